This is an optimization exercise on Yosys and OpenROAD, whose aim is small area, not a production implementation.
At most, simulation tests tie the RTL to the original design; equivalence was not proved.
Order is by start time. A run may have started before the one above it ended, and the first run may already hold edits.
Not every run is shown, and edits may drop behaviour that the tests do not exercise.
The RTL of runs 1, 4, 5, 9 and 10 was laid out without a check of its function.

**design/flow/design.v**
```verilog
module CORDIC_Stage (
	input clk,
	input rst,
	input sign_in,
	input USE_SIN_in,
	input [7:0] ite,
	input [32:0] arctan_in_1,
	input [32:0] arctan_in_2,
	input [32:0] target_in,
	input [32:0] curr_angle_in,
	input [32:0] x_in,
	input [32:0] y_in,
	output sign_out,
	output USE_SIN_out,
	output [32:0] curr_angle_out,
	output [32:0] x_out,
	output [32:0] y_out,
	output [32:0] target_out
	);
	reg sign;
	reg [32:0] x[0:1];
	reg [32:0] y[0:1];
	reg [32:0] y_tmp[0:3];
	reg [32:0] x_tmp[0:3];
	reg [3:0] count[0:1];
	reg [32:0] current_angle[0:1];
	reg [32:0] atan[0:1];
	reg [32:0] target_q;
	reg USE_SIN_q;
	reg sign_q;
	reg [32:0] x_q;
	reg [32:0] y_q;
	reg [32:0] current_angle_q;
	always @(posedge clk) begin
			sign = sign_in;
			target_q <= target_in;
			USE_SIN_q <= USE_SIN_in;
			count[0] = ite[7:4];
			y_tmp[0] = sign ? y_in : ~y_in+1;
			y_tmp[1] = {y_tmp[0][32], y_tmp[0][31:0]>>count[0]};
			x_tmp[0] = sign ? x_in : ~x_in+1;
			x_tmp[1] = {x_tmp[0][32], x_tmp[0][31:0]>>count[0]};
			x[0] = x_in + y_tmp[1];
			y[0] = x_tmp[1] + y_in;
			atan[0] = sign ? arctan_in_1 : ~arctan_in_1+1;
			current_angle[0] = curr_angle_in + atan[0];
			if (current_angle[0] > target_in) begin
				sign = 1'b0;
			end
			else begin
				sign = 1'b1;
			end
			count[1] = ite[3:0];
			y_tmp[2] = sign ? y[0] : ~y[0]+1;
			y_tmp[3] = {y_tmp[2][32], y_tmp[2][31:0]>>count[1]};
			x_tmp[2] = sign ? x[0] : ~x[0]+1;
			x_tmp[3] = {x_tmp[2][32], x_tmp[2][31:0]>>count[1]};
			x[1] = x[0] + y_tmp[3];
			y[1] = x_tmp[3] + y[0];
			atan[1] = sign ? arctan_in_2 : ~arctan_in_2+1;
			current_angle[1] = current_angle[0] + atan[1];
			if (current_angle[1] > target_in) begin
				sign = 1'b0;
			end
			else begin
				sign = 1'b1;
			end
			sign_q <= sign;
			x_q <= x[1];
			y_q <= y[1];
			current_angle_q <= current_angle[1];
	end
	assign sign_out = sign_q;
	assign curr_angle_out = current_angle_q;
	assign x_out = x_q;
	assign y_out = y_q;
	assign USE_SIN_out = USE_SIN_q;
	assign target_out = target_q;
endmodule
module CORDIC_Top (
    input clk,
    input [31:0] target,
	 output [31:0] cos_x
);
	wire sign_intermediate[0:6];
	wire USE_SIN_intermediate[0:6];
	wire [32:0] angle_intermediate[0:6];
	wire [32:0] x_intermediate[0:6];
	wire [32:0] y_intermediate[0:6];
	wire [32:0] target_intermediate[0:6];
	wire [32:0] arctan[0:13];
	wire [7:0] ite[0:6];
	wire [32:0] x_init = 33'b01;
	wire [32:0] y_init = 33'b001;
	assign arctan[0]  = 33'b000011111010110110111011000000000;
	assign arctan[1]  = 33'b000001111111010101101110101010000;
	assign arctan[2]  = 33'b000000111111111010101011011110000;
	assign arctan[3]  = 33'b000000011111111111010101010111000;
	assign arctan[4]  = 33'b000000001111111111111010101010110;
	assign arctan[5]  = 33'b000000000111111111111111010101011;
	assign arctan[6]  = 33'b000000000011111111111111111010110;
	assign arctan[7]  = 33'b000000000001111111111111111111011;
	assign arctan[8]  = 33'b000000000000111111111111111111111;
	assign arctan[9]  = 33'b000000000000100000000000000000000;
	assign arctan[10] = 33'b000000000000010000000000000000000;
	assign arctan[11] = 33'b000000000000001000000000000000000;
	assign arctan[12] = 33'b000000000000000100000000000000000;
	assign arctan[13] = 33'b000000000000000010000000000000000;
	assign ite[0]  = 8'b00100011;
	assign ite[1]  = 8'b01000101;
	assign ite[2]  = 8'b01100111;
	assign ite[3]  = 8'b10001001;
	assign ite[4]  = 8'b10101011;
	assign ite[5]  = 8'b11001101;
	assign ite[6]  = 8'b11101111;
	reg init_sign;
	reg USE_SIN;
	wire [32:0] init_angle = 33'b000111011010110001100111000000000;
	reg [32:0] ext_target;
	reg [32:0] fin_target;
	always @* begin
		ext_target = { 1'b0 , target};
		USE_SIN = 0;
		if (ext_target > init_angle) begin
			if (ext_target > 33'b00111) begin
				fin_target = 33'b011001001000011111101101010100010 + (~ext_target + 1);
				init_sign = 1;
				USE_SIN = 1;
			end else begin
				init_sign = 1;
				fin_target = ext_target;
			end
		end
		else begin
			init_sign = 0;
			fin_target = ext_target;
		end
	end
	CORDIC_Stage stage1(
		 .clk(clk),
		 .sign_in(init_sign),
		 .USE_SIN_in(USE_SIN),
		 .ite(ite[0]),
		 .target_in(fin_target),
		 .arctan_in_1(arctan[0]),
		 .arctan_in_2(arctan[1]),
		 .curr_angle_in(init_angle),
		 .x_in(x_init),
		 .y_in(y_init),
		 .sign_out(sign_intermediate[0]),
		 .curr_angle_out(angle_intermediate[0]),
		 .x_out(x_intermediate[0]),
		 .y_out(y_intermediate[0]),
		 .target_out(target_intermediate[0]),
		 .USE_SIN_out(USE_SIN_intermediate[0])
	);
	CORDIC_Stage stage2(
		 .clk(clk),
		 .sign_in(sign_intermediate[0]),
		 .USE_SIN_in(USE_SIN_intermediate[0]),
		 .ite(ite[1]),
		 .target_in(target_intermediate[0]),
		 .arctan_in_1(arctan[2]),
		 .arctan_in_2(arctan[3]),
		 .curr_angle_in(angle_intermediate[0]),
		 .x_in(x_intermediate[0]),
		 .y_in(y_intermediate[0]),
		 .sign_out(sign_intermediate[1]),
		 .curr_angle_out(angle_intermediate[1]),
		 .x_out(x_intermediate[1]),
		 .y_out(y_intermediate[1]),
		 .target_out(target_intermediate[1]),
		 .USE_SIN_out(USE_SIN_intermediate[1])
	);
	CORDIC_Stage stage3(
		 .clk(clk),
		 .sign_in(sign_intermediate[1]),
		 .USE_SIN_in(USE_SIN_intermediate[1]),
		 .ite(ite[2]),
		 .target_in(target_intermediate[1]),
		 .arctan_in_1(arctan[4]),
		 .arctan_in_2(arctan[5]),
		 .curr_angle_in(angle_intermediate[1]),
		 .x_in(x_intermediate[1]),
		 .y_in(y_intermediate[1]),
		 .sign_out(sign_intermediate[2]),
		 .curr_angle_out(angle_intermediate[2]),
		 .x_out(x_intermediate[2]),
		 .y_out(y_intermediate[2]),
		 .target_out(target_intermediate[2]),
		 .USE_SIN_out(USE_SIN_intermediate[2])
	);
	CORDIC_Stage stage4(
		 .clk(clk),
		 .sign_in(sign_intermediate[2]),
		 .USE_SIN_in(USE_SIN_intermediate[2]),
		 .ite(ite[3]),
		 .target_in(target_intermediate[2]),
		 .arctan_in_1(arctan[6]),
		 .arctan_in_2(arctan[7]),
		 .curr_angle_in(angle_intermediate[2]),
		 .x_in(x_intermediate[2]),
		 .y_in(y_intermediate[2]),
		 .sign_out(sign_intermediate[3]),
		 .curr_angle_out(angle_intermediate[3]),
		 .x_out(x_intermediate[3]),
		 .y_out(y_intermediate[3]),
		 .target_out(target_intermediate[3]),
		 .USE_SIN_out(USE_SIN_intermediate[3])
	);
	CORDIC_Stage stage5(
		 .clk(clk),
		 .sign_in(sign_intermediate[3]),
		 .USE_SIN_in(USE_SIN_intermediate[3]),
		 .ite(ite[4]),
		 .target_in(target_intermediate[3]),
		 .arctan_in_1(arctan[8]),
		 .arctan_in_2(arctan[9]),
		 .curr_angle_in(angle_intermediate[3]),
		 .x_in(x_intermediate[3]),
		 .y_in(y_intermediate[3]),
		 .sign_out(sign_intermediate[4]),
		 .curr_angle_out(angle_intermediate[4]),
		 .x_out(x_intermediate[4]),
		 .y_out(y_intermediate[4]),
		 .target_out(target_intermediate[4]),
		 .USE_SIN_out(USE_SIN_intermediate[4])
	);
	CORDIC_Stage stage6(
		 .clk(clk),
		 .sign_in(sign_intermediate[4]),
		 .USE_SIN_in(USE_SIN_intermediate[4]),
		 .ite(ite[5]),
		 .target_in(target_intermediate[4]),
		 .arctan_in_1(arctan[10]),
		 .arctan_in_2(arctan[11]),
		 .curr_angle_in(angle_intermediate[4]),
		 .x_in(x_intermediate[4]),
		 .y_in(y_intermediate[4]),
		 .sign_out(sign_intermediate[5]),
		 .curr_angle_out(angle_intermediate[5]),
		 .x_out(x_intermediate[5]),
		 .y_out(y_intermediate[5]),
		 .target_out(target_intermediate[5]),
		 .USE_SIN_out(USE_SIN_intermediate[5])
	);
	CORDIC_Stage stage7(
		 .clk(clk),
		 .sign_in(sign_intermediate[5]),
		 .USE_SIN_in(USE_SIN_intermediate[5]),
		 .ite(ite[6]),
		 .target_in(target_intermediate[5]),
		 .arctan_in_1(arctan[12]),
		 .arctan_in_2(arctan[13]),
		 .curr_angle_in(angle_intermediate[5]),
		 .x_in(x_intermediate[5]),
		 .y_in(y_intermediate[5]),
		 .sign_out(sign_intermediate[6]),
		 .curr_angle_out(angle_intermediate[6]),
		 .x_out(x_intermediate[6]),
		 .y_out(y_intermediate[6]),
		 .target_out(target_intermediate[6]),
		 .USE_SIN_out(USE_SIN_intermediate[6])
	);
	wire [31:0] K = 32'b01101101111011001010110110001011;
	wire [31:0] done;
	assign done = USE_SIN_intermediate[6] ? y_intermediate[6][31:0] : x_intermediate[6][31:0];
	assign cos_x = done*K;
endmodule
```
**design/flow/run.sh**
```bash
#!/bin/bash
# synth_recipe.tcl (not shown) runs the flow's synth.tcl, then flattens the netlist and writes it again
# the make line also repeats each setting of config.mk as NAME=value (left out here)
make -C /OpenROAD-flow-scripts/flow DESIGN_CONFIG=/design/flow/config.mk WORK_HOME=/design/flow/orfs CLKGATE_MAP_FILE= SYNTH_SCRIPT=/design/flow/synth_recipe.tcl finish
```
**design/flow/config.mk**
```make
export PLATFORM = sky130hd
export DESIGN_NAME = CORDIC_Top
export DESIGN_NICKNAME = CORDIC_Top
export VERILOG_FILES = /design/flow/design.v
export SDC_FILE = /design/flow/constraint.sdc
export NUM_CORES = 4
export LEC_CHECK = 0
export CAP_MARGIN = 20
export CORE_MARGIN = 2
export CORE_UTILIZATION = 40
export SLEW_MARGIN = 20
```
**design/flow/constraint.sdc**
```tcl
create_clock -name core_clock -period 10.0 [get_ports {clk}]
set_input_delay 2.0000 -clock core_clock [delete_from_list [all_inputs] [get_ports {clk}]]
set_output_delay 2.0000 -clock core_clock [all_outputs]
set_load 0.01 [all_outputs]
```
==> impl_metrics.ini, run 1 <==
[synth]
synth_xor_area_frac = 0.1243
muxShareOfSynthArea = 0.0006792
synth-simple-area-share = 0.1602
synth_nets = 8525
yosys.area.top_type = ha_1
ys.flop_type = dfxtp_1
synth_seq_cells = 572
synth_fa_ha_area_frac = 0.2858
synth_top_family_by_area = adder cells
synthTopCellsByArea = ha_1 22%, dfxtp_1 19%, xnor2_1 8.5%
synth-compound-area-share = 0.1843
async_reset_ff_frac = 0
synth_top_area_frac = 0.2153
avgSynthCellArea_um2 = 8.405
synth_seq_area_share = 0.1884
synth_area_mm2 = 0.06079
syn-instance-count = 7232
synth_edf_count = 0
yosys_warnings = 9
synthDistinctLibCells = 101

[critical_path]
crit_required_ns = 8.00
ff2ff_setup_slack_ns = 0.77
r2r_cells = 42
cp_cell_sequence = ha_1 > inv_1 > fa_1 > fa_1 > fa_1 > fa_1 > inv_1 > fa_1 > fa_1 > fa_1 > ha_1 > and3_1 > and3_1 > o211ai_1 > nand3_1 > o41ai_1 > buf_4 > o2111ai_1 > a21oi_1 > xnor2_1 > clkdlybuf4s50_1
worstSetupPathType = reg2out
crit_fanout = 5
r2r-end = stage2.sign_q$_DFF_P_
cp-end-kind = primary output
start_kind = flip-flop
cp.arrival_ns = 7.73
slowest_stage = fa_1
worst_path_most_repeated_cell = fa_1
rr_startpoint = stage1.sign_q$_DFF_P_
slowest_delay_ns = 0.59

[placed_design]
portBuffers = 64
place_area_mm2 = 0.06457
place.gp.congestion = 0.9197
hpwl_um = 137600

[final_layout]
regArea_mm2 = 0.01146
n_antenna_cell = 0
area_growth_syn_to_layout_pct = 10.60
multiInputGateArea_mm2 = 0.04600
fin_nets = 8695
final_area_mm2 = 0.06723
drive_gt1_frac = 0.04786
fill_cells = 14950

[clocking]
cts.clk_slew.worst_paths_ns = 0.06
clk_latency_ns = 0.69
clkSinkCount = 572
cts_root_buffer = clkbuf_16
numCtsBuffers = 70
clockBufferDepth = 3
cts_tree = yes
post_cts_buffers = 0
cts.htree.levels = 3

[grt]
grt_pass1_vias = 49800
grt_usage = 0.2038
grt_overflow = 0
antenna_found_initial = 1
grt_pass1_wl_um = 260700
grt_max_degree = 40

[sta]
min_period_over_period = 0.9729
setup_viol = 0
fin_skew_ns = 0.03949
rsz0062_at_grt = yes
finalCriticalPeriod_ns = 9.729
relSlewSlack = 0.3481
fmax_mhz = 102.8
worst_pin_slew_ns = 0.9626
hold_violations = 0
fin_setup_tns_ns = 0
slew_viol_final = 0

[worst_hold_path]
hp-class = reg2reg
min_from = stage4.target_q[0]$_DFF_P_
min_path_cells = 0
min_to = stage5.target_q[0]$_DFF_P_

[routing]
wl_per_cell_um = 16.90
drc = 0
vias = 50360
wl_um = 160400
drt_first_pass_iters = 6
drt_iter0_drc = 2729
postRouteAntennaNets = 0
vias_per_cell = 5.307

[die]
coreArea_mm2 = 0.1514
dieArea_mm2 = 0.1551
rows = 143
dieHeight_um = 393.8
initial_core_util = 0.4016
die_w_um = 393.8
ios = 65

[run]
max_cap_violations = 0

[outcome]
status = timing/DRC/antenna clean
## final cells by class
class | instances | share of cell area
inverters | 811 | 0.04528
clock inverters | 40 | 0.01035
multi-input cells | 5757 | 0.6842
repair buffers | 190 | 0.02380
clock buffers | 89 | 0.02816
well taps | 2030 | 0.03778
flip-flops and latches | 572 | 0.1705
## synth_stat cells, drive strengths merged (182+ instances only)
library cell	number
nand2	333
xor2	271
a21o	224
dfxtp	572
nor2	515
inv	809
fa	214
nor3	182
a21oi	520
xnor2	589
o21ai	335
ha	1046
## registers in the layout, summed over array words and instances (netlist names), 33 cells and up
register         cells
stage1.target_q     33
stage2.target_q     33
stage3.target_q     33
stage4.target_q     33
stage5.target_q     33
stage6.target_q     33
## timing repair
action,CTS,global route
endpoints found under the setup margin,1,18
gates resized for setup,5,22
hold buffers,0,0
## logic make-up after synthesis
group,Yosys count
buffers and inverters,903
flip-flops,572
XOR/XNOR,861
AO/OA/AOI/OAI,1734
AND/OR/NAND/NOR,1898
multiplexers,4
adder cells (fa/ha/maj),1260
## per-stage QoR
step,instances,setup WS [ns],util,hold WS (ns)
finish,9489,0.2714,0.4442,0.3467
global route,9489,-0.05039,0.4442,0.3533
CTS,9489,0.08758,0.4437,0.3459
detailed placement,9360,0.4766,0.4266,0.3316
global placement,9360,0.5468,0.4266,0.3385
floorplan,7232,0.1835,-,0.3230
## layer usage
metal / GRT usage / vias up / part of all wire
met2: 0.3548 / 813 / 0.47
met4: 0.05768 / 0 / 0.025
li1: - / 25740 / -
met1: 0.2657 / 23600 / 0.47
met3: 0.02116 / 206 / 0.034
met5: 0 / - / 0
## worst max-delay path: cells and delay by family, from the launching register on
family          cells  cell delay, ns
compound gates      4            0.70
flops               1            0.36
fa+ha+maj           9            4.27
xor+xnor            1            0.15
simple gates        3            0.61
buf+inv             4            0.99
## layout by cell type, fill, tap and decap left out, drive strengths merged, types with 121 or more instances in the layout
master  netlist  layout
a21o        224     224
a21oi       520     520
buf          24     126
dfxtp       572     572
fa          214     214
ha         1046    1046
inv         809     812
nand2       333     333
nand2b      129     129
nand3       132     132
nor2        515     515
nor2b       121     121
nor3        182     182
o21a        139     139
o21ai       335     335
xnor2       589     589
xor2        271     271
## worst max path at each step
stage,startpoint,endpoint,slack (ns),cells past startpoint
finish,stage7.y_q[16]$_DFF_P_,cos_x[30],0.27,21
global route,stage7.y_q[2]$_DFF_P_,cos_x[31],-0.05,29
CTS,stage7.y_q[16]$_DFF_P_,cos_x[30],0.09,21
detailed placement,stage7.y_q[2]$_DFF_P_,cos_x[31],0.48,26
global placement,stage7.y_q[2]$_DFF_P_,cos_x[31],0.55,26
floorplan,stage2.sign_q$_DFF_P_,stage3.sign_q$_DFF_P_,0.18,43
Power of run 1 is not shown: default switching activity piles up to over one toggle a cycle in this logic, so the estimate is an artifact.
==> run 2: changes to the inputs <==
==> design/flow/design.v (replaced) <==
module CORDIC_Stage #(parameter SH = 2) (
	input s,
	input [32:0] x_in,
	output [32:0] x_out
);
	wire [31:0] lo = s ? x_in[31:0] : ~x_in[31:0];
	wire [32:0] t = {s ? x_in[32] : ~x_in[32], lo >> SH};
	wire cin = ~s & ~(|x_in[SH-1:0]);
	assign x_out = x_in + t + cin;
endmodule
module CORDIC_Top (
    input clk,
    input [31:0] target,
    output [31:0] cos_x
);
	wire s0 = target > 32'h3b58ce00;
	wire big = target > 32'hc90fdaa2;
	wire [31:0] r1w = s0 ? (32'h6e5b96a2 - target) : (target - 32'h1bfd5800);
	wire r1pos = big | (~r1w[31] & (r1w[30] | r1w[29]));
	wire r1neg = ~big & r1w[31] & ~(r1w[30] & r1w[29]);
	wire [29:0] r1c = r1pos ? 30'h1fffffff : r1neg ? 30'h20000000 : r1w[29:0];
	reg [29:0] q1_r; reg q1_s0;
	always @(posedge clk) begin q1_r <= r1c; q1_s0 <= s0; end
	wire c1_s1 = ~q1_r[29];
	wire [29:0] c1_r2 = q1_r + (c1_s1 ? 30'h301522b0 : 30'hfeadd50);
	wire c1_s2 = ~c1_r2[29];
	wire [29:0] c1_r3 = c1_r2 + (c1_s2 ? 30'h3802a910 : 30'h7fd56f0);
	wire c1_s3 = ~c1_r3[29];
	wire [29:0] c1_r4 = c1_r3 + (c1_s3 ? 30'h3c005548 : 30'h3ffaab8);
	wire c1_pos = ~c1_r4[29] & (|c1_r4[28:26]);
	wire c1_neg = c1_r4[29] & ~(&c1_r4[28:26]);
	wire [26:0] c1_r4c = c1_pos ? 27'h3ffffff : c1_neg ? 27'h4000000 : c1_r4[26:0];
	reg [26:0] q2_r; reg [3:0] q2_s;
	always @(posedge clk) begin q2_r <= c1_r4c; q2_s <= {c1_s3, c1_s2, c1_s1, q1_s0}; end
	wire c2_s4 = ~q2_r[26];
	wire [26:0] c2_r5a = q2_r + (c2_s4 ? 27'h6000aaa : 27'h1fff556);
	wire c2_wrap = ~(c2_s4 | (|q2_s));
	wire [26:0] c2_r5 = c2_wrap ? 27'h4000000 : c2_r5a;
	wire c2_s5 = ~c2_r5[26];
	wire [26:0] c2_r6 = c2_r5 + (c2_s5 ? 27'h7000155 : 27'hfffeab);
	wire c2_s6 = ~c2_r6[26];
	wire [26:0] c2_r7 = c2_r6 + (c2_s6 ? 27'h780002a : 27'h7fffd6);
	wire c2_pos = ~c2_r7[26] & (|c2_r7[25:23]);
	wire c2_neg = c2_r7[26] & ~(&c2_r7[25:23]);
	wire [23:0] c2_r7c = c2_pos ? 24'h7fffff : c2_neg ? 24'h800000 : c2_r7[23:0];
	reg [23:0] q3_r; reg [6:0] q3_s;
	always @(posedge clk) begin q3_r <= c2_r7c; q3_s <= {c2_s6, c2_s5, c2_s4, q2_s}; end
	wire c3_s7 = ~q3_r[23];
	wire [23:0] c3_r8 = q3_r + (c3_s7 ? 24'hc00005 : 24'h3ffffb);
	wire c3_s8 = ~c3_r8[23];
	wire [23:0] c3_r9 = c3_r8 + (c3_s8 ? 24'he00001 : 24'h1fffff);
	wire [7:0] c3_q9 = c3_r9[23:16];
	wire c3_s9 = ~c3_q9[7];
	wire [7:0] c3_q10 = c3_q9 + (c3_s9 ? 8'hf0 : 8'h10);
	wire c3_s10 = ~c3_q10[7];
	wire [7:0] c3_q11 = c3_q10 + (c3_s10 ? 8'hf8 : 8'h08);
	wire c3_s11 = ~c3_q11[7];
	wire [7:0] c3_q12 = c3_q11 + (c3_s11 ? 8'hfc : 8'h04);
	wire c3_s12 = ~c3_q12[7];
	wire [7:0] c3_q13 = c3_q12 + (c3_s12 ? 8'hfe : 8'h02);
	wire c3_s13 = ~c3_q13[7];
	reg [32:0] c3_x5;
	always @* begin
		case (q3_s[4:0])
			5'd0: c3_x5 = 33'h169ce5000;
			5'd1: c3_x5 = 33'h137bdc000;
			5'd2: c3_x5 = 33'h15b807000;
			5'd3: c3_x5 = 33'h11b220000;
			5'd4: c3_x5 = 33'h16509b000;
			5'd5: c3_x5 = 33'h12c4c4000;
			5'd6: c3_x5 = 33'h154d39000;
			5'd7: c3_x5 = 33'h10be00000;
			5'd8: c3_x5 = 33'h167fdb000;
			5'd9: c3_x5 = 33'h132b24000;
			5'd10: c3_x5 = 33'h158c39000;
			5'd11: c3_x5 = 33'h1143e0000;
			5'd12: c3_x5 = 33'h162ea5000;
			5'd13: c3_x5 = 33'h12683c000;
			5'd14: c3_x5 = 33'h151a87000;
			5'd15: c3_x5 = 33'h104000000;
			5'd16: c3_x5 = 33'h06909b000;
			5'd17: c3_x5 = 33'h035624000;
			5'd18: c3_x5 = 33'h05a479000;
			5'd19: c3_x5 = 33'h017de0000;
			5'd20: c3_x5 = 33'h0641e5000;
			5'd21: c3_x5 = 33'h02993c000;
			5'd22: c3_x5 = 33'h053647000;
			5'd23: c3_x5 = 33'h008200000;
			5'd24: c3_x5 = 33'h0672a5000;
			5'd25: c3_x5 = 33'h0302dc000;
			5'd26: c3_x5 = 33'h057747000;
			5'd27: c3_x5 = 33'h010c20000;
			5'd28: c3_x5 = 33'h061edb000;
			5'd29: c3_x5 = 33'h0239c4000;
			5'd30: c3_x5 = 33'h0501f9000;
			5'd31: c3_x5 = 33'h000000001;
			default: c3_x5 = 33'h0;
		endcase
	end
	wire [32:0] c3_x6, c3_x7, c3_x8;
	CORDIC_Stage #(.SH(7)) it5 (.s(q3_s[5]), .x_in(c3_x5), .x_out(c3_x6));
	CORDIC_Stage #(.SH(8)) it6 (.s(q3_s[6]), .x_in(c3_x6), .x_out(c3_x7));
	CORDIC_Stage #(.SH(9)) it7 (.s(c3_s7), .x_in(c3_x7), .x_out(c3_x8));
	reg [32:0] q4_x; reg [13:8] q4_s;
	always @(posedge clk) begin q4_x <= c3_x8; q4_s <= {c3_s13, c3_s12, c3_s11, c3_s10, c3_s9, c3_s8}; end
	wire [32:0] c4_x9, c4_x10;
	CORDIC_Stage #(.SH(10)) it8 (.s(q4_s[8]), .x_in(q4_x), .x_out(c4_x9));
	CORDIC_Stage #(.SH(11)) it9 (.s(q4_s[9]), .x_in(c4_x9), .x_out(c4_x10));
	reg [32:0] q5_x; reg [13:10] q5_s;
	always @(posedge clk) begin q5_x <= c4_x10; q5_s <= q4_s[13:10]; end
	wire [32:0] c5_x11, c5_x12;
	CORDIC_Stage #(.SH(12)) it10 (.s(q5_s[10]), .x_in(q5_x), .x_out(c5_x11));
	CORDIC_Stage #(.SH(13)) it11 (.s(q5_s[11]), .x_in(c5_x11), .x_out(c5_x12));
	reg [32:0] q6_x; reg [13:12] q6_s;
	always @(posedge clk) begin q6_x <= c5_x12; q6_s <= q5_s[13:12]; end
	wire [32:0] c6_x13, c6_x14;
	CORDIC_Stage #(.SH(14)) it12 (.s(q6_s[12]), .x_in(q6_x), .x_out(c6_x13));
	CORDIC_Stage #(.SH(15)) it13 (.s(q6_s[13]), .x_in(c6_x13), .x_out(c6_x14));
	reg [31:0] q7_x;
	always @(posedge clk) q7_x <= c6_x14[31:0];
	assign cos_x = q7_x * 32'h6DECAD8B;
endmodule
==> impl_metrics.ini, run 2 <==
[synth]
muxShareOfSynthArea = 0.004953
synth_seq_cells = 246
synthMostInstantiatedCell = ha_1
synth_nets = 5393
synth-simple-area-share = 0.1425
yosys-top-cells-count = 566 x ha_1, 494 x inv_1, 469 x xnor2_1
synth_fa_ha_area_frac = 0.3031
ys.flop_type = dfxtp_1
synth_area_mm2 = 0.03764
syn-instance-count = 4578
synth_seq_area_share = 0.1309
synthDistinctLibCells = 91
yosys_warnings = 1
avgSynthCellArea_um2 = 8.221
synth_xor_area_frac = 0.1518
synth-compound-area-share = 0.2066
synthTopCellsByArea = ha_1 19%, dfxtp_1 13%, fa_1 11%
synth_edf_count = 0
synth_top_area_frac = 0.1882
yosys.area.top_type = ha_1
async_reset_ff_frac = 0
synth_top_family_by_area = adder cells

[sta]
worst_pin_slew_ns = 0.9141
fmax_mhz = 104.1
hold_violations = 0
min_period_over_period = 0.9603
hold_slack_ns = 0.3240
slew_viol_final = 0
relSlewSlack = 0.3854
setup_viol = 0
fin_skew_ns = 0.05053
finalCriticalPeriod_ns = 9.603

[final_layout]
regArea_mm2 = 0.004935
drive_gt1_frac = 0.03858
fin_nets = 5431
fill_cells = 9363
multiInputGateArea_mm2 = 0.03051
final_cell_mix = 566 x ha_1, 494 x inv_1, 468 x xnor2_1, 337 x a21oi_1, 305 x nor2_1
fin_cells = 5894
area_growth_syn_to_layout_pct = 8.946
final_common_cell = ha_1
n_antenna_cell = 0

[clocking]
clk_latency_ns = 0.62
clkSinkCount = 246
cts.clk_slew.worst_paths_ns = 0.06
cts_tree = yes
numCtsBuffers = 30
cts_root_buffer = clkbuf_16
clockBufferDepth = 3
cts.htree.levels = 1

[worst_hold_path]
min_path_cells = 0
hp-class = reg2reg

[critical_path]
crit_fanout = 6
worstSetupPathType = reg2out
cp-end-kind = primary output
cp-endpoint = cos_x[30]
crit_start = q7_x[14]$_DFF_P_
r2r_cells = 40
ff2ff_setup_slack_ns = 0.84
crit_required_ns = 8.00
start_kind = flip-flop
cp.arrival_ns = 7.60
r2r-end = q3_r[2]$_SDFF_PP1_
rr_startpoint = q2_r[26]$_SDFF_PP0_

[grt]
antenna_found_initial = 0
grt_pass1_wl_um = 157700
grt_overflow = 0
grt_max_degree = 39
grt_pass1_vias = 30890
grt_usage = 0.1940

[die]
coreArea_mm2 = 0.09333
rows = 112
dieArea_mm2 = 0.09656
die_w_um = 310.7
initial_core_util = 0.4033
ios = 65
dieHeight_um = 310.7

[routing]
wl_per_cell_um = 16.09
drt_iter0_drc = 1837
drt_first_pass_iters = 8
drc = 0
wl_um = 94840
postRouteAntennaNets = 0
vias_per_cell = 5.324
vias = 31380

[placed_design]
hpwl_um = 80390
place.gp.congestion = 0.8919
place_inst = 5838
portBuffers = 64

[run]
max_cap_violations = 0

[outcome]
status = timing/DRC/antenna clean
[run 2: cell families (layout without fill, tap and decap cells)]
logic type / after synthesis / in the layout
flops: 246 / 246
xor+xnor: 650 / 650
fa+ha+maj: 782 / 782
simple gates: 1076 / 1076
compound gates: 1207 / 1207
mux: 16 / 16
buf+inv: 601 / 663
[run 2: per-layer routing]
metal / track usage / routed length [um] / vias to the layer above
met3: 0.01993 / 3254 / 106
met1: 0.2605 / 45090 / 14710
met2: 0.3350 / 44530 / 509
met4: 0.04260 / 1957 / 0
li1: - / - / 16060
met5: 0 / 0 / -
[run 2: worst min-delay path by stage]
| stage | slack [ns] | startpoint | end |
|---|---|---|---|
| floorplan | 0.31 | q1_s0$_DFF_P_ | q2_s[0]$_DFF_P_ |
| global placement | 0.31 | q4_s[12]$_DFF_P_ | q5_s[12]$_DFF_P_ |
| detailed placement | 0.31 | q1_s0$_DFF_P_ | q2_s[0]$_DFF_P_ |
| CTS | 0.33 | q1_s0$_DFF_P_ | q2_s[0]$_DFF_P_ |
| global route | 0.34 | q4_s[13]$_DFF_P_ | q5_s[13]$_DFF_P_ |
| finish | 0.32 | q1_s0$_DFF_P_ | q2_s[0]$_DFF_P_ |
[run 2: per-stage QoR]
step / cell area [um2] / setup TNS [ns] / utilization / setup WS (ns)
after floorplan: 37650 / 0 / - / 0.09066
after global placement: 39840 / 0 / 0.4268 / 0.8256
after detailed placement: 39840 / 0 / 0.4268 / 0.6046
after CTS: 40960 / 0 / 0.4389 / 0.2430
after global routing: 41000 / -0.01006 / 0.4393 / -0.01006
final: 41000 / 0 / 0.4393 / 0.3972
[run 2: area by class of cell]
| cell class | instances | area share |
|---|---|---|
| inverter | 496 | 0.04541 |
| clock inverter | 20 | 0.007507 |
| tap | 1254 | 0.03827 |
| timing repair buffer | 111 | 0.02453 |
| multi-input combinational | 3731 | 0.7441 |
| clock buffer | 36 | 0.01987 |
| sequential | 246 | 0.1204 |
[run 2: what timing repair did]
item,4_1_cts,5_1_grt
hold buffers,0,0
endpoints found under the setup margin,0,27
gates resized for setup,0,18
setup buffers,0,0
[run 2: worst max-delay path, cell delays in order, from the launching register on]
cell	delay, ns
dfxtp_1	0.39
ha_1	0.36
inv_1	0.08
fa_1	0.52
fa_1	0.55
inv_1	0.05
fa_1	0.41
fa_1	0.48
fa_1	0.53
fa_1	0.49
inv_1	0.05
fa_1	0.47
inv_1	0.08
ha_1	0.37
a21o_1	0.21
a21oi_1	0.15
nor2b_1	0.07
o21ai_0	0.13
and3b_2	0.26
a21oi_1	0.11
or3_1	0.36
a21oi_1	0.18
xnor2_1	0.15
clkdlybuf4s50_1	0.56
Power of run 2 is left out for the same reason.
--- run 3: outline of the changes from run 2 ---
design/flow/design.v: 122 -> 1667 lines; modules unchanged: 0
  CORDIC_Stage_8: new, 109 lines, not shown
  CORDIC_Stage_9: new, 107 lines, not shown
  CORDIC_Stage_10: new, 105 lines, not shown
  CORDIC_Stage_11: new, 103 lines
  CORDIC_Stage_12: new, 101 lines
  CORDIC_Stage_13: new, 99 lines
  CORDIC_Stage_14: new, 97 lines
  CORDIC_Stage_15: new, 95 lines
  CORDIC_Mul: new, 459 lines, shown in part
  CORDIC_Top: edited, 112 -> 392 lines, not shown
  removed: CORDIC_Stage
==> module CORDIC_Stage_11 as of run 3 <==
module CORDIC_Stage_11 (input s, input [32:0] x, output [32:0] y);
	wire cin = ~s & ~(|x[10:0]);
	wire ns = ~s;
	wire as_1 = x[0] ^ (x[11] ^ ns) ^ cin;
	wire ac_2 = (x[0] & (x[11] ^ ns)) | (x[0] & cin) | ((x[11] ^ ns) & cin);
	wire as_3 = x[1] ^ (x[12] ^ ns) ^ ac_2;
	wire ac_4 = (x[1] & (x[12] ^ ns)) | (x[1] & ac_2) | ((x[12] ^ ns) & ac_2);
	wire as_5 = x[2] ^ (x[13] ^ ns) ^ ac_4;
	wire ac_6 = (x[2] & (x[13] ^ ns)) | (x[2] & ac_4) | ((x[13] ^ ns) & ac_4);
	wire as_7 = x[3] ^ (x[14] ^ ns) ^ ac_6;
	wire ac_8 = (x[3] & (x[14] ^ ns)) | (x[3] & ac_6) | ((x[14] ^ ns) & ac_6);
	wire as_9 = x[4] ^ (x[15] ^ ns) ^ ac_8;
	wire ac_10 = (x[4] & (x[15] ^ ns)) | (x[4] & ac_8) | ((x[15] ^ ns) & ac_8);
	wire az_11 = x[5] ^ (x[16] ^ ns);
	wire ak_12 = x[5] & (x[16] ^ ns);
	wire az_13 = x[6] ^ (x[17] ^ ns) ^ ak_12;
	wire ak_14 = (x[6] & (x[17] ^ ns)) | (x[6] & ak_12) | ((x[17] ^ ns) & ak_12);
	wire az_15 = x[7] ^ (x[18] ^ ns) ^ ak_14;
	wire ak_16 = (x[7] & (x[18] ^ ns)) | (x[7] & ak_14) | ((x[18] ^ ns) & ak_14);
	wire az_17 = x[8] ^ (x[19] ^ ns) ^ ak_16;
	wire ak_18 = (x[8] & (x[19] ^ ns)) | (x[8] & ak_16) | ((x[19] ^ ns) & ak_16);
	wire az_19 = x[9] ^ (x[20] ^ ns) ^ ak_18;
	wire ak_20 = (x[9] & (x[20] ^ ns)) | (x[9] & ak_18) | ((x[20] ^ ns) & ak_18);
	wire ao_21 = az_11 ^ ac_10;
	wire ao_22 = az_13 ^ (ac_10 & az_11);
	wire ap_23 = az_11 & az_13;
	wire ao_24 = az_15 ^ (ac_10 & ap_23);
	wire ap_25 = ap_23 & az_15;
	wire ao_26 = az_17 ^ (ac_10 & ap_25);
	wire ap_27 = ap_25 & az_17;
	wire ao_28 = az_19 ^ (ac_10 & ap_27);
	wire ap_29 = ap_27 & az_19;
	wire aco_30 = ak_20 | (ac_10 & ap_29);
	wire az_31 = x[10] ^ (x[21] ^ ns);
	wire ak_32 = x[10] & (x[21] ^ ns);
	wire az_33 = x[11] ^ (x[22] ^ ns) ^ ak_32;
	wire ak_34 = (x[11] & (x[22] ^ ns)) | (x[11] & ak_32) | ((x[22] ^ ns) & ak_32);
	wire az_35 = x[12] ^ (x[23] ^ ns) ^ ak_34;
	wire ak_36 = (x[12] & (x[23] ^ ns)) | (x[12] & ak_34) | ((x[23] ^ ns) & ak_34);
	wire az_37 = x[13] ^ (x[24] ^ ns) ^ ak_36;
	wire ak_38 = (x[13] & (x[24] ^ ns)) | (x[13] & ak_36) | ((x[24] ^ ns) & ak_36);
	wire az_39 = x[14] ^ (x[25] ^ ns) ^ ak_38;
	wire ak_40 = (x[14] & (x[25] ^ ns)) | (x[14] & ak_38) | ((x[25] ^ ns) & ak_38);
	wire ao_41 = az_31 ^ aco_30;
	wire ao_42 = az_33 ^ (aco_30 & az_31);
	wire ap_43 = az_31 & az_33;
	wire ao_44 = az_35 ^ (aco_30 & ap_43);
	wire ap_45 = ap_43 & az_35;
	wire ao_46 = az_37 ^ (aco_30 & ap_45);
	wire ap_47 = ap_45 & az_37;
	wire ao_48 = az_39 ^ (aco_30 & ap_47);
	wire ap_49 = ap_47 & az_39;
	wire aco_50 = ak_40 | (aco_30 & ap_49);
	wire az_51 = x[15] ^ (x[26] ^ ns);
	wire ak_52 = x[15] & (x[26] ^ ns);
	wire az_53 = x[16] ^ (x[27] ^ ns) ^ ak_52;
	wire ak_54 = (x[16] & (x[27] ^ ns)) | (x[16] & ak_52) | ((x[27] ^ ns) & ak_52);
	wire az_55 = x[17] ^ (x[28] ^ ns) ^ ak_54;
	wire ak_56 = (x[17] & (x[28] ^ ns)) | (x[17] & ak_54) | ((x[28] ^ ns) & ak_54);
	wire az_57 = x[18] ^ (x[29] ^ ns) ^ ak_56;
	wire ak_58 = (x[18] & (x[29] ^ ns)) | (x[18] & ak_56) | ((x[29] ^ ns) & ak_56);
	wire az_59 = x[19] ^ (x[30] ^ ns) ^ ak_58;
	wire ak_60 = (x[19] & (x[30] ^ ns)) | (x[19] & ak_58) | ((x[30] ^ ns) & ak_58);
	wire ao_61 = az_51 ^ aco_50;
	wire ao_62 = az_53 ^ (aco_50 & az_51);
	wire ap_63 = az_51 & az_53;
	wire ao_64 = az_55 ^ (aco_50 & ap_63);
	wire ap_65 = ap_63 & az_55;
	wire ao_66 = az_57 ^ (aco_50 & ap_65);
	wire ap_67 = ap_65 & az_57;
	wire ao_68 = az_59 ^ (aco_50 & ap_67);
	wire ap_69 = ap_67 & az_59;
	wire aco_70 = ak_60 | (aco_50 & ap_69);
	wire az_71 = x[20] ^ (x[31] ^ ns);
	wire ak_72 = x[20] & (x[31] ^ ns);
	wire ao_73 = az_71 ^ aco_70;
	wire aco_74 = ak_72 | (aco_70 & az_71);
	wire hi_75 = x[21] ^ aco_74;
	wire hq_76 = x[21];
	wire hi_77 = x[22] ^ (aco_74 & hq_76);
	wire hq_78 = hq_76 & x[22];
	wire hi_79 = x[23] ^ (aco_74 & hq_78);
	wire hq_80 = hq_78 & x[23];
	wire hi_81 = x[24] ^ (aco_74 & hq_80);
	wire hq_82 = hq_80 & x[24];
	wire hi_83 = x[25] ^ (aco_74 & hq_82);
	wire hq_84 = hq_82 & x[25];
	wire hi_85 = x[26] ^ (aco_74 & hq_84);
	wire hq_86 = hq_84 & x[26];
	wire hi_87 = x[27] ^ (aco_74 & hq_86);
	wire hq_88 = hq_86 & x[27];
	wire hi_89 = x[28] ^ (aco_74 & hq_88);
	wire hq_90 = hq_88 & x[28];
	wire hi_91 = x[29] ^ (aco_74 & hq_90);
	wire hq_92 = hq_90 & x[29];
	wire hi_93 = x[30] ^ (aco_74 & hq_92);
	wire hq_94 = hq_92 & x[30];
	wire hi_95 = x[31] ^ (aco_74 & hq_94);
	wire hq_96 = hq_94 & x[31];
	wire hco_97 = aco_74 & hq_96;
	assign y[31:0] = {hi_95, hi_93, hi_91, hi_89, hi_87, hi_85, hi_83, hi_81, hi_79, hi_77, hi_75, ao_73, ao_68, ao_66, ao_64, ao_62, ao_61, ao_48, ao_46, ao_44, ao_42, ao_41, ao_28, ao_26, ao_24, ao_22, ao_21, as_9, as_7, as_5, as_3, as_1};
	assign y[32] = s ? hco_97 : ~hco_97;
endmodule
==> module CORDIC_Stage_12 as of run 3 <==
module CORDIC_Stage_12 (input s, input [32:0] x, output [32:0] y);
	wire cin = ~s & ~(|x[11:0]);
	wire ns = ~s;
	wire as_1 = x[0] ^ (x[12] ^ ns) ^ cin;
	wire ac_2 = (x[0] & (x[12] ^ ns)) | (x[0] & cin) | ((x[12] ^ ns) & cin);
	wire as_3 = x[1] ^ (x[13] ^ ns) ^ ac_2;
	wire ac_4 = (x[1] & (x[13] ^ ns)) | (x[1] & ac_2) | ((x[13] ^ ns) & ac_2);
	wire as_5 = x[2] ^ (x[14] ^ ns) ^ ac_4;
	wire ac_6 = (x[2] & (x[14] ^ ns)) | (x[2] & ac_4) | ((x[14] ^ ns) & ac_4);
	wire as_7 = x[3] ^ (x[15] ^ ns) ^ ac_6;
	wire ac_8 = (x[3] & (x[15] ^ ns)) | (x[3] & ac_6) | ((x[15] ^ ns) & ac_6);
	wire as_9 = x[4] ^ (x[16] ^ ns) ^ ac_8;
	wire ac_10 = (x[4] & (x[16] ^ ns)) | (x[4] & ac_8) | ((x[16] ^ ns) & ac_8);
	wire az_11 = x[5] ^ (x[17] ^ ns);
	wire ak_12 = x[5] & (x[17] ^ ns);
	wire az_13 = x[6] ^ (x[18] ^ ns) ^ ak_12;
	wire ak_14 = (x[6] & (x[18] ^ ns)) | (x[6] & ak_12) | ((x[18] ^ ns) & ak_12);
	wire az_15 = x[7] ^ (x[19] ^ ns) ^ ak_14;
	wire ak_16 = (x[7] & (x[19] ^ ns)) | (x[7] & ak_14) | ((x[19] ^ ns) & ak_14);
	wire az_17 = x[8] ^ (x[20] ^ ns) ^ ak_16;
	wire ak_18 = (x[8] & (x[20] ^ ns)) | (x[8] & ak_16) | ((x[20] ^ ns) & ak_16);
	wire az_19 = x[9] ^ (x[21] ^ ns) ^ ak_18;
	wire ak_20 = (x[9] & (x[21] ^ ns)) | (x[9] & ak_18) | ((x[21] ^ ns) & ak_18);
	wire ao_21 = az_11 ^ ac_10;
	wire ao_22 = az_13 ^ (ac_10 & az_11);
	wire ap_23 = az_11 & az_13;
	wire ao_24 = az_15 ^ (ac_10 & ap_23);
	wire ap_25 = ap_23 & az_15;
	wire ao_26 = az_17 ^ (ac_10 & ap_25);
	wire ap_27 = ap_25 & az_17;
	wire ao_28 = az_19 ^ (ac_10 & ap_27);
	wire ap_29 = ap_27 & az_19;
	wire aco_30 = ak_20 | (ac_10 & ap_29);
	wire az_31 = x[10] ^ (x[22] ^ ns);
	wire ak_32 = x[10] & (x[22] ^ ns);
	wire az_33 = x[11] ^ (x[23] ^ ns) ^ ak_32;
	wire ak_34 = (x[11] & (x[23] ^ ns)) | (x[11] & ak_32) | ((x[23] ^ ns) & ak_32);
	wire az_35 = x[12] ^ (x[24] ^ ns) ^ ak_34;
	wire ak_36 = (x[12] & (x[24] ^ ns)) | (x[12] & ak_34) | ((x[24] ^ ns) & ak_34);
	wire az_37 = x[13] ^ (x[25] ^ ns) ^ ak_36;
	wire ak_38 = (x[13] & (x[25] ^ ns)) | (x[13] & ak_36) | ((x[25] ^ ns) & ak_36);
	wire az_39 = x[14] ^ (x[26] ^ ns) ^ ak_38;
	wire ak_40 = (x[14] & (x[26] ^ ns)) | (x[14] & ak_38) | ((x[26] ^ ns) & ak_38);
	wire ao_41 = az_31 ^ aco_30;
	wire ao_42 = az_33 ^ (aco_30 & az_31);
	wire ap_43 = az_31 & az_33;
	wire ao_44 = az_35 ^ (aco_30 & ap_43);
	wire ap_45 = ap_43 & az_35;
	wire ao_46 = az_37 ^ (aco_30 & ap_45);
	wire ap_47 = ap_45 & az_37;
	wire ao_48 = az_39 ^ (aco_30 & ap_47);
	wire ap_49 = ap_47 & az_39;
	wire aco_50 = ak_40 | (aco_30 & ap_49);
	wire az_51 = x[15] ^ (x[27] ^ ns);
	wire ak_52 = x[15] & (x[27] ^ ns);
	wire az_53 = x[16] ^ (x[28] ^ ns) ^ ak_52;
	wire ak_54 = (x[16] & (x[28] ^ ns)) | (x[16] & ak_52) | ((x[28] ^ ns) & ak_52);
	wire az_55 = x[17] ^ (x[29] ^ ns) ^ ak_54;
	wire ak_56 = (x[17] & (x[29] ^ ns)) | (x[17] & ak_54) | ((x[29] ^ ns) & ak_54);
	wire az_57 = x[18] ^ (x[30] ^ ns) ^ ak_56;
	wire ak_58 = (x[18] & (x[30] ^ ns)) | (x[18] & ak_56) | ((x[30] ^ ns) & ak_56);
	wire az_59 = x[19] ^ (x[31] ^ ns) ^ ak_58;
	wire ak_60 = (x[19] & (x[31] ^ ns)) | (x[19] & ak_58) | ((x[31] ^ ns) & ak_58);
	wire ao_61 = az_51 ^ aco_50;
	wire ao_62 = az_53 ^ (aco_50 & az_51);
	wire ap_63 = az_51 & az_53;
	wire ao_64 = az_55 ^ (aco_50 & ap_63);
	wire ap_65 = ap_63 & az_55;
	wire ao_66 = az_57 ^ (aco_50 & ap_65);
	wire ap_67 = ap_65 & az_57;
	wire ao_68 = az_59 ^ (aco_50 & ap_67);
	wire ap_69 = ap_67 & az_59;
	wire aco_70 = ak_60 | (aco_50 & ap_69);
	wire hi_71 = x[20] ^ aco_70;
	wire hq_72 = x[20];
	wire hi_73 = x[21] ^ (aco_70 & hq_72);
	wire hq_74 = hq_72 & x[21];
	wire hi_75 = x[22] ^ (aco_70 & hq_74);
	wire hq_76 = hq_74 & x[22];
	wire hi_77 = x[23] ^ (aco_70 & hq_76);
	wire hq_78 = hq_76 & x[23];
	wire hi_79 = x[24] ^ (aco_70 & hq_78);
	wire hq_80 = hq_78 & x[24];
	wire hi_81 = x[25] ^ (aco_70 & hq_80);
	wire hq_82 = hq_80 & x[25];
	wire hi_83 = x[26] ^ (aco_70 & hq_82);
	wire hq_84 = hq_82 & x[26];
	wire hi_85 = x[27] ^ (aco_70 & hq_84);
	wire hq_86 = hq_84 & x[27];
	wire hi_87 = x[28] ^ (aco_70 & hq_86);
	wire hq_88 = hq_86 & x[28];
	wire hi_89 = x[29] ^ (aco_70 & hq_88);
	wire hq_90 = hq_88 & x[29];
	wire hi_91 = x[30] ^ (aco_70 & hq_90);
	wire hq_92 = hq_90 & x[30];
	wire hi_93 = x[31] ^ (aco_70 & hq_92);
	wire hq_94 = hq_92 & x[31];
	wire hco_95 = aco_70 & hq_94;
	assign y[31:0] = {hi_93, hi_91, hi_89, hi_87, hi_85, hi_83, hi_81, hi_79, hi_77, hi_75, hi_73, hi_71, ao_68, ao_66, ao_64, ao_62, ao_61, ao_48, ao_46, ao_44, ao_42, ao_41, ao_28, ao_26, ao_24, ao_22, ao_21, as_9, as_7, as_5, as_3, as_1};
	assign y[32] = s ? hco_95 : ~hco_95;
endmodule
==> module CORDIC_Stage_13 as of run 3 <==
module CORDIC_Stage_13 (input s, input [32:0] x, output [32:0] y);
	wire cin = ~s & ~(|x[12:0]);
	wire ns = ~s;
	wire as_1 = x[0] ^ (x[13] ^ ns) ^ cin;
	wire ac_2 = (x[0] & (x[13] ^ ns)) | (x[0] & cin) | ((x[13] ^ ns) & cin);
	wire as_3 = x[1] ^ (x[14] ^ ns) ^ ac_2;
	wire ac_4 = (x[1] & (x[14] ^ ns)) | (x[1] & ac_2) | ((x[14] ^ ns) & ac_2);
	wire as_5 = x[2] ^ (x[15] ^ ns) ^ ac_4;
	wire ac_6 = (x[2] & (x[15] ^ ns)) | (x[2] & ac_4) | ((x[15] ^ ns) & ac_4);
	wire as_7 = x[3] ^ (x[16] ^ ns) ^ ac_6;
	wire ac_8 = (x[3] & (x[16] ^ ns)) | (x[3] & ac_6) | ((x[16] ^ ns) & ac_6);
	wire as_9 = x[4] ^ (x[17] ^ ns) ^ ac_8;
	wire ac_10 = (x[4] & (x[17] ^ ns)) | (x[4] & ac_8) | ((x[17] ^ ns) & ac_8);
	wire az_11 = x[5] ^ (x[18] ^ ns);
	wire ak_12 = x[5] & (x[18] ^ ns);
	wire az_13 = x[6] ^ (x[19] ^ ns) ^ ak_12;
	wire ak_14 = (x[6] & (x[19] ^ ns)) | (x[6] & ak_12) | ((x[19] ^ ns) & ak_12);
	wire az_15 = x[7] ^ (x[20] ^ ns) ^ ak_14;
	wire ak_16 = (x[7] & (x[20] ^ ns)) | (x[7] & ak_14) | ((x[20] ^ ns) & ak_14);
	wire az_17 = x[8] ^ (x[21] ^ ns) ^ ak_16;
	wire ak_18 = (x[8] & (x[21] ^ ns)) | (x[8] & ak_16) | ((x[21] ^ ns) & ak_16);
	wire az_19 = x[9] ^ (x[22] ^ ns) ^ ak_18;
	wire ak_20 = (x[9] & (x[22] ^ ns)) | (x[9] & ak_18) | ((x[22] ^ ns) & ak_18);
	wire ao_21 = az_11 ^ ac_10;
	wire ao_22 = az_13 ^ (ac_10 & az_11);
	wire ap_23 = az_11 & az_13;
	wire ao_24 = az_15 ^ (ac_10 & ap_23);
	wire ap_25 = ap_23 & az_15;
	wire ao_26 = az_17 ^ (ac_10 & ap_25);
	wire ap_27 = ap_25 & az_17;
	wire ao_28 = az_19 ^ (ac_10 & ap_27);
	wire ap_29 = ap_27 & az_19;
	wire aco_30 = ak_20 | (ac_10 & ap_29);
	wire az_31 = x[10] ^ (x[23] ^ ns);
	wire ak_32 = x[10] & (x[23] ^ ns);
	wire az_33 = x[11] ^ (x[24] ^ ns) ^ ak_32;
	wire ak_34 = (x[11] & (x[24] ^ ns)) | (x[11] & ak_32) | ((x[24] ^ ns) & ak_32);
	wire az_35 = x[12] ^ (x[25] ^ ns) ^ ak_34;
	wire ak_36 = (x[12] & (x[25] ^ ns)) | (x[12] & ak_34) | ((x[25] ^ ns) & ak_34);
	wire az_37 = x[13] ^ (x[26] ^ ns) ^ ak_36;
	wire ak_38 = (x[13] & (x[26] ^ ns)) | (x[13] & ak_36) | ((x[26] ^ ns) & ak_36);
	wire az_39 = x[14] ^ (x[27] ^ ns) ^ ak_38;
	wire ak_40 = (x[14] & (x[27] ^ ns)) | (x[14] & ak_38) | ((x[27] ^ ns) & ak_38);
	wire ao_41 = az_31 ^ aco_30;
	wire ao_42 = az_33 ^ (aco_30 & az_31);
	wire ap_43 = az_31 & az_33;
	wire ao_44 = az_35 ^ (aco_30 & ap_43);
	wire ap_45 = ap_43 & az_35;
	wire ao_46 = az_37 ^ (aco_30 & ap_45);
	wire ap_47 = ap_45 & az_37;
	wire ao_48 = az_39 ^ (aco_30 & ap_47);
	wire ap_49 = ap_47 & az_39;
	wire aco_50 = ak_40 | (aco_30 & ap_49);
	wire az_51 = x[15] ^ (x[28] ^ ns);
	wire ak_52 = x[15] & (x[28] ^ ns);
	wire az_53 = x[16] ^ (x[29] ^ ns) ^ ak_52;
	wire ak_54 = (x[16] & (x[29] ^ ns)) | (x[16] & ak_52) | ((x[29] ^ ns) & ak_52);
	wire az_55 = x[17] ^ (x[30] ^ ns) ^ ak_54;
	wire ak_56 = (x[17] & (x[30] ^ ns)) | (x[17] & ak_54) | ((x[30] ^ ns) & ak_54);
	wire az_57 = x[18] ^ (x[31] ^ ns) ^ ak_56;
	wire ak_58 = (x[18] & (x[31] ^ ns)) | (x[18] & ak_56) | ((x[31] ^ ns) & ak_56);
	wire ao_59 = az_51 ^ aco_50;
	wire ao_60 = az_53 ^ (aco_50 & az_51);
	wire ap_61 = az_51 & az_53;
	wire ao_62 = az_55 ^ (aco_50 & ap_61);
	wire ap_63 = ap_61 & az_55;
	wire ao_64 = az_57 ^ (aco_50 & ap_63);
	wire ap_65 = ap_63 & az_57;
	wire aco_66 = ak_58 | (aco_50 & ap_65);
	wire hi_67 = x[19] ^ aco_66;
	wire hq_68 = x[19];
	wire hi_69 = x[20] ^ (aco_66 & hq_68);
	wire hq_70 = hq_68 & x[20];
	wire hi_71 = x[21] ^ (aco_66 & hq_70);
	wire hq_72 = hq_70 & x[21];
	wire hi_73 = x[22] ^ (aco_66 & hq_72);
	wire hq_74 = hq_72 & x[22];
	wire hi_75 = x[23] ^ (aco_66 & hq_74);
	wire hq_76 = hq_74 & x[23];
	wire hi_77 = x[24] ^ (aco_66 & hq_76);
	wire hq_78 = hq_76 & x[24];
	wire hi_79 = x[25] ^ (aco_66 & hq_78);
	wire hq_80 = hq_78 & x[25];
	wire hi_81 = x[26] ^ (aco_66 & hq_80);
	wire hq_82 = hq_80 & x[26];
	wire hi_83 = x[27] ^ (aco_66 & hq_82);
	wire hq_84 = hq_82 & x[27];
	wire hi_85 = x[28] ^ (aco_66 & hq_84);
	wire hq_86 = hq_84 & x[28];
	wire hi_87 = x[29] ^ (aco_66 & hq_86);
	wire hq_88 = hq_86 & x[29];
	wire hi_89 = x[30] ^ (aco_66 & hq_88);
	wire hq_90 = hq_88 & x[30];
	wire hi_91 = x[31] ^ (aco_66 & hq_90);
	wire hq_92 = hq_90 & x[31];
	wire hco_93 = aco_66 & hq_92;
	assign y[31:0] = {hi_91, hi_89, hi_87, hi_85, hi_83, hi_81, hi_79, hi_77, hi_75, hi_73, hi_71, hi_69, hi_67, ao_64, ao_62, ao_60, ao_59, ao_48, ao_46, ao_44, ao_42, ao_41, ao_28, ao_26, ao_24, ao_22, ao_21, as_9, as_7, as_5, as_3, as_1};
	assign y[32] = s ? hco_93 : ~hco_93;
endmodule
==> module CORDIC_Stage_14 as of run 3 <==
module CORDIC_Stage_14 (input s, input [32:0] x, output [32:0] y);
	wire cin = ~s & ~(|x[13:0]);
	wire ns = ~s;
	wire as_1 = x[0] ^ (x[14] ^ ns) ^ cin;
	wire ac_2 = (x[0] & (x[14] ^ ns)) | (x[0] & cin) | ((x[14] ^ ns) & cin);
	wire as_3 = x[1] ^ (x[15] ^ ns) ^ ac_2;
	wire ac_4 = (x[1] & (x[15] ^ ns)) | (x[1] & ac_2) | ((x[15] ^ ns) & ac_2);
	wire as_5 = x[2] ^ (x[16] ^ ns) ^ ac_4;
	wire ac_6 = (x[2] & (x[16] ^ ns)) | (x[2] & ac_4) | ((x[16] ^ ns) & ac_4);
	wire as_7 = x[3] ^ (x[17] ^ ns) ^ ac_6;
	wire ac_8 = (x[3] & (x[17] ^ ns)) | (x[3] & ac_6) | ((x[17] ^ ns) & ac_6);
	wire as_9 = x[4] ^ (x[18] ^ ns) ^ ac_8;
	wire ac_10 = (x[4] & (x[18] ^ ns)) | (x[4] & ac_8) | ((x[18] ^ ns) & ac_8);
	wire az_11 = x[5] ^ (x[19] ^ ns);
	wire ak_12 = x[5] & (x[19] ^ ns);
	wire az_13 = x[6] ^ (x[20] ^ ns) ^ ak_12;
	wire ak_14 = (x[6] & (x[20] ^ ns)) | (x[6] & ak_12) | ((x[20] ^ ns) & ak_12);
	wire az_15 = x[7] ^ (x[21] ^ ns) ^ ak_14;
	wire ak_16 = (x[7] & (x[21] ^ ns)) | (x[7] & ak_14) | ((x[21] ^ ns) & ak_14);
	wire az_17 = x[8] ^ (x[22] ^ ns) ^ ak_16;
	wire ak_18 = (x[8] & (x[22] ^ ns)) | (x[8] & ak_16) | ((x[22] ^ ns) & ak_16);
	wire az_19 = x[9] ^ (x[23] ^ ns) ^ ak_18;
	wire ak_20 = (x[9] & (x[23] ^ ns)) | (x[9] & ak_18) | ((x[23] ^ ns) & ak_18);
	wire ao_21 = az_11 ^ ac_10;
	wire ao_22 = az_13 ^ (ac_10 & az_11);
	wire ap_23 = az_11 & az_13;
	wire ao_24 = az_15 ^ (ac_10 & ap_23);
	wire ap_25 = ap_23 & az_15;
	wire ao_26 = az_17 ^ (ac_10 & ap_25);
	wire ap_27 = ap_25 & az_17;
	wire ao_28 = az_19 ^ (ac_10 & ap_27);
	wire ap_29 = ap_27 & az_19;
	wire aco_30 = ak_20 | (ac_10 & ap_29);
	wire az_31 = x[10] ^ (x[24] ^ ns);
	wire ak_32 = x[10] & (x[24] ^ ns);
	wire az_33 = x[11] ^ (x[25] ^ ns) ^ ak_32;
	wire ak_34 = (x[11] & (x[25] ^ ns)) | (x[11] & ak_32) | ((x[25] ^ ns) & ak_32);
	wire az_35 = x[12] ^ (x[26] ^ ns) ^ ak_34;
	wire ak_36 = (x[12] & (x[26] ^ ns)) | (x[12] & ak_34) | ((x[26] ^ ns) & ak_34);
	wire az_37 = x[13] ^ (x[27] ^ ns) ^ ak_36;
	wire ak_38 = (x[13] & (x[27] ^ ns)) | (x[13] & ak_36) | ((x[27] ^ ns) & ak_36);
	wire az_39 = x[14] ^ (x[28] ^ ns) ^ ak_38;
	wire ak_40 = (x[14] & (x[28] ^ ns)) | (x[14] & ak_38) | ((x[28] ^ ns) & ak_38);
	wire ao_41 = az_31 ^ aco_30;
	wire ao_42 = az_33 ^ (aco_30 & az_31);
	wire ap_43 = az_31 & az_33;
	wire ao_44 = az_35 ^ (aco_30 & ap_43);
	wire ap_45 = ap_43 & az_35;
	wire ao_46 = az_37 ^ (aco_30 & ap_45);
	wire ap_47 = ap_45 & az_37;
	wire ao_48 = az_39 ^ (aco_30 & ap_47);
	wire ap_49 = ap_47 & az_39;
	wire aco_50 = ak_40 | (aco_30 & ap_49);
	wire az_51 = x[15] ^ (x[29] ^ ns);
	wire ak_52 = x[15] & (x[29] ^ ns);
	wire az_53 = x[16] ^ (x[30] ^ ns) ^ ak_52;
	wire ak_54 = (x[16] & (x[30] ^ ns)) | (x[16] & ak_52) | ((x[30] ^ ns) & ak_52);
	wire az_55 = x[17] ^ (x[31] ^ ns) ^ ak_54;
	wire ak_56 = (x[17] & (x[31] ^ ns)) | (x[17] & ak_54) | ((x[31] ^ ns) & ak_54);
	wire ao_57 = az_51 ^ aco_50;
	wire ao_58 = az_53 ^ (aco_50 & az_51);
	wire ap_59 = az_51 & az_53;
	wire ao_60 = az_55 ^ (aco_50 & ap_59);
	wire ap_61 = ap_59 & az_55;
	wire aco_62 = ak_56 | (aco_50 & ap_61);
	wire hi_63 = x[18] ^ aco_62;
	wire hq_64 = x[18];
	wire hi_65 = x[19] ^ (aco_62 & hq_64);
	wire hq_66 = hq_64 & x[19];
	wire hi_67 = x[20] ^ (aco_62 & hq_66);
	wire hq_68 = hq_66 & x[20];
	wire hi_69 = x[21] ^ (aco_62 & hq_68);
	wire hq_70 = hq_68 & x[21];
	wire hi_71 = x[22] ^ (aco_62 & hq_70);
	wire hq_72 = hq_70 & x[22];
	wire hi_73 = x[23] ^ (aco_62 & hq_72);
	wire hq_74 = hq_72 & x[23];
	wire hi_75 = x[24] ^ (aco_62 & hq_74);
	wire hq_76 = hq_74 & x[24];
	wire hi_77 = x[25] ^ (aco_62 & hq_76);
	wire hq_78 = hq_76 & x[25];
	wire hi_79 = x[26] ^ (aco_62 & hq_78);
	wire hq_80 = hq_78 & x[26];
	wire hi_81 = x[27] ^ (aco_62 & hq_80);
	wire hq_82 = hq_80 & x[27];
	wire hi_83 = x[28] ^ (aco_62 & hq_82);
	wire hq_84 = hq_82 & x[28];
	wire hi_85 = x[29] ^ (aco_62 & hq_84);
	wire hq_86 = hq_84 & x[29];
	wire hi_87 = x[30] ^ (aco_62 & hq_86);
	wire hq_88 = hq_86 & x[30];
	wire hi_89 = x[31] ^ (aco_62 & hq_88);
	wire hq_90 = hq_88 & x[31];
	wire hco_91 = aco_62 & hq_90;
	assign y[31:0] = {hi_89, hi_87, hi_85, hi_83, hi_81, hi_79, hi_77, hi_75, hi_73, hi_71, hi_69, hi_67, hi_65, hi_63, ao_60, ao_58, ao_57, ao_48, ao_46, ao_44, ao_42, ao_41, ao_28, ao_26, ao_24, ao_22, ao_21, as_9, as_7, as_5, as_3, as_1};
	assign y[32] = s ? hco_91 : ~hco_91;
endmodule
==> module CORDIC_Stage_15 as of run 3 <==
module CORDIC_Stage_15 (input s, input [32:0] x, output [32:0] y);
	wire cin = ~s & ~(|x[14:0]);
	wire ns = ~s;
	wire as_1 = x[0] ^ (x[15] ^ ns) ^ cin;
	wire ac_2 = (x[0] & (x[15] ^ ns)) | (x[0] & cin) | ((x[15] ^ ns) & cin);
	wire as_3 = x[1] ^ (x[16] ^ ns) ^ ac_2;
	wire ac_4 = (x[1] & (x[16] ^ ns)) | (x[1] & ac_2) | ((x[16] ^ ns) & ac_2);
	wire as_5 = x[2] ^ (x[17] ^ ns) ^ ac_4;
	wire ac_6 = (x[2] & (x[17] ^ ns)) | (x[2] & ac_4) | ((x[17] ^ ns) & ac_4);
	wire as_7 = x[3] ^ (x[18] ^ ns) ^ ac_6;
	wire ac_8 = (x[3] & (x[18] ^ ns)) | (x[3] & ac_6) | ((x[18] ^ ns) & ac_6);
	wire as_9 = x[4] ^ (x[19] ^ ns) ^ ac_8;
	wire ac_10 = (x[4] & (x[19] ^ ns)) | (x[4] & ac_8) | ((x[19] ^ ns) & ac_8);
	wire az_11 = x[5] ^ (x[20] ^ ns);
	wire ak_12 = x[5] & (x[20] ^ ns);
	wire az_13 = x[6] ^ (x[21] ^ ns) ^ ak_12;
	wire ak_14 = (x[6] & (x[21] ^ ns)) | (x[6] & ak_12) | ((x[21] ^ ns) & ak_12);
	wire az_15 = x[7] ^ (x[22] ^ ns) ^ ak_14;
	wire ak_16 = (x[7] & (x[22] ^ ns)) | (x[7] & ak_14) | ((x[22] ^ ns) & ak_14);
	wire az_17 = x[8] ^ (x[23] ^ ns) ^ ak_16;
	wire ak_18 = (x[8] & (x[23] ^ ns)) | (x[8] & ak_16) | ((x[23] ^ ns) & ak_16);
	wire az_19 = x[9] ^ (x[24] ^ ns) ^ ak_18;
	wire ak_20 = (x[9] & (x[24] ^ ns)) | (x[9] & ak_18) | ((x[24] ^ ns) & ak_18);
	wire ao_21 = az_11 ^ ac_10;
	wire ao_22 = az_13 ^ (ac_10 & az_11);
	wire ap_23 = az_11 & az_13;
	wire ao_24 = az_15 ^ (ac_10 & ap_23);
	wire ap_25 = ap_23 & az_15;
	wire ao_26 = az_17 ^ (ac_10 & ap_25);
	wire ap_27 = ap_25 & az_17;
	wire ao_28 = az_19 ^ (ac_10 & ap_27);
	wire ap_29 = ap_27 & az_19;
	wire aco_30 = ak_20 | (ac_10 & ap_29);
	wire az_31 = x[10] ^ (x[25] ^ ns);
	wire ak_32 = x[10] & (x[25] ^ ns);
	wire az_33 = x[11] ^ (x[26] ^ ns) ^ ak_32;
	wire ak_34 = (x[11] & (x[26] ^ ns)) | (x[11] & ak_32) | ((x[26] ^ ns) & ak_32);
	wire az_35 = x[12] ^ (x[27] ^ ns) ^ ak_34;
	wire ak_36 = (x[12] & (x[27] ^ ns)) | (x[12] & ak_34) | ((x[27] ^ ns) & ak_34);
	wire az_37 = x[13] ^ (x[28] ^ ns) ^ ak_36;
	wire ak_38 = (x[13] & (x[28] ^ ns)) | (x[13] & ak_36) | ((x[28] ^ ns) & ak_36);
	wire az_39 = x[14] ^ (x[29] ^ ns) ^ ak_38;
	wire ak_40 = (x[14] & (x[29] ^ ns)) | (x[14] & ak_38) | ((x[29] ^ ns) & ak_38);
	wire ao_41 = az_31 ^ aco_30;
	wire ao_42 = az_33 ^ (aco_30 & az_31);
	wire ap_43 = az_31 & az_33;
	wire ao_44 = az_35 ^ (aco_30 & ap_43);
	wire ap_45 = ap_43 & az_35;
	wire ao_46 = az_37 ^ (aco_30 & ap_45);
	wire ap_47 = ap_45 & az_37;
	wire ao_48 = az_39 ^ (aco_30 & ap_47);
	wire ap_49 = ap_47 & az_39;
	wire aco_50 = ak_40 | (aco_30 & ap_49);
	wire az_51 = x[15] ^ (x[30] ^ ns);
	wire ak_52 = x[15] & (x[30] ^ ns);
	wire az_53 = x[16] ^ (x[31] ^ ns) ^ ak_52;
	wire ak_54 = (x[16] & (x[31] ^ ns)) | (x[16] & ak_52) | ((x[31] ^ ns) & ak_52);
	wire ao_55 = az_51 ^ aco_50;
	wire ao_56 = az_53 ^ (aco_50 & az_51);
	wire ap_57 = az_51 & az_53;
	wire aco_58 = ak_54 | (aco_50 & ap_57);
	wire hi_59 = x[17] ^ aco_58;
	wire hq_60 = x[17];
	wire hi_61 = x[18] ^ (aco_58 & hq_60);
	wire hq_62 = hq_60 & x[18];
	wire hi_63 = x[19] ^ (aco_58 & hq_62);
	wire hq_64 = hq_62 & x[19];
	wire hi_65 = x[20] ^ (aco_58 & hq_64);
	wire hq_66 = hq_64 & x[20];
	wire hi_67 = x[21] ^ (aco_58 & hq_66);
	wire hq_68 = hq_66 & x[21];
	wire hi_69 = x[22] ^ (aco_58 & hq_68);
	wire hq_70 = hq_68 & x[22];
	wire hi_71 = x[23] ^ (aco_58 & hq_70);
	wire hq_72 = hq_70 & x[23];
	wire hi_73 = x[24] ^ (aco_58 & hq_72);
	wire hq_74 = hq_72 & x[24];
	wire hi_75 = x[25] ^ (aco_58 & hq_74);
	wire hq_76 = hq_74 & x[25];
	wire hi_77 = x[26] ^ (aco_58 & hq_76);
	wire hq_78 = hq_76 & x[26];
	wire hi_79 = x[27] ^ (aco_58 & hq_78);
	wire hq_80 = hq_78 & x[27];
	wire hi_81 = x[28] ^ (aco_58 & hq_80);
	wire hq_82 = hq_80 & x[28];
	wire hi_83 = x[29] ^ (aco_58 & hq_82);
	wire hq_84 = hq_82 & x[29];
	wire hi_85 = x[30] ^ (aco_58 & hq_84);
	wire hq_86 = hq_84 & x[30];
	wire hi_87 = x[31] ^ (aco_58 & hq_86);
	wire hq_88 = hq_86 & x[31];
	wire hco_89 = aco_58 & hq_88;
	assign y[31:0] = {hi_87, hi_85, hi_83, hi_81, hi_79, hi_77, hi_75, hi_73, hi_71, hi_69, hi_67, hi_65, hi_63, hi_61, hi_59, ao_56, ao_55, ao_48, ao_46, ao_44, ao_42, ao_41, ao_28, ao_26, ao_24, ao_22, ao_21, as_9, as_7, as_5, as_3, as_1};
	assign y[32] = s ? hco_89 : ~hco_89;
endmodule
==> module CORDIC_Mul as of run 3, first 34 of 459 lines <==
module CORDIC_Mul (input [31:0] a, output [31:0] y);
	wire ms_1 = ~a[2] ^ ~a[0] ^ 1'b1;
	wire mc_2 = (~a[2] & ~a[0]) | (~a[2] & 1'b1) | (~a[0] & 1'b1);
	wire ms_3 = ~a[4] ^ ~a[2] ^ a[0];
	wire mc_4 = (~a[4] & ~a[2]) | (~a[4] & a[0]) | (~a[2] & a[0]);
	wire ms_5 = ~a[5] ^ ~a[3] ^ a[1];
	wire mc_6 = (~a[5] & ~a[3]) | (~a[5] & a[1]) | (~a[3] & a[1]);
	wire ms_7 = ~a[6] ^ ~a[4] ^ a[2];
	wire mc_8 = (~a[6] & ~a[4]) | (~a[6] & a[2]) | (~a[4] & a[2]);
	wire ms_9 = ~a[7] ^ ~a[5] ^ a[3];
	wire mc_10 = (~a[7] & ~a[5]) | (~a[7] & a[3]) | (~a[5] & a[3]);
	wire ms_11 = ~a[8] ^ ~a[6] ^ a[4];
	wire mc_12 = (~a[8] & ~a[6]) | (~a[8] & a[4]) | (~a[6] & a[4]);
	wire ms_13 = ~a[9] ^ ~a[7] ^ a[5];
	wire mc_14 = (~a[9] & ~a[7]) | (~a[9] & a[5]) | (~a[7] & a[5]);
	wire ms_15 = ~a[2] ^ ~a[0] ^ 1'b1;
	wire mc_16 = (~a[2] & ~a[0]) | (~a[2] & 1'b1) | (~a[0] & 1'b1);
	wire ms_17 = ~a[10] ^ ~a[8] ^ a[6];
	wire mc_18 = (~a[10] & ~a[8]) | (~a[10] & a[6]) | (~a[8] & a[6]);
	wire ms_19 = ~a[11] ^ ~a[9] ^ a[7];
	wire mc_20 = (~a[11] & ~a[9]) | (~a[11] & a[7]) | (~a[9] & a[7]);
	wire ms_21 = ~a[12] ^ ~a[10] ^ a[8];
	wire mc_22 = (~a[12] & ~a[10]) | (~a[12] & a[8]) | (~a[10] & a[8]);
	wire ms_23 = ~a[5] ^ ~a[3] ^ ~a[0];
	wire mc_24 = (~a[5] & ~a[3]) | (~a[5] & ~a[0]) | (~a[3] & ~a[0]);
	wire ms_25 = ~a[13] ^ ~a[11] ^ a[9];
	wire mc_26 = (~a[13] & ~a[11]) | (~a[13] & a[9]) | (~a[11] & a[9]);
	wire ms_27 = ~a[6] ^ ~a[4] ^ ~a[1];
	wire mc_28 = (~a[6] & ~a[4]) | (~a[6] & ~a[1]) | (~a[4] & ~a[1]);
	wire ms_29 = ~a[14] ^ ~a[12] ^ a[10];
	wire mc_30 = (~a[14] & ~a[12]) | (~a[14] & a[10]) | (~a[12] & a[10]);
	wire ms_31 = ~a[7] ^ ~a[5] ^ ~a[2];
	wire mc_32 = (~a[7] & ~a[5]) | (~a[7] & ~a[2]) | (~a[5] & ~a[2]);
	wire ms_33 = ~a[15] ^ ~a[13] ^ a[11];
==> impl_metrics.ini, run 3 <==
[outcome]
status = timing/DRC/antenna clean

[die]
ios = 65
coreArea_mm2 = 0.06308
dieHeight_um = 256.7
dieArea_mm2 = 0.06590
rows = 92
die_w_um = 256.7
initial_core_util = 0.4050

[grt]
grt_overflow = 0
grt_usage = 0.1945
grt_max_degree = 59
grt_pass1_vias = 19930
antenna_found_initial = 0
grt_pass1_wl_um = 105100

[sta]
relSlewSlack = 0.3455
finalCriticalPeriod_ns = 9.607
worst_pin_slew_ns = 0.9804
setup_viol = 0
slew_viol_final = 0
fmax_mhz = 104.1
min_period_over_period = 0.9607
fin_skew_ns = 0.02368
hold_violations = 0
worst_slack_ns = 0.3931
fin_setup_tns_ns = 0

[final_layout]
fin_cells = 3646
area_growth_syn_to_layout_pct = 10.35
final_common_cell = inv_1
fill_cells = 6171
final_area_mm2 = 0.02819
drive_gt1_frac = 0.07071
fin_nets = 3327
final_cell_mix = 378 x inv_1, 353 x fa_1, 288 x xnor2_1, 209 x dfxtp_1, 158 x ha_1
n_antenna_cell = 0

[clocking]
clkSinkCount = 216
cts_hold_buffers = 0
cts_tree = yes
clk_latency_ns = 0.54
cts.htree.levels = 1
cts.clk_slew.worst_paths_ns = 0.06
clockBufferDepth = 3
cts_root_buffer = clkbuf_16
numCtsBuffers = 25

[synth]
synthTopCellsByArea = fa_1 28%, dfxtp_1 17%, xnor2_1 9.9%
syn-instance-count = 2750
synth_nets = 3294
synthDistinctLibCells = 95
synth_top_area_frac = 0.2766
synth_seq_area_share = 0.1693
yosys-top-cells-count = 378 x inv_1, 353 x fa_1, 289 x xnor2_1
async_reset_ff_frac = 0
yosys_warnings = 1
synthMostInstantiatedCell = inv_1
ys.flop_type = dfxtp_1
synth_area_mm2 = 0.02554
synth_edf_count = 0
avgSynthCellArea_um2 = 9.289
yosys.area.top_type = fa_1
synth_seq_cells = 216

[critical_path]
cp.arrival_ns = 7.61
r2r_cells = 31
start_kind = flip-flop
cp-end-kind = primary output
rr_startpoint = q4_s[8]$_DFF_P_
r2r-end = q5_x[29]$_DFF_P_
crit_required_ns = 8.00
crit_start = q7_x[18]$_DFF_P_
worstSetupPathType = reg2out
ff2ff_setup_slack_ns = 0.90
crit_fanout = 5

[routing]
vias_per_cell = 5.160
drt_first_pass_iters = 8
drt_iter0_drc = 1212
drc = 0
postRouteAntennaNets = 0
wl_um = 63650
vias = 18810
wl_per_cell_um = 17.46

[worst_hold_path]
min_path_cells = 0
hp-class = reg2reg
min_to = q6_s[13]$_DFF_P_
min_from = q5_s[13]$_DFF_P_

[run]
max_cap_violations = 0

[placed_design]
place_area_mm2 = 0.02712
preCtsSetupSlack_ns = -0.2452
place_inst = 3587
place.gp.congestion = 0.9162
hpwl_um = 52630
portBuffers = 64
run 3: changes by cell type in the layout (fill, tap and decap cells not counted), moves of 67 or more:
cell	before	now
o21ai_0	264	97
xnor2_1	468	288
ha_1	566	158
o21a_1	81	14
a21oi_1	337	95
a21o_1	163	22
fa_1	216	353
inv_1	494	378
nor2_1	305	117
run 3: what timing repair did:
action,4_1_cts,5_1_grt
pin swaps,0,5
setup endpoints to repair,4,39
setup buffers,0,12
endpoints found under the hold margin,0,0
cloned,0,3
gates resized for setup,5,18
run 3: logic make-up (layout without fill, tap and decap cells):
logic type	after synthesis	after routing	synth area share
AO/OA/AOI/OAI	403	406	0.1048
XOR/XNOR	434	434	0.1488
adder cells (fa/ha/maj)	513	513	0.3548
buffers and inverters	537	584	0.08518
flip-flops	216	216	0.1693
multiplexers	11	11	0.005878
other	1	1	0.0001468
AND/OR/NAND/NOR	635	635	0.1311
run 3: cell type report:
cell class	count	area, um2	area share
Clock inverter	13	165.2	0.005859
Tap cell	846	1059	0.03755
Multi-Input combinational cell	2000	19160	0.6798
Clock buffer	31	688.2	0.02441
Inverter	382	1434	0.05087
Sequential cell	216	4335	0.1538
Timing Repair Buffer	158	1346	0.04776
run 3: worst max path at each step:
stage	cells after the start	end
after CTS	22	cos_x[30]
final	21	cos_x[30]
after global placement	30	q1_r[17]$_SDFF_PP1_
after global routing	31	q1_r[14]$_SDFF_PP1_
after detailed placement	30	q1_r[6]$_SDFF_PP1_
after floorplan	31	q1_r[12]$_SDFF_PP1_
run 3: metrics by stage:
| stage | util | hold slack (ns) |
|---|---|---|
| floorplan | - | 0.3096 |
| global placement | 0.4298 | 0.3112 |
| detailed placement | 0.4299 | 0.3121 |
| CTS | 0.4436 | 0.3259 |
| global route | 0.4469 | 0.3357 |
| finish | 0.4469 | 0.3252 |
run 3: worst max-delay path: stages (launching register included):
cell,delay (ns)
dfxtp_1,0.55
inv_1,0.16
fa_1,0.47
fa_1,0.49
inv_1,0.05
fa_1,0.48
fa_1,0.47
inv_1,0.07
ha_1,0.16
fa_1,0.16
inv_1,0.04
fa_1,0.37
fa_1,0.40
fa_1,0.39
fa_1,0.39
fa_1,0.49
or4_1,0.47
o41ai_4,0.28
nand3_2,0.19
o41a_1,0.35
nor2_1,0.11
clkdlybuf4s50_1,0.54
run 3: metal layers:
layer	part of all wire	track usage
met1	0.46	0.2625
met2	0.49	0.3342
met3	0.039	0.02620
met4	0.019	0.03779
met5	0	0
Power of run 3 is left out for the same reason.
==> run 4: changes to the inputs <==
--- a/design/flow/design.v
+++ b/design/flow/design.v
@@ -815,370 +815,370 @@
 	assign y[32] = s ? hco_89 : ~hco_89;
 endmodule
 module CORDIC_Mul (input [31:0] a, output [31:0] y);
-	wire ms_1 = ~a[2] ^ ~a[0] ^ 1'b1;
-	wire mc_2 = (~a[2] & ~a[0]) | (~a[2] & 1'b1) | (~a[0] & 1'b1);
-	wire ms_3 = ~a[4] ^ ~a[2] ^ a[0];
-	wire mc_4 = (~a[4] & ~a[2]) | (~a[4] & a[0]) | (~a[2] & a[0]);
-	wire ms_5 = ~a[5] ^ ~a[3] ^ a[1];
-	wire mc_6 = (~a[5] & ~a[3]) | (~a[5] & a[1]) | (~a[3] & a[1]);
-	wire ms_7 = ~a[6] ^ ~a[4] ^ a[2];
-	wire mc_8 = (~a[6] & ~a[4]) | (~a[6] & a[2]) | (~a[4] & a[2]);
-	wire ms_9 = ~a[7] ^ ~a[5] ^ a[3];
-	wire mc_10 = (~a[7] & ~a[5]) | (~a[7] & a[3]) | (~a[5] & a[3]);
-	wire ms_11 = ~a[8] ^ ~a[6] ^ a[4];
-	wire mc_12 = (~a[8] & ~a[6]) | (~a[8] & a[4]) | (~a[6] & a[4]);
-	wire ms_13 = ~a[9] ^ ~a[7] ^ a[5];
-	wire mc_14 = (~a[9] & ~a[7]) | (~a[9] & a[5]) | (~a[7] & a[5]);
-	wire ms_15 = ~a[2] ^ ~a[0] ^ 1'b1;
-	wire mc_16 = (~a[2] & ~a[0]) | (~a[2] & 1'b1) | (~a[0] & 1'b1);
-	wire ms_17 = ~a[10] ^ ~a[8] ^ a[6];
-	wire mc_18 = (~a[10] & ~a[8]) | (~a[10] & a[6]) | (~a[8] & a[6]);
-	wire ms_19 = ~a[11] ^ ~a[9] ^ a[7];
-	wire mc_20 = (~a[11] & ~a[9]) | (~a[11] & a[7]) | (~a[9] & a[7]);
-	wire ms_21 = ~a[12] ^ ~a[10] ^ a[8];
-	wire mc_22 = (~a[12] & ~a[10]) | (~a[12] & a[8]) | (~a[10] & a[8]);
-	wire ms_23 = ~a[5] ^ ~a[3] ^ ~a[0];
-	wire mc_24 = (~a[5] & ~a[3]) | (~a[5] & ~a[0]) | (~a[3] & ~a[0]);
-	wire ms_25 = ~a[13] ^ ~a[11] ^ a[9];
-	wire mc_26 = (~a[13] & ~a[11]) | (~a[13] & a[9]) | (~a[11] & a[9]);
-	wire ms_27 = ~a[6] ^ ~a[4] ^ ~a[1];
-	wire mc_28 = (~a[6] & ~a[4]) | (~a[6] & ~a[1]) | (~a[4] & ~a[1]);
-	wire ms_29 = ~a[14] ^ ~a[12] ^ a[10];
-	wire mc_30 = (~a[14] & ~a[12]) | (~a[14] & a[10]) | (~a[12] & a[10]);
-	wire ms_31 = ~a[7] ^ ~a[5] ^ ~a[2];
-	wire mc_32 = (~a[7] & ~a[5]) | (~a[7] & ~a[2]) | (~a[5] & ~a[2]);
-	wire ms_33 = ~a[15] ^ ~a[13] ^ a[11];
-	wire mc_34 = (~a[15] & ~a[13]) | (~a[15] & a[11]) | (~a[13] & a[11]);
-	wire ms_35 = ~a[8] ^ ~a[6] ^ ~a[3];
-	wire mc_36 = (~a[8] & ~a[6]) | (~a[8] & ~a[3]) | (~a[6] & ~a[3]);
-	wire ms_37 = ~a[16] ^ ~a[14] ^ a[12];
-	wire mc_38 = (~a[16] & ~a[14]) | (~a[16] & a[12]) | (~a[14] & a[12]);
-	wire ms_39 = ~a[9] ^ ~a[7] ^ ~a[4];
-	wire mc_40 = (~a[9] & ~a[7]) | (~a[9] & ~a[4]) | (~a[7] & ~a[4]);
-	wire ms_41 = ~a[17] ^ ~a[15] ^ a[13];
-	wire mc_42 = (~a[17] & ~a[15]) | (~a[17] & a[13]) | (~a[15] & a[13]);
-	wire ms_43 = ~a[10] ^ ~a[8] ^ ~a[5];
-	wire mc_44 = (~a[10] & ~a[8]) | (~a[10] & ~a[5]) | (~a[8] & ~a[5]);
-	wire ms_45 = ~a[18] ^ ~a[16] ^ a[14];
-	wire mc_46 = (~a[18] & ~a[16]) | (~a[18] & a[14]) | (~a[16] & a[14]);
-	wire ms_47 = ~a[11] ^ ~a[9] ^ ~a[6];
-	wire mc_48 = (~a[11] & ~a[9]) | (~a[11] & ~a[6]) | (~a[9] & ~a[6]);
-	wire ms_49 = ~a[4] ^ a[2] ^ ~a[0];
-	wire mc_50 = (~a[4] & a[2]) | (~a[4] & ~a[0]) | (a[2] & ~a[0]);
-	wire ms_51 = ~a[19] ^ ~a[17] ^ a[15];
-	wire mc_52 = (~a[19] & ~a[17]) | (~a[19] & a[15]) | (~a[17] & a[15]);
-	wire ms_53 = ~a[12] ^ ~a[10] ^ ~a[7];
-	wire mc_54 = (~a[12] & ~a[10]) | (~a[12] & ~a[7]) | (~a[10] & ~a[7]);
-	wire ms_55 = ~a[5] ^ a[3] ^ ~a[1];
-	wire mc_56 = (~a[5] & a[3]) | (~a[5] & ~a[1]) | (a[3] & ~a[1]);
-	wire ms_57 = ~a[20] ^ ~a[18] ^ a[16];
-	wire mc_58 = (~a[20] & ~a[18]) | (~a[20] & a[16]) | (~a[18] & a[16]);
-	wire ms_59 = ~a[13] ^ ~a[11] ^ ~a[8];
-	wire mc_60 = (~a[13] & ~a[11]) | (~a[13] & ~a[8]) | (~a[11] & ~a[8]);
-	wire ms_61 = ~a[6] ^ a[4] ^ ~a[2];
-	wire mc_62 = (~a[6] & a[4]) | (~a[6] & ~a[2]) | (a[4] & ~a[2]);
-	wire ms_63 = ~a[21] ^ ~a[19] ^ a[17];
-	wire mc_64 = (~a[21] & ~a[19]) | (~a[21] & a[17]) | (~a[19] & a[17]);
-	wire ms_65 = ~a[14] ^ ~a[12] ^ ~a[9];
-	wire mc_66 = (~a[14] & ~a[12]) | (~a[14] & ~a[9]) | (~a[12] & ~a[9]);
-	wire ms_67 = ~a[7] ^ a[5] ^ ~a[3];
-	wire mc_68 = (~a[7] & a[5]) | (~a[7] & ~a[3]) | (a[5] & ~a[3]);
-	wire ms_69 = ~a[22] ^ ~a[20] ^ a[18];
-	wire mc_70 = (~a[22] & ~a[20]) | (~a[22] & a[18]) | (~a[20] & a[18]);
-	wire ms_71 = ~a[15] ^ ~a[13] ^ ~a[10];
-	wire mc_72 = (~a[15] & ~a[13]) | (~a[15] & ~a[10]) | (~a[13] & ~a[10]);
-	wire ms_73 = ~a[8] ^ a[6] ^ ~a[4];
-	wire mc_74 = (~a[8] & a[6]) | (~a[8] & ~a[4]) | (a[6] & ~a[4]);
-	wire ms_75 = ~a[23] ^ ~a[21] ^ a[19];
-	wire mc_76 = (~a[23] & ~a[21]) | (~a[23] & a[19]) | (~a[21] & a[19]);
-	wire ms_77 = ~a[16] ^ ~a[14] ^ ~a[11];
-	wire mc_78 = (~a[16] & ~a[14]) | (~a[16] & ~a[11]) | (~a[14] & ~a[11]);
-	wire ms_79 = ~a[9] ^ a[7] ^ ~a[5];
-	wire mc_80 = (~a[9] & a[7]) | (~a[9] & ~a[5]) | (a[7] & ~a[5]);
-	wire ms_81 = ~a[24] ^ ~a[22] ^ a[20];
-	wire mc_82 = (~a[24] & ~a[22]) | (~a[24] & a[20]) | (~a[22] & a[20]);
-	wire ms_83 = ~a[17] ^ ~a[15] ^ ~a[12];
-	wire mc_84 = (~a[17] & ~a[15]) | (~a[17] & ~a[12]) | (~a[15] & ~a[12]);
-	wire ms_85 = ~a[10] ^ a[8] ^ ~a[6];
-	wire mc_86 = (~a[10] & a[8]) | (~a[10] & ~a[6]) | (a[8] & ~a[6]);
-	wire ms_87 = ~a[25] ^ ~a[23] ^ a[21];
-	wire mc_88 = (~a[25] & ~a[23]) | (~a[25] & a[21]) | (~a[23] & a[21]);
-	wire ms_89 = ~a[18] ^ ~a[16] ^ ~a[13];
-	wire mc_90 = (~a[18] & ~a[16]) | (~a[18] & ~a[13]) | (~a[16] & ~a[13]);
-	wire ms_91 = ~a[11] ^ a[9] ^ ~a[7];
-	wire mc_92 = (~a[11] & a[9]) | (~a[11] & ~a[7]) | (a[9] & ~a[7]);
-	wire ms_93 = ~a[5] ^ ~a[0] ^ 1'b1;
-	wire mc_94 = (~a[5] & ~a[0]) | (~a[5] & 1'b1) | (~a[0] & 1'b1);
-	wire ms_95 = ~a[26] ^ ~a[24] ^ a[22];
-	wire mc_96 = (~a[26] & ~a[24]) | (~a[26] & a[22]) | (~a[24] & a[22]);
-	wire ms_97 = ~a[19] ^ ~a[17] ^ ~a[14];
-	wire mc_98 = (~a[19] & ~a[17]) | (~a[19] & ~a[14]) | (~a[17] & ~a[14]);
-	wire ms_99 = ~a[12] ^ a[10] ^ ~a[8];
-	wire mc_100 = (~a[12] & a[10]) | (~a[12] & ~a[8]) | (a[10] & ~a[8]);
-	wire ms_101 = ~a[27] ^ ~a[25] ^ a[23];
-	wire mc_102 = (~a[27] & ~a[25]) | (~a[27] & a[23]) | (~a[25] & a[23]);
-	wire ms_103 = ~a[20] ^ ~a[18] ^ ~a[15];
-	wire mc_104 = (~a[20] & ~a[18]) | (~a[20] & ~a[15]) | (~a[18] & ~a[15]);
-	wire ms_105 = ~a[13] ^ a[11] ^ ~a[9];
-	wire mc_106 = (~a[13] & a[11]) | (~a[13] & ~a[9]) | (a[11] & ~a[9]);
-	wire ms_107 = ~a[28] ^ ~a[26] ^ a[24];
-	wire mc_108 = (~a[28] & ~a[26]) | (~a[28] & a[24]) | (~a[26] & a[24]);
-	wire ms_109 = ~a[21] ^ ~a[19] ^ ~a[16];
-	wire mc_110 = (~a[21] & ~a[19]) | (~a[21] & ~a[16]) | (~a[19] & ~a[16]);
-	wire ms_111 = ~a[14] ^ a[12] ^ ~a[10];
-	wire mc_112 = (~a[14] & a[12]) | (~a[14] & ~a[10]) | (a[12] & ~a[10]);
-	wire ms_113 = ~a[8] ^ ~a[3] ^ ~a[0];
-	wire mc_114 = (~a[8] & ~a[3]) | (~a[8] & ~a[0]) | (~a[3] & ~a[0]);
-	wire ms_115 = ~a[29] ^ ~a[27] ^ a[25];
-	wire mc_116 = (~a[29] & ~a[27]) | (~a[29] & a[25]) | (~a[27] & a[25]);
-	wire ms_117 = ~a[22] ^ ~a[20] ^ ~a[17];
-	wire mc_118 = (~a[22] & ~a[20]) | (~a[22] & ~a[17]) | (~a[20] & ~a[17]);
-	wire ms_119 = ~a[15] ^ a[13] ^ ~a[11];
-	wire mc_120 = (~a[15] & a[13]) | (~a[15] & ~a[11]) | (a[13] & ~a[11]);
-	wire ms_121 = ~a[9] ^ ~a[4] ^ ~a[1];
-	wire mc_122 = (~a[9] & ~a[4]) | (~a[9] & ~a[1]) | (~a[4] & ~a[1]);
-	wire ms_123 = ~a[30] ^ ~a[28] ^ a[26];
-	wire mc_124 = (~a[30] & ~a[28]) | (~a[30] & a[26]) | (~a[28] & a[26]);
-	wire ms_125 = ~a[23] ^ ~a[21] ^ ~a[18];
-	wire mc_126 = (~a[23] & ~a[21]) | (~a[23] & ~a[18]) | (~a[21] & ~a[18]);
-	wire ms_127 = ~a[16] ^ a[14] ^ ~a[12];
-	wire mc_128 = (~a[16] & a[14]) | (~a[16] & ~a[12]) | (a[14] & ~a[12]);
-	wire ms_129 = ~a[10] ^ ~a[5] ^ ~a[2];
-	wire mc_130 = (~a[10] & ~a[5]) | (~a[10] & ~a[2]) | (~a[5] & ~a[2]);
-	wire ms_131 = ~a[31] ^ ~a[29] ^ a[27];
-	wire mc_132 = (~a[31] & ~a[29]) | (~a[31] & a[27]) | (~a[29] & a[27]);
-	wire ms_133 = ~a[24] ^ ~a[22] ^ ~a[19];
-	wire mc_134 = (~a[24] & ~a[22]) | (~a[24] & ~a[19]) | (~a[22] & ~a[19]);
-	wire ms_135 = ~a[17] ^ a[15] ^ ~a[13];
-	wire mc_136 = (~a[17] & a[15]) | (~a[17] & ~a[13]) | (a[15] & ~a[13]);
-	wire ms_137 = ~a[11] ^ ~a[6] ^ ~a[3];
-	wire mc_138 = (~a[11] & ~a[6]) | (~a[11] & ~a[3]) | (~a[6] & ~a[3]);
-	wire ms_139 = mc_2 ^ ~a[3] ^ ~a[1];
-	wire mc_140 = (mc_2 & ~a[3]) | (mc_2 & ~a[1]) | (~a[3] & ~a[1]);
-	wire ms_141 = mc_8 ^ ms_9 ^ ~a[0];
-	wire mc_142 = (mc_8 & ms_9) | (mc_8 & ~a[0]) | (ms_9 & ~a[0]);
-	wire ms_143 = mc_10 ^ ms_11 ^ ~a[1];
-	wire mc_144 = (mc_10 & ms_11) | (mc_10 & ~a[1]) | (ms_11 & ~a[1]);
-	wire ms_145 = mc_12 ^ ms_13 ^ ms_15;
-	wire mc_146 = (mc_12 & ms_13) | (mc_12 & ms_15) | (ms_13 & ms_15);
-	wire ms_147 = mc_14 ^ mc_16 ^ ms_17;
-	wire mc_148 = (mc_14 & mc_16) | (mc_14 & ms_17) | (mc_16 & ms_17);
-	wire ms_149 = mc_18 ^ ms_19 ^ ~a[4];
-	wire mc_150 = (mc_18 & ms_19) | (mc_18 & ~a[4]) | (ms_19 & ~a[4]);
-	wire ms_151 = mc_20 ^ ms_21 ^ ms_23;
-	wire mc_152 = (mc_20 & ms_21) | (mc_20 & ms_23) | (ms_21 & ms_23);
-	wire ms_153 = mc_22 ^ mc_24 ^ ms_25;
-	wire mc_154 = (mc_22 & mc_24) | (mc_22 & ms_25) | (mc_24 & ms_25);
-	wire ms_155 = mc_26 ^ mc_28 ^ ms_29;
-	wire mc_156 = (mc_26 & mc_28) | (mc_26 & ms_29) | (mc_28 & ms_29);
-	wire ms_157 = ms_31 ^ ~a[0] ^ 1'b1;
-	wire mc_158 = (ms_31 & ~a[0]) | (ms_31 & 1'b1) | (~a[0] & 1'b1);
-	wire ms_159 = mc_30 ^ mc_32 ^ ms_33;
-	wire mc_160 = (mc_30 & mc_32) | (mc_30 & ms_33) | (mc_32 & ms_33);
-	wire ms_161 = mc_34 ^ mc_36 ^ ms_37;
-	wire mc_162 = (mc_34 & mc_36) | (mc_34 & ms_37) | (mc_36 & ms_37);
-	wire ms_163 = ms_39 ^ ~a[2] ^ a[0];
-	wire mc_164 = (ms_39 & ~a[2]) | (ms_39 & a[0]) | (~a[2] & a[0]);
-	wire ms_165 = mc_38 ^ mc_40 ^ ms_41;
-	wire mc_166 = (mc_38 & mc_40) | (mc_38 & ms_41) | (mc_40 & ms_41);
-	wire ms_167 = ms_43 ^ ~a[3] ^ a[1];
-	wire mc_168 = (ms_43 & ~a[3]) | (ms_43 & a[1]) | (~a[3] & a[1]);
-	wire ms_169 = mc_42 ^ mc_44 ^ ms_45;
-	wire mc_170 = (mc_42 & mc_44) | (mc_42 & ms_45) | (mc_44 & ms_45);
-	wire ms_171 = ms_47 ^ ms_49 ^ 1'b1;
-	wire mc_172 = (ms_47 & ms_49) | (ms_47 & 1'b1) | (ms_49 & 1'b1);
-	wire ms_173 = mc_46 ^ mc_48 ^ mc_50;
-	wire mc_174 = (mc_46 & mc_48) | (mc_46 & mc_50) | (mc_48 & mc_50);
-	wire ms_175 = ms_51 ^ ms_53 ^ ms_55;
-	wire mc_176 = (ms_51 & ms_53) | (ms_51 & ms_55) | (ms_53 & ms_55);
-	wire ms_177 = mc_52 ^ mc_54 ^ mc_56;
-	wire mc_178 = (mc_52 & mc_54) | (mc_52 & mc_56) | (mc_54 & mc_56);
-	wire ms_179 = ms_57 ^ ms_59 ^ ms_61;
-	wire mc_180 = (ms_57 & ms_59) | (ms_57 & ms_61) | (ms_59 & ms_61);
-	wire ms_181 = mc_58 ^ mc_60 ^ mc_62;
-	wire mc_182 = (mc_58 & mc_60) | (mc_58 & mc_62) | (mc_60 & mc_62);
-	wire ms_183 = ms_63 ^ ms_65 ^ ms_67;
-	wire mc_184 = (ms_63 & ms_65) | (ms_63 & ms_67) | (ms_65 & ms_67);
-	wire ms_185 = mc_64 ^ mc_66 ^ mc_68;
-	wire mc_186 = (mc_64 & mc_66) | (mc_64 & mc_68) | (mc_66 & mc_68);
-	wire ms_187 = ms_69 ^ ms_71 ^ ms_73;
-	wire mc_188 = (ms_69 & ms_71) | (ms_69 & ms_73) | (ms_71 & ms_73);
-	wire ms_189 = mc_70 ^ mc_72 ^ mc_74;
-	wire mc_190 = (mc_70 & mc_72) | (mc_70 & mc_74) | (mc_72 & mc_74);
-	wire ms_191 = ms_75 ^ ms_77 ^ ms_79;
-	wire mc_192 = (ms_75 & ms_77) | (ms_75 & ms_79) | (ms_77 & ms_79);
-	wire ms_193 = mc_76 ^ mc_78 ^ mc_80;
-	wire mc_194 = (mc_76 & mc_78) | (mc_76 & mc_80) | (mc_78 & mc_80);
-	wire ms_195 = ms_81 ^ ms_83 ^ ms_85;
-	wire mc_196 = (ms_81 & ms_83) | (ms_81 & ms_85) | (ms_83 & ms_85);
-	wire ms_197 = mc_82 ^ mc_84 ^ mc_86;
-	wire mc_198 = (mc_82 & mc_84) | (mc_82 & mc_86) | (mc_84 & mc_86);
-	wire ms_199 = ms_87 ^ ms_89 ^ ms_91;
-	wire mc_200 = (ms_87 & ms_89) | (ms_87 & ms_91) | (ms_89 & ms_91);
-	wire ms_201 = mc_88 ^ mc_90 ^ mc_92;
-	wire mc_202 = (mc_88 & mc_90) | (mc_88 & mc_92) | (mc_90 & mc_92);
-	wire ms_203 = mc_94 ^ ms_95 ^ ms_97;
-	wire mc_204 = (mc_94 & ms_95) | (mc_94 & ms_97) | (ms_95 & ms_97);
-	wire ms_205 = ms_99 ^ ~a[6] ^ ~a[1];
-	wire mc_206 = (ms_99 & ~a[6]) | (ms_99 & ~a[1]) | (~a[6] & ~a[1]);
-	wire ms_207 = mc_96 ^ mc_98 ^ mc_100;
-	wire mc_208 = (mc_96 & mc_98) | (mc_96 & mc_100) | (mc_98 & mc_100);
-	wire ms_209 = ms_101 ^ ms_103 ^ ms_105;
-	wire mc_210 = (ms_101 & ms_103) | (ms_101 & ms_105) | (ms_103 & ms_105);
-	wire ms_211 = mc_102 ^ mc_104 ^ mc_106;
-	wire mc_212 = (mc_102 & mc_104) | (mc_102 & mc_106) | (mc_104 & mc_106);
-	wire ms_213 = ms_107 ^ ms_109 ^ ms_111;
-	wire mc_214 = (ms_107 & ms_109) | (ms_107 & ms_111) | (ms_109 & ms_111);
-	wire ms_215 = mc_108 ^ mc_110 ^ mc_112;
-	wire mc_216 = (mc_108 & mc_110) | (mc_108 & mc_112) | (mc_110 & mc_112);
-	wire ms_217 = mc_114 ^ ms_115 ^ ms_117;
-	wire mc_218 = (mc_114 & ms_115) | (mc_114 & ms_117) | (ms_115 & ms_117);
-	wire ms_219 = mc_116 ^ mc_118 ^ mc_120;
-	wire mc_220 = (mc_116 & mc_118) | (mc_116 & mc_120) | (mc_118 & mc_120);
-	wire ms_221 = mc_122 ^ ms_123 ^ ms_125;
-	wire mc_222 = (mc_122 & ms_123) | (mc_122 & ms_125) | (ms_123 & ms_125);
-	wire ms_223 = mc_124 ^ mc_126 ^ mc_128;
-	wire mc_224 = (mc_124 & mc_126) | (mc_124 & mc_128) | (mc_126 & mc_128);
-	wire ms_225 = mc_130 ^ ms_131 ^ ms_133;
-	wire mc_226 = (mc_130 & ms_131) | (mc_130 & ms_133) | (ms_131 & ms_133);
-	wire ms_227 = ms_135 ^ ms_137 ^ a[0];
-	wire mc_228 = (ms_135 & ms_137) | (ms_135 & a[0]) | (ms_137 & a[0]);
-	wire ms_229 = mc_146 ^ ms_147 ^ ~a[3];
-	wire mc_230 = (mc_146 & ms_147) | (mc_146 & ~a[3]) | (ms_147 & ~a[3]);
-	wire ms_231 = mc_148 ^ ms_149 ^ ~a[2];
-	wire mc_232 = (mc_148 & ms_149) | (mc_148 & ~a[2]) | (ms_149 & ~a[2]);
-	wire ms_233 = mc_150 ^ ms_151 ^ 1'b1;
-	wire mc_234 = (mc_150 & ms_151) | (mc_150 & 1'b1) | (ms_151 & 1'b1);
-	wire ms_235 = mc_152 ^ ms_153 ^ ms_27;
-	wire mc_236 = (mc_152 & ms_153) | (mc_152 & ms_27) | (ms_153 & ms_27);
-	wire ms_237 = mc_154 ^ ms_155 ^ ms_157;
-	wire mc_238 = (mc_154 & ms_155) | (mc_154 & ms_157) | (ms_155 & ms_157);
-	wire ms_239 = mc_156 ^ mc_158 ^ ms_159;
-	wire mc_240 = (mc_156 & mc_158) | (mc_156 & ms_159) | (mc_158 & ms_159);
-	wire ms_241 = mc_160 ^ ms_161 ^ ms_163;
-	wire mc_242 = (mc_160 & ms_161) | (mc_160 & ms_163) | (ms_161 & ms_163);
-	wire ms_243 = mc_162 ^ mc_164 ^ ms_165;
-	wire mc_244 = (mc_162 & mc_164) | (mc_162 & ms_165) | (mc_164 & ms_165);
-	wire ms_245 = mc_166 ^ mc_168 ^ ms_169;
-	wire mc_246 = (mc_166 & mc_168) | (mc_166 & ms_169) | (mc_168 & ms_169);
-	wire ms_247 = mc_170 ^ mc_172 ^ ms_173;
-	wire mc_248 = (mc_170 & mc_172) | (mc_170 & ms_173) | (mc_172 & ms_173);
-	wire ms_249 = mc_174 ^ mc_176 ^ ms_177;
-	wire mc_250 = (mc_174 & mc_176) | (mc_174 & ms_177) | (mc_176 & ms_177);
-	wire ms_251 = ms_179 ^ ~a[0] ^ 1'b1;
-	wire mc_252 = (ms_179 & ~a[0]) | (ms_179 & 1'b1) | (~a[0] & 1'b1);
-	wire ms_253 = mc_178 ^ mc_180 ^ ms_181;
-	wire mc_254 = (mc_178 & mc_180) | (mc_178 & ms_181) | (mc_180 & ms_181);
-	wire ms_255 = mc_182 ^ mc_184 ^ ms_185;
-	wire mc_256 = (mc_182 & mc_184) | (mc_182 & ms_185) | (mc_184 & ms_185);
-	wire ms_257 = mc_186 ^ mc_188 ^ ms_189;
-	wire mc_258 = (mc_186 & mc_188) | (mc_186 & ms_189) | (mc_188 & ms_189);
-	wire ms_259 = mc_190 ^ mc_192 ^ ms_193;
-	wire mc_260 = (mc_190 & mc_192) | (mc_190 & ms_193) | (mc_192 & ms_193);
-	wire ms_261 = mc_194 ^ mc_196 ^ ms_197;
-	wire mc_262 = (mc_194 & mc_196) | (mc_194 & ms_197) | (mc_196 & ms_197);
-	wire ms_263 = mc_198 ^ mc_200 ^ ms_201;
-	wire mc_264 = (mc_198 & mc_200) | (mc_198 & ms_201) | (mc_200 & ms_201);
-	wire ms_265 = mc_202 ^ mc_204 ^ mc_206;
-	wire mc_266 = (mc_202 & mc_204) | (mc_202 & mc_206) | (mc_204 & mc_206);
-	wire ms_267 = ms_207 ^ ms_209 ^ ~a[7];
-	wire mc_268 = (ms_207 & ms_209) | (ms_207 & ~a[7]) | (ms_209 & ~a[7]);
-	wire ms_269 = mc_208 ^ mc_210 ^ ms_211;
-	wire mc_270 = (mc_208 & mc_210) | (mc_208 & ms_211) | (mc_210 & ms_211);
-	wire ms_271 = ms_213 ^ ms_113 ^ 1'b1;
-	wire mc_272 = (ms_213 & ms_113) | (ms_213 & 1'b1) | (ms_113 & 1'b1);
-	wire ms_273 = mc_212 ^ mc_214 ^ ms_215;
-	wire mc_274 = (mc_212 & mc_214) | (mc_212 & ms_215) | (mc_214 & ms_215);
-	wire ms_275 = ms_217 ^ ms_119 ^ ms_121;
-	wire mc_276 = (ms_217 & ms_119) | (ms_217 & ms_121) | (ms_119 & ms_121);
-	wire ms_277 = mc_216 ^ mc_218 ^ ms_219;
-	wire mc_278 = (mc_216 & mc_218) | (mc_216 & ms_219) | (mc_218 & ms_219);
-	wire ms_279 = ms_221 ^ ms_127 ^ ms_129;
-	wire mc_280 = (ms_221 & ms_127) | (ms_221 & ms_129) | (ms_127 & ms_129);
-	wire ms_281 = mc_220 ^ mc_222 ^ ms_223;
-	wire mc_282 = (mc_220 & mc_222) | (mc_220 & ms_223) | (mc_222 & ms_223);
-	wire ms_283 = mc_238 ^ ms_239 ^ ms_35;
-	wire mc_284 = (mc_238 & ms_239) | (mc_238 & ms_35) | (ms_239 & ms_35);
-	wire ms_285 = mc_242 ^ ms_243 ^ ms_167;
-	wire mc_286 = (mc_242 & ms_243) | (mc_242 & ms_167) | (ms_243 & ms_167);
-	wire ms_287 = mc_244 ^ ms_245 ^ ms_171;
-	wire mc_288 = (mc_244 & ms_245) | (mc_244 & ms_171) | (ms_245 & ms_171);
-	wire ms_289 = mc_246 ^ ms_247 ^ ms_175;
-	wire mc_290 = (mc_246 & ms_247) | (mc_246 & ms_175) | (ms_247 & ms_175);
-	wire ms_291 = mc_248 ^ ms_249 ^ ms_251;
-	wire mc_292 = (mc_248 & ms_249) | (mc_248 & ms_251) | (ms_249 & ms_251);
-	wire ms_293 = mc_250 ^ mc_252 ^ ms_253;
-	wire mc_294 = (mc_250 & mc_252) | (mc_250 & ms_253) | (mc_252 & ms_253);
-	wire ms_295 = mc_254 ^ ms_255 ^ ms_187;
-	wire mc_296 = (mc_254 & ms_255) | (mc_254 & ms_187) | (ms_255 & ms_187);
-	wire ms_297 = mc_256 ^ ms_257 ^ ms_191;
-	wire mc_298 = (mc_256 & ms_257) | (mc_256 & ms_191) | (ms_257 & ms_191);
-	wire ms_299 = mc_258 ^ ms_259 ^ ms_195;
-	wire mc_300 = (mc_258 & ms_259) | (mc_258 & ms_195) | (ms_259 & ms_195);
-	wire ms_301 = mc_260 ^ ms_261 ^ ms_199;
-	wire mc_302 = (mc_260 & ms_261) | (mc_260 & ms_199) | (ms_261 & ms_199);
-	wire ms_303 = mc_262 ^ ms_263 ^ ms_203;
-	wire mc_304 = (mc_262 & ms_263) | (mc_262 & ms_203) | (ms_263 & ms_203);
-	wire ms_305 = mc_264 ^ ms_265 ^ ms_267;
-	wire mc_306 = (mc_264 & ms_265) | (mc_264 & ms_267) | (ms_265 & ms_267);
-	wire ms_307 = mc_266 ^ mc_268 ^ ms_269;
-	wire mc_308 = (mc_266 & mc_268) | (mc_266 & ms_269) | (mc_268 & ms_269);
-	wire ms_309 = mc_270 ^ mc_272 ^ ms_273;
-	wire mc_310 = (mc_270 & mc_272) | (mc_270 & ms_273) | (mc_272 & ms_273);
-	wire ms_311 = mc_274 ^ mc_276 ^ ms_277;
-	wire mc_312 = (mc_274 & mc_276) | (mc_274 & ms_277) | (mc_276 & ms_277);
-	wire ms_313 = mc_278 ^ mc_280 ^ ms_281;
-	wire mc_314 = (mc_278 & mc_280) | (mc_278 & ms_281) | (mc_280 & ms_281);
-	wire ms_315 = mc_284 ^ mc_240 ^ ms_241;
-	wire mc_316 = (mc_284 & mc_240) | (mc_284 & ms_241) | (mc_240 & ms_241);
-	wire ms_317 = mc_292 ^ ms_293 ^ ms_183;
-	wire mc_318 = (mc_292 & ms_293) | (mc_292 & ms_183) | (ms_293 & ms_183);
-	wire ms_319 = mc_294 ^ ms_295 ^ ~a[2];
-	wire mc_320 = (mc_294 & ms_295) | (mc_294 & ~a[2]) | (ms_295 & ~a[2]);
-	wire ms_321 = mc_296 ^ ms_297 ^ ~a[3];
-	wire mc_322 = (mc_296 & ms_297) | (mc_296 & ~a[3]) | (ms_297 & ~a[3]);
-	wire ms_323 = mc_298 ^ ms_299 ^ ~a[4];
-	wire mc_324 = (mc_298 & ms_299) | (mc_298 & ~a[4]) | (ms_299 & ~a[4]);
-	wire ms_325 = mc_300 ^ ms_301 ^ ms_93;
-	wire mc_326 = (mc_300 & ms_301) | (mc_300 & ms_93) | (ms_301 & ms_93);
-	wire ms_327 = mc_302 ^ ms_303 ^ ms_205;
-	wire mc_328 = (mc_302 & ms_303) | (mc_302 & ms_205) | (ms_303 & ms_205);
-	wire ms_329 = mc_304 ^ ms_305 ^ ~a[2];
-	wire mc_330 = (mc_304 & ms_305) | (mc_304 & ~a[2]) | (ms_305 & ~a[2]);
-	wire ms_331 = mc_306 ^ ms_307 ^ ms_271;
-	wire mc_332 = (mc_306 & ms_307) | (mc_306 & ms_271) | (ms_307 & ms_271);
-	wire ms_333 = mc_308 ^ ms_309 ^ ms_275;
-	wire mc_334 = (mc_308 & ms_309) | (mc_308 & ms_275) | (ms_309 & ms_275);
-	wire ms_335 = mc_310 ^ ms_311 ^ ms_279;
-	wire mc_336 = (mc_310 & ms_311) | (mc_310 & ms_279) | (ms_311 & ms_279);
-	wire ms_337 = mc_312 ^ ms_313 ^ ms_225;
-	wire mc_338 = (mc_312 & ms_313) | (mc_312 & ms_225) | (ms_313 & ms_225);
-	wire ms_339 = mc_336 ^ ms_337 ^ ms_227;
-	wire mc_340 = (mc_336 & ms_337) | (mc_336 & ms_227) | (ms_337 & ms_227);
-	wire fs_341 = ~a[0] ^ 1'b1 ^ 1'b0;
-	wire fc_342 = (~a[0] & 1'b1) | (~a[0] & 1'b0) | (1'b1 & 1'b0);
-	wire fs_343 = ~a[1] ^ 1'b0 ^ fc_342;
-	wire fc_344 = (~a[1] & 1'b0) | (~a[1] & fc_342) | (1'b0 & fc_342);
+	wire ms_1 = a[2] ^ a[0] ^ 1'b1;
+	wire mc_2 = (a[2] & a[0]) | (a[2] & 1'b1) | (a[0] & 1'b1);
+	wire ms_3 = a[3] ^ a[1] ^ 1'b1;
+	wire mc_4 = (a[3] & a[1]) | (a[3] & 1'b1) | (a[1] & 1'b1);
+	wire ms_5 = a[4] ^ a[2] ^ ~a[0];
+	wire mc_6 = (a[4] & a[2]) | (a[4] & ~a[0]) | (a[2] & ~a[0]);
+	wire ms_7 = a[5] ^ a[3] ^ ~a[1];
+	wire mc_8 = (a[5] & a[3]) | (a[5] & ~a[1]) | (a[3] & ~a[1]);
+	wire ms_9 = a[6] ^ a[4] ^ ~a[2];
+	wire mc_10 = (a[6] & a[4]) | (a[6] & ~a[2]) | (a[4] & ~a[2]);
+	wire ms_11 = a[7] ^ a[5] ^ a[0];
+	wire mc_12 = (a[7] & a[5]) | (a[7] & a[0]) | (a[5] & a[0]);
+	wire ms_13 = a[8] ^ a[6] ^ a[1];
+	wire mc_14 = (a[8] & a[6]) | (a[8] & a[1]) | (a[6] & a[1]);
+	wire ms_15 = a[9] ^ a[7] ^ a[2];
+	wire mc_16 = (a[9] & a[7]) | (a[9] & a[2]) | (a[7] & a[2]);
+	wire ms_17 = a[10] ^ a[8] ^ a[3];
+	wire mc_18 = (a[10] & a[8]) | (a[10] & a[3]) | (a[8] & a[3]);
+	wire ms_19 = a[11] ^ a[9] ^ a[4];
+	wire mc_20 = (a[11] & a[9]) | (a[11] & a[4]) | (a[9] & a[4]);
+	wire ms_21 = a[12] ^ a[10] ^ a[5];
+	wire mc_22 = (a[12] & a[10]) | (a[12] & a[5]) | (a[10] & a[5]);
+	wire ms_23 = a[3] ^ a[0] ^ ~a[8];
+	wire mc_24 = (a[3] & a[0]) | (a[3] & ~a[8]) | (a[0] & ~a[8]);
+	wire ms_25 = a[13] ^ a[11] ^ a[6];
+	wire mc_26 = (a[13] & a[11]) | (a[13] & a[6]) | (a[11] & a[6]);
+	wire ms_27 = a[4] ^ a[1] ^ ~a[9];
+	wire mc_28 = (a[4] & a[1]) | (a[4] & ~a[9]) | (a[1] & ~a[9]);
+	wire ms_29 = a[14] ^ a[12] ^ a[7];
+	wire mc_30 = (a[14] & a[12]) | (a[14] & a[7]) | (a[12] & a[7]);
+	wire ms_31 = a[5] ^ a[2] ^ a[0];
+	wire mc_32 = (a[5] & a[2]) | (a[5] & a[0]) | (a[2] & a[0]);
+	wire ms_33 = a[15] ^ a[13] ^ a[8];
+	wire mc_34 = (a[15] & a[13]) | (a[15] & a[8]) | (a[13] & a[8]);
+	wire ms_35 = a[6] ^ a[3] ^ a[1];
+	wire mc_36 = (a[6] & a[3]) | (a[6] & a[1]) | (a[3] & a[1]);
+	wire ms_37 = a[16] ^ a[14] ^ a[9];
+	wire mc_38 = (a[16] & a[14]) | (a[16] & a[9]) | (a[14] & a[9]);
+	wire ms_39 = a[7] ^ a[4] ^ a[2];
+	wire mc_40 = (a[7] & a[4]) | (a[7] & a[2]) | (a[4] & a[2]);
+	wire ms_41 = ~1'b1 ^ a[12] ^ a[0];
+	wire mc_42 = (~1'b1 & a[12]) | (~1'b1 & a[0]) | (a[12] & a[0]);
+	wire ms_43 = a[17] ^ a[15] ^ a[10];
+	wire mc_44 = (a[17] & a[15]) | (a[17] & a[10]) | (a[15] & a[10]);
+	wire ms_45 = a[8] ^ a[5] ^ a[3];
+	wire mc_46 = (a[8] & a[5]) | (a[8] & a[3]) | (a[5] & a[3]);
+	wire ms_47 = a[18] ^ a[16] ^ a[11];
+	wire mc_48 = (a[18] & a[16]) | (a[18] & a[11]) | (a[16] & a[11]);
+	wire ms_49 = a[9] ^ a[6] ^ a[4];
+	wire mc_50 = (a[9] & a[6]) | (a[9] & a[4]) | (a[6] & a[4]);
+	wire ms_51 = ~a[0] ^ a[14] ^ a[2];
+	wire mc_52 = (~a[0] & a[14]) | (~a[0] & a[2]) | (a[14] & a[2]);
+	wire ms_53 = a[19] ^ a[17] ^ a[12];
+	wire mc_54 = (a[19] & a[17]) | (a[19] & a[12]) | (a[17] & a[12]);
+	wire ms_55 = a[10] ^ a[7] ^ a[5];
+	wire mc_56 = (a[10] & a[7]) | (a[10] & a[5]) | (a[7] & a[5]);
+	wire ms_57 = ~a[1] ^ a[15] ^ a[3];
+	wire mc_58 = (~a[1] & a[15]) | (~a[1] & a[3]) | (a[15] & a[3]);
+	wire ms_59 = a[20] ^ a[18] ^ a[13];
+	wire mc_60 = (a[20] & a[18]) | (a[20] & a[13]) | (a[18] & a[13]);
+	wire ms_61 = a[11] ^ a[8] ^ a[6];
+	wire mc_62 = (a[11] & a[8]) | (a[11] & a[6]) | (a[8] & a[6]);
+	wire ms_63 = a[2] ^ a[0] ^ ~a[16];
+	wire mc_64 = (a[2] & a[0]) | (a[2] & ~a[16]) | (a[0] & ~a[16]);
+	wire ms_65 = a[21] ^ a[19] ^ a[14];
+	wire mc_66 = (a[21] & a[19]) | (a[21] & a[14]) | (a[19] & a[14]);
+	wire ms_67 = a[12] ^ a[9] ^ a[7];
+	wire mc_68 = (a[12] & a[9]) | (a[12] & a[7]) | (a[9] & a[7]);
+	wire ms_69 = a[3] ^ a[1] ^ ~a[17];
+	wire mc_70 = (a[3] & a[1]) | (a[3] & ~a[17]) | (a[1] & ~a[17]);
+	wire ms_71 = a[22] ^ a[20] ^ a[15];
+	wire mc_72 = (a[22] & a[20]) | (a[22] & a[15]) | (a[20] & a[15]);
+	wire ms_73 = a[13] ^ a[10] ^ a[8];
+	wire mc_74 = (a[13] & a[10]) | (a[13] & a[8]) | (a[10] & a[8]);
+	wire ms_75 = a[4] ^ a[2] ^ ~a[18];
+	wire mc_76 = (a[4] & a[2]) | (a[4] & ~a[18]) | (a[2] & ~a[18]);
+	wire ms_77 = a[23] ^ a[21] ^ a[16];
+	wire mc_78 = (a[23] & a[21]) | (a[23] & a[16]) | (a[21] & a[16]);
+	wire ms_79 = a[14] ^ a[11] ^ a[9];
+	wire mc_80 = (a[14] & a[11]) | (a[14] & a[9]) | (a[11] & a[9]);
+	wire ms_81 = a[5] ^ a[3] ^ ~a[19];
+	wire mc_82 = (a[5] & a[3]) | (a[5] & ~a[19]) | (a[3] & ~a[19]);
+	wire ms_83 = a[24] ^ a[22] ^ a[17];
+	wire mc_84 = (a[24] & a[22]) | (a[24] & a[17]) | (a[22] & a[17]);
+	wire ms_85 = a[15] ^ a[12] ^ a[10];
+	wire mc_86 = (a[15] & a[12]) | (a[15] & a[10]) | (a[12] & a[10]);
+	wire ms_87 = a[6] ^ a[4] ^ ~a[20];
+	wire mc_88 = (a[6] & a[4]) | (a[6] & ~a[20]) | (a[4] & ~a[20]);
+	wire ms_89 = a[25] ^ a[23] ^ a[18];
+	wire mc_90 = (a[25] & a[23]) | (a[25] & a[18]) | (a[23] & a[18]);
+	wire ms_91 = a[16] ^ a[13] ^ a[11];
+	wire mc_92 = (a[16] & a[13]) | (a[16] & a[11]) | (a[13] & a[11]);
+	wire ms_93 = a[7] ^ a[5] ^ a[0];
+	wire mc_94 = (a[7] & a[5]) | (a[7] & a[0]) | (a[5] & a[0]);
+	wire ms_95 = a[26] ^ a[24] ^ a[19];
+	wire mc_96 = (a[26] & a[24]) | (a[26] & a[19]) | (a[24] & a[19]);
+	wire ms_97 = a[17] ^ a[14] ^ a[12];
+	wire mc_98 = (a[17] & a[14]) | (a[17] & a[12]) | (a[14] & a[12]);
+	wire ms_99 = a[8] ^ a[6] ^ a[1];
+	wire mc_100 = (a[8] & a[6]) | (a[8] & a[1]) | (a[6] & a[1]);
+	wire ms_101 = a[27] ^ a[25] ^ a[20];
+	wire mc_102 = (a[27] & a[25]) | (a[27] & a[20]) | (a[25] & a[20]);
+	wire ms_103 = a[18] ^ a[15] ^ a[13];
+	wire mc_104 = (a[18] & a[15]) | (a[18] & a[13]) | (a[15] & a[13]);
+	wire ms_105 = a[9] ^ a[7] ^ a[2];
+	wire mc_106 = (a[9] & a[7]) | (a[9] & a[2]) | (a[7] & a[2]);
+	wire ms_107 = a[28] ^ a[26] ^ a[21];
+	wire mc_108 = (a[28] & a[26]) | (a[28] & a[21]) | (a[26] & a[21]);
+	wire ms_109 = a[19] ^ a[16] ^ a[14];
+	wire mc_110 = (a[19] & a[16]) | (a[19] & a[14]) | (a[16] & a[14]);
+	wire ms_111 = a[10] ^ a[8] ^ a[3];
+	wire mc_112 = (a[10] & a[8]) | (a[10] & a[3]) | (a[8] & a[3]);
+	wire ms_113 = ~a[0] ^ a[24] ^ a[12];
+	wire mc_114 = (~a[0] & a[24]) | (~a[0] & a[12]) | (a[24] & a[12]);
+	wire ms_115 = a[29] ^ a[27] ^ a[22];
+	wire mc_116 = (a[29] & a[27]) | (a[29] & a[22]) | (a[27] & a[22]);
+	wire ms_117 = a[20] ^ a[17] ^ a[15];
+	wire mc_118 = (a[20] & a[17]) | (a[20] & a[15]) | (a[17] & a[15]);
+	wire ms_119 = a[11] ^ a[9] ^ a[4];
+	wire mc_120 = (a[11] & a[9]) | (a[11] & a[4]) | (a[9] & a[4]);
+	wire ms_121 = ~a[1] ^ a[25] ^ a[13];
+	wire mc_122 = (~a[1] & a[25]) | (~a[1] & a[13]) | (a[25] & a[13]);
+	wire ms_123 = a[30] ^ a[28] ^ a[23];
+	wire mc_124 = (a[30] & a[28]) | (a[30] & a[23]) | (a[28] & a[23]);
+	wire ms_125 = a[21] ^ a[18] ^ a[16];
+	wire mc_126 = (a[21] & a[18]) | (a[21] & a[16]) | (a[18] & a[16]);
+	wire ms_127 = a[12] ^ a[10] ^ a[5];
+	wire mc_128 = (a[12] & a[10]) | (a[12] & a[5]) | (a[10] & a[5]);
+	wire ms_129 = ~a[2] ^ a[26] ^ a[14];
+	wire mc_130 = (~a[2] & a[26]) | (~a[2] & a[14]) | (a[26] & a[14]);
+	wire ms_131 = a[31] ^ a[29] ^ a[24];
+	wire mc_132 = (a[31] & a[29]) | (a[31] & a[24]) | (a[29] & a[24]);
+	wire ms_133 = a[22] ^ a[19] ^ a[17];
+	wire mc_134 = (a[22] & a[19]) | (a[22] & a[17]) | (a[19] & a[17]);
+	wire ms_135 = a[13] ^ a[11] ^ a[6];
+	wire mc_136 = (a[13] & a[11]) | (a[13] & a[6]) | (a[11] & a[6]);
+	wire ms_137 = a[27] ^ a[15] ^ a[0];
+	wire mc_138 = (a[27] & a[15]) | (a[27] & a[0]) | (a[15] & a[0]);
+	wire ms_139 = mc_10 ^ ms_11 ^ ~a[3];
+	wire mc_140 = (mc_10 & ms_11) | (mc_10 & ~a[3]) | (ms_11 & ~a[3]);
+	wire ms_141 = mc_12 ^ ms_13 ^ ~a[4];
+	wire mc_142 = (mc_12 & ms_13) | (mc_12 & ~a[4]) | (ms_13 & ~a[4]);
+	wire ms_143 = mc_14 ^ ms_15 ^ a[0];
+	wire mc_144 = (mc_14 & ms_15) | (mc_14 & a[0]) | (ms_15 & a[0]);
+	wire ms_145 = mc_16 ^ ms_17 ^ a[1];
+	wire mc_146 = (mc_16 & ms_17) | (mc_16 & a[1]) | (ms_17 & a[1]);
+	wire ms_147 = mc_18 ^ ms_19 ^ a[2];
+	wire mc_148 = (mc_18 & ms_19) | (mc_18 & a[2]) | (ms_19 & a[2]);
+	wire ms_149 = mc_20 ^ ms_21 ^ ms_23;
+	wire mc_150 = (mc_20 & ms_21) | (mc_20 & ms_23) | (ms_21 & ms_23);
+	wire ms_151 = mc_22 ^ mc_24 ^ ms_25;
+	wire mc_152 = (mc_22 & mc_24) | (mc_22 & ms_25) | (mc_24 & ms_25);
+	wire ms_153 = mc_26 ^ mc_28 ^ ms_29;
+	wire mc_154 = (mc_26 & mc_28) | (mc_26 & ms_29) | (mc_28 & ms_29);
+	wire ms_155 = mc_30 ^ mc_32 ^ ms_33;
+	wire mc_156 = (mc_30 & mc_32) | (mc_30 & ms_33) | (mc_32 & ms_33);
+	wire ms_157 = mc_34 ^ mc_36 ^ ms_37;
+	wire mc_158 = (mc_34 & mc_36) | (mc_34 & ms_37) | (mc_36 & ms_37);
+	wire ms_159 = mc_38 ^ mc_40 ^ ms_43;
+	wire mc_160 = (mc_38 & mc_40) | (mc_38 & ms_43) | (mc_40 & ms_43);
+	wire ms_161 = mc_42 ^ a[13] ^ a[1];
+	wire mc_162 = (mc_42 & a[13]) | (mc_42 & a[1]) | (a[13] & a[1]);
+	wire ms_163 = mc_44 ^ mc_46 ^ ms_47;
+	wire mc_164 = (mc_44 & mc_46) | (mc_44 & ms_47) | (mc_46 & ms_47);
+	wire ms_165 = mc_48 ^ mc_50 ^ ms_53;
+	wire mc_166 = (mc_48 & mc_50) | (mc_48 & ms_53) | (mc_50 & ms_53);
+	wire ms_167 = ~ms_55 ^ mc_52 ^ ms_57;
+	wire mc_168 = (~ms_55 & mc_52) | (~ms_55 & ms_57) | (mc_52 & ms_57);
+	wire ms_169 = mc_54 ^ mc_56 ^ ms_59;
+	wire mc_170 = (mc_54 & mc_56) | (mc_54 & ms_59) | (mc_56 & ms_59);
+	wire ms_171 = ms_61 ^ ms_63 ^ ~mc_58;
+	wire mc_172 = (ms_61 & ms_63) | (ms_61 & ~mc_58) | (ms_63 & ~mc_58);
+	wire ms_173 = mc_60 ^ mc_62 ^ mc_64;
+	wire mc_174 = (mc_60 & mc_62) | (mc_60 & mc_64) | (mc_62 & mc_64);
+	wire ms_175 = ms_65 ^ ms_67 ^ ms_69;
+	wire mc_176 = (ms_65 & ms_67) | (ms_65 & ms_69) | (ms_67 & ms_69);
+	wire ms_177 = mc_66 ^ mc_68 ^ mc_70;
+	wire mc_178 = (mc_66 & mc_68) | (mc_66 & mc_70) | (mc_68 & mc_70);
+	wire ms_179 = ms_71 ^ ms_73 ^ ms_75;
+	wire mc_180 = (ms_71 & ms_73) | (ms_71 & ms_75) | (ms_73 & ms_75);
+	wire ms_181 = mc_72 ^ mc_74 ^ mc_76;
+	wire mc_182 = (mc_72 & mc_74) | (mc_72 & mc_76) | (mc_74 & mc_76);
+	wire ms_183 = ms_77 ^ ms_79 ^ ms_81;
+	wire mc_184 = (ms_77 & ms_79) | (ms_77 & ms_81) | (ms_79 & ms_81);
+	wire ms_185 = mc_78 ^ mc_80 ^ mc_82;
+	wire mc_186 = (mc_78 & mc_80) | (mc_78 & mc_82) | (mc_80 & mc_82);
+	wire ms_187 = ms_83 ^ ms_85 ^ ms_87;
+	wire mc_188 = (ms_83 & ms_85) | (ms_83 & ms_87) | (ms_85 & ms_87);
+	wire ms_189 = mc_84 ^ mc_86 ^ mc_88;
+	wire mc_190 = (mc_84 & mc_86) | (mc_84 & mc_88) | (mc_86 & mc_88);
+	wire ms_191 = ms_89 ^ ms_91 ^ ms_93;
+	wire mc_192 = (ms_89 & ms_91) | (ms_89 & ms_93) | (ms_91 & ms_93);
+	wire ms_193 = mc_90 ^ mc_92 ^ mc_94;
+	wire mc_194 = (mc_90 & mc_92) | (mc_90 & mc_94) | (mc_92 & mc_94);
+	wire ms_195 = ms_95 ^ ms_97 ^ ms_99;
+	wire mc_196 = (ms_95 & ms_97) | (ms_95 & ms_99) | (ms_97 & ms_99);
+	wire ms_197 = mc_96 ^ mc_98 ^ mc_100;
+	wire mc_198 = (mc_96 & mc_98) | (mc_96 & mc_100) | (mc_98 & mc_100);
+	wire ms_199 = ms_101 ^ ms_103 ^ ms_105;
+	wire mc_200 = (ms_101 & ms_103) | (ms_101 & ms_105) | (ms_103 & ms_105);
+	wire ms_201 = mc_102 ^ mc_104 ^ mc_106;
+	wire mc_202 = (mc_102 & mc_104) | (mc_102 & mc_106) | (mc_104 & mc_106);
+	wire ms_203 = ms_107 ^ ms_109 ^ ms_111;
+	wire mc_204 = (ms_107 & ms_109) | (ms_107 & ms_111) | (ms_109 & ms_111);
+	wire ms_205 = mc_108 ^ mc_110 ^ mc_112;
+	wire mc_206 = (mc_108 & mc_110) | (mc_108 & mc_112) | (mc_110 & mc_112);
+	wire ms_207 = ms_115 ^ ms_117 ^ ms_119;
+	wire mc_208 = (ms_115 & ms_117) | (ms_115 & ms_119) | (ms_117 & ms_119);
+	wire ms_209 = mc_116 ^ mc_118 ^ mc_120;
+	wire mc_210 = (mc_116 & mc_118) | (mc_116 & mc_120) | (mc_118 & mc_120);
+	wire ms_211 = ms_123 ^ ms_125 ^ ms_127;
+	wire mc_212 = (ms_123 & ms_125) | (ms_123 & ms_127) | (ms_125 & ms_127);
+	wire ms_213 = mc_124 ^ mc_126 ^ mc_128;
+	wire mc_214 = (mc_124 & mc_126) | (mc_124 & mc_128) | (mc_126 & mc_128);
+	wire ms_215 = ms_131 ^ ms_133 ^ ms_135;
+	wire mc_216 = (ms_131 & ms_133) | (ms_131 & ms_135) | (ms_133 & ms_135);
+	wire ms_217 = a[3] ^ 1'b1 ^ ~mc_130;
+	wire mc_218 = (a[3] & 1'b1) | (a[3] & ~mc_130) | (1'b1 & ~mc_130);
+	wire ms_219 = mc_142 ^ ms_143 ^ ~a[5];
+	wire mc_220 = (mc_142 & ms_143) | (mc_142 & ~a[5]) | (ms_143 & ~a[5]);
+	wire ms_221 = mc_144 ^ ms_145 ^ ~a[6];
+	wire mc_222 = (mc_144 & ms_145) | (mc_144 & ~a[6]) | (ms_145 & ~a[6]);
+	wire ms_223 = mc_146 ^ ms_147 ^ ~a[7];
+	wire mc_224 = (mc_146 & ms_147) | (mc_146 & ~a[7]) | (ms_147 & ~a[7]);
+	wire ms_225 = mc_150 ^ ms_151 ^ ms_27;
+	wire mc_226 = (mc_150 & ms_151) | (mc_150 & ms_27) | (ms_151 & ms_27);
+	wire ms_227 = mc_152 ^ ms_153 ^ ms_31;
+	wire mc_228 = (mc_152 & ms_153) | (mc_152 & ms_31) | (ms_153 & ms_31);
+	wire ms_229 = mc_154 ^ ms_155 ^ ms_35;
+	wire mc_230 = (mc_154 & ms_155) | (mc_154 & ms_35) | (ms_155 & ms_35);
+	wire ms_231 = mc_156 ^ ms_157 ^ ms_39;
+	wire mc_232 = (mc_156 & ms_157) | (mc_156 & ms_39) | (ms_157 & ms_39);
+	wire ms_233 = mc_158 ^ ms_159 ^ ms_45;
+	wire mc_234 = (mc_158 & ms_159) | (mc_158 & ms_45) | (ms_159 & ms_45);
+	wire ms_235 = mc_160 ^ ms_163 ^ ms_49;
+	wire mc_236 = (mc_160 & ms_163) | (mc_160 & ms_49) | (ms_163 & ms_49);
+	wire ms_237 = mc_164 ^ ms_165 ^ ~ms_167;
+	wire mc_238 = (mc_164 & ms_165) | (mc_164 & ~ms_167) | (ms_165 & ~ms_167);
+	wire ms_239 = mc_166 ^ ms_169 ^ ms_171;
+	wire mc_240 = (mc_166 & ms_169) | (mc_166 & ms_171) | (ms_169 & ms_171);
+	wire ms_241 = mc_170 ^ mc_172 ^ ms_173;
+	wire mc_242 = (mc_170 & mc_172) | (mc_170 & ms_173) | (mc_172 & ms_173);
+	wire ms_243 = mc_174 ^ mc_176 ^ ms_177;
+	wire mc_244 = (mc_174 & mc_176) | (mc_174 & ms_177) | (mc_176 & ms_177);
+	wire ms_245 = mc_178 ^ mc_180 ^ ms_181;
+	wire mc_246 = (mc_178 & mc_180) | (mc_178 & ms_181) | (mc_180 & ms_181);
+	wire ms_247 = mc_182 ^ mc_184 ^ ms_185;
+	wire mc_248 = (mc_182 & mc_184) | (mc_182 & ms_185) | (mc_184 & ms_185);
+	wire ms_249 = mc_186 ^ mc_188 ^ ms_189;
+	wire mc_250 = (mc_186 & mc_188) | (mc_186 & ms_189) | (mc_188 & ms_189);
+	wire ms_251 = ~ms_191 ^ a[21] ^ a[9];
+	wire mc_252 = (~ms_191 & a[21]) | (~ms_191 & a[9]) | (a[21] & a[9]);
+	wire ms_253 = mc_190 ^ mc_192 ^ ms_193;
+	wire mc_254 = (mc_190 & mc_192) | (mc_190 & ms_193) | (mc_192 & ms_193);
+	wire ms_255 = ~ms_195 ^ a[22] ^ a[10];
+	wire mc_256 = (~ms_195 & a[22]) | (~ms_195 & a[10]) | (a[22] & a[10]);
+	wire ms_257 = mc_194 ^ mc_196 ^ ms_197;
+	wire mc_258 = (mc_194 & mc_196) | (mc_194 & ms_197) | (mc_196 & ms_197);
+	wire ms_259 = ~ms_199 ^ a[23] ^ a[11];
+	wire mc_260 = (~ms_199 & a[23]) | (~ms_199 & a[11]) | (a[23] & a[11]);
+	wire ms_261 = mc_198 ^ mc_200 ^ ms_201;
+	wire mc_262 = (mc_198 & mc_200) | (mc_198 & ms_201) | (mc_200 & ms_201);
+	wire ms_263 = mc_202 ^ mc_204 ^ ms_205;
+	wire mc_264 = (mc_202 & mc_204) | (mc_202 & ms_205) | (mc_204 & ms_205);
+	wire ms_265 = ~ms_207 ^ mc_114 ^ ms_121;
+	wire mc_266 = (~ms_207 & mc_114) | (~ms_207 & ms_121) | (mc_114 & ms_121);
+	wire ms_267 = mc_206 ^ mc_208 ^ ms_209;
+	wire mc_268 = (mc_206 & mc_208) | (mc_206 & ms_209) | (mc_208 & ms_209);
+	wire ms_269 = ~ms_211 ^ mc_122 ^ ms_129;
+	wire mc_270 = (~ms_211 & mc_122) | (~ms_211 & ms_129) | (mc_122 & ms_129);
+	wire ms_271 = mc_210 ^ mc_212 ^ ms_213;
+	wire mc_272 = (mc_210 & mc_212) | (mc_210 & ms_213) | (mc_212 & ms_213);
+	wire ms_273 = ms_215 ^ ms_217 ^ ~ms_137;
+	wire mc_274 = (ms_215 & ms_217) | (ms_215 & ~ms_137) | (ms_217 & ~ms_137);
+	wire ms_275 = mc_224 ^ mc_148 ^ ms_149;
+	wire mc_276 = (mc_224 & mc_148) | (mc_224 & ms_149) | (mc_148 & ms_149);
+	wire ms_277 = mc_226 ^ ms_227 ^ ~a[10];
+	wire mc_278 = (mc_226 & ms_227) | (mc_226 & ~a[10]) | (ms_227 & ~a[10]);
+	wire ms_279 = mc_228 ^ ms_229 ^ ~a[11];
+	wire mc_280 = (mc_228 & ms_229) | (mc_228 & ~a[11]) | (ms_229 & ~a[11]);
+	wire ms_281 = mc_230 ^ ms_231 ^ ~ms_41;
+	wire mc_282 = (mc_230 & ms_231) | (mc_230 & ~ms_41) | (ms_231 & ~ms_41);
+	wire ms_283 = mc_232 ^ ms_233 ^ ~ms_161;
+	wire mc_284 = (mc_232 & ms_233) | (mc_232 & ~ms_161) | (ms_233 & ~ms_161);
+	wire ms_285 = mc_234 ^ ms_235 ^ ~mc_162;
+	wire mc_286 = (mc_234 & ms_235) | (mc_234 & ~mc_162) | (ms_235 & ~mc_162);
+	wire ms_287 = mc_238 ^ ms_239 ^ ~mc_168;
+	wire mc_288 = (mc_238 & ms_239) | (mc_238 & ~mc_168) | (ms_239 & ~mc_168);
+	wire ms_289 = mc_240 ^ ms_241 ^ ms_175;
+	wire mc_290 = (mc_240 & ms_241) | (mc_240 & ms_175) | (ms_241 & ms_175);
+	wire ms_291 = mc_242 ^ ms_243 ^ ms_179;
+	wire mc_292 = (mc_242 & ms_243) | (mc_242 & ms_179) | (ms_243 & ms_179);
+	wire ms_293 = mc_244 ^ ms_245 ^ ms_183;
+	wire mc_294 = (mc_244 & ms_245) | (mc_244 & ms_183) | (ms_245 & ms_183);
+	wire ms_295 = mc_246 ^ ms_247 ^ ms_187;
+	wire mc_296 = (mc_246 & ms_247) | (mc_246 & ms_187) | (ms_247 & ms_187);
+	wire ms_297 = mc_248 ^ ms_249 ^ ~ms_251;
+	wire mc_298 = (mc_248 & ms_249) | (mc_248 & ~ms_251) | (ms_249 & ~ms_251);
+	wire ms_299 = mc_250 ^ ms_253 ^ ~mc_252;
+	wire mc_300 = (mc_250 & ms_253) | (mc_250 & ~mc_252) | (ms_253 & ~mc_252);
+	wire ms_301 = mc_254 ^ ms_257 ^ ~mc_256;
+	wire mc_302 = (mc_254 & ms_257) | (mc_254 & ~mc_256) | (ms_257 & ~mc_256);
+	wire ms_303 = mc_258 ^ ms_261 ^ ms_203;
+	wire mc_304 = (mc_258 & ms_261) | (mc_258 & ms_203) | (ms_261 & ms_203);
+	wire ms_305 = mc_262 ^ ms_263 ^ ~ms_265;
+	wire mc_306 = (mc_262 & ms_263) | (mc_262 & ~ms_265) | (ms_263 & ~ms_265);
+	wire ms_307 = mc_264 ^ ms_267 ^ ~mc_266;
+	wire mc_308 = (mc_264 & ms_267) | (mc_264 & ~mc_266) | (ms_267 & ~mc_266);
+	wire ms_309 = mc_268 ^ ms_271 ^ ms_273;
+	wire mc_310 = (mc_268 & ms_271) | (mc_268 & ms_273) | (ms_271 & ms_273);
+	wire ms_311 = mc_284 ^ ms_285 ^ ~ms_51;
+	wire mc_312 = (mc_284 & ms_285) | (mc_284 & ~ms_51) | (ms_285 & ~ms_51);
+	wire ms_313 = mc_286 ^ mc_236 ^ ms_237;
+	wire mc_314 = (mc_286 & mc_236) | (mc_286 & ms_237) | (mc_236 & ms_237);
+	wire ms_315 = mc_288 ^ ms_289 ^ ~a[5];
+	wire mc_316 = (mc_288 & ms_289) | (mc_288 & ~a[5]) | (ms_289 & ~a[5]);
+	wire ms_317 = mc_290 ^ ms_291 ^ ~a[6];
+	wire mc_318 = (mc_290 & ms_291) | (mc_290 & ~a[6]) | (ms_291 & ~a[6]);
+	wire ms_319 = mc_292 ^ ms_293 ^ ~a[7];
+	wire mc_320 = (mc_292 & ms_293) | (mc_292 & ~a[7]) | (ms_293 & ~a[7]);
+	wire ms_321 = mc_294 ^ ms_295 ^ ~a[8];
+	wire mc_322 = (mc_294 & ms_295) | (mc_294 & ~a[8]) | (ms_295 & ~a[8]);
+	wire ms_323 = mc_298 ^ ms_299 ^ ~ms_255;
+	wire mc_324 = (mc_298 & ms_299) | (mc_298 & ~ms_255) | (ms_299 & ~ms_255);
+	wire ms_325 = mc_300 ^ ms_301 ^ ~ms_259;
+	wire mc_326 = (mc_300 & ms_301) | (mc_300 & ~ms_259) | (ms_301 & ~ms_259);
+	wire ms_327 = mc_302 ^ ms_303 ^ ~mc_260;
+	wire mc_328 = (mc_302 & ms_303) | (mc_302 & ~mc_260) | (ms_303 & ~mc_260);
+	wire ms_329 = mc_306 ^ ms_307 ^ ~ms_269;
+	wire mc_330 = (mc_306 & ms_307) | (mc_306 & ~ms_269) | (ms_307 & ~ms_269);
+	wire ms_331 = mc_308 ^ ms_309 ^ ~mc_270;
+	wire mc_332 = (mc_308 & ms_309) | (mc_308 & ~mc_270) | (ms_309 & ~mc_270);
+	wire ms_333 = mc_314 ^ ms_287 ^ ~a[4];
+	wire mc_334 = (mc_314 & ms_287) | (mc_314 & ~a[4]) | (ms_287 & ~a[4]);
+	wire ms_335 = mc_322 ^ mc_296 ^ ms_297;
+	wire mc_336 = (mc_322 & mc_296) | (mc_322 & ms_297) | (mc_296 & ms_297);
+	wire ms_337 = mc_326 ^ ms_327 ^ ~ms_113;
+	wire mc_338 = (mc_326 & ms_327) | (mc_326 & ~ms_113) | (ms_327 & ~ms_113);
+	wire ms_339 = mc_328 ^ mc_304 ^ ms_305;
+	wire mc_340 = (mc_328 & mc_304) | (mc_328 & ms_305) | (mc_304 & ms_305);
+	wire fs_341 = a[0] ^ 1'b1 ^ 1'b0;
+	wire fc_342 = (a[0] & 1'b1) | (a[0] & 1'b0) | (1'b1 & 1'b0);
+	wire fs_343 = a[1] ^ 1'b1 ^ fc_342;
+	wire fc_344 = (a[1] & 1'b1) | (a[1] & fc_342) | (1'b1 & fc_342);
 	wire fs_345 = ms_1 ^ 1'b0 ^ fc_344;
 	wire fc_346 = (ms_1 & 1'b0) | (ms_1 & fc_344) | (1'b0 & fc_344);
-	wire fs_347 = ms_139 ^ 1'b0 ^ fc_346;
-	wire fc_348 = (ms_139 & 1'b0) | (ms_139 & fc_346) | (1'b0 & fc_346);
-	wire fs_349 = mc_140 ^ ms_3 ^ fc_348;
-	wire fc_350 = (mc_140 & ms_3) | (mc_140 & fc_348) | (ms_3 & fc_348);
-	wire fs_351 = mc_4 ^ ms_5 ^ fc_350;
-	wire fc_352 = (mc_4 & ms_5) | (mc_4 & fc_350) | (ms_5 & fc_350);
-	wire fz_353 = mc_6 ^ ms_7;
-	wire fk_354 = mc_6 & ms_7;
-	wire fz_355 = ms_141 ^ 1'b1 ^ fk_354;
-	wire fk_356 = (ms_141 & 1'b1) | (ms_141 & fk_354) | (1'b1 & fk_354);
-	wire fz_357 = mc_142 ^ ms_143 ^ fk_356;
-	wire fk_358 = (mc_142 & ms_143) | (mc_142 & fk_356) | (ms_143 & fk_356);
-	wire fz_359 = mc_144 ^ ms_145 ^ fk_358;
-	wire fk_360 = (mc_144 & ms_145) | (mc_144 & fk_358) | (ms_145 & fk_358);
-	wire fz_361 = ms_229 ^ ~a[1] ^ fk_360;
-	wire fk_362 = (ms_229 & ~a[1]) | (ms_229 & fk_360) | (~a[1] & fk_360);
-	wire fz_363 = mc_230 ^ ms_231 ^ fk_362;
-	wire fk_364 = (mc_230 & ms_231) | (mc_230 & fk_362) | (ms_231 & fk_362);
+	wire fs_347 = mc_2 ^ ms_3 ^ fc_346;
+	wire fc_348 = (mc_2 & ms_3) | (mc_2 & fc_346) | (ms_3 & fc_346);
+	wire fs_349 = mc_4 ^ ms_5 ^ fc_348;
+	wire fc_350 = (mc_4 & ms_5) | (mc_4 & fc_348) | (ms_5 & fc_348);
+	wire fs_351 = mc_6 ^ ms_7 ^ fc_350;
+	wire fc_352 = (mc_6 & ms_7) | (mc_6 & fc_350) | (ms_7 & fc_350);
+	wire fz_353 = mc_8 ^ ms_9;
+	wire fk_354 = mc_8 & ms_9;
+	wire fz_355 = ms_139 ^ 1'b0 ^ fk_354;
+	wire fk_356 = (ms_139 & 1'b0) | (ms_139 & fk_354) | (1'b0 & fk_354);
+	wire fz_357 = mc_140 ^ ms_141 ^ fk_356;
+	wire fk_358 = (mc_140 & ms_141) | (mc_140 & fk_356) | (ms_141 & fk_356);
+	wire fz_359 = ms_219 ^ 1'b0 ^ fk_358;
+	wire fk_360 = (ms_219 & 1'b0) | (ms_219 & fk_358) | (1'b0 & fk_358);
+	wire fz_361 = mc_220 ^ ms_221 ^ fk_360;
+	wire fk_362 = (mc_220 & ms_221) | (mc_220 & fk_360) | (ms_221 & fk_360);
+	wire fz_363 = mc_222 ^ ms_223 ^ fk_362;
+	wire fk_364 = (mc_222 & ms_223) | (mc_222 & fk_362) | (ms_223 & fk_362);
 	wire fo_365 = fz_353 ^ fc_352;
 	wire fo_366 = fz_355 ^ (fc_352 & fz_353);
 	wire fp_367 = fz_353 & fz_355;
@@ -1191,18 +1191,18 @@
 	wire fo_374 = fz_363 ^ (fc_352 & fp_373);
 	wire fp_375 = fp_373 & fz_363;
 	wire fco_376 = fk_364 | (fc_352 & fp_375);
-	wire fz_377 = mc_232 ^ ms_233;
-	wire fk_378 = mc_232 & ms_233;
-	wire fz_379 = mc_234 ^ ms_235 ^ fk_378;
-	wire fk_380 = (mc_234 & ms_235) | (mc_234 & fk_378) | (ms_235 & fk_378);
-	wire fz_381 = mc_236 ^ ms_237 ^ fk_380;
-	wire fk_382 = (mc_236 & ms_237) | (mc_236 & fk_380) | (ms_237 & fk_380);
-	wire fz_383 = ms_283 ^ ~a[1] ^ fk_382;
-	wire fk_384 = (ms_283 & ~a[1]) | (ms_283 & fk_382) | (~a[1] & fk_382);
-	wire fz_385 = ms_315 ^ 1'b0 ^ fk_384;
-	wire fk_386 = (ms_315 & 1'b0) | (ms_315 & fk_384) | (1'b0 & fk_384);
-	wire fz_387 = mc_316 ^ ms_285 ^ fk_386;
-	wire fk_388 = (mc_316 & ms_285) | (mc_316 & fk_386) | (ms_285 & fk_386);
+	wire fz_377 = ms_275 ^ 1'b0;
+	wire fk_378 = ms_275 & 1'b0;
+	wire fz_379 = mc_276 ^ ms_225 ^ fk_378;
+	wire fk_380 = (mc_276 & ms_225) | (mc_276 & fk_378) | (ms_225 & fk_378);
+	wire fz_381 = ms_277 ^ 1'b0 ^ fk_380;
+	wire fk_382 = (ms_277 & 1'b0) | (ms_277 & fk_380) | (1'b0 & fk_380);
+	wire fz_383 = mc_278 ^ ms_279 ^ fk_382;
+	wire fk_384 = (mc_278 & ms_279) | (mc_278 & fk_382) | (ms_279 & fk_382);
+	wire fz_385 = mc_280 ^ ms_281 ^ fk_384;
+	wire fk_386 = (mc_280 & ms_281) | (mc_280 & fk_384) | (ms_281 & fk_384);
+	wire fz_387 = mc_282 ^ ms_283 ^ fk_386;
+	wire fk_388 = (mc_282 & ms_283) | (mc_282 & fk_386) | (ms_283 & fk_386);
 	wire fo_389 = fz_377 ^ fco_376;
 	wire fo_390 = fz_379 ^ (fco_376 & fz_377);
 	wire fp_391 = fz_377 & fz_379;
@@ -1215,20 +1215,20 @@
 	wire fo_398 = fz_387 ^ (fco_376 & fp_397);
 	wire fp_399 = fp_397 & fz_387;
 	wire fco_400 = fk_388 | (fco_376 & fp_399);
-	wire fz_401 = mc_286 ^ ms_287;
-	wire fk_402 = mc_286 & ms_287;
-	wire fz_403 = mc_288 ^ ms_289 ^ fk_402;
-	wire fk_404 = (mc_288 & ms_289) | (mc_288 & fk_402) | (ms_289 & fk_402);
-	wire fz_405 = mc_290 ^ ms_291 ^ fk_404;
-	wire fk_406 = (mc_290 & ms_291) | (mc_290 & fk_404) | (ms_291 & fk_404);
-	wire fz_407 = ms_317 ^ ~a[1] ^ fk_406;
-	wire fk_408 = (ms_317 & ~a[1]) | (ms_317 & fk_406) | (~a[1] & fk_406);
-	wire fz_409 = mc_318 ^ ms_319 ^ fk_408;
-	wire fk_410 = (mc_318 & ms_319) | (mc_318 & fk_408) | (ms_319 & fk_408);
-	wire fz_411 = mc_320 ^ ms_321 ^ fk_410;
-	wire fk_412 = (mc_320 & ms_321) | (mc_320 & fk_410) | (ms_321 & fk_410);
-	wire fz_413 = mc_322 ^ ms_323 ^ fk_412;
-	wire fk_414 = (mc_322 & ms_323) | (mc_322 & fk_412) | (ms_323 & fk_412);
+	wire fz_401 = ms_311 ^ 1'b0;
+	wire fk_402 = ms_311 & 1'b0;
+	wire fz_403 = mc_312 ^ ms_313 ^ fk_402;
+	wire fk_404 = (mc_312 & ms_313) | (mc_312 & fk_402) | (ms_313 & fk_402);
+	wire fz_405 = ms_333 ^ 1'b0 ^ fk_404;
+	wire fk_406 = (ms_333 & 1'b0) | (ms_333 & fk_404) | (1'b0 & fk_404);
+	wire fz_407 = mc_334 ^ ms_315 ^ fk_406;
+	wire fk_408 = (mc_334 & ms_315) | (mc_334 & fk_406) | (ms_315 & fk_406);
+	wire fz_409 = mc_316 ^ ms_317 ^ fk_408;
+	wire fk_410 = (mc_316 & ms_317) | (mc_316 & fk_408) | (ms_317 & fk_408);
+	wire fz_411 = mc_318 ^ ms_319 ^ fk_410;
+	wire fk_412 = (mc_318 & ms_319) | (mc_318 & fk_410) | (ms_319 & fk_410);
+	wire fz_413 = mc_320 ^ ms_321 ^ fk_412;
+	wire fk_414 = (mc_320 & ms_321) | (mc_320 & fk_412) | (ms_321 & fk_412);
 	wire fo_415 = fz_401 ^ fco_400;
 	wire fo_416 = fz_403 ^ (fco_400 & fz_401);
 	wire fp_417 = fz_401 & fz_403;
@@ -1243,20 +1243,20 @@
 	wire fo_426 = fz_413 ^ (fco_400 & fp_425);
 	wire fp_427 = fp_425 & fz_413;
 	wire fco_428 = fk_414 | (fco_400 & fp_427);
-	wire fz_429 = mc_324 ^ ms_325;
-	wire fk_430 = mc_324 & ms_325;
-	wire fz_431 = mc_326 ^ ms_327 ^ fk_430;
-	wire fk_432 = (mc_326 & ms_327) | (mc_326 & fk_430) | (ms_327 & fk_430);
-	wire fz_433 = mc_328 ^ ms_329 ^ fk_432;
-	wire fk_434 = (mc_328 & ms_329) | (mc_328 & fk_432) | (ms_329 & fk_432);
-	wire fz_435 = mc_330 ^ ms_331 ^ fk_434;
-	wire fk_436 = (mc_330 & ms_331) | (mc_330 & fk_434) | (ms_331 & fk_434);
-	wire fz_437 = mc_332 ^ ms_333 ^ fk_436;
-	wire fk_438 = (mc_332 & ms_333) | (mc_332 & fk_436) | (ms_333 & fk_436);
-	wire fz_439 = mc_334 ^ ms_335 ^ fk_438;
-	wire fk_440 = (mc_334 & ms_335) | (mc_334 & fk_438) | (ms_335 & fk_438);
-	wire fz_441 = ms_339 ^ 1'b0 ^ fk_440;
-	wire fk_442 = (ms_339 & 1'b0) | (ms_339 & fk_440) | (1'b0 & fk_440);
+	wire fz_429 = ms_335 ^ 1'b0;
+	wire fk_430 = ms_335 & 1'b0;
+	wire fz_431 = mc_336 ^ ms_323 ^ fk_430;
+	wire fk_432 = (mc_336 & ms_323) | (mc_336 & fk_430) | (ms_323 & fk_430);
+	wire fz_433 = mc_324 ^ ms_325 ^ fk_432;
+	wire fk_434 = (mc_324 & ms_325) | (mc_324 & fk_432) | (ms_325 & fk_432);
+	wire fz_435 = ms_337 ^ 1'b0 ^ fk_434;
+	wire fk_436 = (ms_337 & 1'b0) | (ms_337 & fk_434) | (1'b0 & fk_434);
+	wire fz_437 = mc_338 ^ ms_339 ^ fk_436;
+	wire fk_438 = (mc_338 & ms_339) | (mc_338 & fk_436) | (ms_339 & fk_436);
+	wire fz_439 = mc_340 ^ ms_329 ^ fk_438;
+	wire fk_440 = (mc_340 & ms_329) | (mc_340 & fk_438) | (ms_329 & fk_438);
+	wire fz_441 = mc_330 ^ ms_331 ^ fk_440;
+	wire fk_442 = (mc_330 & ms_331) | (mc_330 & fk_440) | (ms_331 & fk_440);
 	wire fo_443 = fz_429 ^ fco_428;
 	wire fo_444 = fz_431 ^ (fco_428 & fz_429);
 	wire fp_445 = fz_429 & fz_431;
@@ -1271,7 +1271,7 @@
 	wire fo_454 = fz_441 ^ (fco_428 & fp_453);
 	wire fp_455 = fp_453 & fz_441;
 	wire fco_456 = fk_442 | (fco_428 & fp_455);
-	assign y = {fo_454, fo_452, fo_450, fo_448, fo_446, fo_444, fo_443, fo_426, fo_424, fo_422, fo_420, fo_418, fo_416, fo_415, fo_398, fo_396, fo_394, fo_392, fo_390, fo_389, fo_374, fo_372, fo_370, fo_368, fo_366, fo_365, fs_351, fs_349, fs_347, fs_345, fs_343, fs_341};
+	assign y = ~{fo_454, fo_452, fo_450, fo_448, fo_446, fo_444, fo_443, fo_426, fo_424, fo_422, fo_420, fo_418, fo_416, fo_415, fo_398, fo_396, fo_394, fo_392, fo_390, fo_389, fo_374, fo_372, fo_370, fo_368, fo_366, fo_365, fs_351, fs_349, fs_347, fs_345, fs_343, fs_341};
 endmodule
 module CORDIC_Top (
     input clk,
--- a/design/flow/config.mk
+++ b/design/flow/config.mk
@@ -5,7 +5,8 @@
 export SDC_FILE = /design/flow/constraint.sdc
 export NUM_CORES = 4
 export LEC_CHECK = 0
-export CAP_MARGIN = 20
+export CAP_MARGIN = 10
 export CORE_MARGIN = 2
 export CORE_UTILIZATION = 40
-export SLEW_MARGIN = 20
+export CTS_BUF_LIST = sky130_fd_sc_hd__clkbuf_4
+export SLEW_MARGIN = 10
==> impl_metrics.ini, run 4 <==
[outcome]
status = timing/DRC/antenna clean

[synth]
synth_seq_area_share = 0.1724
yosys-top-cells-count = 382 x inv_1, 347 x fa_1, 269 x xnor2_1
synthDistinctLibCells = 87
synth_edf_count = 0
synth_nets = 3242
syn-instance-count = 2708
muxShareOfSynthArea = 0.002594
synth_top_family_by_area = adder cells
synth_area_mm2 = 0.02508
async_reset_ff_frac = 0
synth_top_area_frac = 0.2770
synth_xor_area_frac = 0.1514
synthTopCellsByArea = fa_1 28%, dfxtp_1 17%, xnor2_1 9.4%
synthMostInstantiatedCell = inv_1
yosys_warnings = 1
avgSynthCellArea_um2 = 9.261
synth-simple-area-share = 0.1359
synth-compound-area-share = 0.1060
ys.flop_type = dfxtp_1
yosys.area.top_type = fa_1
synth_seq_cells = 216
synth_fa_ha_area_frac = 0.3550

[final_layout]
final_common_cell = inv_1
fin_nets = 3357
area_growth_syn_to_layout_pct = 11.49
fin_cells = 3704
fill_cells = 6041
final_area_mm2 = 0.02796
final_cell_mix = 382 x inv_1, 347 x fa_1, 269 x xnor2_1, 203 x dfxtp_1, 162 x xor2_1
drive_gt1_frac = 0.09075

[sta]
setup_viol = 0
finalCriticalPeriod_ns = 9.534
relSlewSlack = 0.3062
fin_setup_tns_ns = 0
hold_violations = 0
fmax_mhz = 104.9
rsz0062_at_grt = no
min_period_over_period = 0.9534
hold_slack_ns = 0.2959
fin_skew_ns = 0.06736
worst_pin_slew_ns = 1.027
slew_viol_final = 0

[die]
coreArea_mm2 = 0.06183
rows = 91
die_w_um = 254.4
ios = 65
dieHeight_um = 254.4
dieArea_mm2 = 0.06472
initial_core_util = 0.4056

[critical_path]
crit_fanout = 7
start_kind = flip-flop
worstSetupPathType = reg2out
rr_startpoint = q3_s[5]$_DFF_P_
crit_required_ns = 8.00
r2r-end = q4_x[29]$_DFF_P_
crit_start = q7_x[12]$_DFF_P_
cp-end-kind = primary output
r2r_cells = 37
ff2ff_setup_slack_ns = 0.82
cp.arrival_ns = 7.53

[clocking]
cts_hold_buffers = 0
cts.clk_slew.worst_paths_ns = 0.07
cts_root_buffer = clkbuf_4
numCtsBuffers = 57
clk_latency_ns = 0.79
cts_tree = yes
clkSinkCount = 216
cts.htree.levels = 2
clockBufferDepth = 3

[routing]
drt_iter0_drc = 1006
postRouteAntennaNets = 0
wl_um = 63070
wl_per_cell_um = 17.03
drt_first_pass_iters = 5
vias = 19010
drc = 0
vias_per_cell = 5.133

[worst_hold_path]
min_path_cells = 0
min_from = q3_s[9]$_SDFF_PP1_
min_to = q4_s[9]$_DFF_P_
hp-class = reg2reg

[placed_design]
hpwl_um = 52260
place_area_mm2 = 0.02717
place.gp.congestion = 0.9182
portBuffers = 64
place_inst = 3601

[grt]
antenna_found_initial = 2
grt_overflow = 0
grt_usage = 0.2014
grt_pass1_wl_um = 104600
grt_max_degree = 55
grt_pass1_vias = 19890

[run]
max_cap_violations = 0
[run 4: cell types whose count changed after synthesis, moves of 7 or more]
cell | before | now
nor3b_1 | 16 | 2
xor2_1 | 145 | 162
nand2b_1 | 20 | 33
and4b_1 | 1 | 8
nor2_1 | 117 | 126
nand2_1 | 157 | 134
and2_1 | 23 | 13
a211oi_1 | 9 | 20
xnor2_1 | 289 | 269
nand3b_1 | 9 | 16
buf_2 | 12 | 2
buf_4 | 34 | 2
nor2b_1 | 13 | 23
[run 4: worst max-delay path: stages (launching register included)]
cell and delay (ns):
dfxtp_1 0.69, inv_1 0.26, fa_1 0.50, fa_1 0.57, fa_1 0.44, fa_1 0.49
fa_1 0.51, inv_1 0.04, ha_1 0.19, inv_1 0.06, fa_1 0.16, inv_1 0.05
fa_1 0.39, fa_1 0.37, inv_1 0.08, fa_1 0.42, nand4b_1 0.26, a21oi_2 0.22
and2_1 0.20, nand3b_1 0.10, xnor2_1 0.17, clkdlybuf4s50_1 0.56
[run 4: worst max path at each step]
stage | end | cells past startpoint
floorplan | q1_r[18]$_SDFF_PP1_ | 32
global placement | q1_r[1]$_SDFF_PP1_ | 35
detailed placement | q1_r[1]$_SDFF_PP1_ | 35
CTS | cos_x[31] | 26
global route | cos_x[31] | 26
finish | cos_x[31] | 21
[run 4: metrics by stage]
stage                     setup WS, ns  utilization
after detailed placement       -0.1936       0.4395
after global placement        -0.03729       0.4395
after CTS                      0.01934       0.4515
after global routing           0.02113       0.4522
final                           0.4660       0.4522
after floorplan                 0.2864            -
[run 4: repair_timing]
action / CTS / global route
gates resized for setup: 0 / 19
hold endpoints to repair: 0 / 0
endpoints found under the setup margin: 0 / 12
buffers inserted: 0 / 0
[run 4: cell type report]
cell class | count | area, um2 | share of cell area
antenna | 2 | 5.005 | 0.0001790
clock buffer | 77 | 578.1 | 0.02067
clock inverter | 24 | 161.4 | 0.005773
inverter | 384 | 1441 | 0.05155
multi-input combinational | 1988 | 18860 | 0.6745
sequential | 216 | 4348 | 0.1555
tap | 837 | 1047 | 0.03745
timing repair buffer | 176 | 1519 | 0.05433
[run 4: logic make-up (layout without fill, tap and decap cells)]
family          count (synthesis)  count (layout)
fa+ha+maj                     504             504
flops                         216             216
other cells                     1               3
compound gates                409             409
xor+xnor                      432             432
mux                             5               5
simple gates                  637             637
buf+inv                       504             661
[run 4: metal layers]
| metal | vias to the layer above | track usage | wire [um] |
|---|---|---|---|
| li1 | 9161 | - | - |
| met1 | 9321 | 0.2730 | 28900 |
| met2 | 448 | 0.3388 | 30080 |
| met3 | 81 | 0.03072 | 2927 |
| met4 | 0 | 0.04588 | 1148 |
| met5 | - | 0 | 0 |
Power of run 4 is left out for the same reason.
==> run 5: changes to the inputs <==
==> design/flow/config.mk (replaced) <==
export PLATFORM = sky130hd
export DESIGN_NAME = CORDIC_Top
export DESIGN_NICKNAME = CORDIC_Top
export VERILOG_FILES = /design/flow/design.v
export SDC_FILE = /design/flow/constraint.sdc
export NUM_CORES = 4
export LEC_CHECK = 0
export CAP_MARGIN = 20
export CORE_MARGIN = 2
export CORE_UTILIZATION = 40
export SLEW_MARGIN = 20
==> impl_metrics.ini, run 5 <==
[final_layout]
area_growth_syn_to_layout_pct = 12.17
fill_cells = 5993
n_antenna_cell = 0
final_area_mm2 = 0.02813
fin_cells = 3645
final_cell_mix = 382 x inv_1, 347 x fa_1, 269 x xnor2_1, 212 x dfxtp_1, 162 x xor2_1
final_common_cell = inv_1
fin_nets = 3324
drive_gt1_frac = 0.07372

[placed_design]
place_area_mm2 = 0.02717
portBuffers = 64
place.gp.congestion = 0.9182
hpwl_um = 52260
place_inst = 3601

[synth]
async_reset_ff_frac = 0
syn-instance-count = 2708
synthTopCellsByArea = fa_1 28%, dfxtp_1 17%, xnor2_1 9.4%
ys.flop_type = dfxtp_1
synthDistinctLibCells = 87
yosys.area.top_type = fa_1
synthMostInstantiatedCell = inv_1
synth_seq_area_share = 0.1724
synth_edf_count = 0
synth_seq_cells = 216
synth_area_mm2 = 0.02508
yosys-top-cells-count = 382 x inv_1, 347 x fa_1, 269 x xnor2_1
synth_top_area_frac = 0.2770
avgSynthCellArea_um2 = 9.261
synth_nets = 3242
yosys_warnings = 1

[routing]
wl_um = 62690
vias_per_cell = 5.130
drt_iter0_drc = 1028
drc = 0
drt_first_pass_iters = 5
vias = 18700
wl_per_cell_um = 17.20
postRouteAntennaNets = 0

[clocking]
clockBufferDepth = 3
cts_root_buffer = clkbuf_16
cts.clk_slew.worst_paths_ns = 0.07
cts_hold_buffers = 0
numCtsBuffers = 24
post_cts_buffers = 0
cts.htree.levels = 1
cts_tree = yes
clkSinkCount = 216
clk_latency_ns = 0.55
post_cts_resized = 0

[sta]
worst_pin_slew_ns = 1.050
slew_viol_final = 0
fin_skew_ns = 0.01979
min_period_over_period = 0.9517
relSlewSlack = 0.2908
rsz0062_at_grt = no
finalCriticalPeriod_ns = 9.517
fin_setup_tns_ns = 0
hold_slack_ns = 0.3066
fmax_mhz = 105.1
hold_violations = 0
setup_viol = 0

[grt]
grt_overflow = 0
grt_max_degree = 55
antenna_found_initial = 0
grt_pass1_vias = 19550
grt_pass1_wl_um = 103500
grt_usage = 0.1991

[die]
rows = 91
dieArea_mm2 = 0.06472
die_w_um = 254.4
coreArea_mm2 = 0.06183
dieHeight_um = 254.4
initial_core_util = 0.4056
ios = 65

[run]
max_cap_violations = 0

[critical_path]
crit_buf_inv = 7
worst_path_most_repeated_cell = fa_1
cp-end-kind = flip-flop
slowest_delay_ns = 0.55
worstSetupPathType = in2reg
crit_fanout = 27
start_kind = input pin
slowest_stage = or4_4
cp_top_family = simple AND/OR/NAND/NOR gates
cp.arrival_ns = 9.92
crit_required_ns = 10.41

[outcome]
status = timing/DRC/antenna clean

[worst_hold_path]
hp-class = reg2reg
[run 5: changes by cell type in the layout (fill, tap and decap cells not counted), moves of 2 or more]
cell / change
o21ai_1: +2
clkinvlp_4: -2
clkbuf_4: -77
clkinv_1: -13
dfxtp_4: -3
bufinv_16: +5
diode_2: -2
clkbuf_16: +25
inv_6: +3
dfxtp_1: +9
o21ai_0: -2
dfxtp_2: -6
[run 5: area by class of cell]
class,count,area [um2],area share
Inverter,384,1441,0.05124
Timing Repair Buffer,176,1519,0.05400
Tap cell,837,1047,0.03723
Clock buffer,26,629.4,0.02237
Multi-Input combinational cell,1988,18870,0.6708
Clock inverter,18,294.0,0.01045
Sequential cell,216,4329,0.1539
[run 5: worst paths after layout]
| check | depth (start not counted) | to | slack (ns) | from |
|---|---|---|---|---|
| worst max-delay path | 35 | q1_r[1]$_SDFF_PP1_ | 0.48 | target[19] |
| worst min-delay path | 0 | q4_s[9]$_DFF_P_ | 0.31 | q3_s[9]$_SDFF_PP1_ |
| worst max register to register | 37 | q4_x[29]$_DFF_P_ | 0.81 | q3_s[5]$_DFF_P_ |
| worst min register to register | 0 | q4_s[9]$_DFF_P_ | 0.31 | q3_s[9]$_SDFF_PP1_ |
[run 5: metrics by stage]
step,worst slack [ns],util
detailed placement,-0.1936,0.4395
floorplan,0.2864,-
CTS,0.3243,0.4545
global placement,-0.03729,0.4395
global route,0.001554,0.4550
finish,0.4834,0.4550
[run 5: kinds of logic (layout without fill, tap and decap cells)]
kind of cell	count (synthesis)	count (layout)	share of synthesized area
simple gates	637	637	0.1359
fa+ha+maj	504	504	0.3550
buf+inv	504	604	0.07653
xor+xnor	432	432	0.1514
compound gates	409	409	0.1060
flops	216	216	0.1724
mux	5	5	0.002594
other cells	1	1	0.0001495
[run 5: routing by layer]
layer / GRT usage / routed length (um) / share of wire / vias to the layer above
met2: 0.3355 / 29860 / 0.48 / 396
met5: 0 / 0 / 0 / -
met1: 0.2702 / 28580 / 0.46 / 9184
met4: 0.04571 / 1389 / 0.022 / 0
met3: 0.02888 / 2853 / 0.046 / 73
li1: - / - / - / 9047
Power of run 5 is left out for the same reason.
==> run 6: changes to the inputs <==
--- a/design/flow/design.v
+++ b/design/flow/design.v
@@ -1,4 +1,4 @@
-module CORDIC_Stage_8 (input s, input [32:0] x, output [32:0] y);
+module CORDIC_Stage_8 (input s, input [31:0] x, output [31:0] y);
 	wire cin = ~s & ~(|x[7:0]);
 	wire ns = ~s;
 	wire as_1 = x[0] ^ (x[8] ^ ns) ^ cin;
@@ -104,10 +104,9 @@
 	wire hi_101 = x[31] ^ (aco_86 & hq_100);
 	wire hq_102 = hq_100 & x[31];
 	wire hco_103 = aco_86 & hq_102;
-	assign y[31:0] = {hi_101, hi_99, hi_97, hi_95, hi_93, hi_91, hi_89, hi_87, ao_84, ao_82, ao_80, ao_79, ao_68, ao_66, ao_64, ao_62, ao_61, ao_48, ao_46, ao_44, ao_42, ao_41, ao_28, ao_26, ao_24, ao_22, ao_21, as_9, as_7, as_5, as_3, as_1};
-	assign y[32] = s ? hco_103 : ~hco_103;
+	assign y = {hi_101, hi_99, hi_97, hi_95, hi_93, hi_91, hi_89, hi_87, ao_84, ao_82, ao_80, ao_79, ao_68, ao_66, ao_64, ao_62, ao_61, ao_48, ao_46, ao_44, ao_42, ao_41, ao_28, ao_26, ao_24, ao_22, ao_21, as_9, as_7, as_5, as_3, as_1};
 endmodule
-module CORDIC_Stage_9 (input s, input [32:0] x, output [32:0] y);
+module CORDIC_Stage_9 (input s, input [31:0] x, output [31:0] y);
 	wire cin = ~s & ~(|x[8:0]);
 	wire ns = ~s;
 	wire as_1 = x[0] ^ (x[9] ^ ns) ^ cin;
@@ -211,10 +210,9 @@
 	wire hi_99 = x[31] ^ (aco_82 & hq_98);
 	wire hq_100 = hq_98 & x[31];
 	wire hco_101 = aco_82 & hq_100;
-	assign y[31:0] = {hi_99, hi_97, hi_95, hi_93, hi_91, hi_89, hi_87, hi_85, hi_83, ao_80, ao_78, ao_77, ao_68, ao_66, ao_64, ao_62, ao_61, ao_48, ao_46, ao_44, ao_42, ao_41, ao_28, ao_26, ao_24, ao_22, ao_21, as_9, as_7, as_5, as_3, as_1};
-	assign y[32] = s ? hco_101 : ~hco_101;
+	assign y = {hi_99, hi_97, hi_95, hi_93, hi_91, hi_89, hi_87, hi_85, hi_83, ao_80, ao_78, ao_77, ao_68, ao_66, ao_64, ao_62, ao_61, ao_48, ao_46, ao_44, ao_42, ao_41, ao_28, ao_26, ao_24, ao_22, ao_21, as_9, as_7, as_5, as_3, as_1};
 endmodule
-module CORDIC_Stage_10 (input s, input [32:0] x, output [32:0] y);
+module CORDIC_Stage_10 (input s, input [31:0] x, output [31:0] y);
 	wire cin = ~s & ~(|x[9:0]);
 	wire ns = ~s;
 	wire as_1 = x[0] ^ (x[10] ^ ns) ^ cin;
@@ -316,10 +314,9 @@
 	wire hi_97 = x[31] ^ (aco_78 & hq_96);
 	wire hq_98 = hq_96 & x[31];
 	wire hco_99 = aco_78 & hq_98;
-	assign y[31:0] = {hi_97, hi_95, hi_93, hi_91, hi_89, hi_87, hi_85, hi_83, hi_81, hi_79, ao_76, ao_75, ao_68, ao_66, ao_64, ao_62, ao_61, ao_48, ao_46, ao_44, ao_42, ao_41, ao_28, ao_26, ao_24, ao_22, ao_21, as_9, as_7, as_5, as_3, as_1};
-	assign y[32] = s ? hco_99 : ~hco_99;
+	assign y = {hi_97, hi_95, hi_93, hi_91, hi_89, hi_87, hi_85, hi_83, hi_81, hi_79, ao_76, ao_75, ao_68, ao_66, ao_64, ao_62, ao_61, ao_48, ao_46, ao_44, ao_42, ao_41, ao_28, ao_26, ao_24, ao_22, ao_21, as_9, as_7, as_5, as_3, as_1};
 endmodule
-module CORDIC_Stage_11 (input s, input [32:0] x, output [32:0] y);
+module CORDIC_Stage_11 (input s, input [31:0] x, output [31:0] y);
 	wire cin = ~s & ~(|x[10:0]);
 	wire ns = ~s;
 	wire as_1 = x[0] ^ (x[11] ^ ns) ^ cin;
@@ -419,10 +416,9 @@
 	wire hi_95 = x[31] ^ (aco_74 & hq_94);
 	wire hq_96 = hq_94 & x[31];
 	wire hco_97 = aco_74 & hq_96;
-	assign y[31:0] = {hi_95, hi_93, hi_91, hi_89, hi_87, hi_85, hi_83, hi_81, hi_79, hi_77, hi_75, ao_73, ao_68, ao_66, ao_64, ao_62, ao_61, ao_48, ao_46, ao_44, ao_42, ao_41, ao_28, ao_26, ao_24, ao_22, ao_21, as_9, as_7, as_5, as_3, as_1};
-	assign y[32] = s ? hco_97 : ~hco_97;
+	assign y = {hi_95, hi_93, hi_91, hi_89, hi_87, hi_85, hi_83, hi_81, hi_79, hi_77, hi_75, ao_73, ao_68, ao_66, ao_64, ao_62, ao_61, ao_48, ao_46, ao_44, ao_42, ao_41, ao_28, ao_26, ao_24, ao_22, ao_21, as_9, as_7, as_5, as_3, as_1};
 endmodule
-module CORDIC_Stage_12 (input s, input [32:0] x, output [32:0] y);
+module CORDIC_Stage_12 (input s, input [31:0] x, output [31:0] y);
 	wire cin = ~s & ~(|x[11:0]);
 	wire ns = ~s;
 	wire as_1 = x[0] ^ (x[12] ^ ns) ^ cin;
@@ -520,10 +516,9 @@
 	wire hi_93 = x[31] ^ (aco_70 & hq_92);
 	wire hq_94 = hq_92 & x[31];
 	wire hco_95 = aco_70 & hq_94;
-	assign y[31:0] = {hi_93, hi_91, hi_89, hi_87, hi_85, hi_83, hi_81, hi_79, hi_77, hi_75, hi_73, hi_71, ao_68, ao_66, ao_64, ao_62, ao_61, ao_48, ao_46, ao_44, ao_42, ao_41, ao_28, ao_26, ao_24, ao_22, ao_21, as_9, as_7, as_5, as_3, as_1};
-	assign y[32] = s ? hco_95 : ~hco_95;
+	assign y = {hi_93, hi_91, hi_89, hi_87, hi_85, hi_83, hi_81, hi_79, hi_77, hi_75, hi_73, hi_71, ao_68, ao_66, ao_64, ao_62, ao_61, ao_48, ao_46, ao_44, ao_42, ao_41, ao_28, ao_26, ao_24, ao_22, ao_21, as_9, as_7, as_5, as_3, as_1};
 endmodule
-module CORDIC_Stage_13 (input s, input [32:0] x, output [32:0] y);
+module CORDIC_Stage_13 (input s, input [31:0] x, output [31:0] y);
 	wire cin = ~s & ~(|x[12:0]);
 	wire ns = ~s;
 	wire as_1 = x[0] ^ (x[13] ^ ns) ^ cin;
@@ -619,10 +614,9 @@
 	wire hi_91 = x[31] ^ (aco_66 & hq_90);
 	wire hq_92 = hq_90 & x[31];
 	wire hco_93 = aco_66 & hq_92;
-	assign y[31:0] = {hi_91, hi_89, hi_87, hi_85, hi_83, hi_81, hi_79, hi_77, hi_75, hi_73, hi_71, hi_69, hi_67, ao_64, ao_62, ao_60, ao_59, ao_48, ao_46, ao_44, ao_42, ao_41, ao_28, ao_26, ao_24, ao_22, ao_21, as_9, as_7, as_5, as_3, as_1};
-	assign y[32] = s ? hco_93 : ~hco_93;
+	assign y = {hi_91, hi_89, hi_87, hi_85, hi_83, hi_81, hi_79, hi_77, hi_75, hi_73, hi_71, hi_69, hi_67, ao_64, ao_62, ao_60, ao_59, ao_48, ao_46, ao_44, ao_42, ao_41, ao_28, ao_26, ao_24, ao_22, ao_21, as_9, as_7, as_5, as_3, as_1};
 endmodule
-module CORDIC_Stage_14 (input s, input [32:0] x, output [32:0] y);
+module CORDIC_Stage_14 (input s, input [31:0] x, output [31:0] y);
 	wire cin = ~s & ~(|x[13:0]);
 	wire ns = ~s;
 	wire as_1 = x[0] ^ (x[14] ^ ns) ^ cin;
@@ -716,10 +710,9 @@
 	wire hi_89 = x[31] ^ (aco_62 & hq_88);
 	wire hq_90 = hq_88 & x[31];
 	wire hco_91 = aco_62 & hq_90;
-	assign y[31:0] = {hi_89, hi_87, hi_85, hi_83, hi_81, hi_79, hi_77, hi_75, hi_73, hi_71, hi_69, hi_67, hi_65, hi_63, ao_60, ao_58, ao_57, ao_48, ao_46, ao_44, ao_42, ao_41, ao_28, ao_26, ao_24, ao_22, ao_21, as_9, as_7, as_5, as_3, as_1};
-	assign y[32] = s ? hco_91 : ~hco_91;
+	assign y = {hi_89, hi_87, hi_85, hi_83, hi_81, hi_79, hi_77, hi_75, hi_73, hi_71, hi_69, hi_67, hi_65, hi_63, ao_60, ao_58, ao_57, ao_48, ao_46, ao_44, ao_42, ao_41, ao_28, ao_26, ao_24, ao_22, ao_21, as_9, as_7, as_5, as_3, as_1};
 endmodule
-module CORDIC_Stage_15 (input s, input [32:0] x, output [32:0] y);
+module CORDIC_Stage_15 (input s, input [31:0] x, output [31:0] y);
 	wire cin = ~s & ~(|x[14:0]);
 	wire ns = ~s;
 	wire as_1 = x[0] ^ (x[15] ^ ns) ^ cin;
@@ -811,8 +804,7 @@
 	wire hi_87 = x[31] ^ (aco_58 & hq_86);
 	wire hq_88 = hq_86 & x[31];
 	wire hco_89 = aco_58 & hq_88;
-	assign y[31:0] = {hi_87, hi_85, hi_83, hi_81, hi_79, hi_77, hi_75, hi_73, hi_71, hi_69, hi_67, hi_65, hi_63, hi_61, hi_59, ao_56, ao_55, ao_48, ao_46, ao_44, ao_42, ao_41, ao_28, ao_26, ao_24, ao_22, ao_21, as_9, as_7, as_5, as_3, as_1};
-	assign y[32] = s ? hco_89 : ~hco_89;
+	assign y = {hi_87, hi_85, hi_83, hi_81, hi_79, hi_77, hi_75, hi_73, hi_71, hi_69, hi_67, hi_65, hi_63, hi_61, hi_59, ao_56, ao_55, ao_48, ao_46, ao_44, ao_42, ao_41, ao_28, ao_26, ao_24, ao_22, ao_21, as_9, as_7, as_5, as_3, as_1};
 endmodule
 module CORDIC_Mul (input [31:0] a, output [31:0] y);
 	wire ms_1 = a[2] ^ a[0] ^ 1'b1;
@@ -1543,125 +1535,40 @@
 	wire e8_11 = ((q2_r) ^ 25'h1000000) >= 25'h1bfffd1;
 	wire s7 = s6 ? e7_1 : e7_0;
 	wire s8 = s6 ? (s7 ? e8_11 : e8_10) : (s7 ? e8_01 : e8_00);
-	wire [24:0] ec_a = q2_r;
 	wire [24:0] ec_k = (s6 ? (s7 ? (s8 ? 25'h1200030 : 25'h160002e) : (s8 ? 25'h1a00026 : 25'h1e00024)) : (s7 ? (s8 ? 25'h1fffdc : 25'h5fffda) : (s8 ? 25'h9fffd2 : 25'hdfffd0)));
-	wire ecs_1 = ec_a[0] ^ ec_k[0] ^ 1'b0;
-	wire ecc_2 = (ec_a[0] & ec_k[0]) | (ec_a[0] & 1'b0) | (ec_k[0] & 1'b0);
-	wire ecs_3 = ec_a[1] ^ ec_k[1] ^ ecc_2;
-	wire ecc_4 = (ec_a[1] & ec_k[1]) | (ec_a[1] & ecc_2) | (ec_k[1] & ecc_2);
-	wire ecs_5 = ec_a[2] ^ ec_k[2] ^ ecc_4;
-	wire ecc_6 = (ec_a[2] & ec_k[2]) | (ec_a[2] & ecc_4) | (ec_k[2] & ecc_4);
-	wire ecs_7 = ec_a[3] ^ ec_k[3] ^ ecc_6;
-	wire ecc_8 = (ec_a[3] & ec_k[3]) | (ec_a[3] & ecc_6) | (ec_k[3] & ecc_6);
-	wire ecs_9 = ec_a[4] ^ ec_k[4] ^ ecc_8;
-	wire ecc_10 = (ec_a[4] & ec_k[4]) | (ec_a[4] & ecc_8) | (ec_k[4] & ecc_8);
-	wire ecz_11 = ec_a[5] ^ ec_k[5];
-	wire eck_12 = ec_a[5] & ec_k[5];
-	wire ecz_13 = ec_a[6] ^ ec_k[6] ^ eck_12;
-	wire eck_14 = (ec_a[6] & ec_k[6]) | (ec_a[6] & eck_12) | (ec_k[6] & eck_12);
-	wire ecz_15 = ec_a[7] ^ ec_k[7] ^ eck_14;
-	wire eck_16 = (ec_a[7] & ec_k[7]) | (ec_a[7] & eck_14) | (ec_k[7] & eck_14);
-	wire ecz_17 = ec_a[8] ^ ec_k[8] ^ eck_16;
-	wire eck_18 = (ec_a[8] & ec_k[8]) | (ec_a[8] & eck_16) | (ec_k[8] & eck_16);
-	wire ecz_19 = ec_a[9] ^ ec_k[9] ^ eck_18;
-	wire eck_20 = (ec_a[9] & ec_k[9]) | (ec_a[9] & eck_18) | (ec_k[9] & eck_18);
-	wire eco_21 = ecz_11 ^ ecc_10;
-	wire eco_22 = ecz_13 ^ (ecc_10 & ecz_11);
-	wire ecp_23 = ecz_11 & ecz_13;
-	wire eco_24 = ecz_15 ^ (ecc_10 & ecp_23);
-	wire ecp_25 = ecp_23 & ecz_15;
-	wire eco_26 = ecz_17 ^ (ecc_10 & ecp_25);
-	wire ecp_27 = ecp_25 & ecz_17;
-	wire eco_28 = ecz_19 ^ (ecc_10 & ecp_27);
-	wire ecp_29 = ecp_27 & ecz_19;
-	wire ecco_30 = eck_20 | (ecc_10 & ecp_29);
-	wire ecz_31 = ec_a[10] ^ ec_k[10];
-	wire eck_32 = ec_a[10] & ec_k[10];
-	wire ecz_33 = ec_a[11] ^ ec_k[11] ^ eck_32;
-	wire eck_34 = (ec_a[11] & ec_k[11]) | (ec_a[11] & eck_32) | (ec_k[11] & eck_32);
-	wire ecz_35 = ec_a[12] ^ ec_k[12] ^ eck_34;
-	wire eck_36 = (ec_a[12] & ec_k[12]) | (ec_a[12] & eck_34) | (ec_k[12] & eck_34);
-	wire ecz_37 = ec_a[13] ^ ec_k[13] ^ eck_36;
-	wire eck_38 = (ec_a[13] & ec_k[13]) | (ec_a[13] & eck_36) | (ec_k[13] & eck_36);
-	wire ecz_39 = ec_a[14] ^ ec_k[14] ^ eck_38;
-	wire eck_40 = (ec_a[14] & ec_k[14]) | (ec_a[14] & eck_38) | (ec_k[14] & eck_38);
-	wire eco_41 = ecz_31 ^ ecco_30;
-	wire eco_42 = ecz_33 ^ (ecco_30 & ecz_31);
-	wire ecp_43 = ecz_31 & ecz_33;
-	wire eco_44 = ecz_35 ^ (ecco_30 & ecp_43);
-	wire ecp_45 = ecp_43 & ecz_35;
-	wire eco_46 = ecz_37 ^ (ecco_30 & ecp_45);
-	wire ecp_47 = ecp_45 & ecz_37;
-	wire eco_48 = ecz_39 ^ (ecco_30 & ecp_47);
-	wire ecp_49 = ecp_47 & ecz_39;
-	wire ecco_50 = eck_40 | (ecco_30 & ecp_49);
-	wire ecz_51 = ec_a[15] ^ ec_k[15];
-	wire eck_52 = ec_a[15] & ec_k[15];
-	wire ecz_53 = ec_a[16] ^ ec_k[16] ^ eck_52;
-	wire eck_54 = (ec_a[16] & ec_k[16]) | (ec_a[16] & eck_52) | (ec_k[16] & eck_52);
-	wire ecz_55 = ec_a[17] ^ ec_k[17] ^ eck_54;
-	wire eck_56 = (ec_a[17] & ec_k[17]) | (ec_a[17] & eck_54) | (ec_k[17] & eck_54);
-	wire ecz_57 = ec_a[18] ^ ec_k[18] ^ eck_56;
-	wire eck_58 = (ec_a[18] & ec_k[18]) | (ec_a[18] & eck_56) | (ec_k[18] & eck_56);
-	wire ecz_59 = ec_a[19] ^ ec_k[19] ^ eck_58;
-	wire eck_60 = (ec_a[19] & ec_k[19]) | (ec_a[19] & eck_58) | (ec_k[19] & eck_58);
-	wire eco_61 = ecz_51 ^ ecco_50;
-	wire eco_62 = ecz_53 ^ (ecco_50 & ecz_51);
-	wire ecp_63 = ecz_51 & ecz_53;
-	wire eco_64 = ecz_55 ^ (ecco_50 & ecp_63);
-	wire ecp_65 = ecp_63 & ecz_55;
-	wire eco_66 = ecz_57 ^ (ecco_50 & ecp_65);
-	wire ecp_67 = ecp_65 & ecz_57;
-	wire eco_68 = ecz_59 ^ (ecco_50 & ecp_67);
-	wire ecp_69 = ecp_67 & ecz_59;
-	wire ecco_70 = eck_60 | (ecco_50 & ecp_69);
-	wire ecz_71 = ec_a[20] ^ ec_k[20];
-	wire eck_72 = ec_a[20] & ec_k[20];
-	wire ecz_73 = ec_a[21] ^ ec_k[21] ^ eck_72;
-	wire eck_74 = (ec_a[21] & ec_k[21]) | (ec_a[21] & eck_72) | (ec_k[21] & eck_72);
-	wire ecz_75 = ec_a[22] ^ ec_k[22] ^ eck_74;
-	wire eck_76 = (ec_a[22] & ec_k[22]) | (ec_a[22] & eck_74) | (ec_k[22] & eck_74);
-	wire ecz_77 = ec_a[23] ^ ec_k[23] ^ eck_76;
-	wire eck_78 = (ec_a[23] & ec_k[23]) | (ec_a[23] & eck_76) | (ec_k[23] & eck_76);
-	wire ecz_79 = ec_a[24] ^ ec_k[24] ^ eck_78;
-	wire eck_80 = (ec_a[24] & ec_k[24]) | (ec_a[24] & eck_78) | (ec_k[24] & eck_78);
-	wire eco_81 = ecz_71 ^ ecco_70;
-	wire eco_82 = ecz_73 ^ (ecco_70 & ecz_71);
-	wire ecp_83 = ecz_71 & ecz_73;
-	wire eco_84 = ecz_75 ^ (ecco_70 & ecp_83);
-	wire ecp_85 = ecp_83 & ecz_75;
-	wire eco_86 = ecz_77 ^ (ecco_70 & ecp_85);
-	wire ecp_87 = ecp_85 & ecz_77;
-	wire eco_88 = ecz_79 ^ (ecco_70 & ecp_87);
-	wire ecp_89 = ecp_87 & ecz_79;
-	wire ecco_90 = eck_80 | (ecco_70 & ecp_89);
-	wire [24:0] r9 = {eco_88, eco_86, eco_84, eco_82, eco_81, eco_68, eco_66, eco_64, eco_62, eco_61, eco_48, eco_46, eco_44, eco_42, eco_41, eco_28, eco_26, eco_24, eco_22, eco_21, ecs_9, ecs_7, ecs_5, ecs_3, ecs_1};
-	wire [8:0] q9 = r9[24:16];
+	wire [16:0] ec_c;
+	assign ec_c[0] = 1'b0;
+	genvar gi;
+	generate for (gi = 0; gi < 16; gi = gi + 1) begin : ecc
+		assign ec_c[gi+1] = (q2_r[gi] & ec_k[gi]) | (ec_c[gi] & (q2_r[gi] | ec_k[gi]));
+	end endgenerate
+	wire [8:0] r9h = q2_r[24:16] + ec_k[24:16] + {8'b0, ec_c[16]};
+	wire [8:0] q9 = r9h;
 	wire q9pos = ~q9[8] & (|q9[7:5]);
 	wire q9neg = q9[8] & ~(&q9[7:5]);
 	wire [5:0] u = q9pos ? 6'h3f : q9neg ? 6'h00 : {~q9[5], q9[4:0]};
 	reg [13:0] q3_s;
 	always @(posedge clk) q3_s <= {u[1], u[2], u[3], u[4], u[5], s8, s7, s6, q2_s};
-	wire [32:0] x6 = (q3_s[0] ? (q3_s[1] ? (q3_s[2] ? (q3_s[3] ? (q3_s[4] ? (q3_s[5] ? 33'h1 : 33'h102000000) : (q3_s[5] ? 33'h4080000 : 33'h105f80000)) : (q3_s[4] ? (q3_s[5] ? 33'h8304000 : 33'h10a0fc000) : (q3_s[5] ? 33'hbf7c000 : 33'h10dc84000))) : (q3_s[3] ? (q3_s[4] ? (q3_s[5] ? 33'h10e38400 : 33'h112a07c00) : (q3_s[5] ? 33'h14667c00 : 33'h116158400)) : (q3_s[4] ? (q3_s[5] ? 33'h180dbc00 : 33'h119ae4400) : (q3_s[5] ? 33'h1b584400 : 33'h11cebbc00)))) : (q3_s[2] ? (q3_s[3] ? (q3_s[4] ? (q3_s[5] ? 33'h23e37880 : 33'h125550780) : (q3_s[5] ? 33'h26d0c780 : 33'h12836b880)) : (q3_s[4] ? (q3_s[5] ? 33'h29e6e780 : 33'h12b409880) : (q3_s[5] ? 33'h2ca4d880 : 33'h12df3a780))) : (q3_s[3] ? (q3_s[4] ? (q3_s[5] ? 33'h308e1b80 : 33'h131cd6480) : (q3_s[5] ? 33'h3317a480 : 33'h1344cdb80)) : (q3_s[4] ? (q3_s[5] ? 33'h35cd0480 : 33'h136f77b80) : (q3_s[5] ? 33'h382d3b80 : 33'h1394e4480))))) : (q3_s[1] ? (q3_s[2] ? (q3_s[3] ? (q3_s[4] ? (q3_s[5] ? 33'h50bfcf20 : 33'h1517f50e0) : (q3_s[5] ? 33'h524bc0e0 : 33'h153051f20)) : (q3_s[4] ? (q3_s[5] ? 33'h540b38e0 : 33'h154bda720) : (q3_s[5] ? 33'h557d3720 : 33'h15629e8e0))) : (q3_s[3] ? (q3_s[4] ? (q3_s[5] ? 33'h582358e0 : 33'h158c58720) : (q3_s[5] ? 33'h59751720 : 33'h15a1208e0)) : (q3_s[4] ? (q3_s[5] ? 33'h5afc1f20 : 33'h15b9300e0) : (q3_s[5] ? 33'h5c3770e0 : 33'h15cc96f20)))) : (q3_s[2] ? (q3_s[3] ? (q3_s[4] ? (q3_s[5] ? 33'h62b18b60 : 33'h16329d4a0) : (q3_s[5] ? 33'h63b024a0 : 33'h164247b60)) : (q3_s[4] ? (q3_s[5] ? 33'h64e68ca0 : 33'h165561360) : (q3_s[5] ? 33'h65d3c360 : 33'h1663f9ca0))) : (q3_s[3] ? (q3_s[4] ? (q3_s[5] ? 33'h67f8a4a0 : 33'h1685bfb60) : (q3_s[5] ? 33'h68cdab60 : 33'h1692db4a0)) : (q3_s[4] ? (q3_s[5] ? 33'h69dbc360 : 33'h16a379ca0) : (q3_s[5] ? 33'h6aa1eca0 : 33'h16afab360))))));
-	wire [32:0] x7, x8;
+	wire [31:0] x6 = (q3_s[0] ? (q3_s[1] ? (q3_s[2] ? (q3_s[3] ? (q3_s[4] ? (q3_s[5] ? 32'h1 : 32'h2000000) : (q3_s[5] ? 32'h4080000 : 32'h5f80000)) : (q3_s[4] ? (q3_s[5] ? 32'h8304000 : 32'ha0fc000) : (q3_s[5] ? 32'hbf7c000 : 32'hdc84000))) : (q3_s[3] ? (q3_s[4] ? (q3_s[5] ? 32'h10e38400 : 32'h12a07c00) : (q3_s[5] ? 32'h14667c00 : 32'h16158400)) : (q3_s[4] ? (q3_s[5] ? 32'h180dbc00 : 32'h19ae4400) : (q3_s[5] ? 32'h1b584400 : 32'h1cebbc00)))) : (q3_s[2] ? (q3_s[3] ? (q3_s[4] ? (q3_s[5] ? 32'h23e37880 : 32'h25550780) : (q3_s[5] ? 32'h26d0c780 : 32'h2836b880)) : (q3_s[4] ? (q3_s[5] ? 32'h29e6e780 : 32'h2b409880) : (q3_s[5] ? 32'h2ca4d880 : 32'h2df3a780))) : (q3_s[3] ? (q3_s[4] ? (q3_s[5] ? 32'h308e1b80 : 32'h31cd6480) : (q3_s[5] ? 32'h3317a480 : 32'h344cdb80)) : (q3_s[4] ? (q3_s[5] ? 32'h35cd0480 : 32'h36f77b80) : (q3_s[5] ? 32'h382d3b80 : 32'h394e4480))))) : (q3_s[1] ? (q3_s[2] ? (q3_s[3] ? (q3_s[4] ? (q3_s[5] ? 32'h50bfcf20 : 32'h517f50e0) : (q3_s[5] ? 32'h524bc0e0 : 32'h53051f20)) : (q3_s[4] ? (q3_s[5] ? 32'h540b38e0 : 32'h54bda720) : (q3_s[5] ? 32'h557d3720 : 32'h5629e8e0))) : (q3_s[3] ? (q3_s[4] ? (q3_s[5] ? 32'h582358e0 : 32'h58c58720) : (q3_s[5] ? 32'h59751720 : 32'h5a1208e0)) : (q3_s[4] ? (q3_s[5] ? 32'h5afc1f20 : 32'h5b9300e0) : (q3_s[5] ? 32'h5c3770e0 : 32'h5cc96f20)))) : (q3_s[2] ? (q3_s[3] ? (q3_s[4] ? (q3_s[5] ? 32'h62b18b60 : 32'h6329d4a0) : (q3_s[5] ? 32'h63b024a0 : 32'h64247b60)) : (q3_s[4] ? (q3_s[5] ? 32'h64e68ca0 : 32'h65561360) : (q3_s[5] ? 32'h65d3c360 : 32'h663f9ca0))) : (q3_s[3] ? (q3_s[4] ? (q3_s[5] ? 32'h67f8a4a0 : 32'h685bfb60) : (q3_s[5] ? 32'h68cdab60 : 32'h692db4a0)) : (q3_s[4] ? (q3_s[5] ? 32'h69dbc360 : 32'h6a379ca0) : (q3_s[5] ? 32'h6aa1eca0 : 32'h6afab360))))));
+	wire [31:0] x7, x8;
 	CORDIC_Stage_8 it6 (.s(q3_s[6]), .x(x6), .y(x7));
 	CORDIC_Stage_9 it7 (.s(q3_s[7]), .x(x7), .y(x8));
-	reg [32:0] q4_x; reg [13:8] q4_s;
+	reg [31:0] q4_x; reg [13:8] q4_s;
 	always @(posedge clk) begin q4_x <= x8; q4_s <= q3_s[13:8]; end
-	wire [32:0] x9, x10;
+	wire [31:0] x9, x10;
 	CORDIC_Stage_10 it8 (.s(q4_s[8]), .x(q4_x), .y(x9));
 	CORDIC_Stage_11 it9 (.s(q4_s[9]), .x(x9), .y(x10));
-	reg [32:0] q5_x; reg [13:10] q5_s;
+	reg [31:0] q5_x; reg [13:10] q5_s;
 	always @(posedge clk) begin q5_x <= x10; q5_s <= q4_s[13:10]; end
-	wire [32:0] x11, x12;
+	wire [31:0] x11, x12;
 	CORDIC_Stage_12 it10 (.s(q5_s[10]), .x(q5_x), .y(x11));
 	CORDIC_Stage_13 it11 (.s(q5_s[11]), .x(x11), .y(x12));
-	reg [32:0] q6_x; reg [13:12] q6_s;
+	reg [31:0] q6_x; reg [13:12] q6_s;
 	always @(posedge clk) begin q6_x <= x12; q6_s <= q5_s[13:12]; end
-	wire [32:0] x13, x14;
+	wire [31:0] x13, x14;
 	CORDIC_Stage_14 it12 (.s(q6_s[12]), .x(q6_x), .y(x13));
 	CORDIC_Stage_15 it13 (.s(q6_s[13]), .x(x13), .y(x14));
 	reg [31:0] q7_x;
-	always @(posedge clk) q7_x <= x14[31:0];
+	always @(posedge clk) q7_x <= x14;
 	CORDIC_Mul mul (.a(q7_x), .y(cos_x));
 endmodule
==> design/flow/config.mk (replaced) <==
export PLATFORM = sky130hd
export DESIGN_NAME = CORDIC_Top
export DESIGN_NICKNAME = CORDIC_Top
export VERILOG_FILES = /design/flow/design.v
export SDC_FILE = /design/flow/constraint.sdc
export NUM_CORES = 4
export LEC_CHECK = 0
export CAP_MARGIN = 10
export CORE_MARGIN = 2
export CORE_UTILIZATION = 60
export CTS_BUF_LIST = sky130_fd_sc_hd__clkbuf_4
export GPL_TIMING_DRIVEN = 0
export SLEW_MARGIN = 10
==> impl_metrics.ini, run 6 <==
[synth]
synth_edf_count = 0
yosys_warnings = 1
avgSynthCellArea_um2 = 9.336
async_reset_ff_frac = 0
synth_seq_area_share = 0.1758
synth_top_area_frac = 0.2742
yosys-top-cells-count = 366 x inv_1, 337 x fa_1, 309 x xnor2_1
synth_nets = 3157
synth_seq_cells = 216
yosys.area.top_type = fa_1
synthTopCellsByArea = fa_1 27%, dfxtp_1 18%, xnor2_1 11%
synthDistinctLibCells = 87
synth_area_mm2 = 0.02460
synthMostInstantiatedCell = inv_1
syn-instance-count = 2635
ys.flop_type = dfxtp_1

[critical_path]
rr_startpoint = q3_s[2]$_DFF_P_
crit_buf_inv = 5
start_kind = input pin
cp.arrival_ns = 10.15
slowest_delay_ns = 0.51
ff2ff_setup_slack_ns = 0.53
worst_path_most_repeated_cell = fa_1
crit_required_ns = 10.56
r2r-end = q4_x[29]$_DFF_P_
cp_top_family = adder cells
crit_fanout = 10
worstSetupPathType = in2reg
r2r_cells = 36
cp-end-kind = flip-flop
slowest_stage = clkdlybuf4s50_1

[outcome]
status = timing/DRC/antenna clean

[routing]
drt_first_pass_iters = 5
wl_um = 61260
drc = 0
wl_per_cell_um = 18.50
drt_iter0_drc = 1310
vias_per_cell = 5.700
vias = 18880
postRouteAntennaNets = 0

[sta]
slew_viol_final = 0
fmax_mhz = 104.3
relSlewSlack = 0.3881
fin_skew_ns = 0.03949
finalCriticalPeriod_ns = 9.590
hold_slack_ns = 0.3276
worst_pin_slew_ns = 0.9095
min_period_over_period = 0.9590
fin_setup_tns_ns = 0
setup_viol = 0
hold_violations = 0

[final_layout]
drive_gt1_frac = 0.05796
final_util = 0.6578
fin_nets = 3262
fill_cells = 3339
fin_cells = 3312
multiInputGateArea_mm2 = 0.01854
final_common_cell = inv_1
area_growth_syn_to_layout_pct = 8.682
regArea_mm2 = 0.004343
final_cell_mix = 366 x inv_1, 337 x fa_1, 309 x xnor2_1, 203 x dfxtp_1, 152 x ha_1

[die]
rows = 74
ios = 65
die_w_um = 206.5
initial_core_util = 0.6052
dieArea_mm2 = 0.04264
coreArea_mm2 = 0.04065
dieHeight_um = 206.5

[clocking]
cts.clk_slew.worst_paths_ns = 0.07
clk_latency_ns = 0.73
cts_hold_buffers = 0
clkSinkCount = 216
numCtsBuffers = 54
clockBufferDepth = 3
cts.htree.levels = 2
cts_tree = yes
cts_root_buffer = clkbuf_4

[grt]
grt_pass1_vias = 19330
antenna_found_initial = 2
grt_overflow = 0
grt_pass1_wl_um = 100000
grt_usage = 0.2975
grt_max_degree = 16

[worst_hold_path]
min_to = q5_s[12]$_DFF_P_
hp-class = reg2reg
min_from = q4_s[12]$_DFF_P_
min_path_cells = 0

[placed_design]
place_inst = 3217
hpwl_um = 50290
place.gp.congestion = 0.9711
portBuffers = 50

[run]
max_cap_violations = 0
-- run 6: what timing repair did --
action	4_1_cts	5_1_grt
setup buffers	0	2
resized for setup	8	49
endpoints found under the setup margin	37	50
pin swaps	0	3
-- run 6: cell families after synthesis --
| family | synth area share |
|---|---|
| and+or+nand+nor | 0.1295 |
| adders and majority gates | 0.3524 |
| buffers and inverters | 0.07507 |
| xor gates and xnor gates | 0.1563 |
| AOI/OAI and AO/OA | 0.1056 |
| DFF | 0.1758 |
| muxes | 0.005238 |
| other | 0.0001524 |
-- run 6: metal layers --
layer  GRT usage  vias up  wire length (um)
met5           0        -                 0
li1            -     8930                 -
met3     0.04163      102              3676
met2      0.4780      610             28230
met4     0.07449        0              1075
met1      0.4245     9236             28270
-- run 6: worst max path at each step --
stage	cells after the start	slack, ns	startpoint	endpoint
floorplan	31	1.21	target[11]	q1_r[17]$_SDFF_PP1_
global placement	32	-1.06	target[11]	q1_r[25]$_SDFF_PP1_
detailed placement	32	-1.17	target[11]	q1_r[25]$_SDFF_PP1_
CTS	32	0.001	q3_s[3]$_DFF_P_	q4_x[29]$_DFF_P_
global route	32	-0.02	target[27]	q1_r[11]$_SDFF_PP1_
finish	32	0.41	target[26]	q1_r[11]$_SDFF_PP1_
-- run 6: worst register-to-register path, delay by kind of cell, from the launching register on --
kind / cells / cell delay (ns)
simple gates: 7 / 1.35
xor+xnor: 3 / 0.68
buf+inv: 8 / 1.32
flops: 1 / 0.48
compound gates: 9 / 2.66
fa+ha+maj: 9 / 2.88
-- run 6: stage by stage --
step                cell area [um2]  setup slack, ns
global route                  26730         -0.01641
finish                        26740           0.4099
detailed placement            25770           -1.170
CTS                           26620         0.001289
floorplan                     24600            1.210
global placement              25770           -1.059
-- run 6: cell type report --
cell class | count | area share
diodes | 2 | 0.0001872
plain buffers | 108 | 0.01731
clock buffers | 64 | 0.01797
clock inverters | 30 | 0.01254
inverters | 371 | 0.05208
multi-input cells | 1937 | 0.6933
flip-flops and latches | 216 | 0.1624
well taps | 532 | 0.02490
repair buffers | 52 | 0.01928
Power of run 6 is left out for the same reason.
==> run 7: changes to the inputs <==
--- a/design/flow/config.mk
+++ b/design/flow/config.mk
@@ -7,7 +7,7 @@
 export LEC_CHECK = 0
 export CAP_MARGIN = 10
 export CORE_MARGIN = 2
-export CORE_UTILIZATION = 60
+export CORE_UTILIZATION = 40
 export CTS_BUF_LIST = sky130_fd_sc_hd__clkbuf_4
 export GPL_TIMING_DRIVEN = 0
 export SLEW_MARGIN = 10
==> impl_metrics.ini, run 7 <==
[outcome]
status = timing/DRC/antenna clean

[synth]
synth_top_area_frac = 0.2742
yosys_warnings = 1
synthDistinctLibCells = 87
syn-instance-count = 2635
yosys.area.top_type = fa_1
synth_nets = 3157
yosys-top-cells-count = 366 x inv_1, 337 x fa_1, 309 x xnor2_1
avgSynthCellArea_um2 = 9.336
synthTopCellsByArea = fa_1 27%, dfxtp_1 18%, xnor2_1 11%
synth_seq_cells = 216
ys.flop_type = dfxtp_1
async_reset_ff_frac = 0
synth_seq_area_share = 0.1758
synthMostInstantiatedCell = inv_1
synth_edf_count = 0
synth_area_mm2 = 0.02460

[final_layout]
drive_gt1_frac = 0.06403
final_common_cell = inv_1
area_growth_syn_to_layout_pct = 9.745
fin_nets = 3264
final_cell_mix = 366 x inv_1, 337 x fa_1, 308 x xnor2_1, 200 x dfxtp_1, 151 x ha_1
fill_cells = 5911

[sta]
hold_violations = 0
setup_viol = 0
hold_slack_ns = 0.3111
finalCriticalPeriod_ns = 9.553
fin_skew_ns = 0.03447
worst_pin_slew_ns = 1.000
fmax_mhz = 104.7
relSlewSlack = 0.3293
slew_viol_final = 0
min_period_over_period = 0.9553

[die]
rows = 90
dieArea_mm2 = 0.06350
dieHeight_um = 252.0
coreArea_mm2 = 0.06058
ios = 65
initial_core_util = 0.4061
die_w_um = 252.0

[grt]
grt_pass1_vias = 19820
antenna_found_initial = 1
grt_usage = 0.2049
grt_overflow = 0
grt_max_degree = 16
grt_pass1_wl_um = 104700

[critical_path]
slowest_stage = dfxtp_1
worstSetupPathType = reg2out
crit_fanout = 5
cp-end-kind = primary output
cp_top_family = adder cells
slowest_delay_ns = 0.57
crit_buf_inv = 10
crit_required_ns = 8.00
start_kind = flip-flop
cp.arrival_ns = 7.55
worst_path_most_repeated_cell = fa_1

[routing]
vias_per_cell = 5.240
drt_iter0_drc = 1137
drt_first_pass_iters = 5
drc = 0
wl_per_cell_um = 17.73
vias = 18670
postRouteAntennaNets = 0
wl_um = 63170

[worst_hold_path]
hp-class = reg2reg

[clocking]
clockBufferDepth = 3
clk_latency_ns = 0.74
clkSinkCount = 216
cts_tree = yes
cts.htree.levels = 2
cts_root_buffer = clkbuf_4
cts_hold_buffers = 0
cts.clk_slew.worst_paths_ns = 0.08
numCtsBuffers = 55

[placed_design]
portBuffers = 50
place.gp.congestion = 0.9311
hpwl_um = 52590

[run]
max_cap_violations = 0
-- run 7: cell counts after synthesis --
Identical to the previous run, type by type.
-- run 7: worst reg2reg max path: cells and delay by family, from the launching register on --
| family | cells | cell delay, ns |
|---|---|---|
| adder cells (fa/ha/maj) | 11 | 3.63 |
| AND/OR/NAND/NOR | 7 | 1.59 |
| buffers and inverters | 7 | 1.49 |
| AO/OA/AOI/OAI | 5 | 1.28 |
| multiplexers | 1 | 0.54 |
| XOR/XNOR | 2 | 0.46 |
| flip-flops | 1 | 0.39 |
-- run 7: logic make-up (layout without fill, tap and decap cells) --
logic type	count (synthesis)	after routing	share of synthesized area
XOR/XNOR	439	439	0.1563
AND/OR/NAND/NOR	607	607	0.1295
other	1	2	0.0001524
multiplexers	9	9	0.005238
flip-flops	216	216	0.1758
buffers and inverters	482	627	0.07507
AO/OA/AOI/OAI	390	390	0.1056
adder cells (fa/ha/maj)	491	491	0.3524
-- run 7: metal layers --
layer / vias up / track usage / wire, um
li1: 8930 / - / -
met1: 9150 / 0.2640 / 27500
met2: 459 / 0.3550 / 31170
met3: 131 / 0.02538 / 2495
met4: 0 / 0.06982 / 2006
met5: - / 0 / 0
-- run 7: path summary, 6_finish.rpt --
kind | startpoint | end | slack [ns] | depth (start not counted)
worst max-delay path | q7_x[17]$_DFF_P_ | cos_x[31] | 0.45 | 25
worst min-delay path | q4_s[13]$_DFF_P_ | q5_s[13]$_DFF_P_ | 0.31 | 0
worst max register to register | q3_s[2]$_DFF_P_ | q4_x[29]$_DFF_P_ | 0.54 | 33
worst min register to register | q4_s[13]$_DFF_P_ | q5_s[13]$_DFF_P_ | 0.31 | 0
-- run 7: through the flow --
step / utilization / cell area, um2 / TNS [ns] / setup slack (ns) / cells
after floorplan: - / 24600 / 0 / 1.210 / 2635
final: 0.4456 / 27000 / 0 / 0.4468 / 3563
after CTS: 0.4432 / 26850 / 0 / 0.001203 / 3562
after global routing: 0.4456 / 27000 / -0.06588 / -0.02252 / 3563
after detailed placement: 0.4305 / 26080 / -32.68 / -1.221 / 3467
after global placement: 0.4305 / 26080 / -28.73 / -1.078 / 3467
-- run 7: final cells by class --
cell class / count / area [um2] / share of cell area
inverter: 371 / 1393 / 0.05158
multi-input combinational: 1937 / 18570 / 0.6879
antenna: 1 / 2.502 / 0.00009269
timing repair buffer: 52 / 515.5 / 0.01909
clock inverter: 23 / 180.2 / 0.006673
buffer: 109 / 473.0 / 0.01752
clock buffer: 72 / 540.5 / 0.02002
sequential: 216 / 4344 / 0.1609
tap: 782 / 978.4 / 0.03624
-- run 7: what timing repair did --
action,CTS,global route
gates resized for setup,15,57
setup buffers,0,2
endpoints found under the setup margin,38,47
pin swaps,0,1
Power of run 7 is left out for the same reason.
==> run 8: changes to the inputs <==
--- a/design/flow/config.mk
+++ b/design/flow/config.mk
@@ -8,6 +8,8 @@
 export CAP_MARGIN = 10
 export CORE_MARGIN = 2
 export CORE_UTILIZATION = 40
-export CTS_BUF_LIST = sky130_fd_sc_hd__clkbuf_4
+export CTS_BUF_LIST = sky130_fd_sc_hd__clkbuf_8
+export CTS_CLUSTER_DIAMETER = 60
+export CTS_CLUSTER_SIZE = 16
 export GPL_TIMING_DRIVEN = 0
 export SLEW_MARGIN = 10
==> impl_metrics.ini, run 8 <==
[sta]
hold_violations = 0
fmax_mhz = 105.1
slew_viol_final = 0
fin_skew_ns = 0.03015
relSlewSlack = 0.3209
finalCriticalPeriod_ns = 9.515
setup_viol = 0
min_period_over_period = 0.9515
worst_pin_slew_ns = 1.013

[die]
dieHeight_um = 252.0
rows = 90
coreArea_mm2 = 0.06058
die_w_um = 252.0
ios = 65
initial_core_util = 0.4061
dieArea_mm2 = 0.06350

[synth]
yosys.area.top_type = fa_1
synth_top_area_frac = 0.2742
async_reset_ff_frac = 0
synth_seq_cells = 216
synth_fa_ha_area_frac = 0.3524
synth_seq_area_share = 0.1758
muxShareOfSynthArea = 0.005239
synth_top_family_by_area = adder cells
synthDistinctLibCells = 87
synth_xor_area_frac = 0.1563
yosys-top-cells-count = 366 x inv_1, 337 x fa_1, 309 x xnor2_1
syn-instance-count = 2635
synth-compound-area-share = 0.1056
avgSynthCellArea_um2 = 9.336
ys.flop_type = dfxtp_1
yosys_warnings = 1
synth_edf_count = 0
synthMostInstantiatedCell = inv_1
synthTopCellsByArea = fa_1 27%, dfxtp_1 18%, xnor2_1 11%
synth_nets = 3157
synth_area_mm2 = 0.02460
synth-simple-area-share = 0.1295

[grt]
grt_max_degree = 17
grt_pass1_wl_um = 104100
grt_pass1_vias = 19590
grt_usage = 0.2027
antenna_found_initial = 0
grt_overflow = 0

[critical_path]
cp.arrival_ns = 7.52
start_kind = flip-flop
crit_required_ns = 8.00
rr_startpoint = q3_s[2]$_DFF_P_
crit_fanout = 5
cp-end-kind = primary output
crit_start = q7_x[17]$_DFF_P_
worstSetupPathType = reg2out

[routing]
wl_per_cell_um = 17.89
vias = 18410
postRouteAntennaNets = 0
drt_first_pass_iters = 7
drc = 0
drt_iter0_drc = 1133
wl_um = 62720
vias_per_cell = 5.251

[final_layout]
fin_cells = 3506
fin_nets = 3232
final_cell_mix = 367 x inv_1, 337 x fa_1, 308 x xnor2_1, 205 x dfxtp_1, 151 x ha_1
final_common_cell = inv_1
drive_gt1_frac = 0.04737
area_growth_syn_to_layout_pct = 8.997
final_area_mm2 = 0.02681

[outcome]
status = timing/DRC/antenna clean

[clocking]
clockBufferDepth = 3
clk_latency_ns = 0.57
numCtsBuffers = 23
cts_tree = yes
cts_root_buffer = clkbuf_8
cts.htree.levels = 1
cts.clk_slew.worst_paths_ns = 0.10
clkSinkCount = 216

[placed_design]
place_area_mm2 = 0.02608
place.gp.congestion = 0.9311
portBuffers = 50
place_inst = 3467
hpwl_um = 52590

[worst_hold_path]
hp-class = reg2reg
min_from = q3_s[8]$_DFF_P_

[run]
max_cap_violations = 0
-- run 8: changes by cell type in the layout (fill, tap and decap cells not counted), moves of 2 or more --
cell	previous run	this run
buf_4	4	6
clkbuf_1	63	61
clkbuf_4	73	1
clkbuf_8	0	25
clkinv_1	15	4
clkinv_2	6	1
clkinv_8	0	4
clkinvlp_4	2	0
dfxtp_1	200	205
dfxtp_2	16	11
inv_6	0	3
-- run 8: cells by family (layout without fill, tap and decap cells) --
| family | count (synthesis) | in the layout |
|---|---|---|
| compound gates | 390 | 390 |
| other cells | 1 | 2 |
| xor+xnor | 439 | 439 |
| fa+ha+maj | 491 | 491 |
| simple gates | 607 | 607 |
| mux | 9 | 9 |
| flops | 216 | 216 |
| buf+inv | 482 | 570 |
-- run 8: worst paths after layout --
path	end	slack (ns)	cells past startpoint
worst max-delay path	cos_x[31]	0.48	25
worst min register to register	q4_s[8]$_DFF_P_	0.33	0
worst max register to register	q4_x[29]$_DFF_P_	0.58	34
worst min-delay path	q4_s[8]$_DFF_P_	0.33	0
-- run 8: worst max-delay path, cell delays in order, from the launching register on --
cell,delay (ns)
dfxtp_1,0.60
inv_1,0.25
fa_1,0.45
fa_1,0.55
inv_1,0.05
fa_1,0.50
inv_1,0.05
fa_1,0.37
inv_1,0.08
fa_1,0.16
inv_1,0.05
fa_1,0.53
inv_1,0.04
ha_1,0.18
inv_1,0.06
fa_1,0.16
inv_1,0.05
fa_1,0.38
fa_1,0.37
inv_1,0.07
fa_1,0.41
nand4b_1,0.24
a21oi_1,0.39
nand4b_1,0.17
xnor2_1,0.19
clkdlybuf4s50_1,0.56
-- run 8: stage by stage --
stage	util	hold slack [ns]	TNS, ns	setup WS [ns]
global placement	0.4305	0.3144	-28.73	-1.078
floorplan	-	0.3096	0	1.210
CTS	0.4401	0.3233	0	0.006656
global route	0.4426	0.3157	-0.03800	-0.02080
detailed placement	0.4305	0.3121	-32.68	-1.221
finish	0.4426	0.3260	0	0.4849
-- run 8: layout make-up --
| type | instances | area [um2] |
|---|---|---|
| clock inverter | 13 | 180.2 |
| tap | 782 | 978.4 |
| fill | 5913 | 33770 |
| timing repair buffer | 54 | 533.0 |
| antenna | 1 | 2.502 |
| inverter | 371 | 1393 |
| clock buffer | 25 | 344.1 |
| sequential | 216 | 4338 |
| buffer | 107 | 465.4 |
| multi-input combinational | 1937 | 18580 |
-- run 8: repair_timing --
action                     CTS  global route
pin swaps                    0             2
hold buffers                 0             0
setup endpoints to repair   34            46
setup buffers                0             4
resized for setup           18            48
-- run 8: routing by layer --
| layer | part of all wire | wire length, um | global-route usage | vias up |
|---|---|---|---|---|
| met5 | 0 | 0 | 0 | - |
| li1 | - | - | - | 8827 |
| met4 | 0.028 | 1727 | 0.05444 | 0 |
| met3 | 0.036 | 2286 | 0.02218 | 102 |
| met2 | 0.50 | 31250 | 0.3573 | 380 |
| met1 | 0.44 | 27460 | 0.2638 | 9100 |
Power of run 8 is left out for the same reason.
==> run 9: changes to the inputs <==
--- a/design/flow/design.v
+++ b/design/flow/design.v
@@ -1401,23 +1401,23 @@
 	wire eap_117 = eaz_111 & eaz_113;
 	wire eaco_118 = eak_114 | (eaco_110 & eap_117);
 	wire [31:0] r3w = {eao_116, eao_115, eao_108, eao_106, eao_104, eao_102, eao_101, eao_88, eao_86, eao_84, eao_82, eao_81, eao_68, eao_66, eao_64, eao_62, eao_61, eao_48, eao_46, eao_44, eao_42, eao_41, eao_28, eao_26, eao_24, eao_22, eao_21, eas_9, eas_7, eas_5, eas_3, eas_1};
-	wire r3pos = big | (~r3w[31] & (|r3w[30:27]));
-	wire r3neg = ~big & r3w[31] & ~(&r3w[30:27]);
-	wire [27:0] r3c = r3pos ? 28'h7ffffff : r3neg ? 28'h8000000 : r3w[27:0];
-	reg [27:0] q1_r; reg [2:0] q1_s;
+	wire r3sg = ~big & r3w[31];
+	wire r3b = big | (r3w[31] ? (&r3w[30:27]) : (|r3w[30:27]));
+	wire [28:0] r3c = {r3sg, r3b, r3w[26:0]};
+	reg [28:0] q1_r; reg [2:0] q1_s;
 	always @(posedge clk) begin q1_r <= r3c; q1_s <= {s2, s1, s0}; end
-	wire s3 = ~q1_r[27];
-	wire d4_0 = ((q1_r) ^ 28'h8000000) >= 28'h4005548;
-	wire d4_1 = ((q1_r) ^ 28'h8000000) >= 28'hbffaab8;
-	wire d5_00 = ((q1_r) ^ 28'h8000000) >= 28'h2005ff2;
-	wire d5_01 = ((q1_r) ^ 28'h8000000) >= 28'h6004a9e;
-	wire d5_10 = ((q1_r) ^ 28'h8000000) >= 28'h9ffb562;
-	wire d5_11 = ((q1_r) ^ 28'h8000000) >= 28'hdffa00e;
+	wire s3 = ~q1_r[28];
+	wire d4_0 = ((q1_r) ^ 29'h10000000) >= 29'hc005548;
+	wire d4_1 = ((q1_r) ^ 29'h10000000) >= 29'h13ffaab8;
+	wire d5_00 = ((q1_r) ^ 29'h10000000) >= 29'ha005ff2;
+	wire d5_01 = ((q1_r) ^ 29'h10000000) >= 29'he004a9e;
+	wire d5_10 = ((q1_r) ^ 29'h10000000) >= 29'h11ffb562;
+	wire d5_11 = ((q1_r) ^ 29'h10000000) >= 29'h15ffa00e;
 	wire s4 = s3 ? d4_1 : d4_0;
 	wire wrapz = ~(s4 | s3 | (|q1_s));
 	wire s5 = ~wrapz & (s3 ? (s4 ? d5_11 : d5_10) : (s4 ? d5_01 : d5_00));
-	wire [27:0] eb_a = q1_r;
-	wire [27:0] eb_k = (s3 ? (s4 ? (s5 ? 28'h9006147 : 28'hb005e9d) : (s5 ? 28'hd004bf3 : 28'hf004949)) : (s4 ? (s5 ? 28'hffb6b7 : 28'h2ffb40d) : (s5 ? 28'h4ffa163 : 28'h6ff9eb9)));
+	wire [28:0] eb_a = q1_r;
+	wire [28:0] eb_k = (s3 ? (s4 ? (s5 ? 29'h19006147 : 29'h1b005e9d) : (s5 ? 29'h1d004bf3 : 29'h1f004949)) : (s4 ? (s5 ? 29'hffb6b7 : 29'h2ffb40d) : (s5 ? 29'h4ffa163 : 29'h6ff9eb9)));
 	wire ebs_1 = eb_a[0] ^ eb_k[0] ^ 1'b0;
 	wire ebc_2 = (eb_a[0] & eb_k[0]) | (eb_a[0] & 1'b0) | (eb_k[0] & 1'b0);
 	wire ebs_3 = eb_a[1] ^ eb_k[1] ^ ebc_2;
@@ -1514,38 +1514,42 @@
 	wire ebk_94 = (eb_a[26] & eb_k[26]) | (eb_a[26] & ebk_92) | (eb_k[26] & ebk_92);
 	wire ebz_95 = eb_a[27] ^ eb_k[27] ^ ebk_94;
 	wire ebk_96 = (eb_a[27] & eb_k[27]) | (eb_a[27] & ebk_94) | (eb_k[27] & ebk_94);
-	wire ebo_97 = ebz_91 ^ ebco_90;
-	wire ebo_98 = ebz_93 ^ (ebco_90 & ebz_91);
-	wire ebp_99 = ebz_91 & ebz_93;
-	wire ebo_100 = ebz_95 ^ (ebco_90 & ebp_99);
-	wire ebp_101 = ebp_99 & ebz_95;
-	wire ebco_102 = ebk_96 | (ebco_90 & ebp_101);
-	wire [27:0] r6w = {ebo_100, ebo_98, ebo_97, ebo_88, ebo_86, ebo_84, ebo_82, ebo_81, ebo_68, ebo_66, ebo_64, ebo_62, ebo_61, ebo_48, ebo_46, ebo_44, ebo_42, ebo_41, ebo_28, ebo_26, ebo_24, ebo_22, ebo_21, ebs_9, ebs_7, ebs_5, ebs_3, ebs_1};
-	wire r6pos = ~r6w[27] & (|r6w[26:24]);
-	wire r6neg = wrapz | (r6w[27] & ~(&r6w[26:24]));
-	wire [24:0] r6c = r6neg ? 25'h1000000 : r6pos ? 25'h0ffffff : r6w[24:0];
-	reg [24:0] q2_r; reg [5:0] q2_s;
+	wire ebz_97 = eb_a[28] ^ eb_k[28] ^ ebk_96;
+	wire ebk_98 = (eb_a[28] & eb_k[28]) | (eb_a[28] & ebk_96) | (eb_k[28] & ebk_96);
+	wire ebo_99 = ebz_91 ^ ebco_90;
+	wire ebo_100 = ebz_93 ^ (ebco_90 & ebz_91);
+	wire ebp_101 = ebz_91 & ebz_93;
+	wire ebo_102 = ebz_95 ^ (ebco_90 & ebp_101);
+	wire ebp_103 = ebp_101 & ebz_95;
+	wire ebo_104 = ebz_97 ^ (ebco_90 & ebp_103);
+	wire ebp_105 = ebp_103 & ebz_97;
+	wire ebco_106 = ebk_98 | (ebco_90 & ebp_105);
+	wire [28:0] r6w = {ebo_104, ebo_102, ebo_100, ebo_99, ebo_88, ebo_86, ebo_84, ebo_82, ebo_81, ebo_68, ebo_66, ebo_64, ebo_62, ebo_61, ebo_48, ebo_46, ebo_44, ebo_42, ebo_41, ebo_28, ebo_26, ebo_24, ebo_22, ebo_21, ebs_9, ebs_7, ebs_5, ebs_3, ebs_1};
+	wire r6sg = wrapz | r6w[28];
+	wire r6b = ~wrapz & (r6w[28] ? (&r6w[27:24]) : (|r6w[27:24]));
+	wire [25:0] r6c = {r6sg, r6b, r6w[23:0]};
+	reg [25:0] q2_r; reg [5:0] q2_s;
 	always @(posedge clk) begin q2_r <= r6c; q2_s <= {s5, s4, s3, q1_s}; end
-	wire s6 = ~q2_r[24];
-	wire e7_0 = ((q2_r) ^ 25'h1000000) >= 25'h80002a;
-	wire e7_1 = ((q2_r) ^ 25'h1000000) >= 25'h17fffd6;
-	wire e8_00 = ((q2_r) ^ 25'h1000000) >= 25'h40002f;
-	wire e8_01 = ((q2_r) ^ 25'h1000000) >= 25'hc00025;
-	wire e8_10 = ((q2_r) ^ 25'h1000000) >= 25'h13fffdb;
-	wire e8_11 = ((q2_r) ^ 25'h1000000) >= 25'h1bfffd1;
+	wire s6 = ~q2_r[25];
+	wire e7_0 = ((q2_r) ^ 26'h2000000) >= 26'h180002a;
+	wire e7_1 = ((q2_r) ^ 26'h2000000) >= 26'h27fffd6;
+	wire e8_00 = ((q2_r) ^ 26'h2000000) >= 26'h140002f;
+	wire e8_01 = ((q2_r) ^ 26'h2000000) >= 26'h1c00025;
+	wire e8_10 = ((q2_r) ^ 26'h2000000) >= 26'h23fffdb;
+	wire e8_11 = ((q2_r) ^ 26'h2000000) >= 26'h2bfffd1;
 	wire s7 = s6 ? e7_1 : e7_0;
 	wire s8 = s6 ? (s7 ? e8_11 : e8_10) : (s7 ? e8_01 : e8_00);
-	wire [24:0] ec_k = (s6 ? (s7 ? (s8 ? 25'h1200030 : 25'h160002e) : (s8 ? 25'h1a00026 : 25'h1e00024)) : (s7 ? (s8 ? 25'h1fffdc : 25'h5fffda) : (s8 ? 25'h9fffd2 : 25'hdfffd0)));
+	wire [25:0] ec_k = (s6 ? (s7 ? (s8 ? 26'h3200030 : 26'h360002e) : (s8 ? 26'h3a00026 : 26'h3e00024)) : (s7 ? (s8 ? 26'h1fffdc : 26'h5fffda) : (s8 ? 26'h9fffd2 : 26'hdfffd0)));
 	wire [16:0] ec_c;
 	assign ec_c[0] = 1'b0;
 	genvar gi;
 	generate for (gi = 0; gi < 16; gi = gi + 1) begin : ecc
 		assign ec_c[gi+1] = (q2_r[gi] & ec_k[gi]) | (ec_c[gi] & (q2_r[gi] | ec_k[gi]));
 	end endgenerate
-	wire [8:0] r9h = q2_r[24:16] + ec_k[24:16] + {8'b0, ec_c[16]};
-	wire [8:0] q9 = r9h;
-	wire q9pos = ~q9[8] & (|q9[7:5]);
-	wire q9neg = q9[8] & ~(&q9[7:5]);
+	wire [9:0] r9h = q2_r[25:16] + ec_k[25:16] + {9'b0, ec_c[16]};
+	wire [9:0] q9 = r9h;
+	wire q9pos = ~q9[9] & (|q9[8:5]);
+	wire q9neg = q9[9] & ~(&q9[8:5]);
 	wire [5:0] u = q9pos ? 6'h3f : q9neg ? 6'h00 : {~q9[5], q9[4:0]};
 	reg [13:0] q3_s;
 	always @(posedge clk) q3_s <= {u[1], u[2], u[3], u[4], u[5], s8, s7, s6, q2_s};
--- a/design/flow/config.mk
+++ b/design/flow/config.mk
@@ -8,8 +8,8 @@
 export CAP_MARGIN = 10
 export CORE_MARGIN = 2
 export CORE_UTILIZATION = 40
-export CTS_BUF_LIST = sky130_fd_sc_hd__clkbuf_8
-export CTS_CLUSTER_DIAMETER = 60
-export CTS_CLUSTER_SIZE = 16
+export CTS_BUF_LIST = sky130_fd_sc_hd__clkbuf_16
+export CTS_CLUSTER_DIAMETER = 80
+export CTS_CLUSTER_SIZE = 30
 export GPL_TIMING_DRIVEN = 0
 export SLEW_MARGIN = 10
==> impl_metrics.ini, run 9 <==
[outcome]
status = timing/DRC/antenna clean

[synth]
synth_top_area_frac = 0.2761
synth_area_mm2 = 0.02450
syn-instance-count = 2572
yosys-top-cells-count = 355 x inv_1, 338 x fa_1, 288 x xnor2_1
synthDistinctLibCells = 91
synth_nets = 3100
yosys.area.top_type = fa_1
avgSynthCellArea_um2 = 9.528
async_reset_ff_frac = 0
yosys_warnings = 1
synthMostInstantiatedCell = inv_1
ys.flop_type = dfxtp_1
synth_edf_count = 0
synth_seq_area_share = 0.1781
synthTopCellsByArea = fa_1 28%, dfxtp_1 18%, xnor2_1 10%
synth_seq_cells = 218

[routing]
drc = 0
wl_um = 60200
postRouteAntennaNets = 0
wl_per_cell_um = 17.54
drt_first_pass_iters = 5
vias_per_cell = 5.219
drt_iter0_drc = 896
vias = 17910

[grt]
grt.busiest_layer = met2
grt_pass1_vias = 18990
met2_usage = 0.3482
grt_usage = 0.1939
grt_pass1_wl_um = 99130
gr-usage-met3 = 0.01888
grt_overflow = 0
grt_max_degree = 30
gr-usage-met1 = 0.2501
antenna_found_initial = 0

[final_layout]
area_growth_syn_to_layout_pct = 8.869
fin_nets = 3169
drive_gt1_frac = 0.04530
final_util = 0.4412
final_cell_mix = 356 x inv_1, 338 x fa_1, 288 x xnor2_1, 218 x dfxtp_1, 156 x ha_1
n_antenna_cell = 0
fill_cells = 5789
final_common_cell = inv_1

[sta]
min_period_over_period = 0.9630
slew_viol_final = 0
hold_violations = 0
worst_pin_slew_ns = 1.131
setup_viol = 0
finalCriticalPeriod_ns = 9.630
fmax_mhz = 103.8
fin_skew_ns = 0.02080
relSlewSlack = 0.2381
hold_slack_ns = 0.3157

[critical_path]
crit_fanout = 6
cp.arrival_ns = 10.03
crit_start = target[0]
r2r-end = q4_x[29]$_DFF_P_
rr_startpoint = q3_s[3]$_DFF_P_
r2r_cells = 34
slowest_delay_ns = 0.56
start_kind = input pin
slowest_stage = or4_1
cp-end-kind = flip-flop
crit_required_ns = 10.40
ff2ff_setup_slack_ns = 0.55
cp-endpoint = q1_r[27]$_DFF_P_
worstSetupPathType = in2reg

[clocking]
clkSinkCount = 218
cts.htree.levels = 1
cts.clk_slew.worst_paths_ns = 0.10
numCtsBuffers = 14
clockBufferDepth = 3
clk_latency_ns = 0.51
cts_hold_buffers = 0
cts_tree = yes
cts_root_buffer = clkbuf_16

[die]
coreArea_mm2 = 0.06047
dieArea_mm2 = 0.06326
dieHeight_um = 251.5
ios = 65
rows = 90
initial_core_util = 0.4052
die_w_um = 251.5

[placed_design]
hpwl_um = 50410
portBuffers = 51
place.gp.congestion = 0.8983

[worst_hold_path]
hp-class = reg2reg

[run]
max_cap_violations = 0
## run 9: what timing repair did
action                                  CTS  global route
pin swaps                                 2             2
endpoints found under the setup margin    3            12
endpoints found under the hold margin     0             0
setup buffers                             1             1
gates resized for setup                  14            43
## run 9: worst min path at each step
stage	endpoint	slack (ns)	cells past startpoint	start
4_1_cts	q6_s[13]$_DFF_P_	0.32	0	q5_s[13]$_DFF_P_
5_1_grt	q6_s[12]$_DFF_P_	0.33	0	q5_s[12]$_DFF_P_
3_5_place_dp	q5_s[12]$_DFF_P_	0.31	0	q4_s[12]$_DFF_P_
6_report	q6_s[12]$_DFF_P_	0.32	0	q5_s[12]$_DFF_P_
3_3_place_gp	q5_s[11]$_DFF_P_	0.32	0	q4_s[11]$_DFF_P_
2_1_floorplan	q3_s[0]$_DFF_P_	0.31	0	q2_s[0]$_DFF_P_
## run 9: cell families (layout without fill, tap and decap cells)
family                   Yosys count  in the layout  share of synthesized area
multiplexers                      17             17                   0.009242
adder cells (fa/ha/maj)          501            501                     0.3587
AND/OR/NAND/NOR                  595            595                     0.1299
AO/OA/AOI/OAI                    330            330                    0.09252
flip-flops                       218            218                     0.1781
other                              1              1                  0.0001530
XOR/XNOR                         440            440                     0.1576
buffers and inverters            470            547                    0.07373
## run 9: metrics by stage
stage          setup slack [ns]  setup TNS [ns]  cell area, um2  instances
6_report                 0.3697               0           26680       3431
5_1_grt              -0.0007727      -0.0007727           26680       3431
4_1_cts                 0.01030               0           26550       3430
3_5_place_dp             -1.253          -2.385           25990       3405
3_3_place_gp             -1.092          -1.941           25990       3405
2_1_floorplan            0.7479               0           24500       2572
## run 9: cell type report
type | count | area, um2 | area share
Sequential cell | 218 | 4364 | 0.1636
Clock inverter | 9 | 112.6 | 0.004221
Buffer | 112 | 481.7 | 0.01806
Inverter | 358 | 1348 | 0.05051
Timing Repair Buffer | 53 | 530.5 | 0.01989
Multi-Input combinational cell | 1884 | 18490 | 0.6930
Clock buffer | 15 | 375.4 | 0.01407
Tap cell | 782 | 978.4 | 0.03668
## run 9: layer usage
layer  share of wire  wire length (um)  vias up
met5               0                 0        -
met3           0.042              2554       87
li1                -                 -     8589
met2            0.50             30060      438
met4           0.023              1393        0
met1            0.44             26190     8792
## run 9: critical path, delay by kind of cell
kind	cells	cell delay [ns]
simple gates	8	1.85
mux	1	0.29
xor+xnor	4	0.54
compound gates	9	2.39
buf+inv	2	0.53
fa+ha+maj	7	2.40
Power of run 9 is left out for the same reason.
==> run 10: changes to the inputs <==
--- a/design/flow/config.mk
+++ b/design/flow/config.mk
@@ -8,8 +8,8 @@
 export CAP_MARGIN = 10
 export CORE_MARGIN = 2
 export CORE_UTILIZATION = 40
-export CTS_BUF_LIST = sky130_fd_sc_hd__clkbuf_16
-export CTS_CLUSTER_DIAMETER = 80
-export CTS_CLUSTER_SIZE = 30
+export CTS_BUF_LIST = sky130_fd_sc_hd__clkbuf_8
+export CTS_CLUSTER_DIAMETER = 50
+export CTS_CLUSTER_SIZE = 20
 export GPL_TIMING_DRIVEN = 0
 export SLEW_MARGIN = 10
==> impl_metrics.ini, run 10 <==
[synth]
synth_area_mm2 = 0.02450
synth_seq_cells = 218
synth_edf_count = 0
synthTopCellsByArea = fa_1 28%, dfxtp_1 18%, xnor2_1 10%
synthDistinctLibCells = 91
yosys-top-cells-count = 355 x inv_1, 338 x fa_1, 288 x xnor2_1
yosys.area.top_type = fa_1
yosys_warnings = 1
synthMostInstantiatedCell = inv_1
synth_top_area_frac = 0.2761
async_reset_ff_frac = 0
avgSynthCellArea_um2 = 9.528
synth_seq_area_share = 0.1781
syn-instance-count = 2572
synth_nets = 3100
ys.flop_type = dfxtp_1

[worst_hold_path]
min_to = q4_s[10]$_DFF_P_
min_path_cells = 0
min_from = q3_s[10]$_SDFF_PP1_
hp-class = reg2reg

[critical_path]
cp.arrival_ns = 10.17
crit_start = target[9]
start_kind = input pin
crit_fanout = 10
worstSetupPathType = in2reg
slowest_delay_ns = 0.51
r2r-end = q4_x[29]$_DFF_P_
ff2ff_setup_slack_ns = 0.51
r2r_cells = 37
slowest_stage = clkdlybuf4s50_1
crit_required_ns = 10.47
rr_startpoint = q3_s[2]$_DFF_P_
cp-end-kind = flip-flop

[die]
rows = 90
initial_core_util = 0.4052
ios = 65
dieArea_mm2 = 0.06326
dieHeight_um = 251.5
coreArea_mm2 = 0.06047
die_w_um = 251.5

[final_layout]
multiInputGateArea_mm2 = 0.01847
regArea_mm2 = 0.004364
drive_gt1_frac = 0.04989
n_antenna_cell = 0
final_common_cell = inv_1
final_cell_mix = 357 x inv_1, 338 x fa_1, 288 x xnor2_1, 218 x dfxtp_1, 156 x ha_1
fin_nets = 3179
fill_cells = 5782
area_growth_syn_to_layout_pct = 8.920

[clocking]
clockBufferDepth = 3
clk_latency_ns = 0.58
cts_root_buffer = clkbuf_8
cts_tree = yes
cts.clk_slew.worst_paths_ns = 0.10
clkSinkCount = 218
cts.htree.levels = 1
numCtsBuffers = 22

[grt]
antenna_found_initial = 0
grt_pass1_vias = 19050
grt_max_degree = 18
grt_usage = 0.1941
grt_pass1_wl_um = 99270
grt_overflow = 0

[placed_design]
place.gp.congestion = 0.8983
hpwl_um = 50410
portBuffers = 51

[routing]
drt_iter0_drc = 903
wl_um = 60340
drc = 0
vias = 17950
vias_per_cell = 5.206
postRouteAntennaNets = 0
drt_first_pass_iters = 7
wl_per_cell_um = 17.50

[sta]
min_period_over_period = 0.9698
hold_violations = 0
finalCriticalPeriod_ns = 9.698
worst_pin_slew_ns = 1.206
setup_viol = 0
fin_skew_ns = 0.03081
hold_slack_ns = 0.3332
fmax_mhz = 103.1
slew_viol_final = 0
relSlewSlack = 0.1855

[outcome]
status = timing/DRC/antenna clean

[run]
max_cap_violations = 0
[run 10: cell count changes in the layout (fill, tap and decap cells not counted), sizes merged]
cell | previous run | this run
buf | 39 | 42
bufinv | 0 | 2
clkbuf | 90 | 99
clkdlybuf4s50 | 49 | 50
clkinvlp | 1 | 3
dlymetal6s2s | 2 | 1
inv | 362 | 363
[run 10: how the worst max path moves through the flow]
stage | end | slack (ns) | cells after the start
6_report | q1_r[27]$_DFF_P_ | 0.30 | 32
5_1_grt | q4_x[29]$_DFF_P_ | -0.01 | 37
4_1_cts | q4_x[29]$_DFF_P_ | 0.02 | 34
3_5_place_dp | q1_r[27]$_DFF_P_ | -1.25 | 32
3_3_place_gp | q1_r[27]$_DFF_P_ | -1.09 | 32
2_1_floorplan | q1_r[27]$_DFF_P_ | 0.75 | 30
[run 10: final cells by class]
class                   instances  area share
plain buffers                 112     0.01800
clock buffers                  25     0.01289
clock inverters                14    0.006047
inverters                     358     0.05049
multi-input cells            1884      0.6921
flip-flops and latches        218      0.1635
well taps                     782     0.03666
repair buffers                 55     0.02035
[run 10: per-stage QoR]
stage | instances | setup WS [ns] | setup TNS [ns] | util | area, um2
finish | 3448 | 0.3017 | 0 | 0.4414 | 26690
CTS | 3444 | 0.01509 | 0 | 0.4391 | 26550
global route | 3448 | -0.01302 | -0.01516 | 0.4414 | 26690
floorplan | 2572 | 0.7479 | 0 | - | 24500
global placement | 3405 | -1.092 | -1.941 | 0.4299 | 25990
detailed placement | 3405 | -1.253 | -2.385 | 0.4299 | 25990
[run 10: worst max-delay path: cells and delay by family]
family	cells	cell delay, ns
xor gates and xnor gates	4	0.57
AOI/OAI and AO/OA	9	2.41
muxes	1	0.19
adders and majority gates	7	2.38
and+or+nand+nor	8	1.72
buffers and inverters	3	0.84
[run 10: kinds of logic after synthesis]
logic type	share of synthesized area
AO/OA/AOI/OAI	0.09252
adder cells (fa/ha/maj)	0.3587
multiplexers	0.009242
AND/OR/NAND/NOR	0.1299
other	0.0001530
XOR/XNOR	0.1576
flip-flops	0.1781
buffers and inverters	0.07373
[run 10: repair_timing]
action,4_1_cts,5_1_grt
hold buffers,0,0
pin swaps,0,3
gates resized for setup,13,39
setup buffers,0,4
endpoints found under the setup margin,3,15
[run 10: layer usage]
metal  wire length, um  track usage  vias up  share of wire
li1                  -            -     8616              -
met1             26250       0.2482     8803           0.44
met2             30100       0.3495      443           0.50
met3              2556      0.02105       87          0.042
met4              1431      0.04779        0          0.024
met5                 0            0        -              0
Power of run 10 is left out for the same reason.
==> run 11: changes to the inputs <==
--- a/design/flow/design.v
+++ b/design/flow/design.v
@@ -431,92 +431,88 @@
 	wire ac_8 = (x[3] & (x[15] ^ ns)) | (x[3] & ac_6) | ((x[15] ^ ns) & ac_6);
 	wire as_9 = x[4] ^ (x[16] ^ ns) ^ ac_8;
 	wire ac_10 = (x[4] & (x[16] ^ ns)) | (x[4] & ac_8) | ((x[16] ^ ns) & ac_8);
-	wire az_11 = x[5] ^ (x[17] ^ ns);
-	wire ak_12 = x[5] & (x[17] ^ ns);
-	wire az_13 = x[6] ^ (x[18] ^ ns) ^ ak_12;
-	wire ak_14 = (x[6] & (x[18] ^ ns)) | (x[6] & ak_12) | ((x[18] ^ ns) & ak_12);
-	wire az_15 = x[7] ^ (x[19] ^ ns) ^ ak_14;
-	wire ak_16 = (x[7] & (x[19] ^ ns)) | (x[7] & ak_14) | ((x[19] ^ ns) & ak_14);
+	wire as_11 = x[5] ^ (x[17] ^ ns) ^ ac_10;
+	wire ac_12 = (x[5] & (x[17] ^ ns)) | (x[5] & ac_10) | ((x[17] ^ ns) & ac_10);
+	wire as_13 = x[6] ^ (x[18] ^ ns) ^ ac_12;
+	wire ac_14 = (x[6] & (x[18] ^ ns)) | (x[6] & ac_12) | ((x[18] ^ ns) & ac_12);
+	wire az_15 = x[7] ^ (x[19] ^ ns);
+	wire ak_16 = x[7] & (x[19] ^ ns);
 	wire az_17 = x[8] ^ (x[20] ^ ns) ^ ak_16;
 	wire ak_18 = (x[8] & (x[20] ^ ns)) | (x[8] & ak_16) | ((x[20] ^ ns) & ak_16);
 	wire az_19 = x[9] ^ (x[21] ^ ns) ^ ak_18;
 	wire ak_20 = (x[9] & (x[21] ^ ns)) | (x[9] & ak_18) | ((x[21] ^ ns) & ak_18);
-	wire ao_21 = az_11 ^ ac_10;
-	wire ao_22 = az_13 ^ (ac_10 & az_11);
-	wire ap_23 = az_11 & az_13;
-	wire ao_24 = az_15 ^ (ac_10 & ap_23);
-	wire ap_25 = ap_23 & az_15;
-	wire ao_26 = az_17 ^ (ac_10 & ap_25);
-	wire ap_27 = ap_25 & az_17;
-	wire ao_28 = az_19 ^ (ac_10 & ap_27);
+	wire az_21 = x[10] ^ (x[22] ^ ns) ^ ak_20;
+	wire ak_22 = (x[10] & (x[22] ^ ns)) | (x[10] & ak_20) | ((x[22] ^ ns) & ak_20);
+	wire az_23 = x[11] ^ (x[23] ^ ns) ^ ak_22;
+	wire ak_24 = (x[11] & (x[23] ^ ns)) | (x[11] & ak_22) | ((x[23] ^ ns) & ak_22);
+	wire ao_25 = az_15 ^ ac_14;
+	wire ao_26 = az_17 ^ (ac_14 & az_15);
+	wire ap_27 = az_15 & az_17;
+	wire ao_28 = az_19 ^ (ac_14 & ap_27);
 	wire ap_29 = ap_27 & az_19;
-	wire aco_30 = ak_20 | (ac_10 & ap_29);
-	wire az_31 = x[10] ^ (x[22] ^ ns);
-	wire ak_32 = x[10] & (x[22] ^ ns);
-	wire az_33 = x[11] ^ (x[23] ^ ns) ^ ak_32;
-	wire ak_34 = (x[11] & (x[23] ^ ns)) | (x[11] & ak_32) | ((x[23] ^ ns) & ak_32);
-	wire az_35 = x[12] ^ (x[24] ^ ns) ^ ak_34;
-	wire ak_36 = (x[12] & (x[24] ^ ns)) | (x[12] & ak_34) | ((x[24] ^ ns) & ak_34);
+	wire ao_30 = az_21 ^ (ac_14 & ap_29);
+	wire ap_31 = ap_29 & az_21;
+	wire ao_32 = az_23 ^ (ac_14 & ap_31);
+	wire ap_33 = ap_31 & az_23;
+	wire aco_34 = ak_24 | (ac_14 & ap_33);
+	wire az_35 = x[12] ^ (x[24] ^ ns);
+	wire ak_36 = x[12] & (x[24] ^ ns);
 	wire az_37 = x[13] ^ (x[25] ^ ns) ^ ak_36;
 	wire ak_38 = (x[13] & (x[25] ^ ns)) | (x[13] & ak_36) | ((x[25] ^ ns) & ak_36);
 	wire az_39 = x[14] ^ (x[26] ^ ns) ^ ak_38;
 	wire ak_40 = (x[14] & (x[26] ^ ns)) | (x[14] & ak_38) | ((x[26] ^ ns) & ak_38);
-	wire ao_41 = az_31 ^ aco_30;
-	wire ao_42 = az_33 ^ (aco_30 & az_31);
-	wire ap_43 = az_31 & az_33;
-	wire ao_44 = az_35 ^ (aco_30 & ap_43);
-	wire ap_45 = ap_43 & az_35;
-	wire ao_46 = az_37 ^ (aco_30 & ap_45);
-	wire ap_47 = ap_45 & az_37;
-	wire ao_48 = az_39 ^ (aco_30 & ap_47);
+	wire az_41 = x[15] ^ (x[27] ^ ns) ^ ak_40;
+	wire ak_42 = (x[15] & (x[27] ^ ns)) | (x[15] & ak_40) | ((x[27] ^ ns) & ak_40);
+	wire az_43 = x[16] ^ (x[28] ^ ns) ^ ak_42;
+	wire ak_44 = (x[16] & (x[28] ^ ns)) | (x[16] & ak_42) | ((x[28] ^ ns) & ak_42);
+	wire ao_45 = az_35 ^ aco_34;
+	wire ao_46 = az_37 ^ (aco_34 & az_35);
+	wire ap_47 = az_35 & az_37;
+	wire ao_48 = az_39 ^ (aco_34 & ap_47);
 	wire ap_49 = ap_47 & az_39;
-	wire aco_50 = ak_40 | (aco_30 & ap_49);
-	wire az_51 = x[15] ^ (x[27] ^ ns);
-	wire ak_52 = x[15] & (x[27] ^ ns);
-	wire az_53 = x[16] ^ (x[28] ^ ns) ^ ak_52;
-	wire ak_54 = (x[16] & (x[28] ^ ns)) | (x[16] & ak_52) | ((x[28] ^ ns) & ak_52);
-	wire az_55 = x[17] ^ (x[29] ^ ns) ^ ak_54;
-	wire ak_56 = (x[17] & (x[29] ^ ns)) | (x[17] & ak_54) | ((x[29] ^ ns) & ak_54);
+	wire ao_50 = az_41 ^ (aco_34 & ap_49);
+	wire ap_51 = ap_49 & az_41;
+	wire ao_52 = az_43 ^ (aco_34 & ap_51);
+	wire ap_53 = ap_51 & az_43;
+	wire aco_54 = ak_44 | (aco_34 & ap_53);
+	wire az_55 = x[17] ^ (x[29] ^ ns);
+	wire ak_56 = x[17] & (x[29] ^ ns);
 	wire az_57 = x[18] ^ (x[30] ^ ns) ^ ak_56;
 	wire ak_58 = (x[18] & (x[30] ^ ns)) | (x[18] & ak_56) | ((x[30] ^ ns) & ak_56);
 	wire az_59 = x[19] ^ (x[31] ^ ns) ^ ak_58;
 	wire ak_60 = (x[19] & (x[31] ^ ns)) | (x[19] & ak_58) | ((x[31] ^ ns) & ak_58);
-	wire ao_61 = az_51 ^ aco_50;
-	wire ao_62 = az_53 ^ (aco_50 & az_51);
-	wire ap_63 = az_51 & az_53;
-	wire ao_64 = az_55 ^ (aco_50 & ap_63);
-	wire ap_65 = ap_63 & az_55;
-	wire ao_66 = az_57 ^ (aco_50 & ap_65);
-	wire ap_67 = ap_65 & az_57;
-	wire ao_68 = az_59 ^ (aco_50 & ap_67);
-	wire ap_69 = ap_67 & az_59;
-	wire aco_70 = ak_60 | (aco_50 & ap_69);
-	wire hi_71 = x[20] ^ aco_70;
-	wire hq_72 = x[20];
-	wire hi_73 = x[21] ^ (aco_70 & hq_72);
-	wire hq_74 = hq_72 & x[21];
-	wire hi_75 = x[22] ^ (aco_70 & hq_74);
-	wire hq_76 = hq_74 & x[22];
-	wire hi_77 = x[23] ^ (aco_70 & hq_76);
-	wire hq_78 = hq_76 & x[23];
-	wire hi_79 = x[24] ^ (aco_70 & hq_78);
-	wire hq_80 = hq_78 & x[24];
-	wire hi_81 = x[25] ^ (aco_70 & hq_80);
-	wire hq_82 = hq_80 & x[25];
-	wire hi_83 = x[26] ^ (aco_70 & hq_82);
-	wire hq_84 = hq_82 & x[26];
-	wire hi_85 = x[27] ^ (aco_70 & hq_84);
-	wire hq_86 = hq_84 & x[27];
-	wire hi_87 = x[28] ^ (aco_70 & hq_86);
-	wire hq_88 = hq_86 & x[28];
-	wire hi_89 = x[29] ^ (aco_70 & hq_88);
-	wire hq_90 = hq_88 & x[29];
-	wire hi_91 = x[30] ^ (aco_70 & hq_90);
-	wire hq_92 = hq_90 & x[30];
-	wire hi_93 = x[31] ^ (aco_70 & hq_92);
-	wire hq_94 = hq_92 & x[31];
-	wire hco_95 = aco_70 & hq_94;
-	assign y = {hi_93, hi_91, hi_89, hi_87, hi_85, hi_83, hi_81, hi_79, hi_77, hi_75, hi_73, hi_71, ao_68, ao_66, ao_64, ao_62, ao_61, ao_48, ao_46, ao_44, ao_42, ao_41, ao_28, ao_26, ao_24, ao_22, ao_21, as_9, as_7, as_5, as_3, as_1};
+	wire ao_61 = az_55 ^ aco_54;
+	wire ao_62 = az_57 ^ (aco_54 & az_55);
+	wire ap_63 = az_55 & az_57;
+	wire ao_64 = az_59 ^ (aco_54 & ap_63);
+	wire ap_65 = ap_63 & az_59;
+	wire aco_66 = ak_60 | (aco_54 & ap_65);
+	wire hi_67 = x[20] ^ aco_66;
+	wire hq_68 = x[20];
+	wire hi_69 = x[21] ^ (aco_66 & hq_68);
+	wire hq_70 = hq_68 & x[21];
+	wire hi_71 = x[22] ^ (aco_66 & hq_70);
+	wire hq_72 = hq_70 & x[22];
+	wire hi_73 = x[23] ^ (aco_66 & hq_72);
+	wire hq_74 = hq_72 & x[23];
+	wire hi_75 = x[24] ^ (aco_66 & hq_74);
+	wire hq_76 = hq_74 & x[24];
+	wire hi_77 = x[25] ^ (aco_66 & hq_76);
+	wire hq_78 = hq_76 & x[25];
+	wire hi_79 = x[26] ^ (aco_66 & hq_78);
+	wire hq_80 = hq_78 & x[26];
+	wire hi_81 = x[27] ^ (aco_66 & hq_80);
+	wire hq_82 = hq_80 & x[27];
+	wire hi_83 = x[28] ^ (aco_66 & hq_82);
+	wire hq_84 = hq_82 & x[28];
+	wire hi_85 = x[29] ^ (aco_66 & hq_84);
+	wire hq_86 = hq_84 & x[29];
+	wire hi_87 = x[30] ^ (aco_66 & hq_86);
+	wire hq_88 = hq_86 & x[30];
+	wire hi_89 = x[31] ^ (aco_66 & hq_88);
+	wire hq_90 = hq_88 & x[31];
+	wire hco_91 = aco_66 & hq_90;
+	assign y = {hi_89, hi_87, hi_85, hi_83, hi_81, hi_79, hi_77, hi_75, hi_73, hi_71, hi_69, hi_67, ao_64, ao_62, ao_61, ao_52, ao_50, ao_48, ao_46, ao_45, ao_32, ao_30, ao_28, ao_26, ao_25, as_13, as_11, as_9, as_7, as_5, as_3, as_1};
 endmodule
 module CORDIC_Stage_13 (input s, input [31:0] x, output [31:0] y);
 	wire cin = ~s & ~(|x[12:0]);
@@ -531,90 +527,86 @@
 	wire ac_8 = (x[3] & (x[16] ^ ns)) | (x[3] & ac_6) | ((x[16] ^ ns) & ac_6);
 	wire as_9 = x[4] ^ (x[17] ^ ns) ^ ac_8;
 	wire ac_10 = (x[4] & (x[17] ^ ns)) | (x[4] & ac_8) | ((x[17] ^ ns) & ac_8);
-	wire az_11 = x[5] ^ (x[18] ^ ns);
-	wire ak_12 = x[5] & (x[18] ^ ns);
-	wire az_13 = x[6] ^ (x[19] ^ ns) ^ ak_12;
-	wire ak_14 = (x[6] & (x[19] ^ ns)) | (x[6] & ak_12) | ((x[19] ^ ns) & ak_12);
-	wire az_15 = x[7] ^ (x[20] ^ ns) ^ ak_14;
-	wire ak_16 = (x[7] & (x[20] ^ ns)) | (x[7] & ak_14) | ((x[20] ^ ns) & ak_14);
+	wire as_11 = x[5] ^ (x[18] ^ ns) ^ ac_10;
+	wire ac_12 = (x[5] & (x[18] ^ ns)) | (x[5] & ac_10) | ((x[18] ^ ns) & ac_10);
+	wire as_13 = x[6] ^ (x[19] ^ ns) ^ ac_12;
+	wire ac_14 = (x[6] & (x[19] ^ ns)) | (x[6] & ac_12) | ((x[19] ^ ns) & ac_12);
+	wire az_15 = x[7] ^ (x[20] ^ ns);
+	wire ak_16 = x[7] & (x[20] ^ ns);
 	wire az_17 = x[8] ^ (x[21] ^ ns) ^ ak_16;
 	wire ak_18 = (x[8] & (x[21] ^ ns)) | (x[8] & ak_16) | ((x[21] ^ ns) & ak_16);
 	wire az_19 = x[9] ^ (x[22] ^ ns) ^ ak_18;
 	wire ak_20 = (x[9] & (x[22] ^ ns)) | (x[9] & ak_18) | ((x[22] ^ ns) & ak_18);
-	wire ao_21 = az_11 ^ ac_10;
-	wire ao_22 = az_13 ^ (ac_10 & az_11);
-	wire ap_23 = az_11 & az_13;
-	wire ao_24 = az_15 ^ (ac_10 & ap_23);
-	wire ap_25 = ap_23 & az_15;
-	wire ao_26 = az_17 ^ (ac_10 & ap_25);
-	wire ap_27 = ap_25 & az_17;
-	wire ao_28 = az_19 ^ (ac_10 & ap_27);
+	wire az_21 = x[10] ^ (x[23] ^ ns) ^ ak_20;
+	wire ak_22 = (x[10] & (x[23] ^ ns)) | (x[10] & ak_20) | ((x[23] ^ ns) & ak_20);
+	wire az_23 = x[11] ^ (x[24] ^ ns) ^ ak_22;
+	wire ak_24 = (x[11] & (x[24] ^ ns)) | (x[11] & ak_22) | ((x[24] ^ ns) & ak_22);
+	wire ao_25 = az_15 ^ ac_14;
+	wire ao_26 = az_17 ^ (ac_14 & az_15);
+	wire ap_27 = az_15 & az_17;
+	wire ao_28 = az_19 ^ (ac_14 & ap_27);
 	wire ap_29 = ap_27 & az_19;
-	wire aco_30 = ak_20 | (ac_10 & ap_29);
-	wire az_31 = x[10] ^ (x[23] ^ ns);
-	wire ak_32 = x[10] & (x[23] ^ ns);
-	wire az_33 = x[11] ^ (x[24] ^ ns) ^ ak_32;
-	wire ak_34 = (x[11] & (x[24] ^ ns)) | (x[11] & ak_32) | ((x[24] ^ ns) & ak_32);
-	wire az_35 = x[12] ^ (x[25] ^ ns) ^ ak_34;
-	wire ak_36 = (x[12] & (x[25] ^ ns)) | (x[12] & ak_34) | ((x[25] ^ ns) & ak_34);
+	wire ao_30 = az_21 ^ (ac_14 & ap_29);
+	wire ap_31 = ap_29 & az_21;
+	wire ao_32 = az_23 ^ (ac_14 & ap_31);
+	wire ap_33 = ap_31 & az_23;
+	wire aco_34 = ak_24 | (ac_14 & ap_33);
+	wire az_35 = x[12] ^ (x[25] ^ ns);
+	wire ak_36 = x[12] & (x[25] ^ ns);
 	wire az_37 = x[13] ^ (x[26] ^ ns) ^ ak_36;
 	wire ak_38 = (x[13] & (x[26] ^ ns)) | (x[13] & ak_36) | ((x[26] ^ ns) & ak_36);
 	wire az_39 = x[14] ^ (x[27] ^ ns) ^ ak_38;
 	wire ak_40 = (x[14] & (x[27] ^ ns)) | (x[14] & ak_38) | ((x[27] ^ ns) & ak_38);
-	wire ao_41 = az_31 ^ aco_30;
-	wire ao_42 = az_33 ^ (aco_30 & az_31);
-	wire ap_43 = az_31 & az_33;
-	wire ao_44 = az_35 ^ (aco_30 & ap_43);
-	wire ap_45 = ap_43 & az_35;
-	wire ao_46 = az_37 ^ (aco_30 & ap_45);
-	wire ap_47 = ap_45 & az_37;
-	wire ao_48 = az_39 ^ (aco_30 & ap_47);
+	wire az_41 = x[15] ^ (x[28] ^ ns) ^ ak_40;
+	wire ak_42 = (x[15] & (x[28] ^ ns)) | (x[15] & ak_40) | ((x[28] ^ ns) & ak_40);
+	wire az_43 = x[16] ^ (x[29] ^ ns) ^ ak_42;
+	wire ak_44 = (x[16] & (x[29] ^ ns)) | (x[16] & ak_42) | ((x[29] ^ ns) & ak_42);
+	wire ao_45 = az_35 ^ aco_34;
+	wire ao_46 = az_37 ^ (aco_34 & az_35);
+	wire ap_47 = az_35 & az_37;
+	wire ao_48 = az_39 ^ (aco_34 & ap_47);
 	wire ap_49 = ap_47 & az_39;
-	wire aco_50 = ak_40 | (aco_30 & ap_49);
-	wire az_51 = x[15] ^ (x[28] ^ ns);
-	wire ak_52 = x[15] & (x[28] ^ ns);
-	wire az_53 = x[16] ^ (x[29] ^ ns) ^ ak_52;
-	wire ak_54 = (x[16] & (x[29] ^ ns)) | (x[16] & ak_52) | ((x[29] ^ ns) & ak_52);
-	wire az_55 = x[17] ^ (x[30] ^ ns) ^ ak_54;
-	wire ak_56 = (x[17] & (x[30] ^ ns)) | (x[17] & ak_54) | ((x[30] ^ ns) & ak_54);
+	wire ao_50 = az_41 ^ (aco_34 & ap_49);
+	wire ap_51 = ap_49 & az_41;
+	wire ao_52 = az_43 ^ (aco_34 & ap_51);
+	wire ap_53 = ap_51 & az_43;
+	wire aco_54 = ak_44 | (aco_34 & ap_53);
+	wire az_55 = x[17] ^ (x[30] ^ ns);
+	wire ak_56 = x[17] & (x[30] ^ ns);
 	wire az_57 = x[18] ^ (x[31] ^ ns) ^ ak_56;
 	wire ak_58 = (x[18] & (x[31] ^ ns)) | (x[18] & ak_56) | ((x[31] ^ ns) & ak_56);
-	wire ao_59 = az_51 ^ aco_50;
-	wire ao_60 = az_53 ^ (aco_50 & az_51);
-	wire ap_61 = az_51 & az_53;
-	wire ao_62 = az_55 ^ (aco_50 & ap_61);
-	wire ap_63 = ap_61 & az_55;
-	wire ao_64 = az_57 ^ (aco_50 & ap_63);
-	wire ap_65 = ap_63 & az_57;
-	wire aco_66 = ak_58 | (aco_50 & ap_65);
-	wire hi_67 = x[19] ^ aco_66;
-	wire hq_68 = x[19];
-	wire hi_69 = x[20] ^ (aco_66 & hq_68);
-	wire hq_70 = hq_68 & x[20];
-	wire hi_71 = x[21] ^ (aco_66 & hq_70);
-	wire hq_72 = hq_70 & x[21];
-	wire hi_73 = x[22] ^ (aco_66 & hq_72);
-	wire hq_74 = hq_72 & x[22];
-	wire hi_75 = x[23] ^ (aco_66 & hq_74);
-	wire hq_76 = hq_74 & x[23];
-	wire hi_77 = x[24] ^ (aco_66 & hq_76);
-	wire hq_78 = hq_76 & x[24];
-	wire hi_79 = x[25] ^ (aco_66 & hq_78);
-	wire hq_80 = hq_78 & x[25];
-	wire hi_81 = x[26] ^ (aco_66 & hq_80);
-	wire hq_82 = hq_80 & x[26];
-	wire hi_83 = x[27] ^ (aco_66 & hq_82);
-	wire hq_84 = hq_82 & x[27];
-	wire hi_85 = x[28] ^ (aco_66 & hq_84);
-	wire hq_86 = hq_84 & x[28];
-	wire hi_87 = x[29] ^ (aco_66 & hq_86);
-	wire hq_88 = hq_86 & x[29];
-	wire hi_89 = x[30] ^ (aco_66 & hq_88);
-	wire hq_90 = hq_88 & x[30];
-	wire hi_91 = x[31] ^ (aco_66 & hq_90);
-	wire hq_92 = hq_90 & x[31];
-	wire hco_93 = aco_66 & hq_92;
-	assign y = {hi_91, hi_89, hi_87, hi_85, hi_83, hi_81, hi_79, hi_77, hi_75, hi_73, hi_71, hi_69, hi_67, ao_64, ao_62, ao_60, ao_59, ao_48, ao_46, ao_44, ao_42, ao_41, ao_28, ao_26, ao_24, ao_22, ao_21, as_9, as_7, as_5, as_3, as_1};
+	wire ao_59 = az_55 ^ aco_54;
+	wire ao_60 = az_57 ^ (aco_54 & az_55);
+	wire ap_61 = az_55 & az_57;
+	wire aco_62 = ak_58 | (aco_54 & ap_61);
+	wire hi_63 = x[19] ^ aco_62;
+	wire hq_64 = x[19];
+	wire hi_65 = x[20] ^ (aco_62 & hq_64);
+	wire hq_66 = hq_64 & x[20];
+	wire hi_67 = x[21] ^ (aco_62 & hq_66);
+	wire hq_68 = hq_66 & x[21];
+	wire hi_69 = x[22] ^ (aco_62 & hq_68);
+	wire hq_70 = hq_68 & x[22];
+	wire hi_71 = x[23] ^ (aco_62 & hq_70);
+	wire hq_72 = hq_70 & x[23];
+	wire hi_73 = x[24] ^ (aco_62 & hq_72);
+	wire hq_74 = hq_72 & x[24];
+	wire hi_75 = x[25] ^ (aco_62 & hq_74);
+	wire hq_76 = hq_74 & x[25];
+	wire hi_77 = x[26] ^ (aco_62 & hq_76);
+	wire hq_78 = hq_76 & x[26];
+	wire hi_79 = x[27] ^ (aco_62 & hq_78);
+	wire hq_80 = hq_78 & x[27];
+	wire hi_81 = x[28] ^ (aco_62 & hq_80);
+	wire hq_82 = hq_80 & x[28];
+	wire hi_83 = x[29] ^ (aco_62 & hq_82);
+	wire hq_84 = hq_82 & x[29];
+	wire hi_85 = x[30] ^ (aco_62 & hq_84);
+	wire hq_86 = hq_84 & x[30];
+	wire hi_87 = x[31] ^ (aco_62 & hq_86);
+	wire hq_88 = hq_86 & x[31];
+	wire hco_89 = aco_62 & hq_88;
+	assign y = {hi_87, hi_85, hi_83, hi_81, hi_79, hi_77, hi_75, hi_73, hi_71, hi_69, hi_67, hi_65, hi_63, ao_60, ao_59, ao_52, ao_50, ao_48, ao_46, ao_45, ao_32, ao_30, ao_28, ao_26, ao_25, as_13, as_11, as_9, as_7, as_5, as_3, as_1};
 endmodule
 module CORDIC_Stage_14 (input s, input [31:0] x, output [31:0] y);
 	wire cin = ~s & ~(|x[13:0]);
@@ -629,88 +621,86 @@
 	wire ac_8 = (x[3] & (x[17] ^ ns)) | (x[3] & ac_6) | ((x[17] ^ ns) & ac_6);
 	wire as_9 = x[4] ^ (x[18] ^ ns) ^ ac_8;
 	wire ac_10 = (x[4] & (x[18] ^ ns)) | (x[4] & ac_8) | ((x[18] ^ ns) & ac_8);
-	wire az_11 = x[5] ^ (x[19] ^ ns);
-	wire ak_12 = x[5] & (x[19] ^ ns);
-	wire az_13 = x[6] ^ (x[20] ^ ns) ^ ak_12;
-	wire ak_14 = (x[6] & (x[20] ^ ns)) | (x[6] & ak_12) | ((x[20] ^ ns) & ak_12);
+	wire as_11 = x[5] ^ (x[19] ^ ns) ^ ac_10;
+	wire ac_12 = (x[5] & (x[19] ^ ns)) | (x[5] & ac_10) | ((x[19] ^ ns) & ac_10);
+	wire az_13 = x[6] ^ (x[20] ^ ns);
+	wire ak_14 = x[6] & (x[20] ^ ns);
 	wire az_15 = x[7] ^ (x[21] ^ ns) ^ ak_14;
 	wire ak_16 = (x[7] & (x[21] ^ ns)) | (x[7] & ak_14) | ((x[21] ^ ns) & ak_14);
 	wire az_17 = x[8] ^ (x[22] ^ ns) ^ ak_16;
 	wire ak_18 = (x[8] & (x[22] ^ ns)) | (x[8] & ak_16) | ((x[22] ^ ns) & ak_16);
 	wire az_19 = x[9] ^ (x[23] ^ ns) ^ ak_18;
 	wire ak_20 = (x[9] & (x[23] ^ ns)) | (x[9] & ak_18) | ((x[23] ^ ns) & ak_18);
-	wire ao_21 = az_11 ^ ac_10;
-	wire ao_22 = az_13 ^ (ac_10 & az_11);
-	wire ap_23 = az_11 & az_13;
-	wire ao_24 = az_15 ^ (ac_10 & ap_23);
-	wire ap_25 = ap_23 & az_15;
-	wire ao_26 = az_17 ^ (ac_10 & ap_25);
+	wire az_21 = x[10] ^ (x[24] ^ ns) ^ ak_20;
+	wire ak_22 = (x[10] & (x[24] ^ ns)) | (x[10] & ak_20) | ((x[24] ^ ns) & ak_20);
+	wire ao_23 = az_13 ^ ac_12;
+	wire ao_24 = az_15 ^ (ac_12 & az_13);
+	wire ap_25 = az_13 & az_15;
+	wire ao_26 = az_17 ^ (ac_12 & ap_25);
 	wire ap_27 = ap_25 & az_17;
-	wire ao_28 = az_19 ^ (ac_10 & ap_27);
+	wire ao_28 = az_19 ^ (ac_12 & ap_27);
 	wire ap_29 = ap_27 & az_19;
-	wire aco_30 = ak_20 | (ac_10 & ap_29);
-	wire az_31 = x[10] ^ (x[24] ^ ns);
-	wire ak_32 = x[10] & (x[24] ^ ns);
-	wire az_33 = x[11] ^ (x[25] ^ ns) ^ ak_32;
-	wire ak_34 = (x[11] & (x[25] ^ ns)) | (x[11] & ak_32) | ((x[25] ^ ns) & ak_32);
+	wire ao_30 = az_21 ^ (ac_12 & ap_29);
+	wire ap_31 = ap_29 & az_21;
+	wire aco_32 = ak_22 | (ac_12 & ap_31);
+	wire az_33 = x[11] ^ (x[25] ^ ns);
+	wire ak_34 = x[11] & (x[25] ^ ns);
 	wire az_35 = x[12] ^ (x[26] ^ ns) ^ ak_34;
 	wire ak_36 = (x[12] & (x[26] ^ ns)) | (x[12] & ak_34) | ((x[26] ^ ns) & ak_34);
 	wire az_37 = x[13] ^ (x[27] ^ ns) ^ ak_36;
 	wire ak_38 = (x[13] & (x[27] ^ ns)) | (x[13] & ak_36) | ((x[27] ^ ns) & ak_36);
 	wire az_39 = x[14] ^ (x[28] ^ ns) ^ ak_38;
 	wire ak_40 = (x[14] & (x[28] ^ ns)) | (x[14] & ak_38) | ((x[28] ^ ns) & ak_38);
-	wire ao_41 = az_31 ^ aco_30;
-	wire ao_42 = az_33 ^ (aco_30 & az_31);
-	wire ap_43 = az_31 & az_33;
-	wire ao_44 = az_35 ^ (aco_30 & ap_43);
-	wire ap_45 = ap_43 & az_35;
-	wire ao_46 = az_37 ^ (aco_30 & ap_45);
+	wire az_41 = x[15] ^ (x[29] ^ ns) ^ ak_40;
+	wire ak_42 = (x[15] & (x[29] ^ ns)) | (x[15] & ak_40) | ((x[29] ^ ns) & ak_40);
+	wire ao_43 = az_33 ^ aco_32;
+	wire ao_44 = az_35 ^ (aco_32 & az_33);
+	wire ap_45 = az_33 & az_35;
+	wire ao_46 = az_37 ^ (aco_32 & ap_45);
 	wire ap_47 = ap_45 & az_37;
-	wire ao_48 = az_39 ^ (aco_30 & ap_47);
+	wire ao_48 = az_39 ^ (aco_32 & ap_47);
 	wire ap_49 = ap_47 & az_39;
-	wire aco_50 = ak_40 | (aco_30 & ap_49);
-	wire az_51 = x[15] ^ (x[29] ^ ns);
-	wire ak_52 = x[15] & (x[29] ^ ns);
-	wire az_53 = x[16] ^ (x[30] ^ ns) ^ ak_52;
-	wire ak_54 = (x[16] & (x[30] ^ ns)) | (x[16] & ak_52) | ((x[30] ^ ns) & ak_52);
+	wire ao_50 = az_41 ^ (aco_32 & ap_49);
+	wire ap_51 = ap_49 & az_41;
+	wire aco_52 = ak_42 | (aco_32 & ap_51);
+	wire az_53 = x[16] ^ (x[30] ^ ns);
+	wire ak_54 = x[16] & (x[30] ^ ns);
 	wire az_55 = x[17] ^ (x[31] ^ ns) ^ ak_54;
 	wire ak_56 = (x[17] & (x[31] ^ ns)) | (x[17] & ak_54) | ((x[31] ^ ns) & ak_54);
-	wire ao_57 = az_51 ^ aco_50;
-	wire ao_58 = az_53 ^ (aco_50 & az_51);
-	wire ap_59 = az_51 & az_53;
-	wire ao_60 = az_55 ^ (aco_50 & ap_59);
-	wire ap_61 = ap_59 & az_55;
-	wire aco_62 = ak_56 | (aco_50 & ap_61);
-	wire hi_63 = x[18] ^ aco_62;
-	wire hq_64 = x[18];
-	wire hi_65 = x[19] ^ (aco_62 & hq_64);
-	wire hq_66 = hq_64 & x[19];
-	wire hi_67 = x[20] ^ (aco_62 & hq_66);
-	wire hq_68 = hq_66 & x[20];
-	wire hi_69 = x[21] ^ (aco_62 & hq_68);
-	wire hq_70 = hq_68 & x[21];
-	wire hi_71 = x[22] ^ (aco_62 & hq_70);
-	wire hq_72 = hq_70 & x[22];
-	wire hi_73 = x[23] ^ (aco_62 & hq_72);
-	wire hq_74 = hq_72 & x[23];
-	wire hi_75 = x[24] ^ (aco_62 & hq_74);
-	wire hq_76 = hq_74 & x[24];
-	wire hi_77 = x[25] ^ (aco_62 & hq_76);
-	wire hq_78 = hq_76 & x[25];
-	wire hi_79 = x[26] ^ (aco_62 & hq_78);
-	wire hq_80 = hq_78 & x[26];
-	wire hi_81 = x[27] ^ (aco_62 & hq_80);
-	wire hq_82 = hq_80 & x[27];
-	wire hi_83 = x[28] ^ (aco_62 & hq_82);
-	wire hq_84 = hq_82 & x[28];
-	wire hi_85 = x[29] ^ (aco_62 & hq_84);
-	wire hq_86 = hq_84 & x[29];
-	wire hi_87 = x[30] ^ (aco_62 & hq_86);
-	wire hq_88 = hq_86 & x[30];
-	wire hi_89 = x[31] ^ (aco_62 & hq_88);
-	wire hq_90 = hq_88 & x[31];
-	wire hco_91 = aco_62 & hq_90;
-	assign y = {hi_89, hi_87, hi_85, hi_83, hi_81, hi_79, hi_77, hi_75, hi_73, hi_71, hi_69, hi_67, hi_65, hi_63, ao_60, ao_58, ao_57, ao_48, ao_46, ao_44, ao_42, ao_41, ao_28, ao_26, ao_24, ao_22, ao_21, as_9, as_7, as_5, as_3, as_1};
+	wire ao_57 = az_53 ^ aco_52;
+	wire ao_58 = az_55 ^ (aco_52 & az_53);
+	wire ap_59 = az_53 & az_55;
+	wire aco_60 = ak_56 | (aco_52 & ap_59);
+	wire hi_61 = x[18] ^ aco_60;
+	wire hq_62 = x[18];
+	wire hi_63 = x[19] ^ (aco_60 & hq_62);
+	wire hq_64 = hq_62 & x[19];
+	wire hi_65 = x[20] ^ (aco_60 & hq_64);
+	wire hq_66 = hq_64 & x[20];
+	wire hi_67 = x[21] ^ (aco_60 & hq_66);
+	wire hq_68 = hq_66 & x[21];
+	wire hi_69 = x[22] ^ (aco_60 & hq_68);
+	wire hq_70 = hq_68 & x[22];
+	wire hi_71 = x[23] ^ (aco_60 & hq_70);
+	wire hq_72 = hq_70 & x[23];
+	wire hi_73 = x[24] ^ (aco_60 & hq_72);
+	wire hq_74 = hq_72 & x[24];
+	wire hi_75 = x[25] ^ (aco_60 & hq_74);
+	wire hq_76 = hq_74 & x[25];
+	wire hi_77 = x[26] ^ (aco_60 & hq_76);
+	wire hq_78 = hq_76 & x[26];
+	wire hi_79 = x[27] ^ (aco_60 & hq_78);
+	wire hq_80 = hq_78 & x[27];
+	wire hi_81 = x[28] ^ (aco_60 & hq_80);
+	wire hq_82 = hq_80 & x[28];
+	wire hi_83 = x[29] ^ (aco_60 & hq_82);
+	wire hq_84 = hq_82 & x[29];
+	wire hi_85 = x[30] ^ (aco_60 & hq_84);
+	wire hq_86 = hq_84 & x[30];
+	wire hi_87 = x[31] ^ (aco_60 & hq_86);
+	wire hq_88 = hq_86 & x[31];
+	wire hco_89 = aco_60 & hq_88;
+	assign y = {hi_87, hi_85, hi_83, hi_81, hi_79, hi_77, hi_75, hi_73, hi_71, hi_69, hi_67, hi_65, hi_63, hi_61, ao_58, ao_57, ao_50, ao_48, ao_46, ao_44, ao_43, ao_30, ao_28, ao_26, ao_24, ao_23, as_11, as_9, as_7, as_5, as_3, as_1};
 endmodule
 module CORDIC_Stage_15 (input s, input [31:0] x, output [31:0] y);
 	wire cin = ~s & ~(|x[14:0]);
@@ -725,86 +715,84 @@
 	wire ac_8 = (x[3] & (x[18] ^ ns)) | (x[3] & ac_6) | ((x[18] ^ ns) & ac_6);
 	wire as_9 = x[4] ^ (x[19] ^ ns) ^ ac_8;
 	wire ac_10 = (x[4] & (x[19] ^ ns)) | (x[4] & ac_8) | ((x[19] ^ ns) & ac_8);
-	wire az_11 = x[5] ^ (x[20] ^ ns);
-	wire ak_12 = x[5] & (x[20] ^ ns);
-	wire az_13 = x[6] ^ (x[21] ^ ns) ^ ak_12;
-	wire ak_14 = (x[6] & (x[21] ^ ns)) | (x[6] & ak_12) | ((x[21] ^ ns) & ak_12);
+	wire as_11 = x[5] ^ (x[20] ^ ns) ^ ac_10;
+	wire ac_12 = (x[5] & (x[20] ^ ns)) | (x[5] & ac_10) | ((x[20] ^ ns) & ac_10);
+	wire az_13 = x[6] ^ (x[21] ^ ns);
+	wire ak_14 = x[6] & (x[21] ^ ns);
 	wire az_15 = x[7] ^ (x[22] ^ ns) ^ ak_14;
 	wire ak_16 = (x[7] & (x[22] ^ ns)) | (x[7] & ak_14) | ((x[22] ^ ns) & ak_14);
 	wire az_17 = x[8] ^ (x[23] ^ ns) ^ ak_16;
 	wire ak_18 = (x[8] & (x[23] ^ ns)) | (x[8] & ak_16) | ((x[23] ^ ns) & ak_16);
 	wire az_19 = x[9] ^ (x[24] ^ ns) ^ ak_18;
 	wire ak_20 = (x[9] & (x[24] ^ ns)) | (x[9] & ak_18) | ((x[24] ^ ns) & ak_18);
-	wire ao_21 = az_11 ^ ac_10;
-	wire ao_22 = az_13 ^ (ac_10 & az_11);
-	wire ap_23 = az_11 & az_13;
-	wire ao_24 = az_15 ^ (ac_10 & ap_23);
-	wire ap_25 = ap_23 & az_15;
-	wire ao_26 = az_17 ^ (ac_10 & ap_25);
+	wire az_21 = x[10] ^ (x[25] ^ ns) ^ ak_20;
+	wire ak_22 = (x[10] & (x[25] ^ ns)) | (x[10] & ak_20) | ((x[25] ^ ns) & ak_20);
+	wire ao_23 = az_13 ^ ac_12;
+	wire ao_24 = az_15 ^ (ac_12 & az_13);
+	wire ap_25 = az_13 & az_15;
+	wire ao_26 = az_17 ^ (ac_12 & ap_25);
 	wire ap_27 = ap_25 & az_17;
-	wire ao_28 = az_19 ^ (ac_10 & ap_27);
+	wire ao_28 = az_19 ^ (ac_12 & ap_27);
 	wire ap_29 = ap_27 & az_19;
-	wire aco_30 = ak_20 | (ac_10 & ap_29);
-	wire az_31 = x[10] ^ (x[25] ^ ns);
-	wire ak_32 = x[10] & (x[25] ^ ns);
-	wire az_33 = x[11] ^ (x[26] ^ ns) ^ ak_32;
-	wire ak_34 = (x[11] & (x[26] ^ ns)) | (x[11] & ak_32) | ((x[26] ^ ns) & ak_32);
+	wire ao_30 = az_21 ^ (ac_12 & ap_29);
+	wire ap_31 = ap_29 & az_21;
+	wire aco_32 = ak_22 | (ac_12 & ap_31);
+	wire az_33 = x[11] ^ (x[26] ^ ns);
+	wire ak_34 = x[11] & (x[26] ^ ns);
 	wire az_35 = x[12] ^ (x[27] ^ ns) ^ ak_34;
 	wire ak_36 = (x[12] & (x[27] ^ ns)) | (x[12] & ak_34) | ((x[27] ^ ns) & ak_34);
 	wire az_37 = x[13] ^ (x[28] ^ ns) ^ ak_36;
 	wire ak_38 = (x[13] & (x[28] ^ ns)) | (x[13] & ak_36) | ((x[28] ^ ns) & ak_36);
 	wire az_39 = x[14] ^ (x[29] ^ ns) ^ ak_38;
 	wire ak_40 = (x[14] & (x[29] ^ ns)) | (x[14] & ak_38) | ((x[29] ^ ns) & ak_38);
-	wire ao_41 = az_31 ^ aco_30;
-	wire ao_42 = az_33 ^ (aco_30 & az_31);
-	wire ap_43 = az_31 & az_33;
-	wire ao_44 = az_35 ^ (aco_30 & ap_43);
-	wire ap_45 = ap_43 & az_35;
-	wire ao_46 = az_37 ^ (aco_30 & ap_45);
+	wire az_41 = x[15] ^ (x[30] ^ ns) ^ ak_40;
+	wire ak_42 = (x[15] & (x[30] ^ ns)) | (x[15] & ak_40) | ((x[30] ^ ns) & ak_40);
+	wire ao_43 = az_33 ^ aco_32;
+	wire ao_44 = az_35 ^ (aco_32 & az_33);
+	wire ap_45 = az_33 & az_35;
+	wire ao_46 = az_37 ^ (aco_32 & ap_45);
 	wire ap_47 = ap_45 & az_37;
-	wire ao_48 = az_39 ^ (aco_30 & ap_47);
+	wire ao_48 = az_39 ^ (aco_32 & ap_47);
 	wire ap_49 = ap_47 & az_39;
-	wire aco_50 = ak_40 | (aco_30 & ap_49);
-	wire az_51 = x[15] ^ (x[30] ^ ns);
-	wire ak_52 = x[15] & (x[30] ^ ns);
-	wire az_53 = x[16] ^ (x[31] ^ ns) ^ ak_52;
-	wire ak_54 = (x[16] & (x[31] ^ ns)) | (x[16] & ak_52) | ((x[31] ^ ns) & ak_52);
-	wire ao_55 = az_51 ^ aco_50;
-	wire ao_56 = az_53 ^ (aco_50 & az_51);
-	wire ap_57 = az_51 & az_53;
-	wire aco_58 = ak_54 | (aco_50 & ap_57);
-	wire hi_59 = x[17] ^ aco_58;
-	wire hq_60 = x[17];
-	wire hi_61 = x[18] ^ (aco_58 & hq_60);
-	wire hq_62 = hq_60 & x[18];
-	wire hi_63 = x[19] ^ (aco_58 & hq_62);
-	wire hq_64 = hq_62 & x[19];
-	wire hi_65 = x[20] ^ (aco_58 & hq_64);
-	wire hq_66 = hq_64 & x[20];
-	wire hi_67 = x[21] ^ (aco_58 & hq_66);
-	wire hq_68 = hq_66 & x[21];
-	wire hi_69 = x[22] ^ (aco_58 & hq_68);
-	wire hq_70 = hq_68 & x[22];
-	wire hi_71 = x[23] ^ (aco_58 & hq_70);
-	wire hq_72 = hq_70 & x[23];
-	wire hi_73 = x[24] ^ (aco_58 & hq_72);
-	wire hq_74 = hq_72 & x[24];
-	wire hi_75 = x[25] ^ (aco_58 & hq_74);
-	wire hq_76 = hq_74 & x[25];
-	wire hi_77 = x[26] ^ (aco_58 & hq_76);
-	wire hq_78 = hq_76 & x[26];
-	wire hi_79 = x[27] ^ (aco_58 & hq_78);
-	wire hq_80 = hq_78 & x[27];
-	wire hi_81 = x[28] ^ (aco_58 & hq_80);
-	wire hq_82 = hq_80 & x[28];
-	wire hi_83 = x[29] ^ (aco_58 & hq_82);
-	wire hq_84 = hq_82 & x[29];
-	wire hi_85 = x[30] ^ (aco_58 & hq_84);
-	wire hq_86 = hq_84 & x[30];
-	wire hi_87 = x[31] ^ (aco_58 & hq_86);
-	wire hq_88 = hq_86 & x[31];
-	wire hco_89 = aco_58 & hq_88;
-	assign y = {hi_87, hi_85, hi_83, hi_81, hi_79, hi_77, hi_75, hi_73, hi_71, hi_69, hi_67, hi_65, hi_63, hi_61, hi_59, ao_56, ao_55, ao_48, ao_46, ao_44, ao_42, ao_41, ao_28, ao_26, ao_24, ao_22, ao_21, as_9, as_7, as_5, as_3, as_1};
+	wire ao_50 = az_41 ^ (aco_32 & ap_49);
+	wire ap_51 = ap_49 & az_41;
+	wire aco_52 = ak_42 | (aco_32 & ap_51);
+	wire az_53 = x[16] ^ (x[31] ^ ns);
+	wire ak_54 = x[16] & (x[31] ^ ns);
+	wire ao_55 = az_53 ^ aco_52;
+	wire aco_56 = ak_54 | (aco_52 & az_53);
+	wire hi_57 = x[17] ^ aco_56;
+	wire hq_58 = x[17];
+	wire hi_59 = x[18] ^ (aco_56 & hq_58);
+	wire hq_60 = hq_58 & x[18];
+	wire hi_61 = x[19] ^ (aco_56 & hq_60);
+	wire hq_62 = hq_60 & x[19];
+	wire hi_63 = x[20] ^ (aco_56 & hq_62);
+	wire hq_64 = hq_62 & x[20];
+	wire hi_65 = x[21] ^ (aco_56 & hq_64);
+	wire hq_66 = hq_64 & x[21];
+	wire hi_67 = x[22] ^ (aco_56 & hq_66);
+	wire hq_68 = hq_66 & x[22];
+	wire hi_69 = x[23] ^ (aco_56 & hq_68);
+	wire hq_70 = hq_68 & x[23];
+	wire hi_71 = x[24] ^ (aco_56 & hq_70);
+	wire hq_72 = hq_70 & x[24];
+	wire hi_73 = x[25] ^ (aco_56 & hq_72);
+	wire hq_74 = hq_72 & x[25];
+	wire hi_75 = x[26] ^ (aco_56 & hq_74);
+	wire hq_76 = hq_74 & x[26];
+	wire hi_77 = x[27] ^ (aco_56 & hq_76);
+	wire hq_78 = hq_76 & x[27];
+	wire hi_79 = x[28] ^ (aco_56 & hq_78);
+	wire hq_80 = hq_78 & x[28];
+	wire hi_81 = x[29] ^ (aco_56 & hq_80);
+	wire hq_82 = hq_80 & x[29];
+	wire hi_83 = x[30] ^ (aco_56 & hq_82);
+	wire hq_84 = hq_82 & x[30];
+	wire hi_85 = x[31] ^ (aco_56 & hq_84);
+	wire hq_86 = hq_84 & x[31];
+	wire hco_87 = aco_56 & hq_86;
+	assign y = {hi_85, hi_83, hi_81, hi_79, hi_77, hi_75, hi_73, hi_71, hi_69, hi_67, hi_65, hi_63, hi_61, hi_59, hi_57, ao_55, ao_50, ao_48, ao_46, ao_44, ao_43, ao_30, ao_28, ao_26, ao_24, ao_23, as_11, as_9, as_7, as_5, as_3, as_1};
 endmodule
 module CORDIC_Mul (input [31:0] a, output [31:0] y);
 	wire ms_1 = a[2] ^ a[0] ^ 1'b1;
@@ -1159,111 +1147,105 @@
 	wire fc_350 = (mc_4 & ms_5) | (mc_4 & fc_348) | (ms_5 & fc_348);
 	wire fs_351 = mc_6 ^ ms_7 ^ fc_350;
 	wire fc_352 = (mc_6 & ms_7) | (mc_6 & fc_350) | (ms_7 & fc_350);
-	wire fz_353 = mc_8 ^ ms_9;
-	wire fk_354 = mc_8 & ms_9;
-	wire fz_355 = ms_139 ^ 1'b0 ^ fk_354;
-	wire fk_356 = (ms_139 & 1'b0) | (ms_139 & fk_354) | (1'b0 & fk_354);
-	wire fz_357 = mc_140 ^ ms_141 ^ fk_356;
-	wire fk_358 = (mc_140 & ms_141) | (mc_140 & fk_356) | (ms_141 & fk_356);
-	wire fz_359 = ms_219 ^ 1'b0 ^ fk_358;
-	wire fk_360 = (ms_219 & 1'b0) | (ms_219 & fk_358) | (1'b0 & fk_358);
+	wire fs_353 = mc_8 ^ ms_9 ^ fc_352;
+	wire fc_354 = (mc_8 & ms_9) | (mc_8 & fc_352) | (ms_9 & fc_352);
+	wire fs_355 = ms_139 ^ 1'b0 ^ fc_354;
+	wire fc_356 = (ms_139 & 1'b0) | (ms_139 & fc_354) | (1'b0 & fc_354);
+	wire fs_357 = mc_140 ^ ms_141 ^ fc_356;
+	wire fc_358 = (mc_140 & ms_141) | (mc_140 & fc_356) | (ms_141 & fc_356);
+	wire fz_359 = ms_219 ^ 1'b0;
+	wire fk_360 = ms_219 & 1'b0;
 	wire fz_361 = mc_220 ^ ms_221 ^ fk_360;
 	wire fk_362 = (mc_220 & ms_221) | (mc_220 & fk_360) | (ms_221 & fk_360);
 	wire fz_363 = mc_222 ^ ms_223 ^ fk_362;
 	wire fk_364 = (mc_222 & ms_223) | (mc_222 & fk_362) | (ms_223 & fk_362);
-	wire fo_365 = fz_353 ^ fc_352;
-	wire fo_366 = fz_355 ^ (fc_352 & fz_353);
-	wire fp_367 = fz_353 & fz_355;
-	wire fo_368 = fz_357 ^ (fc_352 & fp_367);
-	wire fp_369 = fp_367 & fz_357;
-	wire fo_370 = fz_359 ^ (fc_352 & fp_369);
-	wire fp_371 = fp_369 & fz_359;
-	wire fo_372 = fz_361 ^ (fc_352 & fp_371);
-	wire fp_373 = fp_371 & fz_361;
-	wire fo_374 = fz_363 ^ (fc_352 & fp_373);
+	wire fz_365 = ms_275 ^ 1'b0 ^ fk_364;
+	wire fk_366 = (ms_275 & 1'b0) | (ms_275 & fk_364) | (1'b0 & fk_364);
+	wire fz_367 = mc_276 ^ ms_225 ^ fk_366;
+	wire fk_368 = (mc_276 & ms_225) | (mc_276 & fk_366) | (ms_225 & fk_366);
+	wire fz_369 = ms_277 ^ 1'b0 ^ fk_368;
+	wire fk_370 = (ms_277 & 1'b0) | (ms_277 & fk_368) | (1'b0 & fk_368);
+	wire fo_371 = fz_359 ^ fc_358;
+	wire fo_372 = fz_361 ^ (fc_358 & fz_359);
+	wire fp_373 = fz_359 & fz_361;
+	wire fo_374 = fz_363 ^ (fc_358 & fp_373);
 	wire fp_375 = fp_373 & fz_363;
-	wire fco_376 = fk_364 | (fc_352 & fp_375);
-	wire fz_377 = ms_275 ^ 1'b0;
-	wire fk_378 = ms_275 & 1'b0;
-	wire fz_379 = mc_276 ^ ms_225 ^ fk_378;
-	wire fk_380 = (mc_276 & ms_225) | (mc_276 & fk_378) | (ms_225 & fk_378);
-	wire fz_381 = ms_277 ^ 1'b0 ^ fk_380;
-	wire fk_382 = (ms_277 & 1'b0) | (ms_277 & fk_380) | (1'b0 & fk_380);
-	wire fz_383 = mc_278 ^ ms_279 ^ fk_382;
-	wire fk_384 = (mc_278 & ms_279) | (mc_278 & fk_382) | (ms_279 & fk_382);
+	wire fo_376 = fz_365 ^ (fc_358 & fp_375);
+	wire fp_377 = fp_375 & fz_365;
+	wire fo_378 = fz_367 ^ (fc_358 & fp_377);
+	wire fp_379 = fp_377 & fz_367;
+	wire fo_380 = fz_369 ^ (fc_358 & fp_379);
+	wire fp_381 = fp_379 & fz_369;
+	wire fco_382 = fk_370 | (fc_358 & fp_381);
+	wire fz_383 = mc_278 ^ ms_279;
+	wire fk_384 = mc_278 & ms_279;
 	wire fz_385 = mc_280 ^ ms_281 ^ fk_384;
 	wire fk_386 = (mc_280 & ms_281) | (mc_280 & fk_384) | (ms_281 & fk_384);
 	wire fz_387 = mc_282 ^ ms_283 ^ fk_386;
 	wire fk_388 = (mc_282 & ms_283) | (mc_282 & fk_386) | (ms_283 & fk_386);
-	wire fo_389 = fz_377 ^ fco_376;
-	wire fo_390 = fz_379 ^ (fco_376 & fz_377);
-	wire fp_391 = fz_377 & fz_379;
-	wire fo_392 = fz_381 ^ (fco_376 & fp_391);
-	wire fp_393 = fp_391 & fz_381;
-	wire fo_394 = fz_383 ^ (fco_376 & fp_393);
-	wire fp_395 = fp_393 & fz_383;
-	wire fo_396 = fz_385 ^ (fco_376 & fp_395);
-	wire fp_397 = fp_395 & fz_385;
-	wire fo_398 = fz_387 ^ (fco_376 & fp_397);
+	wire fz_389 = ms_311 ^ 1'b0 ^ fk_388;
+	wire fk_390 = (ms_311 & 1'b0) | (ms_311 & fk_388) | (1'b0 & fk_388);
+	wire fz_391 = mc_312 ^ ms_313 ^ fk_390;
+	wire fk_392 = (mc_312 & ms_313) | (mc_312 & fk_390) | (ms_313 & fk_390);
+	wire fz_393 = ms_333 ^ 1'b0 ^ fk_392;
+	wire fk_394 = (ms_333 & 1'b0) | (ms_333 & fk_392) | (1'b0 & fk_392);
+	wire fo_395 = fz_383 ^ fco_382;
+	wire fo_396 = fz_385 ^ (fco_382 & fz_383);
+	wire fp_397 = fz_383 & fz_385;
+	wire fo_398 = fz_387 ^ (fco_382 & fp_397);
 	wire fp_399 = fp_397 & fz_387;
-	wire fco_400 = fk_388 | (fco_376 & fp_399);
-	wire fz_401 = ms_311 ^ 1'b0;
-	wire fk_402 = ms_311 & 1'b0;
-	wire fz_403 = mc_312 ^ ms_313 ^ fk_402;
-	wire fk_404 = (mc_312 & ms_313) | (mc_312 & fk_402) | (ms_313 & fk_402);
-	wire fz_405 = ms_333 ^ 1'b0 ^ fk_404;
-	wire fk_406 = (ms_333 & 1'b0) | (ms_333 & fk_404) | (1'b0 & fk_404);
-	wire fz_407 = mc_334 ^ ms_315 ^ fk_406;
-	wire fk_408 = (mc_334 & ms_315) | (mc_334 & fk_406) | (ms_315 & fk_406);
+	wire fo_400 = fz_389 ^ (fco_382 & fp_399);
+	wire fp_401 = fp_399 & fz_389;
+	wire fo_402 = fz_391 ^ (fco_382 & fp_401);
+	wire fp_403 = fp_401 & fz_391;
+	wire fo_404 = fz_393 ^ (fco_382 & fp_403);
+	wire fp_405 = fp_403 & fz_393;
+	wire fco_406 = fk_394 | (fco_382 & fp_405);
+	wire fz_407 = mc_334 ^ ms_315;
+	wire fk_408 = mc_334 & ms_315;
 	wire fz_409 = mc_316 ^ ms_317 ^ fk_408;
 	wire fk_410 = (mc_316 & ms_317) | (mc_316 & fk_408) | (ms_317 & fk_408);
 	wire fz_411 = mc_318 ^ ms_319 ^ fk_410;
 	wire fk_412 = (mc_318 & ms_319) | (mc_318 & fk_410) | (ms_319 & fk_410);
 	wire fz_413 = mc_320 ^ ms_321 ^ fk_412;
 	wire fk_414 = (mc_320 & ms_321) | (mc_320 & fk_412) | (ms_321 & fk_412);
-	wire fo_415 = fz_401 ^ fco_400;
-	wire fo_416 = fz_403 ^ (fco_400 & fz_401);
-	wire fp_417 = fz_401 & fz_403;
-	wire fo_418 = fz_405 ^ (fco_400 & fp_417);
-	wire fp_419 = fp_417 & fz_405;
-	wire fo_420 = fz_407 ^ (fco_400 & fp_419);
-	wire fp_421 = fp_419 & fz_407;
-	wire fo_422 = fz_409 ^ (fco_400 & fp_421);
-	wire fp_423 = fp_421 & fz_409;
-	wire fo_424 = fz_411 ^ (fco_400 & fp_423);
-	wire fp_425 = fp_423 & fz_411;
-	wire fo_426 = fz_413 ^ (fco_400 & fp_425);
-	wire fp_427 = fp_425 & fz_413;
-	wire fco_428 = fk_414 | (fco_400 & fp_427);
-	wire fz_429 = ms_335 ^ 1'b0;
-	wire fk_430 = ms_335 & 1'b0;
-	wire fz_431 = mc_336 ^ ms_323 ^ fk_430;
-	wire fk_432 = (mc_336 & ms_323) | (mc_336 & fk_430) | (ms_323 & fk_430);
-	wire fz_433 = mc_324 ^ ms_325 ^ fk_432;
-	wire fk_434 = (mc_324 & ms_325) | (mc_324 & fk_432) | (ms_325 & fk_432);
-	wire fz_435 = ms_337 ^ 1'b0 ^ fk_434;
-	wire fk_436 = (ms_337 & 1'b0) | (ms_337 & fk_434) | (1'b0 & fk_434);
-	wire fz_437 = mc_338 ^ ms_339 ^ fk_436;
-	wire fk_438 = (mc_338 & ms_339) | (mc_338 & fk_436) | (ms_339 & fk_436);
-	wire fz_439 = mc_340 ^ ms_329 ^ fk_438;
-	wire fk_440 = (mc_340 & ms_329) | (mc_340 & fk_438) | (ms_329 & fk_438);
-	wire fz_441 = mc_330 ^ ms_331 ^ fk_440;
-	wire fk_442 = (mc_330 & ms_331) | (mc_330 & fk_440) | (ms_331 & fk_440);
-	wire fo_443 = fz_429 ^ fco_428;
-	wire fo_444 = fz_431 ^ (fco_428 & fz_429);
-	wire fp_445 = fz_429 & fz_431;
-	wire fo_446 = fz_433 ^ (fco_428 & fp_445);
-	wire fp_447 = fp_445 & fz_433;
-	wire fo_448 = fz_435 ^ (fco_428 & fp_447);
-	wire fp_449 = fp_447 & fz_435;
-	wire fo_450 = fz_437 ^ (fco_428 & fp_449);
-	wire fp_451 = fp_449 & fz_437;
-	wire fo_452 = fz_439 ^ (fco_428 & fp_451);
-	wire fp_453 = fp_451 & fz_439;
-	wire fo_454 = fz_441 ^ (fco_428 & fp_453);
-	wire fp_455 = fp_453 & fz_441;
-	wire fco_456 = fk_442 | (fco_428 & fp_455);
-	assign y = ~{fo_454, fo_452, fo_450, fo_448, fo_446, fo_444, fo_443, fo_426, fo_424, fo_422, fo_420, fo_418, fo_416, fo_415, fo_398, fo_396, fo_394, fo_392, fo_390, fo_389, fo_374, fo_372, fo_370, fo_368, fo_366, fo_365, fs_351, fs_349, fs_347, fs_345, fs_343, fs_341};
+	wire fz_415 = ms_335 ^ 1'b0 ^ fk_414;
+	wire fk_416 = (ms_335 & 1'b0) | (ms_335 & fk_414) | (1'b0 & fk_414);
+	wire fz_417 = mc_336 ^ ms_323 ^ fk_416;
+	wire fk_418 = (mc_336 & ms_323) | (mc_336 & fk_416) | (ms_323 & fk_416);
+	wire fo_419 = fz_407 ^ fco_406;
+	wire fo_420 = fz_409 ^ (fco_406 & fz_407);
+	wire fp_421 = fz_407 & fz_409;
+	wire fo_422 = fz_411 ^ (fco_406 & fp_421);
+	wire fp_423 = fp_421 & fz_411;
+	wire fo_424 = fz_413 ^ (fco_406 & fp_423);
+	wire fp_425 = fp_423 & fz_413;
+	wire fo_426 = fz_415 ^ (fco_406 & fp_425);
+	wire fp_427 = fp_425 & fz_415;
+	wire fo_428 = fz_417 ^ (fco_406 & fp_427);
+	wire fp_429 = fp_427 & fz_417;
+	wire fco_430 = fk_418 | (fco_406 & fp_429);
+	wire fz_431 = mc_324 ^ ms_325;
+	wire fk_432 = mc_324 & ms_325;
+	wire fz_433 = ms_337 ^ 1'b0 ^ fk_432;
+	wire fk_434 = (ms_337 & 1'b0) | (ms_337 & fk_432) | (1'b0 & fk_432);
+	wire fz_435 = mc_338 ^ ms_339 ^ fk_434;
+	wire fk_436 = (mc_338 & ms_339) | (mc_338 & fk_434) | (ms_339 & fk_434);
+	wire fz_437 = mc_340 ^ ms_329 ^ fk_436;
+	wire fk_438 = (mc_340 & ms_329) | (mc_340 & fk_436) | (ms_329 & fk_436);
+	wire fz_439 = mc_330 ^ ms_331 ^ fk_438;
+	wire fk_440 = (mc_330 & ms_331) | (mc_330 & fk_438) | (ms_331 & fk_438);
+	wire fo_441 = fz_431 ^ fco_430;
+	wire fo_442 = fz_433 ^ (fco_430 & fz_431);
+	wire fp_443 = fz_431 & fz_433;
+	wire fo_444 = fz_435 ^ (fco_430 & fp_443);
+	wire fp_445 = fp_443 & fz_435;
+	wire fo_446 = fz_437 ^ (fco_430 & fp_445);
+	wire fp_447 = fp_445 & fz_437;
+	wire fo_448 = fz_439 ^ (fco_430 & fp_447);
+	wire fp_449 = fp_447 & fz_439;
+	wire fco_450 = fk_440 | (fco_430 & fp_449);
+	assign y = ~{fo_448, fo_446, fo_444, fo_442, fo_441, fo_428, fo_426, fo_424, fo_422, fo_420, fo_419, fo_404, fo_402, fo_400, fo_398, fo_396, fo_395, fo_380, fo_378, fo_376, fo_374, fo_372, fo_371, fs_357, fs_355, fs_353, fs_351, fs_349, fs_347, fs_345, fs_343, fs_341};
 endmodule
 module CORDIC_Top (
     input clk,
@@ -1428,103 +1410,93 @@
 	wire ebc_8 = (eb_a[3] & eb_k[3]) | (eb_a[3] & ebc_6) | (eb_k[3] & ebc_6);
 	wire ebs_9 = eb_a[4] ^ eb_k[4] ^ ebc_8;
 	wire ebc_10 = (eb_a[4] & eb_k[4]) | (eb_a[4] & ebc_8) | (eb_k[4] & ebc_8);
-	wire ebz_11 = eb_a[5] ^ eb_k[5];
-	wire ebk_12 = eb_a[5] & eb_k[5];
-	wire ebz_13 = eb_a[6] ^ eb_k[6] ^ ebk_12;
-	wire ebk_14 = (eb_a[6] & eb_k[6]) | (eb_a[6] & ebk_12) | (eb_k[6] & ebk_12);
-	wire ebz_15 = eb_a[7] ^ eb_k[7] ^ ebk_14;
-	wire ebk_16 = (eb_a[7] & eb_k[7]) | (eb_a[7] & ebk_14) | (eb_k[7] & ebk_14);
-	wire ebz_17 = eb_a[8] ^ eb_k[8] ^ ebk_16;
-	wire ebk_18 = (eb_a[8] & eb_k[8]) | (eb_a[8] & ebk_16) | (eb_k[8] & ebk_16);
-	wire ebz_19 = eb_a[9] ^ eb_k[9] ^ ebk_18;
-	wire ebk_20 = (eb_a[9] & eb_k[9]) | (eb_a[9] & ebk_18) | (eb_k[9] & ebk_18);
-	wire ebo_21 = ebz_11 ^ ebc_10;
-	wire ebo_22 = ebz_13 ^ (ebc_10 & ebz_11);
-	wire ebp_23 = ebz_11 & ebz_13;
-	wire ebo_24 = ebz_15 ^ (ebc_10 & ebp_23);
-	wire ebp_25 = ebp_23 & ebz_15;
-	wire ebo_26 = ebz_17 ^ (ebc_10 & ebp_25);
-	wire ebp_27 = ebp_25 & ebz_17;
-	wire ebo_28 = ebz_19 ^ (ebc_10 & ebp_27);
-	wire ebp_29 = ebp_27 & ebz_19;
-	wire ebco_30 = ebk_20 | (ebc_10 & ebp_29);
-	wire ebz_31 = eb_a[10] ^ eb_k[10];
-	wire ebk_32 = eb_a[10] & eb_k[10];
-	wire ebz_33 = eb_a[11] ^ eb_k[11] ^ ebk_32;
-	wire ebk_34 = (eb_a[11] & eb_k[11]) | (eb_a[11] & ebk_32) | (eb_k[11] & ebk_32);
-	wire ebz_35 = eb_a[12] ^ eb_k[12] ^ ebk_34;
-	wire ebk_36 = (eb_a[12] & eb_k[12]) | (eb_a[12] & ebk_34) | (eb_k[12] & ebk_34);
-	wire ebz_37 = eb_a[13] ^ eb_k[13] ^ ebk_36;
-	wire ebk_38 = (eb_a[13] & eb_k[13]) | (eb_a[13] & ebk_36) | (eb_k[13] & ebk_36);
-	wire ebz_39 = eb_a[14] ^ eb_k[14] ^ ebk_38;
-	wire ebk_40 = (eb_a[14] & eb_k[14]) | (eb_a[14] & ebk_38) | (eb_k[14] & ebk_38);
-	wire ebo_41 = ebz_31 ^ ebco_30;
-	wire ebo_42 = ebz_33 ^ (ebco_30 & ebz_31);
-	wire ebp_43 = ebz_31 & ebz_33;
-	wire ebo_44 = ebz_35 ^ (ebco_30 & ebp_43);
-	wire ebp_45 = ebp_43 & ebz_35;
-	wire ebo_46 = ebz_37 ^ (ebco_30 & ebp_45);
-	wire ebp_47 = ebp_45 & ebz_37;
-	wire ebo_48 = ebz_39 ^ (ebco_30 & ebp_47);
-	wire ebp_49 = ebp_47 & ebz_39;
-	wire ebco_50 = ebk_40 | (ebco_30 & ebp_49);
-	wire ebz_51 = eb_a[15] ^ eb_k[15];
-	wire ebk_52 = eb_a[15] & eb_k[15];
-	wire ebz_53 = eb_a[16] ^ eb_k[16] ^ ebk_52;
-	wire ebk_54 = (eb_a[16] & eb_k[16]) | (eb_a[16] & ebk_52) | (eb_k[16] & ebk_52);
-	wire ebz_55 = eb_a[17] ^ eb_k[17] ^ ebk_54;
-	wire ebk_56 = (eb_a[17] & eb_k[17]) | (eb_a[17] & ebk_54) | (eb_k[17] & ebk_54);
-	wire ebz_57 = eb_a[18] ^ eb_k[18] ^ ebk_56;
-	wire ebk_58 = (eb_a[18] & eb_k[18]) | (eb_a[18] & ebk_56) | (eb_k[18] & ebk_56);
-	wire ebz_59 = eb_a[19] ^ eb_k[19] ^ ebk_58;
-	wire ebk_60 = (eb_a[19] & eb_k[19]) | (eb_a[19] & ebk_58) | (eb_k[19] & ebk_58);
-	wire ebo_61 = ebz_51 ^ ebco_50;
-	wire ebo_62 = ebz_53 ^ (ebco_50 & ebz_51);
-	wire ebp_63 = ebz_51 & ebz_53;
-	wire ebo_64 = ebz_55 ^ (ebco_50 & ebp_63);
-	wire ebp_65 = ebp_63 & ebz_55;
-	wire ebo_66 = ebz_57 ^ (ebco_50 & ebp_65);
-	wire ebp_67 = ebp_65 & ebz_57;
-	wire ebo_68 = ebz_59 ^ (ebco_50 & ebp_67);
-	wire ebp_69 = ebp_67 & ebz_59;
-	wire ebco_70 = ebk_60 | (ebco_50 & ebp_69);
-	wire ebz_71 = eb_a[20] ^ eb_k[20];
-	wire ebk_72 = eb_a[20] & eb_k[20];
-	wire ebz_73 = eb_a[21] ^ eb_k[21] ^ ebk_72;
-	wire ebk_74 = (eb_a[21] & eb_k[21]) | (eb_a[21] & ebk_72) | (eb_k[21] & ebk_72);
-	wire ebz_75 = eb_a[22] ^ eb_k[22] ^ ebk_74;
-	wire ebk_76 = (eb_a[22] & eb_k[22]) | (eb_a[22] & ebk_74) | (eb_k[22] & ebk_74);
-	wire ebz_77 = eb_a[23] ^ eb_k[23] ^ ebk_76;
-	wire ebk_78 = (eb_a[23] & eb_k[23]) | (eb_a[23] & ebk_76) | (eb_k[23] & ebk_76);
-	wire ebz_79 = eb_a[24] ^ eb_k[24] ^ ebk_78;
-	wire ebk_80 = (eb_a[24] & eb_k[24]) | (eb_a[24] & ebk_78) | (eb_k[24] & ebk_78);
-	wire ebo_81 = ebz_71 ^ ebco_70;
-	wire ebo_82 = ebz_73 ^ (ebco_70 & ebz_71);
-	wire ebp_83 = ebz_71 & ebz_73;
-	wire ebo_84 = ebz_75 ^ (ebco_70 & ebp_83);
-	wire ebp_85 = ebp_83 & ebz_75;
-	wire ebo_86 = ebz_77 ^ (ebco_70 & ebp_85);
-	wire ebp_87 = ebp_85 & ebz_77;
-	wire ebo_88 = ebz_79 ^ (ebco_70 & ebp_87);
-	wire ebp_89 = ebp_87 & ebz_79;
-	wire ebco_90 = ebk_80 | (ebco_70 & ebp_89);
-	wire ebz_91 = eb_a[25] ^ eb_k[25];
-	wire ebk_92 = eb_a[25] & eb_k[25];
-	wire ebz_93 = eb_a[26] ^ eb_k[26] ^ ebk_92;
-	wire ebk_94 = (eb_a[26] & eb_k[26]) | (eb_a[26] & ebk_92) | (eb_k[26] & ebk_92);
-	wire ebz_95 = eb_a[27] ^ eb_k[27] ^ ebk_94;
-	wire ebk_96 = (eb_a[27] & eb_k[27]) | (eb_a[27] & ebk_94) | (eb_k[27] & ebk_94);
-	wire ebz_97 = eb_a[28] ^ eb_k[28] ^ ebk_96;
-	wire ebk_98 = (eb_a[28] & eb_k[28]) | (eb_a[28] & ebk_96) | (eb_k[28] & ebk_96);
-	wire ebo_99 = ebz_91 ^ ebco_90;
-	wire ebo_100 = ebz_93 ^ (ebco_90 & ebz_91);
-	wire ebp_101 = ebz_91 & ebz_93;
-	wire ebo_102 = ebz_95 ^ (ebco_90 & ebp_101);
-	wire ebp_103 = ebp_101 & ebz_95;
-	wire ebo_104 = ebz_97 ^ (ebco_90 & ebp_103);
-	wire ebp_105 = ebp_103 & ebz_97;
-	wire ebco_106 = ebk_98 | (ebco_90 & ebp_105);
-	wire [28:0] r6w = {ebo_104, ebo_102, ebo_100, ebo_99, ebo_88, ebo_86, ebo_84, ebo_82, ebo_81, ebo_68, ebo_66, ebo_64, ebo_62, ebo_61, ebo_48, ebo_46, ebo_44, ebo_42, ebo_41, ebo_28, ebo_26, ebo_24, ebo_22, ebo_21, ebs_9, ebs_7, ebs_5, ebs_3, ebs_1};
+	wire ebs_11 = eb_a[5] ^ eb_k[5] ^ ebc_10;
+	wire ebc_12 = (eb_a[5] & eb_k[5]) | (eb_a[5] & ebc_10) | (eb_k[5] & ebc_10);
+	wire ebs_13 = eb_a[6] ^ eb_k[6] ^ ebc_12;
+	wire ebc_14 = (eb_a[6] & eb_k[6]) | (eb_a[6] & ebc_12) | (eb_k[6] & ebc_12);
+	wire ebs_15 = eb_a[7] ^ eb_k[7] ^ ebc_14;
+	wire ebc_16 = (eb_a[7] & eb_k[7]) | (eb_a[7] & ebc_14) | (eb_k[7] & ebc_14);
+	wire ebs_17 = eb_a[8] ^ eb_k[8] ^ ebc_16;
+	wire ebc_18 = (eb_a[8] & eb_k[8]) | (eb_a[8] & ebc_16) | (eb_k[8] & ebc_16);
+	wire ebs_19 = eb_a[9] ^ eb_k[9] ^ ebc_18;
+	wire ebc_20 = (eb_a[9] & eb_k[9]) | (eb_a[9] & ebc_18) | (eb_k[9] & ebc_18);
+	wire ebz_21 = eb_a[10] ^ eb_k[10];
+	wire ebk_22 = eb_a[10] & eb_k[10];
+	wire ebz_23 = eb_a[11] ^ eb_k[11] ^ ebk_22;
+	wire ebk_24 = (eb_a[11] & eb_k[11]) | (eb_a[11] & ebk_22) | (eb_k[11] & ebk_22);
+	wire ebz_25 = eb_a[12] ^ eb_k[12] ^ ebk_24;
+	wire ebk_26 = (eb_a[12] & eb_k[12]) | (eb_a[12] & ebk_24) | (eb_k[12] & ebk_24);
+	wire ebz_27 = eb_a[13] ^ eb_k[13] ^ ebk_26;
+	wire ebk_28 = (eb_a[13] & eb_k[13]) | (eb_a[13] & ebk_26) | (eb_k[13] & ebk_26);
+	wire ebz_29 = eb_a[14] ^ eb_k[14] ^ ebk_28;
+	wire ebk_30 = (eb_a[14] & eb_k[14]) | (eb_a[14] & ebk_28) | (eb_k[14] & ebk_28);
+	wire ebz_31 = eb_a[15] ^ eb_k[15] ^ ebk_30;
+	wire ebk_32 = (eb_a[15] & eb_k[15]) | (eb_a[15] & ebk_30) | (eb_k[15] & ebk_30);
+	wire ebo_33 = ebz_21 ^ ebc_20;
+	wire ebo_34 = ebz_23 ^ (ebc_20 & ebz_21);
+	wire ebp_35 = ebz_21 & ebz_23;
+	wire ebo_36 = ebz_25 ^ (ebc_20 & ebp_35);
+	wire ebp_37 = ebp_35 & ebz_25;
+	wire ebo_38 = ebz_27 ^ (ebc_20 & ebp_37);
+	wire ebp_39 = ebp_37 & ebz_27;
+	wire ebo_40 = ebz_29 ^ (ebc_20 & ebp_39);
+	wire ebp_41 = ebp_39 & ebz_29;
+	wire ebo_42 = ebz_31 ^ (ebc_20 & ebp_41);
+	wire ebp_43 = ebp_41 & ebz_31;
+	wire ebco_44 = ebk_32 | (ebc_20 & ebp_43);
+	wire ebz_45 = eb_a[16] ^ eb_k[16];
+	wire ebk_46 = eb_a[16] & eb_k[16];
+	wire ebz_47 = eb_a[17] ^ eb_k[17] ^ ebk_46;
+	wire ebk_48 = (eb_a[17] & eb_k[17]) | (eb_a[17] & ebk_46) | (eb_k[17] & ebk_46);
+	wire ebz_49 = eb_a[18] ^ eb_k[18] ^ ebk_48;
+	wire ebk_50 = (eb_a[18] & eb_k[18]) | (eb_a[18] & ebk_48) | (eb_k[18] & ebk_48);
+	wire ebz_51 = eb_a[19] ^ eb_k[19] ^ ebk_50;
+	wire ebk_52 = (eb_a[19] & eb_k[19]) | (eb_a[19] & ebk_50) | (eb_k[19] & ebk_50);
+	wire ebz_53 = eb_a[20] ^ eb_k[20] ^ ebk_52;
+	wire ebk_54 = (eb_a[20] & eb_k[20]) | (eb_a[20] & ebk_52) | (eb_k[20] & ebk_52);
+	wire ebz_55 = eb_a[21] ^ eb_k[21] ^ ebk_54;
+	wire ebk_56 = (eb_a[21] & eb_k[21]) | (eb_a[21] & ebk_54) | (eb_k[21] & ebk_54);
+	wire ebo_57 = ebz_45 ^ ebco_44;
+	wire ebo_58 = ebz_47 ^ (ebco_44 & ebz_45);
+	wire ebp_59 = ebz_45 & ebz_47;
+	wire ebo_60 = ebz_49 ^ (ebco_44 & ebp_59);
+	wire ebp_61 = ebp_59 & ebz_49;
+	wire ebo_62 = ebz_51 ^ (ebco_44 & ebp_61);
+	wire ebp_63 = ebp_61 & ebz_51;
+	wire ebo_64 = ebz_53 ^ (ebco_44 & ebp_63);
+	wire ebp_65 = ebp_63 & ebz_53;
+	wire ebo_66 = ebz_55 ^ (ebco_44 & ebp_65);
+	wire ebp_67 = ebp_65 & ebz_55;
+	wire ebco_68 = ebk_56 | (ebco_44 & ebp_67);
+	wire ebz_69 = eb_a[22] ^ eb_k[22];
+	wire ebk_70 = eb_a[22] & eb_k[22];
+	wire ebz_71 = eb_a[23] ^ eb_k[23] ^ ebk_70;
+	wire ebk_72 = (eb_a[23] & eb_k[23]) | (eb_a[23] & ebk_70) | (eb_k[23] & ebk_70);
+	wire ebz_73 = eb_a[24] ^ eb_k[24] ^ ebk_72;
+	wire ebk_74 = (eb_a[24] & eb_k[24]) | (eb_a[24] & ebk_72) | (eb_k[24] & ebk_72);
+	wire ebz_75 = eb_a[25] ^ eb_k[25] ^ ebk_74;
+	wire ebk_76 = (eb_a[25] & eb_k[25]) | (eb_a[25] & ebk_74) | (eb_k[25] & ebk_74);
+	wire ebz_77 = eb_a[26] ^ eb_k[26] ^ ebk_76;
+	wire ebk_78 = (eb_a[26] & eb_k[26]) | (eb_a[26] & ebk_76) | (eb_k[26] & ebk_76);
+	wire ebz_79 = eb_a[27] ^ eb_k[27] ^ ebk_78;
+	wire ebk_80 = (eb_a[27] & eb_k[27]) | (eb_a[27] & ebk_78) | (eb_k[27] & ebk_78);
+	wire ebo_81 = ebz_69 ^ ebco_68;
+	wire ebo_82 = ebz_71 ^ (ebco_68 & ebz_69);
+	wire ebp_83 = ebz_69 & ebz_71;
+	wire ebo_84 = ebz_73 ^ (ebco_68 & ebp_83);
+	wire ebp_85 = ebp_83 & ebz_73;
+	wire ebo_86 = ebz_75 ^ (ebco_68 & ebp_85);
+	wire ebp_87 = ebp_85 & ebz_75;
+	wire ebo_88 = ebz_77 ^ (ebco_68 & ebp_87);
+	wire ebp_89 = ebp_87 & ebz_77;
+	wire ebo_90 = ebz_79 ^ (ebco_68 & ebp_89);
+	wire ebp_91 = ebp_89 & ebz_79;
+	wire ebco_92 = ebk_80 | (ebco_68 & ebp_91);
+	wire ebz_93 = eb_a[28] ^ eb_k[28];
+	wire ebk_94 = eb_a[28] & eb_k[28];
+	wire ebo_95 = ebz_93 ^ ebco_92;
+	wire ebco_96 = ebk_94 | (ebco_92 & ebz_93);
+	wire [28:0] r6w = {ebo_95, ebo_90, ebo_88, ebo_86, ebo_84, ebo_82, ebo_81, ebo_66, ebo_64, ebo_62, ebo_60, ebo_58, ebo_57, ebo_42, ebo_40, ebo_38, ebo_36, ebo_34, ebo_33, ebs_19, ebs_17, ebs_15, ebs_13, ebs_11, ebs_9, ebs_7, ebs_5, ebs_3, ebs_1};
 	wire r6sg = wrapz | r6w[28];
 	wire r6b = ~wrapz & (r6w[28] ? (&r6w[27:24]) : (|r6w[27:24]));
 	wire [25:0] r6c = {r6sg, r6b, r6w[23:0]};
--- a/design/flow/config.mk
+++ b/design/flow/config.mk
@@ -8,8 +8,8 @@
 export CAP_MARGIN = 10
 export CORE_MARGIN = 2
 export CORE_UTILIZATION = 40
-export CTS_BUF_LIST = sky130_fd_sc_hd__clkbuf_8
-export CTS_CLUSTER_DIAMETER = 50
-export CTS_CLUSTER_SIZE = 20
+export CTS_BUF_LIST = sky130_fd_sc_hd__clkbuf_16
+export CTS_CLUSTER_DIAMETER = 80
+export CTS_CLUSTER_SIZE = 30
 export GPL_TIMING_DRIVEN = 0
 export SLEW_MARGIN = 10
==> impl_metrics.ini, run 11 <==
[sta]
hold_slack_ns = 0.3212
slew_viol_final = 0
setup_viol = 0
hold_violations = 0
finalCriticalPeriod_ns = 9.562
min_period_over_period = 0.9562
rsz0062_at_grt = no
relSlewSlack = 0.5024
worst_slack_ns = 0.4377
worst_pin_slew_ns = 0.7432
fin_skew_ns = 0.02467
fmax_mhz = 104.6

[run]
max_cap_violations = 0

[routing]
wl_per_cell_um = 17.81
postRouteAntennaNets = 0
wl_um = 61210
drt_first_pass_iters = 5
drc = 0
vias_per_cell = 5.203
vias = 17880
drt_iter0_drc = 975

[clocking]
cts_root_buffer = clkbuf_16
clkSinkCount = 218
cts.htree.levels = 1
clk_latency_ns = 0.52
clockBufferDepth = 3
cts.clk_slew.worst_paths_ns = 0.09
cts_tree = yes
numCtsBuffers = 16

[die]
rows = 90
ios = 65
die_w_um = 250.7
coreArea_mm2 = 0.06025
initial_core_util = 0.4042
dieHeight_um = 250.7
dieArea_mm2 = 0.06286

[grt]
gr-usage-met3 = 0.02432
antenna_found_initial = 0
grt.busiest_layer = met2
grt_usage = 0.1991
met2_usage = 0.3415
grt_pass1_vias = 19180
grt_pass1_wl_um = 100700
gr-usage-met1 = 0.2589
grt_overflow = 0
grt_max_degree = 29

[critical_path]
crit_required_ns = 8.00
cp-end-kind = primary output
start_kind = flip-flop
cp.arrival_ns = 7.56
slowest_stage = dfxtp_1
worstSetupPathType = reg2out
crit_fanout = 6
slowest_delay_ns = 0.65

[synth]
synthTopCellsByArea = fa_1 28%, dfxtp_1 18%, xnor2_1 9.9%
synth_xor_area_frac = 0.1543
avgSynthCellArea_um2 = 9.464
synth_fa_ha_area_frac = 0.3594
synth-compound-area-share = 0.1012
synth_top_area_frac = 0.2804
synth_seq_cells = 218
synthMostInstantiatedCell = inv_1
synth_edf_count = 0
ys.flop_type = dfxtp_1
muxShareOfSynthArea = 0.004882
yosys.area.top_type = fa_1
syn-instance-count = 2573
synth_top_family_by_area = adder cells
yosys-top-cells-count = 355 x inv_1, 341 x fa_1, 276 x xnor2_1
synth-simple-area-share = 0.1278
synth_nets = 3100
yosys_warnings = 1
synth_area_mm2 = 0.02435
async_reset_ff_frac = 0
synthDistinctLibCells = 94
synth_seq_area_share = 0.1792

[final_layout]
final_common_cell = inv_1
fill_cells = 5796
n_antenna_cell = 0
area_growth_syn_to_layout_pct = 9.049
fin_nets = 3171
multiInputGateArea_mm2 = 0.01825
regArea_mm2 = 0.004368
final_cell_mix = 354 x inv_1, 341 x fa_1, 275 x xnor2_1, 215 x dfxtp_1, 153 x ha_1
drive_gt1_frac = 0.04484

[placed_design]
preCtsSetupSlack_ns = -0.5318
portBuffers = 51
hpwl_um = 51260
place.gp.congestion = 0.9427

[worst_hold_path]
hp-class = reg2reg

[outcome]
status = timing/DRC/antenna clean
==> run 11: changes by cell type after synthesis, sizes merged, moves of 7 or more <==
cell	previous run	this run
o21a	19	10
a31oi	23	14
nor3	34	41
buf	38	31
o21ai	67	92
o211ai	10	21
nor2	116	142
a2111oi	8	1
a211oi	4	13
nand3	68	57
xnor2	289	276
a31o	5	12
==> run 11: per-stage QoR <==
stage,area (um2),util,setup TNS (ns),cells
after detailed placement,25840,0.4289,-1.834,3406
after global routing,26550,0.4407,0,3436
after CTS,26480,0.4395,0,3434
final,26550,0.4407,0,3436
after global placement,25840,0.4289,-1.016,3406
after floorplan,24350,-,0,2573
==> run 11: cell type report <==
class / count / area share
plain buffers: 102 / 0.01645
clock buffers: 17 / 0.01602
clock inverters: 11 / 0.007492
inverters: 361 / 0.05117
multi-input cells: 1890 / 0.6872
flip-flops and latches: 218 / 0.1645
well taps: 782 / 0.03685
repair buffers: 55 / 0.02036
==> run 11: final timing paths <==
| check | cells past startpoint | to | from | slack, ns |
|---|---|---|---|---|
| setup / recovery | 28 | cos_x[31] | q7_x[15]$_DFF_P_ | 0.44 |
| hold / removal | 0 | q3_s[4]$_DFF_P_ | q2_s[4]$_DFF_P_ | 0.32 |
| setup reg to reg | 40 | q4_x[29]$_DFF_P_ | q3_s[4]$_DFF_P_ | 0.49 |
| hold reg to reg | 0 | q3_s[4]$_DFF_P_ | q2_s[4]$_DFF_P_ | 0.32 |
==> run 11: critical path, delay by kind of cell (launching register included) <==
family | cells | cell delay (ns)
flops | 1 | 0.65
buf+inv | 11 | 1.40
compound gates | 1 | 0.26
simple gates | 3 | 0.52
fa+ha+maj | 12 | 4.08
xor+xnor | 1 | 0.13
==> run 11: what timing repair did <==
item / CTS / global route
setup endpoints to repair: 6 / 26
buffers inserted: 0 / 4
gates resized for setup: 6 / 29
hold buffers: 0 / 0
==> run 11: cell families (layout without fill, tap and decap cells) <==
| kind of cell | after synthesis | count (layout) |
|---|---|---|
| simple gates | 597 | 597 |
| fa+ha+maj | 495 | 495 |
| buf+inv | 465 | 546 |
| xor+xnor | 428 | 428 |
| compound gates | 360 | 360 |
| flops | 218 | 218 |
| mux | 9 | 9 |
| other cells | 1 | 1 |
==> run 11: layer usage <==
layer / share of wire / wire, um
met3: 0.047 / 2902
met4: 0.033 / 2037
met5: 0 / 0
met1: 0.44 / 26860
met2: 0.48 / 29410
Power of run 11 is left out for the same reason.
==> run 12: changes to the inputs <==
==> design/flow/flow/run.sh (new file) <==
#!/bin/bash
# The standard layout (standard.sh: standard synthesis and ORFS flow with
# config.mk's settings), with the port buffers made of the smallest buffer
# cell instead of the one buffer_ports picks by itself.  Every input and
# output port still gets its own buffer.
set -euo pipefail
export BUFFER_PORTS_ARGS="-buffer_cell sky130_fd_sc_hd__buf_1"
bash standard.sh > standard.log 2>&1
==> design/flow/standard.sh (new file) <==
#!/bin/bash
# synth_recipe.tcl (not shown) runs the flow's synth.tcl, then flattens the netlist and writes it again
# the make line also repeats each setting of config.mk as NAME=value (left out here)
make -C /OpenROAD-flow-scripts/flow DESIGN_CONFIG=/design/flow/config.mk WORK_HOME=/design/flow/orfs CLKGATE_MAP_FILE= SYNTH_SCRIPT=/design/flow/synth_recipe.tcl "${@:-finish}"
removed: design/flow/run.sh
==> impl_metrics.ini, run 12 <==
[routing]
drt_iter0_drc = 903
wl_per_cell_um = 17.67
drc = 0
vias = 17860
vias_per_cell = 5.203
wl_um = 60670
drt_first_pass_iters = 5
postRouteAntennaNets = 0

[sta]
relSlewSlack = 0.4435
finalCriticalPeriod_ns = 9.555
hold_slack_ns = 0.3225
worst_pin_slew_ns = 0.8336
fmax_mhz = 104.7
min_period_over_period = 0.9555
setup_viol = 0
hold_violations = 0
fin_skew_ns = 0.01899
rsz0062_at_grt = yes
slew_viol_final = 0

[die]
coreArea_mm2 = 0.06025
die_w_um = 250.7
rows = 90
ios = 65
dieArea_mm2 = 0.06286
initial_core_util = 0.4042
dieHeight_um = 250.7

[grt]
grt_overflow = 0
grt_pass1_vias = 18750
grt_max_degree = 31
antenna_found_initial = 0
grt_usage = 0.1957
grt_pass1_wl_um = 99150

[critical_path]
crit_required_ns = 10.41
slowest_stage = fa_1
crit_fanout = 10
r2r_cells = 39
slowest_delay_ns = 0.49
rr_startpoint = q3_s[4]$_DFF_P_
cp-end-kind = flip-flop
start_kind = flip-flop
r2r-end = q4_x[29]$_DFF_P_
ff2ff_setup_slack_ns = 0.45
crit_start = q3_s[4]$_DFF_P_
worstSetupPathType = reg2reg
cp.arrival_ns = 9.96
worst_path_most_repeated_cell = fa_1

[final_layout]
final_util = 0.4352
final_area_mm2 = 0.02622
area_growth_syn_to_layout_pct = 7.672
n_antenna_cell = 0
fin_nets = 3168
final_cell_mix = 355 x inv_1, 341 x fa_1, 275 x xnor2_1, 215 x dfxtp_1, 152 x ha_1
fin_cells = 3433
drive_gt1_frac = 0.04263
final_common_cell = inv_1

[outcome]
status = timing/DRC/antenna clean

[placed_design]
place.gp.congestion = 0.9475
place_area_mm2 = 0.02552
place_inst = 3406
portBuffers = 51
hpwl_um = 50870

[synth]
ys.flop_type = dfxtp_1
synthMostInstantiatedCell = inv_1
synth_edf_count = 0
yosys-top-cells-count = 355 x inv_1, 341 x fa_1, 276 x xnor2_1
yosys_warnings = 1
yosys.area.top_type = fa_1
synth_area_mm2 = 0.02435
avgSynthCellArea_um2 = 9.464
synthDistinctLibCells = 94
synth_nets = 3100
synth_seq_area_share = 0.1792
synth_top_area_frac = 0.2804
async_reset_ff_frac = 0
syn-instance-count = 2573
synth_seq_cells = 218
synthTopCellsByArea = fa_1 28%, dfxtp_1 18%, xnor2_1 9.9%

[worst_hold_path]
min_from = q2_s[3]$_DFF_P_
min_path_cells = 0
hp-class = reg2reg
min_to = q3_s[3]$_DFF_P_

[clocking]
cts.htree.levels = 1
post_cts_buffers = 0
cts.clk_slew.worst_paths_ns = 0.09
clk_latency_ns = 0.52
clkSinkCount = 218
cts_root_buffer = clkbuf_16
clockBufferDepth = 3
numCtsBuffers = 17
cts_tree = yes

[run]
max_cap_violations = 0
==> run 12: cell counts after synthesis <==
No cell type changed its count.
==> run 12: layout make-up <==
class                           count  area [um2]
Fill cell                        5844       34030
Multi-Input combinational cell   1890       18230
Sequential cell                   218        4368
Inverter                          361        1355
Tap cell                          782       978.4
Buffer                            102       432.9
Clock buffer                       17       425.4
Clock inverter                     12       234.0
Timing Repair Buffer               51       191.4
==> run 12: worst max-delay path, delay by kind of cell, from the launching register on <==
| kind | cells | cell delay, ns |
|---|---|---|
| buf+inv | 7 | 1.09 |
| flops | 1 | 0.44 |
| simple gates | 10 | 1.57 |
| compound gates | 8 | 1.80 |
| xor+xnor | 3 | 0.80 |
| fa+ha+maj | 11 | 3.73 |
==> run 12: worst max path at each step <==
stage	to	slack [ns]	cells after the start
floorplan	q1_r[27]$_DFF_P_	1.13	32
global route	q4_x[29]$_DFF_P_	-0.07	39
global placement	q4_x[29]$_DFF_P_	-0.47	40
finish	q4_x[29]$_DFF_P_	0.45	39
detailed placement	q4_x[29]$_DFF_P_	-0.55	40
CTS	q4_x[29]$_DFF_P_	0.04	40
==> run 12: cells by family after synthesis <==
family / count (synthesis) / synth area share
AND/OR/NAND/NOR: 597 / 0.1278
AO/OA/AOI/OAI: 360 / 0.1012
flip-flops: 218 / 0.1792
XOR/XNOR: 428 / 0.1543
adder cells (fa/ha/maj): 495 / 0.3594
multiplexers: 9 / 0.004881
buffers and inverters: 465 / 0.07307
other: 1 / 0.0001540
==> run 12: repair_timing <==
item,in CTS,in global routing
hold buffers,0,0
setup endpoints to repair,11,32
resized for setup,5,22
==> run 12: routing by layer <==
layer / wire length [um] / GRT usage / vias up
met5: 0 / 0 / -
met4: 1769 / 0.05731 / 0
met3: 2699 / 0.02577 / 93
met2: 29840 / 0.3442 / 448
met1: 26360 / 0.2505 / 8796
li1: - / - / 8526
==> run 12: per-stage QoR <==
stage | TNS (ns) | setup WS (ns)
floorplan | 0 | 1.126
global placement | -1.231 | -0.4711
detailed placement | -1.827 | -0.5505
CTS | 0 | 0.04359
global route | -0.07153 | -0.07153
finish | 0 | 0.4452
Power of run 12 is left out for the same reason.
==> run 13: changes to the inputs <==
==> design/flow/flow/run.sh (replaced) <==
#!/bin/bash
# The standard layout (standard.sh: standard synthesis and ORFS flow with
# config.mk's settings), with two changes:
#  - the port buffers are made of the smallest buffer cell instead of the one
#    buffer_ports picks by itself (every input and output port still gets its
#    own buffer);
#  - clock tree synthesis adds no dummy loads (same arguments as ORFS builds
#    from config.mk, plus -dont_use_dummy_load).
set -euo pipefail
export BUFFER_PORTS_ARGS="-buffer_cell sky130_fd_sc_hd__buf_1"
export CTS_ARGS="-sink_clustering_enable -repair_clock_nets -sink_clustering_size 30 -sink_clustering_max_diameter 80 -buf_list sky130_fd_sc_hd__clkbuf_16 -dont_use_dummy_load"
bash standard.sh > standard.log 2>&1
==> impl_metrics.ini, run 13 <==
[outcome]
status = timing/DRC/antenna clean

[worst_hold_path]
hp-class = reg2reg

[die]
rows = 90
dieHeight_um = 250.7
ios = 65
die_w_um = 250.7
coreArea_mm2 = 0.06025
dieArea_mm2 = 0.06286
initial_core_util = 0.4042

[sta]
fin_skew_ns = 0.05061
hold_violations = 0
worst_pin_slew_ns = 0.8499
worst_slack_ns = 0.4171
setup_viol = 0
fin_setup_tns_ns = 0
relSlewSlack = 0.4326
slew_viol_final = 0
min_period_over_period = 0.9583
fmax_mhz = 104.4
finalCriticalPeriod_ns = 9.583
rsz0062_at_grt = yes

[routing]
drt_iter0_drc = 972
vias_per_cell = 5.212
drc = 0
postRouteAntennaNets = 0
drt_first_pass_iters = 5
vias = 17830
wl_per_cell_um = 17.75
wl_um = 60720

[synth]
synth_xor_area_frac = 0.1543
syn-instance-count = 2573
synth_area_mm2 = 0.02435
synthTopCellsByArea = fa_1 28%, dfxtp_1 18%, xnor2_1 9.9%
synth-compound-area-share = 0.1012
avgSynthCellArea_um2 = 9.464
async_reset_ff_frac = 0
synth_edf_count = 0
muxShareOfSynthArea = 0.004882
synth-simple-area-share = 0.1278
yosys-top-cells-count = 355 x inv_1, 341 x fa_1, 276 x xnor2_1
synthMostInstantiatedCell = inv_1
synth_top_family_by_area = adder cells
synth_top_area_frac = 0.2804
synth_fa_ha_area_frac = 0.3594
synth_seq_cells = 218
ys.flop_type = dfxtp_1
yosys.area.top_type = fa_1
yosys_warnings = 1
synth_seq_area_share = 0.1792
synthDistinctLibCells = 94
synth_nets = 3100

[grt]
antenna_found_initial = 0
grt_overflow = 0
grt_pass1_vias = 18710
grt_max_degree = 31
grt_usage = 0.1956
grt_pass1_wl_um = 99120

[critical_path]
crit_fanout = 10
cp_top_family = adder cells
worst_path_most_repeated_cell = fa_1
worstSetupPathType = reg2reg
slowest_stage = fa_1
crit_required_ns = 10.39
cp.arrival_ns = 9.97
slowest_delay_ns = 0.56
crit_buf_inv = 7
cp-end-kind = flip-flop
start_kind = flip-flop

[final_layout]
fin_nets = 3168
fin_cells = 3421
n_antenna_cell = 0
final_common_cell = inv_1
drive_gt1_frac = 0.03789
final_util = 0.4313
area_growth_syn_to_layout_pct = 6.706
fill_cells = 5873
final_cell_mix = 355 x inv_1, 341 x fa_1, 275 x xnor2_1, 216 x dfxtp_1, 152 x ha_1

[clocking]
clkSinkCount = 218
cts.htree.levels = 1
cts_root_buffer = clkbuf_16
post_cts_resized = 3
cts_hold_buffers = 0
cts_tree = yes
clk_latency_ns = 0.52
clockBufferDepth = 3
numCtsBuffers = 17
cts.clk_slew.worst_paths_ns = 0.07
post_cts_buffers = 0

[placed_design]
preCtsSetupSlack_ns = -0.5505
place_inst = 3406
place.gp.congestion = 0.9475
hpwl_um = 50870
portBuffers = 51

[run]
max_cap_violations = 0
run 13: cell types whose count changed in the layout (fill, tap and decap cells not counted), sizes merged:
cell    change
inv         -5
clkinv      -7
run 13: layout make-up:
cell class | instances | area (um2) | area share
plain buffers | 102 | 432.9 | 0.01666
clock buffers | 17 | 425.4 | 0.01637
inverters | 361 | 1355 | 0.05215
multi-input cells | 1890 | 18230 | 0.7017
flip-flops and latches | 218 | 4367 | 0.1681
well taps | 782 | 978.4 | 0.03766
repair buffers | 51 | 191.4 | 0.007368
run 13: cell families (layout without fill, tap and decap cells):
logic type | count (synthesis) | count (layout)
flops | 218 | 218
simple gates | 597 | 597
buf+inv | 465 | 531
other cells | 1 | 1
fa+ha+maj | 495 | 495
mux | 9 | 9
compound gates | 360 | 360
xor+xnor | 428 | 428
run 13: final timing paths:
| check | startpoint | end | slack, ns | depth (start not counted) |
|---|---|---|---|---|
| worst max-delay path | q3_s[4]$_DFF_P_ | q4_x[29]$_DFF_P_ | 0.42 | 39 |
| worst min-delay path | q2_s[3]$_DFF_P_ | q3_s[3]$_DFF_P_ | 0.32 | 0 |
| worst max register to register | q3_s[4]$_DFF_P_ | q4_x[29]$_DFF_P_ | 0.42 | 39 |
| worst min register to register | q2_s[3]$_DFF_P_ | q3_s[3]$_DFF_P_ | 0.32 | 0 |
run 13: routing by layer:
layer	share of wire	GRT usage	vias up
li1	-	-	8514
met1	0.43	0.2514	8749
met2	0.49	0.3437	476
met3	0.048	0.02504	92
met4	0.028	0.05697	0
met5	0	0	-
run 13: metrics by stage:
stage	cell area, um2	hold slack, ns
final	25980	0.3158
after global routing	25980	0.3218
after CTS	25950	0.3151
after detailed placement	25520	0.3121
after global placement	25520	0.3120
after floorplan	24350	0.3096
run 13: worst register-to-register path, delay by kind of cell, from the launching register on:
| family | cells | cell delay (ns) |
|---|---|---|
| adder cells (fa/ha/maj) | 12 | 3.84 |
| XOR/XNOR | 2 | 0.41 |
| buffers and inverters | 7 | 1.07 |
| AO/OA/AOI/OAI | 8 | 2.04 |
| AND/OR/NAND/NOR | 10 | 1.67 |
| flip-flops | 1 | 0.43 |
Power of run 13 is left out for the same reason.
==> run 14: changes to the inputs <==
--- a/design/flow/flow/run.sh
+++ b/design/flow/flow/run.sh
@@ -8,5 +8,5 @@
 #    from config.mk, plus -dont_use_dummy_load).
 set -euo pipefail
 export BUFFER_PORTS_ARGS="-buffer_cell sky130_fd_sc_hd__buf_1"
-export CTS_ARGS="-sink_clustering_enable -repair_clock_nets -sink_clustering_size 30 -sink_clustering_max_diameter 80 -buf_list sky130_fd_sc_hd__clkbuf_16 -dont_use_dummy_load"
+export CTS_ARGS="-sink_clustering_enable -repair_clock_nets -sink_clustering_size 20 -sink_clustering_max_diameter 50 -buf_list sky130_fd_sc_hd__clkbuf_8 -dont_use_dummy_load"
 bash standard.sh > standard.log 2>&1
--- a/design/flow/config.mk
+++ b/design/flow/config.mk
@@ -8,8 +8,8 @@
 export CAP_MARGIN = 10
 export CORE_MARGIN = 2
 export CORE_UTILIZATION = 40
-export CTS_BUF_LIST = sky130_fd_sc_hd__clkbuf_16
-export CTS_CLUSTER_DIAMETER = 80
-export CTS_CLUSTER_SIZE = 30
+export CTS_BUF_LIST = sky130_fd_sc_hd__clkbuf_8
+export CTS_CLUSTER_DIAMETER = 50
+export CTS_CLUSTER_SIZE = 20
 export GPL_TIMING_DRIVEN = 0
 export SLEW_MARGIN = 10
==> impl_metrics.ini, run 14 <==
[outcome]
status = timing/DRC/antenna clean

[critical_path]
cp.arrival_ns = 10.05
worst_path_most_repeated_cell = fa_1
crit_buf_inv = 7
cp-end-kind = flip-flop
crit_fanout = 10
cp_top_family = adder cells
worstSetupPathType = reg2reg
start_kind = flip-flop
crit_required_ns = 10.45
slowest_delay_ns = 0.56
slowest_stage = fa_1

[clocking]
clkSinkCount = 218
clockBufferDepth = 3
post_cts_resized = 3
cts.htree.levels = 1
numCtsBuffers = 25
cts_hold_buffers = 0
cts.clk_slew.worst_paths_ns = 0.09
cts_root_buffer = clkbuf_8
cts_tree = yes
post_cts_buffers = 0
clk_latency_ns = 0.58

[run]
max_cap_violations = 0

[die]
initial_core_util = 0.4042
dieHeight_um = 250.7
dieArea_mm2 = 0.06286
rows = 90
coreArea_mm2 = 0.06025
die_w_um = 250.7
ios = 65

[routing]
wl_um = 60550
vias = 17860
postRouteAntennaNets = 0
drt_first_pass_iters = 6
vias_per_cell = 5.207
wl_per_cell_um = 17.66
drc = 0
drt_iter0_drc = 1000

[sta]
hold_violations = 0
setup_viol = 0
rsz0062_at_grt = yes
finalCriticalPeriod_ns = 9.594
relSlewSlack = 0.4382
min_period_over_period = 0.9594
worst_slack_ns = 0.4062
fin_skew_ns = 0.07715
worst_pin_slew_ns = 0.8416
slew_viol_final = 0
fmax_mhz = 104.2

[grt]
antenna_found_initial = 0
grt_pass1_wl_um = 98860
grt_overflow = 0
grt_max_degree = 17
grt_usage = 0.1952
grt_pass1_vias = 18750

[synth]
synth_nets = 3100
synthDistinctLibCells = 94
syn-instance-count = 2573
synthMostInstantiatedCell = inv_1
ys.flop_type = dfxtp_1
yosys.area.top_type = fa_1
synth_top_area_frac = 0.2804
synth_seq_cells = 218
yosys_warnings = 1
async_reset_ff_frac = 0
synth_area_mm2 = 0.02435
yosys-top-cells-count = 355 x inv_1, 341 x fa_1, 276 x xnor2_1
synth_seq_area_share = 0.1792
avgSynthCellArea_um2 = 9.464
synth_edf_count = 0
synthTopCellsByArea = fa_1 28%, dfxtp_1 18%, xnor2_1 9.9%

[final_layout]
regArea_mm2 = 0.004367
final_common_cell = inv_1
n_antenna_cell = 0
final_area_mm2 = 0.02590
final_cell_mix = 355 x inv_1, 341 x fa_1, 275 x xnor2_1, 216 x dfxtp_1, 152 x ha_1
fill_cells = 5887
final_util = 0.4299
fin_nets = 3176
drive_gt1_frac = 0.04042
multiInputGateArea_mm2 = 0.01823
area_growth_syn_to_layout_pct = 6.356

[placed_design]
preCtsSetupSlack_ns = -0.5505
place_area_mm2 = 0.02552
hpwl_um = 50870
portBuffers = 51
place.gp.congestion = 0.9475

[worst_hold_path]
hp-class = reg2reg
[run 14: kinds of logic after synthesis]
kind of cell | after synthesis | synth area share
AO/OA/AOI/OAI | 360 | 0.1012
XOR/XNOR | 428 | 0.1543
adder cells (fa/ha/maj) | 495 | 0.3594
buffers and inverters | 465 | 0.07307
flip-flops | 218 | 0.1792
multiplexers | 9 | 0.004881
other | 1 | 0.0001540
AND/OR/NAND/NOR | 597 | 0.1278
[run 14: path summary, 6_finish.rpt]
path                 startpoint                to  slack, ns  cells past startpoint
max reg2reg     q3_s[4]$_DFF_P_  q4_x[29]$_DFF_P_       0.41                     39
min reg2reg  q3_s[9]$_SDFF_PP1_   q4_s[9]$_DFF_P_       0.27                      0
min          q3_s[9]$_SDFF_PP1_   q4_s[9]$_DFF_P_       0.27                      0
max             q3_s[4]$_DFF_P_  q4_x[29]$_DFF_P_       0.41                     39
[run 14: worst register-to-register path: cells and delay by family, from the launching register on]
family	cells	cell delay, ns
adders and majority gates	12	3.85
DFF	1	0.44
and+or+nand+nor	10	1.68
xor gates and xnor gates	2	0.41
AOI/OAI and AO/OA	8	2.04
buffers and inverters	7	1.08
[run 14: through the flow]
step,std cells,hold slack [ns],setup TNS [ns]
4_1_cts,3430,0.2771,0
3_5_place_dp,3406,0.3121,-1.827
5_1_grt,3429,0.2839,-0.1065
3_3_place_gp,3406,0.3120,-1.231
6_report,3429,0.2709,0
2_1_floorplan,2573,0.3096,0
[run 14: area by class of cell]
type,instances,area share
multi-input combinational,1890,0.7039
sequential,218,0.1686
inverter,361,0.05232
tap,782,0.03778
buffer,102,0.01672
clock buffer,25,0.01329
timing repair buffer,51,0.007392
[run 14: routing by layer]
| layer | track usage | wire length [um] |
|---|---|---|
| met5 | 0 | 0 |
| met4 | 0.05800 | 1736 |
| met3 | 0.02640 | 2849 |
| met2 | 0.3429 | 29740 |
| met1 | 0.2495 | 26230 |
Power of run 14 is left out for the same reason.
==> run 15: changes to the inputs <==
--- a/design/flow/flow/run.sh
+++ b/design/flow/flow/run.sh
@@ -4,9 +4,12 @@
 #  - the port buffers are made of the smallest buffer cell instead of the one
 #    buffer_ports picks by itself (every input and output port still gets its
 #    own buffer);
+#  - after global routing, repair_timing -recover_power downsizes the gates
+#    that are not timing-critical (ORFS RECOVER_POWER);
 #  - clock tree synthesis adds no dummy loads (same arguments as ORFS builds
 #    from config.mk, plus -dont_use_dummy_load).
 set -euo pipefail
 export BUFFER_PORTS_ARGS="-buffer_cell sky130_fd_sc_hd__buf_1"
 export CTS_ARGS="-sink_clustering_enable -repair_clock_nets -sink_clustering_size 20 -sink_clustering_max_diameter 50 -buf_list sky130_fd_sc_hd__clkbuf_8 -dont_use_dummy_load"
+export RECOVER_POWER=100
 bash standard.sh > standard.log 2>&1
==> impl_metrics.ini, run 15 <==
[grt]
grt_usage = 0.1952
grt_max_degree = 17
antenna_found_initial = 0
grt_pass1_wl_um = 98860
grt_overflow = 0
grt_pass1_vias = 18750

[sta]
min_period_over_period = 0.9581
rsz0062_at_grt = yes
hold_slack_ns = 0.2712
fmax_mhz = 104.4
setup_viol = 0
fin_skew_ns = 0.07575
hold_violations = 0
worst_slack_ns = 0.4186
relSlewSlack = 0.4386
finalCriticalPeriod_ns = 9.581
slew_viol_final = 0
worst_pin_slew_ns = 0.8410

[critical_path]
slowest_stage = fa_1
cp-endpoint = q4_x[29]$_DFF_P_
ff2ff_setup_slack_ns = 0.42
cp-end-kind = flip-flop
crit_start = q3_s[4]$_DFF_P_
worstSetupPathType = reg2reg
start_kind = flip-flop
r2r_cells = 39
worst_path_most_repeated_cell = fa_1
crit_fanout = 10
slowest_delay_ns = 0.56
r2r-end = q4_x[29]$_DFF_P_
cp.arrival_ns = 10.03
rr_startpoint = q3_s[4]$_DFF_P_
crit_required_ns = 10.45

[synth]
yosys-top-cells-count = 355 x inv_1, 341 x fa_1, 276 x xnor2_1
yosys.area.top_type = fa_1
synth_edf_count = 0
ys.flop_type = dfxtp_1
synthTopCellsByArea = fa_1 28%, dfxtp_1 18%, xnor2_1 9.9%
async_reset_ff_frac = 0
yosys_warnings = 1
synthDistinctLibCells = 94
synth_seq_area_share = 0.1792
synth_area_mm2 = 0.02435
synth_top_area_frac = 0.2804
synth_seq_cells = 218
syn-instance-count = 2573
avgSynthCellArea_um2 = 9.464
synth_nets = 3100
synthMostInstantiatedCell = inv_1

[placed_design]
portBuffers = 51
hpwl_um = 50870
place.gp.congestion = 0.9475
preCtsSetupSlack_ns = -0.5505

[clocking]
cts_hold_buffers = 0
cts.htree.levels = 1
cts_root_buffer = clkbuf_8
clkSinkCount = 218
post_cts_buffers = 0
cts.clk_slew.worst_paths_ns = 0.09
numCtsBuffers = 25
post_cts_resized = 3
clockBufferDepth = 3
clk_latency_ns = 0.58
cts_tree = yes

[final_layout]
n_antenna_cell = 0
final_cell_mix = 356 x inv_1, 341 x fa_1, 275 x xnor2_1, 216 x dfxtp_1, 152 x ha_1
fin_nets = 3176
final_common_cell = inv_1
area_growth_syn_to_layout_pct = 6.290
multiInputGateArea_mm2 = 0.01822
regArea_mm2 = 0.004367
drive_gt1_frac = 0.03740
fill_cells = 5892

[die]
dieArea_mm2 = 0.06286
ios = 65
coreArea_mm2 = 0.06025
rows = 90
dieHeight_um = 250.7
die_w_um = 250.7
initial_core_util = 0.4042

[routing]
postRouteAntennaNets = 0
wl_per_cell_um = 17.64
vias = 17870
drt_iter0_drc = 951
drt_first_pass_iters = 5
vias_per_cell = 5.210
drc = 0
wl_um = 60470

[run]
max_cap_violations = 0

[worst_hold_path]
hp-class = reg2reg

[outcome]
status = timing/DRC/antenna clean
run 15: layer usage:
layer	part of all wire	vias up	GRT usage
li1	-	8536	-
met1	0.43	8744	0.2495
met2	0.49	486	0.3429
met3	0.046	100	0.02640
met4	0.028	0	0.05800
met5	0	-	0
run 15: cells by family (layout without fill, tap and decap cells):
kind of cell | Yosys count | count (layout) | synth area share
AOI/OAI and AO/OA | 360 | 360 | 0.1012
xor gates and xnor gates | 428 | 428 | 0.1543
adders and majority gates | 495 | 495 | 0.3594
buffers and inverters | 465 | 539 | 0.07307
DFF | 218 | 218 | 0.1792
muxes | 9 | 9 | 0.004881
other | 1 | 1 | 0.0001540
and+or+nand+nor | 597 | 597 | 0.1278
run 15: cell type report:
type | count | area share
tap | 782 | 0.03781
sequential | 218 | 0.1687
clock buffer | 25 | 0.01329
buffer | 102 | 0.01658
inverter | 361 | 0.05236
timing repair buffer | 51 | 0.007397
multi-input combinational | 1890 | 0.7038
run 15: worst min path at each step:
stage	startpoint	to	slack (ns)	cells past startpoint
CTS	q3_s[9]$_SDFF_PP1_	q4_s[9]$_DFF_P_	0.28	0
global placement	q3_s[10]$_SDFF_PP1_	q4_s[10]$_DFF_P_	0.31	0
global route	q3_s[9]$_SDFF_PP1_	q4_s[9]$_DFF_P_	0.28	0
floorplan	q2_s[0]$_DFF_P_	q3_s[0]$_DFF_P_	0.31	0
detailed placement	q3_s[10]$_SDFF_PP1_	q4_s[10]$_DFF_P_	0.31	0
finish	q3_s[9]$_SDFF_PP1_	q4_s[9]$_DFF_P_	0.27	0
run 15: critical path: cells and delay by family, from the launching register on:
family / cells / cell delay (ns)
simple gates: 10 / 1.65
flops: 1 / 0.43
buf+inv: 7 / 1.08
compound gates: 8 / 2.03
fa+ha+maj: 12 / 3.85
xor+xnor: 2 / 0.41
run 15: per-stage QoR:
| step | TNS [ns] | instances | instance area [um2] | utilization |
|---|---|---|---|---|
| global route | -0.4434 | 3429 | 25880 | 0.4296 |
| global placement | -1.231 | 3406 | 25520 | 0.4236 |
| detailed placement | -1.827 | 3406 | 25520 | 0.4236 |
| finish | 0 | 3429 | 25880 | 0.4296 |
| CTS | 0 | 3430 | 25870 | 0.4294 |
| floorplan | 0 | 2573 | 24350 | - |
Power of run 15 is left out for the same reason.
==> run 16: changes to the inputs <==
==> design/flow/flow/run.sh (replaced) <==
#!/bin/bash
# The standard layout (standard.sh: standard synthesis and ORFS flow with
# config.mk's settings), with these changes:
#  - the port buffers are made of the smallest buffer cell instead of the one
#    buffer_ports picks by itself (every input and output port still gets its
#    own buffer);
#  - clock tree synthesis adds no dummy loads (same arguments as ORFS builds
#    from config.mk, plus -dont_use_dummy_load).
set -euo pipefail
export BUFFER_PORTS_ARGS="-buffer_cell sky130_fd_sc_hd__buf_1"
export CTS_ARGS="-sink_clustering_enable -repair_clock_nets -sink_clustering_size 20 -sink_clustering_max_diameter 50 -buf_list sky130_fd_sc_hd__clkbuf_8 -dont_use_dummy_load"
bash standard.sh > standard.log 2>&1
==> impl_metrics.ini, run 16 <==
[outcome]
status = timing/DRC/antenna clean

[synth]
async_reset_ff_frac = 0
syn-instance-count = 2573
synth_seq_cells = 218
yosys.area.top_type = fa_1
yosys-top-cells-count = 355 x inv_1, 341 x fa_1, 276 x xnor2_1
yosys_warnings = 1
synth_nets = 3100
ys.flop_type = dfxtp_1
synth_top_area_frac = 0.2804
synthDistinctLibCells = 94
synth_seq_area_share = 0.1792
synth_area_mm2 = 0.02435
synthTopCellsByArea = fa_1 28%, dfxtp_1 18%, xnor2_1 9.9%
synthMostInstantiatedCell = inv_1
avgSynthCellArea_um2 = 9.464
synth_edf_count = 0

[sta]
fin_setup_tns_ns = 0
fin_skew_ns = 0.07715
slew_viol_final = 0
min_period_over_period = 0.9594
relSlewSlack = 0.4382
setup_viol = 0
fmax_mhz = 104.2
worst_slack_ns = 0.4062
rsz0062_at_grt = yes
hold_violations = 0
worst_pin_slew_ns = 0.8416
finalCriticalPeriod_ns = 9.594

[clocking]
post_cts_buffers = 0
cts_tree = yes
numCtsBuffers = 25
clkSinkCount = 218
clk_latency_ns = 0.58
clockBufferDepth = 3
cts.htree.levels = 1
cts.clk_slew.worst_paths_ns = 0.09
cts_root_buffer = clkbuf_8

[critical_path]
cp.arrival_ns = 10.05
slowest_delay_ns = 0.56
worst_path_most_repeated_cell = fa_1
r2r_cells = 39
crit_fanout = 10
cp-end-kind = flip-flop
start_kind = flip-flop
crit_required_ns = 10.45
slowest_stage = fa_1
worstSetupPathType = reg2reg

[final_layout]
final_util = 0.4299
fin_cells = 3429
area_growth_syn_to_layout_pct = 6.356
final_common_cell = inv_1
fill_cells = 5887
final_cell_mix = 355 x inv_1, 341 x fa_1, 275 x xnor2_1, 216 x dfxtp_1, 152 x ha_1
fin_nets = 3176
n_antenna_cell = 0
drive_gt1_frac = 0.04042

[die]
coreArea_mm2 = 0.06025
dieArea_mm2 = 0.06286
ios = 65
rows = 90
dieHeight_um = 250.7
die_w_um = 250.7
initial_core_util = 0.4042

[worst_hold_path]
min_path_cells = 0
hp-class = reg2reg

[grt]
grt_max_degree = 17
antenna_found_initial = 0
grt_pass1_wl_um = 98860
grt_pass1_vias = 18750
grt_overflow = 0
grt_usage = 0.1952

[placed_design]
portBuffers = 51
hpwl_um = 50870
place.gp.congestion = 0.9475
preCtsSetupSlack_ns = -0.5505
place_inst = 3406

[routing]
vias = 17860
vias_per_cell = 5.207
wl_um = 60550
drt_iter0_drc = 1000
drt_first_pass_iters = 6
wl_per_cell_um = 17.66
postRouteAntennaNets = 0
drc = 0

[run]
max_cap_violations = 0
==> run 16: cell type report <==
| class | count | area (um2) | area share |
|---|---|---|---|
| flip-flops and latches | 218 | 4367 | 0.1686 |
| inverters | 361 | 1355 | 0.05232 |
| clock buffers | 25 | 344.1 | 0.01329 |
| plain buffers | 102 | 432.9 | 0.01672 |
| well taps | 782 | 978.4 | 0.03778 |
| multi-input cells | 1890 | 18230 | 0.7039 |
| repair buffers | 51 | 191.4 | 0.007392 |
==> run 16: per-layer routing <==
metal,global-route usage,part of all wire
met4,0.05800,0.029
met3,0.02640,0.047
met5,0,0
met2,0.3429,0.49
met1,0.2495,0.43
==> run 16: critical path, delay by kind of cell (launching register included) <==
family          cells  cell delay, ns
fa+ha+maj          12            3.85
xor+xnor            2            0.41
buf+inv             7            1.07
compound gates      8            2.04
simple gates       10            1.67
flops               1            0.44
==> run 16: final timing paths <==
path	from	end	slack (ns)
worst max-delay path	q3_s[4]$_DFF_P_	q4_x[29]$_DFF_P_	0.41
worst min-delay path	q3_s[9]$_SDFF_PP1_	q4_s[9]$_DFF_P_	0.27
worst max register to register	q3_s[4]$_DFF_P_	q4_x[29]$_DFF_P_	0.41
worst min register to register	q3_s[9]$_SDFF_PP1_	q4_s[9]$_DFF_P_	0.27
==> run 16: cells by family (layout without fill, tap and decap cells) <==
| logic type | count (synthesis) | in the layout | synth area share |
|---|---|---|---|
| adder cells (fa/ha/maj) | 495 | 495 | 0.3594 |
| XOR/XNOR | 428 | 428 | 0.1543 |
| multiplexers | 9 | 9 | 0.004881 |
| AO/OA/AOI/OAI | 360 | 360 | 0.1012 |
| flip-flops | 218 | 218 | 0.1792 |
| AND/OR/NAND/NOR | 597 | 597 | 0.1278 |
| buffers and inverters | 465 | 539 | 0.07307 |
| other | 1 | 1 | 0.0001540 |
==> run 16: repair_timing <==
item / CTS / global route
resized for setup: 3 / 22
hold buffers: 0 / 0
pin swaps: 0 / 0
setup endpoints to repair: 7 / 32
==> run 16: stage by stage <==
step | instance area, um2 | hold slack, ns
2_1_floorplan | 24350 | 0.3096
3_3_place_gp | 25520 | 0.3120
3_5_place_dp | 25520 | 0.3121
4_1_cts | 25870 | 0.2771
5_1_grt | 25900 | 0.2839
6_report | 25900 | 0.2709
Power of run 16 is left out for the same reason.
==> run 17: changes to the inputs <==
--- a/design/flow/flow/run.sh
+++ b/design/flow/flow/run.sh
@@ -8,5 +8,5 @@
 #    from config.mk, plus -dont_use_dummy_load).
 set -euo pipefail
 export BUFFER_PORTS_ARGS="-buffer_cell sky130_fd_sc_hd__buf_1"
-export CTS_ARGS="-sink_clustering_enable -repair_clock_nets -sink_clustering_size 20 -sink_clustering_max_diameter 50 -buf_list sky130_fd_sc_hd__clkbuf_8 -dont_use_dummy_load"
+export CTS_ARGS="-sink_clustering_enable -repair_clock_nets -sink_clustering_size 26 -sink_clustering_max_diameter 60 -buf_list sky130_fd_sc_hd__clkbuf_8 -dont_use_dummy_load"
 bash standard.sh > standard.log 2>&1
--- a/design/flow/config.mk
+++ b/design/flow/config.mk
@@ -9,7 +9,7 @@
 export CORE_MARGIN = 2
 export CORE_UTILIZATION = 40
 export CTS_BUF_LIST = sky130_fd_sc_hd__clkbuf_8
-export CTS_CLUSTER_DIAMETER = 50
-export CTS_CLUSTER_SIZE = 20
+export CTS_CLUSTER_DIAMETER = 60
+export CTS_CLUSTER_SIZE = 26
 export GPL_TIMING_DRIVEN = 0
 export SLEW_MARGIN = 10
==> impl_metrics.ini, run 17 <==
[sta]
hold_slack_ns = 0.3257
hold_violations = 0
worst_pin_slew_ns = 0.8325
finalCriticalPeriod_ns = 9.548
relSlewSlack = 0.4443
fin_skew_ns = 0.07666
worst_slack_ns = 0.4521
fmax_mhz = 104.7
setup_viol = 0
min_period_over_period = 0.9548
slew_viol_final = 0

[routing]
drc = 0
drt_iter0_drc = 934
vias = 17840
wl_um = 60710
drt_first_pass_iters = 5
vias_per_cell = 5.203
postRouteAntennaNets = 0
wl_per_cell_um = 17.71

[synth]
async_reset_ff_frac = 0
synth_top_area_frac = 0.2804
synth_area_mm2 = 0.02435
syn-instance-count = 2573
synth_edf_count = 0
synthMostInstantiatedCell = inv_1
synth_seq_cells = 218
synth_seq_area_share = 0.1792
synthTopCellsByArea = fa_1 28%, dfxtp_1 18%, xnor2_1 9.9%
yosys-top-cells-count = 355 x inv_1, 341 x fa_1, 276 x xnor2_1
synthDistinctLibCells = 94
synth_nets = 3100
yosys.area.top_type = fa_1
avgSynthCellArea_um2 = 9.464
yosys_warnings = 1
ys.flop_type = dfxtp_1

[clocking]
cts_root_buffer = clkbuf_8
clkSinkCount = 218
cts_hold_buffers = 0
cts_tree = yes
clk_latency_ns = 0.59
cts.clk_slew.worst_paths_ns = 0.08
clockBufferDepth = 3
cts.htree.levels = 1
numCtsBuffers = 21

[grt]
grt_pass1_vias = 18730
antenna_found_initial = 1
grt_pass1_wl_um = 98970
grt_overflow = 0
grt_max_degree = 26
grt_usage = 0.1953

[critical_path]
rr_startpoint = q3_s[2]$_DFF_P_
crit_fanout = 10
worstSetupPathType = in2reg
r2r_cells = 35
cp-end-kind = flip-flop
slowest_delay_ns = 0.54
r2r-end = q4_x[29]$_DFF_P_
cp.arrival_ns = 9.99
ff2ff_setup_slack_ns = 0.49
slowest_stage = a21oi_1
crit_start = target[26]
crit_required_ns = 10.45
start_kind = input pin

[outcome]
status = timing/DRC/antenna clean

[placed_design]
portBuffers = 51
place.gp.congestion = 0.9475
preCtsSetupSlack_ns = -0.5505
place_area_mm2 = 0.02552
hpwl_um = 50870

[worst_hold_path]
min_from = q5_s[13]$_DFF_P_
hp-class = reg2reg
min_path_cells = 0
min_to = q6_s[13]$_DFF_P_

[die]
dieArea_mm2 = 0.06286
ios = 65
dieHeight_um = 250.7
coreArea_mm2 = 0.06025
rows = 90
initial_core_util = 0.4042
die_w_um = 250.7

[final_layout]
final_area_mm2 = 0.02588
fin_nets = 3174
area_growth_syn_to_layout_pct = 6.269
final_cell_mix = 354 x inv_1, 341 x fa_1, 275 x xnor2_1, 216 x dfxtp_1, 152 x ha_1
multiInputGateArea_mm2 = 0.01824
drive_gt1_frac = 0.04083
regArea_mm2 = 0.004367
fill_cells = 5879
final_common_cell = inv_1

[run]
max_cap_violations = 0
run 17: cell counts after synthesis:
No cell type changed its count.
run 17: cell families after synthesis:
group           count (synthesis)  share of synthesized area
compound gates                360                     0.1012
xor+xnor                      428                     0.1543
fa+ha+maj                     495                     0.3594
buf+inv                       465                    0.07307
flops                         218                     0.1792
mux                             9                   0.004881
other cells                     1                  0.0001540
simple gates                  597                     0.1278
run 17: layout make-up:
class	count	share of cell area
well taps	782	0.03781
plain buffers	102	0.01683
flip-flops and latches	218	0.1688
multi-input cells	1890	0.7048
diodes	1	0.00009671
inverters	361	0.05251
repair buffers	53	0.007978
clock buffers	21	0.01117
run 17: timing repair:
item | in CTS | in global routing
gates cloned | 0 | 0
setup buffers | 0 | 2
setup endpoints to repair | 5 | 30
resized for setup | 3 | 28
pin swaps | 0 | 1
run 17: worst max-delay path by stage:
| stage | endpoint | cells after the start |
|---|---|---|
| finish | q1_r[27]$_DFF_P_ | 32 |
| global route | q1_r[27]$_DFF_P_ | 32 |
| CTS | q7_x[24]$_DFF_P_ | 35 |
| detailed placement | q4_x[29]$_DFF_P_ | 40 |
| global placement | q4_x[29]$_DFF_P_ | 40 |
| floorplan | q1_r[27]$_DFF_P_ | 32 |
run 17: critical path, delay by kind of cell:
kind	cells	cell delay, ns
compound gates	10	2.96
buf+inv	5	0.97
simple gates	6	1.00
xor+xnor	4	0.72
fa+ha+maj	7	2.31
run 17: stage by stage:
step | cells | util | TNS (ns)
floorplan | 2573 | - | 0
global placement | 3406 | 0.4236 | -1.231
detailed placement | 3406 | 0.4236 | -1.827
CTS | 3427 | 0.4286 | 0
global route | 3428 | 0.4295 | -0.008031
finish | 3428 | 0.4295 | 0
run 17: layer usage:
layer  wire, um  global-route usage
met3       2894             0.02629
met2      29820              0.3435
met4       1678             0.05595
met1      26320              0.2502
met5          0                   0
Power of run 17 is left out for the same reason.
==> run 18: changes to the inputs <==
--- a/design/flow/flow/run.sh
+++ b/design/flow/flow/run.sh
@@ -8,5 +8,5 @@
 #    from config.mk, plus -dont_use_dummy_load).
 set -euo pipefail
 export BUFFER_PORTS_ARGS="-buffer_cell sky130_fd_sc_hd__buf_1"
-export CTS_ARGS="-sink_clustering_enable -repair_clock_nets -sink_clustering_size 26 -sink_clustering_max_diameter 60 -buf_list sky130_fd_sc_hd__clkbuf_8 -dont_use_dummy_load"
+export CTS_ARGS="-sink_clustering_enable -repair_clock_nets -sink_clustering_size 10 -sink_clustering_max_diameter 40 -buf_list sky130_fd_sc_hd__clkbuf_4 -dont_use_dummy_load"
 bash standard.sh > standard.log 2>&1
--- a/design/flow/config.mk
+++ b/design/flow/config.mk
@@ -8,8 +8,8 @@
 export CAP_MARGIN = 10
 export CORE_MARGIN = 2
 export CORE_UTILIZATION = 40
-export CTS_BUF_LIST = sky130_fd_sc_hd__clkbuf_8
-export CTS_CLUSTER_DIAMETER = 60
-export CTS_CLUSTER_SIZE = 26
+export CTS_BUF_LIST = sky130_fd_sc_hd__clkbuf_4
+export CTS_CLUSTER_DIAMETER = 40
+export CTS_CLUSTER_SIZE = 10
 export GPL_TIMING_DRIVEN = 0
 export SLEW_MARGIN = 10
==> impl_metrics.ini, run 18 <==
[routing]
drt_first_pass_iters = 5
drc = 0
wl_per_cell_um = 17.69
wl_um = 60790
postRouteAntennaNets = 0
drt_iter0_drc = 895
vias_per_cell = 5.205
vias = 17880

[clocking]
cts.clk_slew.worst_paths_ns = 0.09
numCtsBuffers = 31
cts_tree = yes
cts.htree.levels = 1
clkSinkCount = 218
post_cts_buffers = 0
clockBufferDepth = 3
clk_latency_ns = 0.73
cts_root_buffer = clkbuf_4

[sta]
slew_viol_final = 0
relSlewSlack = 0.4370
setup_viol = 0
fmax_mhz = 104.0
min_period_over_period = 0.9616
rsz0062_at_grt = yes
fin_setup_tns_ns = 0
finalCriticalPeriod_ns = 9.616
worst_pin_slew_ns = 0.8433
fin_skew_ns = 0.05273
hold_violations = 0

[grt]
grt_max_degree = 17
antenna_found_initial = 1
grt_overflow = 0
grt_pass1_vias = 18820
grt_usage = 0.1954
grt_pass1_wl_um = 99080

[run]
max_cap_violations = 0

[critical_path]
slowest_delay_ns = 0.56
worst_path_most_repeated_cell = fa_1
crit_fanout = 10
cp-end-kind = flip-flop
worstSetupPathType = reg2reg
cp.arrival_ns = 10.18
crit_buf_inv = 7
crit_required_ns = 10.57
start_kind = flip-flop
cp_top_family = adder cells
slowest_stage = fa_1

[placed_design]
place_inst = 3406
place_area_mm2 = 0.02552
hpwl_um = 50870
place.gp.congestion = 0.9475
portBuffers = 51

[die]
coreArea_mm2 = 0.06025
rows = 90
dieHeight_um = 250.7
dieArea_mm2 = 0.06286
die_w_um = 250.7
ios = 65
initial_core_util = 0.4042

[final_layout]
area_growth_syn_to_layout_pct = 6.022
final_common_cell = inv_1
fill_cells = 5903
drive_gt1_frac = 0.04335
fin_cells = 3436
final_cell_mix = 355 x inv_1, 341 x fa_1, 275 x xnor2_1, 216 x dfxtp_1, 152 x ha_1
final_area_mm2 = 0.02582
fin_nets = 3182

[synth]
yosys-top-cells-count = 355 x inv_1, 341 x fa_1, 276 x xnor2_1
synth_nets = 3100
yosys_warnings = 1
synthMostInstantiatedCell = inv_1
ys.flop_type = dfxtp_1
synth_edf_count = 0
synthTopCellsByArea = fa_1 28%, dfxtp_1 18%, xnor2_1 9.9%
synth_seq_cells = 218
synth_top_area_frac = 0.2804
async_reset_ff_frac = 0
yosys.area.top_type = fa_1
syn-instance-count = 2573
synth_area_mm2 = 0.02435
avgSynthCellArea_um2 = 9.464
synth_seq_area_share = 0.1792
synthDistinctLibCells = 94

[outcome]
status = timing/DRC/antenna clean

[worst_hold_path]
hp-class = reg2reg
-- run 18: worst paths after layout --
path / slack [ns] / depth (start not counted) / endpoint / start
min reg2reg: 0.29 / 0 / q3_s[2]$_DFF_P_ / q2_s[2]$_DFF_P_
max reg2reg: 0.38 / 39 / q4_x[29]$_DFF_P_ / q3_s[4]$_DFF_P_
min: 0.29 / 0 / q3_s[2]$_DFF_P_ / q2_s[2]$_DFF_P_
max: 0.38 / 39 / q4_x[29]$_DFF_P_ / q3_s[4]$_DFF_P_
-- run 18: per-stage QoR --
step	worst slack (ns)	utilization	hold slack, ns
after floorplan	1.126	-	0.3096
after global placement	-0.4711	0.4236	0.3120
after detailed placement	-0.5505	0.4236	0.3121
after CTS	0.006428	0.4278	0.2828
after global routing	-0.1042	0.4285	0.2761
final	0.3839	0.4285	0.2900
-- run 18: logic make-up (layout without fill, tap and decap cells) --
group,Yosys count,after routing,synth area share
flip-flops,218,218,0.1792
adder cells (fa/ha/maj),495,495,0.3594
AO/OA/AOI/OAI,360,360,0.1012
multiplexers,9,9,0.004881
AND/OR/NAND/NOR,597,597,0.1278
buffers and inverters,465,545,0.07307
other,1,2,0.0001540
XOR/XNOR,428,428,0.1543
-- run 18: layout make-up --
| type | instances | area, um2 | area share |
|---|---|---|---|
| antenna | 1 | 2.502 | 0.00009693 |
| buffer | 102 | 434.2 | 0.01682 |
| clock buffer | 31 | 232.7 | 0.009015 |
| inverter | 361 | 1355 | 0.05249 |
| multi-input combinational | 1890 | 18260 | 0.7071 |
| sequential | 218 | 4367 | 0.1691 |
| tap | 782 | 978.4 | 0.03790 |
| timing repair buffer | 51 | 191.4 | 0.007415 |
-- run 18: timing repair --
action	4_1_cts	5_1_grt
endpoints found under the setup margin	9	30
gates resized for setup	6	22
hold buffers	0	0
-- run 18: routing by layer --
layer	vias up	share of wire	global-route usage
li1	8549	-	-
met3	91	0.045	0.02827
met1	8790	0.44	0.2498
met4	0	0.027	0.05714
met5	-	0	0
met2	454	0.49	0.3423
-- run 18: worst register-to-register path: cells and delay by family, from the launching register on --
family / cells / cell delay, ns
AOI/OAI and AO/OA: 8 / 2.06
adders and majority gates: 12 / 3.77
and+or+nand+nor: 10 / 1.70
DFF: 1 / 0.44
buffers and inverters: 7 / 1.09
xor gates and xnor gates: 2 / 0.41
Power of run 18 is left out for the same reason.

[what the ideal ports hide]
No port has a modelled driver above. Below, the same layouts with a new extraction and two added sets of constraints. Step 1: set_driving_cell puts a clkbuf_16 on clk and a buf_2 on each other input, an assumption about the parent block. Step 2 also shifts input and output timing later by t, the mid clock arrival at the registers, as if the neighbouring blocks saw the same clock. a / b / c = no drivers / after step 1 / after step 2; a / b = the first two.
run | t, ns | setup WS [ns] | worst setup path after step 2 | latest minus earliest clock arrival (ns) | slew at the worst register clock pin (ns)
run 1 | 0.748 | 0.271 / 0.194 / 0.772 | register to register | 0.045 / 0.045 | 0.07 / 0.07
run 2 | 0.657 | 0.397 / 0.332 / 0.838 | register to register | 0.055 / 0.055 | 0.08 / 0.08
run 3 | 0.581 | 0.393 / 0.340 / -0.152 | input to register | 0.027 / 0.027 | 0.06 / 0.06
run 4 | 0.814 | 0.466 / 0.414 / -0.239 | input to register | 0.069 / 0.070 | 0.08 / 0.08
run 5 | 0.591 | 0.483 / 0.449 / -0.080 | input to register | 0.021 / 0.021 | 0.07 / 0.07
run 6 | 0.766 | 0.410 / 0.441 / -0.325 | input to register | 0.041 / 0.041 | 0.08 / 0.08
run 7 | 0.780 | 0.447 / 0.393 / -0.160 | input to register | 0.046 / 0.047 | 0.08 / 0.08
run 8 | 0.603 | 0.485 / 0.436 / -0.058 | input to register | 0.030 / 0.030 | 0.10 / 0.10
run 9 | 0.548 | 0.370 / 0.398 / -0.150 | input to register | 0.021 / 0.021 | 0.10 / 0.10
run 10 | 0.614 | 0.302 / 0.329 / -0.285 | input to register | 0.033 / 0.034 | 0.10 / 0.10
run 11 | 0.565 | 0.438 / 0.385 / 0.030 | input to register | 0.026 / 0.025 | 0.10 / 0.10
run 12 | 0.564 | 0.445 / 0.445 / 0.065 | input to register | 0.020 / 0.020 | 0.10 / 0.10
run 13 | 0.548 | 0.417 / 0.417 / 0.049 | input to register | 0.052 / 0.052 | 0.10 / 0.10
run 14 | 0.594 | 0.406 / 0.406 / -0.107 | input to register | 0.077 / 0.077 | 0.09 / 0.09
run 15 | 0.595 | 0.419 / 0.419 / -0.079 | input to register | 0.076 / 0.076 | 0.09 / 0.09
run 16 | 0.594 | 0.406 / 0.406 / -0.107 | input to register | 0.077 / 0.077 | 0.09 / 0.09
run 17 | 0.603 | 0.452 / 0.482 / -0.121 | input to register | 0.077 / 0.077 | 0.13 / 0.13
run 18 | 0.747 | 0.384 / 0.384 / -0.119 | input to register | 0.060 / 0.060 | 0.11 / 0.11
Met with ideal ports but missed after step 2: setup timing in 13 of these runs. For run 6, which loses most, drivers alone change the setup slack by +0.031 ns; drivers and shift together by -0.735 ns.
